Background: an optimization exercise with open tools, aiming at small area, a short achievable clock period and few clock cycles. Do not read the settings as production practice.
Where RTL was checked, it was by simulation tests only, not by an equivalence proof against the original.
The runs stand in the order in which they began. Some may have run side by side, so a run need not build on the results above it, and the first need not be the original design.
The series may have gaps, and a smaller design here may also do less where the tests do not look.
No functional check of the RTL was part of runs 1, 3 to 7, 21 and 24.
Power is estimated from default activity; no workload was simulated.

File: run.sh
#!/bin/bash
# synth_recipe.tcl (not shown) runs the flow's synth.tcl, then flattens the netlist and writes it again
# the make line also repeats each setting of config.mk as NAME=value (left out here)
make -C /OpenROAD-flow-scripts/flow DESIGN_CONFIG=/design/flow/config.mk WORK_HOME=/design/flow/orfs CLKGATE_MAP_FILE= SYNTH_SCRIPT=/design/flow/synth_recipe.tcl finish
File: config.mk
export PLATFORM = sky130hd
export DESIGN_NAME = conv_layer
export DESIGN_NICKNAME = conv_layer
export VERILOG_FILES = /design/flow/design.v
export SDC_FILE = /design/flow/constraint.sdc
export NUM_CORES = 4
export LEC_CHECK = 0
export CAP_MARGIN = 20
export CORE_AREA = 5 5 475 475
export DIE_AREA = 0 0 480 480
export SLEW_MARGIN = 20
File: constraint.sdc
create_clock -name core_clock -period 7.0 [get_ports {clk}]
set_input_delay 1.4000 -clock core_clock [delete_from_list [all_inputs] [get_ports {clk}]]
set_output_delay 1.4000 -clock core_clock [all_outputs]
set_load 0.01 [all_outputs]
File: design.v
`timescale 1ns / 1ps
module conv_layer #(
    parameter INPUT_CHANNELS = 3,
    parameter OUTPUT_CHANNELS = 32,
    parameter KERNEL_SIZE = 3,
    parameter INPUT_WIDTH = 4,
    parameter INPUT_HEIGHT = 4,
    parameter WEIGHT_BITS = 4,
    parameter ACTIVATION_BITS = 8
) (
    input wire clk,
    input wire rst_n,
    input wire [ACTIVATION_BITS-1:0] input_data,
    input wire input_valid,
    output wire input_ready,
    input wire [WEIGHT_BITS*256-1:0] weights_flat,   
    input wire [7:0] weight_addr,
    input wire weight_valid,
    output wire [ACTIVATION_BITS-1:0] output_data,
    output wire output_valid,
    input wire output_ready,
    input wire start,
    output wire done,
    input wire [7:0] stride,
    input wire [7:0] padding,
    input wire [255:0] bias_flat   
);
localparam KERNEL_ELEMENTS = KERNEL_SIZE * KERNEL_SIZE * INPUT_CHANNELS;
localparam OUTPUT_WIDTH = (INPUT_WIDTH + 2 * 1 - KERNEL_SIZE) / 1 + 1;   
localparam OUTPUT_HEIGHT = (INPUT_HEIGHT + 2 * 1 - KERNEL_SIZE) / 1 + 1;
reg [2:0] state;
reg [2:0] next_state;
reg [9:0] x_counter;
reg [9:0] y_counter;
reg [7:0] out_channel_counter;
reg [7:0] in_channel_counter;
reg [1:0] kernel_x_counter;
reg [1:0] kernel_y_counter;
reg [ACTIVATION_BITS-1:0] input_buffer [0:KERNEL_SIZE-1][0:KERNEL_SIZE-1];
reg [WEIGHT_BITS-1:0] weight_buffer [0:KERNEL_SIZE-1][0:KERNEL_SIZE-1];
reg [ACTIVATION_BITS-1:0] output_buffer [0:31];
reg [15:0] accumulator;   
reg [15:0] bias_accumulator;
reg processing_active;
reg input_buffer_valid;
reg weight_buffer_valid;
wire [WEIGHT_BITS-1:0] weights [0:255];
wire [7:0] bias [0:31];
genvar w;
generate
    for (w = 0; w < 256; w = w + 1) begin : WEIGHT_UNPACK
        assign weights[w] = weights_flat[(w+1)*WEIGHT_BITS-1:w*WEIGHT_BITS];
    end
endgenerate
genvar b;
generate
    for (b = 0; b < 32; b = b + 1) begin : BIAS_UNPACK
        assign bias[b] = bias_flat[(b+1)*8-1:b*8];
    end
endgenerate
localparam IDLE = 3'd0;
localparam LOAD_WEIGHTS = 3'd1;
localparam LOAD_INPUT = 3'd2;
localparam CONVOLVE = 3'd3;
localparam ACCUMULATE = 3'd4;
localparam ACTIVATE = 3'd5;
localparam OUTPUT = 3'd6;
always @(posedge clk or negedge rst_n) begin
    if (!rst_n) begin
        state <= IDLE;
    end else begin
        state <= next_state;
    end
end
always @(*) begin
    next_state = state;
    case (state)
        IDLE: begin
            if (start)
                next_state = LOAD_WEIGHTS;
        end
        LOAD_WEIGHTS: begin
            if (weight_valid && kernel_x_counter == KERNEL_SIZE-1 && kernel_y_counter == KERNEL_SIZE-1)
                next_state = LOAD_INPUT;
        end
        LOAD_INPUT: begin
            if (input_valid && kernel_x_counter == KERNEL_SIZE-1 && kernel_y_counter == KERNEL_SIZE-1)
                next_state = CONVOLVE;
        end
        CONVOLVE: begin
            if (kernel_x_counter == KERNEL_SIZE-1 && kernel_y_counter == KERNEL_SIZE-1) begin
                if (in_channel_counter == INPUT_CHANNELS-1)
                    next_state = ACCUMULATE;
                else
                    next_state = LOAD_INPUT;
            end
        end
        ACCUMULATE: begin
            next_state = ACTIVATE;
        end
        ACTIVATE: begin
            next_state = OUTPUT;
        end
        OUTPUT: begin
            if (output_ready) begin
                if (x_counter == OUTPUT_WIDTH-1 && y_counter == OUTPUT_HEIGHT-1 && out_channel_counter == OUTPUT_CHANNELS-1)
                    next_state = IDLE;
                else
                    next_state = LOAD_INPUT;
            end
        end
        default: next_state = IDLE;
    endcase
end
always @(posedge clk or negedge rst_n) begin
    if (!rst_n) begin
        x_counter <= 10'd0;
        y_counter <= 10'd0;
        out_channel_counter <= 8'd0;
        in_channel_counter <= 8'd0;
        kernel_x_counter <= 2'd0;
        kernel_y_counter <= 2'd0;
    end else begin
        case (state)
            IDLE: begin
                x_counter <= 10'd0;
                y_counter <= 10'd0;
                out_channel_counter <= 8'd0;
                in_channel_counter <= 8'd0;
                kernel_x_counter <= 2'd0;
                kernel_y_counter <= 2'd0;
            end
            LOAD_WEIGHTS, LOAD_INPUT: begin
                if ((state == LOAD_WEIGHTS && weight_valid) || (state == LOAD_INPUT && input_valid)) begin
                    if (kernel_x_counter == KERNEL_SIZE-1) begin
                        kernel_x_counter <= 2'd0;
                        if (kernel_y_counter == KERNEL_SIZE-1) begin
                            kernel_y_counter <= 2'd0;
                        end else begin
                            kernel_y_counter <= kernel_y_counter + 1;
                        end
                    end else begin
                        kernel_x_counter <= kernel_x_counter + 1;
                    end
                end
            end
            CONVOLVE: begin
                if (kernel_x_counter == KERNEL_SIZE-1) begin
                    kernel_x_counter <= 2'd0;
                    if (kernel_y_counter == KERNEL_SIZE-1) begin
                        kernel_y_counter <= 2'd0;
                        if (in_channel_counter == INPUT_CHANNELS-1)
                            in_channel_counter <= 8'd0;
                        else
                            in_channel_counter <= in_channel_counter + 1;
                    end else begin
                        kernel_y_counter <= kernel_y_counter + 1;
                    end
                end else begin
                    kernel_x_counter <= kernel_x_counter + 1;
                end
            end
            OUTPUT: begin
                if (output_ready) begin
                    if (x_counter == OUTPUT_WIDTH-1) begin
                        x_counter <= 10'd0;
                        if (y_counter == OUTPUT_HEIGHT-1) begin
                            y_counter <= 10'd0;
                            if (out_channel_counter == OUTPUT_CHANNELS-1) begin
                                out_channel_counter <= 8'd0;
                            end else begin
                                out_channel_counter <= out_channel_counter + 1;
                            end
                        end else begin
                            y_counter <= y_counter + 1;
                        end
                    end else begin
                        x_counter <= x_counter + 1;
                    end
                end
            end
        endcase
    end
end
integer i, j;   
always @(posedge clk or negedge rst_n) begin
    if (!rst_n) begin
        input_buffer_valid <= 1'b0;
        for (i = 0; i < KERNEL_SIZE; i = i + 1) begin
            for (j = 0; j < KERNEL_SIZE; j = j + 1) begin
                input_buffer[i][j] <= {ACTIVATION_BITS{1'b0}};
            end
        end
    end else if (state == LOAD_INPUT && input_valid) begin
        if (x_counter < INPUT_WIDTH && y_counter < INPUT_HEIGHT) begin
            input_buffer[kernel_x_counter][kernel_y_counter] <= input_data;
        end else begin
            input_buffer[kernel_x_counter][kernel_y_counter] <= {ACTIVATION_BITS{1'b0}};   
        end
        if (kernel_x_counter == KERNEL_SIZE-1 && kernel_y_counter == KERNEL_SIZE-1) begin
            input_buffer_valid <= 1'b1;
        end
    end else if (state == CONVOLVE) begin
        input_buffer_valid <= 1'b0;
    end
end
always @(posedge clk or negedge rst_n) begin
    if (!rst_n) begin
        weight_buffer_valid <= 1'b0;
        for (i = 0; i < KERNEL_SIZE; i = i + 1) begin
            for (j = 0; j < KERNEL_SIZE; j = j + 1) begin
                weight_buffer[i][j] <= {WEIGHT_BITS{1'b0}};
            end
        end
    end else if (state == LOAD_WEIGHTS && weight_valid) begin
        weight_buffer[kernel_x_counter][kernel_y_counter] <= weights[weight_addr];
        if (kernel_x_counter == KERNEL_SIZE-1 && kernel_y_counter == KERNEL_SIZE-1) begin
            weight_buffer_valid <= 1'b1;
        end
    end else if (state == CONVOLVE) begin
        weight_buffer_valid <= 1'b0;
    end
end
wire [ACTIVATION_BITS+WEIGHT_BITS-1:0] mult_results [0:KERNEL_SIZE-1][0:KERNEL_SIZE-1];
genvar k, l;
generate
    for (k = 0; k < KERNEL_SIZE; k = k + 1) begin : KERNEL_X
        for (l = 0; l < KERNEL_SIZE; l = l + 1) begin : KERNEL_Y
            assign mult_results[k][l] = input_buffer[k][l] * weight_buffer[k][l];
        end
    end
endgenerate
always @(posedge clk or negedge rst_n) begin
    if (!rst_n) begin
        accumulator <= 16'h0;
        bias_accumulator <= 16'h0;
    end else if (state == CONVOLVE) begin
        accumulator <= accumulator + mult_results[kernel_x_counter][kernel_y_counter];
    end else if (state == ACCUMULATE) begin
        bias_accumulator <= accumulator + bias[out_channel_counter];
        accumulator <= 16'h0;
    end else if (state == IDLE) begin
        accumulator <= 16'h0;
        bias_accumulator <= 16'h0;
    end
end
reg [ACTIVATION_BITS-1:0] activated_output;
always @(posedge clk or negedge rst_n) begin
    if (!rst_n) begin
        activated_output <= {ACTIVATION_BITS{1'b0}};
    end else if (state == ACTIVATE) begin
        if (bias_accumulator[15]) begin   
            activated_output <= {ACTIVATION_BITS{1'b0}};
        end else begin
            activated_output <= bias_accumulator[ACTIVATION_BITS-1:0];
        end
    end
end
assign output_data = activated_output;
assign output_valid = (state == OUTPUT);
assign input_ready = (state == LOAD_INPUT);
assign done = (state == IDLE && processing_active);
always @(posedge clk or negedge rst_n) begin
    if (!rst_n) begin
        processing_active <= 1'b0;
    end else begin
        if (start)
            processing_active <= 1'b1;
        else if (done)
            processing_active <= 1'b0;
    end
end
endmodule
==> impl_metrics.prom, run 1 <==
# TYPE chip_impl_metric gauge
chip_impl_metric{name="grt_remaining_overflow",unit=""} 0
chip_impl_info{name="post_synth_main_area_contributors",value="dfrtp_1 16%, fa_1 7.6%, ha_1 7.6%"} 1
chip_impl_metric{name="grt_antenna_before_repair",unit=""} 261
chip_impl_metric{name="clk_pin_slew",unit="ps"} 90
chip_impl_metric{name="worst-endpoint-arrival",unit="ps"} 6310
chip_impl_info{name="most_used_cell_cp",value="a21oi_1"} 1
chip_impl_metric{name="layout-area-overhead-vs-synth",unit="%"} 61.8
chip_impl_info{name="largest_registers",value="input_buffer x72, weight_buffer x36, accumulator x16"} 1
chip_impl_metric{name="power_frac_clock",unit="%"} 12.9
chip_impl_metric{name="detailed_place_hpwl",unit="µm"} 320000
chip_impl_info{name="unrepaired_setup_endpoints_after_global_routing",value="no"} 1
chip_impl_metric{name="ctsHoldBuffers",unit=""} 0
chip_impl_metric{name="place_ws",unit="ps"} 805
chip_impl_metric{name="fin_crit",unit="ps"} 5880
chip_impl_metric{name="dr.pass1.iters",unit=""} 9
chip_impl_metric{name="grt_pass1_wl",unit="µm"} 466000
chip_impl_metric{name="initial_core_util",unit="%"} 13.4
chip_impl_info{name="cts_tree",value="yes"} 1
chip_impl_metric{name="timing.reg2reg.worst_path_depth",unit=""} 22
chip_impl_metric{name="gp_routability_congestion",unit=""} 1.07
chip_impl_metric{name="placementRows",unit=""} 172
chip_impl_info{name="cts-root-buf",value="clkbuf_16"} 1
chip_impl_info{name="synth_largest_area_cell",value="dfrtp_1"} 1
chip_impl_metric{name="drc_errors",unit=""} 0
chip_impl_metric{name="dr_total_vias",unit=""} 43100
chip_impl_metric{name="timing.critical_path.required",unit="ps"} 7430
chip_impl_metric{name="area_fraction_of_the_dominant_cell_type_after_synthesis",unit="%"} 15.7
chip_impl_info{name="cp_cell_sequence",value="and2_1 > fa_1 > inv_1 > fa_1 > inv_1 > ha_1 > nor2b_1 > o21ai_0 > a21oi_1 > nor2_1 > xor2_1 > o22ai_1 > nor4_1 > a21oi_1 > ha_1 > a21o_1 > a21oi_1 > o21a_1 > a31oi_1 > a41o_1 > nand3_1 > mux2i_1"} 1
chip_impl_metric{name="drive_gt1_share",unit="%"} 6.62
chip_impl_metric{name="worst_slew_pin_slew",unit="ps"} 1310
chip_impl_info{name="result_of_the_run",value="no timing/DRC/antenna violations"} 1
chip_impl_metric{name="largest_reg_flops",unit=""} 72
chip_impl_metric{name="drtAntennaViolNets",unit=""} 0
chip_impl_metric{name="asyncSetResetFlopFracSynth",unit="%"} 100
chip_impl_metric{name="die_width",unit="µm"} 480
chip_impl_metric{name="fin_util",unit="%"} 21.7
chip_impl_metric{name="mappedNetlistArea",unit="µm²"} 29500
chip_impl_metric{name="post_synth_edffs",unit=""} 0
chip_impl_metric{name="cap_violations",unit=""} 0
chip_impl_metric{name="numClockSinks",unit=""} 185
chip_impl_metric{name="worst_ir_drop_on_vdd",unit="mV"} 0.196
chip_impl_info{name="timing.hold.worst.class",value="reg2reg"} 1
chip_impl_metric{name="slew_violations",unit=""} 0
chip_impl_metric{name="post_cts_buffers",unit=""} 0
chip_impl_metric{name="first_global_vias",unit=""} 41900
chip_impl_metric{name="p_int",unit="µW"} 4010
chip_impl_metric{name="floorplan.core_area",unit="µm²"} 220000
chip_impl_metric{name="die_height",unit="µm"} 480
chip_impl_metric{name="detailed_route_iter0_violations",unit=""} 5107
chip_impl_metric{name="floorplan.die_area",unit="µm²"} 230000
chip_impl_metric{name="clock_path_buffers",unit=""} 2
chip_impl_metric{name="io_pins",unit=""} 1329
chip_impl_metric{name="postSynthNetCount",unit=""} 5501
chip_impl_metric{name="fin_tns_setup",unit="ps"} 0
chip_impl_metric{name="via_density_per_instance",unit=""} 5.23
chip_impl_metric{name="final_nets",unit=""} 6731
chip_impl_metric{name="clk_latency",unit="ps"} 500
chip_impl_metric{name="hold-path-cell-count",unit=""} 2
chip_impl_metric{name="slew_headroom",unit="%"} 12.5
chip_impl_info{name="critPathCaptureType",value="flip-flop"} 1
chip_impl_info{name="ys.flop_type",value="dfrtp_1"} 1
chip_impl_metric{name="filler_cell_count",unit=""} 24600
chip_impl_metric{name="pwr_density_cell",unit="nW/µm²"} 171
chip_impl_info{name="timing.setup.critical_path_class",value="reg2reg"} 1
chip_impl_info{name="max_flop_register",value="input_buffer"} 1
chip_impl_metric{name="synth-seq-area-share",unit="%"} 15.7
chip_impl_metric{name="final_area",unit="µm²"} 47700
chip_impl_metric{name="synth_seq_cells",unit=""} 185
chip_impl_metric{name="switching_power_share_of_the_total",unit="%"} 50.8
chip_impl_metric{name="route.final.wire_length",unit="µm"} 376000
chip_impl_metric{name="worst_clock_skew",unit="ps"} 16.5
chip_impl_metric{name="post_cts.resized_instances",unit=""} 0
chip_impl_metric{name="synth.distinct_cells",unit=""} 97
chip_impl_metric{name="post_synth.cell_area_avg",unit="µm²"} 7.58
chip_impl_metric{name="number_of_warnings_issued_by_yosys",unit=""} 3
chip_impl_metric{name="pwr-share-seq",unit="%"} 22.5
chip_impl_metric{name="max_freq",unit="MHz"} 170
chip_impl_metric{name="comb_power_share",unit="%"} 64.5
chip_impl_metric{name="cp_slowest_stage_delay",unit="ps"} 540
chip_impl_metric{name="switch_pwr",unit="µW"} 4140
chip_impl_info{name="cp-start-kind",value="flip-flop"} 1
chip_impl_info{name="cp_slowest_cell",value="nor4_1"} 1
chip_impl_metric{name="finalHoldViolCount",unit=""} 0
chip_impl_metric{name="worst-path-max-fanout",unit=""} 9
chip_impl_metric{name="htree_levels",unit=""} 4
chip_impl_metric{name="placed_area",unit="µm²"} 46700
chip_impl_metric{name="grt_max_degree",unit=""} 84
chip_impl_metric{name="min_period_over_period",unit="%"} 84.0
chip_impl_metric{name="total_leakage_power",unit="µW"} 0.0182
chip_impl_metric{name="port-buffer-count",unit=""} 1312
chip_impl_metric{name="avgRoutedWirePerCell",unit="µm"} 45.7
chip_impl_metric{name="final_critical_path_setup_slack",unit="ps"} 1120
chip_impl_metric{name="groute.usage.overall",unit="%"} 31.0
chip_impl_metric{name="finalPower",unit="µW"} 8150
chip_impl_metric{name="cts-buffers-inserted",unit=""} 17
chip_impl_metric{name="setup-violations-final",unit=""} 0
chip_impl_metric{name="synthCells",unit=""} 3892
==> worst paths after layout <==
kind | from | to | slack (ps)
max reg2reg | weight_buffer[8][1]$_DFFE_PN0P_ | accumulator[14]$_DFFE_PN0P_ | 1120
min in group asynchronous | rst_n | x_counter[6]$_DFFE_PN0P_ | 950
max | weight_buffer[8][1]$_DFFE_PN0P_ | accumulator[14]$_DFFE_PN0P_ | 1120
min | bias_accumulator[0]$_DFFE_PN0P_ | bias_accumulator[0]$_DFFE_PN0P_ | 490
min reg2reg | bias_accumulator[0]$_DFFE_PN0P_ | bias_accumulator[0]$_DFFE_PN0P_ | 490
max in group asynchronous | rst_n | input_buffer[8][0]$_DFFE_PN0P_ | 4660
==> cells in the final DEF, fill, tap and decap left out, types with 57 or more instances in the layout <==
cell type	Yosys	layout
a21oi_1	116	116
nand3_1	311	311
ha_1	179	179
o21ai_0	237	234
nand2_1	377	377
a32oi_1	57	57
inv_1	209	209
nor2_1	199	192
a22oi_1	242	242
nand4_1	91	91
nand2b_1	77	76
nor3_1	66	65
fa_1	112	112
clkdlybuf4s50_1	0	1303
a22o_1	74	74
buf_4	22	168
and2_1	228	226
diode_2	0	142
o22ai_1	74	74
dfrtp_1	185	185
==> metrics by stage <==
| step | cells | hold WS, ps |
|---|---|---|
| CTS | 8093 | 491 |
| finish | 8235 | 487 |
| floorplan | 3892 | 438 |
| detailed placement | 8061 | 472 |
| global placement | 8059 | 456 |
| global route | 8189 | 509 |
==> per-layer routing <==
metal  up-vias  wire length, µm  track usage (%)  share of wire, %
met5         -              235                0             0.062
met4        38            45100             31.3                12
met3      1024            26300             6.11               7.0
met2      3133           171000             49.8                45
met1     21600           134000             33.4                36
li1      17300                -                -                 -
==> cell families after synthesis <==
group                    synth area share [%]
AO/OA/AOI/OAI                            28.5
XOR/XNOR                                 2.46
adder cells (fa/ha/maj)                  15.2
buffers and inverters                    7.25
flip-flops                               15.7
multiplexers                             2.16
AND/OR/NAND/NOR                          28.7
==> critical path, delay by kind of cell (launching register included) <==
| kind | cells | cell delay, ps |
|---|---|---|
| and+or+nand+nor | 5 | 1130 |
| AOI/OAI and AO/OA | 9 | 1720 |
| xor gates and xnor gates | 1 | 460 |
| buffers and inverters | 2 | 90 |
| DFF | 1 | 490 |
| adders and majority gates | 4 | 1730 |
| muxes | 1 | 180 |
==> power by group through the flow <==
stage	combinational, µW	clock [µW]	sequential (µW)
after global routing	5640	1110	1890
after floorplan	2820	0	1610
after CTS	5190	1080	1830
final	5260	1050	1840
after global placement	5100	0	1830
after detailed placement	5150	0	1850
==> synthesized netlist by cell type, types with 91 or more instances <==
cell type  count
nand2_1      377
ha_1         179
nand3_1      311
o21ai_0      237
a22oi_1      242
a21oi_1      116
and2_1       228
dfrtp_1      185
nand4_1       91
clkbuf_1     151
inv_1        209
nor2_1       199
fa_1         112
==> area by class of cell <==
class	count	area, µm²	area share [%]
Multi-Input combinational cell	3221	23100	48.4
Timing Repair Buffer	1486	14500	30.4
Sequential cell	185	4630	9.70
Tap cell	2958	3700	7.76
Inverter	211	792	1.66
Clock buffer	17	425	0.892
Antenna cell	142	355	0.745
Clock inverter	15	200	0.420
==> inputs of run 2 (changes only) <==
==> design.v (replaced) <==
`timescale 1ns / 1ps
module conv_layer #(
    parameter INPUT_CHANNELS = 3,
    parameter OUTPUT_CHANNELS = 32,
    parameter KERNEL_SIZE = 3,
    parameter INPUT_WIDTH = 4,
    parameter INPUT_HEIGHT = 4,
    parameter WEIGHT_BITS = 4,
    parameter ACTIVATION_BITS = 8
) (
    input wire clk,
    input wire rst_n,
    input wire [ACTIVATION_BITS-1:0] input_data,
    input wire input_valid,
    output wire input_ready,
    input wire [WEIGHT_BITS*256-1:0] weights_flat,
    input wire [7:0] weight_addr,
    input wire weight_valid,
    output wire [ACTIVATION_BITS-1:0] output_data,
    output wire output_valid,
    input wire output_ready,
    input wire start,
    output wire done,
    input wire [7:0] stride,
    input wire [7:0] padding,
    input wire [255:0] bias_flat
);
localparam TAPS = KERNEL_SIZE * KERNEL_SIZE;                   
localparam MACS = TAPS * INPUT_CHANNELS;                         
localparam NOUT = INPUT_WIDTH * INPUT_HEIGHT * OUTPUT_CHANNELS;  
reg        act;       
reg        wl;        
reg [4:0]  m;         
reg [8:0]  nc;        
reg        fin;       
reg        last1;     
reg        ov;        
reg        done_r;
reg [WEIGHT_BITS-1:0]     wsr [0:TAPS-1];
reg [ACTIVATION_BITS-1:0] in_reg;
reg [15:0]                acc;
reg [ACTIVATION_BITS-1:0] out_reg;
wire wload = act & ~wl & weight_valid;
assign input_ready = act & wl & ~fin & ~(ov & (m == MACS-1));
wire taken = input_valid & input_ready;
wire last_in = taken & (m == MACS-1);
wire [WEIGHT_BITS-1:0] wsel = weights_flat[{weight_addr, 2'b00} +: WEIGHT_BITS];
wire [7:0] bsel = bias_flat[{nc[8:4], 3'b000} +: 8];
wire [15:0] sum = acc + in_reg * wsr[TAPS-1];
always @(posedge clk or negedge rst_n) begin
    if (!rst_n) begin
        act    <= 1'b0;
        wl     <= 1'b0;
        m      <= 5'd0;
        nc     <= 9'd0;
        fin    <= 1'b0;
        last1  <= 1'b0;
        ov     <= 1'b0;
        done_r <= 1'b0;
    end else begin
        last1  <= last_in;
        ov     <= last1 | (ov & ~output_ready);
        done_r <= fin & ov & output_ready;
        if (start)
            act <= 1'b1;
        else if (fin & ov & output_ready)
            act <= 1'b0;
        if (fin & ov & output_ready) begin
            fin <= 1'b0;
            wl  <= 1'b0;
        end else if (last_in & (nc == NOUT-1))
            fin <= 1'b1;
        if (wload | taken) begin
            if (wload & (m == TAPS-1)) begin
                m  <= 5'd0;
                wl <= 1'b1;
            end else if (m == MACS-1)
                m <= 5'd0;
            else
                m <= m + 5'd1;
        end
        if (last_in)
            nc <= nc + 9'd1;
    end
end
integer i;
always @(posedge clk) begin
    if (wload | taken) begin
        for (i = 0; i < TAPS-1; i = i + 1)
            wsr[i] <= wsr[i+1];
        wsr[TAPS-1] <= wl ? wsr[0] : wsel;
    end
    in_reg <= taken ? input_data : {ACTIVATION_BITS{1'b0}};
    if (last1 | ~act)
        acc <= {8'd0, bsel};
    else
        acc <= sum;
    if (last1)
        out_reg <= sum[15] ? {ACTIVATION_BITS{1'b0}} : sum[ACTIVATION_BITS-1:0];
end
assign output_data  = out_reg;
assign output_valid = ov;
assign done         = done_r;
endmodule
==> run 2 against run 1 <==
  * Clock power is 56% lower
  * Register-to-register slack gained 1100 ps
  * Sequential cell count decreased by 97
  * Critical path type unchanged
  * Count of clock-buffer cells in the layout fell by 8
  * Critical path depth is 8 lower
  * Sequential share of layout area is 2.4 points lower
  * Synthesized area down 50%
  * Non-clock buffer count shrank 127
  * Combinational power is 54% lower
  * Largest cell class is now buffers
  * Maximum frequency rose by 22%
==> impl_metrics.prom, run 2 <==
# TYPE chip_impl_metric gauge
chip_impl_metric{name="filler_cell_count",unit=""} 24600
chip_impl_metric{name="drc_errors",unit=""} 0
chip_impl_metric{name="placed_instance_count",unit=""} 5292
chip_impl_metric{name="number_of_warnings_issued_by_yosys",unit=""} 2
chip_impl_metric{name="avgRoutedWirePerCell",unit="µm"} 30.3
chip_impl_info{name="critPathCaptureType",value="flip-flop"} 1
chip_impl_metric{name="detailed_place_hpwl",unit="µm"} 147000
chip_impl_metric{name="route.final.wire_length",unit="µm"} 161000
chip_impl_metric{name="worst_clock_skew",unit="ps"} 9.15
chip_impl_info{name="mostFrequentLayoutCells",value="1306 x clkdlybuf4s50_1, 326 x mux4_2, 60 x mux2i_1, 57 x inv_1, 49 x o21ai_0"} 1
chip_impl_metric{name="rrSetupSlack",unit="ps"} 2180
chip_impl_metric{name="hold-path-cell-count",unit=""} 0
chip_impl_metric{name="asyncSetResetFlopFracSynth",unit="%"} 22.7
chip_impl_metric{name="place_ws",unit="ps"} 1870
chip_impl_info{name="min_to",value="wsr[0][3]$_DFFE_PN_"} 1
chip_impl_metric{name="comb_power_share",unit="%"} 64.2
chip_impl_metric{name="fin_tns_setup",unit="ps"} 0
chip_impl_info{name="unrepaired_setup_endpoints_after_global_routing",value="no"} 1
chip_impl_metric{name="grt_antenna_before_repair",unit=""} 113
chip_impl_metric{name="total_leakage_power",unit="µW"} 0.0104
chip_impl_metric{name="max_freq",unit="MHz"} 207
chip_impl_metric{name="via_density_per_instance",unit=""} 3.26
chip_impl_metric{name="placementRows",unit=""} 172
chip_impl_metric{name="slew_violations",unit=""} 0
chip_impl_metric{name="io_pins",unit=""} 1329
chip_impl_metric{name="switch_pwr",unit="µW"} 1420
chip_impl_metric{name="numClockSinks",unit=""} 88
chip_impl_info{name="cts_tree",value="yes"} 1
chip_impl_metric{name="post_synth.cell_area_avg",unit="µm²"} 13.5
chip_impl_metric{name="fin_crit",unit="ps"} 4820
chip_impl_metric{name="port-buffer-count",unit=""} 1312
chip_impl_metric{name="largest_reg_flops",unit=""} 36
chip_impl_metric{name="detailed_route_iter0_violations",unit=""} 934
chip_impl_metric{name="post_cts.resized_instances",unit=""} 0
chip_impl_metric{name="cap_violations",unit=""} 0
chip_impl_metric{name="synth.distinct_cells",unit=""} 58
chip_impl_metric{name="switching_power_share_of_the_total",unit="%"} 37.8
chip_impl_metric{name="area_fraction_of_the_dominant_cell_type_after_synthesis",unit="%"} 49.8
chip_impl_metric{name="layout-area-overhead-vs-synth",unit="%"} 115
chip_impl_metric{name="cts-buffers-inserted",unit=""} 9
chip_impl_metric{name="worst_slew_pin_slew",unit="ps"} 1030
chip_impl_metric{name="first_global_vias",unit=""} 19000
chip_impl_metric{name="groute.usage.overall",unit="%"} 13.2
chip_impl_metric{name="synth_seq_cells",unit=""} 88
chip_impl_metric{name="worst-path-max-fanout",unit=""} 9
chip_impl_info{name="worst_path_dominant_cell_family",value="adder cells"} 1
chip_impl_metric{name="clk_pin_slew",unit="ps"} 70
chip_impl_metric{name="fin_util",unit="%"} 14.4
chip_impl_metric{name="pwr_density_cell",unit="nW/µm²"} 118
chip_impl_metric{name="floorplan.core_area",unit="µm²"} 220000
chip_impl_metric{name="final_nets",unit=""} 3711
chip_impl_info{name="layout.cells.most_common",value="clkdlybuf4s50_1"} 1
chip_impl_metric{name="grt_pass1_wl",unit="µm"} 199000
chip_impl_info{name="result_of_the_run",value="no timing/DRC/antenna violations"} 1
chip_impl_metric{name="timing.critical_path.buf_inv",unit=""} 3
chip_impl_metric{name="worst_ir_drop_on_vdd",unit="mV"} 0.110
chip_impl_metric{name="dr.pass1.iters",unit=""} 5
chip_impl_info{name="worstReg2RegStart",value="wsr[8][1]$_DFFE_PN_"} 1
chip_impl_metric{name="post_synth_edffs",unit=""} 44
chip_impl_metric{name="min_period_over_period",unit="%"} 68.9
chip_impl_metric{name="grt_max_degree",unit=""} 82
chip_impl_metric{name="power_frac_clock",unit="%"} 12.4
chip_impl_info{name="hp-start",value="wsr[1][3]$_DFFE_PN_"} 1
chip_impl_metric{name="initial_core_util",unit="%"} 6.71
chip_impl_info{name="timing.hold.worst.class",value="reg2reg"} 1
chip_impl_metric{name="floorplan.die_area",unit="µm²"} 230000
chip_impl_metric{name="p_int",unit="µW"} 2330
chip_impl_metric{name="timing.critical_path.required",unit="ps"} 7230
chip_impl_info{name="largest_registers",value="wsr x36, acc x16, nc x9"} 1
chip_impl_metric{name="synth-seq-area-share",unit="%"} 15.6
chip_impl_metric{name="final_critical_path_setup_slack",unit="ps"} 2180
chip_impl_metric{name="die_width",unit="µm"} 480
chip_impl_info{name="ys.flop_type",value="edfxtp_1"} 1
chip_impl_metric{name="dr_total_vias",unit=""} 17400
chip_impl_metric{name="clock_path_buffers",unit=""} 2
chip_impl_metric{name="post_cts_buffers",unit=""} 0
chip_impl_metric{name="gp_routability_congestion",unit=""} 1.00
chip_impl_info{name="cp_cell_sequence",value="and2_1 > fa_1 > fa_1 > inv_1 > fa_1 > inv_1 > ha_1 > inv_1 > o21ai_0 > a2111oi_0 > o21ai_0 > o2111ai_1 > xor2_1 > and2_1"} 1
chip_impl_metric{name="htree_levels",unit=""} 3
chip_impl_metric{name="mappedNetlistArea",unit="µm²"} 14800
chip_impl_info{name="timing.setup.critical_path_class",value="reg2reg"} 1
chip_impl_info{name="max_flop_register",value="wsr"} 1
chip_impl_metric{name="die_height",unit="µm"} 480
chip_impl_info{name="most_used_standard_cell_by_instance_count_after_synthesis",value="mux4_2"} 1
chip_impl_info{name="synth_commonest_cells",value="326 x mux4_2, 60 x mux2i_1, 57 x inv_1"} 1
chip_impl_metric{name="worst-endpoint-arrival",unit="ps"} 5050
chip_impl_info{name="synth_largest_area_cell",value="mux4_2"} 1
chip_impl_metric{name="final_area",unit="µm²"} 31700
chip_impl_info{name="cts-root-buf",value="clkbuf_16"} 1
chip_impl_metric{name="instances_no_fill",unit=""} 5335
chip_impl_metric{name="synthCells",unit=""} 1090
chip_impl_info{name="post_synth_main_area_contributors",value="mux4_2 50%, edfxtp_1 9.0%, mux2i_1 4.1%"} 1
chip_impl_metric{name="clk_latency",unit="ps"} 360
chip_impl_metric{name="pwr-share-seq",unit="%"} 23.4
chip_impl_metric{name="drtAntennaViolNets",unit=""} 0
chip_impl_metric{name="grt_remaining_overflow",unit=""} 0
chip_impl_info{name="cp-start-kind",value="flip-flop"} 1
chip_impl_metric{name="placed_area",unit="µm²"} 31400
chip_impl_metric{name="finalHoldViolCount",unit=""} 0
chip_impl_metric{name="slew_headroom",unit="%"} 31.1
chip_impl_metric{name="cp_slowest_stage_delay",unit="ps"} 590
chip_impl_metric{name="drive_gt1_share",unit="%"} 18.9
chip_impl_metric{name="setup-violations-final",unit=""} 0
chip_impl_info{name="critical_path.reg2reg.endpoint",value="out_reg[2]$_SDFFCE_PP0P_"} 1
chip_impl_metric{name="ctsHoldBuffers",unit=""} 0
chip_impl_metric{name="timing.reg2reg.worst_path_depth",unit=""} 14
chip_impl_info{name="cp_slowest_cell",value="edfxtp_1"} 1
chip_impl_metric{name="postSynthNetCount",unit=""} 2456
run 2: cell types whose count changed in the layout (fill, tap and decap cells not counted), moves of 167 or more:
cell and change:
nand3_1 -302, mux4_2 +325, o21ai_0 -185, a22oi_1 -239
and2_1 -186, dfrtp_1 -167, nand2_1 -344
run 2: worst max path at each step:
stage / start / end / cells past startpoint
2_1_floorplan: wsr[8][1]$_DFFE_PN_ / out_reg[0]$_SDFFCE_PP0P_ / 14
3_3_place_gp: weight_addr[0] / wsr[8][2]$_DFFE_PN_ / 8
3_5_place_dp: weight_addr[0] / wsr[8][2]$_DFFE_PN_ / 8
4_1_cts: wsr[8][1]$_DFFE_PN_ / out_reg[0]$_SDFFCE_PP0P_ / 14
5_1_grt: wsr[8][1]$_DFFE_PN_ / out_reg[3]$_SDFFCE_PP0P_ / 14
6_report: wsr[8][1]$_DFFE_PN_ / out_reg[2]$_SDFFCE_PP0P_ / 14
run 2: power groups by stage:
| stage | clock network (µW) | logic, µW | registers, µW |
|---|---|---|---|
| 2_1_floorplan | 0 | 1110 | 826 |
| 3_3_place_gp | 0 | 2440 | 881 |
| 3_5_place_dp | 0 | 2450 | 886 |
| 4_1_cts | 485 | 2470 | 877 |
| 5_1_grt | 505 | 2610 | 894 |
| 6_report | 464 | 2410 | 876 |
run 2: cells by family after synthesis:
logic type / count (synthesis) / synth area share, %
buffers and inverters: 172 / 6.06
AND/OR/NAND/NOR: 162 / 5.83
flip-flops: 88 / 15.6
multiplexers: 429 / 58.1
AO/OA/AOI/OAI: 170 / 7.98
adder cells (fa/ha/maj): 48 / 5.14
XOR/XNOR: 21 / 1.25
run 2: cell type report:
class / instances / area (µm²) / share of cell area, %
multi-input cells: 830 / 11600 / 36.6
clock inverters: 7 / 45.0 / 0.142
well taps: 2958 / 3700 / 11.7
diodes: 27 / 67.6 / 0.213
clock buffers: 9 / 225 / 0.710
inverters: 57 / 214 / 0.675
flip-flops and latches: 88 / 2310 / 7.29
repair buffers: 1359 / 13500 / 42.7
run 2: metrics by stage:
stage | total power, µW | hold WS [ps]
after floorplan | 1930 | 400
after global placement | 3320 | 400
after detailed placement | 3340 | 405
after CTS | 3830 | 415
after global routing | 4010 | 427
final | 3750 | 418
run 2: layer usage:
| metal | track usage, % | wire length [µm] | vias to the layer above |
|---|---|---|---|
| met1 | 14.3 | 58400 | 8795 |
| met4 | 3.51 | 5830 | 46 |
| met5 | 0 | 302 | - |
| met2 | 25.2 | 85200 | 1081 |
| met3 | 3.40 | 11700 | 255 |
| li1 | - | - | 7225 |
run 2: worst register-to-register path: cells and delay by family (launching register included):
family	cells	cell delay, ps
buf+inv	3	180
compound gates	4	1150
xor+xnor	1	500
simple gates	2	500
flops	1	590
fa+ha+maj	4	1790
Testbench counts for the RTL of run 2, summed over its fixed seeds: cycles 166,038.
==> inputs of run 3 (changes only) <==
==> design.v (replaced) <==
`timescale 1ns / 1ps
module conv_layer_sel8 (
    input  wire [7:0] d,
    input  wire [7:0] s,
    output wire       y
);
assign y = &(d | s);
endmodule
module conv_layer #(
    parameter INPUT_CHANNELS = 3,
    parameter OUTPUT_CHANNELS = 32,
    parameter KERNEL_SIZE = 3,
    parameter INPUT_WIDTH = 4,
    parameter INPUT_HEIGHT = 4,
    parameter WEIGHT_BITS = 4,
    parameter ACTIVATION_BITS = 8
) (
    input wire clk,
    input wire rst_n,
    input wire [ACTIVATION_BITS-1:0] input_data,
    input wire input_valid,
    output wire input_ready,
    input wire [WEIGHT_BITS*256-1:0] weights_flat,
    input wire [7:0] weight_addr,
    input wire weight_valid,
    output wire [ACTIVATION_BITS-1:0] output_data,
    output wire output_valid,
    input wire output_ready,
    input wire start,
    output wire done,
    input wire [7:0] stride,
    input wire [7:0] padding,
    input wire [255:0] bias_flat
);
localparam TAPS = KERNEL_SIZE * KERNEL_SIZE;                   
localparam MACS = TAPS * INPUT_CHANNELS;                         
localparam NOUT = INPUT_WIDTH * INPUT_HEIGHT * OUTPUT_CHANNELS;  
reg        act;       
reg        wl;        
reg [4:0]  m;         
reg [8:0]  nc;        
reg        fin;       
reg        last1;     
reg        ov;        
reg        rdy;       
reg        done_r;
reg [WEIGHT_BITS-1:0]     wsr [0:TAPS-1];
reg [ACTIVATION_BITS-1:0] in_reg;
reg [15:0]                acc;
reg [ACTIVATION_BITS-1:0] out_reg;
wire wload   = act & ~wl & weight_valid;
wire taken   = input_valid & rdy;
wire last_in = taken & (m == MACS-1);
wire finish  = fin & ov & output_ready;
reg       act_n, wl_n, fin_n, ov_n;
reg [4:0] m_n;
always @(*) begin
    act_n = start | (act & ~finish);
    ov_n  = last1 | (ov & ~output_ready);
    m_n   = m;
    wl_n  = wl;
    if (wload | taken) begin
        if ((wload & (m == TAPS-1)) | (m == MACS-1))
            m_n = 5'd0;
        else
            m_n = m + 5'd1;
    end
    if (wload & (m == TAPS-1))
        wl_n = 1'b1;
    fin_n = fin;
    if (last_in & (nc == NOUT-1))
        fin_n = 1'b1;
    if (finish) begin
        wl_n  = 1'b0;
        fin_n = 1'b0;
    end
end
always @(posedge clk or negedge rst_n) begin
    if (!rst_n) begin
        act    <= 1'b0;
        wl     <= 1'b0;
        m      <= 5'd0;
        nc     <= 9'd0;
        fin    <= 1'b0;
        last1  <= 1'b0;
        ov     <= 1'b0;
        rdy    <= 1'b0;
        done_r <= 1'b0;
    end else begin
        act    <= act_n;
        wl     <= wl_n;
        m      <= m_n;
        fin    <= fin_n;
        last1  <= last_in;
        ov     <= ov_n;
        rdy    <= act_n & wl_n & ~fin_n & ~(ov_n & (m_n == MACS-1));
        done_r <= finish;
        if (last_in)
            nc <= nc + 9'd1;
    end
end
wire [7:0]  wlo = ~(8'd1 << weight_addr[2:0]);
wire [31:0] whi = ~((32'd1 << weight_addr[7:3]) & {32{wload}});
wire [WEIGHT_BITS-1:0] wtree;
genvar b, g, e;
generate
    for (b = 0; b < WEIGHT_BITS; b = b + 1) begin : WB
        wire [31:0] gy;
        wire [3:0]  py;
        for (g = 0; g < 32; g = g + 1) begin : WG
            wire [7:0] gd;
            for (e = 0; e < 8; e = e + 1) begin : WE
                assign gd[e] = weights_flat[WEIGHT_BITS*(8*g+e) + b];
            end
            conv_layer_sel8 u_g (.d(gd), .s(wlo), .y(gy[g]));
        end
        for (g = 0; g < 4; g = g + 1) begin : WP
            conv_layer_sel8 u_p (.d(gy[8*g +: 8]), .s(whi[8*g +: 8]), .y(py[g]));
        end
        assign wtree[b] = &py;
    end
endgenerate
wire wrot  = taken;
wire whold = ~(wload | taken);
wire [WEIGHT_BITS-1:0] w8_n = wtree & (wsr[0] | {WEIGHT_BITS{~wrot}})
                                    & (wsr[TAPS-1] | {WEIGHT_BITS{~whold}});
wire [7:0] blo = ~(8'd1 << nc[6:4]);
wire [3:0] bhi = ~(4'd1 << nc[8:7]);
wire [7:0] bsel;
generate
    for (b = 0; b < 8; b = b + 1) begin : BB
        wire [3:0] gy;
        for (g = 0; g < 4; g = g + 1) begin : BG
            wire [7:0] gd;
            for (e = 0; e < 8; e = e + 1) begin : BE
                assign gd[e] = bias_flat[8*(8*g+e) + b];
            end
            conv_layer_sel8 u_g (.d(gd), .s(blo), .y(gy[g]));
        end
        assign bsel[b] = &(gy | bhi);
    end
endgenerate
wire [15:0] sum = acc + in_reg * wsr[TAPS-1];
integer i;
always @(posedge clk) begin
    if (wload | taken) begin
        for (i = 0; i < TAPS-1; i = i + 1)
            wsr[i] <= wsr[i+1];
    end
    wsr[TAPS-1] <= w8_n;
    in_reg <= taken ? input_data : {ACTIVATION_BITS{1'b0}};
    if (last1 | ~act)
        acc <= {8'd0, bsel};
    else
        acc <= sum;
    if (last1)
        out_reg <= sum[15] ? {ACTIVATION_BITS{1'b0}} : sum[ACTIVATION_BITS-1:0];
end
assign input_ready  = rdy;
assign output_data  = out_reg;
assign output_valid = ov;
assign done         = done_r;
endmodule
==> flow/run.sh (new file) <==
#!/bin/bash
# Standard ORFS layout, with every port buffered by the smallest buffer
# instead of the default clkdlybuf4s50_1.
set -euo pipefail
export BUFFER_PORTS_ARGS="-buffer_cell sky130_fd_sc_hd__buf_1"
if [[ -f flow/place_pins_args ]]; then
  export PLACE_PINS_ARGS="$(cat flow/place_pins_args)"
fi
bash standard.sh finish > standard.log 2>&1
==> standard.sh (new file) <==
#!/bin/bash
# synth_recipe.tcl (not shown) runs the flow's synth.tcl, then flattens the netlist and writes it again
# the make line also repeats each setting of config.mk as NAME=value (left out here)
make -C /OpenROAD-flow-scripts/flow DESIGN_CONFIG=/design/flow/config.mk WORK_HOME=/design/flow/orfs CLKGATE_MAP_FILE= SYNTH_SCRIPT=/design/flow/synth_recipe.tcl "${@:-finish}"
--- a/config.mk
+++ b/config.mk
@@ -9,3 +9,4 @@
 export CORE_AREA = 5 5 475 475
 export DIE_AREA = 0 0 480 480
 export SLEW_MARGIN = 20
+export SYNTH_HIERARCHICAL = 1
removed: run.sh
==> run 3 against run 2 <==
  * Still clean on timing, DRC and antenna
  * Clock power is 6.7% higher
  * Setup slack worse by 240 ps
  * Synthesized area is 20% lower
  * Maximum frequency is 4.8% lower
  * Sequential share of layout area is 3.3 points higher
  * Utilization is 4.6 points lower
  * Die area stayed put
  * First-iteration DRC count is 55% higher
  * Global-route usage is 0.47 points lower
  * Sequential power is 0.5% lower
  * Worst hold slack better by 2.6 ps
  * Critical path type is now in2reg
  * Highest routed layer unchanged
==> impl_metrics.prom, run 3 <==
# TYPE chip_impl_metric gauge
chip_impl_metric{name="worst-endpoint-arrival",unit="ps"} 5330
chip_impl_info{name="worstReg2RegStart",value="wsr[8][2]$_DFF_P_"} 1
chip_impl_metric{name="numClockSinks",unit=""} 89
chip_impl_metric{name="slew_violations",unit=""} 0
chip_impl_metric{name="drtAntennaViolNets",unit=""} 0
chip_impl_metric{name="grt_max_degree",unit=""} 66
chip_impl_info{name="largest_registers",value="wsr x36, acc x16, nc x9"} 1
chip_impl_metric{name="dr.pass1.iters",unit=""} 6
chip_impl_metric{name="largest_reg_flops",unit=""} 36
chip_impl_metric{name="ctsHoldBuffers",unit=""} 0
chip_impl_metric{name="synth.distinct_cells",unit=""} 54
chip_impl_metric{name="p_int",unit="µW"} 1770
chip_impl_metric{name="die_height",unit="µm"} 480
chip_impl_metric{name="min_period_over_period",unit="%"} 72.3
chip_impl_info{name="result_of_the_run",value="no timing/DRC/antenna violations"} 1
chip_impl_metric{name="synthCells",unit=""} 1386
chip_impl_metric{name="asyncSetResetFlopFracSynth",unit="%"} 23.6
chip_impl_metric{name="multiplexer_share_of_the_synthesized_area",unit="%"} 1.89
chip_impl_info{name="most_used_standard_cell_by_instance_count_after_synthesis",value="o22ai_1"} 1
chip_impl_metric{name="mappedNetlistArea",unit="µm²"} 11800
chip_impl_metric{name="post_synth_xor_area_fraction",unit="%"} 1.12
chip_impl_metric{name="placementRows",unit=""} 172
chip_impl_metric{name="floorplan.die_area",unit="µm²"} 230000
chip_impl_metric{name="synth_compound_gate_area_share",unit="%"} 40.9
chip_impl_metric{name="clk_latency",unit="ps"} 360
chip_impl_info{name="timing.hold.worst.class",value="reg2reg"} 1
chip_impl_info{name="post_synth_main_area_contributors",value="o22ai_1 37%, nor4_2 19%, edfxtp_1 10%"} 1
chip_impl_info{name="synth_commonest_cells",value="705 x o22ai_1, 176 x nor4_2, 74 x nand2_1"} 1
chip_impl_metric{name="synth_seq_cells",unit=""} 89
chip_impl_metric{name="route.final.wire_length",unit="µm"} 159000
chip_impl_info{name="hp-start",value="wsr[1][2]$_DFFE_PN_"} 1
chip_impl_metric{name="fin_crit",unit="ps"} 5060
chip_impl_info{name="crit_start",value="weight_addr[0]"} 1
chip_impl_metric{name="post_synth.cell_area_avg",unit="µm²"} 8.50
chip_impl_info{name="synth_largest_area_cell",value="o22ai_1"} 1
chip_impl_metric{name="via_density_per_instance",unit=""} 3.52
chip_impl_metric{name="grt_antenna_before_repair",unit=""} 106
chip_impl_metric{name="grt_pass1_wl",unit="µm"} 195000
chip_impl_metric{name="clock_path_buffers",unit=""} 2
chip_impl_metric{name="post_synth_and_or_nand_nor_area_fraction",unit="%"} 28.1
chip_impl_metric{name="switching_power_share_of_the_total",unit="%"} 45.2
chip_impl_metric{name="drive_gt1_share",unit="%"} 11.1
chip_impl_metric{name="cap_violations",unit=""} 0
chip_impl_metric{name="groute.usage.overall",unit="%"} 12.7
chip_impl_metric{name="switch_pwr",unit="µW"} 1460
chip_impl_metric{name="total_leakage_power",unit="µW"} 0.00608
chip_impl_info{name="layout.cells.most_common",value="buf_1"} 1
chip_impl_info{name="mostFrequentLayoutCells",value="1312 x buf_1, 705 x o22ai_1, 173 x nor4_2, 72 x nand2_1, 67 x buf_4"} 1
chip_impl_metric{name="cts-buffers-inserted",unit=""} 9
chip_impl_metric{name="die_width",unit="µm"} 480
chip_impl_metric{name="clk_pin_slew",unit="ps"} 70
chip_impl_metric{name="post_cts.resized_instances",unit=""} 0
chip_impl_metric{name="finalHoldViolCount",unit=""} 0
chip_impl_metric{name="fin_tns_setup",unit="ps"} 0
chip_impl_info{name="ys.flop_type",value="edfxtp_1"} 1
chip_impl_metric{name="power_frac_clock",unit="%"} 15.3
chip_impl_metric{name="finalPower",unit="µW"} 3230
chip_impl_metric{name="number_of_warnings_issued_by_yosys",unit=""} 8
chip_impl_metric{name="layout-area-overhead-vs-synth",unit="%"} 84.0
chip_impl_info{name="unrepaired_setup_endpoints_after_global_routing",value="no"} 1
chip_impl_metric{name="post_synth_fa_ha_maj_area_fraction",unit="%"} 6.44
chip_impl_metric{name="worst_clock_skew",unit="ps"} 12.4
chip_impl_metric{name="post_cts_buffers",unit=""} 0
chip_impl_metric{name="first_global_vias",unit=""} 20200
chip_impl_metric{name="post_synth_edffs",unit=""} 40
chip_impl_metric{name="area_fraction_of_the_dominant_cell_type_after_synthesis",unit="%"} 37.4
chip_impl_metric{name="worst_slew_pin_slew",unit="ps"} 1190
chip_impl_metric{name="final_nets",unit=""} 4142
chip_impl_metric{name="dr_total_vias",unit=""} 20400
chip_impl_info{name="timing.setup.critical_path_class",value="in2reg"} 1
chip_impl_metric{name="worst_ir_drop_on_vdd",unit="mV"} 0.158
chip_impl_metric{name="drc_errors",unit=""} 0
chip_impl_metric{name="detailed_route_iter0_violations",unit=""} 1451
chip_impl_metric{name="avgRoutedWirePerCell",unit="µm"} 27.4
chip_impl_metric{name="slew_headroom",unit="%"} 20.1
chip_impl_metric{name="pwr-share-seq",unit="%"} 27.0
chip_impl_metric{name="htree_levels",unit=""} 3
chip_impl_metric{name="io_pins",unit=""} 1329
chip_impl_info{name="critPathCaptureType",value="flip-flop"} 1
chip_impl_info{name="cp-start-kind",value="primary input"} 1
chip_impl_info{name="synth_top_family_by_area",value="compound AO/OA/AOI/OAI gates"} 1
chip_impl_info{name="cts_tree",value="yes"} 1
chip_impl_metric{name="synth-seq-area-share",unit="%"} 19.4
chip_impl_metric{name="detailed_place_hpwl",unit="µm"} 139000
chip_impl_info{name="cts-root-buf",value="clkbuf_16"} 1
chip_impl_metric{name="pwr_density_cell",unit="nW/µm²"} 149
chip_impl_metric{name="floorplan.core_area",unit="µm²"} 220000
chip_impl_info{name="max_flop_register",value="wsr"} 1
chip_impl_metric{name="initial_core_util",unit="%"} 5.36
chip_impl_metric{name="postSynthNetCount",unit=""} 2752
chip_impl_metric{name="comb_power_share",unit="%"} 57.7
chip_impl_metric{name="gp_routability_congestion",unit=""} 1.02
chip_impl_metric{name="worst-path-max-fanout",unit=""} 26
chip_impl_metric{name="max_freq",unit="MHz"} 198
chip_impl_metric{name="grt_remaining_overflow",unit=""} 0
chip_impl_metric{name="setup-violations-final",unit=""} 0
chip_impl_metric{name="timing.critical_path.required",unit="ps"} 7270
chip_impl_metric{name="port-buffer-count",unit=""} 1312
-- run 3: cell types whose count changed in the layout (fill, tap and decap cells not counted), moves of 17 or more --
cell / before / now
buf_1: 0 / 1312
nor4_2: 3 / 173
nand2_1: 33 / 72
mux4_2: 326 / 8
o22ai_1: 9 / 705
mux2i_1: 60 / 2
diode_2: 27 / 54
o221ai_1: 20 / 0
o21ai_0: 49 / 9
buf_4: 44 / 67
mux2_2: 33 / 2
clkdlybuf4s50_1: 1306 / 0
a221oi_1: 17 / 0
-- run 3: worst paths after layout --
kind / to / slack (ps) / depth (start not counted)
hold / removal: wsr[0][2]$_DFFE_PN_ / 420 / 0
setup reg to reg: out_reg[7]$_SDFFCE_PP0P_ / 2650 / 12
max in group asynchronous: nc[6]$_DFFE_PN0P_ / 5720 / 2
hold reg to reg: wsr[0][2]$_DFFE_PN_ / 420 / 0
min in group asynchronous: fin$_DFF_PN0_ / 1010 / 2
setup / recovery: wsr[8][1]$_DFF_P_ / 1940 / 10
-- run 3: Yosys stat by module (local to each module, per instance) --
module	area [µm²]	flip-flops and latches	times used
conv_layer	5180	89	1
conv_layer_sel8	37.5	0	176
-- run 3: layout make-up --
type / count / area [µm²]
Antenna cell: 54 / 135
Fill cell: 25800 / 198000
Clock inverter: 6 / 51.3
Tap cell: 2958 / 3700
Clock buffer: 10 / 250
Sequential cell: 89 / 2290
Multi-Input combinational cell: 1230 / 9320
Inverter: 51 / 191
Timing Repair Buffer: 1395 / 5750
-- run 3: stage by stage --
step / hold WS, ps / util, % / instance area, µm² / std cells / worst slack [ps]
final: 421 / 9.87 / 21700 / 5793 / 1940
after global routing: 426 / 9.85 / 21600 / 5776 / 1600
after CTS: 421 / 9.81 / 21500 / 5739 / 1730
after detailed placement: 405 / 9.67 / 21200 / 5723 / 1390
after global placement: 400 / 9.67 / 21200 / 5723 / 1510
after floorplan: 400 / - / 11800 / 1386 / 1930
-- run 3: power by group through the flow --
| stage | clock network [µW] | registers [µW] | logic (µW) |
|---|---|---|---|
| floorplan | 0 | 830 | 1060 |
| global route | 538 | 896 | 2060 |
| detailed placement | 0 | 883 | 1880 |
| finish | 495 | 872 | 1860 |
| global placement | 0 | 877 | 1870 |
| CTS | 514 | 873 | 1890 |
-- run 3: worst max-delay path: stages --
cell and delay, ps:
buf_1 320, nor2_1 130, nand2_4 430, buf_12 290
o22ai_1 150, nor4_2 680, o22ai_1 480, nor4_2 780
nand4_1 330, nor3_1 280
-- run 3: logic make-up after synthesis --
group                      count (synthesis)
AOI/OAI and AO/OA                        762
xor gates and xnor gates                  15
adders and majority gates                 48
buffers and inverters                     67
DFF                                       89
muxes                                     12
and+or+nand+nor                          393
-- run 3: metal layers --
layer	GRT usage (%)	part of all wire (%)	vias to the layer above
met4	7.03	6.0	60
met2	22.3	49	1459
met3	5.19	10	319
met1	12.9	34	9516
met5	0	0.25	-
li1	-	-	9028
==> inputs of run 4 (changes only) <==
--- a/config.mk
+++ b/config.mk
@@ -6,7 +6,7 @@
 export NUM_CORES = 4
 export LEC_CHECK = 0
 export CAP_MARGIN = 20
-export CORE_AREA = 5 5 475 475
-export DIE_AREA = 0 0 480 480
+export CORE_AREA = 5 5 395 395
+export DIE_AREA = 0 0 400 400
 export SLEW_MARGIN = 20
 export SYNTH_HIERARCHICAL = 1
==> run 4 against run 3 <==
  * Still clean
  * Combinational power down 4%
  * Total power down 2.4%
  * Non-clock buffer count down 29
  * Synthesized area unchanged
  * Sequential share of layout area up 0.83 points
  * Final cell count down 17%
  * Design area down 7.3%
==> impl_metrics.prom, run 4 <==
# TYPE chip_impl_metric gauge
chip_impl_metric{name="postSynthNetCount",unit=""} 2752
chip_impl_metric{name="gp_routability_congestion",unit=""} 0.955
chip_impl_info{name="synth_largest_area_cell",value="o22ai_1"} 1
chip_impl_info{name="synth_commonest_cells",value="705 x o22ai_1, 176 x nor4_2, 74 x nand2_1"} 1
chip_impl_metric{name="clk_latency",unit="ps"} 370
chip_impl_info{name="worstReg2RegStart",value="wsr[8][2]$_DFF_P_"} 1
chip_impl_metric{name="detailed_place_hpwl",unit="µm"} 110000
chip_impl_metric{name="mappedNetlistArea",unit="µm²"} 11800
chip_impl_info{name="cp-start-kind",value="primary input"} 1
chip_impl_metric{name="final_nets",unit=""} 4113
chip_impl_info{name="layout.cells.most_common",value="buf_1"} 1
chip_impl_metric{name="cap_violations",unit=""} 0
chip_impl_metric{name="drc_errors",unit=""} 0
chip_impl_metric{name="max_freq",unit="MHz"} 193
chip_impl_metric{name="avgRoutedWirePerCell",unit="µm"} 26.3
chip_impl_metric{name="placementRows",unit=""} 143
chip_impl_metric{name="rrSetupSlack",unit="ps"} 2620
chip_impl_info{name="unrepaired_setup_endpoints_after_global_routing",value="no"} 1
chip_impl_metric{name="multiplexer_share_of_the_synthesized_area",unit="%"} 1.89
chip_impl_metric{name="io_pins",unit=""} 1329
chip_impl_info{name="critPathCaptureType",value="flip-flop"} 1
chip_impl_metric{name="fin_crit",unit="ps"} 5180
chip_impl_metric{name="instances_no_fill",unit=""} 4818
chip_impl_metric{name="post_synth.cell_area_avg",unit="µm²"} 8.50
chip_impl_metric{name="floorplan.core_area",unit="µm²"} 152000
chip_impl_info{name="largest_registers",value="wsr x36, acc x16, nc x9"} 1
chip_impl_metric{name="worst-endpoint-arrival",unit="ps"} 5460
chip_impl_info{name="post_synth_main_area_contributors",value="o22ai_1 37%, nor4_2 19%, edfxtp_1 10%"} 1
chip_impl_metric{name="post_synth_xor_area_fraction",unit="%"} 1.12
chip_impl_info{name="ys.flop_type",value="edfxtp_1"} 1
chip_impl_metric{name="grt_remaining_overflow",unit=""} 0
chip_impl_metric{name="number_of_warnings_issued_by_yosys",unit=""} 8
chip_impl_info{name="most_used_standard_cell_by_instance_count_after_synthesis",value="o22ai_1"} 1
chip_impl_metric{name="worst_slew_pin_slew",unit="ps"} 967
chip_impl_metric{name="synth.distinct_cells",unit=""} 54
chip_impl_metric{name="min_period_over_period",unit="%"} 74.0
chip_impl_metric{name="dr_total_vias",unit=""} 20700
chip_impl_info{name="cts-root-buf",value="clkbuf_16"} 1
chip_impl_metric{name="final_area",unit="µm²"} 20100
chip_impl_info{name="top_signal_layer_used",value="met5"} 1
chip_impl_metric{name="timing.critical_path.required",unit="ps"} 7280
chip_impl_metric{name="die_height",unit="µm"} 400
chip_impl_metric{name="setup-violations-final",unit=""} 0
chip_impl_metric{name="synthCells",unit=""} 1386
chip_impl_metric{name="port-buffer-count",unit=""} 1312
chip_impl_metric{name="layout-area-overhead-vs-synth",unit="%"} 70.7
chip_impl_metric{name="slew_violations",unit=""} 0
chip_impl_info{name="cts_tree",value="yes"} 1
chip_impl_metric{name="htree_levels",unit=""} 3
chip_impl_info{name="endpoint",value="wsr[8][0]$_DFF_P_"} 1
chip_impl_metric{name="fin_tns_setup",unit="ps"} 0
chip_impl_metric{name="timing.reg2reg.worst_path_depth",unit=""} 12
chip_impl_metric{name="worst-path-max-fanout",unit=""} 52
chip_impl_metric{name="area_fraction_of_the_dominant_cell_type_after_synthesis",unit="%"} 37.4
chip_impl_metric{name="floorplan.die_area",unit="µm²"} 160000
chip_impl_metric{name="placed_area",unit="µm²"} 19700
chip_impl_metric{name="cts-buffers-inserted",unit=""} 9
chip_impl_metric{name="total_leakage_power",unit="µW"} 0.00589
chip_impl_metric{name="initial_core_util",unit="%"} 7.77
chip_impl_metric{name="die_width",unit="µm"} 400
chip_impl_metric{name="drtAntennaViolNets",unit=""} 0
chip_impl_metric{name="groute.usage.overall",unit="%"} 14.1
chip_impl_info{name="timing.hold.worst.class",value="reg2reg"} 1
chip_impl_metric{name="asyncSetResetFlopFracSynth",unit="%"} 23.6
chip_impl_info{name="crit_start",value="weight_addr[1]"} 1
chip_impl_metric{name="pwr_density_cell",unit="nW/µm²"} 157
chip_impl_metric{name="numClockSinks",unit=""} 89
chip_impl_metric{name="detailed_route_iter0_violations",unit=""} 2398
chip_impl_metric{name="synth_seq_cells",unit=""} 89
chip_impl_metric{name="post_synth_and_or_nand_nor_area_fraction",unit="%"} 28.1
chip_impl_metric{name="slew_headroom",unit="%"} 35.5
chip_impl_metric{name="m1WireLength",unit="µm"} 47800
chip_impl_metric{name="worst_ir_drop_on_vdd",unit="mV"} 0.139
chip_impl_metric{name="via_density_per_instance",unit=""} 4.30
chip_impl_info{name="timing.setup.critical_path_class",value="in2reg"} 1
chip_impl_info{name="critical_path.reg2reg.endpoint",value="out_reg[1]$_SDFFCE_PP0P_"} 1
chip_impl_metric{name="post_synth_edffs",unit=""} 40
chip_impl_info{name="mostFrequentLayoutCells",value="1312 x buf_1, 705 x o22ai_1, 176 x nor4_2, 73 x nand2_1, 51 x inv_1"} 1
chip_impl_metric{name="finalHoldViolCount",unit=""} 0
chip_impl_metric{name="grt_max_degree",unit=""} 80
chip_impl_metric{name="post_cts.resized_instances",unit=""} 0
chip_impl_info{name="result_of_the_run",value="no timing/DRC/antenna violations"} 1
chip_impl_metric{name="post_synth_fa_ha_maj_area_fraction",unit="%"} 6.44
chip_impl_metric{name="synth-seq-area-share",unit="%"} 19.4
chip_impl_metric{name="largest_reg_flops",unit=""} 36
chip_impl_metric{name="routed_length_on_met2",unit="µm"} 64200
chip_impl_metric{name="met3_wirelength",unit="µm"} 10600
chip_impl_metric{name="clock_path_buffers",unit=""} 2
chip_impl_metric{name="grt_pass1_wl",unit="µm"} 156000
chip_impl_metric{name="post_cts_buffers",unit=""} 0
chip_impl_metric{name="drive_gt1_share",unit="%"} 10.1
chip_impl_info{name="synth_top_family_by_area",value="compound AO/OA/AOI/OAI gates"} 1
chip_impl_metric{name="synth_compound_gate_area_share",unit="%"} 40.9
chip_impl_metric{name="first_global_vias",unit=""} 19100
chip_impl_info{name="max_flop_register",value="wsr"} 1
chip_impl_metric{name="worst_clock_skew",unit="ps"} 16.3
chip_impl_metric{name="route.final.wire_length",unit="µm"} 127000
chip_impl_metric{name="placed_instance_count",unit=""} 4765
chip_impl_metric{name="grt_antenna_before_repair",unit=""} 57
chip_impl_metric{name="dr.pass1.iters",unit=""} 6
chip_impl_metric{name="clk_pin_slew",unit="ps"} 70
chip_impl_metric{name="ctsHoldBuffers",unit=""} 0
[run 4: cell count changes in the layout (fill, tap and decap cells not counted), sizes merged]
| cell | previous run | this run |
|---|---|---|
| diode | 54 | 36 |
| clkinv | 0 | 2 |
| buf | 1395 | 1366 |
| clkinvlp | 1 | 0 |
| clkbuf | 10 | 9 |
[run 4: Yosys stat by module (local to each module, per instance)]
module	copies in the design	cell area [µm²]
conv_layer	1	5180
conv_layer_sel8	176	37.5
[run 4: through the flow]
step | total power (µW) | utilization (%) | hold WS, ps | worst slack (ps)
finish | 3150 | 13.3 | 416 | 1820
global route | 3410 | 13.3 | 422 | 1680
CTS | 3190 | 13.2 | 419 | 1720
detailed placement | 2680 | 13.0 | 405 | 1340
global placement | 2660 | 13.0 | 400 | 1410
floorplan | 1890 | - | 400 | 1930
[run 4: area by class of cell]
type                            count  area, µm²
Fill cell                       17600     131000
Multi-Input combinational cell   1230       9290
Timing Repair Buffer             1366       5420
Tap cell                         2030       2540
Sequential cell                    89       2290
Clock buffer                        9        225
Inverter                           51        191
Antenna cell                       36       90.1
Clock inverter                      7       66.3
[run 4: cell families after synthesis]
logic type | Yosys count
mux | 12
compound gates | 762
flops | 89
fa+ha+maj | 48
simple gates | 393
xor+xnor | 15
buf+inv | 67
[run 4: critical path, stage by stage]
cell and delay [ps]:
buf_1 360, or3_4 670, buf_4 660, o22ai_1 210, nor4_2 340, buf_4 250
o22ai_1 90, nor4_2 780, nand4_1 350, nor3_1 250
[run 4: power breakdown]
part,switching (µW),total (µW),internal [µW]
Sequential,132,881,750
Clock,238,489,251
Combinational,1040,1780,739
[run 4: layer usage]
layer | track usage, % | vias up
li1 | - | 8951
met1 | 16.6 | 9977
met2 | 25.2 | 1514
met3 | 3.14 | 236
met4 | 4.93 | 20
met5 | 0.862 | -
[run 4: how the worst min path moves through the flow]
stage	from	slack (ps)	endpoint	depth (start not counted)
5_1_grt	wsr[3][0]$_DFFE_PN_	420	wsr[2][0]$_DFFE_PN_	0
2_1_floorplan	wsr[1][0]$_DFFE_PN_	400	wsr[0][0]$_DFFE_PN_	0
6_report	wsr[1][2]$_DFFE_PN_	420	wsr[0][2]$_DFFE_PN_	0
3_3_place_gp	wsr[6][0]$_DFFE_PN_	400	wsr[5][0]$_DFFE_PN_	0
3_5_place_dp	wsr[2][1]$_DFFE_PN_	400	wsr[1][1]$_DFFE_PN_	0
4_1_cts	wsr[4][3]$_DFFE_PN_	420	wsr[3][3]$_DFFE_PN_	0
==> inputs of run 5 (changes only) <==
--- a/design.v
+++ b/design.v
@@ -4,7 +4,7 @@
     input  wire [7:0] s,
     output wire       y
 );
-assign y = &(d | s);
+assign y = |(d & s);
 endmodule
 module conv_layer #(
     parameter INPUT_CHANNELS = 3,
@@ -45,7 +45,7 @@
 reg        rdy;       
 reg        done_r;
 reg [WEIGHT_BITS-1:0]     wsr [0:TAPS-1];
-reg [ACTIVATION_BITS-1:0] in_reg;
+reg [ACTIVATION_BITS+WEIGHT_BITS-1:0] prod;   
 reg [15:0]                acc;
 reg [ACTIVATION_BITS-1:0] out_reg;
 wire wload   = act & ~wl & weight_valid;
@@ -99,8 +99,8 @@
             nc <= nc + 9'd1;
     end
 end
-wire [7:0]  wlo = ~(8'd1 << weight_addr[2:0]);
-wire [31:0] whi = ~((32'd1 << weight_addr[7:3]) & {32{wload}});
+wire [7:0]  wlo = 8'd1 << weight_addr[2:0];
+wire [31:0] whi = (32'd1 << weight_addr[7:3]) & {32{wload}};
 wire [WEIGHT_BITS-1:0] wtree;
 genvar b, g, e;
 generate
@@ -117,15 +117,15 @@
         for (g = 0; g < 4; g = g + 1) begin : WP
             conv_layer_sel8 u_p (.d(gy[8*g +: 8]), .s(whi[8*g +: 8]), .y(py[g]));
         end
-        assign wtree[b] = &py;
+        assign wtree[b] = |py;
     end
 endgenerate
 wire wrot  = taken;
 wire whold = ~(wload | taken);
-wire [WEIGHT_BITS-1:0] w8_n = wtree & (wsr[0] | {WEIGHT_BITS{~wrot}})
-                                    & (wsr[TAPS-1] | {WEIGHT_BITS{~whold}});
-wire [7:0] blo = ~(8'd1 << nc[6:4]);
-wire [3:0] bhi = ~(4'd1 << nc[8:7]);
+wire [WEIGHT_BITS-1:0] w8_n = wtree | (wsr[0] & {WEIGHT_BITS{wrot}})
+                                    | (wsr[TAPS-1] & {WEIGHT_BITS{whold}});
+wire [7:0] blo = 8'd1 << nc[6:4];
+wire [3:0] bhi = 4'd1 << nc[8:7];
 wire [7:0] bsel;
 generate
     for (b = 0; b < 8; b = b + 1) begin : BB
@@ -137,10 +137,10 @@
             end
             conv_layer_sel8 u_g (.d(gd), .s(blo), .y(gy[g]));
         end
-        assign bsel[b] = &(gy | bhi);
+        assign bsel[b] = |(gy & bhi);
     end
 endgenerate
-wire [15:0] sum = acc + in_reg * wsr[TAPS-1];
+wire [15:0] sum = acc + prod;
 integer i;
 always @(posedge clk) begin
     if (wload | taken) begin
@@ -148,7 +148,7 @@
             wsr[i] <= wsr[i+1];
     end
     wsr[TAPS-1] <= w8_n;
-    in_reg <= taken ? input_data : {ACTIVATION_BITS{1'b0}};
+    prod <= taken ? input_data * wsr[0] : {(ACTIVATION_BITS+WEIGHT_BITS){1'b0}};
     if (last1 | ~act)
         acc <= {8'd0, bsel};
     else
==> run 5 against run 4 <==
  * Synthesized cell count rose by 0.22%
  * Critical path depth fell by 1
  * Clock skew fell by 9.5 ps
  * Critical path type unchanged
  * Still clean
  * Setup slack improved by 18 ps
  * Highest routed layer unchanged
  * Wire length rose by 14%
  * Critical endpoint is now wsr[8][1]$_DFF_P_
==> impl_metrics.prom, run 5 <==
# TYPE chip_impl_metric gauge
chip_impl_metric{name="fin_tns_setup",unit="ps"} 0
chip_impl_metric{name="synth-seq-area-share",unit="%"} 20.2
chip_impl_info{name="post_synth_main_area_contributors",value="a22oi_1 45%, edfxtp_1 10%, nand4_1 9.7%"} 1
chip_impl_info{name="largest_registers",value="wsr x36, acc x16, prod x12"} 1
chip_impl_info{name="max_flop_register",value="wsr"} 1
chip_impl_info{name="cp_cell_sequence",value="buf_1 > and3b_4 > buf_4 > a22oi_1 > nand4_1 > a22oi_1 > nand4_1 > or4_1 > a221o_1"} 1
chip_impl_metric{name="number_of_warnings_issued_by_yosys",unit=""} 8
chip_impl_metric{name="grt_max_degree",unit=""} 129
chip_impl_metric{name="placementRows",unit=""} 143
chip_impl_metric{name="dr.pass1.iters",unit=""} 8
chip_impl_metric{name="post_synth_fa_ha_maj_area_fraction",unit="%"} 5.73
chip_impl_metric{name="io_pins",unit=""} 1329
chip_impl_metric{name="max_freq",unit="MHz"} 194
chip_impl_info{name="critPathCaptureType",value="flip-flop"} 1
chip_impl_metric{name="final_nets",unit=""} 4091
chip_impl_info{name="timing.setup.critical_path_class",value="in2reg"} 1
chip_impl_metric{name="largest_reg_flops",unit=""} 36
chip_impl_metric{name="die_height",unit="µm"} 400
chip_impl_metric{name="slew_headroom",unit="%"} 21.6
chip_impl_metric{name="worst-endpoint-arrival",unit="ps"} 5390
chip_impl_metric{name="layout-area-overhead-vs-synth",unit="%"} 69.9
chip_impl_metric{name="drtAntennaViolNets",unit=""} 0
chip_impl_metric{name="post_synth_xor_area_fraction",unit="%"} 1.48
chip_impl_info{name="layout.cells.most_common",value="buf_1"} 1
chip_impl_metric{name="cap_violations",unit=""} 0
chip_impl_metric{name="pwr_density_cell",unit="nW/µm²"} 161
chip_impl_info{name="synth_top_family_by_area",value="compound AO/OA/AOI/OAI gates"} 1
chip_impl_metric{name="port-buffer-count",unit=""} 1312
chip_impl_metric{name="worst-path-max-fanout",unit=""} 67
chip_impl_metric{name="clk_latency",unit="ps"} 340
chip_impl_metric{name="worst_ir_drop_on_vdd",unit="mV"} 0.131
chip_impl_metric{name="cts-buffers-inserted",unit=""} 9
chip_impl_metric{name="synth_seq_cells",unit=""} 93
chip_impl_info{name="ys.flop_type",value="edfxtp_1"} 1
chip_impl_metric{name="asyncSetResetFlopFracSynth",unit="%"} 22.6
chip_impl_metric{name="filler_cell_count",unit=""} 17700
chip_impl_metric{name="fin_crit",unit="ps"} 5160
chip_impl_metric{name="grt_pass1_wl",unit="µm"} 173000
chip_impl_info{name="timing.hold.worst.class",value="reg2reg"} 1
chip_impl_metric{name="finalPower",unit="µW"} 3210
chip_impl_metric{name="cp_slowest_stage_delay",unit="ps"} 660
chip_impl_metric{name="grt_antenna_before_repair",unit=""} 120
chip_impl_metric{name="timing.critical_path.required",unit="ps"} 7230
chip_impl_metric{name="drc_errors",unit=""} 0
chip_impl_metric{name="final.hold.worst_slack",unit="ps"} 419
chip_impl_metric{name="post_cts_buffers",unit=""} 0
chip_impl_metric{name="slew_violations",unit=""} 0
chip_impl_metric{name="first_global_vias",unit=""} 19100
chip_impl_metric{name="drive_gt1_share",unit="%"} 3.40
chip_impl_info{name="mostFrequentLayoutCells",value="1312 x buf_1, 704 x a22oi_1, 182 x nand4_1, 41 x nand2_1, 41 x nor2_1"} 1
chip_impl_metric{name="ctsHoldBuffers",unit=""} 0
chip_impl_metric{name="htree_levels",unit=""} 3
chip_impl_metric{name="post_synth_edffs",unit=""} 40
chip_impl_metric{name="synth_compound_gate_area_share",unit="%"} 50.5
chip_impl_metric{name="detailed_place_hpwl",unit="µm"} 125000
chip_impl_info{name="unrepaired_setup_endpoints_after_global_routing",value="no"} 1
chip_impl_metric{name="groute.usage.overall",unit="%"} 16.2
chip_impl_info{name="most_used_standard_cell_by_instance_count_after_synthesis",value="a22oi_1"} 1
chip_impl_metric{name="gp_routability_congestion",unit=""} 0.975
chip_impl_metric{name="post_synth_and_or_nand_nor_area_fraction",unit="%"} 18.5
chip_impl_metric{name="post_cts.resized_instances",unit=""} 0
chip_impl_metric{name="dr_total_vias",unit=""} 21300
chip_impl_metric{name="min_period_over_period",unit="%"} 73.7
chip_impl_info{name="cp-start-kind",value="primary input"} 1
chip_impl_metric{name="multiplexer_share_of_the_synthesized_area",unit="%"} 2.08
chip_impl_metric{name="synth.distinct_cells",unit=""} 67
chip_impl_metric{name="setup-violations-final",unit=""} 0
chip_impl_metric{name="die_width",unit="µm"} 400
chip_impl_metric{name="initial_core_util",unit="%"} 7.75
chip_impl_metric{name="floorplan.core_area",unit="µm²"} 152000
chip_impl_metric{name="mappedNetlistArea",unit="µm²"} 11700
chip_impl_metric{name="worst_clock_skew",unit="ps"} 6.80
chip_impl_metric{name="grt_remaining_overflow",unit=""} 0
chip_impl_metric{name="worst_slew_pin_slew",unit="ps"} 1180
chip_impl_metric{name="detailed_route_iter0_violations",unit=""} 2561
chip_impl_metric{name="total_leakage_power",unit="µW"} 0.00562
chip_impl_info{name="cp_slowest_cell",value="a22oi_1"} 1
chip_impl_metric{name="numClockSinks",unit=""} 93
chip_impl_metric{name="synthCells",unit=""} 1389
chip_impl_info{name="synth_commonest_cells",value="704 x a22oi_1, 182 x nand4_1, 43 x nor2_1"} 1
chip_impl_metric{name="route.final.wire_length",unit="µm"} 144000
chip_impl_metric{name="via_density_per_instance",unit=""} 4.44
chip_impl_metric{name="area_fraction_of_the_dominant_cell_type_after_synthesis",unit="%"} 45.0
chip_impl_metric{name="postSynthNetCount",unit=""} 2753
chip_impl_info{name="cts_tree",value="yes"} 1
chip_impl_info{name="synth_largest_area_cell",value="a22oi_1"} 1
chip_impl_metric{name="avgRoutedWirePerCell",unit="µm"} 30.0
chip_impl_metric{name="clock_path_buffers",unit=""} 2
chip_impl_info{name="result_of_the_run",value="no timing/DRC/antenna violations"} 1
chip_impl_metric{name="clk_pin_slew",unit="ps"} 60
chip_impl_metric{name="finalHoldViolCount",unit=""} 0
chip_impl_metric{name="post_synth.cell_area_avg",unit="µm²"} 8.46
chip_impl_metric{name="floorplan.die_area",unit="µm²"} 160000
chip_impl_info{name="cts-root-buf",value="clkbuf_16"} 1
-- run 5: final timing paths --
check,startpoint,endpoint,slack (ps),cells after the start
max,weight_addr[0],wsr[8][1]$_DFF_P_,1840,9
min,wsr[7][1]$_DFFE_PN_,wsr[6][1]$_DFFE_PN_,420,0
max reg2reg,act$_DFF_PN0_,wsr[8][0]$_DFF_P_,3310,9
min reg2reg,wsr[7][1]$_DFFE_PN_,wsr[6][1]$_DFFE_PN_,420,0
max in group asynchronous,rst_n,m[0]$_DFF_PN0_,5710,2
min in group asynchronous,rst_n,ov$_DFF_PN0_,1060,2
-- run 5: final cells by class --
type | instances | area [µm²] | area share [%]
clock inverters | 6 | 93.8 | 0.470
clock buffers | 10 | 239 | 1.20
multi-input cells | 1251 | 9290 | 46.5
diodes | 32 | 80.1 | 0.401
flip-flops and latches | 93 | 2370 | 11.9
repair buffers | 1345 | 5250 | 26.3
well taps | 2030 | 2540 | 12.7
inverters | 27 | 103 | 0.514
-- run 5: metrics by stage --
| stage | setup slack (ps) | utilization, % | cell area [µm²] | std cells |
|---|---|---|---|---|
| after floorplan | 561 | - | 11800 | 1389 |
| after global placement | 1270 | 12.9 | 19500 | 4746 |
| after detailed placement | 1250 | 12.9 | 19500 | 4746 |
| after CTS | 1610 | 13.1 | 19900 | 4762 |
| after global routing | 1530 | 13.1 | 19900 | 4781 |
| final | 1840 | 13.2 | 20000 | 4794 |
-- run 5: worst max-delay path: cells and delay by family --
| kind | cells | cell delay (ps) |
|---|---|---|
| AOI/OAI and AO/OA | 3 | 1300 |
| buffers and inverters | 2 | 730 |
| and+or+nand+nor | 4 | 1690 |
-- run 5: modules after synthesis (local to each module, per instance) --
module	cell area, µm²	flip-flops and latches
conv_layer_sel8	36.3	0
conv_layer	5360	93
-- run 5: metal layers --
layer / vias up / track usage (%) / share of wire (%)
met4: 62 / 4.56 / 3.6
met2: 1711 / 27.1 / 47
li1: 8953 / - / -
met5: - / 0.369 / 0.28
met3: 362 / 5.53 / 11
met1: 10200 / 19.7 / 38
-- run 5: report_power, final --
group | internal, µW | switching [µW] | total [µW]
clock network | 325 | 207 | 532
logic | 703 | 1060 | 1770
registers | 799 | 112 | 911
total | 1830 | 1380 | 3210
-- run 5: logic make-up after synthesis --
group | Yosys count
simple gates | 376
compound gates | 796
fa+ha+maj | 46
mux | 14
xor+xnor | 19
flops | 93
buf+inv | 45
==> inputs of run 6 (changes only) <==
--- a/config.mk
+++ b/config.mk
@@ -8,5 +8,6 @@
 export CAP_MARGIN = 20
 export CORE_AREA = 5 5 395 395
 export DIE_AREA = 0 0 400 400
+export SETUP_SLACK_MARGIN = 3.6
 export SLEW_MARGIN = 20
 export SYNTH_HIERARCHICAL = 1
==> run 6 against run 5 <==
  * Die area stayed put
  * Largest cell class unchanged
  * Synthesized area is the same
  * Sequential power up 0.5%
  * Design area grew 11%
  * First-iteration DRC count is 16% higher
  * Via count up 5.1%
  * Maximum frequency rose by 23%
  * Clock skew increased by 1.6 ps
  * Total power increased by 16%
  * Setup slack better by 950 ps
  * Highest routed layer unchanged
  * Wire length up 14%
  * Largest power group unchanged
==> impl_metrics.prom, run 6 <==
# TYPE chip_impl_metric gauge
chip_impl_metric{name="numClockSinks",unit=""} 93
chip_impl_metric{name="number_of_warnings_issued_by_yosys",unit=""} 8
chip_impl_metric{name="timing.reg2reg.worst_path_depth",unit=""} 7
chip_impl_metric{name="via_density_per_instance",unit=""} 4.56
chip_impl_metric{name="layout-area-overhead-vs-synth",unit="%"} 88.4
chip_impl_metric{name="io_pins",unit=""} 1329
chip_impl_metric{name="dr_total_vias",unit=""} 22400
chip_impl_metric{name="synth_seq_cells",unit=""} 93
chip_impl_info{name="synth_largest_area_cell",value="a22oi_1"} 1
chip_impl_metric{name="timing.critical_path.required",unit="ps"} 7240
chip_impl_metric{name="grt_pass1_wl",unit="µm"} 196000
chip_impl_metric{name="cap_violations",unit=""} 0
chip_impl_metric{name="fin_tns_setup",unit="ps"} 0
chip_impl_metric{name="worst-path-max-fanout",unit=""} 8
chip_impl_metric{name="detailed_route_iter0_violations",unit=""} 2970
chip_impl_metric{name="htree_levels",unit=""} 3
chip_impl_metric{name="dr.pass1.iters",unit=""} 6
chip_impl_metric{name="min_period_over_period",unit="%"} 60.1
chip_impl_metric{name="finalPower",unit="µW"} 3730
chip_impl_metric{name="register_area",unit="µm²"} 2370
chip_impl_info{name="unrepaired_setup_endpoints_after_global_routing",value="yes"} 1
chip_impl_info{name="max_flop_register",value="wsr"} 1
chip_impl_metric{name="setup-violations-final",unit=""} 0
chip_impl_metric{name="final_area",unit="µm²"} 22100
chip_impl_metric{name="ctsHoldBuffers",unit=""} 0
chip_impl_info{name="synth_commonest_cells",value="704 x a22oi_1, 182 x nand4_1, 43 x nor2_1"} 1
chip_impl_metric{name="groute.usage.overall",unit="%"} 18.6
chip_impl_metric{name="final_nets",unit=""} 4180
chip_impl_metric{name="placed_area",unit="µm²"} 19700
chip_impl_info{name="most_used_standard_cell_by_instance_count_after_synthesis",value="a22oi_1"} 1
chip_impl_info{name="ys.flop_type",value="edfxtp_1"} 1
chip_impl_info{name="layout.cells.most_common",value="buf_1"} 1
chip_impl_info{name="cp-start-kind",value="primary input"} 1
chip_impl_info{name="largest_registers",value="wsr x36, acc x16, prod x12"} 1
chip_impl_metric{name="clock_path_buffers",unit=""} 2
chip_impl_metric{name="drtAntennaViolNets",unit=""} 0
chip_impl_metric{name="placementRows",unit=""} 143
chip_impl_metric{name="cts-buffers-inserted",unit=""} 9
chip_impl_metric{name="initial_core_util",unit="%"} 7.75
chip_impl_metric{name="first_global_vias",unit=""} 20900
chip_impl_metric{name="synth-seq-area-share",unit="%"} 20.2
chip_impl_metric{name="gp_routability_congestion",unit=""} 0.997
chip_impl_info{name="cts_tree",value="yes"} 1
chip_impl_metric{name="grt_antenna_before_repair",unit=""} 116
chip_impl_info{name="post_synth_main_area_contributors",value="a22oi_1 45%, edfxtp_1 10%, nand4_1 9.7%"} 1
chip_impl_metric{name="area_fraction_of_the_dominant_cell_type_after_synthesis",unit="%"} 45.0
chip_impl_metric{name="pwr_density_cell",unit="nW/µm²"} 168
chip_impl_metric{name="detailed_place_hpwl",unit="µm"} 130000
chip_impl_metric{name="hold-path-cell-count",unit=""} 0
chip_impl_info{name="critPathCaptureType",value="flip-flop"} 1
chip_impl_metric{name="worst_clock_skew",unit="ps"} 8.40
chip_impl_info{name="timing.hold.worst.class",value="reg2reg"} 1
chip_impl_metric{name="drive_gt1_share",unit="%"} 9.54
chip_impl_metric{name="largest_reg_flops",unit=""} 36
chip_impl_metric{name="asyncSetResetFlopFracSynth",unit="%"} 22.6
chip_impl_metric{name="max_freq",unit="MHz"} 238
chip_impl_info{name="result_of_the_run",value="no timing/DRC/antenna violations"} 1
chip_impl_metric{name="slew_headroom",unit="%"} 39.9
chip_impl_metric{name="worst_ir_drop_on_vdd",unit="mV"} 0.134
chip_impl_metric{name="grt_max_degree",unit=""} 54
chip_impl_metric{name="fin_crit",unit="ps"} 4210
chip_impl_metric{name="avgRoutedWirePerCell",unit="µm"} 33.5
chip_impl_metric{name="die_height",unit="µm"} 400
chip_impl_metric{name="port-buffer-count",unit=""} 1312
chip_impl_info{name="cts-root-buf",value="clkbuf_16"} 1
chip_impl_metric{name="floorplan.core_area",unit="µm²"} 152000
chip_impl_metric{name="synth.distinct_cells",unit=""} 67
chip_impl_metric{name="clk_pin_slew",unit="ps"} 70
chip_impl_metric{name="filler_cell_count",unit=""} 17500
chip_impl_metric{name="route.final.wire_length",unit="µm"} 165000
chip_impl_metric{name="floorplan.die_area",unit="µm²"} 160000
chip_impl_metric{name="final.hold.worst_slack",unit="ps"} 421
chip_impl_metric{name="postSynthNetCount",unit=""} 2753
chip_impl_metric{name="die_width",unit="µm"} 400
chip_impl_metric{name="drc_errors",unit=""} 0
chip_impl_metric{name="clk_latency",unit="ps"} 340
chip_impl_metric{name="post_synth_edffs",unit=""} 40
chip_impl_info{name="mostFrequentLayoutCells",value="1301 x buf_1, 671 x a22oi_1, 182 x nand4_1, 55 x buf_4, 40 x edfxtp_1"} 1
chip_impl_metric{name="finalHoldViolCount",unit=""} 0
chip_impl_metric{name="worst_slew_pin_slew",unit="ps"} 898
chip_impl_metric{name="mappedNetlistArea",unit="µm²"} 11700
chip_impl_metric{name="grt_remaining_overflow",unit=""} 0
chip_impl_info{name="timing.setup.critical_path_class",value="in2reg"} 1
chip_impl_metric{name="worst-endpoint-arrival",unit="ps"} 4450
chip_impl_metric{name="multi_input_comb_area",unit="µm²"} 9730
chip_impl_metric{name="synthCells",unit=""} 1389
chip_impl_metric{name="post_synth.cell_area_avg",unit="µm²"} 8.46
chip_impl_metric{name="slew_violations",unit=""} 0
chip_impl_metric{name="total_leakage_power",unit="µW"} 0.00651
## run 6: changes by cell type in the layout (fill, tap and decap cells not counted), sizes merged, moves of 2 or more
cell / previous run / this run
clkbuf: 10 / 12
diode: 32 / 59
bufbuf: 0 / 15
and3b: 4 / 6
buf: 1345 / 1413
inv: 27 / 29
## run 6: through the flow
stage | setup WS [ps] | cells | util [%]
after floorplan | 2370 | 1389 | -
final | 2790 | 4910 | 14.6
after global placement | 1140 | 4755 | 13.0
after CTS | 2750 | 4837 | 14.2
after global routing | 2760 | 4886 | 14.6
after detailed placement | 937 | 4758 | 13.0
## run 6: what timing repair did
action,in CTS,in global routing
pin swaps,56,50
gates cloned,21,3
setup buffers,42,11
gates resized for setup,113,62
endpoints found under the setup margin,11,12
## run 6: power breakdown
part / internal, µW / leakage [µW] / total, µW / switching, µW
clock network: 351 / 0.000168 / 569 / 218
registers: 797 / 0.000920 / 916 / 119
logic: 977 / 0.00542 / 2240 / 1260
## run 6: path summary, 6_finish.rpt
kind	startpoint	end	slack, ps
setup reg to reg	act$_DFF_PN0_	wsr[8][3]$_DFF_P_	3530
hold reg to reg	wsr[6][2]$_DFFE_PN_	wsr[5][2]$_DFFE_PN_	420
setup / recovery	weight_addr[1]	wsr[8][3]$_DFF_P_	2790
hold / removal	wsr[6][2]$_DFFE_PN_	wsr[5][2]$_DFFE_PN_	420
min in group asynchronous	rst_n	done_r$_DFF_PN0_	1030
max in group asynchronous	rst_n	nc[4]$_DFFE_PN0P_	5710
## run 6: final cells by class
cell class | count | share of cell area [%]
Antenna cell | 59 | 0.667
Clock buffer | 9 | 1.02
Clock inverter | 7 | 0.543
Inverter | 27 | 0.469
Multi-Input combinational cell | 1254 | 44.0
Sequential cell | 93 | 10.7
Tap cell | 2030 | 11.5
Timing Repair Buffer | 1431 | 31.1
## run 6: routing by layer
layer	up-vias	share of wire [%]	GRT usage (%)	routed length (µm)
li1	9191	-	-	-
met5	-	0.25	0.985	418
met4	68	4.9	7.27	8040
met1	10800	38	21.8	62200
met3	411	12	8.23	20300
met2	1881	45	29.7	73800
## run 6: kinds of logic (layout without fill, tap and decap cells)
group | after synthesis | in the layout | synth area share (%)
AOI/OAI and AO/OA | 796 | 796 | 50.5
xor gates and xnor gates | 19 | 19 | 1.48
adders and majority gates | 46 | 46 | 5.73
buffers and inverters | 45 | 1474 | 1.59
DFF | 93 | 93 | 20.2
muxes | 14 | 14 | 2.08
other | 0 | 59 | 0
and+or+nand+nor | 376 | 379 | 18.5
## run 6: critical path, cell delays in order
cell and delay, ps:
buf_16 130, nor3b_4 160, buf_12 150, buf_16 160, a22oi_1 170, nand4_1 180, a22oi_2 470, nand4_1 580
or4_4 710, a221o_1 280
## run 6: modules after synthesis (local to each module, per instance)
module           flip-flops and latches  area, µm²  cells inside
conv_layer_sel8                       0       36.3             5
conv_layer                           93       5360           509
==> inputs of run 7 (changes only) <==
--- a/config.mk
+++ b/config.mk
@@ -8,6 +8,6 @@
 export CAP_MARGIN = 20
 export CORE_AREA = 5 5 395 395
 export DIE_AREA = 0 0 400 400
-export SETUP_SLACK_MARGIN = 3.6
+export SETUP_SLACK_MARGIN = 3.0
 export SLEW_MARGIN = 20
 export SYNTH_HIERARCHICAL = 1
==> run 7 against run 6 <==
  * Maximum frequency down 1.7%
  * Count of clock-buffer cells in the layout up 3
  * Synthesized area unchanged
  * Largest cell class unchanged
  * Clock skew up 1.5 ps
==> impl_metrics.prom, run 7 <==
# TYPE chip_impl_metric gauge
chip_impl_metric{name="worst_clock_skew",unit="ps"} 9.85
chip_impl_metric{name="avgRoutedWirePerCell",unit="µm"} 32.9
chip_impl_metric{name="cp_slowest_stage_delay",unit="ps"} 620
chip_impl_metric{name="largest_reg_flops",unit=""} 36
chip_impl_metric{name="worst_ir_drop_on_vdd",unit="mV"} 0.153
chip_impl_metric{name="first_global_vias",unit=""} 20300
chip_impl_metric{name="io_pins",unit=""} 1329
chip_impl_metric{name="synthCells",unit=""} 1389
chip_impl_metric{name="p_int",unit="µW"} 1870
chip_impl_info{name="largest_registers",value="wsr x36, acc x16, prod x12"} 1
chip_impl_metric{name="detailed_route_iter0_violations",unit=""} 2645
chip_impl_metric{name="fin_crit",unit="ps"} 4280
chip_impl_metric{name="via_density_per_instance",unit=""} 4.50
chip_impl_metric{name="gp_routability_congestion",unit=""} 0.934
chip_impl_metric{name="grt_max_degree",unit=""} 73
chip_impl_metric{name="worst-path-max-fanout",unit=""} 45
chip_impl_info{name="cp-start-kind",value="primary input"} 1
chip_impl_info{name="crit_start",value="weight_addr[2]"} 1
chip_impl_info{name="cts-root-buf",value="clkbuf_16"} 1
chip_impl_metric{name="grt_remaining_overflow",unit=""} 0
chip_impl_metric{name="area_fraction_of_the_dominant_cell_type_after_synthesis",unit="%"} 45.0
chip_impl_info{name="cp_slowest_cell",value="or4_4"} 1
chip_impl_info{name="unrepaired_setup_endpoints_after_global_routing",value="yes"} 1
chip_impl_metric{name="initial_core_util",unit="%"} 7.75
chip_impl_metric{name="floorplan.core_area",unit="µm²"} 152000
chip_impl_metric{name="total_leakage_power",unit="µW"} 0.00605
chip_impl_metric{name="worst_slew_pin_slew",unit="ps"} 928
chip_impl_metric{name="switching_power_share_of_the_total",unit="%"} 44.2
chip_impl_metric{name="pwr-share-seq",unit="%"} 27.1
chip_impl_metric{name="grt_pass1_wl",unit="µm"} 193000
chip_impl_metric{name="detailed_place_hpwl",unit="µm"} 131000
chip_impl_info{name="post_synth_main_area_contributors",value="a22oi_1 45%, edfxtp_1 10%, nand4_1 9.7%"} 1
chip_impl_metric{name="pwr_density_cell",unit="nW/µm²"} 159
chip_impl_metric{name="port-buffer-count",unit=""} 1312
chip_impl_metric{name="groute.usage.overall",unit="%"} 18.3
chip_impl_info{name="synth_largest_area_cell",value="a22oi_1"} 1
chip_impl_metric{name="numClockSinks",unit=""} 93
chip_impl_metric{name="grt_antenna_before_repair",unit=""} 153
chip_impl_metric{name="switch_pwr",unit="µW"} 1480
chip_impl_info{name="ys.flop_type",value="edfxtp_1"} 1
chip_impl_metric{name="slew_headroom",unit="%"} 38.1
chip_impl_metric{name="clk_latency",unit="ps"} 340
chip_impl_info{name="max_flop_register",value="wsr"} 1
chip_impl_metric{name="clk_pin_slew",unit="ps"} 70
chip_impl_metric{name="clock_path_buffers",unit=""} 2
chip_impl_metric{name="slew_violations",unit=""} 0
chip_impl_info{name="worst_path_dominant_cell_family",value="simple AND/OR/NAND/NOR gates"} 1
chip_impl_info{name="result_of_the_run",value="no timing/DRC/antenna violations"} 1
chip_impl_metric{name="filler_cell_count",unit=""} 17600
chip_impl_info{name="mostFrequentLayoutCells",value="1308 x buf_1, 673 x a22oi_1, 182 x nand4_1, 45 x buf_4"} 1
chip_impl_metric{name="postSynthNetCount",unit=""} 2753
chip_impl_info{name="most_used_standard_cell_by_instance_count_after_synthesis",value="a22oi_1"} 1
chip_impl_metric{name="fin_util",unit="%"} 13.9
chip_impl_metric{name="synth-seq-area-share",unit="%"} 20.2
chip_impl_metric{name="asyncSetResetFlopFracSynth",unit="%"} 22.6
chip_impl_metric{name="die_height",unit="µm"} 400
chip_impl_info{name="critPathCaptureType",value="flip-flop"} 1
chip_impl_info{name="timing.setup.critical_path_class",value="in2reg"} 1
chip_impl_metric{name="final_nets",unit=""} 4140
chip_impl_info{name="layout.cells.most_common",value="buf_1"} 1
chip_impl_metric{name="placementRows",unit=""} 143
chip_impl_metric{name="dr_total_vias",unit=""} 21900
chip_impl_metric{name="htree_levels",unit=""} 3
chip_impl_metric{name="cts-buffers-inserted",unit=""} 9
chip_impl_metric{name="drtAntennaViolNets",unit=""} 0
chip_impl_metric{name="setup-violations-final",unit=""} 0
chip_impl_metric{name="timing.critical_path.buf_inv",unit=""} 5
chip_impl_metric{name="dr.pass1.iters",unit=""} 6
chip_impl_metric{name="floorplan.die_area",unit="µm²"} 160000
chip_impl_metric{name="max_freq",unit="MHz"} 233
chip_impl_metric{name="comb_power_share",unit="%"} 57.6
chip_impl_metric{name="finalHoldViolCount",unit=""} 0
chip_impl_info{name="worstReg2RegStart",value="act$_DFF_PN0_"} 1
chip_impl_metric{name="drive_gt1_share",unit="%"} 6.72
chip_impl_metric{name="route.final.wire_length",unit="µm"} 160000
chip_impl_metric{name="fin_tns_setup",unit="ps"} 0
chip_impl_metric{name="cap_violations",unit=""} 0
chip_impl_metric{name="power_frac_clock",unit="%"} 15.3
chip_impl_metric{name="post_synth.cell_area_avg",unit="µm²"} 8.46
chip_impl_metric{name="synth_seq_cells",unit=""} 93
chip_impl_metric{name="number_of_warnings_issued_by_yosys",unit=""} 8
chip_impl_metric{name="layout-area-overhead-vs-synth",unit="%"} 79.3
chip_impl_metric{name="worst-endpoint-arrival",unit="ps"} 4520
chip_impl_metric{name="post_synth_edffs",unit=""} 40
chip_impl_metric{name="drc_errors",unit=""} 0
chip_impl_info{name="hp-start",value="wsr[7][2]$_DFFE_PN_"} 1
chip_impl_info{name="cts_tree",value="yes"} 1
chip_impl_info{name="cp_cell_sequence",value="buf_16 > buf_12 > nor3_4 > buf_12 > buf_4 > buf_4 > a22oi_1 > nand4_1 > a22oi_2 > nand4_1 > or4_4 > a221o_1"} 1
chip_impl_metric{name="mappedNetlistArea",unit="µm²"} 11700
chip_impl_info{name="synth_commonest_cells",value="704 x a22oi_1, 182 x nand4_1, 43 x nor2_1"} 1
chip_impl_metric{name="ctsHoldBuffers",unit=""} 0
chip_impl_metric{name="timing.critical_path.required",unit="ps"} 7240
chip_impl_metric{name="die_width",unit="µm"} 400
chip_impl_info{name="timing.hold.worst.class",value="reg2reg"} 1
chip_impl_metric{name="synth.distinct_cells",unit=""} 67
chip_impl_metric{name="min_period_over_period",unit="%"} 61.2
==> run 7: cell types whose count changed in the layout (fill, tap and decap cells not counted), sizes merged <==
cell,change
buf,-29
clkinv,-1
and3,+1
inv,-1
bufinv,-2
diode,-1
nor2,-1
bufbuf,-9
and3b,+1
clkinvlp,+1
==> run 7: repair_timing <==
item / 4_1_cts / 5_1_grt
setup endpoints to repair: 5 / 9
gates resized for setup: 70 / 13
pin swaps: 31 / 23
buffers inserted: 29 / 0
cloned: 14 / 0
==> run 7: final timing paths <==
path / to / slack [ps] / cells after the start
min in group asynchronous: done_r$_DFF_PN0_ / 1030 / 2
max reg2reg: wsr[8][3]$_DFF_P_ / 3640 / 9
min: wsr[6][2]$_DFFE_PN_ / 420 / 0
min reg2reg: wsr[6][2]$_DFFE_PN_ / 420 / 0
max: wsr[8][0]$_DFF_P_ / 2720 / 12
max in group asynchronous: m[0]$_DFF_PN0_ / 5730 / 2
==> run 7: worst reg2reg max path, delay by kind of cell, from the launching register on <==
family                 cells  cell delay [ps]
AND/OR/NAND/NOR            6             1920
buffers and inverters      1              230
flip-flops                 1              450
AO/OA/AOI/OAI              2              650
==> run 7: cell families after synthesis <==
kind of cell / synth area share (%)
xor gates and xnor gates: 1.48
and+or+nand+nor: 18.5
muxes: 2.08
adders and majority gates: 5.73
buffers and inverters: 1.59
DFF: 20.2
AOI/OAI and AO/OA: 50.5
==> run 7: layer usage <==
metal / vias to the layer above / wire length [µm] / part of all wire [%] / global-route usage (%)
li1: 9104 / - / - / -
met1: 10600 / 63800 / 40 / 22.5
met2: 1755 / 73300 / 46 / 29.7
met3: 377 / 18300 / 11 / 7.25
met4: 92 / 4450 / 2.8 / 4.22
met5: - / 578 / 0.36 / 2.46
==> run 7: metrics by stage <==
step	total power, µW	std cells	hold slack (ps)	cell area (µm²)	worst slack (ps)
4_1_cts	3340	4811	413	20900	2680
3_5_place_dp	2720	4752	405	19600	1100
5_1_grt	3590	4846	426	21000	2660
3_3_place_gp	2680	4752	400	19600	1140
2_1_floorplan	1890	1389	400	11800	2370
6_report	3350	4869	419	21100	2720
==> run 7: area by class of cell <==
cell class	count	area, µm²	share of cell area, %
diodes	58	145	0.689
clock inverters	4	52.6	0.249
clock buffers	12	258	1.22
multi-input cells	1255	9550	45.3
inverters	27	103	0.487
well taps	2030	2540	12.1
repair buffers	1390	6050	28.7
flip-flops and latches	93	2370	11.2
==> run 7: power groups by stage <==
stage          Sequential (µW)  Combinational [µW]  Clock [µW]
6_report                   909                1930         514
5_1_grt                    927                2120         546
4_1_cts                    908                1910         526
3_5_place_dp               919                1800           0
3_3_place_gp               910                1770           0
2_1_floorplan              871                1020           0
==> run 7: Yosys stat by module, one instance, submodules excluded <==
module	area, µm²	cells inside	copies in the design
conv_layer	5360	509	1
conv_layer_sel8	36.3	5	176
==> inputs of run 8 (changes only) <==
--- a/design.v
+++ b/design.v
@@ -5,6 +5,29 @@
     output wire       y
 );
 assign y = |(d & s);
+endmodule
+module conv_layer_nor2 (input wire a, input wire b, output wire y);
+assign y = ~(a | b);
+endmodule
+module conv_layer_nand3 (input wire a, input wire b, input wire c, output wire y);
+assign y = ~(a & b & c);
+endmodule
+module conv_layer_ready (
+    input  wire       act, wl, fin, ov, l2,
+    input  wire [4:0] m,
+    input  wire [8:0] nc,
+    input  wire       rdy, start, weight_valid, input_valid, output_ready,
+    output wire       rdy_n
+);
+wire taken  = input_valid & rdy;
+wire wload  = act & ~wl & weight_valid;
+wire finish = fin & ov & output_ready;
+wire act_n  = start | (act & ~finish);
+wire wl_n   = (wl | (wload & (m == 5'd8))) & ~finish;
+wire fin_n  = (fin | (taken & (m == 5'd26) & (nc == 9'd511))) & ~finish;
+wire ov_n   = l2 | (ov & ~output_ready);
+wire m26_n  = wl & ((taken & (m == 5'd25)) | (~taken & (m == 5'd26)));
+assign rdy_n = act_n & wl_n & ~fin_n & ~(ov_n & m26_n);
 endmodule
 module conv_layer #(
     parameter INPUT_CHANNELS = 3,
@@ -40,41 +63,27 @@
 reg [4:0]  m;         
 reg [8:0]  nc;        
 reg        fin;       
-reg        last1;     
+reg        p1;        
+reg        l1;        
+reg        l2;        
 reg        ov;        
 reg        rdy;       
 reg        done_r;
-reg [WEIGHT_BITS-1:0]     wsr [0:TAPS-1];
-reg [ACTIVATION_BITS+WEIGHT_BITS-1:0] prod;   
-reg [15:0]                acc;
-reg [ACTIVATION_BITS-1:0] out_reg;
+reg [WEIGHT_BITS-1:0]                 wsr [0:TAPS-1];
+reg [ACTIVATION_BITS-1:0]             in_reg;
+reg [ACTIVATION_BITS+WEIGHT_BITS-1:0] prod;
+reg [15:0]                            acc;
+reg [ACTIVATION_BITS-1:0]             out_reg;
 wire wload   = act & ~wl & weight_valid;
 wire taken   = input_valid & rdy;
 wire last_in = taken & (m == MACS-1);
 wire finish  = fin & ov & output_ready;
-reg       act_n, wl_n, fin_n, ov_n;
-reg [4:0] m_n;
-always @(*) begin
-    act_n = start | (act & ~finish);
-    ov_n  = last1 | (ov & ~output_ready);
-    m_n   = m;
-    wl_n  = wl;
-    if (wload | taken) begin
-        if ((wload & (m == TAPS-1)) | (m == MACS-1))
-            m_n = 5'd0;
-        else
-            m_n = m + 5'd1;
-    end
-    if (wload & (m == TAPS-1))
-        wl_n = 1'b1;
-    fin_n = fin;
-    if (last_in & (nc == NOUT-1))
-        fin_n = 1'b1;
-    if (finish) begin
-        wl_n  = 1'b0;
-        fin_n = 1'b0;
-    end
-end
+wire rdy_n;
+conv_layer_ready u_ready (
+    .act(act), .wl(wl), .fin(fin), .ov(ov), .l2(l2), .m(m), .nc(nc),
+    .rdy(rdy), .start(start), .weight_valid(weight_valid),
+    .input_valid(input_valid), .output_ready(output_ready), .rdy_n(rdy_n)
+);
 always @(posedge clk or negedge rst_n) begin
     if (!rst_n) begin
         act    <= 1'b0;
@@ -82,26 +91,43 @@
         m      <= 5'd0;
         nc     <= 9'd0;
         fin    <= 1'b0;
-        last1  <= 1'b0;
+        p1     <= 1'b0;
+        l1     <= 1'b0;
+        l2     <= 1'b0;
         ov     <= 1'b0;
         rdy    <= 1'b0;
         done_r <= 1'b0;
     end else begin
-        act    <= act_n;
-        wl     <= wl_n;
-        m      <= m_n;
-        fin    <= fin_n;
-        last1  <= last_in;
-        ov     <= ov_n;
-        rdy    <= act_n & wl_n & ~fin_n & ~(ov_n & (m_n == MACS-1));
+        act    <= start | (act & ~finish);
+        p1     <= taken;
+        l1     <= last_in;
+        l2     <= l1;
+        ov     <= l2 | (ov & ~output_ready);
+        rdy    <= rdy_n;
         done_r <= finish;
+        if (wload | taken) begin
+            if ((wload & (m == TAPS-1)) | (m == MACS-1))
+                m <= 5'd0;
+            else
+                m <= m + 5'd1;
+        end
+        if (finish)
+            wl <= 1'b0;
+        else if (wload & (m == TAPS-1))
+            wl <= 1'b1;
+        if (finish)
+            fin <= 1'b0;
+        else if (last_in & (nc == NOUT-1))
+            fin <= 1'b1;
         if (last_in)
             nc <= nc + 9'd1;
     end
 end
 wire [7:0]  wlo = 8'd1 << weight_addr[2:0];
 wire [31:0] whi = (32'd1 << weight_addr[7:3]) & {32{wload}};
-wire [WEIGHT_BITS-1:0] wtree;
+wire wrot  = taken;
+wire whold = ~(wload | taken);
+wire [WEIGHT_BITS-1:0] w8_n;
 genvar b, g, e;
 generate
     for (b = 0; b < WEIGHT_BITS; b = b + 1) begin : WB
@@ -117,13 +143,13 @@
         for (g = 0; g < 4; g = g + 1) begin : WP
             conv_layer_sel8 u_p (.d(gy[8*g +: 8]), .s(whi[8*g +: 8]), .y(py[g]));
         end
-        assign wtree[b] = |py;
+        wire n01, n23;
+        wire q = ~((wsr[0][b] & wrot) | (wsr[TAPS-1][b] & whold));
+        conv_layer_nor2  u_n01 (.a(py[0]), .b(py[1]), .y(n01));
+        conv_layer_nor2  u_n23 (.a(py[2]), .b(py[3]), .y(n23));
+        conv_layer_nand3 u_w8  (.a(n01), .b(n23), .c(q), .y(w8_n[b]));
     end
 endgenerate
-wire wrot  = taken;
-wire whold = ~(wload | taken);
-wire [WEIGHT_BITS-1:0] w8_n = wtree | (wsr[0] & {WEIGHT_BITS{wrot}})
-                                    | (wsr[TAPS-1] & {WEIGHT_BITS{whold}});
 wire [7:0] blo = 8'd1 << nc[6:4];
 wire [3:0] bhi = 4'd1 << nc[8:7];
 wire [7:0] bsel;
@@ -148,12 +174,13 @@
             wsr[i] <= wsr[i+1];
     end
     wsr[TAPS-1] <= w8_n;
-    prod <= taken ? input_data * wsr[0] : {(ACTIVATION_BITS+WEIGHT_BITS){1'b0}};
-    if (last1 | ~act)
+    in_reg <= input_data;
+    prod <= p1 ? in_reg * wsr[TAPS-1] : {(ACTIVATION_BITS+WEIGHT_BITS){1'b0}};
+    if (l2 | ~act)
         acc <= {8'd0, bsel};
     else
         acc <= sum;
-    if (last1)
+    if (l2)
         out_reg <= sum[15] ? {ACTIVATION_BITS{1'b0}} : sum[ACTIVATION_BITS-1:0];
 end
 assign input_ready  = rdy;
==> run 8 against run 7 <==
  * Still clean
  * Utilization shrank 0.31 points
  * Register-to-register slack worse by 240 ps
  * Via count grew 2.1%
  * Non-clock buffer count is 26 lower
  * Count of clock-buffer cells in the layout decreased by 2
  * Critical path depth is 2 lower
  * Clock skew grew 1.1 ps
  * Maximum frequency rose by 6.6%
  * Sequential cell count up 10
  * Critical endpoint unchanged
==> impl_metrics.prom, run 8 <==
# TYPE chip_impl_metric gauge
chip_impl_info{name="result_of_the_run",value="no timing/DRC/antenna violations"} 1
chip_impl_metric{name="fin_crit",unit="ps"} 4020
chip_impl_metric{name="drtAntennaViolNets",unit=""} 0
chip_impl_metric{name="synth.distinct_cells",unit=""} 67
chip_impl_metric{name="post_synth_edffs",unit=""} 40
chip_impl_metric{name="port-buffer-count",unit=""} 1312
chip_impl_metric{name="drc_errors",unit=""} 0
chip_impl_metric{name="drive_gt1_share",unit="%"} 4.42
chip_impl_metric{name="finalHoldViolCount",unit=""} 0
chip_impl_info{name="ys.flop_type",value="edfxtp_1"} 1
chip_impl_metric{name="worst-path-max-fanout",unit=""} 36
chip_impl_info{name="most_used_standard_cell_by_instance_count_after_synthesis",value="a22oi_1"} 1
chip_impl_metric{name="clk_pin_slew",unit="ps"} 80
chip_impl_metric{name="clock_path_buffers",unit=""} 2
chip_impl_metric{name="final_area",unit="µm²"} 20600
chip_impl_metric{name="area_fraction_of_the_dominant_cell_type_after_synthesis",unit="%"} 43.9
chip_impl_metric{name="slew_violations",unit=""} 0
chip_impl_metric{name="gp_routability_congestion",unit=""} 0.956
chip_impl_metric{name="grt_max_degree",unit=""} 108
chip_impl_metric{name="die_width",unit="µm"} 400
chip_impl_metric{name="detailed_route_iter0_violations",unit=""} 2940
chip_impl_metric{name="grt_remaining_overflow",unit=""} 0
chip_impl_metric{name="synth-seq-area-share",unit="%"} 21.3
chip_impl_info{name="mostFrequentLayoutCells",value="1309 x buf_1, 705 x a22oi_1, 183 x nand4_1, 57 x nor2_1, 48 x nand2_1"} 1
chip_impl_metric{name="die_height",unit="µm"} 400
chip_impl_info{name="cts_tree",value="yes"} 1
chip_impl_metric{name="groute.usage.overall",unit="%"} 17.5
chip_impl_metric{name="place_ws",unit="ps"} 1810
chip_impl_metric{name="dr.pass1.iters",unit=""} 6
chip_impl_metric{name="timing.critical_path.required",unit="ps"} 7220
chip_impl_metric{name="post_synth.cell_area_avg",unit="µm²"} 8.41
chip_impl_info{name="cts-root-buf",value="clkbuf_16"} 1
chip_impl_metric{name="fin_tns_setup",unit="ps"} 0
chip_impl_metric{name="slew_headroom",unit="%"} 38.1
chip_impl_info{name="critPathCaptureType",value="flip-flop"} 1
chip_impl_metric{name="initial_core_util",unit="%"} 7.98
chip_impl_metric{name="grt_util_met2",unit="%"} 29.0
chip_impl_info{name="timing.setup.critical_path_class",value="in2reg"} 1
chip_impl_metric{name="worst-endpoint-arrival",unit="ps"} 4240
chip_impl_metric{name="layout-area-overhead-vs-synth",unit="%"} 70.3
chip_impl_metric{name="cap_violations",unit=""} 0
chip_impl_metric{name="asyncSetResetFlopFracSynth",unit="%"} 22.3
chip_impl_info{name="grt_busiest_layer",value="met2"} 1
chip_impl_info{name="max_flop_register",value="wsr"} 1
chip_impl_metric{name="via_density_per_instance",unit=""} 4.57
chip_impl_metric{name="worst_ir_drop_on_vdd",unit="mV"} 0.145
chip_impl_info{name="synth_commonest_cells",value="708 x a22oi_1, 183 x nand4_1, 64 x nor2_1"} 1
chip_impl_metric{name="worst_slew_pin_slew",unit="ps"} 926
chip_impl_metric{name="pwr_density_cell",unit="nW/µm²"} 160
chip_impl_metric{name="first_global_vias",unit=""} 20200
chip_impl_metric{name="number_of_warnings_issued_by_yosys",unit=""} 8
chip_impl_metric{name="worst_clock_skew",unit="ps"} 10.9
chip_impl_info{name="post_synth_main_area_contributors",value="a22oi_1 44%, edfxtp_1 9.9%, nand4_1 9.5%"} 1
chip_impl_info{name="largest_registers",value="wsr x36, acc x16, prod x12"} 1
chip_impl_info{name="worstReg2RegStart",value="wsr[8][2]$_DFF_P_"} 1
chip_impl_info{name="synth_largest_area_cell",value="a22oi_1"} 1
chip_impl_info{name="crit_start",value="weight_addr[2]"} 1
chip_impl_metric{name="synth_seq_cells",unit=""} 103
chip_impl_metric{name="grt_antenna_before_repair",unit=""} 145
chip_impl_metric{name="met1_usage",unit="%"} 20.7
chip_impl_metric{name="grt_pass1_wl",unit="µm"} 187000
chip_impl_metric{name="route.final.wire_length",unit="µm"} 156000
chip_impl_metric{name="filler_cell_count",unit=""} 17700
chip_impl_metric{name="synthCells",unit=""} 1438
chip_impl_metric{name="final.hold.worst_slack",unit="ps"} 355
chip_impl_metric{name="grt.met3_usage",unit="%"} 5.11
chip_impl_metric{name="dr_total_vias",unit=""} 22400
chip_impl_info{name="hp-start",value="l1$_DFF_PN0_"} 1
chip_impl_metric{name="placementRows",unit=""} 143
chip_impl_metric{name="max_freq",unit="MHz"} 249
chip_impl_metric{name="final_critical_path_setup_slack",unit="ps"} 2980
chip_impl_metric{name="placed_area",unit="µm²"} 20000
chip_impl_metric{name="cts-buffers-inserted",unit=""} 9
chip_impl_metric{name="floorplan.die_area",unit="µm²"} 160000
chip_impl_info{name="timing.hold.worst.class",value="reg2reg"} 1
chip_impl_metric{name="mappedNetlistArea",unit="µm²"} 12100
chip_impl_metric{name="avgRoutedWirePerCell",unit="µm"} 31.9
chip_impl_metric{name="clk_latency",unit="ps"} 360
chip_impl_info{name="unrepaired_setup_endpoints_after_global_routing",value="yes"} 1
chip_impl_metric{name="postSynthNetCount",unit=""} 2802
chip_impl_info{name="cp-start-kind",value="primary input"} 1
chip_impl_metric{name="numClockSinks",unit=""} 103
chip_impl_metric{name="setup-violations-final",unit=""} 0
chip_impl_metric{name="floorplan.core_area",unit="µm²"} 152000
chip_impl_metric{name="total_leakage_power",unit="µW"} 0.00591
chip_impl_metric{name="largest_reg_flops",unit=""} 36
chip_impl_metric{name="htree_levels",unit=""} 3
chip_impl_metric{name="min_period_over_period",unit="%"} 57.4
chip_impl_metric{name="io_pins",unit=""} 1329
chip_impl_info{name="layout.cells.most_common",value="buf_1"} 1
chip_impl_metric{name="detailed_place_hpwl",unit="µm"} 134000
chip_impl_metric{name="final_nets",unit=""} 4167
run 8: changes by cell type after synthesis, sizes merged, moves of 8 or more:
cell / before / now
dfxtp: 32 / 40
inv: 26 / 34
nor2: 43 / 65
o21ai: 18 / 27
nand3: 9 / 17
run 8: final timing paths:
path                                  endpoint  slack, ps  cells past startpoint
setup / recovery             wsr[8][0]$_DFF_P_       2980                     10
hold / removal                    l2$_DFF_PN0_        360                      0
setup reg to reg           prod[10]$_SDFF_PN0_       3400                     10
hold reg to reg                   l2$_DFF_PN0_        360                      0
max in group asynchronous     m[0]$_DFFE_PN0P_       5740                      2
min in group asynchronous         l1$_DFF_PN0_       1020                      2
run 8: worst max-delay path, stage by stage:
cell,delay (ps)
buf_4,300
nor3_4,60
buf_4,240
buf_4,320
a22oi_1,240
nand4_1,470
a22oi_1,340
nand4_1,310
nor2_4,360
nand3_1,120
run 8: per-layer routing:
layer  up-vias  part of all wire, %
met5         -                 0.22
met4        42                  4.1
met3       376                  9.8
met2      1871                   48
met1     10900                   38
li1       9191                    -
run 8: per-module statistics from Yosys (local to each module, per instance):
module,flops+latches,cells inside,cell area (µm²)
conv_layer,103,529,5540
conv_layer_nand3,0,1,5.00
conv_layer_nor2,0,1,3.75
conv_layer_ready,0,17,116
conv_layer_sel8,0,5,36.3
run 8: timing repair:
| action | 4_1_cts | 5_1_grt |
|---|---|---|
| cloned | 3 | 2 |
| setup buffers | 5 | 0 |
| resized for setup | 18 | 3 |
| hold buffers | 0 | 0 |
| pin swaps | 6 | 6 |
| endpoints found under the setup margin | 4 | 3 |
run 8: logic make-up after synthesis:
logic type | after synthesis | synth area share [%]
buffers and inverters | 48 | 1.51
muxes | 12 | 1.84
adders and majority gates | 46 | 5.56
xor gates and xnor gates | 18 | 1.30
and+or+nand+nor | 413 | 19.2
AOI/OAI and AO/OA | 798 | 49.3
DFF | 103 | 21.3
run 8: cell type report:
class / count / area (µm²) / share of cell area (%)
timing repair buffer: 1364 / 5410 / 26.3
antenna: 55 / 138 / 0.668
tap: 2030 / 2540 / 12.3
multi-input combinational: 1290 / 9510 / 46.2
clock buffer: 10 / 229 / 1.11
clock inverter: 6 / 62.6 / 0.304
inverter: 35 / 131 / 0.638
sequential: 103 / 2580 / 12.5
run 8: metrics by stage:
| stage | total power, µW | cells | util [%] |
|---|---|---|---|
| after floorplan | 1950 | 1438 | - |
| final | 3290 | 4893 | 13.6 |
| after global routing | 3540 | 4875 | 13.6 |
| after detailed placement | 2770 | 4811 | 13.2 |
| after CTS | 3300 | 4835 | 13.5 |
| after global placement | 2740 | 4810 | 13.2 |
run 8: report_power, final:
part	internal, µW	switching [µW]
registers	841	132
clock network	252	241
logic	708	1120
Testbench counts for the RTL of run 8, summed over its fixed seeds: cycles 166,050.
==> inputs of run 9 (changes only) <==
--- a/config.mk
+++ b/config.mk
@@ -8,6 +8,6 @@
 export CAP_MARGIN = 20
 export CORE_AREA = 5 5 395 395
 export DIE_AREA = 0 0 400 400
-export SETUP_SLACK_MARGIN = 3.0
+export SETUP_SLACK_MARGIN = 3.6
 export SLEW_MARGIN = 20
 export SYNTH_HIERARCHICAL = 1
==> run 9 against run 8 <==
  * Via count is 1.7% higher
  * Combinational power is 5% higher
  * Sequential cell count stayed put
  * Critical path depth stayed put
  * Sequential power hardly changed
  * Die area stayed put
  * Largest power group unchanged
  * Highest routed layer unchanged
==> impl_metrics.prom, run 9 <==
# TYPE chip_impl_metric gauge
chip_impl_metric{name="post_synth_xor_area_fraction",unit="%"} 1.30
chip_impl_info{name="timing.hold.worst.class",value="reg2reg"} 1
chip_impl_metric{name="floorplan.core_area",unit="µm²"} 152000
chip_impl_info{name="worst_path_dominant_cell_family",value="simple AND/OR/NAND/NOR gates"} 1
chip_impl_metric{name="initial_core_util",unit="%"} 7.98
chip_impl_metric{name="total_leakage_power",unit="µW"} 0.00642
chip_impl_metric{name="via_density_per_instance",unit=""} 4.60
chip_impl_metric{name="postSynthNetCount",unit=""} 2802
chip_impl_metric{name="timing.critical_path.buf_inv",unit=""} 3
chip_impl_metric{name="pwr_density_cell",unit="nW/µm²"} 155
chip_impl_metric{name="mappedNetlistArea",unit="µm²"} 12100
chip_impl_metric{name="worst-path-max-fanout",unit=""} 35
chip_impl_metric{name="io_pins",unit=""} 1329
chip_impl_metric{name="worst_slew_pin_slew",unit="ps"} 929
chip_impl_metric{name="floorplan.die_area",unit="µm²"} 160000
chip_impl_metric{name="switching_power_share_of_the_total",unit="%"} 45.1
chip_impl_metric{name="drtAntennaViolNets",unit=""} 0
chip_impl_metric{name="grt_antenna_before_repair",unit=""} 152
chip_impl_metric{name="ctsHoldBuffers",unit=""} 0
chip_impl_metric{name="clock_path_buffers",unit=""} 2
chip_impl_metric{name="post_synth_and_or_nand_nor_area_fraction",unit="%"} 19.2
chip_impl_metric{name="synth-seq-area-share",unit="%"} 21.3
chip_impl_metric{name="htree_levels",unit=""} 3
chip_impl_metric{name="asyncSetResetFlopFracSynth",unit="%"} 22.3
chip_impl_info{name="layout.cells.most_common",value="buf_1"} 1
chip_impl_info{name="unrepaired_setup_endpoints_after_global_routing",value="yes"} 1
chip_impl_info{name="synth_top_family_by_area",value="compound AO/OA/AOI/OAI gates"} 1
chip_impl_metric{name="grt_pass1_wl",unit="µm"} 196000
chip_impl_info{name="most_used_standard_cell_by_instance_count_after_synthesis",value="a22oi_1"} 1
chip_impl_info{name="synth_commonest_cells",value="708 x a22oi_1, 183 x nand4_1, 64 x nor2_1"} 1
chip_impl_info{name="cp-start-kind",value="primary input"} 1
chip_impl_metric{name="fin_tns_setup",unit="ps"} 0
chip_impl_metric{name="power_frac_clock",unit="%"} 14.5
chip_impl_metric{name="p_int",unit="µW"} 1860
chip_impl_metric{name="detailed_place_hpwl",unit="µm"} 134000
chip_impl_metric{name="synthCells",unit=""} 1438
chip_impl_info{name="result_of_the_run",value="no timing/DRC/antenna violations"} 1
chip_impl_metric{name="clk_pin_slew",unit="ps"} 80
chip_impl_metric{name="switch_pwr",unit="µW"} 1530
chip_impl_info{name="largest_registers",value="wsr x36, acc x16, prod x12"} 1
chip_impl_metric{name="grt_max_degree",unit=""} 54
chip_impl_metric{name="die_height",unit="µm"} 400
chip_impl_info{name="mostFrequentLayoutCells",value="1309 x buf_1, 674 x a22oi_1, 183 x nand4_1, 55 x nor2_1, 47 x nand2_1"} 1
chip_impl_info{name="timing.setup.critical_path_class",value="in2reg"} 1
chip_impl_metric{name="final_area",unit="µm²"} 21900
chip_impl_metric{name="die_width",unit="µm"} 400
chip_impl_metric{name="largest_reg_flops",unit=""} 36
chip_impl_metric{name="number_of_warnings_issued_by_yosys",unit=""} 8
chip_impl_metric{name="comb_power_share",unit="%"} 56.7
chip_impl_metric{name="slew_violations",unit=""} 0
chip_impl_info{name="synth_largest_area_cell",value="a22oi_1"} 1
chip_impl_metric{name="area_fraction_of_the_dominant_cell_type_after_synthesis",unit="%"} 43.9
chip_impl_metric{name="layout-area-overhead-vs-synth",unit="%"} 80.8
chip_impl_info{name="critPathCaptureType",value="flip-flop"} 1
chip_impl_metric{name="post_synth_fa_ha_maj_area_fraction",unit="%"} 5.56
chip_impl_info{name="cp_slowest_cell",value="a22oi_1"} 1
chip_impl_metric{name="min_period_over_period",unit="%"} 51.6
chip_impl_info{name="cts-root-buf",value="clkbuf_16"} 1
chip_impl_metric{name="synth_seq_cells",unit=""} 103
chip_impl_info{name="cp_cell_sequence",value="buf_16 > and3b_4 > buf_4 > buf_6 > a22oi_1 > nand4_1 > a22oi_1 > nand4_1 > nor2_1 > nand3_2"} 1
chip_impl_metric{name="worst_clock_skew",unit="ps"} 12.4
chip_impl_metric{name="route.final.wire_length",unit="µm"} 163000
chip_impl_metric{name="filler_cell_count",unit=""} 17600
chip_impl_metric{name="dr_total_vias",unit=""} 22700
chip_impl_metric{name="timing.critical_path.required",unit="ps"} 7230
chip_impl_metric{name="synth_compound_gate_area_share",unit="%"} 49.3
chip_impl_metric{name="clk_latency",unit="ps"} 360
chip_impl_metric{name="post_synth.cell_area_avg",unit="µm²"} 8.41
chip_impl_metric{name="avgRoutedWirePerCell",unit="µm"} 32.9
chip_impl_metric{name="numClockSinks",unit=""} 103
chip_impl_metric{name="placementRows",unit=""} 143
chip_impl_metric{name="slew_headroom",unit="%"} 38.1
chip_impl_metric{name="fin_crit",unit="ps"} 3610
chip_impl_info{name="post_synth_main_area_contributors",value="a22oi_1 44%, edfxtp_1 9.9%, nand4_1 9.5%"} 1
chip_impl_metric{name="final_nets",unit=""} 4212
chip_impl_metric{name="drive_gt1_share",unit="%"} 7.43
chip_impl_metric{name="finalHoldViolCount",unit=""} 0
chip_impl_metric{name="detailed_route_iter0_violations",unit=""} 3278
chip_impl_metric{name="cap_violations",unit=""} 0
chip_impl_metric{name="dr.pass1.iters",unit=""} 6
chip_impl_metric{name="multiplexer_share_of_the_synthesized_area",unit="%"} 1.84
chip_impl_metric{name="placed_area",unit="µm²"} 20000
chip_impl_metric{name="drc_errors",unit=""} 0
chip_impl_metric{name="max_freq",unit="MHz"} 277
chip_impl_info{name="cts_tree",value="yes"} 1
chip_impl_info{name="ys.flop_type",value="edfxtp_1"} 1
chip_impl_metric{name="port-buffer-count",unit=""} 1312
chip_impl_metric{name="worst_ir_drop_on_vdd",unit="mV"} 0.146
chip_impl_metric{name="post_synth_edffs",unit=""} 40
chip_impl_metric{name="cp_slowest_stage_delay",unit="ps"} 630
chip_impl_metric{name="pwr-share-seq",unit="%"} 28.7
chip_impl_info{name="max_flop_register",value="wsr"} 1
chip_impl_metric{name="synth.distinct_cells",unit=""} 67
chip_impl_metric{name="gp_routability_congestion",unit=""} 0.956
chip_impl_metric{name="worst-endpoint-arrival",unit="ps"} 3840
chip_impl_metric{name="setup-violations-final",unit=""} 0
chip_impl_metric{name="cts-buffers-inserted",unit=""} 9
chip_impl_metric{name="groute.usage.overall",unit="%"} 18.5
chip_impl_metric{name="first_global_vias",unit=""} 20700
chip_impl_metric{name="grt_remaining_overflow",unit=""} 0
==> run 9: worst register-to-register path: stages (launching register included) <==
cell and delay, ps:
dfxtp_2 450, nand2_1 120, fa_1 550, inv_1 60, fa_1 530, fa_1 480
a21oi_1 210, o21ai_0 160, a2111oi_2 360, o21ai_0 120, a21boi_0 180
==> run 9: modules after synthesis (local to each module, per instance) <==
module	flip-flops and latches	cell area, µm²	cells
conv_layer_ready	0	116	17
conv_layer_nor2	0	3.75	1
conv_layer_nand3	0	5.00	1
conv_layer_sel8	0	36.3	5
conv_layer	103	5540	529
==> run 9: metal layers <==
| metal | share of wire [%] | wire, µm | up-vias | GRT usage, % |
|---|---|---|---|---|
| met3 | 9.7 | 15800 | 419 | 4.76 |
| met2 | 48 | 78100 | 1941 | 30.2 |
| met1 | 38 | 62000 | 11100 | 22.1 |
| li1 | - | - | 9287 | - |
| met4 | 4.0 | 6530 | 34 | 9.43 |
| met5 | 0.18 | 299 | - | 2.52 |
==> run 9: timing repair <==
action                                  CTS  global route
buffers inserted                         27             4
cloned                                   23             2
endpoints found under the setup margin    9            11
resized for setup                        97            31
pin swaps                                46            24
==> run 9: power groups by stage <==
stage	registers [µW]	clock network [µW]	logic (µW)
finish	975	493	1930
global route	998	534	2120
CTS	973	506	1910
detailed placement	982	0	1790
global placement	976	0	1760
floorplan	923	0	1020
==> run 9: cell type report <==
cell class,instances,area [µm²],share of cell area [%]
timing repair buffer,1405,6410,29.3
multi-input combinational,1294,9750,44.6
clock inverter,6,62.6,0.286
antenna,62,155,0.710
inverter,35,131,0.601
clock buffer,10,229,1.05
sequential,103,2580,11.8
tap,2030,2540,11.6
==> run 9: logic make-up after synthesis <==
group / after synthesis
and+or+nand+nor: 413
AOI/OAI and AO/OA: 798
xor gates and xnor gates: 18
muxes: 12
adders and majority gates: 46
buffers and inverters: 48
DFF: 103
==> run 9: stage by stage <==
step | power (µW) | worst slack (ps) | utilization (%) | cells | hold slack [ps]
floorplan | 1950 | 2450 | - | 1438 | 331
global placement | 2740 | 1850 | 13.2 | 4810 | 332
detailed placement | 2770 | 1810 | 13.2 | 4811 | 337
CTS | 3390 | 3380 | 14.2 | 4877 | 354
global route | 3650 | 3410 | 14.4 | 4935 | 358
finish | 3400 | 3390 | 14.4 | 4945 | 354
==> run 9: worst paths after layout <==
kind	start	end	slack, ps	cells after the start
hold / removal	l1$_DFF_PN0_	l2$_DFF_PN0_	350	0
max in group asynchronous	rst_n	m[4]$_DFFE_PN0P_	5730	2
hold reg to reg	l1$_DFF_PN0_	l2$_DFF_PN0_	350	0
setup / recovery	weight_addr[2]	wsr[8][0]$_DFF_P_	3390	10
setup reg to reg	wsr[8][3]$_DFF_P_	prod[10]$_SDFF_PN0_	3710	10
min in group asynchronous	rst_n	l1$_DFF_PN0_	1020	2
==> inputs of run 10 (changes only) <==
--- a/config.mk
+++ b/config.mk
@@ -8,6 +8,6 @@
 export CAP_MARGIN = 20
 export CORE_AREA = 5 5 395 395
 export DIE_AREA = 0 0 400 400
-export SETUP_SLACK_MARGIN = 3.6
+export SETUP_SLACK_MARGIN = 4.2
 export SLEW_MARGIN = 20
 export SYNTH_HIERARCHICAL = 1
==> run 10 against run 9 <==
  * Utilization is essentially flat
  * Wire length shrank 2.7%
  * Count of clock-buffer cells in the layout is the same
  * Final cell count shrank 0.38%
  * Largest cell class unchanged
  * Sequential share of layout area is essentially flat
  * Combinational power grew 17%
  * Critical path type unchanged
  * Sequential power is essentially flat
  * Die area is the same
  * Clock power grew 2%
  * Setup slack lost 34 ps
==> impl_metrics.prom, run 10 <==
# TYPE chip_impl_metric gauge
chip_impl_metric{name="placed_area",unit="µm²"} 20000
chip_impl_metric{name="slew_headroom",unit="%"} 24.7
chip_impl_metric{name="dr_total_vias",unit=""} 22500
chip_impl_metric{name="initial_core_util",unit="%"} 7.98
chip_impl_metric{name="number_of_warnings_issued_by_yosys",unit=""} 8
chip_impl_info{name="synth_largest_area_cell",value="a22oi_1"} 1
chip_impl_metric{name="timing.critical_path.required",unit="ps"} 7240
chip_impl_metric{name="avgRoutedWirePerCell",unit="µm"} 32.1
chip_impl_info{name="unrepaired_setup_endpoints_after_global_routing",value="yes"} 1
chip_impl_metric{name="worst_slew_pin_slew",unit="ps"} 1130
chip_impl_metric{name="rrSetupSlack",unit="ps"} 4040
chip_impl_metric{name="grt_remaining_overflow",unit=""} 0
chip_impl_metric{name="finalHoldViolCount",unit=""} 0
chip_impl_metric{name="timing.critical_path.buf_inv",unit=""} 2
chip_impl_metric{name="worst_clock_skew",unit="ps"} 10.9
chip_impl_metric{name="placed_instance_count",unit=""} 4803
chip_impl_metric{name="pwr_density_cell",unit="nW/µm²"} 170
chip_impl_info{name="cp-start-kind",value="primary input"} 1
chip_impl_metric{name="cap_violations",unit=""} 0
chip_impl_metric{name="floorplan.die_area",unit="µm²"} 160000
chip_impl_metric{name="power_frac_clock",unit="%"} 13.5
chip_impl_metric{name="cp_slowest_stage_delay",unit="ps"} 620
chip_impl_info{name="timing.hold.worst.class",value="reg2reg"} 1
chip_impl_metric{name="placementRows",unit=""} 143
chip_impl_metric{name="critical_path_cell_count",unit=""} 9
chip_impl_metric{name="numClockSinks",unit=""} 103
chip_impl_metric{name="first_global_vias",unit=""} 20500
chip_impl_info{name="most_used_cell_cp",value="nand4_1"} 1
chip_impl_info{name="ys.flop_type",value="edfxtp_1"} 1
chip_impl_info{name="max_flop_register",value="wsr"} 1
chip_impl_metric{name="area_fraction_of_the_dominant_cell_type_after_synthesis",unit="%"} 43.9
chip_impl_metric{name="total_leakage_power",unit="µW"} 0.00636
chip_impl_metric{name="clk_latency",unit="ps"} 370
chip_impl_info{name="post_synth_main_area_contributors",value="a22oi_1 44%, edfxtp_1 9.9%, nand4_1 9.5%"} 1
chip_impl_info{name="mostFrequentLayoutCells",value="1309 x buf_1, 676 x a22oi_1, 183 x nand4_1, 52 x buf_4, 51 x nor2_1"} 1
chip_impl_metric{name="timing.reg2reg.worst_path_depth",unit=""} 11
chip_impl_metric{name="slew_violations",unit=""} 0
chip_impl_metric{name="postSynthNetCount",unit=""} 2802
chip_impl_metric{name="max_freq",unit="MHz"} 274
chip_impl_metric{name="detailed_place_hpwl",unit="µm"} 127000
chip_impl_info{name="largest_registers",value="wsr x36, acc x16, prod x12"} 1
chip_impl_metric{name="switching_power_share_of_the_total",unit="%"} 44.9
chip_impl_metric{name="htree_levels",unit=""} 3
chip_impl_metric{name="synth.distinct_cells",unit=""} 67
chip_impl_info{name="cp_cell_sequence",value="buf_16 > buf_4 > and3b_4 > a22oi_2 > nand4_1 > a22oi_1 > nand4_1 > nor2_4 > nand3_2"} 1
chip_impl_metric{name="setup-violations-final",unit=""} 0
chip_impl_metric{name="mappedNetlistArea",unit="µm²"} 12100
chip_impl_metric{name="grt_antenna_before_repair",unit=""} 112
chip_impl_metric{name="finalPower",unit="µW"} 3720
chip_impl_metric{name="grt_max_degree",unit=""} 62
chip_impl_info{name="layout.cells.most_common",value="buf_1"} 1
chip_impl_metric{name="worst-path-max-fanout",unit=""} 14
chip_impl_info{name="result_of_the_run",value="no timing/DRC/antenna violations"} 1
chip_impl_metric{name="cts-buffers-inserted",unit=""} 9
chip_impl_metric{name="ctsHoldBuffers",unit=""} 0
chip_impl_metric{name="io_pins",unit=""} 1329
chip_impl_metric{name="worst_ir_drop_on_vdd",unit="mV"} 0.155
chip_impl_metric{name="floorplan.core_area",unit="µm²"} 152000
chip_impl_metric{name="fin_crit",unit="ps"} 3640
chip_impl_info{name="critical_path.reg2reg.endpoint",value="prod[11]$_SDFF_PN0_"} 1
chip_impl_metric{name="drc_errors",unit=""} 0
chip_impl_metric{name="switch_pwr",unit="µW"} 1670
chip_impl_metric{name="post_synth_edffs",unit=""} 40
chip_impl_metric{name="fin_tns_setup",unit="ps"} 0
chip_impl_metric{name="clock_path_buffers",unit=""} 2
chip_impl_metric{name="comb_power_share",unit="%"} 60.4
chip_impl_info{name="timing.setup.critical_path_class",value="in2reg"} 1
chip_impl_metric{name="die_width",unit="µm"} 400
chip_impl_metric{name="pwr-share-seq",unit="%"} 26.2
chip_impl_info{name="worst_path_dominant_cell_family",value="simple AND/OR/NAND/NOR gates"} 1
chip_impl_metric{name="gp_routability_congestion",unit=""} 0.929
chip_impl_metric{name="detailed_route_iter0_violations",unit=""} 3190
chip_impl_metric{name="final.hold.worst_slack",unit="ps"} 350
chip_impl_metric{name="grt_pass1_wl",unit="µm"} 190000
chip_impl_info{name="cts-root-buf",value="clkbuf_16"} 1
chip_impl_metric{name="instances_no_fill",unit=""} 4926
chip_impl_metric{name="die_height",unit="µm"} 400
chip_impl_metric{name="drive_gt1_share",unit="%"} 8.58
chip_impl_metric{name="port-buffer-count",unit=""} 1312
chip_impl_metric{name="synthCells",unit=""} 1438
chip_impl_metric{name="route.final.wire_length",unit="µm"} 158000
chip_impl_metric{name="asyncSetResetFlopFracSynth",unit="%"} 22.3
chip_impl_metric{name="filler_cell_count",unit=""} 17400
chip_impl_metric{name="drtAntennaViolNets",unit=""} 0
chip_impl_metric{name="groute.usage.overall",unit="%"} 17.8
chip_impl_info{name="endpoint",value="wsr[8][2]$_DFF_P_"} 1
chip_impl_metric{name="dr.pass1.iters",unit=""} 9
chip_impl_info{name="most_used_standard_cell_by_instance_count_after_synthesis",value="a22oi_1"} 1
chip_impl_info{name="critPathCaptureType",value="flip-flop"} 1
chip_impl_metric{name="clk_pin_slew",unit="ps"} 70
chip_impl_metric{name="final_nets",unit=""} 4214
chip_impl_metric{name="post_synth.cell_area_avg",unit="µm²"} 8.41
chip_impl_metric{name="final_area",unit="µm²"} 21900
chip_impl_metric{name="synth_seq_cells",unit=""} 103
chip_impl_metric{name="via_density_per_instance",unit=""} 4.57
chip_impl_info{name="cts_tree",value="yes"} 1
chip_impl_info{name="crit_start",value="weight_addr[0]"} 1
chip_impl_metric{name="p_int",unit="µW"} 2050
chip_impl_metric{name="min_period_over_period",unit="%"} 52.0
chip_impl_metric{name="largest_reg_flops",unit=""} 36
chip_impl_metric{name="synth-seq-area-share",unit="%"} 21.3
chip_impl_metric{name="layout-area-overhead-vs-synth",unit="%"} 81.0
chip_impl_info{name="cp_slowest_cell",value="nand4_1"} 1
chip_impl_metric{name="worst-endpoint-arrival",unit="ps"} 3880
chip_impl_info{name="worstReg2RegStart",value="in_reg[2]$_DFF_P_"} 1
chip_impl_info{name="synth_commonest_cells",value="708 x a22oi_1, 183 x nand4_1, 64 x nor2_1"} 1
## run 10: routing by layer
metal | up-vias | wire [µm] | track usage [%]
met5 | - | 157 | 0.862
met4 | 26 | 7020 | 7.17
met3 | 384 | 16200 | 5.06
met2 | 1931 | 74800 | 29.8
met1 | 10900 | 60100 | 21.5
li1 | 9288 | - | -
## run 10: kinds of logic (layout without fill, tap and decap cells)
logic type	Yosys count	after routing	synth area share, %
simple gates	413	422	19.2
xor+xnor	18	18	1.30
flops	103	103	21.3
compound gates	798	798	49.3
other cells	0	41	0
fa+ha+maj	46	46	5.56
mux	12	12	1.84
buf+inv	48	1456	1.51
## run 10: power by group through the flow
| stage | Sequential, µW | Clock [µW] | Combinational (µW) |
|---|---|---|---|
| finish | 975 | 501 | 2250 |
| global route | 994 | 540 | 2430 |
| CTS | 974 | 514 | 2090 |
| detailed placement | 980 | 0 | 1790 |
| global placement | 971 | 0 | 1760 |
| floorplan | 923 | 0 | 1030 |
## run 10: modules after synthesis (local to each module, per instance)
module | cell area [µm²] | times used | flops+latches
conv_layer_nor2 | 3.75 | 8 | 0
conv_layer_sel8 | 36.3 | 176 | 0
conv_layer_ready | 116 | 1 | 0
conv_layer_nand3 | 5.00 | 4 | 0
conv_layer | 5540 | 1 | 103
## run 10: per-stage QoR
step           utilization, %  worst slack [ps]
6_report                 14.4              3360
5_1_grt                  14.4              3330
2_1_floorplan               -              2450
3_5_place_dp             13.2              1750
3_3_place_gp             13.2              1860
4_1_cts                  14.2              3360
## run 10: repair_timing
action                                  in CTS  in global routing
pin swaps                                   56                 45
resized for setup                          126                 36
setup buffers                               38                  6
endpoints found under the setup margin      50                 48
gates cloned                                20                  2
## run 10: worst min-delay path by stage
| stage | end | startpoint | depth (start not counted) |
|---|---|---|---|
| floorplan | l2$_DFF_PN0_ | l1$_DFF_PN0_ | 0 |
| global placement | l2$_DFF_PN0_ | l1$_DFF_PN0_ | 0 |
| detailed placement | l2$_DFF_PN0_ | l1$_DFF_PN0_ | 0 |
| CTS | l2$_DFF_PN0_ | l1$_DFF_PN0_ | 0 |
| global route | l2$_DFF_PN0_ | l1$_DFF_PN0_ | 0 |
| finish | l2$_DFF_PN0_ | l1$_DFF_PN0_ | 0 |
## run 10: cell type report
class	instances	area, µm²	share of cell area, %
Clock inverter	6	50.0	0.229
Sequential cell	103	2590	11.8
Timing Repair Buffer	1405	6280	28.7
Multi-Input combinational cell	1296	9960	45.5
Clock buffer	10	239	1.09
Antenna cell	41	103	0.469
Tap cell	2030	2540	11.6
Inverter	35	131	0.600
==> inputs of run 11 (changes only) <==
--- a/design.v
+++ b/design.v
@@ -13,17 +13,16 @@
 assign y = ~(a & b & c);
 endmodule
 module conv_layer_ready (
-    input  wire       act, wl, fin, ov, l2,
+    input  wire       act, wl, wld, fin, ov, l2,
     input  wire [4:0] m,
     input  wire [8:0] nc,
     input  wire       rdy, start, weight_valid, input_valid, output_ready,
     output wire       rdy_n
 );
 wire taken  = input_valid & rdy;
-wire wload  = act & ~wl & weight_valid;
 wire finish = fin & ov & output_ready;
 wire act_n  = start | (act & ~finish);
-wire wl_n   = (wl | (wload & (m == 5'd8))) & ~finish;
+wire wl_n   = (wl | (wld & (m == 5'd8))) & ~finish;
 wire fin_n  = (fin | (taken & (m == 5'd26) & (nc == 9'd511))) & ~finish;
 wire ov_n   = l2 | (ov & ~output_ready);
 wire m26_n  = wl & ((taken & (m == 5'd25)) | (~taken & (m == 5'd26)));
@@ -60,6 +59,7 @@
 localparam NOUT = INPUT_WIDTH * INPUT_HEIGHT * OUTPUT_CHANNELS;  
 reg        act;       
 reg        wl;        
+reg        wld;       
 reg [4:0]  m;         
 reg [8:0]  nc;        
 reg        fin;       
@@ -74,13 +74,13 @@
 reg [ACTIVATION_BITS+WEIGHT_BITS-1:0] prod;
 reg [15:0]                            acc;
 reg [ACTIVATION_BITS-1:0]             out_reg;
-wire wload   = act & ~wl & weight_valid;
+wire wload   = act & ~wl & ~(wld & (m == TAPS-1)) & weight_valid;
 wire taken   = input_valid & rdy;
 wire last_in = taken & (m == MACS-1);
 wire finish  = fin & ov & output_ready;
 wire rdy_n;
 conv_layer_ready u_ready (
-    .act(act), .wl(wl), .fin(fin), .ov(ov), .l2(l2), .m(m), .nc(nc),
+    .act(act), .wl(wl), .wld(wld), .fin(fin), .ov(ov), .l2(l2), .m(m), .nc(nc),
     .rdy(rdy), .start(start), .weight_valid(weight_valid),
     .input_valid(input_valid), .output_ready(output_ready), .rdy_n(rdy_n)
 );
@@ -88,6 +88,7 @@
     if (!rst_n) begin
         act    <= 1'b0;
         wl     <= 1'b0;
+        wld    <= 1'b0;
         m      <= 5'd0;
         nc     <= 9'd0;
         fin    <= 1'b0;
@@ -99,21 +100,22 @@
         done_r <= 1'b0;
     end else begin
         act    <= start | (act & ~finish);
+        wld    <= wload;
         p1     <= taken;
         l1     <= last_in;
         l2     <= l1;
         ov     <= l2 | (ov & ~output_ready);
         rdy    <= rdy_n;
         done_r <= finish;
-        if (wload | taken) begin
-            if ((wload & (m == TAPS-1)) | (m == MACS-1))
+        if (wld | taken) begin
+            if ((wld & (m == TAPS-1)) | (m == MACS-1))
                 m <= 5'd0;
             else
                 m <= m + 5'd1;
         end
         if (finish)
             wl <= 1'b0;
-        else if (wload & (m == TAPS-1))
+        else if (wld & (m == TAPS-1))
             wl <= 1'b1;
         if (finish)
             fin <= 1'b0;
@@ -126,13 +128,16 @@
 wire [7:0]  wlo = 8'd1 << weight_addr[2:0];
 wire [31:0] whi = (32'd1 << weight_addr[7:3]) & {32{wload}};
 wire wrot  = taken;
-wire whold = ~(wload | taken);
+wire whold = ~(wld | taken);
 wire [WEIGHT_BITS-1:0] w8_n;
+reg  [4*WEIGHT_BITS-1:0] wpr;    
 genvar b, g, e;
 generate
     for (b = 0; b < WEIGHT_BITS; b = b + 1) begin : WB
         wire [31:0] gy;
         wire [3:0]  py;
+        always @(posedge clk)
+            wpr[4*b +: 4] <= py;
         for (g = 0; g < 32; g = g + 1) begin : WG
             wire [7:0] gd;
             for (e = 0; e < 8; e = e + 1) begin : WE
@@ -145,8 +150,8 @@
         end
         wire n01, n23;
         wire q = ~((wsr[0][b] & wrot) | (wsr[TAPS-1][b] & whold));
-        conv_layer_nor2  u_n01 (.a(py[0]), .b(py[1]), .y(n01));
-        conv_layer_nor2  u_n23 (.a(py[2]), .b(py[3]), .y(n23));
+        conv_layer_nor2  u_n01 (.a(wpr[4*b]),   .b(wpr[4*b+1]), .y(n01));
+        conv_layer_nor2  u_n23 (.a(wpr[4*b+2]), .b(wpr[4*b+3]), .y(n23));
         conv_layer_nand3 u_w8  (.a(n01), .b(n23), .c(q), .y(w8_n[b]));
     end
 endgenerate
@@ -169,7 +174,7 @@
 wire [15:0] sum = acc + prod;
 integer i;
 always @(posedge clk) begin
-    if (wload | taken) begin
+    if (wld | taken) begin
         for (i = 0; i < TAPS-1; i = i + 1)
             wsr[i] <= wsr[i+1];
     end
--- a/config.mk
+++ b/config.mk
@@ -8,6 +8,6 @@
 export CAP_MARGIN = 20
 export CORE_AREA = 5 5 395 395
 export DIE_AREA = 0 0 400 400
-export SETUP_SLACK_MARGIN = 4.2
+export SETUP_SLACK_MARGIN = 3.6
 export SLEW_MARGIN = 20
 export SYNTH_HIERARCHICAL = 1
==> run 11 against run 10 <==
  * Utilization shrank 0.38 points
  * Sequential cell count grew 17
  * Largest cell class unchanged
  * Highest routed layer unchanged
  * Critical path type unchanged
  * Worst hold slack gained 9.9 ps
  * Final cell count is essentially flat
  * Combinational power shrank 19%
  * Count of clock-buffer cells in the layout grew 9
  * Global-route usage shrank 1.5 points
  * Clock skew grew 20 ps
  * Sequential share of layout area grew 1.9 points
  * First-iteration DRC count shrank 18%
  * Setup slack gained 130 ps
  * Design area shrank 2.6%
==> impl_metrics.prom, run 11 <==
# TYPE chip_impl_metric gauge
chip_impl_info{name="result_of_the_run",value="no timing/DRC/antenna violations"} 1
chip_impl_metric{name="hold-path-cell-count",unit=""} 0
chip_impl_metric{name="grt_antenna_before_repair",unit=""} 122
chip_impl_info{name="cts-root-buf",value="clkbuf_16"} 1
chip_impl_metric{name="placed_instance_count",unit=""} 4828
chip_impl_info{name="synth_top_family_by_area",value="compound AO/OA/AOI/OAI gates"} 1
chip_impl_info{name="most_used_standard_cell_by_instance_count_after_synthesis",value="a22oi_1"} 1
chip_impl_metric{name="asyncSetResetFlopFracSynth",unit="%"} 20.0
chip_impl_metric{name="total_leakage_power",unit="µW"} 0.00612
chip_impl_metric{name="port-buffer-count",unit=""} 1312
chip_impl_metric{name="timing.critical_path.buf_inv",unit=""} 2
chip_impl_metric{name="post_synth.cell_area_avg",unit="µm²"} 8.55
chip_impl_metric{name="htree_levels",unit=""} 4
chip_impl_info{name="cp-start-kind",value="primary input"} 1
chip_impl_metric{name="max_freq",unit="MHz"} 285
chip_impl_info{name="worst_path_dominant_cell_family",value="simple AND/OR/NAND/NOR gates"} 1
chip_impl_metric{name="clk_pin_slew",unit="ps"} 70
chip_impl_metric{name="placementRows",unit=""} 143
chip_impl_metric{name="cts-buffers-inserted",unit=""} 17
chip_impl_info{name="hp-start",value="l1$_DFF_PN0_"} 1
chip_impl_metric{name="numClockSinks",unit=""} 120
chip_impl_metric{name="via_density_per_instance",unit=""} 4.47
chip_impl_metric{name="worst_clock_skew",unit="ps"} 31.1
chip_impl_metric{name="grt_remaining_overflow",unit=""} 0
chip_impl_info{name="synth_commonest_cells",value="704 x a22oi_1, 182 x nand4_1, 56 x dfxtp_1"} 1
chip_impl_metric{name="drc_errors",unit=""} 0
chip_impl_metric{name="grt_pass1_wl",unit="µm"} 176000
chip_impl_metric{name="groute.usage.overall",unit="%"} 16.3
chip_impl_metric{name="area_fraction_of_the_dominant_cell_type_after_synthesis",unit="%"} 42.3
chip_impl_metric{name="fin_util",unit="%"} 14.1
chip_impl_info{name="timing.setup.critical_path_class",value="in2reg"} 1
chip_impl_metric{name="detailed_route_iter0_violations",unit=""} 2606
chip_impl_metric{name="post_synth_and_or_nand_nor_area_fraction",unit="%"} 19.1
chip_impl_metric{name="post_synth_xor_area_fraction",unit="%"} 1.05
chip_impl_metric{name="synth_compound_gate_area_share",unit="%"} 47.7
chip_impl_metric{name="pwr_density_cell",unit="nW/µm²"} 178
chip_impl_info{name="layout.cells.most_common",value="buf_1"} 1
chip_impl_metric{name="synth.distinct_cells",unit=""} 64
chip_impl_info{name="cp_slowest_cell",value="nand4_1"} 1
chip_impl_metric{name="number_of_warnings_issued_by_yosys",unit=""} 8
chip_impl_metric{name="worst_slew_pin_slew",unit="ps"} 951
chip_impl_metric{name="drive_gt1_share",unit="%"} 5.10
chip_impl_metric{name="fin_tns_setup",unit="ps"} 0
chip_impl_metric{name="synthCells",unit=""} 1461
chip_impl_metric{name="cp_slowest_stage_delay",unit="ps"} 600
chip_impl_metric{name="slew_headroom",unit="%"} 36.1
chip_impl_metric{name="clock_path_buffers",unit=""} 2
chip_impl_metric{name="clk_latency",unit="ps"} 470
chip_impl_info{name="max_flop_register",value="wsr"} 1
chip_impl_metric{name="worst-endpoint-arrival",unit="ps"} 3810
chip_impl_metric{name="gp_routability_congestion",unit=""} 1.00
chip_impl_metric{name="cap_violations",unit=""} 0
chip_impl_metric{name="largest_reg_flops",unit=""} 36
chip_impl_metric{name="post_synth_edffs",unit=""} 40
chip_impl_metric{name="floorplan.die_area",unit="µm²"} 160000
chip_impl_metric{name="grt_max_degree",unit=""} 110
chip_impl_metric{name="layout-area-overhead-vs-synth",unit="%"} 70.8
chip_impl_info{name="mostFrequentLayoutCells",value="1308 x buf_1, 697 x a22oi_1, 182 x nand4_1, 53 x dfxtp_1, 51 x nor2_1"} 1
chip_impl_metric{name="synth_seq_cells",unit=""} 120
chip_impl_metric{name="timing.critical_path.required",unit="ps"} 7300
chip_impl_metric{name="route.final.wire_length",unit="µm"} 144000
chip_impl_metric{name="final.hold.worst_slack",unit="ps"} 360
chip_impl_info{name="ys.flop_type",value="dfxtp_1"} 1
chip_impl_metric{name="first_global_vias",unit=""} 20300
chip_impl_metric{name="min_period_over_period",unit="%"} 50.2
chip_impl_metric{name="slew_violations",unit=""} 0
chip_impl_metric{name="drtAntennaViolNets",unit=""} 0
chip_impl_metric{name="instances_no_fill",unit=""} 4930
chip_impl_metric{name="die_width",unit="µm"} 400
chip_impl_metric{name="finalHoldViolCount",unit=""} 0
chip_impl_info{name="worstReg2RegStart",value="wsr[8][3]$_DFF_P_"} 1
chip_impl_metric{name="rrSetupSlack",unit="ps"} 3710
chip_impl_metric{name="floorplan.core_area",unit="µm²"} 152000
chip_impl_metric{name="avgRoutedWirePerCell",unit="µm"} 29.1
chip_impl_info{name="post_synth_main_area_contributors",value="a22oi_1 42%, edfxtp_1 9.6%, nand4_1 9.1%"} 1
chip_impl_info{name="timing.hold.worst.class",value="reg2reg"} 1
chip_impl_metric{name="multiplexer_share_of_the_synthesized_area",unit="%"} 1.87
chip_impl_info{name="min_to",value="l2$_DFF_PN0_"} 1
chip_impl_metric{name="worst_ir_drop_on_vdd",unit="mV"} 0.132
chip_impl_info{name="critical_path.reg2reg.endpoint",value="prod[11]$_SDFF_PN0_"} 1
chip_impl_metric{name="worst-path-max-fanout",unit=""} 77
chip_impl_info{name="largest_registers",value="wsr x36, acc x16, wpr x16"} 1
chip_impl_info{name="cts_tree",value="yes"} 1
chip_impl_metric{name="dr.pass1.iters",unit=""} 7
chip_impl_metric{name="detailed_place_hpwl",unit="µm"} 125000
chip_impl_metric{name="setup-violations-final",unit=""} 0
chip_impl_info{name="synth_largest_area_cell",value="a22oi_1"} 1
chip_impl_metric{name="final_nets",unit=""} 4196
chip_impl_metric{name="timing.reg2reg.worst_path_depth",unit=""} 11
chip_impl_metric{name="initial_core_util",unit="%"} 8.24
chip_impl_metric{name="die_height",unit="µm"} 400
chip_impl_metric{name="mappedNetlistArea",unit="µm²"} 12500
chip_impl_info{name="cp_cell_sequence",value="buf_2 > and3_4 > buf_12 > a22oi_1 > nand4_1 > a22oi_1 > nand4_1"} 1
chip_impl_metric{name="ctsHoldBuffers",unit=""} 0
chip_impl_info{name="unrepaired_setup_endpoints_after_global_routing",value="yes"} 1
chip_impl_metric{name="dr_total_vias",unit=""} 22000
chip_impl_info{name="critPathCaptureType",value="flip-flop"} 1
chip_impl_metric{name="io_pins",unit=""} 1329
chip_impl_metric{name="post_synth_fa_ha_maj_area_fraction",unit="%"} 5.39
chip_impl_metric{name="fin_crit",unit="ps"} 3510
chip_impl_metric{name="postSynthNetCount",unit=""} 2825
chip_impl_metric{name="synth-seq-area-share",unit="%"} 23.4
## run 11: per-layer routing
layer,GRT usage (%),routed length [µm],vias up
li1,-,-,9289
met1,18.4,52000,10600
met2,27.4,70300,1741
met3,4.61,13100,362
met4,9.54,8020,24
met5,0.462,149,-
## run 11: through the flow
stage	total power [µW]	cell area [µm²]	setup WS, ps
after floorplan	2070	12500	2540
after global placement	2850	20400	2250
after detailed placement	2880	20400	2370
after CTS	3820	21100	3530
after global routing	4090	21300	3590
final	3800	21300	3490
## run 11: worst max-delay path by stage
stage          cells past startpoint             endpoint               from
3_3_place_gp                       7      wpr[13]$_DFF_P_     weight_addr[1]
5_1_grt                           11  prod[11]$_SDFF_PN0_  wsr[8][3]$_DFF_P_
3_5_place_dp                       8      wpr[13]$_DFF_P_     weight_addr[1]
2_1_floorplan                      5      wpr[10]$_DFF_P_     weight_addr[1]
6_report                           7       wpr[7]$_DFF_P_     weight_addr[1]
4_1_cts                            7      wpr[13]$_DFF_P_     weight_addr[2]
## run 11: modules after synthesis (local to each module, per instance)
module            area [µm²]  flip-flops and latches
conv_layer              5930                     120
conv_layer_ready         119                       0
conv_layer_nand3        5.00                       0
conv_layer_sel8         36.3                       0
conv_layer_nor2         3.75                       0
## run 11: final cells by class
cell class	count	area, µm²
fillers	17600	130000
repair buffers	1364	5470
diodes	55	138
flip-flops and latches	120	2930
clock inverters	13	109
multi-input cells	1294	9540
inverters	35	131
clock buffers	19	454
well taps	2030	2540
## run 11: timing repair
action	CTS	global route
gates cloned	0	1
pin swaps	9	8
buffers inserted	8	6
endpoints found under the setup margin	18	11
gates resized for setup	11	17
## run 11: cell families after synthesis
family,Yosys count
compound gates,800
flops,120
mux,13
fa+ha+maj,46
simple gates,419
buf+inv,48
xor+xnor,15
## run 11: report_power, final
| group | internal (µW) | switching [µW] | total [µW] | leakage, µW |
|---|---|---|---|---|
| Clock | 484 | 402 | 885 | 0.000282 |
| Sequential | 947 | 137 | 1080 | 0.00114 |
| Combinational | 722 | 1110 | 1830 | 0.00470 |
Testbench counts for the RTL of run 11, summed over its fixed seeds: cycles 166,062.
==> inputs of run 12 (changes only) <==
--- a/design.v
+++ b/design.v
@@ -11,22 +11,6 @@
 endmodule
 module conv_layer_nand3 (input wire a, input wire b, input wire c, output wire y);
 assign y = ~(a & b & c);
-endmodule
-module conv_layer_ready (
-    input  wire       act, wl, wld, fin, ov, l2,
-    input  wire [4:0] m,
-    input  wire [8:0] nc,
-    input  wire       rdy, start, weight_valid, input_valid, output_ready,
-    output wire       rdy_n
-);
-wire taken  = input_valid & rdy;
-wire finish = fin & ov & output_ready;
-wire act_n  = start | (act & ~finish);
-wire wl_n   = (wl | (wld & (m == 5'd8))) & ~finish;
-wire fin_n  = (fin | (taken & (m == 5'd26) & (nc == 9'd511))) & ~finish;
-wire ov_n   = l2 | (ov & ~output_ready);
-wire m26_n  = wl & ((taken & (m == 5'd25)) | (~taken & (m == 5'd26)));
-assign rdy_n = act_n & wl_n & ~fin_n & ~(ov_n & m26_n);
 endmodule
 module conv_layer #(
     parameter INPUT_CHANNELS = 3,
@@ -67,7 +51,6 @@
 reg        l1;        
 reg        l2;        
 reg        ov;        
-reg        rdy;       
 reg        done_r;
 reg [WEIGHT_BITS-1:0]                 wsr [0:TAPS-1];
 reg [ACTIVATION_BITS-1:0]             in_reg;
@@ -75,15 +58,10 @@
 reg [15:0]                            acc;
 reg [ACTIVATION_BITS-1:0]             out_reg;
 wire wload   = act & ~wl & ~(wld & (m == TAPS-1)) & weight_valid;
-wire taken   = input_valid & rdy;
+assign input_ready = act & wl & ~fin & ~(ov & (m == MACS-1));
+wire taken   = input_valid & input_ready;
 wire last_in = taken & (m == MACS-1);
 wire finish  = fin & ov & output_ready;
-wire rdy_n;
-conv_layer_ready u_ready (
-    .act(act), .wl(wl), .wld(wld), .fin(fin), .ov(ov), .l2(l2), .m(m), .nc(nc),
-    .rdy(rdy), .start(start), .weight_valid(weight_valid),
-    .input_valid(input_valid), .output_ready(output_ready), .rdy_n(rdy_n)
-);
 always @(posedge clk or negedge rst_n) begin
     if (!rst_n) begin
         act    <= 1'b0;
@@ -96,7 +74,6 @@
         l1     <= 1'b0;
         l2     <= 1'b0;
         ov     <= 1'b0;
-        rdy    <= 1'b0;
         done_r <= 1'b0;
     end else begin
         act    <= start | (act & ~finish);
@@ -105,7 +82,6 @@
         l1     <= last_in;
         l2     <= l1;
         ov     <= l2 | (ov & ~output_ready);
-        rdy    <= rdy_n;
         done_r <= finish;
         if (wld | taken) begin
             if ((wld & (m == TAPS-1)) | (m == MACS-1))
@@ -179,8 +155,8 @@
             wsr[i] <= wsr[i+1];
     end
     wsr[TAPS-1] <= w8_n;
-    in_reg <= input_data;
-    prod <= p1 ? in_reg * wsr[TAPS-1] : {(ACTIVATION_BITS+WEIGHT_BITS){1'b0}};
+    in_reg <= taken ? input_data : {ACTIVATION_BITS{1'b0}};
+    prod <= in_reg * (wsr[TAPS-1] & {WEIGHT_BITS{p1}});
     if (l2 | ~act)
         acc <= {8'd0, bsel};
     else
@@ -188,7 +164,6 @@
     if (l2)
         out_reg <= sum[15] ? {ACTIVATION_BITS{1'b0}} : sum[ACTIVATION_BITS-1:0];
 end
-assign input_ready  = rdy;
 assign output_data  = out_reg;
 assign output_valid = ov;
 assign done         = done_r;
==> run 12 against run 11 <==
  * Combinational power is 38% lower
  * Die area stayed put
  * Total power is 21% lower
  * Sequential power is 19% lower
  * Global-route usage is 0.12 points lower
  * Sequential share of layout area hardly changed
  * Utilization is 0.14 points lower
  * Worst hold slack worse by 11 ps
  * Sequential cell count is 1 lower
==> impl_metrics.prom, run 12 <==
# TYPE chip_impl_metric gauge
chip_impl_info{name="result_of_the_run",value="no timing/DRC/antenna violations"} 1
chip_impl_metric{name="met1_usage",unit="%"} 17.7
chip_impl_metric{name="synthCells",unit=""} 1433
chip_impl_metric{name="grt_max_degree",unit=""} 106
chip_impl_metric{name="timing.reg2reg.worst_path_depth",unit=""} 12
chip_impl_metric{name="avgRoutedWirePerCell",unit="µm"} 29.2
chip_impl_metric{name="clk_pin_slew",unit="ps"} 90
chip_impl_metric{name="fin_tns_setup",unit="ps"} 0
chip_impl_metric{name="io_pins",unit=""} 1329
chip_impl_metric{name="layout-area-overhead-vs-synth",unit="%"} 71.9
chip_impl_metric{name="worst_slew_pin_slew",unit="ps"} 929
chip_impl_metric{name="slew_violations",unit=""} 0
chip_impl_metric{name="grt_pass1_wl",unit="µm"} 175000
chip_impl_info{name="min_to",value="l2$_DFF_PN0_"} 1
chip_impl_metric{name="drive_gt1_share",unit="%"} 4.54
chip_impl_metric{name="synth-seq-area-share",unit="%"} 23.6
chip_impl_metric{name="route.final.wire_length",unit="µm"} 142000
chip_impl_metric{name="final.hold.worst_slack",unit="ps"} 349
chip_impl_info{name="cp_cell_sequence",value="buf_8 > nand2_1 > nor2_4 > buf_12 > buf_4 > a22oi_1 > nand4_1 > a22oi_1 > nand4_1"} 1
chip_impl_metric{name="floorplan.core_area",unit="µm²"} 152000
chip_impl_metric{name="place_ws",unit="ps"} 2540
chip_impl_metric{name="area_fraction_of_the_dominant_cell_type_after_synthesis",unit="%"} 43.1
chip_impl_metric{name="grt_remaining_overflow",unit=""} 0
chip_impl_metric{name="drtAntennaViolNets",unit=""} 0
chip_impl_metric{name="hold-path-cell-count",unit=""} 0
chip_impl_metric{name="rrSetupSlack",unit="ps"} 3640
chip_impl_info{name="cp-start-kind",value="primary input"} 1
chip_impl_info{name="crit_start",value="weight_addr[0]"} 1
chip_impl_metric{name="min_period_over_period",unit="%"} 49.4
chip_impl_info{name="unrepaired_setup_endpoints_after_global_routing",value="no"} 1
chip_impl_info{name="hp-start",value="l1$_DFF_PN0_"} 1
chip_impl_metric{name="ctsHoldBuffers",unit=""} 0
chip_impl_info{name="timing.hold.worst.class",value="reg2reg"} 1
chip_impl_info{name="worst_path_dominant_cell_family",value="compound AO/OA/AOI/OAI gates"} 1
chip_impl_info{name="post_synth_main_area_contributors",value="a22oi_1 43%, edfxtp_1 9.8%, nand4_1 9.3%"} 1
chip_impl_info{name="max_flop_register",value="wsr"} 1
chip_impl_info{name="ys.flop_type",value="dfxtp_1"} 1
chip_impl_metric{name="setup-violations-final",unit=""} 0
chip_impl_metric{name="fin_crit",unit="ps"} 3460
chip_impl_metric{name="largest_reg_flops",unit=""} 36
chip_impl_info{name="synth_commonest_cells",value="705 x a22oi_1, 182 x nand4_1, 66 x nor2_1"} 1
chip_impl_metric{name="numClockSinks",unit=""} 119
chip_impl_metric{name="slew_headroom",unit="%"} 38.0
chip_impl_metric{name="final_area",unit="µm²"} 21100
chip_impl_metric{name="filler_cell_count",unit=""} 17600
chip_impl_metric{name="post_synth.cell_area_avg",unit="µm²"} 8.57
chip_impl_metric{name="detailed_route_iter0_violations",unit=""} 2412
chip_impl_metric{name="postSynthNetCount",unit=""} 2797
chip_impl_metric{name="finalHoldViolCount",unit=""} 0
chip_impl_info{name="largest_registers",value="wsr x36, acc x16, wpr x16"} 1
chip_impl_metric{name="clock_path_buffers",unit=""} 2
chip_impl_info{name="grt_busiest_layer",value="met2"} 1
chip_impl_metric{name="final_nets",unit=""} 4148
chip_impl_metric{name="final_critical_path_setup_slack",unit="ps"} 3540
chip_impl_info{name="timing.setup.critical_path_class",value="in2reg"} 1
chip_impl_metric{name="max_freq",unit="MHz"} 289
chip_impl_metric{name="cp_slowest_stage_delay",unit="ps"} 560
chip_impl_info{name="critPathCaptureType",value="flip-flop"} 1
chip_impl_metric{name="grt.met3_usage",unit="%"} 5.57
chip_impl_metric{name="timing.critical_path.required",unit="ps"} 7350
chip_impl_info{name="worstReg2RegStart",value="p1$_DFF_PN0_"} 1
chip_impl_metric{name="htree_levels",unit=""} 4
chip_impl_metric{name="drc_errors",unit=""} 0
chip_impl_metric{name="worst-endpoint-arrival",unit="ps"} 3810
chip_impl_metric{name="number_of_warnings_issued_by_yosys",unit=""} 8
chip_impl_metric{name="floorplan.die_area",unit="µm²"} 160000
chip_impl_info{name="synth_largest_area_cell",value="a22oi_1"} 1
chip_impl_info{name="most_used_standard_cell_by_instance_count_after_synthesis",value="a22oi_1"} 1
chip_impl_metric{name="dr_total_vias",unit=""} 21600
chip_impl_metric{name="detailed_place_hpwl",unit="µm"} 119000
chip_impl_metric{name="synth.distinct_cells",unit=""} 57
chip_impl_info{name="cts-root-buf",value="clkbuf_16"} 1
chip_impl_metric{name="post_synth_edffs",unit=""} 40
chip_impl_metric{name="fin_util",unit="%"} 13.9
chip_impl_metric{name="via_density_per_instance",unit=""} 4.42
chip_impl_metric{name="pwr_density_cell",unit="nW/µm²"} 141
chip_impl_info{name="mostFrequentLayoutCells",value="1308 x buf_1, 699 x a22oi_1, 182 x nand4_1, 63 x nor2_1, 56 x dfxtp_1"} 1
chip_impl_metric{name="cts-buffers-inserted",unit=""} 17
chip_impl_info{name="cts_tree",value="yes"} 1
chip_impl_info{name="layout.cells.most_common",value="buf_1"} 1
chip_impl_metric{name="placementRows",unit=""} 143
chip_impl_metric{name="grt_util_met2",unit="%"} 28.1
chip_impl_metric{name="grt_antenna_before_repair",unit=""} 113
chip_impl_info{name="cp_slowest_cell",value="a22oi_1"} 1
chip_impl_metric{name="timing.critical_path.buf_inv",unit=""} 3
chip_impl_metric{name="die_height",unit="µm"} 400
chip_impl_metric{name="worst_clock_skew",unit="ps"} 38.6
chip_impl_metric{name="worst_ir_drop_on_vdd",unit="mV"} 0.183
chip_impl_metric{name="placed_area",unit="µm²"} 20100
chip_impl_metric{name="die_width",unit="µm"} 400
chip_impl_metric{name="dr.pass1.iters",unit=""} 6
chip_impl_metric{name="gp_routability_congestion",unit=""} 0.981
chip_impl_metric{name="synth_seq_cells",unit=""} 119
chip_impl_metric{name="worst-path-max-fanout",unit=""} 105
chip_impl_metric{name="asyncSetResetFlopFracSynth",unit="%"} 19.3
chip_impl_metric{name="cap_violations",unit=""} 0
chip_impl_metric{name="total_leakage_power",unit="µW"} 0.00611
chip_impl_metric{name="clk_latency",unit="ps"} 490
chip_impl_metric{name="mappedNetlistArea",unit="µm²"} 12300
chip_impl_metric{name="first_global_vias",unit=""} 20000
chip_impl_info{name="critical_path.reg2reg.endpoint",value="prod[11]$_DFF_P_"} 1
chip_impl_metric{name="initial_core_util",unit="%"} 8.10
chip_impl_metric{name="port-buffer-count",unit=""} 1312
chip_impl_metric{name="groute.usage.overall",unit="%"} 16.2
[run 12: cell types whose count changed after synthesis, moves of 10 or more]
cell,previous run,this run
nor3_1,26,16
and2_1,32,13
o21ai_0,26,16
nand2_1,44,31
nor2_1,54,66
and3_1,7,30
[run 12: power breakdown]
part	switching [µW]	leakage [µW]	internal [µW]
Clock	492	0.000279	476
Sequential	63.8	0.00115	808
Combinational	682	0.00469	461
[run 12: area by class of cell]
cell class	count	area [µm²]	area share [%]
Sequential cell	119	2900	13.7
Timing Repair Buffer	1350	5410	25.6
Clock buffer	17	425	2.02
Inverter	28	105	0.498
Clock inverter	15	154	0.729
Antenna cell	52	130	0.617
Tap cell	2030	2540	12.0
Multi-Input combinational cell	1268	9440	44.7
[run 12: worst max path at each step]
stage                            end  slack [ps]  depth (start not counted)
detailed placement   wpr[15]$_DFF_P_        2540                          8
floorplan            wpr[11]$_DFF_P_        2550                          5
global route        prod[11]$_DFF_P_        3560                         12
global placement     wpr[15]$_DFF_P_        2550                          8
CTS                  wpr[14]$_DFF_P_        3620                          7
finish                wpr[6]$_DFF_P_        3540                          9
[run 12: Yosys stat by module (local to each module, per instance)]
module	flip-flops and latches	cell area [µm²]	times used
conv_layer_nor2	0	3.75	8
conv_layer	119	5840	1
conv_layer_sel8	0	36.3	176
conv_layer_nand3	0	5.00	4
[run 12: what timing repair did]
action	in CTS	in global routing
gates resized for setup	40	8
buffers inserted	4	1
endpoints found under the setup margin	21	5
pin swaps	14	4
gates cloned	2	0
[run 12: worst register-to-register path: stages, from the launching register on]
cell       delay, ps
dfrtp_4          510
buf_4            170
and3_1           150
fa_1             490
inv_1             60
fa_1             530
inv_1             60
ha_4             320
nand3_2          110
nor3b_4          240
a2111oi_4         70
or4b_4           520
nand3_2           70
[run 12: metrics by stage]
stage          std cells  total power (µW)
2_1_floorplan       1433              1390
3_3_place_gp        4787              1990
3_5_place_dp        4788              2000
4_1_cts             4826              3050
5_1_grt             4860              3180
6_report            4879              2980
[run 12: per-layer routing]
metal / up-vias / share of wire, %
met2: 1607 / 50
li1: 9153 / -
met1: 10400 / 36
met3: 353 / 9.5
met5: - / 0.27
met4: 36 / 4.6
[run 12: cell families after synthesis]
kind of cell	count (synthesis)	share of synthesized area, %
AOI/OAI and AO/OA	782	47.3
xor gates and xnor gates	19	1.36
adders and majority gates	46	5.48
buffers and inverters	47	1.50
DFF	119	23.6
muxes	14	1.98
and+or+nand+nor	406	18.8
Testbench counts for the RTL of run 12, summed over its fixed seeds: cycles 166,062.
==> inputs of run 13 (changes only) <==
--- a/config.mk
+++ b/config.mk
@@ -8,6 +8,6 @@
 export CAP_MARGIN = 20
 export CORE_AREA = 5 5 395 395
 export DIE_AREA = 0 0 400 400
-export SETUP_SLACK_MARGIN = 3.6
+export SETUP_SLACK_MARGIN = 4.0
 export SLEW_MARGIN = 20
 export SYNTH_HIERARCHICAL = 1
==> run 13 against run 12 <==
  * Sequential share of layout area decreased by 0.94 points
  * Count of clock-buffer cells in the layout increased by 2
  * Clock skew decreased by 23 ps
  * Via count increased by 4.3%
  * Design area increased by 7.4%
  * Register-to-register slack improved by 130 ps
  * Combinational power increased by 13%
  * Global-route usage increased by 0.95 points
  * Sequential cell count unchanged
  * Clock power about the same
  * Synthesized area unchanged
  * Die area unchanged
  * Critical path type unchanged
  * Largest power group unchanged
  * Highest routed layer unchanged
==> impl_metrics.prom, run 13 <==
# TYPE chip_impl_metric gauge
chip_impl_info{name="critPathCaptureType",value="flip-flop"} 1
chip_impl_info{name="result_of_the_run",value="no timing/DRC/antenna violations"} 1
chip_impl_metric{name="fin_tns_setup",unit="ps"} 0
chip_impl_metric{name="worst-endpoint-arrival",unit="ps"} 3570
chip_impl_info{name="unrepaired_setup_endpoints_after_global_routing",value="yes"} 1
chip_impl_metric{name="floorplan.die_area",unit="µm²"} 160000
chip_impl_metric{name="slew_headroom",unit="%"} 37.5
chip_impl_metric{name="die_width",unit="µm"} 400
chip_impl_metric{name="die_height",unit="µm"} 400
chip_impl_metric{name="p_int",unit="µW"} 1900
chip_impl_metric{name="min_period_over_period",unit="%"} 46.7
chip_impl_metric{name="worst_clock_skew",unit="ps"} 15.8
chip_impl_metric{name="power_frac_clock",unit="%"} 30.9
chip_impl_metric{name="cts-buffers-inserted",unit=""} 17
chip_impl_metric{name="numClockSinks",unit=""} 119
chip_impl_metric{name="grt_antenna_before_repair",unit=""} 111
chip_impl_metric{name="clock_path_buffers",unit=""} 2
chip_impl_metric{name="htree_levels",unit=""} 4
chip_impl_metric{name="hold-path-cell-count",unit=""} 0
chip_impl_metric{name="route.final.wire_length",unit="µm"} 155000
chip_impl_metric{name="switching_power_share_of_the_total",unit="%"} 39.5
chip_impl_metric{name="max_freq",unit="MHz"} 306
chip_impl_metric{name="groute.usage.overall",unit="%"} 17.2
chip_impl_metric{name="grt_max_degree",unit=""} 50
chip_impl_metric{name="pwr_density_cell",unit="nW/µm²"} 138
chip_impl_metric{name="synthCells",unit=""} 1433
chip_impl_metric{name="synth-seq-area-share",unit="%"} 23.6
chip_impl_info{name="synth_commonest_cells",value="705 x a22oi_1, 182 x nand4_1, 66 x nor2_1"} 1
chip_impl_metric{name="grt_remaining_overflow",unit=""} 0
chip_impl_info{name="ys.flop_type",value="dfxtp_1"} 1
chip_impl_metric{name="dr.pass1.iters",unit=""} 9
chip_impl_metric{name="detailed_route_iter0_violations",unit=""} 2759
chip_impl_info{name="most_used_standard_cell_by_instance_count_after_synthesis",value="a22oi_1"} 1
chip_impl_info{name="cts-root-buf",value="clkbuf_16"} 1
chip_impl_metric{name="pwr-share-seq",unit="%"} 27.8
chip_impl_metric{name="io_pins",unit=""} 1329
chip_impl_info{name="mostFrequentLayoutCells",value="1308 x buf_1, 659 x a22oi_1, 182 x nand4_1, 65 x buf_4, 54 x dfxtp_1"} 1
chip_impl_metric{name="total_leakage_power",unit="µW"} 0.00674
chip_impl_metric{name="initial_core_util",unit="%"} 8.10
chip_impl_metric{name="comb_power_share",unit="%"} 41.3
chip_impl_info{name="cts_tree",value="yes"} 1
chip_impl_metric{name="area_fraction_of_the_dominant_cell_type_after_synthesis",unit="%"} 43.1
chip_impl_info{name="layout.cells.most_common",value="buf_1"} 1
chip_impl_metric{name="instances_no_fill",unit=""} 4959
chip_impl_metric{name="worst_ir_drop_on_vdd",unit="mV"} 0.167
chip_impl_metric{name="setup-violations-final",unit=""} 0
chip_impl_info{name="most_used_cell_cp",value="nand4_1"} 1
chip_impl_metric{name="port-buffer-count",unit=""} 1312
chip_impl_metric{name="gp_routability_congestion",unit=""} 0.987
chip_impl_metric{name="worst-path-max-fanout",unit=""} 24
chip_impl_info{name="timing.hold.worst.class",value="reg2reg"} 1
chip_impl_metric{name="drive_gt1_share",unit="%"} 9.83
chip_impl_metric{name="drtAntennaViolNets",unit=""} 0
chip_impl_metric{name="floorplan.core_area",unit="µm²"} 152000
chip_impl_info{name="cp-start-kind",value="primary input"} 1
chip_impl_metric{name="drc_errors",unit=""} 0
chip_impl_info{name="synth_largest_area_cell",value="a22oi_1"} 1
chip_impl_metric{name="avgRoutedWirePerCell",unit="µm"} 31.3
chip_impl_metric{name="post_synth.cell_area_avg",unit="µm²"} 8.57
chip_impl_metric{name="cp_slowest_stage_delay",unit="ps"} 740
chip_impl_info{name="cp_cell_sequence",value="buf_16 > buf_4 > nor3_4 > buf_12 > a22oi_2 > nand4_1 > a22oi_1 > nand4_1"} 1
chip_impl_metric{name="synth.distinct_cells",unit=""} 57
chip_impl_metric{name="cap_violations",unit=""} 0
chip_impl_metric{name="clk_pin_slew",unit="ps"} 70
chip_impl_metric{name="mappedNetlistArea",unit="µm²"} 12300
chip_impl_metric{name="timing.reg2reg.worst_path_depth",unit=""} 12
chip_impl_metric{name="switch_pwr",unit="µW"} 1240
chip_impl_info{name="largest_registers",value="wsr x36, acc x16, wpr x16"} 1
chip_impl_metric{name="placed_instance_count",unit=""} 4795
chip_impl_info{name="hp-start",value="l1$_DFF_PN0_"} 1
chip_impl_metric{name="slew_violations",unit=""} 0
chip_impl_info{name="min_to",value="l2$_DFF_PN0_"} 1
chip_impl_metric{name="final_nets",unit=""} 4229
chip_impl_metric{name="detailed_place_hpwl",unit="µm"} 120000
chip_impl_metric{name="number_of_warnings_issued_by_yosys",unit=""} 8
chip_impl_info{name="critical_path.reg2reg.endpoint",value="prod[11]$_DFF_P_"} 1
chip_impl_metric{name="asyncSetResetFlopFracSynth",unit="%"} 19.3
chip_impl_info{name="timing.setup.critical_path_class",value="in2reg"} 1
chip_impl_metric{name="dr_total_vias",unit=""} 22500
chip_impl_metric{name="fin_crit",unit="ps"} 3270
chip_impl_metric{name="via_density_per_instance",unit=""} 4.53
chip_impl_metric{name="rrSetupSlack",unit="ps"} 3770
chip_impl_metric{name="placementRows",unit=""} 143
chip_impl_metric{name="ctsHoldBuffers",unit=""} 0
chip_impl_metric{name="largest_reg_flops",unit=""} 36
chip_impl_metric{name="worst_slew_pin_slew",unit="ps"} 934
chip_impl_info{name="cp_slowest_cell",value="nand4_1"} 1
chip_impl_info{name="max_flop_register",value="wsr"} 1
chip_impl_metric{name="synth_seq_cells",unit=""} 119
chip_impl_info{name="post_synth_main_area_contributors",value="a22oi_1 43%, edfxtp_1 9.8%, nand4_1 9.3%"} 1
chip_impl_metric{name="post_synth_edffs",unit=""} 40
chip_impl_metric{name="first_global_vias",unit=""} 20600
chip_impl_metric{name="grt_pass1_wl",unit="µm"} 184000
chip_impl_metric{name="clk_latency",unit="ps"} 450
chip_impl_metric{name="finalHoldViolCount",unit=""} 0
chip_impl_info{name="crit_start",value="weight_addr[2]"} 1
chip_impl_info{name="worstReg2RegStart",value="p1$_DFF_PN0_"} 1
chip_impl_metric{name="layout-area-overhead-vs-synth",unit="%"} 84.7
chip_impl_metric{name="postSynthNetCount",unit=""} 2797
chip_impl_metric{name="timing.critical_path.required",unit="ps"} 7310
-- run 13: modules after synthesis (local to each module, per instance) --
module            cells inside  cell area (µm²)
conv_layer_nand3             1             5.00
conv_layer                 541             5840
conv_layer_sel8              5             36.3
conv_layer_nor2              1             3.75
-- run 13: worst max-delay path by stage --
stage,endpoint,slack [ps],cells past startpoint
6_report,wpr[7]$_DFF_P_,3730,8
5_1_grt,prod[9]$_DFF_P_,3650,13
4_1_cts,wpr[15]$_DFF_P_,3720,9
3_5_place_dp,wpr[2]$_DFF_P_,2220,8
3_3_place_gp,wpr[2]$_DFF_P_,2270,8
2_1_floorplan,wpr[11]$_DFF_P_,2550,5
-- run 13: repair_timing --
action                                 in CTS  in global routing
setup endpoints to repair                  24                 41
pin swaps                                  51                 45
resized for setup                          90                 74
gates cloned                               13                  8
buffers inserted                           37                 23
endpoints found under the hold margin       0                  0
-- run 13: layout make-up --
| cell class | count | area (µm²) |
|---|---|---|
| Timing Repair Buffer | 1428 | 6540 |
| Fill cell | 17500 | 129000 |
| Antenna cell | 51 | 128 |
| Tap cell | 2030 | 2540 |
| Timing Repair inverter | 1 | 7.51 |
| Clock buffer | 19 | 454 |
| Multi-Input combinational cell | 1270 | 9820 |
| Sequential cell | 119 | 2900 |
| Clock inverter | 13 | 159 |
| Inverter | 28 | 109 |
-- run 13: kinds of logic after synthesis --
kind of cell,after synthesis,synth area share [%]
xor+xnor,19,1.36
fa+ha+maj,46,5.48
simple gates,406,18.8
flops,119,23.6
mux,14,1.98
compound gates,782,47.3
buf+inv,47,1.50
-- run 13: routing by layer --
metal | part of all wire, % | up-vias | global-route usage, %
li1 | - | 9339 | -
met1 | 36 | 10900 | 18.8
met2 | 48 | 1849 | 28.3
met3 | 9.8 | 376 | 6.60
met4 | 5.6 | 40 | 9.56
met5 | 0.28 | - | 2.12
-- run 13: power by group through the flow --
stage	clock [µW]	combinational, µW	sequential, µW
floorplan	0	533	862
global placement	0	1110	881
detailed placement	0	1120	884
CTS	1010	1240	868
global route	1040	1390	878
finish	970	1290	871
-- run 13: worst max-delay path, delay by kind of cell --
family,cells,cell delay (ps)
buf+inv,3,460
compound gates,2,680
simple gates,3,900
-- run 13: stage by stage --
stage          total power, µW  instance area (µm²)  utilization, %  hold slack [ps]  worst slack (ps)
2_1_floorplan             1400                12500               -              331              2550
3_3_place_gp              1990                20200            13.3              333              2270
3_5_place_dp              2010                20200            13.3              337              2220
4_1_cts                   3120                21900            14.4              364              3720
5_1_grt                   3310                22600            14.9              383              3650
6_report                  3130                22700            15.0              361              3730
==> inputs of run 14 (changes only) <==
==> design.v: back to that of run 11 <==
==> run 14 against run 13 <==
  * Via count shrank 0.30%
  * Register-to-register slack gained 240 ps
  * First-iteration DRC count grew 1.7%
  * Non-clock buffer count shrank 2
  * Die area is the same
  * Wire length grew 1.6%
  * Clock power shrank 4.6%
  * Maximum frequency grew 4.7%
  * Combinational power grew about 60%
  * Total power grew 30%
  * Critical path type unchanged
  * Critical endpoint is now wpr[14]$_DFF_P_
==> impl_metrics.prom, run 14 <==
# TYPE chip_impl_metric gauge
chip_impl_info{name="result_of_the_run",value="no timing/DRC/antenna violations"} 1
chip_impl_metric{name="drive_gt1_share",unit="%"} 9.49
chip_impl_metric{name="dr_total_vias",unit=""} 22400
chip_impl_metric{name="clk_latency",unit="ps"} 480
chip_impl_info{name="cp_slowest_cell",value="nand4_1"} 1
chip_impl_metric{name="layout-area-overhead-vs-synth",unit="%"} 82.6
chip_impl_info{name="timing.hold.worst.class",value="reg2reg"} 1
chip_impl_metric{name="clock_path_buffers",unit=""} 2
chip_impl_metric{name="avgRoutedWirePerCell",unit="µm"} 31.7
chip_impl_metric{name="groute.usage.overall",unit="%"} 18.0
chip_impl_metric{name="initial_core_util",unit="%"} 8.24
chip_impl_metric{name="worst-path-max-fanout",unit=""} 7
chip_impl_metric{name="slew_headroom",unit="%"} 41.0
chip_impl_metric{name="detailed_place_hpwl",unit="µm"} 128000
chip_impl_metric{name="die_width",unit="µm"} 400
chip_impl_metric{name="register_area",unit="µm²"} 2930
chip_impl_info{name="cts_tree",value="yes"} 1
chip_impl_metric{name="finalHoldViolCount",unit=""} 0
chip_impl_metric{name="max_freq",unit="MHz"} 321
chip_impl_metric{name="final_nets",unit=""} 4258
chip_impl_metric{name="grt_max_degree",unit=""} 44
chip_impl_metric{name="cts-buffers-inserted",unit=""} 17
chip_impl_metric{name="min_period_over_period",unit="%"} 44.6
chip_impl_metric{name="synth.distinct_cells",unit=""} 64
chip_impl_metric{name="route.final.wire_length",unit="µm"} 158000
chip_impl_info{name="cp_cell_sequence",value="buf_16 > and3b_4 > buf_8 > buf_8 > buf_8 > a22oi_2 > nand4_1 > a22oi_1 > nand4_1"} 1
chip_impl_metric{name="floorplan.die_area",unit="µm²"} 160000
chip_impl_info{name="crit_start",value="weight_addr[0]"} 1
chip_impl_metric{name="mappedNetlistArea",unit="µm²"} 12500
chip_impl_metric{name="worst_ir_drop_on_vdd",unit="mV"} 0.132
chip_impl_metric{name="area_fraction_of_the_dominant_cell_type_after_synthesis",unit="%"} 42.3
chip_impl_metric{name="filler_cell_count",unit=""} 17600
chip_impl_info{name="post_synth_main_area_contributors",value="a22oi_1 42%, edfxtp_1 9.6%, nand4_1 9.1%"} 1
chip_impl_info{name="ys.flop_type",value="dfxtp_1"} 1
chip_impl_info{name="critPathCaptureType",value="flip-flop"} 1
chip_impl_metric{name="power_frac_clock",unit="%"} 22.7
chip_impl_metric{name="port-buffer-count",unit=""} 1312
chip_impl_metric{name="placementRows",unit=""} 143
chip_impl_metric{name="multi_input_comb_area",unit="µm²"} 9940
chip_impl_metric{name="number_of_warnings_issued_by_yosys",unit=""} 8
chip_impl_metric{name="grt_antenna_before_repair",unit=""} 110
chip_impl_metric{name="io_pins",unit=""} 1329
chip_impl_metric{name="first_global_vias",unit=""} 20900
chip_impl_metric{name="htree_levels",unit=""} 4
chip_impl_metric{name="slew_violations",unit=""} 0
chip_impl_info{name="largest_registers",value="wsr x36, acc x16, wpr x16"} 1
chip_impl_metric{name="clk_pin_slew",unit="ps"} 80
chip_impl_metric{name="grt_pass1_wl",unit="µm"} 192000
chip_impl_metric{name="largest_reg_flops",unit=""} 36
chip_impl_metric{name="fin_crit",unit="ps"} 3120
chip_impl_metric{name="grt_remaining_overflow",unit=""} 0
chip_impl_metric{name="via_density_per_instance",unit=""} 4.50
chip_impl_metric{name="drtAntennaViolNets",unit=""} 0
chip_impl_info{name="most_used_cell_cp",value="buf_8"} 1
chip_impl_metric{name="floorplan.core_area",unit="µm²"} 152000
chip_impl_info{name="timing.setup.critical_path_class",value="in2reg"} 1
chip_impl_metric{name="asyncSetResetFlopFracSynth",unit="%"} 20.0
chip_impl_metric{name="die_height",unit="µm"} 400
chip_impl_metric{name="worst-endpoint-arrival",unit="ps"} 3450
chip_impl_metric{name="synth_seq_cells",unit=""} 120
chip_impl_info{name="layout.cells.most_common",value="buf_1"} 1
chip_impl_metric{name="total_leakage_power",unit="µW"} 0.00670
chip_impl_metric{name="dr.pass1.iters",unit=""} 8
chip_impl_info{name="synth_commonest_cells",value="704 x a22oi_1, 182 x nand4_1, 56 x dfxtp_1"} 1
chip_impl_info{name="max_flop_register",value="wsr"} 1
chip_impl_metric{name="fin_util",unit="%"} 15.0
chip_impl_metric{name="numClockSinks",unit=""} 120
chip_impl_metric{name="worst_clock_skew",unit="ps"} 30.5
chip_impl_metric{name="cap_violations",unit=""} 0
chip_impl_info{name="hp-start",value="l1$_DFF_PN0_"} 1
chip_impl_metric{name="post_synth.cell_area_avg",unit="µm²"} 8.55
chip_impl_metric{name="timing.critical_path.required",unit="ps"} 7330
chip_impl_info{name="unrepaired_setup_endpoints_after_global_routing",value="yes"} 1
chip_impl_metric{name="setup-violations-final",unit=""} 0
chip_impl_metric{name="synth-seq-area-share",unit="%"} 23.4
chip_impl_metric{name="switching_power_share_of_the_total",unit="%"} 44.2
chip_impl_metric{name="postSynthNetCount",unit=""} 2825
chip_impl_metric{name="pwr_density_cell",unit="nW/µm²"} 179
chip_impl_metric{name="detailed_route_iter0_violations",unit=""} 2807
chip_impl_metric{name="switch_pwr",unit="µW"} 1800
chip_impl_metric{name="ctsHoldBuffers",unit=""} 0
chip_impl_metric{name="pwr-share-seq",unit="%"} 26.5
chip_impl_info{name="most_used_standard_cell_by_instance_count_after_synthesis",value="a22oi_1"} 1
chip_impl_info{name="cp-start-kind",value="primary input"} 1
chip_impl_metric{name="comb_power_share",unit="%"} 50.7
chip_impl_metric{name="synthCells",unit=""} 1461
chip_impl_metric{name="drc_errors",unit=""} 0
chip_impl_info{name="synth_largest_area_cell",value="a22oi_1"} 1
chip_impl_metric{name="p_int",unit="µW"} 2270
chip_impl_info{name="cts-root-buf",value="clkbuf_16"} 1
chip_impl_info{name="worstReg2RegStart",value="wsr[8][2]$_DFF_P_"} 1
chip_impl_info{name="mostFrequentLayoutCells",value="1308 x buf_1, 655 x a22oi_1, 182 x nand4_1, 60 x buf_4, 52 x dfxtp_1"} 1
chip_impl_metric{name="gp_routability_congestion",unit=""} 0.998
chip_impl_metric{name="fin_tns_setup",unit="ps"} 0
chip_impl_metric{name="worst_slew_pin_slew",unit="ps"} 884
chip_impl_metric{name="post_synth_edffs",unit=""} 40
chip_impl_metric{name="cp_slowest_stage_delay",unit="ps"} 470
==> run 14: per-layer routing <==
metal | routed length, µm | global-route usage, % | up-vias | part of all wire [%]
met2 | 77400 | 31.5 | 1734 | 49
met3 | 14200 | 5.59 | 386 | 9.0
met1 | 58800 | 20.7 | 10900 | 37
li1 | - | - | 9399 | -
met4 | 6850 | 6.54 | 28 | 4.3
met5 | 436 | 1.20 | - | 0.28
==> run 14: cells by family after synthesis <==
family,Yosys count,share of synthesized area [%]
simple gates,419,19.1
fa+ha+maj,46,5.39
mux,13,1.87
buf+inv,48,1.46
flops,120,23.4
compound gates,800,47.7
xor+xnor,15,1.05
==> run 14: cell type report <==
type,instances,share of cell area (%)
flip-flops and latches,120,12.9
clock inverters,15,0.670
clock buffers,17,1.87
inverters,35,0.576
multi-input cells,1294,43.6
well taps,2030,11.1
repair buffers,1426,28.8
diodes,41,0.450
==> run 14: Yosys stat by module (local to each module, per instance) <==
module            flip-flops and latches  cells inside
conv_layer                           120           550
conv_layer_nand3                       0             1
conv_layer_nor2                        0             1
conv_layer_ready                       0            19
conv_layer_sel8                        0             5
==> run 14: path summary, 6_finish.rpt <==
kind	slack [ps]	end	cells after the start
max	3880	wpr[14]$_DFF_P_	9
min	350	l2$_DFF_PN0_	0
max reg2reg	4010	prod[11]$_SDFF_PN0_	11
min reg2reg	350	l2$_DFF_PN0_	0
max in group asynchronous	5840	nc[2]$_DFFE_PN0P_	2
min in group asynchronous	900	done_r$_DFF_PN0_	2
==> run 14: critical path, delay by kind of cell <==
kind,cells,cell delay (ps)
AO/OA/AOI/OAI,2,520
buffers and inverters,4,590
AND/OR/NAND/NOR,3,890
==> run 14: what timing repair did <==
item	4_1_cts	5_1_grt
gates resized for setup	125	41
buffers inserted	40	10
gates cloned	14	4
endpoints found under the setup margin	21	16
pin swaps	56	30
==> run 14: power groups by stage <==
stage	Combinational (µW)	Sequential [µW]	Clock [µW]
after floorplan	1040	1040	0
after global placement	1790	1090	0
after detailed placement	1810	1100	0
after CTS	2020	1080	981
after global routing	2260	1100	1010
final	2060	1080	925
==> run 14: through the flow <==
step	setup WS (ps)	hold WS, ps	instances	total power (µW)	area (µm²)
after CTS	3800	362	4923	4090	22300
final	3880	355	4978	4070	22800
after global placement	2590	336	4837	2880	20400
after global routing	3870	379	4968	4380	22800
after detailed placement	2560	345	4837	2910	20400
after floorplan	2540	331	1461	2070	12600
Testbench counts for the RTL of run 14, summed over its fixed seeds: cycles 166,062.
==> inputs of run 15 (changes only) <==
==> design.v: back to that of run 12 <==
==> flow/run.sh (replaced) <==
#!/bin/bash
# Standard ORFS layout, with every port buffered by the smallest buffer
# instead of the default clkdlybuf4s50_1, and pins one track apart so the
# die can be small. The clock pin is placed first, in the middle of the left
# edge, with no other pin within 6 um, since its wire uses wider spacing.
set -euo pipefail
export BUFFER_PORTS_ARGS="-buffer_cell sky130_fd_sc_hd__buf_1"
# die height from config.mk (DIE_AREA = 0 0 W H)
H=$(awk '/DIE_AREA/ {print $NF}' config.mk | tail -1)
Y=$(awk -v h="$H" 'BEGIN { k = int((h / 2 - 0.34) / 0.68); printf "%.2f", 0.34 + k * 0.68 }')
LO=$(awk -v y="$Y" 'BEGIN { printf "%.2f", y - 6 }')
HI=$(awk -v y="$Y" 'BEGIN { printf "%.2f", y + 6 }')
export CLK_PIN_Y="$Y"
export PRE_IO_PLACEMENT_TCL="$PWD/flow/pre_io.tcl"
export PLACE_PINS_ARGS="-min_distance 1 -min_distance_in_tracks -exclude left:${LO}-${HI}"
echo "die height $H, clk pin at y=$Y, excluded left:${LO}-${HI}" > run_info.log
bash standard.sh finish > standard.log 2>&1
==> flow/pre_io.tcl (new file) <==
# Place the clock pin by itself before the other pins.
place_pin -pin_name clk -layer met3 -location [list 0 $::env(CLK_PIN_Y)] \
  -pin_size {0.8 0.3} -force_to_die_boundary
--- a/config.mk
+++ b/config.mk
@@ -6,8 +6,8 @@
 export NUM_CORES = 4
 export LEC_CHECK = 0
 export CAP_MARGIN = 20
-export CORE_AREA = 5 5 395 395
-export DIE_AREA = 0 0 400 400
+export CORE_AREA = 5 5 205 205
+export DIE_AREA = 0 0 210 210
 export SETUP_SLACK_MARGIN = 4.0
 export SLEW_MARGIN = 20
 export SYNTH_HIERARCHICAL = 1
==> run 15 against run 14 <==
  * The run now fails in global routing (5_1_grt)
  * Synthesized cell count fell by 1.9%
  * Synthesized area is 1.7% lower
==> impl_metrics.prom, run 15 <==
# TYPE chip_impl_metric gauge
chip_impl_info{name="result_of_the_run",value="aborted with a tool error"} 1
chip_impl_info{name="lastStage",value="global routing (5_1_grt)"} 1
chip_impl_info{name="error_message",value="[ERROR GRT-0116] Global routing finished with congestion. Check the congestion regions in the DRC Viewer."} 1
chip_impl_metric{name="initial_core_util",unit="%"} 31.0
chip_impl_metric{name="die_width",unit="µm"} 210
chip_impl_metric{name="post_synth_and_or_nand_nor_area_fraction",unit="%"} 18.8
chip_impl_metric{name="cts-buffers-inserted",unit=""} 17
chip_impl_metric{name="first_global_vias",unit=""} 23000
chip_impl_info{name="cts-root-buf",value="clkbuf_16"} 1
chip_impl_info{name="synth_commonest_cells",value="705 x a22oi_1, 182 x nand4_1, 66 x nor2_1"} 1
chip_impl_metric{name="area_fraction_of_the_dominant_cell_type_after_synthesis",unit="%"} 43.1
chip_impl_metric{name="number_of_warnings_issued_by_yosys",unit=""} 8
chip_impl_info{name="most_used_standard_cell_by_instance_count_after_synthesis",value="a22oi_1"} 1
chip_impl_metric{name="placementRows",unit=""} 73
chip_impl_metric{name="post_synth.cell_area_avg",unit="µm²"} 8.57
chip_impl_metric{name="synth_seq_cells",unit=""} 119
chip_impl_metric{name="multiplexer_share_of_the_synthesized_area",unit="%"} 1.98
chip_impl_metric{name="grt_pass1_wl",unit="µm"} 155000
chip_impl_metric{name="placed_instance_count",unit=""} 3275
chip_impl_metric{name="postSynthNetCount",unit=""} 2797
chip_impl_metric{name="die_height",unit="µm"} 210
chip_impl_metric{name="place_ws",unit="ps"} 2620
chip_impl_metric{name="post_synth_xor_area_fraction",unit="%"} 1.36
chip_impl_info{name="synth_top_family_by_area",value="compound AO/OA/AOI/OAI gates"} 1
chip_impl_info{name="post_synth_main_area_contributors",value="a22oi_1 43%, edfxtp_1 9.8%, nand4_1 9.3%"} 1
chip_impl_info{name="ys.flop_type",value="dfxtp_1"} 1
chip_impl_metric{name="gp_routability_congestion",unit=""} 1.27
chip_impl_metric{name="asyncSetResetFlopFracSynth",unit="%"} 19.3
chip_impl_metric{name="post_synth_fa_ha_maj_area_fraction",unit="%"} 5.48
chip_impl_metric{name="groute.usage.overall",unit="%"} 47.6
chip_impl_metric{name="mappedNetlistArea",unit="µm²"} 12300
chip_impl_metric{name="numClockSinks",unit=""} 119
chip_impl_metric{name="port-buffer-count",unit=""} 1312
chip_impl_metric{name="post_synth_edffs",unit=""} 40
chip_impl_info{name="synth_largest_area_cell",value="a22oi_1"} 1
chip_impl_metric{name="synthCells",unit=""} 1433
chip_impl_metric{name="synth-seq-area-share",unit="%"} 23.6
chip_impl_metric{name="detailed_place_hpwl",unit="µm"} 87700
chip_impl_metric{name="htree_levels",unit=""} 4
chip_impl_metric{name="grt_remaining_overflow",unit=""} 1
chip_impl_metric{name="synth_compound_gate_area_share",unit="%"} 47.3
chip_impl_metric{name="grt_max_degree",unit=""} 129
chip_impl_metric{name="synth.distinct_cells",unit=""} 57
chip_impl_metric{name="io_pins",unit=""} 1328
chip_impl_metric{name="clock_path_buffers",unit=""} 2
==> run 15: changes by cell type after synthesis, moves of 4 or more <==
cell      change
buf_2         +4
nand3_1       +4
nand2_1      -13
nor3_1       -10
o21ai_0      -10
nor2_1       +12
inv_1         -6
a21oi_1       -6
a21o_1        -4
and2_1       -19
nand2b_1      -7
and3_1       +23
==> run 15: layer usage <==
metal  GRT usage [%]  overflow
met3            22.3         0
met1            48.6         0
met5           0.862         0
met4            43.7         0
met2            72.3         1
==> run 15: timing repair <==
| action | in CTS |
|---|---|
| pin swaps | 14 |
| resized for setup | 31 |
| buffers inserted | 13 |
| endpoints found under the setup margin | 58 |
| hold buffers | 0 |
| gates cloned | 4 |
| hold endpoints to repair | 0 |
==> run 15: metrics by stage <==
step | utilization [%] | instance area [µm²]
after global placement | 46.0 | 18200
after CTS | 48.0 | 19000
after detailed placement | 46.0 | 18200
after floorplan | - | 12500
==> run 15: cell families after synthesis <==
logic type,Yosys count
AO/OA/AOI/OAI,782
AND/OR/NAND/NOR,406
flip-flops,119
buffers and inverters,47
adder cells (fa/ha/maj),46
XOR/XNOR,19
multiplexers,14
==> run 15: worst max-delay path by stage <==
stage	startpoint	endpoint	cells past startpoint	slack, ps
floorplan	weight_addr[1]	wpr[11]$_DFF_P_	5	2550
global placement	weight_addr[2]	wpr[7]$_DFF_P_	7	2730
detailed placement	weight_addr[2]	wpr[3]$_DFF_P_	7	2620
CTS	p1$_DFF_PN0_	prod[11]$_DFF_P_	12	3730
==> run 15: power by group through the flow <==
stage,Sequential (µW),Clock [µW],Combinational [µW]
after CTS,867,905,1040
after detailed placement,882,0,996
after global placement,878,0,972
after floorplan,862,0,533
==> run 15: per-module statistics from Yosys (local to each module, per instance) <==
module	area, µm²	cells inside	flops+latches	copies in the design
conv_layer	5840	541	119	1
conv_layer_sel8	36.3	5	0	176
conv_layer_nand3	5.00	1	0	4
conv_layer_nor2	3.75	1	0	8
Testbench counts for the RTL of run 15, summed over its fixed seeds: cycles 166,062.
==> inputs of run 16 (changes only) <==
--- a/config.mk
+++ b/config.mk
@@ -6,8 +6,8 @@
 export NUM_CORES = 4
 export LEC_CHECK = 0
 export CAP_MARGIN = 20
-export CORE_AREA = 5 5 205 205
-export DIE_AREA = 0 0 210 210
-export SETUP_SLACK_MARGIN = 4.0
+export CORE_AREA = 5 5 235 235
+export DIE_AREA = 0 0 240 240
+export SETUP_SLACK_MARGIN = 4.4
 export SLEW_MARGIN = 20
 export SYNTH_HIERARCHICAL = 1
==> run 16 against run 15 <==
  * The flow again stops in global routing (5_1_grt)
  * Synthesized cell count unchanged
  * Synthesized area unchanged
==> impl_metrics.prom, run 16 <==
# TYPE chip_impl_metric gauge
chip_impl_metric{name="grt_remaining_overflow",unit=""} 3
chip_impl_metric{name="post_synth_edffs",unit=""} 40
chip_impl_metric{name="synthCells",unit=""} 1433
chip_impl_metric{name="synth-seq-area-share",unit="%"} 23.6
chip_impl_metric{name="numClockSinks",unit=""} 119
chip_impl_metric{name="area_fraction_of_the_dominant_cell_type_after_synthesis",unit="%"} 43.1
chip_impl_metric{name="htree_levels",unit=""} 4
chip_impl_metric{name="postSynthNetCount",unit=""} 2797
chip_impl_metric{name="port-buffer-count",unit=""} 1312
chip_impl_metric{name="asyncSetResetFlopFracSynth",unit="%"} 19.3
chip_impl_metric{name="mappedNetlistArea",unit="µm²"} 12300
chip_impl_info{name="cts-root-buf",value="clkbuf_16"} 1
chip_impl_metric{name="groute.usage.overall",unit="%"} 35.1
chip_impl_metric{name="gp_routability_congestion",unit=""} 1.11
chip_impl_metric{name="first_global_vias",unit=""} 23100
chip_impl_info{name="synth_commonest_cells",value="705 x a22oi_1, 182 x nand4_1, 66 x nor2_1"} 1
chip_impl_metric{name="grt_pass1_wl",unit="µm"} 148000
chip_impl_metric{name="placementRows",unit=""} 84
chip_impl_info{name="result_of_the_run",value="aborted with a tool error"} 1
chip_impl_metric{name="die_width",unit="µm"} 240
chip_impl_info{name="error_message",value="[ERROR GRT-0116] Global routing finished with congestion. Check the congestion regions in the DRC Viewer."} 1
chip_impl_metric{name="detailed_place_hpwl",unit="µm"} 76600
chip_impl_metric{name="placed_area",unit="µm²"} 18500
chip_impl_metric{name="clock_path_buffers",unit=""} 2
chip_impl_metric{name="cts-buffers-inserted",unit=""} 17
chip_impl_info{name="synth_largest_area_cell",value="a22oi_1"} 1
chip_impl_metric{name="post_synth.cell_area_avg",unit="µm²"} 8.57
chip_impl_info{name="ys.flop_type",value="dfxtp_1"} 1
chip_impl_metric{name="place_ws",unit="ps"} 3170
chip_impl_metric{name="io_pins",unit=""} 1328
chip_impl_metric{name="synth_seq_cells",unit=""} 119
chip_impl_metric{name="number_of_warnings_issued_by_yosys",unit=""} 8
chip_impl_info{name="most_used_standard_cell_by_instance_count_after_synthesis",value="a22oi_1"} 1
chip_impl_info{name="lastStage",value="global routing (5_1_grt)"} 1
chip_impl_metric{name="synth.distinct_cells",unit=""} 57
chip_impl_metric{name="die_height",unit="µm"} 240
chip_impl_info{name="post_synth_main_area_contributors",value="a22oi_1 43%, edfxtp_1 9.8%, nand4_1 9.3%"} 1
chip_impl_metric{name="initial_core_util",unit="%"} 23.4
chip_impl_metric{name="grt_max_degree",unit=""} 79
run 16: cell counts after synthesis:
No cell type changed its count.
run 16: cell families after synthesis:
kind of cell / count (synthesis) / synth area share [%]
adder cells (fa/ha/maj): 46 / 5.48
XOR/XNOR: 19 / 1.36
AND/OR/NAND/NOR: 406 / 18.8
buffers and inverters: 47 / 1.50
multiplexers: 14 / 1.98
flip-flops: 119 / 23.6
AO/OA/AOI/OAI: 782 / 47.3
run 16: worst max path at each step:
stage / to / cells past startpoint / from
global placement: wpr[9]$_DFF_P_ / 7 / weight_addr[1]
detailed placement: wpr[9]$_DFF_P_ / 7 / weight_addr[1]
CTS: prod[11]$_DFF_P_ / 12 / p1$_DFF_PN0_
floorplan: wpr[11]$_DFF_P_ / 5 / weight_addr[1]
run 16: modules after synthesis, one instance, submodules excluded:
module            flip-flops and latches  times used  area [µm²]
conv_layer_nand3                       0           4        5.00
conv_layer                           119           1        5840
conv_layer_sel8                        0         176        36.3
conv_layer_nor2                        0           8        3.75
run 16: timing repair:
action / CTS
setup endpoints to repair: 66
resized for setup: 128
buffers inserted: 41
hold buffers: 0
gates cloned: 26
pin swaps: 48
run 16: routing by layer:
metal	GRT usage [%]	GRT overflow
met2	53.5	2
met5	1.94	0
met1	36.1	0
met4	30.2	1
met3	16.5	0
run 16: per-stage QoR:
step	std cells	total power (µW)
after floorplan	1433	1400
after global placement	3432	1870
after detailed placement	3432	1880
after CTS	3531	2860
run 16: power by group through the flow:
| stage | Sequential [µW] | Clock [µW] | Combinational [µW] |
|---|---|---|---|
| detailed placement | 881 | 0 | 999 |
| CTS | 866 | 852 | 1140 |
| global placement | 880 | 0 | 989 |
| floorplan | 862 | 0 | 538 |
==> inputs of run 17 (changes only) <==
--- a/config.mk
+++ b/config.mk
@@ -8,6 +8,6 @@
 export CAP_MARGIN = 20
 export CORE_AREA = 5 5 235 235
 export DIE_AREA = 0 0 240 240
-export SETUP_SLACK_MARGIN = 4.4
+export SETUP_SLACK_MARGIN = 4.0
 export SLEW_MARGIN = 20
 export SYNTH_HIERARCHICAL = 1
==> run 17 against run 16 <==
  * The run now finishes clean
  * Synthesized cell count did not move
  * Synthesized area did not move
==> impl_metrics.prom, run 17 <==
# TYPE chip_impl_metric gauge
chip_impl_metric{name="slew_headroom",unit="%"} 33.1
chip_impl_metric{name="place_ws",unit="ps"} 3000
chip_impl_metric{name="timing.reg2reg.worst_path_depth",unit=""} 12
chip_impl_metric{name="pwr_density_cell",unit="nW/µm²"} 144
chip_impl_metric{name="min_period_over_period",unit="%"} 46.1
chip_impl_info{name="worstReg2RegStart",value="p1$_DFF_PN0_"} 1
chip_impl_metric{name="switch_pwr",unit="µW"} 997
chip_impl_metric{name="gp_routability_congestion",unit=""} 1.14
chip_impl_metric{name="detailed_place_hpwl",unit="µm"} 76100
chip_impl_metric{name="synth.distinct_cells",unit=""} 57
chip_impl_info{name="result_of_the_run",value="no timing/DRC/antenna violations"} 1
chip_impl_info{name="cp_cell_sequence",value="buf_6 > and3_4 > fa_1 > inv_2 > fa_1 > inv_2 > ha_4 > a21oi_2 > o21bai_2 > a2111oi_4 > or4b_4 > nand3_2"} 1
chip_impl_metric{name="layout-area-overhead-vs-synth",unit="%"} 59.6
chip_impl_info{name="mostFrequentLayoutCells",value="1308 x buf_1, 704 x a22oi_1, 182 x nand4_1, 63 x nor2_1, 53 x dfxtp_1"} 1
chip_impl_metric{name="dr.pass1.iters",unit=""} 9
chip_impl_metric{name="postSynthNetCount",unit=""} 2797
chip_impl_metric{name="timing.critical_path.required",unit="ps"} 7360
chip_impl_metric{name="instances_no_fill",unit=""} 3556
chip_impl_metric{name="floorplan.core_area",unit="µm²"} 52400
chip_impl_metric{name="placementRows",unit=""} 84
chip_impl_metric{name="synth-seq-area-share",unit="%"} 23.6
chip_impl_info{name="cts-root-buf",value="clkbuf_16"} 1
chip_impl_metric{name="p_int",unit="µW"} 1830
chip_impl_metric{name="filler_cell_count",unit=""} 5709
chip_impl_metric{name="total_leakage_power",unit="µW"} 0.00612
chip_impl_metric{name="initial_core_util",unit="%"} 23.4
chip_impl_metric{name="worst_slew_pin_slew",unit="ps"} 1000
chip_impl_info{name="synth_commonest_cells",value="705 x a22oi_1, 182 x nand4_1, 66 x nor2_1"} 1
chip_impl_info{name="most_used_standard_cell_by_instance_count_after_synthesis",value="a22oi_1"} 1
chip_impl_info{name="crit_start",value="p1$_DFF_PN0_"} 1
chip_impl_metric{name="clk_pin_slew",unit="ps"} 70
chip_impl_metric{name="via_density_per_instance",unit=""} 6.05
chip_impl_metric{name="die_width",unit="µm"} 240
chip_impl_info{name="unrepaired_setup_endpoints_after_global_routing",value="yes"} 1
chip_impl_metric{name="grt_max_degree",unit=""} 129
chip_impl_metric{name="switching_power_share_of_the_total",unit="%"} 35.3
chip_impl_metric{name="number_of_warnings_issued_by_yosys",unit=""} 8
chip_impl_metric{name="htree_levels",unit=""} 4
chip_impl_metric{name="clock_path_buffers",unit=""} 2
chip_impl_metric{name="cts-buffers-inserted",unit=""} 17
chip_impl_info{name="layout.cells.most_common",value="buf_1"} 1
chip_impl_metric{name="ctsHoldBuffers",unit=""} 0
chip_impl_info{name="ys.flop_type",value="dfxtp_1"} 1
chip_impl_metric{name="finalHoldViolCount",unit=""} 0
chip_impl_metric{name="clk_latency",unit="ps"} 420
chip_impl_metric{name="placed_instance_count",unit=""} 3440
chip_impl_metric{name="worst-path-max-fanout",unit=""} 6
chip_impl_metric{name="cp_slowest_stage_delay",unit="ps"} 530
chip_impl_metric{name="dr_total_vias",unit=""} 21500
chip_impl_info{name="hp-start",value="l1$_DFF_PN0_"} 1
chip_impl_metric{name="numClockSinks",unit=""} 119
chip_impl_info{name="largest_registers",value="wsr x36, acc x16, wpr x16"} 1
chip_impl_metric{name="drtAntennaViolNets",unit=""} 0
chip_impl_metric{name="drive_gt1_share",unit="%"} 5.59
chip_impl_metric{name="worst_clock_skew",unit="ps"} 9.88
chip_impl_metric{name="power_frac_clock",unit="%"} 31.8
chip_impl_metric{name="first_global_vias",unit=""} 20700
chip_impl_metric{name="mappedNetlistArea",unit="µm²"} 12300
chip_impl_info{name="max_flop_register",value="wsr"} 1
chip_impl_metric{name="area_fraction_of_the_dominant_cell_type_after_synthesis",unit="%"} 43.1
chip_impl_metric{name="drc_errors",unit=""} 0
chip_impl_metric{name="largest_reg_flops",unit=""} 36
chip_impl_metric{name="final_nets",unit=""} 4160
chip_impl_metric{name="synth_seq_cells",unit=""} 119
chip_impl_metric{name="detailed_route_iter0_violations",unit=""} 2230
chip_impl_info{name="timing.setup.critical_path_class",value="reg2reg"} 1
chip_impl_info{name="cp-start-kind",value="flip-flop"} 1
chip_impl_metric{name="final_critical_path_setup_slack",unit="ps"} 3770
chip_impl_metric{name="fin_tns_setup",unit="ps"} 0
chip_impl_metric{name="fin_crit",unit="ps"} 3230
chip_impl_info{name="post_synth_main_area_contributors",value="a22oi_1 43%, edfxtp_1 9.8%, nand4_1 9.3%"} 1
chip_impl_metric{name="post_synth_edffs",unit=""} 40
chip_impl_metric{name="io_pins",unit=""} 1328
chip_impl_metric{name="register_area",unit="µm²"} 2910
chip_impl_metric{name="grt_antenna_before_repair",unit=""} 51
chip_impl_metric{name="slew_violations",unit=""} 0
chip_impl_info{name="timing.hold.worst.class",value="reg2reg"} 1
chip_impl_metric{name="floorplan.die_area",unit="µm²"} 57600
chip_impl_info{name="cp_slowest_cell",value="or4b_4"} 1
chip_impl_metric{name="cap_violations",unit=""} 0
chip_impl_info{name="critPathCaptureType",value="flip-flop"} 1
chip_impl_metric{name="synthCells",unit=""} 1433
chip_impl_info{name="synth_largest_area_cell",value="a22oi_1"} 1
chip_impl_metric{name="max_freq",unit="MHz"} 310
chip_impl_metric{name="avgRoutedWirePerCell",unit="µm"} 26.8
chip_impl_metric{name="setup-violations-final",unit=""} 0
chip_impl_metric{name="pwr-share-seq",unit="%"} 30.8
chip_impl_metric{name="route.final.wire_length",unit="µm"} 95300
chip_impl_metric{name="port-buffer-count",unit=""} 1312
chip_impl_metric{name="comb_power_share",unit="%"} 37.4
chip_impl_metric{name="die_height",unit="µm"} 240
chip_impl_metric{name="worst_ir_drop_on_vdd",unit="mV"} 0.171
chip_impl_metric{name="groute.usage.overall",unit="%"} 29.8
chip_impl_metric{name="post_synth.cell_area_avg",unit="µm²"} 8.57
chip_impl_metric{name="grt_remaining_overflow",unit=""} 0
chip_impl_metric{name="asyncSetResetFlopFracSynth",unit="%"} 19.3
chip_impl_metric{name="worst-endpoint-arrival",unit="ps"} 3580
chip_impl_metric{name="grt_pass1_wl",unit="µm"} 130000
chip_impl_info{name="cts_tree",value="yes"} 1
chip_impl_metric{name="hold-path-cell-count",unit=""} 0
chip_impl_metric{name="multi_input_comb_area",unit="µm²"} 9540
run 17: cell counts after synthesis:
No cell type changed its count.
run 17: through the flow:
step | hold slack (ps) | util (%) | area (µm²) | power, µW
2_1_floorplan | 331 | - | 12500 | 1400
3_5_place_dp | 336 | 35.2 | 18500 | 1870
4_1_cts | 360 | 36.8 | 19300 | 2820
6_report | 369 | 37.4 | 19600 | 2820
3_3_place_gp | 333 | 35.2 | 18400 | 1870
5_1_grt | 381 | 37.3 | 19500 | 2990
run 17: final timing paths:
kind | end | slack, ps
worst min-delay path | l2$_DFF_PN0_ | 370
worst max-delay path | prod[11]$_DFF_P_ | 3770
worst max register to register | prod[11]$_DFF_P_ | 3770
worst min register to register | l2$_DFF_PN0_ | 370
max in group asynchronous | p1$_DFF_PN0_ | 5770
min in group asynchronous | fin$_DFFE_PN0P_ | 950
run 17: Yosys stat by module, one instance, submodules excluded:
module | times used | cell area [µm²] | cells inside
conv_layer_sel8 | 176 | 36.3 | 5
conv_layer | 1 | 5840 | 541
conv_layer_nor2 | 8 | 3.75 | 1
conv_layer_nand3 | 4 | 5.00 | 1
run 17: kinds of logic (layout without fill, tap and decap cells):
logic type                 Yosys count  in the layout  synth area share (%)
AOI/OAI and AO/OA                  782            782                  47.3
xor gates and xnor gates            19             19                  1.36
adders and majority gates           46             46                  5.48
buffers and inverters               47           1420                  1.50
DFF                                119            119                  23.6
muxes                               14             14                  1.98
other                                0             59                     0
and+or+nand+nor                    406            409                  18.8
run 17: power groups by stage:
| stage | registers [µW] | clock network (µW) | logic (µW) |
|---|---|---|---|
| floorplan | 862 | 0 | 533 |
| global placement | 880 | 0 | 988 |
| detailed placement | 880 | 0 | 994 |
| CTS | 867 | 919 | 1030 |
| global route | 878 | 954 | 1160 |
| finish | 868 | 898 | 1060 |
run 17: area by class of cell:
class / count / share of cell area [%]
diodes: 59 / 0.754
inverters: 28 / 0.556
repair buffers: 1359 / 27.6
flip-flops and latches: 119 / 14.8
repair inverters: 1 / 0.0383
well taps: 688 / 4.39
clock buffers: 20 / 2.45
clock inverters: 12 / 0.658
multi-input cells: 1270 / 48.7
run 17: repair_timing:
action	4_1_cts	5_1_grt
cloned	3	1
endpoints found under the hold margin	0	0
setup buffers	14	7
pin swaps	25	18
setup endpoints to repair	26	40
gates resized for setup	37	25
run 17: per-layer routing:
layer,vias up,wire [µm],track usage (%)
met2,1833,41400,46.1
met3,616,11500,10.9
met4,6,10300,24.7
met1,9893,32100,32.4
li1,9173,-,-
met5,-,39,0.673
run 17: worst max-delay path, delay by kind of cell, from the launching register on:
kind | cells | cell delay [ps]
buffers and inverters | 3 | 230
and+or+nand+nor | 3 | 780
DFF | 1 | 510
AOI/OAI and AO/OA | 3 | 360
adders and majority gates | 3 | 1280
==> inputs of run 18 (changes only) <==
--- a/design.v
+++ b/design.v
@@ -54,7 +54,8 @@
 reg        done_r;
 reg [WEIGHT_BITS-1:0]                 wsr [0:TAPS-1];
 reg [ACTIVATION_BITS-1:0]             in_reg;
-reg [ACTIVATION_BITS+WEIGHT_BITS-1:0] prod;
+reg [ACTIVATION_BITS+1:0]             prl;      
+reg [ACTIVATION_BITS+1:0]             prh;      
 reg [15:0]                            acc;
 reg [ACTIVATION_BITS-1:0]             out_reg;
 wire wload   = act & ~wl & ~(wld & (m == TAPS-1)) & weight_valid;
@@ -147,7 +148,7 @@
         assign bsel[b] = |(gy & bhi);
     end
 endgenerate
-wire [15:0] sum = acc + prod;
+wire [15:0] sum = acc + prl + {prh, 2'b00};
 integer i;
 always @(posedge clk) begin
     if (wld | taken) begin
@@ -156,7 +157,8 @@
     end
     wsr[TAPS-1] <= w8_n;
     in_reg <= taken ? input_data : {ACTIVATION_BITS{1'b0}};
-    prod <= in_reg * (wsr[TAPS-1] & {WEIGHT_BITS{p1}});
+    prl <= in_reg * (wsr[TAPS-1][1:0] & {2{p1}});
+    prh <= in_reg * (wsr[TAPS-1][3:2] & {2{p1}});
     if (l2 | ~act)
         acc <= {8'd0, bsel};
     else
--- a/config.mk
+++ b/config.mk
@@ -6,8 +6,8 @@
 export NUM_CORES = 4
 export LEC_CHECK = 0
 export CAP_MARGIN = 20
-export CORE_AREA = 5 5 235 235
-export DIE_AREA = 0 0 240 240
+export CORE_AREA = 5 5 255 255
+export DIE_AREA = 0 0 260 260
 export SETUP_SLACK_MARGIN = 4.0
 export SLEW_MARGIN = 20
 export SYNTH_HIERARCHICAL = 1
==> run 18 against run 17 <==
  * Still clean
  * First-iteration DRC count shrank 2.9%
  * Clock power down 4.6%
  * Critical path depth down 5
  * Sequential share of layout area rose by 0.83 points
  * Total power up 2.7%
  * Synthesized area is 2.0% higher
  * Largest cell class unchanged
  * Highest routed layer unchanged
==> impl_metrics.prom, run 18 <==
# TYPE chip_impl_metric gauge
chip_impl_info{name="synth_commonest_cells",value="704 x a22oi_1, 183 x nand4_1, 64 x dfxtp_1"} 1
chip_impl_metric{name="clk_pin_slew",unit="ps"} 60
chip_impl_info{name="layout.cells.most_common",value="buf_1"} 1
chip_impl_metric{name="grt_antenna_before_repair",unit=""} 33
chip_impl_metric{name="slew_violations",unit=""} 0
chip_impl_metric{name="worst-endpoint-arrival",unit="ps"} 3280
chip_impl_metric{name="ctsHoldBuffers",unit=""} 0
chip_impl_metric{name="area_fraction_of_the_dominant_cell_type_after_synthesis",unit="%"} 42.2
chip_impl_info{name="largest_registers",value="wsr x36, acc x16, wpr x16"} 1
chip_impl_info{name="timing.hold.worst.class",value="reg2reg"} 1
chip_impl_metric{name="largest_reg_flops",unit=""} 36
chip_impl_metric{name="cap_violations",unit=""} 0
chip_impl_metric{name="floorplan.core_area",unit="µm²"} 61800
chip_impl_metric{name="finalHoldViolCount",unit=""} 0
chip_impl_metric{name="clk_latency",unit="ps"} 410
chip_impl_metric{name="drc_errors",unit=""} 0
chip_impl_metric{name="detailed_place_hpwl",unit="µm"} 74900
chip_impl_info{name="hp-start",value="l1$_DFF_PN0_"} 1
chip_impl_metric{name="slew_headroom",unit="%"} 39.5
chip_impl_metric{name="gp_routability_congestion",unit=""} 1.07
chip_impl_metric{name="worst_ir_drop_on_vdd",unit="mV"} 0.137
chip_impl_metric{name="finalPower",unit="µW"} 2900
chip_impl_metric{name="place_ws",unit="ps"} 3020
chip_impl_metric{name="fin_tns_setup",unit="ps"} 0
chip_impl_metric{name="total_leakage_power",unit="µW"} 0.00613
chip_impl_metric{name="floorplan.die_area",unit="µm²"} 67600
chip_impl_metric{name="synthCells",unit=""} 1458
chip_impl_info{name="timing.setup.critical_path_class",value="in2reg"} 1
chip_impl_metric{name="grt_max_degree",unit=""} 129
chip_impl_metric{name="hold-path-cell-count",unit=""} 0
chip_impl_info{name="grt_busiest_layer",value="met2"} 1
chip_impl_metric{name="die_width",unit="µm"} 260
chip_impl_metric{name="min_period_over_period",unit="%"} 43.1
chip_impl_metric{name="dr_total_vias",unit=""} 21700
chip_impl_metric{name="worst_clock_skew",unit="ps"} 10.4
chip_impl_metric{name="via_density_per_instance",unit=""} 5.89
chip_impl_metric{name="setup-violations-final",unit=""} 0
chip_impl_info{name="critPathCaptureType",value="flip-flop"} 1
chip_impl_metric{name="timing.reg2reg.worst_path_depth",unit=""} 7
chip_impl_info{name="min_to",value="l2$_DFF_PN0_"} 1
chip_impl_info{name="cts_tree",value="yes"} 1
chip_impl_metric{name="grt.met3_usage",unit="%"} 9.71
chip_impl_metric{name="synth.distinct_cells",unit=""} 55
chip_impl_metric{name="port-buffer-count",unit=""} 1312
chip_impl_metric{name="final.hold.worst_slack",unit="ps"} 377
chip_impl_metric{name="htree_levels",unit=""} 4
chip_impl_metric{name="final_critical_path_setup_slack",unit="ps"} 3980
chip_impl_metric{name="post_synth_edffs",unit=""} 40
chip_impl_info{name="result_of_the_run",value="no timing/DRC/antenna violations"} 1
chip_impl_metric{name="grt_remaining_overflow",unit=""} 0
chip_impl_metric{name="dr.pass1.iters",unit=""} 6
chip_impl_metric{name="mappedNetlistArea",unit="µm²"} 12500
chip_impl_metric{name="timing.critical_path.required",unit="ps"} 7270
chip_impl_metric{name="met1_usage",unit="%"} 26.8
chip_impl_metric{name="detailed_route_iter0_violations",unit=""} 2166
chip_impl_metric{name="placed_area",unit="µm²"} 18700
chip_impl_metric{name="layout-area-overhead-vs-synth",unit="%"} 56.0
chip_impl_metric{name="final_nets",unit=""} 4163
chip_impl_metric{name="cts-buffers-inserted",unit=""} 17
chip_impl_info{name="cp-start-kind",value="primary input"} 1
chip_impl_metric{name="die_height",unit="µm"} 260
chip_impl_metric{name="number_of_warnings_issued_by_yosys",unit=""} 8
chip_impl_metric{name="synth_seq_cells",unit=""} 127
chip_impl_metric{name="io_pins",unit=""} 1328
chip_impl_metric{name="clock_path_buffers",unit=""} 2
chip_impl_metric{name="grt_util_met2",unit="%"} 39.3
chip_impl_metric{name="rrSetupSlack",unit="ps"} 4340
chip_impl_info{name="critical_path.reg2reg.endpoint",value="out_reg[0]$_SDFFCE_PP0P_"} 1
chip_impl_metric{name="route.final.wire_length",unit="µm"} 94800
chip_impl_metric{name="asyncSetResetFlopFracSynth",unit="%"} 18.1
chip_impl_metric{name="avgRoutedWirePerCell",unit="µm"} 25.8
chip_impl_info{name="cts-root-buf",value="clkbuf_16"} 1
chip_impl_metric{name="max_freq",unit="MHz"} 332
chip_impl_metric{name="numClockSinks",unit=""} 127
chip_impl_metric{name="pwr_density_cell",unit="nW/µm²"} 148
chip_impl_metric{name="initial_core_util",unit="%"} 20.2
chip_impl_info{name="mostFrequentLayoutCells",value="1308 x buf_1, 702 x a22oi_1, 183 x nand4_1, 64 x dfxtp_1, 60 x nor2_1"} 1
chip_impl_metric{name="groute.usage.overall",unit="%"} 25.0
chip_impl_metric{name="drtAntennaViolNets",unit=""} 0
chip_impl_metric{name="fin_crit",unit="ps"} 3020
chip_impl_metric{name="first_global_vias",unit=""} 20600
chip_impl_metric{name="drive_gt1_share",unit="%"} 3.49
chip_impl_metric{name="placementRows",unit=""} 91
chip_impl_metric{name="post_synth.cell_area_avg",unit="µm²"} 8.58
chip_impl_metric{name="grt_pass1_wl",unit="µm"} 129000
chip_impl_metric{name="worst-path-max-fanout",unit=""} 73
chip_impl_info{name="worstReg2RegStart",value="prl[8]$_DFF_P_"} 1
chip_impl_metric{name="worst_slew_pin_slew",unit="ps"} 907
chip_impl_metric{name="final_area",unit="µm²"} 19500
chip_impl_info{name="unrepaired_setup_endpoints_after_global_routing",value="yes"} 1
chip_impl_info{name="post_synth_main_area_contributors",value="a22oi_1 42%, dfxtp_1 10%, edfxtp_1 9.6%"} 1
chip_impl_info{name="ys.flop_type",value="dfxtp_1"} 1
chip_impl_metric{name="synth-seq-area-share",unit="%"} 24.4
chip_impl_info{name="synth_largest_area_cell",value="a22oi_1"} 1
chip_impl_info{name="max_flop_register",value="wsr"} 1
chip_impl_metric{name="postSynthNetCount",unit=""} 2822
chip_impl_info{name="most_used_standard_cell_by_instance_count_after_synthesis",value="a22oi_1"} 1
-- run 18: through the flow --
| stage | cells | utilization, % |
|---|---|---|
| 2_1_floorplan | 1458 | - |
| 5_1_grt | 3673 | 31.6 |
| 3_5_place_dp | 3609 | 30.3 |
| 6_report | 3679 | 31.6 |
| 4_1_cts | 3649 | 31.4 |
| 3_3_place_gp | 3609 | 30.3 |
-- run 18: repair_timing --
action,CTS,global route
gates resized for setup,12,10
pin swaps,2,0
cloned,6,0
setup endpoints to repair,54,49
setup buffers,2,0
-- run 18: worst max-delay path by stage --
stage,endpoint,start,cells after the start
2_1_floorplan,wpr[11]$_DFF_P_,weight_addr[1],5
3_3_place_gp,wpr[2]$_DFF_P_,weight_addr[2],7
3_5_place_dp,wpr[2]$_DFF_P_,weight_addr[2],7
4_1_cts,wpr[2]$_DFF_P_,weight_addr[0],7
5_1_grt,input_ready,m[0]$_DFFE_PN0P_,5
6_report,wpr[10]$_DFF_P_,weight_addr[1],7
-- run 18: where the power goes --
group | internal (µW) | switching (µW) | leakage (µW)
combinational | 484 | 633 | 0.00463
sequential | 864 | 59.9 | 0.00121
clock | 517 | 341 | 0.000292
-- run 18: cells by family (layout without fill, tap and decap cells) --
kind of cell,count (synthesis),after routing,share of synthesized area (%)
flip-flops,127,127,24.4
buffers and inverters,47,1395,1.59
AO/OA/AOI/OAI,811,811,47.8
other,0,30,0
AND/OR/NAND/NOR,396,402,17.8
XOR/XNOR,19,19,1.33
adder cells (fa/ha/maj),46,46,5.26
multiplexers,12,12,1.78
-- run 18: worst max-delay path: stages --
cell,delay [ps]
clkbuf_4,250
and3b_4,340
buf_12,220
a22oi_1,260
nand4_1,170
a22oi_1,320
nand4_1,180
-- run 18: final cells by class --
cell class	instances	area, µm²
clock buffer	22	507
fill	6974	42300
inverter	28	108
timing repair buffer	1335	5200
multi-input combinational	1290	9450
sequential	127	3060
tap	837	1050
antenna	30	75.1
clock inverter	10	70.1
-- run 18: per-module statistics from Yosys (local to each module, per instance) --
| module | cell area [µm²] | times used |
|---|---|---|
| conv_layer_nor2 | 3.75 | 8 |
| conv_layer_nand3 | 5.00 | 4 |
| conv_layer | 6080 | 1 |
| conv_layer_sel8 | 36.3 | 176 |
-- run 18: metal layers --
layer  vias up  part of all wire, %
li1       9194                    -
met1      9982                   33
met2      1904                   44
met3       585                   12
met4        14                   10
met5         -                 0.10
Testbench counts for the RTL of run 18, summed over its fixed seeds: cycles 166,062.
==> inputs of run 19 (changes only) <==
--- a/design.v
+++ b/design.v
@@ -11,6 +11,22 @@
 endmodule
 module conv_layer_nand3 (input wire a, input wire b, input wire c, output wire y);
 assign y = ~(a & b & c);
+endmodule
+module conv_layer_ready (
+    input  wire       act, wl, wld, fin, ov, l2,
+    input  wire [4:0] m,
+    input  wire [8:0] nc,
+    input  wire       rdy, start, weight_valid, input_valid, output_ready,
+    output wire       rdy_n
+);
+wire taken  = input_valid & rdy;
+wire finish = fin & ov & output_ready;
+wire act_n  = start | (act & ~finish);
+wire wl_n   = (wl | (wld & (m == 5'd8))) & ~finish;
+wire fin_n  = (fin | (taken & (m == 5'd26) & (nc == 9'd511))) & ~finish;
+wire ov_n   = l2 | (ov & ~output_ready);
+wire m26_n  = wl & ((taken & (m == 5'd25)) | (~taken & (m == 5'd26)));
+assign rdy_n = act_n & wl_n & ~fin_n & ~(ov_n & m26_n);
 endmodule
 module conv_layer #(
     parameter INPUT_CHANNELS = 3,
@@ -51,6 +67,7 @@
 reg        l1;        
 reg        l2;        
 reg        ov;        
+reg        rdy;       
 reg        done_r;
 reg [WEIGHT_BITS-1:0]                 wsr [0:TAPS-1];
 reg [ACTIVATION_BITS-1:0]             in_reg;
@@ -59,10 +76,15 @@
 reg [15:0]                            acc;
 reg [ACTIVATION_BITS-1:0]             out_reg;
 wire wload   = act & ~wl & ~(wld & (m == TAPS-1)) & weight_valid;
-assign input_ready = act & wl & ~fin & ~(ov & (m == MACS-1));
-wire taken   = input_valid & input_ready;
+wire taken   = input_valid & rdy;
 wire last_in = taken & (m == MACS-1);
 wire finish  = fin & ov & output_ready;
+wire rdy_n;
+conv_layer_ready u_ready (
+    .act(act), .wl(wl), .wld(wld), .fin(fin), .ov(ov), .l2(l2), .m(m), .nc(nc),
+    .rdy(rdy), .start(start), .weight_valid(weight_valid),
+    .input_valid(input_valid), .output_ready(output_ready), .rdy_n(rdy_n)
+);
 always @(posedge clk or negedge rst_n) begin
     if (!rst_n) begin
         act    <= 1'b0;
@@ -75,6 +97,7 @@
         l1     <= 1'b0;
         l2     <= 1'b0;
         ov     <= 1'b0;
+        rdy    <= 1'b0;
         done_r <= 1'b0;
     end else begin
         act    <= start | (act & ~finish);
@@ -83,6 +106,7 @@
         l1     <= last_in;
         l2     <= l1;
         ov     <= l2 | (ov & ~output_ready);
+        rdy    <= rdy_n;
         done_r <= finish;
         if (wld | taken) begin
             if ((wld & (m == TAPS-1)) | (m == MACS-1))
@@ -166,6 +190,7 @@
     if (l2)
         out_reg <= sum[15] ? {ACTIVATION_BITS{1'b0}} : sum[ACTIVATION_BITS-1:0];
 end
+assign input_ready  = rdy;
 assign output_data  = out_reg;
 assign output_valid = ov;
 assign done         = done_r;
==> run 19 against run 18 <==
  * Maximum frequency fell by 1.1%
  * Utilization grew 0.42 points
  * Total power rose by 2.0%
  * Worst hold slack got worse by 25 ps
  * Sequential power rose by 17%
  * Critical path depth is the same
  * Combinational power shrank 9.8%
  * Wire length up 4.1%
  * Synthesized area up 0.82%
  * Critical endpoint is now wpr[9]$_DFF_P_
==> impl_metrics.prom, run 19 <==
# TYPE chip_impl_metric gauge
chip_impl_metric{name="worst_clock_skew",unit="ps"} 12.8
chip_impl_metric{name="drc_errors",unit=""} 0
chip_impl_metric{name="asyncSetResetFlopFracSynth",unit="%"} 18.8
chip_impl_metric{name="place_ws",unit="ps"} 2970
chip_impl_metric{name="pwr_density_cell",unit="nW/µm²"} 149
chip_impl_metric{name="p_int",unit="µW"} 1900
chip_impl_metric{name="route.final.wire_length",unit="µm"} 98600
chip_impl_metric{name="final_critical_path_setup_slack",unit="ps"} 3950
chip_impl_info{name="crit_start",value="weight_addr[0]"} 1
chip_impl_metric{name="filler_cell_count",unit=""} 7029
chip_impl_metric{name="worst-path-max-fanout",unit=""} 93
chip_impl_metric{name="fin_crit",unit="ps"} 3050
chip_impl_info{name="max_flop_register",value="wsr"} 1
chip_impl_metric{name="dr.pass1.iters",unit=""} 7
chip_impl_info{name="synth_commonest_cells",value="704 x a22oi_1, 183 x nand4_1, 67 x nor2_1"} 1
chip_impl_metric{name="setup-violations-final",unit=""} 0
chip_impl_metric{name="max_freq",unit="MHz"} 328
chip_impl_metric{name="timing.critical_path.required",unit="ps"} 7300
chip_impl_metric{name="avgRoutedWirePerCell",unit="µm"} 26.4
chip_impl_metric{name="gp_routability_congestion",unit=""} 1.08
chip_impl_metric{name="synthCells",unit=""} 1467
chip_impl_info{name="ys.flop_type",value="dfxtp_1"} 1
chip_impl_info{name="cp-start-kind",value="primary input"} 1
chip_impl_info{name="cts-root-buf",value="clkbuf_16"} 1
chip_impl_info{name="cp_slowest_cell",value="and3b_4"} 1
chip_impl_metric{name="cp_slowest_stage_delay",unit="ps"} 350
chip_impl_info{name="cp_cell_sequence",value="clkbuf_4 > and3b_4 > buf_16 > a22oi_1 > nand4_1 > a22oi_1 > nand4_1"} 1
chip_impl_metric{name="post_synth_edffs",unit=""} 40
chip_impl_info{name="mostFrequentLayoutCells",value="1308 x buf_1, 703 x a22oi_1, 183 x nand4_1, 64 x nor2_1, 64 x dfxtp_1"} 1
chip_impl_metric{name="postSynthNetCount",unit=""} 2831
chip_impl_metric{name="comb_power_share",unit="%"} 34.1
chip_impl_metric{name="hold-path-cell-count",unit=""} 0
chip_impl_metric{name="pwr-share-seq",unit="%"} 36.5
chip_impl_metric{name="largest_reg_flops",unit=""} 36
chip_impl_info{name="critical_path.reg2reg.endpoint",value="acc[6]$_DFF_P_"} 1
chip_impl_metric{name="first_global_vias",unit=""} 21100
chip_impl_metric{name="clk_latency",unit="ps"} 430
chip_impl_info{name="most_used_standard_cell_by_instance_count_after_synthesis",value="a22oi_1"} 1
chip_impl_metric{name="post_synth.cell_area_avg",unit="µm²"} 8.60
chip_impl_metric{name="placementRows",unit=""} 91
chip_impl_metric{name="initial_core_util",unit="%"} 20.4
chip_impl_info{name="result_of_the_run",value="no timing/DRC/antenna violations"} 1
chip_impl_metric{name="detailed_route_iter0_violations",unit=""} 2007
chip_impl_metric{name="drtAntennaViolNets",unit=""} 0
chip_impl_metric{name="switching_power_share_of_the_total",unit="%"} 35.6
chip_impl_metric{name="total_leakage_power",unit="µW"} 0.00618
chip_impl_info{name="cts_tree",value="yes"} 1
chip_impl_metric{name="finalHoldViolCount",unit=""} 0
chip_impl_metric{name="cts-buffers-inserted",unit=""} 17
chip_impl_info{name="timing.hold.worst.class",value="reg2reg"} 1
chip_impl_metric{name="min_period_over_period",unit="%"} 43.6
chip_impl_metric{name="port-buffer-count",unit=""} 1312
chip_impl_info{name="layout.cells.most_common",value="buf_1"} 1
chip_impl_metric{name="finalPower",unit="µW"} 2960
chip_impl_metric{name="switch_pwr",unit="µW"} 1050
chip_impl_metric{name="worst_ir_drop_on_vdd",unit="mV"} 0.135
chip_impl_metric{name="final_nets",unit=""} 4177
chip_impl_info{name="timing.setup.critical_path_class",value="in2reg"} 1
chip_impl_metric{name="worst_slew_pin_slew",unit="ps"} 986
chip_impl_metric{name="power_frac_clock",unit="%"} 29.4
chip_impl_info{name="post_synth_main_area_contributors",value="a22oi_1 42%, dfxtp_1 10%, edfxtp_1 9.5%"} 1
chip_impl_metric{name="clk_pin_slew",unit="ps"} 60
chip_impl_metric{name="final_area",unit="µm²"} 19800
chip_impl_metric{name="cap_violations",unit=""} 0
chip_impl_metric{name="clock_path_buffers",unit=""} 2
chip_impl_metric{name="die_height",unit="µm"} 260
chip_impl_metric{name="die_width",unit="µm"} 260
chip_impl_info{name="min_to",value="l2$_DFF_PN0_"} 1
chip_impl_info{name="critPathCaptureType",value="flip-flop"} 1
chip_impl_metric{name="io_pins",unit=""} 1328
chip_impl_info{name="hp-start",value="l1$_DFF_PN0_"} 1
chip_impl_metric{name="grt_remaining_overflow",unit=""} 0
chip_impl_metric{name="via_density_per_instance",unit=""} 5.77
chip_impl_metric{name="floorplan.core_area",unit="µm²"} 61800
chip_impl_metric{name="number_of_warnings_issued_by_yosys",unit=""} 8
chip_impl_metric{name="placed_area",unit="µm²"} 18900
chip_impl_metric{name="detailed_place_hpwl",unit="µm"} 79900
chip_impl_metric{name="dr_total_vias",unit=""} 21500
chip_impl_metric{name="groute.usage.overall",unit="%"} 26.1
chip_impl_metric{name="grt_max_degree",unit=""} 97
chip_impl_metric{name="grt_pass1_wl",unit="µm"} 134000
chip_impl_metric{name="mappedNetlistArea",unit="µm²"} 12600
chip_impl_metric{name="timing.reg2reg.worst_path_depth",unit=""} 7
chip_impl_metric{name="worst-endpoint-arrival",unit="ps"} 3350
chip_impl_metric{name="numClockSinks",unit=""} 128
chip_impl_metric{name="slew_violations",unit=""} 0
chip_impl_metric{name="drive_gt1_share",unit="%"} 3.68
chip_impl_metric{name="area_fraction_of_the_dominant_cell_type_after_synthesis",unit="%"} 41.9
chip_impl_metric{name="grt_antenna_before_repair",unit=""} 69
chip_impl_info{name="worstReg2RegStart",value="nc[5]$_DFFE_PN0P_"} 1
chip_impl_info{name="largest_registers",value="wsr x36, acc x16, wpr x16"} 1
chip_impl_metric{name="slew_headroom",unit="%"} 34.2
chip_impl_metric{name="fin_tns_setup",unit="ps"} 0
chip_impl_metric{name="synth.distinct_cells",unit=""} 63
chip_impl_metric{name="htree_levels",unit=""} 4
chip_impl_info{name="unrepaired_setup_endpoints_after_global_routing",value="yes"} 1
chip_impl_metric{name="synth-seq-area-share",unit="%"} 24.4
chip_impl_metric{name="floorplan.die_area",unit="µm²"} 67600
chip_impl_metric{name="layout-area-overhead-vs-synth",unit="%"} 56.8
chip_impl_metric{name="synth_seq_cells",unit=""} 128
chip_impl_info{name="synth_largest_area_cell",value="a22oi_1"} 1
chip_impl_metric{name="rrSetupSlack",unit="ps"} 4190
run 19: what timing repair did:
action,in CTS,in global routing
pin swaps,3,0
gates resized for setup,10,13
setup buffers,3,0
setup endpoints to repair,16,19
gates cloned,3,0
hold buffers,0,0
run 19: metrics by stage:
stage          cells  utilization (%)  hold slack [ps]
4_1_cts         3663             31.6              354
2_1_floorplan   1467                -              331
5_1_grt         3722             31.9              370
3_3_place_gp    3625             30.6              333
6_report        3734             32.0              352
3_5_place_dp    3625             30.6              340
run 19: layout make-up:
class / count / area (µm²) / share of cell area, %
repair buffers: 1341 / 5280 / 26.7
well taps: 837 / 1050 / 5.29
multi-input cells: 1298 / 9510 / 48.1
inverters: 27 / 101 / 0.512
flip-flops and latches: 128 / 3080 / 15.6
clock inverters: 11 / 103 / 0.519
clock buffers: 21 / 472 / 2.38
diodes: 71 / 178 / 0.898
run 19: how the worst max path moves through the flow:
stage / end / slack, ps / cells past startpoint
after floorplan: wpr[0]$_DFF_P_ / 2540 / 5
after global placement: wpr[9]$_DFF_P_ / 2970 / 8
after detailed placement: wpr[9]$_DFF_P_ / 2970 / 8
after CTS: wpr[9]$_DFF_P_ / 3970 / 8
after global routing: wpr[8]$_DFF_P_ / 3900 / 6
final: wpr[9]$_DFF_P_ / 3950 / 7
run 19: per-layer routing:
layer  GRT usage, %  routed length (µm)  vias up
met5              0                  67        -
met3           8.63               10600      550
met4           23.0               10100       10
met1           27.0               32800     9956
li1               -                   -     9280
met2           42.1               45000     1753
run 19: kinds of logic after synthesis:
group	share of synthesized area [%]
xor gates and xnor gates	1.67
muxes	1.76
buffers and inverters	1.39
DFF	24.4
AOI/OAI and AO/OA	46.3
and+or+nand+nor	19.2
adders and majority gates	5.22
run 19: per-module statistics from Yosys (local to each module, per instance):
module,cell area [µm²],times used,flip-flops and latches,cells inside
conv_layer,6060,1,128,556
conv_layer_sel8,36.3,176,0,5
conv_layer_nand3,5.00,4,0,1
conv_layer_ready,119,1,0,19
conv_layer_nor2,3.75,8,0,1
run 19: critical path, delay by kind of cell:
family                 cells  cell delay (ps)
buffers and inverters      2              480
AOI/OAI and AO/OA          2              540
and+or+nand+nor            3              780
run 19: power by group through the flow:
| stage | Clock [µW] | Combinational (µW) | Sequential [µW] |
|---|---|---|---|
| finish | 868 | 1010 | 1080 |
| global route | 935 | 1110 | 1100 |
| CTS | 898 | 996 | 1080 |
| detailed placement | 0 | 984 | 1100 |
| global placement | 0 | 972 | 1090 |
| floorplan | 0 | 501 | 1040 |
Testbench counts for the RTL of run 19, summed over its fixed seeds: cycles 166,062.
==> inputs of run 20 (changes only) <==
==> design.v: back to that of run 18 <==
--- a/config.mk
+++ b/config.mk
@@ -6,8 +6,8 @@
 export NUM_CORES = 4
 export LEC_CHECK = 0
 export CAP_MARGIN = 20
-export CORE_AREA = 5 5 255 255
-export DIE_AREA = 0 0 260 260
+export CORE_AREA = 5 5 235 235
+export DIE_AREA = 0 0 240 240
 export SETUP_SLACK_MARGIN = 4.0
 export SLEW_MARGIN = 20
 export SYNTH_HIERARCHICAL = 1
==> run 20 against run 19 <==
  * Still clean
  * Design area is 0.87% lower
  * Clock power fell by 5.0%
  * Global-route usage up 5.2 points
  * Register-to-register slack gained 50 ps
  * Count of clock-buffer cells in the layout grew 3
  * Combinational power grew 12%
  * Critical path type unchanged
  * Largest cell class unchanged
==> impl_metrics.prom, run 20 <==
# TYPE chip_impl_metric gauge
chip_impl_metric{name="worst-endpoint-arrival",unit="ps"} 3270
chip_impl_metric{name="floorplan.die_area",unit="µm²"} 57600
chip_impl_metric{name="grt_max_degree",unit=""} 129
chip_impl_metric{name="synth_seq_cells",unit=""} 127
chip_impl_info{name="cp_slowest_cell",value="a22oi_1"} 1
chip_impl_info{name="most_used_standard_cell_by_instance_count_after_synthesis",value="a22oi_1"} 1
chip_impl_metric{name="worst_clock_skew",unit="ps"} 9.87
chip_impl_metric{name="grt_pass1_wl",unit="µm"} 135000
chip_impl_metric{name="io_pins",unit=""} 1328
chip_impl_metric{name="dr.pass1.iters",unit=""} 9
chip_impl_info{name="synth_commonest_cells",value="704 x a22oi_1, 183 x nand4_1, 64 x dfxtp_1"} 1
chip_impl_metric{name="fin_crit",unit="ps"} 2990
chip_impl_info{name="largest_registers",value="wsr x36, acc x16, wpr x16"} 1
chip_impl_metric{name="synth_compound_gate_area_share",unit="%"} 47.8
chip_impl_metric{name="route.final.wire_length",unit="µm"} 100000
chip_impl_info{name="crit_start",value="weight_addr[1]"} 1
chip_impl_metric{name="clk_pin_slew",unit="ps"} 60
chip_impl_info{name="cp_cell_sequence",value="buf_2 > and3b_4 > buf_12 > a22oi_2 > nand4_1 > a22oi_1 > nand4_1"} 1
chip_impl_info{name="worstReg2RegStart",value="prl[8]$_DFF_P_"} 1
chip_impl_info{name="timing.setup.critical_path_class",value="in2reg"} 1
chip_impl_metric{name="synthCells",unit=""} 1458
chip_impl_metric{name="power_frac_clock",unit="%"} 28.6
chip_impl_metric{name="final_area",unit="µm²"} 19600
chip_impl_metric{name="worst_slew_pin_slew",unit="ps"} 882
chip_impl_metric{name="finalHoldViolCount",unit=""} 0
chip_impl_metric{name="detailed_place_hpwl",unit="µm"} 79200
chip_impl_info{name="cts-root-buf",value="clkbuf_16"} 1
chip_impl_metric{name="via_density_per_instance",unit=""} 6.00
chip_impl_info{name="unrepaired_setup_endpoints_after_global_routing",value="yes"} 1
chip_impl_metric{name="m1WireLength",unit="µm"} 33700
chip_impl_info{name="synth_largest_area_cell",value="a22oi_1"} 1
chip_impl_metric{name="area_fraction_of_the_dominant_cell_type_after_synthesis",unit="%"} 42.2
chip_impl_metric{name="avgRoutedWirePerCell",unit="µm"} 27.8
chip_impl_metric{name="clk_latency",unit="ps"} 420
chip_impl_metric{name="die_height",unit="µm"} 240
chip_impl_metric{name="htree_levels",unit=""} 4
chip_impl_metric{name="max_freq",unit="MHz"} 334
chip_impl_metric{name="post_synth.cell_area_avg",unit="µm²"} 8.58
chip_impl_metric{name="clock_path_buffers",unit=""} 2
chip_impl_metric{name="postSynthNetCount",unit=""} 2822
chip_impl_metric{name="total_leakage_power",unit="µW"} 0.00618
chip_impl_metric{name="timing.critical_path.required",unit="ps"} 7280
chip_impl_metric{name="cts-buffers-inserted",unit=""} 17
chip_impl_metric{name="mappedNetlistArea",unit="µm²"} 12500
chip_impl_info{name="ys.flop_type",value="dfxtp_1"} 1
chip_impl_metric{name="post_synth_xor_area_fraction",unit="%"} 1.33
chip_impl_metric{name="switching_power_share_of_the_total",unit="%"} 35.4
chip_impl_info{name="cp-start-kind",value="primary input"} 1
chip_impl_metric{name="final_nets",unit=""} 4169
chip_impl_metric{name="first_global_vias",unit=""} 20800
chip_impl_metric{name="slew_violations",unit=""} 0
chip_impl_info{name="top_signal_layer_used",value="met5"} 1
chip_impl_metric{name="synth-seq-area-share",unit="%"} 24.4
chip_impl_info{name="most_used_cell_cp",value="nand4_1"} 1
chip_impl_info{name="post_synth_main_area_contributors",value="a22oi_1 42%, dfxtp_1 10%, edfxtp_1 9.6%"} 1
chip_impl_metric{name="gp_routability_congestion",unit=""} 1.09
chip_impl_metric{name="drc_errors",unit=""} 0
chip_impl_metric{name="initial_core_util",unit="%"} 23.9
chip_impl_metric{name="grt_remaining_overflow",unit=""} 0
chip_impl_metric{name="routed_length_on_met2",unit="µm"} 44200
chip_impl_metric{name="number_of_warnings_issued_by_yosys",unit=""} 8
chip_impl_metric{name="dr_total_vias",unit=""} 21600
chip_impl_metric{name="met3_wirelength",unit="µm"} 11300
chip_impl_metric{name="drive_gt1_share",unit="%"} 3.76
chip_impl_metric{name="drtAntennaViolNets",unit=""} 0
chip_impl_metric{name="floorplan.core_area",unit="µm²"} 52400
chip_impl_metric{name="slew_headroom",unit="%"} 41.2
chip_impl_metric{name="comb_power_share",unit="%"} 39.3
chip_impl_metric{name="timing.critical_path.buf_inv",unit=""} 2
chip_impl_info{name="cts_tree",value="yes"} 1
chip_impl_metric{name="groute.usage.overall",unit="%"} 31.3
chip_impl_metric{name="p_int",unit="µW"} 1860
chip_impl_info{name="max_flop_register",value="wsr"} 1
chip_impl_metric{name="grt_antenna_before_repair",unit=""} 89
chip_impl_metric{name="port-buffer-count",unit=""} 1312
chip_impl_info{name="mostFrequentLayoutCells",value="1308 x buf_1, 701 x a22oi_1, 183 x nand4_1, 64 x dfxtp_1, 60 x nor2_1"} 1
chip_impl_metric{name="post_synth_edffs",unit=""} 40
chip_impl_metric{name="numClockSinks",unit=""} 127
chip_impl_info{name="worst_path_dominant_cell_family",value="simple AND/OR/NAND/NOR gates"} 1
chip_impl_metric{name="largest_reg_flops",unit=""} 36
chip_impl_metric{name="setup-violations-final",unit=""} 0
chip_impl_metric{name="multiplexer_share_of_the_synthesized_area",unit="%"} 1.78
chip_impl_info{name="layout.cells.most_common",value="buf_1"} 1
chip_impl_info{name="result_of_the_run",value="no timing/DRC/antenna violations"} 1
chip_impl_metric{name="cap_violations",unit=""} 0
chip_impl_metric{name="pwr_density_cell",unit="nW/µm²"} 147
chip_impl_info{name="critPathCaptureType",value="flip-flop"} 1
chip_impl_metric{name="switch_pwr",unit="µW"} 1020
chip_impl_info{name="synth_top_family_by_area",value="compound AO/OA/AOI/OAI gates"} 1
chip_impl_metric{name="post_synth_and_or_nand_nor_area_fraction",unit="%"} 17.8
chip_impl_metric{name="fin_tns_setup",unit="ps"} 0
chip_impl_metric{name="worst_ir_drop_on_vdd",unit="mV"} 0.146
chip_impl_metric{name="placementRows",unit=""} 84
chip_impl_metric{name="synth.distinct_cells",unit=""} 55
chip_impl_info{name="hp-start",value="l1$_DFF_PN0_"} 1
chip_impl_metric{name="placed_area",unit="µm²"} 18500
chip_impl_metric{name="asyncSetResetFlopFracSynth",unit="%"} 18.1
chip_impl_metric{name="die_width",unit="µm"} 240
chip_impl_metric{name="pwr-share-seq",unit="%"} 32.1
chip_impl_metric{name="detailed_route_iter0_violations",unit=""} 1989
chip_impl_metric{name="post_synth_fa_ha_maj_area_fraction",unit="%"} 5.26
chip_impl_metric{name="worst-path-max-fanout",unit=""} 96
chip_impl_metric{name="min_period_over_period",unit="%"} 42.7
chip_impl_metric{name="cp_slowest_stage_delay",unit="ps"} 350
chip_impl_info{name="timing.hold.worst.class",value="reg2reg"} 1
chip_impl_metric{name="layout-area-overhead-vs-synth",unit="%"} 56.7
-- run 20: kinds of logic (layout without fill, tap and decap cells) --
kind of cell	Yosys count	in the layout
buffers and inverters	47	1403
other	0	98
muxes	12	12
AOI/OAI and AO/OA	811	811
xor gates and xnor gates	19	19
and+or+nand+nor	396	400
DFF	127	127
adders and majority gates	46	46
-- run 20: cell type report --
cell class | instances | area, µm²
Clock buffer | 24 | 503
Sequential cell | 127 | 3060
Tap cell | 688 | 861
Clock inverter | 8 | 52.6
Inverter | 28 | 108
Timing Repair Buffer | 1343 | 5310
Antenna cell | 98 | 245
Multi-Input combinational cell | 1288 | 9470
Fill cell | 5752 | 32800
-- run 20: power groups by stage --
| stage | Combinational (µW) | Clock (µW) | Sequential, µW |
|---|---|---|---|
| after floorplan | 603 | 0 | 920 |
| after CTS | 1090 | 849 | 924 |
| after global routing | 1250 | 882 | 938 |
| after global placement | 1060 | 0 | 938 |
| final | 1130 | 825 | 926 |
| after detailed placement | 1070 | 0 | 937 |
-- run 20: worst reg2reg max path, cell delays in order (launching register included) --
cell,delay (ps)
dfxtp_1,310
fa_1,470
ha_1,490
o211ai_1,210
or3_1,390
a21oi_1,160
or3_1,300
a21boi_0,150
-- run 20: worst paths after layout --
check | end | slack [ps] | cells after the start
setup / recovery | wpr[5]$_DFF_P_ | 4010 | 7
hold / removal | l2$_DFF_PN0_ | 350 | 0
setup reg to reg | out_reg[0]$_SDFFCE_PP0P_ | 4240 | 7
hold reg to reg | l2$_DFF_PN0_ | 350 | 0
max in group asynchronous | l2$_DFF_PN0_ | 5810 | 2
min in group asynchronous | fin$_DFFE_PN0P_ | 950 | 2
-- run 20: Yosys stat by module (local to each module, per instance) --
module            times used  cells
conv_layer                 1    566
conv_layer_nor2            8      1
conv_layer_nand3           4      1
conv_layer_sel8          176      5
-- run 20: repair_timing --
item                                   in CTS  in global routing
pin swaps                                   6                  4
setup buffers                               2                  6
setup endpoints to repair                  52                 18
gates resized for setup                    22                 18
cloned                                      5                  1
endpoints found under the hold margin       0                  0
hold buffers                                0                  0
-- run 20: layer usage --
metal,up-vias,GRT usage (%)
met5,-,0.505
met3,611,10.3
met1,9973,33.7
met2,1762,48.1
li1,9293,-
met4,2,29.4
-- run 20: per-stage QoR --
| stage | utilization, % | instances | hold WS [ps] | setup WS (ps) | total power, µW |
|---|---|---|---|---|---|
| 2_1_floorplan | - | 1458 | 331 | 2550 | 1520 |
| 3_3_place_gp | 35.4 | 3460 | 333 | 3040 | 2000 |
| 3_5_place_dp | 35.4 | 3460 | 336 | 3030 | 2010 |
| 4_1_cts | 36.7 | 3499 | 353 | 3980 | 2870 |
| 5_1_grt | 37.3 | 3592 | 369 | 3980 | 3070 |
| 6_report | 37.4 | 3604 | 353 | 4010 | 2880 |
Testbench counts for the RTL of run 20, summed over its fixed seeds: cycles 166,062.
==> inputs of run 21 (changes only) <==
--- a/design.v
+++ b/design.v
@@ -6,8 +6,12 @@
 );
 assign y = |(d & s);
 endmodule
-module conv_layer_nor2 (input wire a, input wire b, output wire y);
-assign y = ~(a | b);
+module conv_layer_sel4 (
+    input  wire [3:0] d,
+    input  wire [3:0] s,
+    output wire       y
+);
+assign y = |(d & s);
 endmodule
 module conv_layer_nand3 (input wire a, input wire b, input wire c, output wire y);
 assign y = ~(a & b & c);
@@ -107,14 +111,14 @@
 wire wrot  = taken;
 wire whold = ~(wld | taken);
 wire [WEIGHT_BITS-1:0] w8_n;
-reg  [4*WEIGHT_BITS-1:0] wpr;    
+reg  [8*WEIGHT_BITS-1:0] wpr;    
 genvar b, g, e;
 generate
     for (b = 0; b < WEIGHT_BITS; b = b + 1) begin : WB
         wire [31:0] gy;
-        wire [3:0]  py;
+        wire [7:0]  py;
         always @(posedge clk)
-            wpr[4*b +: 4] <= py;
+            wpr[8*b +: 8] <= py;
         for (g = 0; g < 32; g = g + 1) begin : WG
             wire [7:0] gd;
             for (e = 0; e < 8; e = e + 1) begin : WE
@@ -122,14 +126,13 @@
             end
             conv_layer_sel8 u_g (.d(gd), .s(wlo), .y(gy[g]));
         end
-        for (g = 0; g < 4; g = g + 1) begin : WP
-            conv_layer_sel8 u_p (.d(gy[8*g +: 8]), .s(whi[8*g +: 8]), .y(py[g]));
+        for (g = 0; g < 8; g = g + 1) begin : WP
+            conv_layer_sel4 u_p (.d(gy[4*g +: 4]), .s(whi[4*g +: 4]), .y(py[g]));
         end
-        wire n01, n23;
-        wire q = ~((wsr[0][b] & wrot) | (wsr[TAPS-1][b] & whold));
-        conv_layer_nor2  u_n01 (.a(wpr[4*b]),   .b(wpr[4*b+1]), .y(n01));
-        conv_layer_nor2  u_n23 (.a(wpr[4*b+2]), .b(wpr[4*b+3]), .y(n23));
-        conv_layer_nand3 u_w8  (.a(n01), .b(n23), .c(q), .y(w8_n[b]));
+        wire n0 = ~|wpr[8*b +: 4];
+        wire n1 = ~|wpr[8*b+4 +: 4];
+        wire q  = ~((wsr[0][b] & wrot) | (wsr[TAPS-1][b] & whold));
+        conv_layer_nand3 u_w8 (.a(n0), .b(n1), .c(q), .y(w8_n[b]));
     end
 endgenerate
 wire [7:0] blo = 8'd1 << nc[6:4];
--- a/config.mk
+++ b/config.mk
@@ -6,8 +6,8 @@
 export NUM_CORES = 4
 export LEC_CHECK = 0
 export CAP_MARGIN = 20
-export CORE_AREA = 5 5 235 235
-export DIE_AREA = 0 0 240 240
-export SETUP_SLACK_MARGIN = 4.0
+export CORE_AREA = 5 5 255 255
+export DIE_AREA = 0 0 260 260
+export SETUP_SLACK_MARGIN = 4.4
 export SLEW_MARGIN = 20
 export SYNTH_HIERARCHICAL = 1
==> run 21 against run 20 <==
  * Design area increased by 7.9%
  * Total power up 11%
  * Sequential power rose by about 10%
  * Clock skew up 0.67 ps
  * Highest routed layer unchanged
  * Count of clock-buffer cells in the layout fell by 4
  * Sequential cell count up 16
  * Still clean
  * Sequential share of layout area increased by 0.40 points
==> impl_metrics.prom, run 21 <==
# TYPE chip_impl_metric gauge
chip_impl_metric{name="cp_slowest_stage_delay",unit="ps"} 380
chip_impl_metric{name="floorplan.die_area",unit="µm²"} 67600
chip_impl_info{name="cp_slowest_cell",value="dfrtp_1"} 1
chip_impl_metric{name="area_fraction_of_the_dominant_cell_type_after_synthesis",unit="%"} 41.0
chip_impl_metric{name="total_leakage_power",unit="µW"} 0.00675
chip_impl_metric{name="synth-seq-area-share",unit="%"} 26.2
chip_impl_metric{name="synth.distinct_cells",unit=""} 56
chip_impl_metric{name="multi_input_comb_area",unit="µm²"} 9960
chip_impl_metric{name="fin_crit",unit="ps"} 2940
chip_impl_metric{name="layout-area-overhead-vs-synth",unit="%"} 64.3
chip_impl_info{name="cts-root-buf",value="clkbuf_16"} 1
chip_impl_metric{name="detailed_place_hpwl",unit="µm"} 83800
chip_impl_metric{name="place_ws",unit="ps"} 3030
chip_impl_info{name="timing.setup.critical_path_class",value="reg2out"} 1
chip_impl_metric{name="grt_antenna_before_repair",unit=""} 71
chip_impl_metric{name="groute.usage.overall",unit="%"} 28.9
chip_impl_metric{name="worst-path-max-fanout",unit=""} 2
chip_impl_metric{name="drc_errors",unit=""} 0
chip_impl_info{name="synth_largest_area_cell",value="a22oi_1"} 1
chip_impl_metric{name="synthCells",unit=""} 1490
chip_impl_metric{name="numClockSinks",unit=""} 143
chip_impl_info{name="endpoint",value="input_ready"} 1
chip_impl_metric{name="via_density_per_instance",unit=""} 5.91
chip_impl_info{name="critPathCaptureType",value="primary output"} 1
chip_impl_metric{name="cap_violations",unit=""} 0
chip_impl_metric{name="min_period_over_period",unit="%"} 42.0
chip_impl_metric{name="register_area",unit="µm²"} 3380
chip_impl_metric{name="slew_violations",unit=""} 0
chip_impl_metric{name="filler_cell_count",unit=""} 6847
chip_impl_metric{name="slew_headroom",unit="%"} 33.1
chip_impl_info{name="cp-start-kind",value="flip-flop"} 1
chip_impl_info{name="layout.cells.most_common",value="buf_1"} 1
chip_impl_info{name="mostFrequentLayoutCells",value="1308 x buf_1, 670 x a22oi_1, 167 x nand4_1, 78 x dfxtp_1, 61 x nand2_1"} 1
chip_impl_metric{name="placementRows",unit=""} 91
chip_impl_metric{name="ctsHoldBuffers",unit=""} 0
chip_impl_metric{name="final.hold.worst_slack",unit="ps"} 350
chip_impl_metric{name="worst_slew_pin_slew",unit="ps"} 1000
chip_impl_metric{name="initial_core_util",unit="%"} 20.8
chip_impl_metric{name="grt_pass1_wl",unit="µm"} 145000
chip_impl_metric{name="die_height",unit="µm"} 260
chip_impl_metric{name="io_pins",unit=""} 1328
chip_impl_metric{name="port-buffer-count",unit=""} 1312
chip_impl_metric{name="final_nets",unit=""} 4229
chip_impl_info{name="worst_path_dominant_cell_family",value="flip-flops"} 1
chip_impl_metric{name="route.final.wire_length",unit="µm"} 110000
chip_impl_metric{name="gp_routability_congestion",unit=""} 1.10
chip_impl_metric{name="grt_max_degree",unit=""} 65
chip_impl_metric{name="final_critical_path_setup_slack",unit="ps"} 4060
chip_impl_metric{name="die_width",unit="µm"} 260
chip_impl_info{name="synth_commonest_cells",value="704 x a22oi_1, 167 x nand4_1, 80 x dfxtp_1"} 1
chip_impl_metric{name="rrSetupSlack",unit="ps"} 4380
chip_impl_metric{name="fin_tns_setup",unit="ps"} 0
chip_impl_metric{name="avgRoutedWirePerCell",unit="µm"} 29.1
chip_impl_info{name="timing.hold.worst.class",value="reg2reg"} 1
chip_impl_info{name="unrepaired_setup_endpoints_after_global_routing",value="yes"} 1
chip_impl_info{name="worstReg2RegStart",value="acc[2]$_DFF_P_"} 1
chip_impl_metric{name="p_int",unit="µW"} 2030
chip_impl_metric{name="clk_pin_slew",unit="ps"} 70
chip_impl_metric{name="detailed_route_iter0_violations",unit=""} 2680
chip_impl_metric{name="worst_ir_drop_on_vdd",unit="mV"} 0.116
chip_impl_info{name="result_of_the_run",value="no timing/DRC/antenna violations"} 1
chip_impl_metric{name="asyncSetResetFlopFracSynth",unit="%"} 16.1
chip_impl_metric{name="pwr-share-seq",unit="%"} 32.0
chip_impl_metric{name="finalHoldViolCount",unit=""} 0
chip_impl_metric{name="critical_path_cell_count",unit=""} 5
chip_impl_metric{name="largest_reg_flops",unit=""} 36
chip_impl_metric{name="floorplan.core_area",unit="µm²"} 61800
chip_impl_metric{name="cts-buffers-inserted",unit=""} 17
chip_impl_info{name="crit_start",value="m[0]$_DFFE_PN0P_"} 1
chip_impl_metric{name="clock_path_buffers",unit=""} 2
chip_impl_metric{name="pwr_density_cell",unit="nW/µm²"} 151
chip_impl_metric{name="postSynthNetCount",unit=""} 2854
chip_impl_metric{name="setup-violations-final",unit=""} 0
chip_impl_info{name="ys.flop_type",value="dfxtp_1"} 1
chip_impl_metric{name="synth_seq_cells",unit=""} 143
chip_impl_metric{name="power_frac_clock",unit="%"} 28.2
chip_impl_metric{name="post_synth.cell_area_avg",unit="µm²"} 8.64
chip_impl_info{name="cp_cell_sequence",value="inv_2 > ha_2 > and2_4 > a311oi_2 > buf_2"} 1
chip_impl_metric{name="mappedNetlistArea",unit="µm²"} 12900
chip_impl_info{name="max_flop_register",value="wsr"} 1
chip_impl_metric{name="worst_clock_skew",unit="ps"} 10.5
chip_impl_metric{name="first_global_vias",unit=""} 21600
chip_impl_metric{name="drtAntennaViolNets",unit=""} 0
chip_impl_info{name="post_synth_main_area_contributors",value="a22oi_1 41%, dfxtp_1 12%, edfxtp_1 9.3%"} 1
chip_impl_metric{name="timing.reg2reg.worst_path_depth",unit=""} 8
chip_impl_metric{name="max_freq",unit="MHz"} 340
chip_impl_metric{name="grt_remaining_overflow",unit=""} 0
chip_impl_metric{name="finalPower",unit="µW"} 3190
chip_impl_metric{name="dr.pass1.iters",unit=""} 6
chip_impl_metric{name="comb_power_share",unit="%"} 39.9
chip_impl_metric{name="worst-endpoint-arrival",unit="ps"} 1540
chip_impl_metric{name="switch_pwr",unit="µW"} 1160
chip_impl_info{name="critical_path.reg2reg.endpoint",value="out_reg[7]$_SDFFCE_PP0P_"} 1
chip_impl_info{name="cts_tree",value="yes"} 1
chip_impl_metric{name="post_synth_edffs",unit=""} 40
chip_impl_metric{name="htree_levels",unit=""} 4
chip_impl_metric{name="number_of_warnings_issued_by_yosys",unit=""} 8
chip_impl_metric{name="drive_gt1_share",unit="%"} 8.17
chip_impl_info{name="largest_registers",value="wsr x36, wpr x32, acc x16"} 1
chip_impl_info{name="most_used_standard_cell_by_instance_count_after_synthesis",value="a22oi_1"} 1
chip_impl_metric{name="clk_latency",unit="ps"} 430
chip_impl_metric{name="timing.critical_path.required",unit="ps"} 5600
chip_impl_metric{name="dr_total_vias",unit=""} 22400
chip_impl_metric{name="switching_power_share_of_the_total",unit="%"} 36.5
chip_impl_metric{name="timing.critical_path.buf_inv",unit=""} 2
-- run 21: cell types whose count changed after synthesis, sizes merged --
| cell | before | now |
|---|---|---|
| dfxtp | 64 | 80 |
| nand2 | 35 | 67 |
| nor2 | 62 | 54 |
| nor4 | 0 | 8 |
| nand4 | 183 | 167 |
-- run 21: per-module statistics from Yosys, one instance, submodules excluded --
module,cells,copies in the design
conv_layer,590,1
conv_layer_sel8,5,160
conv_layer_sel4,3,32
conv_layer_nand3,1,4
-- run 21: timing repair --
item | in CTS | in global routing
resized for setup | 73 | 115
cloned | 13 | 6
pin swaps | 16 | 22
setup endpoints to repair | 78 | 89
setup buffers | 14 | 6
-- run 21: metrics by stage --
step	cells	util [%]	cell area, µm²
floorplan	1490	-	13000
global placement	3644	30.9	19100
detailed placement	3644	30.9	19100
CTS	3703	33.0	20400
global route	3771	34.2	21100
finish	3783	34.2	21200
-- run 21: worst min path at each step --
stage	start	end	slack, ps	cells after the start
floorplan	l1$_DFF_PN0_	l2$_DFF_PN0_	330	0
global placement	l1$_DFF_PN0_	l2$_DFF_PN0_	330	0
detailed placement	l1$_DFF_PN0_	l2$_DFF_PN0_	330	0
CTS	l1$_DFF_PN0_	l2$_DFF_PN0_	350	0
global route	l1$_DFF_PN0_	l2$_DFF_PN0_	350	0
finish	l1$_DFF_PN0_	l2$_DFF_PN0_	350	0
-- run 21: area by class of cell --
| class | count | area share [%] |
|---|---|---|
| timing repair buffer | 1371 | 28.0 |
| sequential | 143 | 16.0 |
| antenna | 68 | 0.804 |
| clock inverter | 12 | 0.574 |
| inverter | 28 | 0.520 |
| tap | 837 | 4.95 |
| clock buffer | 20 | 2.11 |
| multi-input combinational | 1304 | 47.1 |
-- run 21: power by group through the flow --
| stage | sequential [µW] | clock, µW | combinational (µW) |
|---|---|---|---|
| floorplan | 1010 | 0 | 604 |
| global route | 1030 | 956 | 1380 |
| finish | 1020 | 899 | 1270 |
| detailed placement | 1030 | 0 | 1090 |
| CTS | 1010 | 921 | 1180 |
| global placement | 1030 | 0 | 1090 |
-- run 21: worst register-to-register path, cell delays in order (launching register included) --
cell and delay (ps):
dfxtp_2 330, inv_2 40, fa_1 570, fa_2 260, nor2b_4 60, o31ai_4 410, a21oi_4 130, or3_4 460
a211oi_2 210
-- run 21: per-layer routing --
metal | track usage, % | routed length, µm | vias to the layer above
met2 | 46.0 | 50000 | 1894
met1 | 29.6 | 36300 | 10400
met3 | 11.1 | 12300 | 651
li1 | - | - | 9392
met4 | 25.3 | 11300 | 16
met5 | 0.0731 | 89 | -
-- run 21: cell families after synthesis --
family                     Yosys count  share of synthesized area (%)
AOI/OAI and AO/OA                  811                           46.4
xor gates and xnor gates            19                           1.29
adders and majority gates           46                           5.11
buffers and inverters               47                           1.55
DFF                                143                           26.2
muxes                               12                           1.73
and+or+nand+nor                    412                           17.7
==> inputs of run 22 (changes only) <==
==> design.v: back to that of run 19 <==
--- a/config.mk
+++ b/config.mk
@@ -8,6 +8,6 @@
 export CAP_MARGIN = 20
 export CORE_AREA = 5 5 255 255
 export DIE_AREA = 0 0 260 260
-export SETUP_SLACK_MARGIN = 4.4
+export SETUP_SLACK_MARGIN = 4.8
 export SLEW_MARGIN = 20
 export SYNTH_HIERARCHICAL = 1
==> run 22 against run 21 <==
  * Still clean on timing, DRC and antenna
  * Non-clock buffer count rose by 72
  * Utilization increased by 3.0 points
  * Combinational power up 6%
  * Worst hold slack better by 11 ps
  * Design area grew 8.6%
  * Sequential share of layout area is 2.5 points lower
  * Maximum frequency up 11%
  * Count of clock-buffer cells in the layout decreased by 2
  * Setup slack gained 280 ps
  * Sequential cell count down 15
  * Largest power group unchanged
==> impl_metrics.prom, run 22 <==
# TYPE chip_impl_metric gauge
chip_impl_metric{name="fin_crit",unit="ps"} 2660
chip_impl_metric{name="worst_slew_pin_slew",unit="ps"} 1020
chip_impl_metric{name="dr_total_vias",unit=""} 23300
chip_impl_metric{name="groute.usage.overall",unit="%"} 30.9
chip_impl_metric{name="die_width",unit="µm"} 260
chip_impl_info{name="result_of_the_run",value="no timing/DRC/antenna violations"} 1
chip_impl_metric{name="fin_util",unit="%"} 37.2
chip_impl_metric{name="slew_violations",unit=""} 0
chip_impl_metric{name="htree_levels",unit=""} 4
chip_impl_metric{name="ctsHoldBuffers",unit=""} 0
chip_impl_metric{name="cp_slowest_stage_delay",unit="ps"} 240
chip_impl_info{name="synth_commonest_cells",value="704 x a22oi_1, 183 x nand4_1, 67 x nor2_1"} 1
chip_impl_info{name="cp_slowest_cell",value="and3b_4"} 1
chip_impl_metric{name="detailed_route_iter0_violations",unit=""} 2878
chip_impl_metric{name="synth_seq_cells",unit=""} 128
chip_impl_metric{name="finalHoldViolCount",unit=""} 0
chip_impl_metric{name="worst-path-max-fanout",unit=""} 6
chip_impl_info{name="critPathCaptureType",value="flip-flop"} 1
chip_impl_info{name="layout.cells.most_common",value="buf_1"} 1
chip_impl_metric{name="drtAntennaViolNets",unit=""} 0
chip_impl_metric{name="route.final.wire_length",unit="µm"} 118000
chip_impl_metric{name="drive_gt1_share",unit="%"} 16.7
chip_impl_metric{name="initial_core_util",unit="%"} 20.4
chip_impl_info{name="synth_largest_area_cell",value="a22oi_1"} 1
chip_impl_metric{name="worst_clock_skew",unit="ps"} 10.2
chip_impl_metric{name="mappedNetlistArea",unit="µm²"} 12600
chip_impl_metric{name="max_freq",unit="MHz"} 376
chip_impl_metric{name="largest_reg_flops",unit=""} 36
chip_impl_metric{name="pwr_density_cell",unit="nW/µm²"} 143
chip_impl_metric{name="clock_path_buffers",unit=""} 2
chip_impl_metric{name="worst-endpoint-arrival",unit="ps"} 2930
chip_impl_metric{name="met1_usage",unit="%"} 31.6
chip_impl_metric{name="first_global_vias",unit=""} 22600
chip_impl_metric{name="min_period_over_period",unit="%"} 38.0
chip_impl_metric{name="avgRoutedWirePerCell",unit="µm"} 30.8
chip_impl_metric{name="grt_max_degree",unit=""} 65
chip_impl_metric{name="worst_ir_drop_on_vdd",unit="mV"} 0.148
chip_impl_metric{name="post_synth.cell_area_avg",unit="µm²"} 8.60
chip_impl_metric{name="post_synth_edffs",unit=""} 40
chip_impl_info{name="post_synth_main_area_contributors",value="a22oi_1 42%, dfxtp_1 10%, edfxtp_1 9.5%"} 1
chip_impl_metric{name="grt_antenna_before_repair",unit=""} 61
chip_impl_metric{name="grt_remaining_overflow",unit=""} 0
chip_impl_info{name="grt_busiest_layer",value="met2"} 1
chip_impl_metric{name="io_pins",unit=""} 1328
chip_impl_metric{name="synth.distinct_cells",unit=""} 63
chip_impl_metric{name="synth-seq-area-share",unit="%"} 24.4
chip_impl_metric{name="number_of_warnings_issued_by_yosys",unit=""} 8
chip_impl_metric{name="placed_instance_count",unit=""} 3624
chip_impl_metric{name="final.hold.worst_slack",unit="ps"} 361
chip_impl_info{name="timing.setup.critical_path_class",value="in2reg"} 1
chip_impl_metric{name="clk_latency",unit="ps"} 430
chip_impl_info{name="cp-start-kind",value="primary input"} 1
chip_impl_info{name="max_flop_register",value="wsr"} 1
chip_impl_info{name="cp_cell_sequence",value="buf_12 > and3b_4 > buf_12 > buf_16 > buf_6 > a22oi_2 > nand4_1 > a22oi_2 > nand4_1"} 1
chip_impl_metric{name="synthCells",unit=""} 1467
chip_impl_info{name="unrepaired_setup_endpoints_after_global_routing",value="yes"} 1
chip_impl_info{name="mostFrequentLayoutCells",value="1287 x buf_1, 546 x a22oi_1, 183 x nand4_1, 158 x a22oi_2, 58 x dfxtp_1"} 1
chip_impl_info{name="most_used_standard_cell_by_instance_count_after_synthesis",value="a22oi_1"} 1
chip_impl_metric{name="cap_violations",unit=""} 0
chip_impl_metric{name="floorplan.core_area",unit="µm²"} 61800
chip_impl_metric{name="layout-area-overhead-vs-synth",unit="%"} 82.1
chip_impl_metric{name="postSynthNetCount",unit=""} 2831
chip_impl_metric{name="timing.critical_path.required",unit="ps"} 7270
chip_impl_metric{name="detailed_place_hpwl",unit="µm"} 80700
chip_impl_metric{name="grt_pass1_wl",unit="µm"} 154000
chip_impl_metric{name="asyncSetResetFlopFracSynth",unit="%"} 18.8
chip_impl_metric{name="drc_errors",unit=""} 0
chip_impl_metric{name="gp_routability_congestion",unit=""} 1.05
chip_impl_metric{name="filler_cell_count",unit=""} 6710
chip_impl_metric{name="port-buffer-count",unit=""} 1312
chip_impl_metric{name="total_leakage_power",unit="µW"} 0.00725
chip_impl_metric{name="fin_tns_setup",unit="ps"} 0
chip_impl_metric{name="grt.met3_usage",unit="%"} 12.1
chip_impl_metric{name="die_height",unit="µm"} 260
chip_impl_info{name="cts-root-buf",value="clkbuf_16"} 1
chip_impl_info{name="timing.hold.worst.class",value="reg2reg"} 1
chip_impl_metric{name="dr.pass1.iters",unit=""} 7
chip_impl_metric{name="grt_util_met2",unit="%"} 49.7
chip_impl_metric{name="cts-buffers-inserted",unit=""} 17
chip_impl_metric{name="placementRows",unit=""} 91
chip_impl_metric{name="final_nets",unit=""} 4284
chip_impl_metric{name="slew_headroom",unit="%"} 32.3
chip_impl_metric{name="numClockSinks",unit=""} 128
chip_impl_info{name="cts_tree",value="yes"} 1
chip_impl_metric{name="setup-violations-final",unit=""} 0
chip_impl_metric{name="clk_pin_slew",unit="ps"} 60
chip_impl_metric{name="floorplan.die_area",unit="µm²"} 67600
chip_impl_metric{name="via_density_per_instance",unit=""} 6.10
chip_impl_info{name="largest_registers",value="wsr x36, acc x16, wpr x16"} 1
chip_impl_metric{name="instances_no_fill",unit=""} 3821
chip_impl_metric{name="area_fraction_of_the_dominant_cell_type_after_synthesis",unit="%"} 41.9
chip_impl_info{name="ys.flop_type",value="dfxtp_1"} 1
-- run 22: changes by cell type in the layout (fill, tap and decap cells not counted), sizes merged, moves of 13 or more --
| cell | before | now |
|---|---|---|
| buf | 1362 | 1424 |
| dfxtp | 80 | 64 |
| diode | 68 | 51 |
| nand2 | 67 | 38 |
| nand4 | 167 | 183 |
| nor2 | 54 | 70 |
| nor3 | 14 | 27 |
-- run 22: cells by family (layout without fill, tap and decap cells) --
logic type,after synthesis,after routing,share of synthesized area (%)
compound gates,784,784,46.3
simple gates,429,437,19.2
flops,128,128,24.4
fa+ha+maj,46,46,5.22
buf+inv,44,1502,1.39
xor+xnor,24,24,1.67
mux,12,12,1.76
other cells,0,51,0
-- run 22: worst paths after layout --
kind,from,cells after the start,slack [ps],end
min in group asynchronous,rst_n,2,940,nc[6]$_DFFE_PN0P_
max reg2reg,acc[2]$_DFF_P_,9,4430,out_reg[4]$_SDFFCE_PP0P_
min,l1$_DFF_PN0_,0,360,l2$_DFF_PN0_
max in group asynchronous,rst_n,2,5780,p1$_DFF_PN0_
max,weight_addr[0],9,4340,wpr[6]$_DFF_P_
min reg2reg,l1$_DFF_PN0_,0,360,l2$_DFF_PN0_
-- run 22: metal layers --
| layer | routed length [µm] | up-vias |
|---|---|---|
| met5 | 190 | - |
| met4 | 12600 | 28 |
| met3 | 14000 | 753 |
| met2 | 52200 | 2179 |
| met1 | 38600 | 10900 |
| li1 | - | 9488 |
-- run 22: through the flow --
step	setup slack [ps]	instance area (µm²)	total power, µW
after global placement	2860	19100	2110
after CTS	4440	22000	3220
final	4340	23000	3280
after detailed placement	2870	19100	2130
after floorplan	2540	13000	1590
after global routing	4340	23000	3450
-- run 22: cell type report --
type	instances	area [µm²]	share of cell area, %
multi-input cells	1303	10800	47.1
clock inverters	14	128	0.555
flip-flops and latches	128	3100	13.5
diodes	51	128	0.555
clock buffers	18	439	1.91
repair buffers	1443	7200	31.3
inverters	27	108	0.468
well taps	837	1050	4.56
-- run 22: what timing repair did --
action / CTS / global route
resized for setup: 273 / 125
pin swaps: 142 / 75
setup buffers: 44 / 24
cloned: 38 / 8
setup endpoints to repair: 112 / 61
-- run 22: per-module statistics from Yosys (local to each module, per instance) --
| module | flops+latches | cells |
|---|---|---|
| conv_layer_nand3 | 0 | 1 |
| conv_layer_ready | 0 | 19 |
| conv_layer | 128 | 556 |
| conv_layer_nor2 | 0 | 1 |
| conv_layer_sel8 | 0 | 5 |
-- run 22: where the power goes --
part           switching (µW)  internal, µW
logic                     754           581
clock network             363           502
registers                 122           960
total                    1240          2040
-- run 22: critical path, delay by kind of cell --
| family | cells | cell delay (ps) |
|---|---|---|
| and+or+nand+nor | 3 | 630 |
| buffers and inverters | 4 | 560 |
| AOI/OAI and AO/OA | 2 | 310 |
Testbench counts for the RTL of run 22, summed over its fixed seeds: cycles 166,062.
==> inputs of run 23 (changes only) <==
--- a/config.mk
+++ b/config.mk
@@ -8,6 +8,6 @@
 export CAP_MARGIN = 20
 export CORE_AREA = 5 5 255 255
 export DIE_AREA = 0 0 260 260
-export SETUP_SLACK_MARGIN = 4.8
+export SETUP_SLACK_MARGIN = 4.4
 export SLEW_MARGIN = 20
 export SYNTH_HIERARCHICAL = 1
==> run 23 against run 22 <==
  * Critical path depth down 2
  * Utilization down 3.5 points
  * Synthesized cell count unchanged
  * Still clean on timing, DRC and antenna
  * Maximum frequency about the same
  * Final cell count down 1.8%
  * Die area unchanged
  * Clock power down 3.4%
  * Design area down 9.3%
==> impl_metrics.prom, run 23 <==
# TYPE chip_impl_metric gauge
chip_impl_metric{name="setup-violations-final",unit=""} 0
chip_impl_metric{name="cap_violations",unit=""} 0
chip_impl_metric{name="final_area",unit="µm²"} 20800
chip_impl_metric{name="finalPower",unit="µW"} 3030
chip_impl_metric{name="detailed_route_iter0_violations",unit=""} 2460
chip_impl_metric{name="postSynthNetCount",unit=""} 2831
chip_impl_metric{name="port-buffer-count",unit=""} 1312
chip_impl_info{name="timing.hold.worst.class",value="reg2reg"} 1
chip_impl_metric{name="worst_clock_skew",unit="ps"} 10.9
chip_impl_info{name="cp-start-kind",value="primary input"} 1
chip_impl_metric{name="final_nets",unit=""} 4209
chip_impl_info{name="cts_tree",value="yes"} 1
chip_impl_info{name="largest_registers",value="wsr x36, acc x16, wpr x16"} 1
chip_impl_metric{name="pwr-share-seq",unit="%"} 35.5
chip_impl_metric{name="worst-path-max-fanout",unit=""} 72
chip_impl_metric{name="dr_total_vias",unit=""} 22200
chip_impl_metric{name="number_of_warnings_issued_by_yosys",unit=""} 8
chip_impl_info{name="result_of_the_run",value="no timing/DRC/antenna violations"} 1
chip_impl_metric{name="filler_cell_count",unit=""} 6959
chip_impl_metric{name="via_density_per_instance",unit=""} 5.92
chip_impl_metric{name="instances_no_fill",unit=""} 3752
chip_impl_metric{name="slew_violations",unit=""} 0
chip_impl_metric{name="die_height",unit="µm"} 260
chip_impl_metric{name="worst-endpoint-arrival",unit="ps"} 2960
chip_impl_metric{name="fin_util",unit="%"} 33.7
chip_impl_metric{name="detailed_place_hpwl",unit="µm"} 80400
chip_impl_metric{name="total_leakage_power",unit="µW"} 0.00649
chip_impl_info{name="layout.cells.most_common",value="buf_1"} 1
chip_impl_metric{name="power_frac_clock",unit="%"} 27.6
chip_impl_info{name="cp_cell_sequence",value="buf_6 > and3_4 > buf_12 > a22oi_1 > nand4_1 > a22oi_1 > nand4_1"} 1
chip_impl_metric{name="dr.pass1.iters",unit=""} 8
chip_impl_info{name="synth_commonest_cells",value="704 x a22oi_1, 183 x nand4_1, 67 x nor2_1"} 1
chip_impl_metric{name="pwr_density_cell",unit="nW/µm²"} 145
chip_impl_metric{name="fin_tns_setup",unit="ps"} 0
chip_impl_metric{name="timing.critical_path.required",unit="ps"} 7300
chip_impl_metric{name="worst_ir_drop_on_vdd",unit="mV"} 0.149
chip_impl_metric{name="placementRows",unit=""} 91
chip_impl_metric{name="floorplan.die_area",unit="µm²"} 67600
chip_impl_metric{name="grt.met3_usage",unit="%"} 8.79
chip_impl_info{name="cp_slowest_cell",value="nand4_1"} 1
chip_impl_metric{name="synthCells",unit=""} 1467
chip_impl_metric{name="numClockSinks",unit=""} 128
chip_impl_info{name="most_used_standard_cell_by_instance_count_after_synthesis",value="a22oi_1"} 1
chip_impl_info{name="cts-root-buf",value="clkbuf_16"} 1
chip_impl_metric{name="asyncSetResetFlopFracSynth",unit="%"} 18.8
chip_impl_info{name="unrepaired_setup_endpoints_after_global_routing",value="yes"} 1
chip_impl_metric{name="switching_power_share_of_the_total",unit="%"} 36.8
chip_impl_metric{name="fin_crit",unit="ps"} 2660
chip_impl_metric{name="comb_power_share",unit="%"} 36.9
chip_impl_metric{name="synth.distinct_cells",unit=""} 63
chip_impl_metric{name="synth_seq_cells",unit=""} 128
chip_impl_metric{name="grt_util_met2",unit="%"} 45.5
chip_impl_metric{name="clk_pin_slew",unit="ps"} 60
chip_impl_metric{name="worst_slew_pin_slew",unit="ps"} 754
chip_impl_metric{name="clock_path_buffers",unit=""} 2
chip_impl_metric{name="cp_slowest_stage_delay",unit="ps"} 300
chip_impl_metric{name="switch_pwr",unit="µW"} 1120
chip_impl_metric{name="die_width",unit="µm"} 260
chip_impl_info{name="synth_largest_area_cell",value="a22oi_1"} 1
chip_impl_metric{name="post_synth_edffs",unit=""} 40
chip_impl_metric{name="layout-area-overhead-vs-synth",unit="%"} 65.2
chip_impl_metric{name="route.final.wire_length",unit="µm"} 107000
chip_impl_metric{name="drc_errors",unit=""} 0
chip_impl_metric{name="clk_latency",unit="ps"} 430
chip_impl_metric{name="largest_reg_flops",unit=""} 36
chip_impl_info{name="ys.flop_type",value="dfxtp_1"} 1
chip_impl_metric{name="drtAntennaViolNets",unit=""} 0
chip_impl_metric{name="placed_instance_count",unit=""} 3625
chip_impl_metric{name="finalHoldViolCount",unit=""} 0
chip_impl_metric{name="placed_area",unit="µm²"} 18900
chip_impl_metric{name="synth-seq-area-share",unit="%"} 24.4
chip_impl_metric{name="min_period_over_period",unit="%"} 38.0
chip_impl_metric{name="cts-buffers-inserted",unit=""} 17
chip_impl_metric{name="first_global_vias",unit=""} 21300
chip_impl_metric{name="grt_pass1_wl",unit="µm"} 139000
chip_impl_metric{name="floorplan.core_area",unit="µm²"} 61800
chip_impl_metric{name="slew_headroom",unit="%"} 49.7
chip_impl_metric{name="grt_max_degree",unit=""} 82
chip_impl_info{name="critPathCaptureType",value="flip-flop"} 1
chip_impl_metric{name="grt_antenna_before_repair",unit=""} 59
chip_impl_metric{name="avgRoutedWirePerCell",unit="µm"} 28.5
chip_impl_info{name="max_flop_register",value="wsr"} 1
chip_impl_metric{name="drive_gt1_share",unit="%"} 8.43
chip_impl_info{name="timing.setup.critical_path_class",value="in2reg"} 1
chip_impl_metric{name="io_pins",unit=""} 1328
chip_impl_metric{name="p_int",unit="µW"} 1910
chip_impl_metric{name="post_synth.cell_area_avg",unit="µm²"} 8.60
chip_impl_info{name="grt_busiest_layer",value="met2"} 1
chip_impl_metric{name="gp_routability_congestion",unit=""} 1.05
chip_impl_metric{name="grt_remaining_overflow",unit=""} 0
chip_impl_metric{name="groute.usage.overall",unit="%"} 27.6
chip_impl_metric{name="met1_usage",unit="%"} 28.8
chip_impl_metric{name="initial_core_util",unit="%"} 20.4
chip_impl_metric{name="htree_levels",unit=""} 4
chip_impl_metric{name="mappedNetlistArea",unit="µm²"} 12600
chip_impl_info{name="post_synth_main_area_contributors",value="a22oi_1 42%, dfxtp_1 10%, edfxtp_1 9.5%"} 1
chip_impl_metric{name="max_freq",unit="MHz"} 376
chip_impl_info{name="mostFrequentLayoutCells",value="1306 x buf_1, 646 x a22oi_1, 183 x nand4_1, 64 x dfxtp_1, 58 x a22oi_2"} 1
chip_impl_metric{name="area_fraction_of_the_dominant_cell_type_after_synthesis",unit="%"} 41.9
## run 23: final cells by class
type,instances,area (µm²),share of cell area (%)
clock buffers,18,429,2.06
repair buffers,1370,5870,28.2
inverters,27,105,0.504
flip-flops and latches,128,3090,14.8
well taps,837,1050,5.02
multi-input cells,1300,10000,48.2
repair inverters,1,7.51,0.0360
clock inverters,14,115,0.552
diodes,57,143,0.684
## run 23: cells by family (layout without fill, tap and decap cells)
logic type | count (synthesis) | count (layout) | share of synthesized area [%]
AOI/OAI and AO/OA | 784 | 784 | 46.3
and+or+nand+nor | 429 | 434 | 19.2
DFF | 128 | 128 | 24.4
adders and majority gates | 46 | 46 | 5.22
buffers and inverters | 44 | 1430 | 1.39
xor gates and xnor gates | 24 | 24 | 1.67
muxes | 12 | 12 | 1.76
other | 0 | 57 | 0
## run 23: worst max-delay path: cells and delay by family
kind	cells	cell delay (ps)
compound gates	2	520
buf+inv	2	310
simple gates	3	600
## run 23: path summary, 6_finish.rpt
path | from | endpoint | slack, ps | cells after the start
max | weight_addr[2] | wpr[13]$_DFF_P_ | 4340 | 7
min | l1$_DFF_PN0_ | l2$_DFF_PN0_ | 350 | 0
max reg2reg | acc[2]$_DFF_P_ | out_reg[5]$_SDFFCE_PP0P_ | 4460 | 9
min reg2reg | l1$_DFF_PN0_ | l2$_DFF_PN0_ | 350 | 0
max in group asynchronous | rst_n | p1$_DFF_PN0_ | 5770 | 2
min in group asynchronous | rst_n | done_r$_DFF_PN0_ | 950 | 2
## run 23: power by group through the flow
stage	clock, µW	sequential, µW	combinational, µW
6_report	836	1080	1120
3_5_place_dp	0	1100	983
2_1_floorplan	0	1040	503
5_1_grt	897	1090	1210
3_3_place_gp	0	1090	974
4_1_cts	866	1080	1050
## run 23: what timing repair did
action	4_1_cts	5_1_grt
gates cloned	13	8
resized for setup	74	98
hold buffers	0	0
buffers inserted	10	7
setup endpoints to repair	68	70
pin swaps	22	28
## run 23: stage by stage
step | hold WS, ps | worst slack (ps)
6_report | 347 | 4340
5_1_grt | 362 | 4360
4_1_cts | 349 | 4360
3_5_place_dp | 336 | 2830
3_3_place_gp | 333 | 2870
2_1_floorplan | 331 | 2540
## run 23: per-layer routing
metal | up-vias | wire length [µm]
met5 | - | 56
met4 | 8 | 11300
met3 | 623 | 11800
met2 | 1962 | 49200
met1 | 10300 | 34600
li1 | 9339 | -
## run 23: modules after synthesis (local to each module, per instance)
module            flops+latches  area, µm²
conv_layer_nor2               0       3.75
conv_layer_ready              0        119
conv_layer                  128       6060
conv_layer_nand3              0       5.00
conv_layer_sel8               0       36.3
==> inputs of run 24 (changes only) <==
--- a/design.v
+++ b/design.v
@@ -6,8 +6,12 @@
 );
 assign y = |(d & s);
 endmodule
-module conv_layer_nor2 (input wire a, input wire b, output wire y);
-assign y = ~(a | b);
+module conv_layer_sel4 (
+    input  wire [3:0] d,
+    input  wire [3:0] s,
+    output wire       y
+);
+assign y = |(d & s);
 endmodule
 module conv_layer_nand3 (input wire a, input wire b, input wire c, output wire y);
 assign y = ~(a & b & c);
@@ -131,14 +135,14 @@
 wire wrot  = taken;
 wire whold = ~(wld | taken);
 wire [WEIGHT_BITS-1:0] w8_n;
-reg  [4*WEIGHT_BITS-1:0] wpr;    
+reg  [8*WEIGHT_BITS-1:0] wpr;    
 genvar b, g, e;
 generate
     for (b = 0; b < WEIGHT_BITS; b = b + 1) begin : WB
         wire [31:0] gy;
-        wire [3:0]  py;
+        wire [7:0]  py;
         always @(posedge clk)
-            wpr[4*b +: 4] <= py;
+            wpr[8*b +: 8] <= py;
         for (g = 0; g < 32; g = g + 1) begin : WG
             wire [7:0] gd;
             for (e = 0; e < 8; e = e + 1) begin : WE
@@ -146,14 +150,13 @@
             end
             conv_layer_sel8 u_g (.d(gd), .s(wlo), .y(gy[g]));
         end
-        for (g = 0; g < 4; g = g + 1) begin : WP
-            conv_layer_sel8 u_p (.d(gy[8*g +: 8]), .s(whi[8*g +: 8]), .y(py[g]));
-        end
-        wire n01, n23;
-        wire q = ~((wsr[0][b] & wrot) | (wsr[TAPS-1][b] & whold));
-        conv_layer_nor2  u_n01 (.a(wpr[4*b]),   .b(wpr[4*b+1]), .y(n01));
-        conv_layer_nor2  u_n23 (.a(wpr[4*b+2]), .b(wpr[4*b+3]), .y(n23));
-        conv_layer_nand3 u_w8  (.a(n01), .b(n23), .c(q), .y(w8_n[b]));
+        for (g = 0; g < 8; g = g + 1) begin : WP
+            conv_layer_sel4 u_p (.d(gy[4*g +: 4]), .s(whi[4*g +: 4]), .y(py[g]));
+        end
+        wire n0 = ~|wpr[8*b +: 4];
+        wire n1 = ~|wpr[8*b+4 +: 4];
+        wire q  = ~((wsr[0][b] & wrot) | (wsr[TAPS-1][b] & whold));
+        conv_layer_nand3 u_w8 (.a(n0), .b(n1), .c(q), .y(w8_n[b]));
     end
 endgenerate
 wire [7:0] blo = 8'd1 << nc[6:4];
==> run 24 against run 23 <==
  * Via count rose by 2.1%
  * Critical path depth unchanged
  * Setup slack better by 6.6 ps
  * Utilization rose by 0.94 points
  * Wire length up 2.1%
  * Sequential share of layout area is 1.1 points higher
  * Sequential cell count rose by 16
  * Final cell count increased by 0.69%
  * Synthesized area up 2.3%
==> impl_metrics.prom, run 24 <==
# TYPE chip_impl_metric gauge
chip_impl_metric{name="largest_reg_flops",unit=""} 36
chip_impl_metric{name="synth_compound_gate_area_share",unit="%"} 45.1
chip_impl_info{name="cp_slowest_cell",value="nand4_1"} 1
chip_impl_metric{name="total_leakage_power",unit="µW"} 0.00695
chip_impl_metric{name="pwr-share-seq",unit="%"} 36.3
chip_impl_info{name="layout.cells.most_common",value="buf_1"} 1
chip_impl_metric{name="die_width",unit="µm"} 260
chip_impl_metric{name="dr_total_vias",unit=""} 22700
chip_impl_metric{name="die_height",unit="µm"} 260
chip_impl_metric{name="groute.usage.overall",unit="%"} 26.8
chip_impl_metric{name="finalHoldViolCount",unit=""} 0
chip_impl_metric{name="postSynthNetCount",unit=""} 2859
chip_impl_metric{name="synth_seq_cells",unit=""} 144
chip_impl_metric{name="grt_remaining_overflow",unit=""} 0
chip_impl_info{name="synth_largest_area_cell",value="a22oi_1"} 1
chip_impl_metric{name="placementRows",unit=""} 91
chip_impl_metric{name="synthCells",unit=""} 1495
chip_impl_metric{name="pwr_density_cell",unit="nW/µm²"} 151
chip_impl_metric{name="cap_violations",unit=""} 0
chip_impl_info{name="most_used_standard_cell_by_instance_count_after_synthesis",value="a22oi_1"} 1
chip_impl_metric{name="area_fraction_of_the_dominant_cell_type_after_synthesis",unit="%"} 40.9
chip_impl_metric{name="port-buffer-count",unit=""} 1312
chip_impl_metric{name="htree_levels",unit=""} 4
chip_impl_metric{name="numClockSinks",unit=""} 144
chip_impl_info{name="synth_top_family_by_area",value="compound AO/OA/AOI/OAI gates"} 1
chip_impl_metric{name="grt_antenna_before_repair",unit=""} 47
chip_impl_metric{name="via_density_per_instance",unit=""} 6.01
chip_impl_info{name="most_used_cell_cp",value="buf_16"} 1
chip_impl_info{name="cp_cell_sequence",value="buf_16 > and3b_4 > buf_16 > a22oi_2 > nand4_1 > a22oi_1 > nand2_1"} 1
chip_impl_metric{name="slew_headroom",unit="%"} 47.7
chip_impl_info{name="largest_registers",value="wsr x36, wpr x32, acc x16"} 1
chip_impl_metric{name="drc_errors",unit=""} 0
chip_impl_metric{name="comb_power_share",unit="%"} 35.0
chip_impl_info{name="post_synth_main_area_contributors",value="a22oi_1 41%, dfxtp_1 12%, edfxtp_1 9.3%"} 1
chip_impl_metric{name="min_period_over_period",unit="%"} 37.9
chip_impl_metric{name="switching_power_share_of_the_total",unit="%"} 36.4
chip_impl_metric{name="mappedNetlistArea",unit="µm²"} 12900
chip_impl_metric{name="layout-area-overhead-vs-synth",unit="%"} 65.9
chip_impl_metric{name="p_int",unit="µW"} 2050
chip_impl_metric{name="grt_pass1_wl",unit="µm"} 136000
chip_impl_info{name="ys.flop_type",value="dfxtp_1"} 1
chip_impl_metric{name="ctsHoldBuffers",unit=""} 0
chip_impl_metric{name="power_frac_clock",unit="%"} 28.7
chip_impl_info{name="unrepaired_setup_endpoints_after_global_routing",value="yes"} 1
chip_impl_metric{name="asyncSetResetFlopFracSynth",unit="%"} 16.7
chip_impl_metric{name="place_ws",unit="ps"} 2910
chip_impl_metric{name="worst_ir_drop_on_vdd",unit="mV"} 0.140
chip_impl_metric{name="worst-endpoint-arrival",unit="ps"} 2970
chip_impl_info{name="result_of_the_run",value="no timing/DRC/antenna violations"} 1
chip_impl_metric{name="gp_routability_congestion",unit=""} 1.11
chip_impl_metric{name="setup-violations-final",unit=""} 0
chip_impl_info{name="cts-root-buf",value="clkbuf_16"} 1
chip_impl_metric{name="io_pins",unit=""} 1328
chip_impl_metric{name="worst-path-max-fanout",unit=""} 10
chip_impl_info{name="timing.setup.critical_path_class",value="in2reg"} 1
chip_impl_metric{name="final_critical_path_setup_slack",unit="ps"} 4350
chip_impl_metric{name="post_synth_and_or_nand_nor_area_fraction",unit="%"} 18.8
chip_impl_metric{name="fin_util",unit="%"} 34.6
chip_impl_info{name="synth_commonest_cells",value="704 x a22oi_1, 168 x nand4_1, 80 x dfxtp_1"} 1
chip_impl_metric{name="synth-seq-area-share",unit="%"} 26.4
chip_impl_metric{name="route.final.wire_length",unit="µm"} 109000
chip_impl_metric{name="cts-buffers-inserted",unit=""} 17
chip_impl_metric{name="detailed_route_iter0_violations",unit=""} 3041
chip_impl_metric{name="slew_violations",unit=""} 0
chip_impl_metric{name="post_synth_xor_area_fraction",unit="%"} 1.70
chip_impl_metric{name="fin_tns_setup",unit="ps"} 0
chip_impl_metric{name="grt_max_degree",unit=""} 97
chip_impl_metric{name="switch_pwr",unit="µW"} 1180
chip_impl_metric{name="max_freq",unit="MHz"} 377
chip_impl_metric{name="dr.pass1.iters",unit=""} 10
chip_impl_metric{name="worst_slew_pin_slew",unit="ps"} 778
chip_impl_metric{name="drive_gt1_share",unit="%"} 8.40
chip_impl_info{name="max_flop_register",value="wsr"} 1
chip_impl_metric{name="post_synth_edffs",unit=""} 40
chip_impl_metric{name="avgRoutedWirePerCell",unit="µm"} 28.9
chip_impl_metric{name="post_synth_fa_ha_maj_area_fraction",unit="%"} 5.10
chip_impl_metric{name="synth.distinct_cells",unit=""} 58
chip_impl_metric{name="final_nets",unit=""} 4255
chip_impl_metric{name="post_synth.cell_area_avg",unit="µm²"} 8.64
chip_impl_metric{name="floorplan.die_area",unit="µm²"} 67600
chip_impl_info{name="mostFrequentLayoutCells",value="1304 x buf_1, 680 x a22oi_1, 168 x nand4_1, 78 x dfxtp_1, 62 x nand2_1"} 1
chip_impl_info{name="timing.hold.worst.class",value="reg2reg"} 1
chip_impl_metric{name="first_global_vias",unit=""} 21200
chip_impl_metric{name="clk_latency",unit="ps"} 440
chip_impl_metric{name="multiplexer_share_of_the_synthesized_area",unit="%"} 1.72
chip_impl_metric{name="initial_core_util",unit="%"} 20.9
chip_impl_info{name="critPathCaptureType",value="flip-flop"} 1
chip_impl_info{name="cts_tree",value="yes"} 1
chip_impl_metric{name="drtAntennaViolNets",unit=""} 0
chip_impl_metric{name="clk_pin_slew",unit="ps"} 60
chip_impl_metric{name="fin_crit",unit="ps"} 2650
chip_impl_metric{name="number_of_warnings_issued_by_yosys",unit=""} 8
chip_impl_metric{name="filler_cell_count",unit=""} 6742
chip_impl_metric{name="floorplan.core_area",unit="µm²"} 61800
chip_impl_metric{name="cp_slowest_stage_delay",unit="ps"} 340
chip_impl_metric{name="worst_clock_skew",unit="ps"} 14.7
chip_impl_metric{name="timing.critical_path.required",unit="ps"} 7320
chip_impl_metric{name="detailed_place_hpwl",unit="µm"} 78700
chip_impl_metric{name="clock_path_buffers",unit=""} 2
chip_impl_metric{name="final.hold.worst_slack",unit="ps"} 360
chip_impl_info{name="cp-start-kind",value="primary input"} 1
## run 24: what timing repair did
action	in CTS	in global routing
endpoints found under the setup margin	83	60
cloned	10	20
pin swaps	25	23
gates resized for setup	86	74
buffers inserted	14	11
## run 24: worst max-delay path, delay by kind of cell
kind / cells / cell delay [ps]
AND/OR/NAND/NOR: 3 / 720
AO/OA/AOI/OAI: 2 / 450
buffers and inverters: 2 / 340
## run 24: worst paths after layout
kind	start	endpoint	slack [ps]	depth (start not counted)
setup / recovery	weight_addr[0]	wpr[7]$_DFF_P_	4350	7
hold / removal	l1$_DFF_PN0_	l2$_DFF_PN0_	360	0
setup reg to reg	prl[2]$_DFF_P_	out_reg[0]$_SDFFCE_PP0P_	4380	9
hold reg to reg	l1$_DFF_PN0_	l2$_DFF_PN0_	360	0
max in group asynchronous	rst_n	p1$_DFF_PN0_	5780	2
min in group asynchronous	rst_n	wld$_DFF_PN0_	950	2
## run 24: per-module statistics from Yosys (local to each module, per instance)
module	cell area (µm²)	flip-flops and latches
conv_layer	6370	144
conv_layer_nand3	5.00	0
conv_layer_ready	119	0
conv_layer_sel4	18.8	0
conv_layer_sel8	36.3	0
## run 24: power groups by stage
| stage | sequential [µW] | combinational (µW) | clock [µW] |
|---|---|---|---|
| floorplan | 1130 | 493 | 0 |
| global placement | 1180 | 952 | 0 |
| detailed placement | 1190 | 963 | 0 |
| CTS | 1170 | 1030 | 953 |
| global route | 1190 | 1230 | 987 |
| finish | 1170 | 1130 | 928 |
## run 24: stage by stage
| stage | std cells | area [µm²] | power (µW) |
|---|---|---|---|
| global route | 3760 | 21400 | 3410 |
| floorplan | 1495 | 13000 | 1630 |
| finish | 3778 | 21400 | 3230 |
| CTS | 3710 | 20500 | 3160 |
| detailed placement | 3654 | 19200 | 2150 |
| global placement | 3654 | 19200 | 2140 |
## run 24: final cells by class
cell class                 instances  area [µm²]  area share (%)
inverter                          27         101           0.473
sequential                       144        3410            15.9
clock buffer                      19         475            2.22
tap                              837        1050            4.89
antenna                           37        92.6           0.432
timing repair buffer            1389        6230            29.1
multi-input combinational       1312        9930            46.3
clock inverter                    13         138           0.643
## run 24: per-layer routing
layer  global-route usage, %  vias to the layer above  part of all wire (%)
met2                    42.2                     2124                    43
met3                    9.81                      684                    13
li1                        -                     9433                     -
met1                    30.0                    10400                    34
met4                    18.9                       14                   9.8
met5                   0.292                        -                  0.10
## run 24: logic make-up after synthesis
group                      after synthesis
and+or+nand+nor                        440
DFF                                    144
buffers and inverters                   42
AOI/OAI and AO/OA                      786
xor gates and xnor gates                25
muxes                                   12
adders and majority gates               46
==> inputs of run 25 (changes only) <==
--- a/design.v
+++ b/design.v
@@ -6,12 +6,8 @@
 );
 assign y = |(d & s);
 endmodule
-module conv_layer_sel4 (
-    input  wire [3:0] d,
-    input  wire [3:0] s,
-    output wire       y
-);
-assign y = |(d & s);
+module conv_layer_nor2 (input wire a, input wire b, output wire y);
+assign y = ~(a | b);
 endmodule
 module conv_layer_nand3 (input wire a, input wire b, input wire c, output wire y);
 assign y = ~(a & b & c);
@@ -135,14 +131,14 @@
 wire wrot  = taken;
 wire whold = ~(wld | taken);
 wire [WEIGHT_BITS-1:0] w8_n;
-reg  [8*WEIGHT_BITS-1:0] wpr;    
+reg  [4*WEIGHT_BITS-1:0] wpr;    
 genvar b, g, e;
 generate
     for (b = 0; b < WEIGHT_BITS; b = b + 1) begin : WB
         wire [31:0] gy;
-        wire [7:0]  py;
+        wire [3:0]  py;
         always @(posedge clk)
-            wpr[8*b +: 8] <= py;
+            wpr[4*b +: 4] <= py;
         for (g = 0; g < 32; g = g + 1) begin : WG
             wire [7:0] gd;
             for (e = 0; e < 8; e = e + 1) begin : WE
@@ -150,13 +146,14 @@
             end
             conv_layer_sel8 u_g (.d(gd), .s(wlo), .y(gy[g]));
         end
-        for (g = 0; g < 8; g = g + 1) begin : WP
-            conv_layer_sel4 u_p (.d(gy[4*g +: 4]), .s(whi[4*g +: 4]), .y(py[g]));
+        for (g = 0; g < 4; g = g + 1) begin : WP
+            conv_layer_sel8 u_p (.d(gy[8*g +: 8]), .s(whi[8*g +: 8]), .y(py[g]));
         end
-        wire n0 = ~|wpr[8*b +: 4];
-        wire n1 = ~|wpr[8*b+4 +: 4];
-        wire q  = ~((wsr[0][b] & wrot) | (wsr[TAPS-1][b] & whold));
-        conv_layer_nand3 u_w8 (.a(n0), .b(n1), .c(q), .y(w8_n[b]));
+        wire n01, n23;
+        wire q = ~((wsr[0][b] & wrot) | (wsr[TAPS-1][b] & whold));
+        conv_layer_nor2  u_n01 (.a(wpr[4*b]),   .b(wpr[4*b+1]), .y(n01));
+        conv_layer_nor2  u_n23 (.a(wpr[4*b+2]), .b(wpr[4*b+3]), .y(n23));
+        conv_layer_nand3 u_w8  (.a(n01), .b(n23), .c(q), .y(w8_n[b]));
     end
 endgenerate
 wire [7:0] blo = 8'd1 << nc[6:4];
--- a/config.mk
+++ b/config.mk
@@ -8,6 +8,6 @@
 export CAP_MARGIN = 20
 export CORE_AREA = 5 5 255 255
 export DIE_AREA = 0 0 260 260
-export SETUP_SLACK_MARGIN = 4.4
+export SETUP_SLACK_MARGIN = 4.6
 export SLEW_MARGIN = 20
 export SYNTH_HIERARCHICAL = 1
==> run 25 against run 24 <==
  * Still clean on timing, DRC and antenna
  * Final cell count grew 0.93%
  * Total power is 0.12% higher
  * Die area unchanged
  * Via count grew 2.2%
  * Sequential share of layout area shrank 2.3 points
  * Global-route usage grew 2.4 points
  * Combinational power up 14%
  * Setup slack gained 63 ps
  * Design area is 6.2% higher
  * First-iteration DRC count decreased by 3.8%
  * Critical path depth increased by 2
  * Largest cell class unchanged
  * Largest power group is now combinational logic
==> impl_metrics.prom, run 25 <==
# TYPE chip_impl_metric gauge
chip_impl_info{name="result_of_the_run",value="no timing/DRC/antenna violations"} 1
chip_impl_metric{name="setup-violations-final",unit=""} 0
chip_impl_metric{name="port-buffer-count",unit=""} 1312
chip_impl_metric{name="placementRows",unit=""} 91
chip_impl_metric{name="m1WireLength",unit="µm"} 38100
chip_impl_metric{name="worst_clock_skew",unit="ps"} 8.78
chip_impl_metric{name="final.hold.worst_slack",unit="ps"} 359
chip_impl_metric{name="final_nets",unit=""} 4265
chip_impl_metric{name="dr_total_vias",unit=""} 23200
chip_impl_metric{name="grt_antenna_before_repair",unit=""} 66
chip_impl_info{name="critPathCaptureType",value="flip-flop"} 1
chip_impl_metric{name="synthCells",unit=""} 1467
chip_impl_metric{name="power_frac_clock",unit="%"} 26.8
chip_impl_metric{name="filler_cell_count",unit=""} 6694
chip_impl_metric{name="timing.critical_path.buf_inv",unit=""} 4
chip_impl_info{name="synth_commonest_cells",value="704 x a22oi_1, 183 x nand4_1, 67 x nor2_1"} 1
chip_impl_info{name="max_flop_register",value="wsr"} 1
chip_impl_metric{name="detailed_place_hpwl",unit="µm"} 79900
chip_impl_metric{name="synth-seq-area-share",unit="%"} 24.4
chip_impl_metric{name="total_leakage_power",unit="µW"} 0.00712
chip_impl_metric{name="fin_tns_setup",unit="ps"} 0
chip_impl_metric{name="cap_violations",unit=""} 0
chip_impl_metric{name="avgRoutedWirePerCell",unit="µm"} 30.5
chip_impl_metric{name="synth_seq_cells",unit=""} 128
chip_impl_metric{name="floorplan.die_area",unit="µm²"} 67600
chip_impl_info{name="post_synth_main_area_contributors",value="a22oi_1 42%, dfxtp_1 10%, edfxtp_1 9.5%"} 1
chip_impl_metric{name="dr.pass1.iters",unit=""} 9
chip_impl_metric{name="slew_headroom",unit="%"} 47.2
chip_impl_info{name="worst_path_dominant_cell_family",value="buffers and inverters"} 1
chip_impl_info{name="layout.cells.most_common",value="buf_1"} 1
chip_impl_info{name="synth_largest_area_cell",value="a22oi_1"} 1
chip_impl_metric{name="area_fraction_of_the_dominant_cell_type_after_synthesis",unit="%"} 41.9
chip_impl_info{name="cp_cell_sequence",value="clkbuf_16 > nor3_4 > buf_12 > buf_12 > buf_16 > a22oi_2 > nand4_1 > a22oi_2 > nand4_1"} 1
chip_impl_metric{name="clk_latency",unit="ps"} 420
chip_impl_metric{name="switch_pwr",unit="µW"} 1210
chip_impl_metric{name="fin_crit",unit="ps"} 2590
chip_impl_info{name="timing.hold.worst.class",value="reg2reg"} 1
chip_impl_metric{name="io_pins",unit=""} 1328
chip_impl_metric{name="pwr_density_cell",unit="nW/µm²"} 142
chip_impl_metric{name="drc_errors",unit=""} 0
chip_impl_metric{name="drive_gt1_share",unit="%"} 15.0
chip_impl_metric{name="rrSetupSlack",unit="ps"} 4430
chip_impl_metric{name="gp_routability_congestion",unit=""} 1.05
chip_impl_metric{name="max_freq",unit="MHz"} 386
chip_impl_metric{name="worst-endpoint-arrival",unit="ps"} 2870
chip_impl_metric{name="finalHoldViolCount",unit=""} 0
chip_impl_metric{name="first_global_vias",unit=""} 22100
chip_impl_metric{name="slew_violations",unit=""} 0
chip_impl_info{name="cts-root-buf",value="clkbuf_16"} 1
chip_impl_metric{name="clock_path_buffers",unit=""} 2
chip_impl_info{name="most_used_standard_cell_by_instance_count_after_synthesis",value="a22oi_1"} 1
chip_impl_metric{name="detailed_route_iter0_violations",unit=""} 2925
chip_impl_info{name="timing.setup.critical_path_class",value="in2reg"} 1
chip_impl_metric{name="via_density_per_instance",unit=""} 6.08
chip_impl_info{name="unrepaired_setup_endpoints_after_global_routing",value="yes"} 1
chip_impl_metric{name="placed_area",unit="µm²"} 18900
chip_impl_metric{name="pwr-share-seq",unit="%"} 33.3
chip_impl_metric{name="final_area",unit="µm²"} 22700
chip_impl_metric{name="ctsHoldBuffers",unit=""} 0
chip_impl_metric{name="numClockSinks",unit=""} 128
chip_impl_info{name="cp-start-kind",value="primary input"} 1
chip_impl_metric{name="route.final.wire_length",unit="µm"} 116000
chip_impl_metric{name="largest_reg_flops",unit=""} 36
chip_impl_metric{name="die_width",unit="µm"} 260
chip_impl_metric{name="met3_wirelength",unit="µm"} 14200
chip_impl_metric{name="number_of_warnings_issued_by_yosys",unit=""} 8
chip_impl_metric{name="asyncSetResetFlopFracSynth",unit="%"} 18.8
chip_impl_metric{name="clk_pin_slew",unit="ps"} 60
chip_impl_metric{name="mappedNetlistArea",unit="µm²"} 12600
chip_impl_metric{name="finalPower",unit="µW"} 3230
chip_impl_metric{name="min_period_over_period",unit="%"} 37.0
chip_impl_metric{name="initial_core_util",unit="%"} 20.4
chip_impl_info{name="largest_registers",value="wsr x36, acc x16, wpr x16"} 1
chip_impl_metric{name="floorplan.core_area",unit="µm²"} 61800
chip_impl_info{name="cp_slowest_cell",value="a22oi_2"} 1
chip_impl_info{name="top_signal_layer_used",value="met5"} 1
chip_impl_metric{name="post_synth_edffs",unit=""} 40
chip_impl_metric{name="grt_remaining_overflow",unit=""} 0
chip_impl_metric{name="comb_power_share",unit="%"} 39.8
chip_impl_metric{name="synth.distinct_cells",unit=""} 63
chip_impl_metric{name="drtAntennaViolNets",unit=""} 0
chip_impl_metric{name="timing.critical_path.required",unit="ps"} 7280
chip_impl_metric{name="switching_power_share_of_the_total",unit="%"} 37.4
chip_impl_metric{name="postSynthNetCount",unit=""} 2831
chip_impl_info{name="cts_tree",value="yes"} 1
chip_impl_metric{name="post_synth.cell_area_avg",unit="µm²"} 8.60
chip_impl_metric{name="cts-buffers-inserted",unit=""} 17
chip_impl_metric{name="worst_slew_pin_slew",unit="ps"} 793
chip_impl_info{name="mostFrequentLayoutCells",value="1302 x buf_1, 551 x a22oi_1, 183 x nand4_1, 153 x a22oi_2, 61 x dfxtp_1"} 1
chip_impl_metric{name="die_height",unit="µm"} 260
chip_impl_metric{name="worst-path-max-fanout",unit=""} 8
chip_impl_metric{name="p_int",unit="µW"} 2020
chip_impl_metric{name="layout-area-overhead-vs-synth",unit="%"} 80.3
chip_impl_metric{name="routed_length_on_met2",unit="µm"} 51400
chip_impl_metric{name="cp_slowest_stage_delay",unit="ps"} 260
chip_impl_metric{name="worst_ir_drop_on_vdd",unit="mV"} 0.162
chip_impl_info{name="ys.flop_type",value="dfxtp_1"} 1
chip_impl_metric{name="htree_levels",unit=""} 4
chip_impl_metric{name="grt_max_degree",unit=""} 85
chip_impl_metric{name="grt_pass1_wl",unit="µm"} 147000
chip_impl_metric{name="groute.usage.overall",unit="%"} 29.2
==> run 25: changes by cell type in the layout (fill, tap and decap cells not counted), sizes merged, moves of 12 or more <==
cell / before / now
nand4: 168 / 183
nor2: 56 / 68
dfxtp: 80 / 64
nand2: 71 / 38
diode: 37 / 62
buf: 1370 / 1404
==> run 25: kinds of logic (layout without fill, tap and decap cells) <==
group / count (synthesis) / in the layout / synth area share [%]
muxes: 12 / 12 / 1.76
and+or+nand+nor: 429 / 434 / 19.2
xor gates and xnor gates: 24 / 24 / 1.67
other: 0 / 62 / 0
buffers and inverters: 44 / 1486 / 1.39
adders and majority gates: 46 / 46 / 5.22
DFF: 128 / 128 / 24.4
AOI/OAI and AO/OA: 784 / 784 / 46.3
==> run 25: final cells by class <==
type | count | area [µm²] | share of cell area [%]
multi-input combinational | 1300 | 10700 | 47.0
timing repair buffer | 1427 | 7070 | 31.1
sequential | 128 | 3100 | 13.6
tap | 837 | 1050 | 4.60
clock buffer | 18 | 450 | 1.98
antenna | 62 | 155 | 0.682
clock inverter | 14 | 124 | 0.545
inverter | 27 | 105 | 0.462
==> run 25: power groups by stage <==
stage	Clock (µW)	Combinational (µW)	Sequential [µW]
after CTS	889	1170	1080
after global routing	925	1380	1100
after global placement	0	997	1090
after floorplan	0	524	1040
after detailed placement	0	1000	1100
final	868	1290	1080
==> run 25: metal layers <==
| metal | GRT usage [%] | vias up |
|---|---|---|
| met4 | 25.4 | 14 |
| met1 | 30.7 | 10700 |
| met2 | 45.9 | 2224 |
| met3 | 11.0 | 715 |
| met5 | 0 | - |
| li1 | - | 9478 |
==> run 25: final timing paths <==
| kind | endpoint | cells after the start | from |
|---|---|---|---|
| min in group asynchronous | nc[0]$_DFFE_PN0P_ | 2 | rst_n |
| worst min-delay path | l2$_DFF_PN0_ | 0 | l1$_DFF_PN0_ |
| worst max register to register | out_reg[3]$_SDFFCE_PP0P_ | 9 | prl[2]$_DFF_P_ |
| worst min register to register | l2$_DFF_PN0_ | 0 | l1$_DFF_PN0_ |
| max in group asynchronous | p1$_DFF_PN0_ | 2 | rst_n |
| worst max-delay path | wpr[2]$_DFF_P_ | 9 | weight_addr[1] |
==> run 25: what timing repair did <==
item,CTS,global route
pin swaps,101,105
buffers inserted,23,17
endpoints found under the setup margin,83,49
cloned,26,30
gates resized for setup,227,139
==> run 25: metrics by stage <==
step | cells | setup slack (ps) | util, %
floorplan | 1467 | 2540 | -
global placement | 3622 | 3010 | 30.6
detailed placement | 3623 | 3020 | 30.6
CTS | 3704 | 4450 | 34.4
global route | 3801 | 4330 | 36.7
finish | 3813 | 4410 | 36.8
==> run 25: modules after synthesis, one instance, submodules excluded <==
| module | copies in the design | cells | flip-flops and latches |
|---|---|---|---|
| conv_layer | 1 | 556 | 128 |
| conv_layer_ready | 1 | 19 | 0 |
| conv_layer_sel8 | 176 | 5 | 0 |
| conv_layer_nand3 | 4 | 1 | 0 |
| conv_layer_nor2 | 8 | 1 | 0 |
Testbench counts for the RTL of run 25, summed over its fixed seeds: cycles 166,062.
==> inputs of run 26 (changes only) <==
--- a/config.mk
+++ b/config.mk
@@ -7,7 +7,8 @@
 export LEC_CHECK = 0
 export CAP_MARGIN = 20
 export CORE_AREA = 5 5 255 255
+export CTS_BUF_LIST = sky130_fd_sc_hd__clkbuf_8
 export DIE_AREA = 0 0 260 260
-export SETUP_SLACK_MARGIN = 4.6
+export SETUP_SLACK_MARGIN = 4.4
 export SLEW_MARGIN = 20
 export SYNTH_HIERARCHICAL = 1
==> run 26 against run 25 <==
  * First-iteration DRC count down 18%
  * Combinational power fell by 16%
  * Critical endpoint is now wpr[13]$_DFF_P_
  * Design area down 11%
  * Die area stayed put
==> impl_metrics.prom, run 26 <==
# TYPE chip_impl_metric gauge
chip_impl_info{name="result_of_the_run",value="no timing/DRC/antenna violations"} 1
chip_impl_metric{name="synth_seq_cells",unit=""} 128
chip_impl_info{name="mostFrequentLayoutCells",value="1306 x buf_1, 669 x a22oi_1, 183 x nand4_1, 63 x dfxtp_1, 53 x nor2_1"} 1
chip_impl_info{name="timing.setup.critical_path_class",value="in2reg"} 1
chip_impl_metric{name="numClockSinks",unit=""} 128
chip_impl_metric{name="initial_core_util",unit="%"} 20.4
chip_impl_metric{name="postSynthNetCount",unit=""} 2831
chip_impl_metric{name="hold-path-cell-count",unit=""} 0
chip_impl_metric{name="synth_compound_gate_area_share",unit="%"} 46.3
chip_impl_metric{name="final_critical_path_setup_slack",unit="ps"} 4340
chip_impl_metric{name="detailed_place_hpwl",unit="µm"} 80400
chip_impl_metric{name="area_fraction_of_the_dominant_cell_type_after_synthesis",unit="%"} 41.9
chip_impl_info{name="cp_cell_sequence",value="buf_6 > and3_4 > buf_12 > a22oi_1 > nand4_1 > a22oi_1 > nand4_1"} 1
chip_impl_metric{name="clk_latency",unit="ps"} 460
chip_impl_metric{name="place_ws",unit="ps"} 2830
chip_impl_metric{name="dr_total_vias",unit=""} 22100
chip_impl_metric{name="groute.usage.overall",unit="%"} 27.0
chip_impl_info{name="layout.cells.most_common",value="buf_1"} 1
chip_impl_metric{name="synthCells",unit=""} 1467
chip_impl_metric{name="setup-violations-final",unit=""} 0
chip_impl_metric{name="pwr_density_cell",unit="nW/µm²"} 136
chip_impl_metric{name="route.final.wire_length",unit="µm"} 104000
chip_impl_info{name="min_to",value="l2$_DFF_PN0_"} 1
chip_impl_metric{name="multiplexer_share_of_the_synthesized_area",unit="%"} 1.76
chip_impl_metric{name="floorplan.die_area",unit="µm²"} 67600
chip_impl_metric{name="fin_util",unit="%"} 32.8
chip_impl_metric{name="max_freq",unit="MHz"} 376
chip_impl_metric{name="clk_pin_slew",unit="ps"} 80
chip_impl_metric{name="final_nets",unit=""} 4200
chip_impl_metric{name="slew_headroom",unit="%"} 48.5
chip_impl_metric{name="largest_reg_flops",unit=""} 36
chip_impl_metric{name="worst_slew_pin_slew",unit="ps"} 772
chip_impl_metric{name="worst-path-max-fanout",unit=""} 72
chip_impl_metric{name="fin_tns_setup",unit="ps"} 0
chip_impl_info{name="worst_path_dominant_cell_family",value="simple AND/OR/NAND/NOR gates"} 1
chip_impl_metric{name="timing.reg2reg.worst_path_depth",unit=""} 9
chip_impl_metric{name="cts-buffers-inserted",unit=""} 17
chip_impl_metric{name="min_period_over_period",unit="%"} 38.0
chip_impl_metric{name="filler_cell_count",unit=""} 7013
chip_impl_info{name="synth_commonest_cells",value="704 x a22oi_1, 183 x nand4_1, 67 x nor2_1"} 1
chip_impl_metric{name="rrSetupSlack",unit="ps"} 4440
chip_impl_info{name="cp_slowest_cell",value="nand4_1"} 1
chip_impl_metric{name="dr.pass1.iters",unit=""} 6
chip_impl_metric{name="avgRoutedWirePerCell",unit="µm"} 27.7
chip_impl_metric{name="worst_ir_drop_on_vdd",unit="mV"} 0.115
chip_impl_metric{name="port-buffer-count",unit=""} 1312
chip_impl_info{name="cts-root-buf",value="clkbuf_8"} 1
chip_impl_metric{name="post_synth_and_or_nand_nor_area_fraction",unit="%"} 19.2
chip_impl_info{name="cts_tree",value="yes"} 1
chip_impl_metric{name="first_global_vias",unit=""} 21200
chip_impl_metric{name="instances_no_fill",unit=""} 3745
chip_impl_metric{name="detailed_route_iter0_violations",unit=""} 2398
chip_impl_metric{name="grt_max_degree",unit=""} 82
chip_impl_metric{name="placementRows",unit=""} 91
chip_impl_metric{name="post_synth_edffs",unit=""} 40
chip_impl_info{name="critical_path.reg2reg.endpoint",value="out_reg[4]$_SDFFCE_PP0P_"} 1
chip_impl_metric{name="worst_clock_skew",unit="ps"} 12.1
chip_impl_metric{name="synth.distinct_cells",unit=""} 63
chip_impl_metric{name="drive_gt1_share",unit="%"} 7.02
chip_impl_info{name="unrepaired_setup_endpoints_after_global_routing",value="yes"} 1
chip_impl_metric{name="via_density_per_instance",unit=""} 5.91
chip_impl_metric{name="clock_path_buffers",unit=""} 2
chip_impl_info{name="worstReg2RegStart",value="prh[0]$_DFF_P_"} 1
chip_impl_metric{name="fin_crit",unit="ps"} 2660
chip_impl_metric{name="worst-endpoint-arrival",unit="ps"} 3000
chip_impl_info{name="synth_largest_area_cell",value="a22oi_1"} 1
chip_impl_metric{name="die_width",unit="µm"} 260
chip_impl_metric{name="synth-seq-area-share",unit="%"} 24.4
chip_impl_metric{name="die_height",unit="µm"} 260
chip_impl_metric{name="post_synth.cell_area_avg",unit="µm²"} 8.60
chip_impl_metric{name="floorplan.core_area",unit="µm²"} 61800
chip_impl_metric{name="timing.critical_path.buf_inv",unit=""} 2
chip_impl_metric{name="placed_instance_count",unit=""} 3625
chip_impl_metric{name="asyncSetResetFlopFracSynth",unit="%"} 18.8
chip_impl_metric{name="layout-area-overhead-vs-synth",unit="%"} 60.6
chip_impl_metric{name="drtAntennaViolNets",unit=""} 0
chip_impl_info{name="timing.hold.worst.class",value="reg2reg"} 1
chip_impl_metric{name="number_of_warnings_issued_by_yosys",unit=""} 8
chip_impl_metric{name="post_synth_fa_ha_maj_area_fraction",unit="%"} 5.22
chip_impl_metric{name="cp_slowest_stage_delay",unit="ps"} 310
chip_impl_metric{name="drc_errors",unit=""} 0
chip_impl_info{name="post_synth_main_area_contributors",value="a22oi_1 42%, dfxtp_1 10%, edfxtp_1 9.5%"} 1
chip_impl_info{name="cp-start-kind",value="primary input"} 1
chip_impl_info{name="ys.flop_type",value="dfxtp_1"} 1
chip_impl_metric{name="timing.critical_path.required",unit="ps"} 7340
chip_impl_metric{name="mappedNetlistArea",unit="µm²"} 12600
chip_impl_metric{name="cap_violations",unit=""} 0
chip_impl_metric{name="multi_input_comb_area",unit="µm²"} 9850
chip_impl_metric{name="slew_violations",unit=""} 0
chip_impl_metric{name="post_synth_xor_area_fraction",unit="%"} 1.67
chip_impl_metric{name="total_leakage_power",unit="µW"} 0.00628
chip_impl_info{name="hp-start",value="l1$_DFF_PN0_"} 1
chip_impl_info{name="largest_registers",value="wsr x36, acc x16, wpr x16"} 1
chip_impl_info{name="most_used_standard_cell_by_instance_count_after_synthesis",value="a22oi_1"} 1
chip_impl_info{name="max_flop_register",value="wsr"} 1
chip_impl_metric{name="finalHoldViolCount",unit=""} 0
chip_impl_metric{name="register_area",unit="µm²"} 3090
chip_impl_metric{name="io_pins",unit=""} 1328
chip_impl_info{name="synth_top_family_by_area",value="compound AO/OA/AOI/OAI gates"} 1
chip_impl_metric{name="htree_levels",unit=""} 4
chip_impl_metric{name="grt_antenna_before_repair",unit=""} 60
chip_impl_metric{name="grt_pass1_wl",unit="µm"} 137000
chip_impl_metric{name="grt_remaining_overflow",unit=""} 0
chip_impl_info{name="critPathCaptureType",value="flip-flop"} 1
chip_impl_metric{name="gp_routability_congestion",unit=""} 1.05
[run 26: cell counts after synthesis]
Identical to the previous run, type by type.
[run 26: layout make-up]
class / instances / share of cell area, %
Sequential cell: 128 / 15.2
Tap cell: 837 / 5.17
Timing Repair Buffer: 1361 / 27.9
Clock buffer: 17 / 1.15
Timing Repair inverter: 1 / 0.0370
Antenna cell: 59 / 0.728
Multi-Input combinational cell: 1300 / 48.6
Inverter: 27 / 0.519
Clock inverter: 15 / 0.586
[run 26: modules after synthesis (local to each module, per instance)]
module | area [µm²] | flops+latches | copies in the design
conv_layer | 6060 | 128 | 1
conv_layer_nand3 | 5.00 | 0 | 4
conv_layer_nor2 | 3.75 | 0 | 8
conv_layer_ready | 119 | 0 | 1
conv_layer_sel8 | 36.3 | 0 | 176
[run 26: cells by family (layout without fill, tap and decap cells)]
kind of cell | Yosys count | in the layout
xor+xnor | 24 | 24
flops | 128 | 128
mux | 12 | 12
compound gates | 784 | 784
simple gates | 429 | 434
buf+inv | 44 | 1421
fa+ha+maj | 46 | 46
other cells | 0 | 59
[run 26: routing by layer]
metal	share of wire [%]	vias up	wire length, µm	GRT usage [%]
met2	46	1904	47900	44.6
met4	9.8	8	10200	21.7
met5	0.053	-	55	0
met1	33	10300	34400	28.4
met3	11	626	11100	8.61
li1	-	9326	-	-
[run 26: worst reg2reg max path, cell delays in order (launching register included)]
cell and delay, ps:
dfxtp_1 320, inv_1 50, fa_1 500, fa_2 390, and2b_2 270, o2111a_2 240
o211ai_4 110, a211oi_4 230, buf_6 170, nor3_2 50
[run 26: worst max path at each step]
stage	start	endpoint	depth (start not counted)
final	weight_addr[1]	wpr[13]$_DFF_P_	7
after global routing	prl[2]$_DFF_P_	out_reg[4]$_SDFFCE_PP0P_	9
after CTS	weight_addr[0]	wpr[3]$_DFF_P_	7
after detailed placement	weight_addr[2]	wpr[3]$_DFF_P_	8
after global placement	weight_addr[2]	wpr[3]$_DFF_P_	8
after floorplan	weight_addr[1]	wpr[0]$_DFF_P_	5
[run 26: what timing repair did]
action / CTS / global route
hold buffers: 0 / 0
setup endpoints to repair: 68 / 55
cloned: 10 / 3
setup buffers: 7 / 9
gates resized for setup: 55 / 75
pin swaps: 13 / 26
[run 26: power by group]
part           switching, µW  internal, µW
Combinational            626           459
Sequential               120           955
Clock                    321           277
Total                   1070          1690
[run 26: metrics by stage]
step                cell area (µm²)  hold WS (ps)  power (µW)
floorplan                     12700           331        1540
global placement              18900           333        2070
detailed placement            18900           336        2080
CTS                           19700           353        2740
global route                  20200           367        2940
finish                        20300           351        2760
==> inputs of run 27 (changes only) <==
--- a/config.mk
+++ b/config.mk
@@ -9,6 +9,6 @@
 export CORE_AREA = 5 5 255 255
 export CTS_BUF_LIST = sky130_fd_sc_hd__clkbuf_8
 export DIE_AREA = 0 0 260 260
-export SETUP_SLACK_MARGIN = 4.4
+export SETUP_SLACK_MARGIN = 4.2
 export SLEW_MARGIN = 20
 export SYNTH_HIERARCHICAL = 1
==> run 27 against run 26 <==
  * Die area is the same
  * Synthesized cell count unchanged
  * Total power fell by 0.73%
  * Critical path depth increased by 1
  * Clock power up 7.5%
  * Synthesized area stayed put
  * Non-clock buffer count down 16
  * Final cell count decreased by 0.24%
  * Critical endpoint unchanged
  * Largest cell class unchanged
  * Largest power group is now registers
  * Highest routed layer unchanged
==> impl_metrics.prom, run 27 <==
# TYPE chip_impl_metric gauge
chip_impl_info{name="result_of_the_run",value="no timing/DRC/antenna violations"} 1
chip_impl_metric{name="post_synth_edffs",unit=""} 40
chip_impl_metric{name="first_global_vias",unit=""} 21200
chip_impl_info{name="post_synth_main_area_contributors",value="a22oi_1 42%, dfxtp_1 10%, edfxtp_1 9.5%"} 1
chip_impl_metric{name="drc_errors",unit=""} 0
chip_impl_metric{name="timing.critical_path.buf_inv",unit=""} 2
chip_impl_metric{name="finalPower",unit="µW"} 2740
chip_impl_metric{name="postSynthNetCount",unit=""} 2831
chip_impl_metric{name="worst_slew_pin_slew",unit="ps"} 978
chip_impl_metric{name="worst-endpoint-arrival",unit="ps"} 3220
chip_impl_metric{name="synth.distinct_cells",unit=""} 63
chip_impl_metric{name="htree_levels",unit=""} 4
chip_impl_metric{name="gp_routability_congestion",unit=""} 1.08
chip_impl_metric{name="drive_gt1_share",unit="%"} 4.48
chip_impl_metric{name="instances_no_fill",unit=""} 3736
chip_impl_metric{name="floorplan.die_area",unit="µm²"} 67600
chip_impl_metric{name="ctsHoldBuffers",unit=""} 0
chip_impl_metric{name="grt_util_met2",unit="%"} 42.0
chip_impl_metric{name="layout-area-overhead-vs-synth",unit="%"} 56.2
chip_impl_info{name="largest_registers",value="wsr x36, acc x16, wpr x16"} 1
chip_impl_metric{name="dr.pass1.iters",unit=""} 8
chip_impl_metric{name="avgRoutedWirePerCell",unit="µm"} 26.5
chip_impl_metric{name="cap_violations",unit=""} 0
chip_impl_metric{name="detailed_route_iter0_violations",unit=""} 2079
chip_impl_metric{name="drtAntennaViolNets",unit=""} 0
chip_impl_info{name="cts-root-buf",value="clkbuf_8"} 1
chip_impl_info{name="most_used_standard_cell_by_instance_count_after_synthesis",value="a22oi_1"} 1
chip_impl_metric{name="slew_headroom",unit="%"} 34.8
chip_impl_metric{name="dr_total_vias",unit=""} 21700
chip_impl_metric{name="finalHoldViolCount",unit=""} 0
chip_impl_info{name="unrepaired_setup_endpoints_after_global_routing",value="yes"} 1
chip_impl_metric{name="synthCells",unit=""} 1467
chip_impl_info{name="timing.setup.critical_path_class",value="in2reg"} 1
chip_impl_metric{name="placed_instance_count",unit=""} 3625
chip_impl_metric{name="final_nets",unit=""} 4183
chip_impl_info{name="timing.hold.worst.class",value="reg2reg"} 1
chip_impl_metric{name="final_area",unit="µm²"} 19700
chip_impl_metric{name="max_freq",unit="MHz"} 347
chip_impl_metric{name="grt_pass1_wl",unit="µm"} 134000
chip_impl_metric{name="grt_remaining_overflow",unit=""} 0
chip_impl_metric{name="grt.met3_usage",unit="%"} 8.84
chip_impl_info{name="layout.cells.most_common",value="buf_1"} 1
chip_impl_metric{name="total_leakage_power",unit="µW"} 0.00615
chip_impl_info{name="cts_tree",value="yes"} 1
chip_impl_metric{name="initial_core_util",unit="%"} 20.4
chip_impl_metric{name="detailed_place_hpwl",unit="µm"} 79900
chip_impl_metric{name="mappedNetlistArea",unit="µm²"} 12600
chip_impl_info{name="synth_commonest_cells",value="704 x a22oi_1, 183 x nand4_1, 67 x nor2_1"} 1
chip_impl_metric{name="cts-buffers-inserted",unit=""} 17
chip_impl_metric{name="synth-seq-area-share",unit="%"} 24.4
chip_impl_info{name="cp_slowest_cell",value="a22oi_1"} 1
chip_impl_metric{name="die_width",unit="µm"} 260
chip_impl_metric{name="clk_latency",unit="ps"} 460
chip_impl_metric{name="grt_antenna_before_repair",unit=""} 67
chip_impl_info{name="mostFrequentLayoutCells",value="1304 x buf_1, 700 x a22oi_1, 183 x nand4_1, 64 x nor2_1, 64 x dfxtp_1"} 1
chip_impl_metric{name="largest_reg_flops",unit=""} 36
chip_impl_metric{name="worst-path-max-fanout",unit=""} 77
chip_impl_metric{name="groute.usage.overall",unit="%"} 26.1
chip_impl_info{name="cp-start-kind",value="primary input"} 1
chip_impl_metric{name="worst_clock_skew",unit="ps"} 14.2
chip_impl_metric{name="met1_usage",unit="%"} 27.1
chip_impl_metric{name="route.final.wire_length",unit="µm"} 99000
chip_impl_info{name="worst_path_dominant_cell_family",value="compound AO/OA/AOI/OAI gates"} 1
chip_impl_metric{name="place_ws",unit="ps"} 2970
chip_impl_metric{name="asyncSetResetFlopFracSynth",unit="%"} 18.8
chip_impl_metric{name="pwr_density_cell",unit="nW/µm²"} 139
chip_impl_metric{name="fin_tns_setup",unit="ps"} 0
chip_impl_metric{name="cp_slowest_stage_delay",unit="ps"} 550
chip_impl_info{name="critPathCaptureType",value="flip-flop"} 1
chip_impl_info{name="grt_busiest_layer",value="met2"} 1
chip_impl_info{name="synth_largest_area_cell",value="a22oi_1"} 1
chip_impl_metric{name="number_of_warnings_issued_by_yosys",unit=""} 8
chip_impl_metric{name="floorplan.core_area",unit="µm²"} 61800
chip_impl_metric{name="placementRows",unit=""} 91
chip_impl_metric{name="setup-violations-final",unit=""} 0
chip_impl_metric{name="min_period_over_period",unit="%"} 41.2
chip_impl_metric{name="io_pins",unit=""} 1328
chip_impl_metric{name="synth_seq_cells",unit=""} 128
chip_impl_metric{name="clk_pin_slew",unit="ps"} 80
chip_impl_metric{name="placed_area",unit="µm²"} 18900
chip_impl_metric{name="timing.critical_path.required",unit="ps"} 7340
chip_impl_metric{name="port-buffer-count",unit=""} 1312
chip_impl_metric{name="die_height",unit="µm"} 260
chip_impl_metric{name="via_density_per_instance",unit=""} 5.81
chip_impl_metric{name="numClockSinks",unit=""} 128
chip_impl_metric{name="post_synth.cell_area_avg",unit="µm²"} 8.60
chip_impl_metric{name="slew_violations",unit=""} 0
chip_impl_metric{name="fin_crit",unit="ps"} 2880
chip_impl_metric{name="clock_path_buffers",unit=""} 2
chip_impl_info{name="cp_cell_sequence",value="clkbuf_4 > nand2_2 > nor2_4 > buf_12 > a22oi_1 > nand4_1 > a22oi_1 > nand4_1"} 1
chip_impl_info{name="max_flop_register",value="wsr"} 1
chip_impl_metric{name="grt_max_degree",unit=""} 97
chip_impl_metric{name="final_critical_path_setup_slack",unit="ps"} 4120
chip_impl_metric{name="worst_ir_drop_on_vdd",unit="mV"} 0.115
chip_impl_info{name="ys.flop_type",value="dfxtp_1"} 1
chip_impl_metric{name="area_fraction_of_the_dominant_cell_type_after_synthesis",unit="%"} 41.9
run 27: cell counts after synthesis:
No cell type changed its count.
run 27: final cells by class:
cell class / instances / area (µm²)
Multi-Input combinational cell: 1300 / 9570
Sequential cell: 128 / 3090
Timing Repair Buffer: 1345 / 5350
Antenna cell: 67 / 168
Inverter: 27 / 101
Fill cell: 7058 / 42100
Tap cell: 837 / 1050
Clock buffer: 18 / 248
Clock inverter: 14 / 140
run 27: cell families (layout without fill, tap and decap cells):
logic type | after synthesis | count (layout) | synth area share (%)
adder cells (fa/ha/maj) | 46 | 46 | 5.22
XOR/XNOR | 24 | 24 | 1.67
AO/OA/AOI/OAI | 784 | 784 | 46.3
other | 0 | 67 | 0
flip-flops | 128 | 128 | 24.4
multiplexers | 12 | 12 | 1.76
buffers and inverters | 44 | 1404 | 1.39
AND/OR/NAND/NOR | 429 | 434 | 19.2
run 27: path summary, 6_finish.rpt:
check | startpoint | end | slack (ps) | cells past startpoint
setup / recovery | weight_addr[2] | wpr[13]$_DFF_P_ | 4120 | 8
hold reg to reg | l1$_DFF_PN0_ | l2$_DFF_PN0_ | 360 | 0
max in group asynchronous | rst_n | nc[5]$_DFFE_PN0P_ | 5830 | 2
min in group asynchronous | rst_n | nc[0]$_DFFE_PN0P_ | 900 | 2
setup reg to reg | nc[6]$_DFFE_PN0P_ | acc[6]$_DFF_P_ | 4330 | 7
hold / removal | l1$_DFF_PN0_ | l2$_DFF_PN0_ | 360 | 0
run 27: per-module statistics from Yosys (local to each module, per instance):
module            cell area, µm²  flip-flops and latches  cells
conv_layer_ready             119                       0     19
conv_layer_nor2             3.75                       0      1
conv_layer_nand3            5.00                       0      1
conv_layer_sel8             36.3                       0      5
conv_layer                  6060                     128    556
run 27: through the flow:
stage                     hold WS (ps)  util, %
after CTS                          359     31.5
after global placement             333     30.6
after global routing               376     31.8
final                              356     31.9
after floorplan                    331        -
after detailed placement           340     30.6
run 27: routing by layer:
layer	up-vias	wire, µm	share of wire, %
met5	-	50	0.051
met4	8	10500	11
met3	589	10800	11
met2	1808	45000	45
met1	10000	32600	33
li1	9295	-	-
run 27: worst reg2reg max path, cell delays in order (launching register included):
cell	delay, ps
dfrtp_1	600
and3b_2	470
buf_4	260
a22oi_1	350
nand4_1	150
mux4_2	490
nand2_1	120
o21ai_0	100
run 27: report_power, final:
| part | internal (µW) | switching [µW] | total, µW |
|---|---|---|---|
| registers | 955 | 126 | 1080 |
| clock network | 326 | 317 | 643 |
| logic | 429 | 585 | 1010 |
run 27: what timing repair did:
action                                  in CTS  in global routing
setup buffers                                5                  1
pin swaps                                    3                  6
endpoints found under the setup margin      46                 28
gates cloned                                 4                  2
resized for setup                           27                 15
==> inputs of run 28 (changes only) <==
--- a/config.mk
+++ b/config.mk
@@ -6,9 +6,9 @@
 export NUM_CORES = 4
 export LEC_CHECK = 0
 export CAP_MARGIN = 20
-export CORE_AREA = 5 5 255 255
+export CORE_AREA = 5 5 245 245
 export CTS_BUF_LIST = sky130_fd_sc_hd__clkbuf_8
-export DIE_AREA = 0 0 260 260
-export SETUP_SLACK_MARGIN = 4.2
+export DIE_AREA = 0 0 250 250
+export SETUP_SLACK_MARGIN = 4.4
 export SLEW_MARGIN = 20
 export SYNTH_HIERARCHICAL = 1
==> run 28 against run 27 <==
  * Still clean
  * Clock skew hardly changed
  * Total power is 2.2% higher
  * Register-to-register slack better by 90 ps
  * Global-route usage is 2.2 points higher
  * Sequential cell count stayed put
  * Combinational power is 6% higher
  * First-iteration DRC count is 25% higher
  * Maximum frequency is 6.1% higher
  * Synthesized cell count stayed put
  * Design area is 2.9% higher
  * Sequential share of layout area is 0.40 points lower
  * Wire length is 0.16% higher
  * Critical path type unchanged
  * Critical endpoint is now wpr[0]$_DFF_P_
  * Highest routed layer unchanged
==> impl_metrics.prom, run 28 <==
# TYPE chip_impl_metric gauge
chip_impl_info{name="result_of_the_run",value="no timing/DRC/antenna violations"} 1
chip_impl_metric{name="grt_max_degree",unit=""} 91
chip_impl_metric{name="finalHoldViolCount",unit=""} 0
chip_impl_info{name="min_to",value="l2$_DFF_PN0_"} 1
chip_impl_metric{name="worst-endpoint-arrival",unit="ps"} 3040
chip_impl_metric{name="cts-buffers-inserted",unit=""} 17
chip_impl_metric{name="clk_pin_slew",unit="ps"} 80
chip_impl_info{name="timing.hold.worst.class",value="reg2reg"} 1
chip_impl_metric{name="floorplan.die_area",unit="µm²"} 62500
chip_impl_info{name="synth_commonest_cells",value="704 x a22oi_1, 183 x nand4_1, 67 x nor2_1"} 1
chip_impl_metric{name="setup-violations-final",unit=""} 0
chip_impl_metric{name="ctsHoldBuffers",unit=""} 0
chip_impl_info{name="mostFrequentLayoutCells",value="1304 x buf_1, 667 x a22oi_1, 183 x nand4_1, 61 x dfxtp_1, 58 x nor2_1"} 1
chip_impl_info{name="max_flop_register",value="wsr"} 1
chip_impl_metric{name="area_fraction_of_the_dominant_cell_type_after_synthesis",unit="%"} 41.9
chip_impl_metric{name="power_frac_clock",unit="%"} 23.5
chip_impl_metric{name="port-buffer-count",unit=""} 1312
chip_impl_metric{name="drc_errors",unit=""} 0
chip_impl_metric{name="worst-path-max-fanout",unit=""} 90
chip_impl_metric{name="detailed_place_hpwl",unit="µm"} 75600
chip_impl_metric{name="timing.reg2reg.worst_path_depth",unit=""} 9
chip_impl_metric{name="final_nets",unit=""} 4204
chip_impl_info{name="timing.setup.critical_path_class",value="in2reg"} 1
chip_impl_metric{name="gp_routability_congestion",unit=""} 1.08
chip_impl_info{name="cts_tree",value="yes"} 1
chip_impl_metric{name="post_synth_edffs",unit=""} 40
chip_impl_metric{name="timing.critical_path.buf_inv",unit=""} 2
chip_impl_metric{name="asyncSetResetFlopFracSynth",unit="%"} 18.8
chip_impl_metric{name="hold-path-cell-count",unit=""} 0
chip_impl_metric{name="detailed_route_iter0_violations",unit=""} 2598
chip_impl_info{name="cts-root-buf",value="clkbuf_8"} 1
chip_impl_metric{name="filler_cell_count",unit=""} 6278
chip_impl_metric{name="total_leakage_power",unit="µW"} 0.00637
chip_impl_metric{name="drive_gt1_share",unit="%"} 7.47
chip_impl_metric{name="fin_tns_setup",unit="ps"} 0
chip_impl_info{name="synth_largest_area_cell",value="a22oi_1"} 1
chip_impl_metric{name="io_pins",unit=""} 1328
chip_impl_metric{name="grt_antenna_before_repair",unit=""} 46
chip_impl_metric{name="first_global_vias",unit=""} 21400
chip_impl_info{name="worst_path_dominant_cell_family",value="simple AND/OR/NAND/NOR gates"} 1
chip_impl_info{name="largest_registers",value="wsr x36, acc x16, wpr x16"} 1
chip_impl_metric{name="rrSetupSlack",unit="ps"} 4420
chip_impl_info{name="worstReg2RegStart",value="prl[2]$_DFF_P_"} 1
chip_impl_metric{name="worst_slew_pin_slew",unit="ps"} 751
chip_impl_metric{name="fin_crit",unit="ps"} 2720
chip_impl_metric{name="initial_core_util",unit="%"} 22.0
chip_impl_metric{name="dr.pass1.iters",unit=""} 6
chip_impl_metric{name="grt_pass1_wl",unit="µm"} 136000
chip_impl_metric{name="placed_instance_count",unit=""} 3553
chip_impl_metric{name="floorplan.core_area",unit="µm²"} 57400
chip_impl_metric{name="post_synth.cell_area_avg",unit="µm²"} 8.60
chip_impl_metric{name="mappedNetlistArea",unit="µm²"} 12600
chip_impl_info{name="post_synth_main_area_contributors",value="a22oi_1 42%, dfxtp_1 10%, edfxtp_1 9.5%"} 1
chip_impl_info{name="hp-start",value="l1$_DFF_PN0_"} 1
chip_impl_metric{name="via_density_per_instance",unit=""} 6.02
chip_impl_metric{name="placementRows",unit=""} 88
chip_impl_metric{name="slew_violations",unit=""} 0
chip_impl_metric{name="htree_levels",unit=""} 4
chip_impl_metric{name="die_width",unit="µm"} 250
chip_impl_metric{name="synthCells",unit=""} 1467
chip_impl_metric{name="worst_ir_drop_on_vdd",unit="mV"} 0.105
chip_impl_metric{name="clock_path_buffers",unit=""} 2
chip_impl_metric{name="place_ws",unit="ps"} 2840
chip_impl_info{name="cp_cell_sequence",value="buf_8 > nand2_4 > nor2_4 > buf_16 > a22oi_2 > nand4_1 > a22oi_2 > nand4_1"} 1
chip_impl_info{name="layout.cells.most_common",value="buf_1"} 1
chip_impl_metric{name="numClockSinks",unit=""} 128
chip_impl_metric{name="number_of_warnings_issued_by_yosys",unit=""} 8
chip_impl_metric{name="clk_latency",unit="ps"} 440
chip_impl_metric{name="switch_pwr",unit="µW"} 1050
chip_impl_metric{name="synth.distinct_cells",unit=""} 63
chip_impl_metric{name="comb_power_share",unit="%"} 38.2
chip_impl_metric{name="dr_total_vias",unit=""} 22100
chip_impl_info{name="most_used_standard_cell_by_instance_count_after_synthesis",value="a22oi_1"} 1
chip_impl_metric{name="grt_remaining_overflow",unit=""} 0
chip_impl_metric{name="drtAntennaViolNets",unit=""} 0
chip_impl_metric{name="min_period_over_period",unit="%"} 38.8
chip_impl_metric{name="instances_no_fill",unit=""} 3667
chip_impl_metric{name="synth-seq-area-share",unit="%"} 24.4
chip_impl_info{name="unrepaired_setup_endpoints_after_global_routing",value="yes"} 1
chip_impl_metric{name="pwr-share-seq",unit="%"} 38.3
chip_impl_metric{name="timing.critical_path.required",unit="ps"} 7320
chip_impl_metric{name="slew_headroom",unit="%"} 49.9
chip_impl_info{name="critical_path.reg2reg.endpoint",value="out_reg[6]$_SDFFCE_PP0P_"} 1
chip_impl_info{name="cp_slowest_cell",value="nand4_1"} 1
chip_impl_metric{name="avgRoutedWirePerCell",unit="µm"} 27.0
chip_impl_info{name="critPathCaptureType",value="flip-flop"} 1
chip_impl_metric{name="die_height",unit="µm"} 250
chip_impl_metric{name="route.final.wire_length",unit="µm"} 99100
chip_impl_metric{name="p_int",unit="µW"} 1750
chip_impl_metric{name="finalPower",unit="µW"} 2800
chip_impl_metric{name="final_critical_path_setup_slack",unit="ps"} 4280
chip_impl_metric{name="postSynthNetCount",unit=""} 2831
chip_impl_metric{name="critical_path_cell_count",unit=""} 8
chip_impl_metric{name="pwr_density_cell",unit="nW/µm²"} 138
chip_impl_metric{name="cp_slowest_stage_delay",unit="ps"} 330
chip_impl_metric{name="worst_clock_skew",unit="ps"} 14.6
chip_impl_metric{name="max_freq",unit="MHz"} 368
chip_impl_info{name="cp-start-kind",value="primary input"} 1
chip_impl_metric{name="synth_seq_cells",unit=""} 128
chip_impl_metric{name="groute.usage.overall",unit="%"} 28.3
chip_impl_metric{name="layout-area-overhead-vs-synth",unit="%"} 60.7
chip_impl_info{name="ys.flop_type",value="dfxtp_1"} 1
chip_impl_metric{name="cap_violations",unit=""} 0
chip_impl_metric{name="largest_reg_flops",unit=""} 36
chip_impl_metric{name="switching_power_share_of_the_total",unit="%"} 37.6
-- run 28: cell counts after synthesis --
Identical to the previous run, type by type.
-- run 28: worst register-to-register path, delay by kind of cell, from the launching register on --
| family | cells | cell delay, ps |
|---|---|---|
| AND/OR/NAND/NOR | 2 | 330 |
| flip-flops | 1 | 330 |
| adder cells (fa/ha/maj) | 2 | 910 |
| buffers and inverters | 2 | 210 |
| AO/OA/AOI/OAI | 3 | 570 |
-- run 28: stage by stage --
step / area [µm²] / utilization (%) / hold slack [ps]
after detailed placement: 18800 / 32.7 / 335
final: 20300 / 35.4 / 359
after global routing: 20200 / 35.3 / 364
after floorplan: 12700 / - / 331
after CTS: 19700 / 34.4 / 364
after global placement: 18800 / 32.7 / 334
-- run 28: timing repair --
item	in CTS	in global routing
endpoints found under the setup margin	26	73
cloned	11	3
pin swaps	14	30
gates resized for setup	67	82
buffers inserted	12	7
-- run 28: per-layer routing --
metal	up-vias	GRT usage [%]	part of all wire, %
met5	-	0.0772	0.050
met4	8	22.5	10
met3	667	10.0	11
met2	1980	45.5	45
met1	10100	30.0	33
li1	9316	-	-
-- run 28: power groups by stage --
stage,Sequential (µW),Combinational [µW],Clock [µW]
6_report,1070,1070,657
5_1_grt,1090,1170,721
4_1_cts,1070,1020,688
3_5_place_dp,1090,965,0
3_3_place_gp,1090,955,0
2_1_floorplan,1040,503,0
-- run 28: layout make-up --
class	count	area [µm²]	area share (%)
repair buffers	1364	5720	28.2
multi-input cells	1302	9880	48.7
clock buffers	18	248	1.22
well taps	765	957	4.72
inverters	27	101	0.500
clock inverters	14	154	0.759
diodes	49	123	0.605
flip-flops and latches	128	3090	15.3
-- run 28: cell families after synthesis --
group	share of synthesized area, %
AOI/OAI and AO/OA	46.3
and+or+nand+nor	19.2
DFF	24.4
adders and majority gates	5.22
buffers and inverters	1.39
xor gates and xnor gates	1.67
muxes	1.76
-- run 28: Yosys stat by module, one instance, submodules excluded --
module            cells inside  area (µm²)
conv_layer_ready            19         119
conv_layer_nand3             1        5.00
conv_layer                 556        6060
conv_layer_nor2              1        3.75
conv_layer_sel8              5        36.3
-- run 28: how the worst max path moves through the flow --
stage / start / endpoint
detailed placement: weight_addr[1] / wpr[13]$_DFF_P_
global placement: weight_addr[1] / wpr[13]$_DFF_P_
finish: weight_addr[1] / wpr[0]$_DFF_P_
global route: weight_addr[1] / wpr[0]$_DFF_P_
floorplan: weight_addr[1] / wpr[0]$_DFF_P_
CTS: weight_addr[2] / wpr[13]$_DFF_P_

## static timing again, ports no longer ideal
How much do the figures lean on ideal ports? The routed layouts below were timed once more, with nothing changed but the port constraints. Step 1 sets driving cells, clkbuf_16 on the clock port and buf_2 on the other inputs (assumed; they add their load-dependent delay and slew). Step 2, shift: input delay + t, output delay - t, t = (earliest + latest rising clock arrival at the registers) / 2. This alone moves slack from input paths to output paths. a / b / c = ideal ports / drivers / drivers and shift; a / b = the first two.
run	shift t [ns]	slack for setup (ns)	worst setup path at the end	worst data-port slew with drivers (ns)
run 1	0.540	1.118 / 1.118 / 0.690	input to register	0.45
run 2	0.403	2.178 / 2.178 / 1.950	input to register	0.38
run 3	0.391	1.937 / 1.813 / 1.422	input to register	0.52
run 4	0.414	1.823 / 1.835 / 1.421	input to register	0.47
run 5	0.378	1.842 / 1.821 / 1.443	input to register	0.41
run 6	0.381	2.791 / 2.634 / 2.253	input to register	0.46
run 7	0.385	2.717 / 2.612 / 2.227	input to register	0.35
run 8	0.392	2.983 / 2.957 / 2.565	input to register	0.43
run 9	0.392	3.390 / 3.270 / 2.878	input to register	0.44
run 10	0.410	3.357 / 3.236 / 2.826	input to register	0.45
run 11	0.516	3.489 / 3.497 / 2.982	input to register	0.43
run 12	0.530	3.539 / 3.533 / 3.004	input to register	0.41
run 13	0.504	3.734 / 3.657 / 3.153	input to register	0.42
run 14	0.518	3.880 / 3.779 / 3.261	input to register	0.41
run 17	0.457	3.771 / 3.771 / 3.501	input to register	0.17
run 18	0.460	3.985 / 3.962 / 3.502	input to register	0.19
run 19	0.466	3.951 / 3.928 / 3.463	input to register	0.15
run 20	0.461	4.010 / 3.943 / 3.482	input to register	0.17
run 21	0.473	4.062 / 4.015 / 3.821	input to register	0.26
run 22	0.474	4.343 / 4.185 / 3.710	input to register	0.23
run 23	0.470	4.342 / 4.309 / 3.840	input to register	0.24
run 24	0.477	4.349 / 4.233 / 3.756	input to register	0.20
run 25	0.466	4.412 / 4.284 / 3.818	input to register	0.20
run 26	0.492	4.340 / 4.308 / 3.816	input to register	0.23
run 27	0.496	4.117 / 4.105 / 3.609	input to register	0.15
run 28	0.484	4.283 / 4.257 / 3.773	input to register	0.25
After both steps setup and hold are still met in every run listed. For run 22, which loses most, drivers alone change the setup slack by -0.158 ns; drivers and shift together by -0.633 ns.
